Background: an optimization exercise with open tools, aiming at small area, a short achievable clock period and few clock cycles per item. Do not read the settings as production practice. Where RTL was checked, it was by simulation tests only, not by an equivalence proof against the original. Order is by start time. A run may have started before the one above it ended, and the first run may already hold edits. Some runs may be left out. An edit can pass the tests and still lose a function that they never use. Only the layout flow was run in runs 13, 32 and 46; the RTL was not checked for function there. In runs 20 to 32 and 34 to 51 the design's own scripts or RTL, not TritonCTS, make the clock network. The clock port is modelled as an ideal driver, which makes a skipped or thinned clock tree look cheaper than it is; a real chip needs a root buffer or a tree. No activity file was given, so power comes from the tool's default toggle rates.

==> design/flow/design.v <==
module divider (clk, quot, rem, fin, dvdend, dvsor, reset);
	output [31:0] quot;
	output [63:0] rem;
	output fin;
	input [63:0] dvdend;
	input [31:0] dvsor;
	input clk, reset;
	reg [31:0] quot;
	reg [63:0] rem;
	reg fin;
	reg [5:0] rep;
	reg carry, borrow;
	always @(posedge clk)
		begin
		if (reset == 1)
			begin
			fin = 0;
			rep = 0;
			end
		else
			begin
			if (rep == 0)
				begin
				rem = dvdend;
				rep = rep + 1;
				end
			else if (rep >= 1)
				begin
				carry = rem[63];
				rem = rem << 1;
				{borrow, rem[63:32]} = {carry, rem[63:32]} - {1'b0, dvsor};
				quot = quot << 1;
				if (borrow == 1)
					rem[63:32] = rem[63:32] + dvsor;
				else
					quot[0:0] = 1;
				if (rep == 32)
					fin = 1;
				rep = rep + 1;
				end
			end
		end
endmodule
==> design/flow/run.sh <==
#!/bin/bash
# synth_recipe.tcl (not shown) runs the flow's synth.tcl, then flattens the netlist and writes it again
# the make line also repeats each setting of config.mk as NAME=value (left out here)
make -C /OpenROAD-flow-scripts/flow DESIGN_CONFIG=/design/flow/config.mk WORK_HOME=/design/flow/orfs CLKGATE_MAP_FILE= SYNTH_SCRIPT=/design/flow/synth_recipe.tcl finish
==> design/flow/config.mk <==
export PLATFORM = sky130hd
export DESIGN_NAME = divider
export DESIGN_NICKNAME = divider
export VERILOG_FILES = /design/flow/design.v
export SDC_FILE = /design/flow/constraint.sdc
export NUM_CORES = 4
export LEC_CHECK = 0
export CAP_MARGIN = 20
export CORE_MARGIN = 2
export CORE_UTILIZATION = 40
export SLEW_MARGIN = 20
==> design/flow/constraint.sdc <==
create_clock -name core_clock -period 7.0 [get_ports {clk}]
set_input_delay 1.4000 -clock core_clock [delete_from_list [all_inputs] [get_ports {clk}]]
set_output_delay 1.4000 -clock core_clock [all_outputs]
set_load 0.01 [all_outputs]
==> results of run 1 <==
critical path, cell delays in order:
cell and delay [ns]:
clkdlybuf4s50_1 0.48, ha_1 0.25, inv_1 0.08, fa_1 0.47
a211oi_1 0.24, nor2_1 0.15, o2111ai_1 0.35, nand2_1 0.18
a31oi_1 0.34, o21ai_1 0.24, xor2_1 0.21, ha_1 0.40
a21oi_1 0.17, nor2b_1 0.06, o21ai_1 0.11, nand2b_1 0.10
a21oi_2 0.16, o21ai_2 0.11, a2111oi_2 0.37, a31oi_1 0.08
a32o_1 0.26, a31o_1 0.17
power groups by stage:
stage | combinational [W] | clock, W | sequential [W]
finish | 0.00388 | 0.000561 | 0.000975
global route | 0.00432 | 0.000598 | 0.000996
CTS | 0.00388 | 0.000581 | 0.000978
detailed placement | 0.00385 | 0 | 0.000990
global placement | 0.00387 | 0 | 0.000988
floorplan | 0.00277 | 0 | 0.00104
sequential cells by signal, summed over array words and instances, names as in the netlist:
register  cells
rem          64
quot         32
rep           6
fin           1
cell families after synthesis:
kind of cell | after synthesis
mux | 5
flops | 103
buf+inv | 77
compound gates | 225
xor+xnor | 57
simple gates | 312
fa+ha+maj | 71
worst min-delay path by stage:
stage	to	slack [ns]	cells after the start
after global placement	quot[20]	0.43	0
after CTS	quot[15]	0.45	0
after detailed placement	quot[15]	0.43	0
after floorplan	rep[0]	0.43	1
after global routing	quot[20]	0.46	0
final	quot[15]	0.45	0
per-layer routing:
layer	wire length (um)	up-vias	part of all wire (%)	global-route usage, %
li1	-	3387	-	-
met1	9480	3142	45	28.2
met5	0	-	0	0
met4	287	0	1.4	6.00
met3	1620	19	7.7	5.50
met2	9650	223	46	33.3
stage by stage:
| stage | instance area (sq um) | instances | util (%) | hold slack, ns | power, W |
|---|---|---|---|---|---|
| 5_1_grt | 10100 | 1270 | 53.9 | 0.459 | 0.00591 |
| 3_3_place_gp | 9740 | 1254 | 52.2 | 0.428 | 0.00485 |
| 6_report | 10100 | 1270 | 53.9 | 0.450 | 0.00542 |
| 3_5_place_dp | 9740 | 1254 | 52.2 | 0.430 | 0.00484 |
| 2_1_floorplan | 7570 | 850 | - | 0.430 | 0.00381 |
| 4_1_cts | 10100 | 1270 | 53.9 | 0.449 | 0.00544 |
synthesized netlist by cell type (2+ instances only):
cell and number:
nor3_1 5, a21o_1 26, nand3_1 8, fa_1 2, o21ai_2 2, o21ai_0 26, o21bai_1 6, nor2b_1 9
dfxtp_1 7, a211oi_1 7, buf_2 5, a221o_1 2, inv_1 48, ha_1 69, nor2_1 68, xor2_1 17
and2_1 6, nand2_1 169, a211o_1 4, o2111ai_1 2, edfxtp_1 96, and3_1 12, o21ai_1 8, a41oi_1 3
or3_1 6, a21oi_1 78, nand3b_1 2, mux2i_1 5, xnor2_1 40, nand4_1 7, nand2b_1 12, clkbuf_1 22
or2_2 2, a31o_1 2, o211ai_1 5, a21oi_2 2, a31oi_1 31, o311a_1 3, o21a_1 6
cell type report:
cell class	count	area, sq um	share of cell area, %
Multi-Input combinational cell	670	4260	42.4
Sequential cell	103	3020	30.1
Timing Repair Buffer	198	1970	19.6
Tap cell	234	293	2.91
Clock buffer	9	225	2.24
Inverter	49	184	1.83
Clock inverter	7	95.1	0.946
==> results.json, run 1 <==
{
  "outcome": "no timing/DRC/antenna violations",
  "ys_warn_count": 1,
  "die_w_um": 142,
  "worstReg2RegStart": "rem[31]",
  "cts.repair.resized": 0,
  "hold_start": "quot[14]",
  "worst_pin_slew_ns": 1.06,
  "synthAdderAreaFrac_pct": 11.9,
  "min_period_over_period_pct": 89.0,
  "grt_pass1_wl_um": 33500,
  "post-place-ws_ns": 0.491,
  "diodes": 0,
  "hold_viol": 0,
  "fmax_ghz": 0.160,
  "synth_flop_cell": "edfxtp_1",
  "grt_usage_pct": 20.9,
  "cts_tree": "done",
  "num-fill-cells": 1786,
  "p_switching_w": 0.00256,
  "grt_start_max_net_pins": 88,
  "power_frac_comb_pct": 71.7,
  "synth-xor-area-share_pct": 6.59,
  "regToRegSetupSlack_ns": 1.84,
  "synth.area.top_cells": "edfxtp_1, ha_1, nand2_1, a21oi_1, xnor2_1",
  "syn_inst": 850,
  "finalSetupViolCount": 0,
  "drc": 0,
  "ios": 195,
  "synth_top_family_by_area": "compound AO/OA/AOI/OAI gates",
  "hold_class": "reg2reg",
  "cp.required_ns": 7.12,
  "numPortBuffers": 194,
  "cp-endpoint": "rem[61]",
  "rsz0062_at_grt": "false",
  "synth.area.mux_share_pct": 0.661,
  "synth_top_area_share_pct": 38.1,
  "die_h_um": 142,
  "p_sw_share_pct": 47.2,
  "min_period_ns": 6.23,
  "cts_buffer_depth": 2,
  "die_area_sq_um": 20000,
  "clock_latency_ns": 0.37,
  "rows": 50,
  "ys_seq_elements": 103,
  "cp-startpoint": "dvsor[0]",
  "vias_per_cell": 5.33,
  "crit_path_end_kind": "flip-flop",
  "reg2reg_to": "rem[61]",
  "ys_seq_area_share_pct": 39.9,
  "antenna_found_initial": 0,
  "tns_ns": 0,
  "areaGrowthSynthToFinish_pct": 32.8,
  "numCtsBuffers": 9,
  "fin_skew_ns": 0.0126,
  "cp.arrival_ns": 6.35,
  "core_area_sq_um": 18600,
  "grt_pass1_vias": 6582,
  "clk_pin_slew_ns": 0.08,
  "ant_nets": 0,
  "fin_ws_ns": 0.769,
  "layout-drive-gt1-share_pct": 3.67,
  "intPower_w": 0.00286,
  "avgRoutedWirePerCell_um": 16.6,
  "leakage_nw": 4.23,
  "ir_drop_v": 0.000262,
  "cap_violations": 0,
  "synthArstFlopShare_pct": 0,
  "syn_area_per_cell_sq_um": 8.91,
  "clockPowerShare_pct": 10.4,
  "routabilityCongestion": 0.853,
  "synth_compound_area_share_pct": 18.9,
  "post_cts_buffers": 0,
  "place_hpwl_um": 15900,
  "cts-root-buf": "clkbuf_16",
  "ys_types": 59,
  "vias": 6771,
  "final_cell_mix": "clkdlybuf4s50_1, nand2_1, edfxtp_1, a21oi_1, ha_1",
  "crit_fanout": 7,
  "cts_hold_buf": 0,
  "r2r_cells": 22,
  "worstSetupPathType": "in2reg",
  "power_density_nw_per_um2": 539,
  "power_frac_seq_pct": 18.0,
  "synthSimpleGateAreaFrac_pct": 18.0,
  "grt.overflow.total": 0,
  "report.final.slew_viol_count": 0,
  "layout_commonest_cell": "clkdlybuf4s50_1",
  "synth_edf_count": 96,
  "cp-start-kind": "input port",
  "cts_sinks": 103,
  "drt_iter0_drc": 366,
  "synth_top_area_cell": "edfxtp_1",
  "slew_headroom_pct": 28.9,
  "firstDrtPassIters": 6,
  "mappedNetlistArea_sq_um": 7570,
  "final_nets": 1200,
  "totalWireLength_um": 21000,
  "cts_max_level": 3,
  "start_util_pct": 40.6
}
Testbench counts, summed over its fixed seeds: cycles 108,800, items 3,200.
==> inputs of run 2 (changes only) <==
==> design/flow/design.v (replaced) <==
module divider (clk, quot, rem, fin, dvdend, dvsor, reset);
	output [31:0] quot;
	output [63:0] rem;
	output fin;
	input [63:0] dvdend;
	input [31:0] dvsor;
	input clk, reset;
	reg [31:0] r;     
	reg [31:0] q;     
	reg [4:0] cnt;    
	reg ld;           
	reg fin;
	reg [31:0] d;     
	wire [31:0] a = {r[30:0], q[31]};
	wire [31:0] p = a ^ ~d;
	wire [31:0] g0 = {a[31:1] & ~d[31:1], a[0] | ~d[0]};
	wire [31:0] p0 = p;
	wire g1_1 = g0[1] | (p0[1] & g0[0]);
	wire p1_1 = p0[1] & p0[0];
	wire g1_3 = g0[3] | (p0[3] & g0[2]);
	wire p1_3 = p0[3] & p0[2];
	wire g1_5 = g0[5] | (p0[5] & g0[4]);
	wire p1_5 = p0[5] & p0[4];
	wire g1_7 = g0[7] | (p0[7] & g0[6]);
	wire p1_7 = p0[7] & p0[6];
	wire g1_9 = g0[9] | (p0[9] & g0[8]);
	wire p1_9 = p0[9] & p0[8];
	wire g1_11 = g0[11] | (p0[11] & g0[10]);
	wire p1_11 = p0[11] & p0[10];
	wire g1_13 = g0[13] | (p0[13] & g0[12]);
	wire p1_13 = p0[13] & p0[12];
	wire g1_15 = g0[15] | (p0[15] & g0[14]);
	wire p1_15 = p0[15] & p0[14];
	wire g1_17 = g0[17] | (p0[17] & g0[16]);
	wire p1_17 = p0[17] & p0[16];
	wire g1_19 = g0[19] | (p0[19] & g0[18]);
	wire p1_19 = p0[19] & p0[18];
	wire g1_21 = g0[21] | (p0[21] & g0[20]);
	wire p1_21 = p0[21] & p0[20];
	wire g1_23 = g0[23] | (p0[23] & g0[22]);
	wire p1_23 = p0[23] & p0[22];
	wire g1_25 = g0[25] | (p0[25] & g0[24]);
	wire p1_25 = p0[25] & p0[24];
	wire g1_27 = g0[27] | (p0[27] & g0[26]);
	wire p1_27 = p0[27] & p0[26];
	wire g1_29 = g0[29] | (p0[29] & g0[28]);
	wire p1_29 = p0[29] & p0[28];
	wire g1_31 = g0[31] | (p0[31] & g0[30]);
	wire p1_31 = p0[31] & p0[30];
	wire g2_2 = g0[2] | (p0[2] & g1_1);
	wire p2_2 = p0[2] & p1_1;
	wire g2_3 = g1_3 | (p1_3 & g1_1);
	wire p2_3 = p1_3 & p1_1;
	wire g2_6 = g0[6] | (p0[6] & g1_5);
	wire p2_6 = p0[6] & p1_5;
	wire g2_7 = g1_7 | (p1_7 & g1_5);
	wire p2_7 = p1_7 & p1_5;
	wire g2_10 = g0[10] | (p0[10] & g1_9);
	wire p2_10 = p0[10] & p1_9;
	wire g2_11 = g1_11 | (p1_11 & g1_9);
	wire p2_11 = p1_11 & p1_9;
	wire g2_14 = g0[14] | (p0[14] & g1_13);
	wire p2_14 = p0[14] & p1_13;
	wire g2_15 = g1_15 | (p1_15 & g1_13);
	wire p2_15 = p1_15 & p1_13;
	wire g2_18 = g0[18] | (p0[18] & g1_17);
	wire p2_18 = p0[18] & p1_17;
	wire g2_19 = g1_19 | (p1_19 & g1_17);
	wire p2_19 = p1_19 & p1_17;
	wire g2_22 = g0[22] | (p0[22] & g1_21);
	wire p2_22 = p0[22] & p1_21;
	wire g2_23 = g1_23 | (p1_23 & g1_21);
	wire p2_23 = p1_23 & p1_21;
	wire g2_26 = g0[26] | (p0[26] & g1_25);
	wire p2_26 = p0[26] & p1_25;
	wire g2_27 = g1_27 | (p1_27 & g1_25);
	wire p2_27 = p1_27 & p1_25;
	wire g2_30 = g0[30] | (p0[30] & g1_29);
	wire p2_30 = p0[30] & p1_29;
	wire g2_31 = g1_31 | (p1_31 & g1_29);
	wire p2_31 = p1_31 & p1_29;
	wire g3_4 = g0[4] | (p0[4] & g2_3);
	wire p3_4 = p0[4] & p2_3;
	wire g3_5 = g1_5 | (p1_5 & g2_3);
	wire p3_5 = p1_5 & p2_3;
	wire g3_6 = g2_6 | (p2_6 & g2_3);
	wire p3_6 = p2_6 & p2_3;
	wire g3_7 = g2_7 | (p2_7 & g2_3);
	wire p3_7 = p2_7 & p2_3;
	wire g3_12 = g0[12] | (p0[12] & g2_11);
	wire p3_12 = p0[12] & p2_11;
	wire g3_13 = g1_13 | (p1_13 & g2_11);
	wire p3_13 = p1_13 & p2_11;
	wire g3_14 = g2_14 | (p2_14 & g2_11);
	wire p3_14 = p2_14 & p2_11;
	wire g3_15 = g2_15 | (p2_15 & g2_11);
	wire p3_15 = p2_15 & p2_11;
	wire g3_20 = g0[20] | (p0[20] & g2_19);
	wire p3_20 = p0[20] & p2_19;
	wire g3_21 = g1_21 | (p1_21 & g2_19);
	wire p3_21 = p1_21 & p2_19;
	wire g3_22 = g2_22 | (p2_22 & g2_19);
	wire p3_22 = p2_22 & p2_19;
	wire g3_23 = g2_23 | (p2_23 & g2_19);
	wire p3_23 = p2_23 & p2_19;
	wire g3_28 = g0[28] | (p0[28] & g2_27);
	wire p3_28 = p0[28] & p2_27;
	wire g3_29 = g1_29 | (p1_29 & g2_27);
	wire p3_29 = p1_29 & p2_27;
	wire g3_30 = g2_30 | (p2_30 & g2_27);
	wire p3_30 = p2_30 & p2_27;
	wire g3_31 = g2_31 | (p2_31 & g2_27);
	wire p3_31 = p2_31 & p2_27;
	wire g4_8 = g0[8] | (p0[8] & g3_7);
	wire p4_8 = p0[8] & p3_7;
	wire g4_9 = g1_9 | (p1_9 & g3_7);
	wire p4_9 = p1_9 & p3_7;
	wire g4_10 = g2_10 | (p2_10 & g3_7);
	wire p4_10 = p2_10 & p3_7;
	wire g4_11 = g2_11 | (p2_11 & g3_7);
	wire p4_11 = p2_11 & p3_7;
	wire g4_12 = g3_12 | (p3_12 & g3_7);
	wire p4_12 = p3_12 & p3_7;
	wire g4_13 = g3_13 | (p3_13 & g3_7);
	wire p4_13 = p3_13 & p3_7;
	wire g4_14 = g3_14 | (p3_14 & g3_7);
	wire p4_14 = p3_14 & p3_7;
	wire g4_15 = g3_15 | (p3_15 & g3_7);
	wire p4_15 = p3_15 & p3_7;
	wire g4_24 = g0[24] | (p0[24] & g3_23);
	wire p4_24 = p0[24] & p3_23;
	wire g4_25 = g1_25 | (p1_25 & g3_23);
	wire p4_25 = p1_25 & p3_23;
	wire g4_26 = g2_26 | (p2_26 & g3_23);
	wire p4_26 = p2_26 & p3_23;
	wire g4_27 = g2_27 | (p2_27 & g3_23);
	wire p4_27 = p2_27 & p3_23;
	wire g4_28 = g3_28 | (p3_28 & g3_23);
	wire p4_28 = p3_28 & p3_23;
	wire g4_29 = g3_29 | (p3_29 & g3_23);
	wire p4_29 = p3_29 & p3_23;
	wire g4_30 = g3_30 | (p3_30 & g3_23);
	wire p4_30 = p3_30 & p3_23;
	wire g4_31 = g3_31 | (p3_31 & g3_23);
	wire p4_31 = p3_31 & p3_23;
	wire g5_16 = g0[16] | (p0[16] & g4_15);
	wire p5_16 = p0[16] & p4_15;
	wire g5_17 = g1_17 | (p1_17 & g4_15);
	wire p5_17 = p1_17 & p4_15;
	wire g5_18 = g2_18 | (p2_18 & g4_15);
	wire p5_18 = p2_18 & p4_15;
	wire g5_19 = g2_19 | (p2_19 & g4_15);
	wire p5_19 = p2_19 & p4_15;
	wire g5_20 = g3_20 | (p3_20 & g4_15);
	wire p5_20 = p3_20 & p4_15;
	wire g5_21 = g3_21 | (p3_21 & g4_15);
	wire p5_21 = p3_21 & p4_15;
	wire g5_22 = g3_22 | (p3_22 & g4_15);
	wire p5_22 = p3_22 & p4_15;
	wire g5_23 = g3_23 | (p3_23 & g4_15);
	wire p5_23 = p3_23 & p4_15;
	wire g5_24 = g4_24 | (p4_24 & g4_15);
	wire p5_24 = p4_24 & p4_15;
	wire g5_25 = g4_25 | (p4_25 & g4_15);
	wire p5_25 = p4_25 & p4_15;
	wire g5_26 = g4_26 | (p4_26 & g4_15);
	wire p5_26 = p4_26 & p4_15;
	wire g5_27 = g4_27 | (p4_27 & g4_15);
	wire p5_27 = p4_27 & p4_15;
	wire g5_28 = g4_28 | (p4_28 & g4_15);
	wire p5_28 = p4_28 & p4_15;
	wire g5_29 = g4_29 | (p4_29 & g4_15);
	wire p5_29 = p4_29 & p4_15;
	wire g5_30 = g4_30 | (p4_30 & g4_15);
	wire p5_30 = p4_30 & p4_15;
	wire g5_31 = g4_31 | (p4_31 & g4_15);
	wire p5_31 = p4_31 & p4_15;
	wire [31:0] c = {g5_30, g5_29, g5_28, g5_27, g5_26, g5_25, g5_24, g5_23, g5_22, g5_21, g5_20, g5_19, g5_18, g5_17, g5_16, g4_15, g4_14, g4_13, g4_12, g4_11, g4_10, g4_9, g4_8, g3_7, g3_6, g3_5, g3_4, g2_3, g2_2, g1_1, g0[0], 1'b1};    
	wire [31:0] diff = p ^ c;
	wire nb = r[31] | g5_31;    
	always @(posedge clk) begin
		ld <= reset;
		d <= dvsor;
		if (reset) begin
			fin <= 1'b0;
			cnt <= 5'd0;
		end else if (!ld) begin
			cnt <= cnt + 5'd1;
			if (cnt == 5'd31)
				fin <= 1'b1;
		end
		if (ld) begin
			r <= dvdend[63:32];
			q <= dvdend[31:0];
		end else begin
			r <= nb ? diff : a;
			q <= {q[30:0], nb};
		end
	end
	assign quot = q;
	assign rem = {r, 32'h0};
endmodule
==> design/flow/flow/run.sh (new file) <==
#!/bin/bash
# Standard layout, with the port buffers made of the smallest buffer cell.
set -euo pipefail
export BUFFER_PORTS_ARGS="-buffer_cell sky130_fd_sc_hd__buf_1"
bash standard.sh > standard.log 2>&1
==> design/flow/standard.sh (new file) <==
#!/bin/bash
# synth_recipe.tcl (not shown) runs the flow's synth.tcl, then flattens the netlist and writes it again
# the make line also repeats each setting of config.mk as NAME=value (left out here)
make -C /OpenROAD-flow-scripts/flow DESIGN_CONFIG=/design/flow/config.mk WORK_HOME=/design/flow/orfs CLKGATE_MAP_FILE= SYNTH_SCRIPT=/design/flow/synth_recipe.tcl "${@:-finish}"
--- a/design/flow/config.mk
+++ b/design/flow/config.mk
@@ -8,4 +8,6 @@
 export CAP_MARGIN = 20
 export CORE_MARGIN = 2
-export CORE_UTILIZATION = 40
+export CORE_UTILIZATION = 60
+export PLACE_DENSITY = 0.75
+export SETUP_SLACK_MARGIN = 5
 export SLEW_MARGIN = 20
removed: design/flow/run.sh
==> results.json, run 2 <==
{
  "cts_max_level": 3,
  "final_nets": 859,
  "antenna_found_initial": 0,
  "worstPathBufferInverterCount": 1,
  "areaGrowthSynthToFinish_pct": 47.9,
  "routabilityCongestion": 0.813,
  "power_density_nw_per_um2": 475,
  "cpPeakStageDelay_ns": 0.43,
  "min_period_over_period_pct": 38.5,
  "slew_headroom_pct": 36.6,
  "synth_edf_count": 0,
  "die_w_um": 95.0,
  "ys_warn_count": 1,
  "hold_viol": 0,
  "cap_violations": 0,
  "cts-root-buf": "clkbuf_8",
  "cts_tree": "done",
  "yosys.cell_count.top_type": "dfxtp_1",
  "core_area_sq_um": 8130,
  "ys_types": 57,
  "start_util_pct": 61.1,
  "num-fill-cells": 333,
  "cp.arrival_ns": 2.96,
  "wl_met3_um": 1580,
  "grt_start_max_net_pins": 67,
  "synth_top_area_cell": "dfxtp_1",
  "clk_pin_slew_ns": 0.12,
  "report.final.slew_viol_count": 0,
  "rsz0062_at_grt": "true",
  "leakage_nw": 3.15,
  "cts_sinks": 103,
  "place_hpwl_um": 8230,
  "crit_family": "adder cells",
  "vias": 4903,
  "ys_seq_elements": 103,
  "firstDrtPassIters": 7,
  "diodes": 0,
  "synth_flop_cell": "dfxtp_1",
  "worst_pin_slew_ns": 0.948,
  "ios": 195,
  "dr.max_layer_used": "met4",
  "hold_class": "reg2reg",
  "outcome": "no timing/DRC/antenna violations",
  "routed-wl-met2_um": 8830,
  "ir_drop_v": 0.000267,
  "layout-drive-gt1-share_pct": 45.5,
  "fmax_ghz": 0.371,
  "worstSetupPathType": "reg2reg",
  "multiInputGateArea_sq_um": 3190,
  "grt_pass1_vias": 4647,
  "fin_ws_ns": 4.31,
  "cts_buffer_depth": 2,
  "crit_chain": "inv_2 > ha_4 > fa_2 > nand2b_4 > a21oi_4 > o21ai_4 > a21oi_2 > o21ai_1 > nand2b_1 > nand2_2 > nand2b_4 > fa_2 > mux2i_1 > o21ai_0",
  "fin_skew_ns": 0.0181,
  "syn_inst": 519,
  "mappedNetlistArea_sq_um": 4970,
  "clock_latency_ns": 0.40,
  "synth.area.top_cells": "dfxtp_1, ha_1, mux2_2, buf_4, nand2_1",
  "avgRoutedWirePerCell_um": 20.8,
  "synthArstFlopShare_pct": 0,
  "crit_fanout": 3,
  "numPortBuffers": 162,
  "finalSetupViolCount": 0,
  "vias_per_cell": 5.89,
  "crit_path_end_kind": "flip-flop",
  "ant_nets": 0,
  "die_h_um": 95.0,
  "min_period_ns": 2.69,
  "grt_pass1_wl_um": 22400,
  "die_area_sq_um": 9030,
  "rows": 33,
  "numCtsBuffers": 9,
  "regToRegSetupSlack_ns": 4.31,
  "ys_seq_area_share_pct": 41.5,
  "synth_common_cells": "dfxtp_1, nand2_1, nor2_1",
  "grt_usage_pct": 32.4,
  "cp.required_ns": 7.26,
  "post-place-ws_ns": 3.97,
  "m1WireLength_um": 5960,
  "syn_area_per_cell_sq_um": 9.58,
  "seq_area_sq_um": 2190,
  "final_cell_mix": "buf_1, buf_6, dfxtp_2, nor2_1",
  "cts_hold_buf": 0,
  "cp-start-kind": "flip-flop",
  "drc": 0,
  "tns_ns": 0,
  "layout_commonest_cell": "buf_1",
  "synth_top_area_share_pct": 41.5,
  "crit_slowest_cell": "fa_2",
  "drt_iter0_drc": 232,
  "totalWireLength_um": 17300,
  "grt.overflow.total": 0
}
[run 2: where the power goes]
| group | switching [W] | total [W] | internal (W) |
|---|---|---|---|
| Sequential | 0.000158 | 0.000925 | 0.000766 |
| Clock | 0.000254 | 0.000398 | 0.000145 |
| Combinational | 0.00109 | 0.00218 | 0.00109 |
[run 2: worst reg2reg max path, stage by stage (launching register included)]
cell	delay (ns)
dfxtp_2	0.36
inv_2	0.05
ha_4	0.15
fa_2	0.35
nand2b_4	0.18
a21oi_4	0.19
o21ai_4	0.08
a21oi_2	0.18
o21ai_1	0.10
nand2b_1	0.12
nand2_2	0.10
nand2b_4	0.08
fa_2	0.43
mux2i_1	0.14
o21ai_0	0.08
[run 2: per-layer routing]
metal  GRT usage [%]  up-vias
li1                -     2150
met1            35.0     2304
met2            59.5      347
met3            9.49      102
met4            12.4        0
met5               0        -
[run 2: area by class of cell]
cell class                      count  area share, %
Tap cell                          105           1.79
Inverter                           39           1.99
Clock inverter                      7           1.21
Sequential cell                   103           29.7
Timing Repair Buffer              208           20.2
Clock buffer                        9           1.68
Multi-Input combinational cell    362           43.4
[run 2: per-stage QoR]
step                util [%]  cell area, sq um  total power, W  instances  hold WS (ns)
finish                  90.5              7360         0.00350        833         0.501
floorplan                  -              5210         0.00182        550         0.470
global route            90.5              7360         0.00364        833         0.513
CTS                     86.0              6990         0.00304        822         0.492
global placement        69.1              5620         0.00202        770         0.451
detailed placement      69.1              5620         0.00206        770         0.469
[run 2: cells by family (layout without fill, tap and decap cells)]
group           Yosys count  after routing  share of synthesized area (%)
flops                   103            103                           41.5
buf+inv                  88            263                           9.48
other cells               1             32                         0.0754
xor+xnor                 23             23                           4.05
simple gates            137            137                           13.0
mux                      38             38                           8.45
fa+ha+maj                38             38                           10.3
compound gates           91             94                           13.2
[run 2: path summary, 6_finish.rpt]
path / from / to / cells past startpoint
setup / recovery: q[31] / r[16] / 14
hold reg to reg: q[8] / q[9] / 1
setup reg to reg: q[31] / r[16] / 14
hold / removal: q[8] / q[9] / 1
[run 2: timing repair]
| item | CTS | global route |
|---|---|---|
| gates cloned | 3 | 0 |
| pin swaps | 37 | 25 |
| resized for setup | 257 | 57 |
| buffers inserted | 33 | 11 |
| endpoints found under the setup margin | 98 | 98 |
Testbench counts for the RTL of run 2, summed over its fixed seeds: cycles 108,800, items 3,200.
==> inputs of run 3 (changes only) <==
--- a/design/flow/config.mk
+++ b/design/flow/config.mk
@@ -6,8 +6,8 @@
 export NUM_CORES = 4
 export LEC_CHECK = 0
+export ABC_CLOCK_PERIOD_IN_PS = 2000
 export CAP_MARGIN = 20
 export CORE_MARGIN = 2
-export CORE_UTILIZATION = 60
-export PLACE_DENSITY = 0.75
-export SETUP_SLACK_MARGIN = 5
+export CORE_UTILIZATION = 40
+export SETUP_SLACK_MARGIN = 4.5
 export SLEW_MARGIN = 20
==> results.json, run 3 <==
{
  "synthArstFlopShare_pct": 0,
  "diodes": 0,
  "cp.arrival_ns": 2.91,
  "drt_iter0_drc": 134,
  "cts_buffer_depth": 2,
  "synth_top_area_cell": "dfxtp_1",
  "tns_ns": 0,
  "min_period_over_period_pct": 37.9,
  "vias": 4209,
  "crit_path_end_kind": "flip-flop",
  "syn_area_per_cell_sq_um": 9.58,
  "post-place-ws_ns": 3.94,
  "cp.required_ns": 7.25,
  "ir_drop_v": 0.000205,
  "ant_nets": 0,
  "clk_pin_slew_ns": 0.08,
  "placedCellCount": 833,
  "drc": 0,
  "die_w_um": 116,
  "p_sw_share_pct": 41.0,
  "cts_hold_buf": 0,
  "clock_latency_ns": 0.36,
  "clockPowerShare_pct": 17.3,
  "outcome": "no timing/DRC/antenna violations",
  "synth_flop_cell": "dfxtp_1",
  "die_area_sq_um": 13300,
  "antenna_found_initial": 0,
  "rows": 40,
  "synth.area.top_cells": "dfxtp_1, ha_1, mux2_2, buf_4, nand2_1",
  "synth_top_area_share_pct": 41.5,
  "fin_skew_ns": 0.0117,
  "intPower_w": 0.00176,
  "power_frac_seq_pct": 28.2,
  "fin_ws_ns": 4.35,
  "worstPathBufferInverterCount": 1,
  "numPortBuffers": 162,
  "hold_class": "reg2reg",
  "die_h_um": 116,
  "cpPeakStageDelay_ns": 0.55,
  "synth_common_cells": "dfxtp_1, nand2_1, nor2_1",
  "design_area_sq_um": 6540,
  "p_switching_w": 0.00123,
  "ios": 195,
  "power_density_nw_per_um2": 456,
  "mappedNetlistArea_sq_um": 4970,
  "cts_sinks": 103,
  "slew_headroom_pct": 23.2,
  "ys_seq_area_share_pct": 41.5,
  "fmax_ghz": 0.377,
  "ys_warn_count": 1,
  "synth_edf_count": 0,
  "cap_violations": 0,
  "numCtsBuffers": 9,
  "grt_pass1_wl_um": 19400,
  "layout_commonest_cell": "buf_1",
  "syn_inst": 519,
  "leakage_nw": 2.76,
  "ys_types": 57,
  "final_nets": 842,
  "avgRoutedWirePerCell_um": 14.7,
  "vias_per_cell": 4.79,
  "firstDrtPassIters": 4,
  "ys_seq_elements": 103,
  "power_w": 0.00299,
  "regToRegSetupSlack_ns": 4.35,
  "instances_no_fill": 878,
  "cts-root-buf": "clkbuf_16",
  "postPlaceCellArea_sq_um": 5670,
  "yosys.cell_count.top_type": "dfxtp_1",
  "totalWireLength_um": 12900,
  "layout-drive-gt1-share_pct": 21.0,
  "hold_viol": 0,
  "grt_pass1_vias": 4065,
  "crit_family": "simple AND/OR/NAND/NOR gates",
  "finalSetupViolCount": 0,
  "cp-start-kind": "flip-flop",
  "routabilityCongestion": 0.840,
  "grt_start_max_net_pins": 67,
  "final_cell_mix": "buf_1, dfxtp_1, nand2_1, inv_1, nor2_1",
  "cts_max_level": 3,
  "crit_chain": "inv_2 > ha_4 > fa_2 > nand2b_4 > a211oi_4 > nor2_1 > or4_4 > a31oi_4 > xnor2_2 > nor3_2 > a211o_1",
  "worst_pin_slew_ns": 1.15,
  "worstSetupPathType": "reg2reg",
  "report.final.slew_viol_count": 0,
  "rsz0062_at_grt": "true",
  "crit_slowest_cell": "or4_4",
  "grt.overflow.total": 0,
  "min_period_ns": 2.65,
  "cts_tree": "done",
  "place_hpwl_um": 8460,
  "start_util_pct": 41.2,
  "areaGrowthSynthToFinish_pct": 31.5,
  "core_area_sq_um": 12100,
  "grt_usage_pct": 18.8,
  "crit_fanout": 3,
  "power_frac_comb_pct": 54.5
}
[run 3: cell types whose count changed in the layout (fill, tap and decap cells not counted), moves of 10 or more]
cell | before | now
buf_6 | 78 | 6
dfxtp_4 | 16 | 0
dfxtp_1 | 35 | 96
ha_4 | 17 | 7
dfxtp_2 | 52 | 7
buf_1 | 98 | 162
[run 3: final cells by class]
type                    count  area (sq um)
flip-flops and latches    103          2070
inverters                  39           146
fillers                  1099          5520
clock buffers               9           225
well taps                 168           210
clock inverters             6          73.8
multi-input cells         364          2960
repair buffers            189           858
[run 3: metrics by stage]
step	util [%]	hold WS, ns
finish	54.2	0.478
global route	54.2	0.497
detailed placement	47.0	0.465
CTS	51.5	0.478
floorplan	-	0.470
global placement	47.0	0.453
[run 3: what timing repair did]
item,CTS,global route
setup endpoints to repair,32,33
pin swaps,12,17
cloned,3,2
gates resized for setup,18,45
setup buffers,11,14
[run 3: metal layers]
metal	share of wire (%)	GRT usage (%)	vias up
li1	-	-	2112
met1	42	21.6	1909
met2	46	31.6	176
met3	10	8.37	12
met4	1.4	5.86	0
met5	0	0	-
[run 3: power by group through the flow]
stage,registers (W),clock network (W),logic [W]
2_1_floorplan,0.000875,0,0.000911
3_3_place_gp,0.000835,0,0.00119
3_5_place_dp,0.000839,0,0.00120
4_1_cts,0.000831,0.000529,0.00141
5_1_grt,0.000862,0.000554,0.00177
6_report,0.000842,0.000515,0.00163
[run 3: worst paths after layout]
kind              startpoint  endpoint  cells past startpoint
hold / removal         q[12]     q[13]                      1
hold reg to reg        q[12]     q[13]                      1
setup reg to reg       q[31]     r[19]                     11
setup / recovery       q[31]     r[19]                     11
[run 3: kinds of logic after synthesis]
family	Yosys count	synth area share, %
other	1	0.0754
XOR/XNOR	23	4.05
multiplexers	38	8.45
AO/OA/AOI/OAI	91	13.2
adder cells (fa/ha/maj)	38	10.3
AND/OR/NAND/NOR	137	13.0
buffers and inverters	88	9.48
flip-flops	103	41.5
==> inputs of run 4 (changes only) <==
==> design/flow/design.v (replaced) <==
module divider (clk, quot, rem, fin, dvdend, dvsor, reset);
	output [31:0] quot;
	output [63:0] rem;
	output fin;
	input [63:0] dvdend;
	input [31:0] dvsor;
	input clk, reset;
	reg [31:0] r;     
	reg [31:0] q;     
	reg [4:0] cnt;    
	reg ld;           
	reg fin;
	reg [31:0] d;     
	wire [31:0] a = {r[30:0], q[31]};
	wire [31:0] p = a ^ ~d;
	wire [31:0] g0 = {a[31:1] & ~d[31:1], a[0] | ~d[0]};
	wire [31:0] p0 = p;
	wire g1_1 = g0[1] | (p0[1] & g0[0]);
	wire p1_1 = p0[1] & p0[0];
	wire g1_3 = g0[3] | (p0[3] & g0[2]);
	wire p1_3 = p0[3] & p0[2];
	wire g1_5 = g0[5] | (p0[5] & g0[4]);
	wire p1_5 = p0[5] & p0[4];
	wire g1_7 = g0[7] | (p0[7] & g0[6]);
	wire p1_7 = p0[7] & p0[6];
	wire g1_9 = g0[9] | (p0[9] & g0[8]);
	wire p1_9 = p0[9] & p0[8];
	wire g1_11 = g0[11] | (p0[11] & g0[10]);
	wire p1_11 = p0[11] & p0[10];
	wire g1_13 = g0[13] | (p0[13] & g0[12]);
	wire p1_13 = p0[13] & p0[12];
	wire g1_15 = g0[15] | (p0[15] & g0[14]);
	wire p1_15 = p0[15] & p0[14];
	wire g1_17 = g0[17] | (p0[17] & g0[16]);
	wire p1_17 = p0[17] & p0[16];
	wire g1_19 = g0[19] | (p0[19] & g0[18]);
	wire p1_19 = p0[19] & p0[18];
	wire g1_21 = g0[21] | (p0[21] & g0[20]);
	wire p1_21 = p0[21] & p0[20];
	wire g1_23 = g0[23] | (p0[23] & g0[22]);
	wire p1_23 = p0[23] & p0[22];
	wire g1_25 = g0[25] | (p0[25] & g0[24]);
	wire p1_25 = p0[25] & p0[24];
	wire g1_27 = g0[27] | (p0[27] & g0[26]);
	wire p1_27 = p0[27] & p0[26];
	wire g1_29 = g0[29] | (p0[29] & g0[28]);
	wire p1_29 = p0[29] & p0[28];
	wire g1_31 = g0[31] | (p0[31] & g0[30]);
	wire p1_31 = p0[31] & p0[30];
	wire g2_3 = g1_3 | (p1_3 & g1_1);
	wire p2_3 = p1_3 & p1_1;
	wire g2_7 = g1_7 | (p1_7 & g1_5);
	wire p2_7 = p1_7 & p1_5;
	wire g2_11 = g1_11 | (p1_11 & g1_9);
	wire p2_11 = p1_11 & p1_9;
	wire g2_15 = g1_15 | (p1_15 & g1_13);
	wire p2_15 = p1_15 & p1_13;
	wire g2_19 = g1_19 | (p1_19 & g1_17);
	wire p2_19 = p1_19 & p1_17;
	wire g2_23 = g1_23 | (p1_23 & g1_21);
	wire p2_23 = p1_23 & p1_21;
	wire g2_27 = g1_27 | (p1_27 & g1_25);
	wire p2_27 = p1_27 & p1_25;
	wire g2_31 = g1_31 | (p1_31 & g1_29);
	wire p2_31 = p1_31 & p1_29;
	wire g3_7 = g2_7 | (p2_7 & g2_3);
	wire p3_7 = p2_7 & p2_3;
	wire g3_15 = g2_15 | (p2_15 & g2_11);
	wire p3_15 = p2_15 & p2_11;
	wire g3_23 = g2_23 | (p2_23 & g2_19);
	wire p3_23 = p2_23 & p2_19;
	wire g3_31 = g2_31 | (p2_31 & g2_27);
	wire p3_31 = p2_31 & p2_27;
	wire g4_15 = g3_15 | (p3_15 & g3_7);
	wire p4_15 = p3_15 & p3_7;
	wire g4_31 = g3_31 | (p3_31 & g3_23);
	wire p4_31 = p3_31 & p3_23;
	wire g5_31 = g4_31 | (p4_31 & g4_15);
	wire p5_31 = p4_31 & p4_15;
	wire g6_23 = g3_23 | (p3_23 & g4_15);
	wire p6_23 = p3_23 & p4_15;
	wire g7_11 = g2_11 | (p2_11 & g3_7);
	wire p7_11 = p2_11 & p3_7;
	wire g7_19 = g2_19 | (p2_19 & g4_15);
	wire p7_19 = p2_19 & p4_15;
	wire g7_27 = g2_27 | (p2_27 & g6_23);
	wire p7_27 = p2_27 & p6_23;
	wire g8_5 = g1_5 | (p1_5 & g2_3);
	wire p8_5 = p1_5 & p2_3;
	wire g8_9 = g1_9 | (p1_9 & g3_7);
	wire p8_9 = p1_9 & p3_7;
	wire g8_13 = g1_13 | (p1_13 & g7_11);
	wire p8_13 = p1_13 & p7_11;
	wire g8_17 = g1_17 | (p1_17 & g4_15);
	wire p8_17 = p1_17 & p4_15;
	wire g8_21 = g1_21 | (p1_21 & g7_19);
	wire p8_21 = p1_21 & p7_19;
	wire g8_25 = g1_25 | (p1_25 & g6_23);
	wire p8_25 = p1_25 & p6_23;
	wire g8_29 = g1_29 | (p1_29 & g7_27);
	wire p8_29 = p1_29 & p7_27;
	wire g9_2 = g0[2] | (p0[2] & g1_1);
	wire p9_2 = p0[2] & p1_1;
	wire g9_4 = g0[4] | (p0[4] & g2_3);
	wire p9_4 = p0[4] & p2_3;
	wire g9_6 = g0[6] | (p0[6] & g8_5);
	wire p9_6 = p0[6] & p8_5;
	wire g9_8 = g0[8] | (p0[8] & g3_7);
	wire p9_8 = p0[8] & p3_7;
	wire g9_10 = g0[10] | (p0[10] & g8_9);
	wire p9_10 = p0[10] & p8_9;
	wire g9_12 = g0[12] | (p0[12] & g7_11);
	wire p9_12 = p0[12] & p7_11;
	wire g9_14 = g0[14] | (p0[14] & g8_13);
	wire p9_14 = p0[14] & p8_13;
	wire g9_16 = g0[16] | (p0[16] & g4_15);
	wire p9_16 = p0[16] & p4_15;
	wire g9_18 = g0[18] | (p0[18] & g8_17);
	wire p9_18 = p0[18] & p8_17;
	wire g9_20 = g0[20] | (p0[20] & g7_19);
	wire p9_20 = p0[20] & p7_19;
	wire g9_22 = g0[22] | (p0[22] & g8_21);
	wire p9_22 = p0[22] & p8_21;
	wire g9_24 = g0[24] | (p0[24] & g6_23);
	wire p9_24 = p0[24] & p6_23;
	wire g9_26 = g0[26] | (p0[26] & g8_25);
	wire p9_26 = p0[26] & p8_25;
	wire g9_28 = g0[28] | (p0[28] & g7_27);
	wire p9_28 = p0[28] & p7_27;
	wire g9_30 = g0[30] | (p0[30] & g8_29);
	wire p9_30 = p0[30] & p8_29;
	wire [31:0] c = {g9_30, g8_29, g9_28, g7_27, g9_26, g8_25, g9_24, g6_23, g9_22, g8_21, g9_20, g7_19, g9_18, g8_17, g9_16, g4_15, g9_14, g8_13, g9_12, g7_11, g9_10, g8_9, g9_8, g3_7, g9_6, g8_5, g9_4, g2_3, g9_2, g1_1, g0[0], 1'b1};    
	wire [31:0] diff = p ^ c;
	wire nb = r[31] | g5_31;    
	always @(posedge clk) begin
		ld <= reset;
		d <= dvsor;
		if (reset) begin
			fin <= 1'b0;
			cnt <= 5'd0;
		end else if (!ld) begin
			cnt <= cnt + 5'd1;
			if (cnt == 5'd31)
				fin <= 1'b1;
		end
		if (ld) begin
			r <= dvdend[63:32];
			q <= dvdend[31:0];
		end else begin
			r <= nb ? diff : a;
			q <= {q[30:0], nb};
		end
	end
	assign quot = q;
	assign rem = {r, 32'h0};
endmodule
==> results.json, run 4 <==
{
  "outcome": "no timing/DRC/antenna violations",
  "min_period_ns": 2.98,
  "cp.arrival_ns": 3.22,
  "worstReg2RegStart": "q[31]",
  "synthSimpleGateAreaFrac_pct": 6.68,
  "ios": 195,
  "rsz0062_at_grt": "true",
  "place_hpwl_um": 8060,
  "drc": 0,
  "synth_top_area_cell": "dfxtp_1",
  "final_nets": 793,
  "crit_chain": "inv_2 > ha_4 > fa_2 > nand2b_4 > a21oi_4 > o2111ai_4 > o21ai_4 > inv_2 > o31ai_4 > a21oi_2 > o21ba_2 > fa_2 > nor2_1 > o22a_1",
  "r2r_cells": 14,
  "ys_seq_elements": 103,
  "whs_path_depth": 2,
  "synthArstFlopShare_pct": 0,
  "regToRegSetupSlack_ns": 4.02,
  "routabilityCongestion": 0.790,
  "post-place-ws_ns": 3.85,
  "grt_usage_pct": 16.9,
  "clock_latency_ns": 0.35,
  "cts-root-buf": "clkbuf_16",
  "fin_skew_ns": 0.00894,
  "cap_violations": 0,
  "firstDrtPassIters": 4,
  "cp.required_ns": 7.24,
  "syn_area_per_cell_sq_um": 10.3,
  "hold_start": "fin",
  "ys_seq_area_share_pct": 42.0,
  "areaGrowthSynthToFinish_pct": 24.9,
  "numCtsBuffers": 9,
  "hold_viol": 0,
  "grt.overflow.total": 0,
  "fmax_ghz": 0.335,
  "crit_path_end_kind": "flip-flop",
  "cts_sinks": 103,
  "diodes": 0,
  "instances_no_fill": 798,
  "synthAdderAreaFrac_pct": 14.9,
  "cpPeakStageDelay_ns": 0.51,
  "crit_slowest_cell": "fa_2",
  "tns_ns": 0,
  "finish.utilization_pct": 51.0,
  "mappedNetlistArea_sq_um": 4910,
  "die_w_um": 115,
  "fin_ws_ns": 4.02,
  "synth_edf_count": 0,
  "synth.area.mux_share_pct": 10.6,
  "core_area_sq_um": 12000,
  "slew_headroom_pct": 45.2,
  "power_density_nw_per_um2": 418,
  "cts_tree": "done",
  "synth.area.top_cells": "dfxtp_1, ha_1, mux2_2, fa_1, buf_4",
  "syn_inst": 477,
  "crit_family": "compound AO/OA/AOI/OAI gates",
  "layout-drive-gt1-share_pct": 15.8,
  "die_h_um": 115,
  "cts_max_level": 3,
  "grt_pass1_vias": 3693,
  "rows": 40,
  "leakage_nw": 2.68,
  "synth_common_cells": "dfxtp_1, inv_1, a21oi_1",
  "start_util_pct": 40.9,
  "synth_top_family_by_area": "adder cells",
  "grt_pass1_wl_um": 17200,
  "synth_compound_area_share_pct": 12.6,
  "worst_hold_path.endpoint": "fin",
  "antenna_found_initial": 0,
  "die_area_sq_um": 13200,
  "final_cell_mix": "buf_1, dfxtp_1, inv_1, conb_1, mux2_2",
  "worst_pin_slew_ns": 0.823,
  "finalSetupViolCount": 0,
  "ant_nets": 0,
  "ir_drop_v": 0.000214,
  "ys_warn_count": 1,
  "cts_buffer_depth": 2,
  "worstPathBufferInverterCount": 2,
  "report.final.slew_viol_count": 0,
  "yosys.cell_count.top_type": "dfxtp_1",
  "crit_fanout": 3,
  "numPortBuffers": 162,
  "totalWireLength_um": 10700,
  "drt_iter0_drc": 154,
  "power_w": 0.00256,
  "synth_top_area_share_pct": 42.0,
  "synth_flop_cell": "dfxtp_1",
  "grt_start_max_net_pins": 70,
  "cp-start-kind": "flip-flop",
  "layout_commonest_cell": "buf_1",
  "synth-xor-area-share_pct": 3.21,
  "vias": 3747,
  "ys_types": 40,
  "avgRoutedWirePerCell_um": 13.5,
  "clk_pin_slew_ns": 0.07,
  "reg2reg_to": "r[30]",
  "min_period_over_period_pct": 42.6,
  "placedCellCount": 772,
  "worstSetupPathType": "reg2reg",
  "hold_class": "reg2reg",
  "vias_per_cell": 4.70
}
run 4: changes by cell type in the layout (fill, tap and decap cells not counted), sizes merged, moves of 14 or more:
cell   previous run  this run
buf             189       175
nor3             17         0
nor2             43        28
nand2            45        23
a31oi            16         1
run 4: final cells by class:
cell class,instances,area (sq um)
Tap cell,147,184
Timing Repair Buffer,175,728
Multi-Input combinational cell,312,2640
Clock inverter,6,97.6
Fill cell,1128,5880
Clock buffer,10,239
Inverter,45,169
Sequential cell,103,2070
run 4: worst min-delay path, stage by stage (launching register included):
cell and delay (ns):
dfxtp_1 0.33, a21oi_1 0.04, nor2_1 0.07
run 4: logic make-up (layout without fill, tap and decap cells):
group	after synthesis	in the layout
AO/OA/AOI/OAI	92	92
XOR/XNOR	18	18
adder cells (fa/ha/maj)	49	49
buffers and inverters	93	236
flip-flops	103	103
multiplexers	48	48
other	1	32
AND/OR/NAND/NOR	73	73
run 4: power by group:
part / internal, W / switching, W / total (W) / leakage, nW
logic: 0.000553 / 0.000603 / 0.00116 / 1.65
clock network: 0.000330 / 0.000233 / 0.000563 / 0.166
registers: 0.000718 / 0.000125 / 0.000843 / 0.867
run 4: repair_timing:
| item | in CTS | in global routing |
|---|---|---|
| buffers inserted | 8 | 2 |
| hold buffers | 0 | 0 |
| pin swaps | 17 | 11 |
| resized for setup | 17 | 14 |
| endpoints found under the setup margin | 33 | 33 |
run 4: worst max-delay path by stage:
stage / startpoint / cells after the start / end / slack, ns
finish: q[31] / 14 / r[30] / 4.02
global route: q[31] / 14 / r[30] / 3.85
CTS: q[31] / 14 / r[30] / 3.86
detailed placement: q[31] / 14 / r[30] / 3.85
global placement: q[31] / 14 / r[30] / 3.89
floorplan: q[31] / 14 / r[30] / 4.08
run 4: per-layer routing:
layer  vias up  GRT usage (%)  wire length (um)
met3        11           7.85               972
met2       154           28.2              4950
met1      1710           19.5              4650
li1       1872              -                 -
met4         0           4.90               168
met5         -              0                 0
run 4: per-stage QoR:
| stage | cell area, sq um | hold WS (ns) |
|---|---|---|
| after global placement | 5570 | 0.462 |
| after CTS | 6050 | 0.487 |
| final | 6130 | 0.481 |
| after floorplan | 5080 | 0.470 |
| after global routing | 6130 | 0.505 |
| after detailed placement | 5590 | 0.460 |
Testbench counts for the RTL of run 4, summed over its fixed seeds: cycles 108,800, items 3,200.
==> inputs of run 5 (changes only) <==
==> design/flow/design.v: back to that of run 2 <==
--- a/design/flow/config.mk
+++ b/design/flow/config.mk
@@ -6,5 +6,5 @@
 export NUM_CORES = 4
 export LEC_CHECK = 0
-export ABC_CLOCK_PERIOD_IN_PS = 2000
+export ABC_AREA = 1
 export CAP_MARGIN = 20
 export CORE_MARGIN = 2
==> results.json, run 5 <==
{
  "min_period_over_period_pct": 34.0,
  "power_density_nw_per_um2": 393,
  "synth.area.top_cells": "dfxtp_1, nand2_1, ha_1, inv_1, nor2_1",
  "ir_drop_v": 0.000216,
  "core_area_sq_um": 13300,
  "rsz0062_at_grt": "false",
  "grt_start_max_net_pins": 90,
  "leakage_nw": 3.37,
  "worstPathBufferInverterCount": 1,
  "worst_pin_slew_ns": 0.961,
  "die_area_sq_um": 14600,
  "clockPowerShare_pct": 20.1,
  "intPower_w": 0.00145,
  "min_period_ns": 2.38,
  "yosys.cell_count.top_type": "nand2_1",
  "p_sw_share_pct": 43.1,
  "fmax_ghz": 0.420,
  "worst_hold_path.endpoint": "q[31]",
  "worstReg2RegStart": "q[31]",
  "die_h_um": 121,
  "power_frac_seq_pct": 31.8,
  "postPlaceCellArea_sq_um": 6040,
  "grt_pass1_wl_um": 21200,
  "grt.overflow.total": 0,
  "cts_tree": "done",
  "grt_pass1_vias": 4561,
  "slew_headroom_pct": 35.9,
  "design_area_sq_um": 6480,
  "vias_per_cell": 4.40,
  "antenna_found_initial": 0,
  "power_frac_comb_pct": 48.0,
  "fin_skew_ns": 0.00882,
  "tns_ns": 0,
  "synth_top_area_cell": "dfxtp_1",
  "synth_edf_count": 0,
  "crit_path_end_kind": "output port",
  "routabilityCongestion": 0.821,
  "cts_sinks": 103,
  "cp.required_ns": 5.60,
  "cpPeakStageDelay_ns": 0.43,
  "ant_nets": 0,
  "synthArstFlopShare_pct": 0,
  "worstSetupPathType": "reg2out",
  "cts_buffer_depth": 2,
  "report.final.slew_viol_count": 0,
  "p_switching_w": 0.00110,
  "diodes": 0,
  "ys_seq_area_share_pct": 37.9,
  "whs_ns": 0.444,
  "die_w_um": 121,
  "totalWireLength_um": 13400,
  "layout-drive-gt1-share_pct": 5.35,
  "clk_pin_slew_ns": 0.07,
  "num-fill-cells": 1443,
  "synth_flop_cell": "dfxtp_1",
  "finish.utilization_pct": 48.7,
  "synth_common_cells": "nand2_1, dfxtp_1, inv_1",
  "vias": 4969,
  "numCtsBuffers": 9,
  "syn_area_per_cell_sq_um": 6.90,
  "grt_usage_pct": 18.4,
  "hold_start": "q[30]",
  "r2r_cells": 15,
  "outcome": "no timing/DRC/antenna violations",
  "hold_class": "reg2reg",
  "crit_family": "flip-flops",
  "regToRegSetupSlack_ns": 4.67,
  "ys_types": 30,
  "syn_inst": 789,
  "mappedNetlistArea_sq_um": 5450,
  "reg2reg_to": "r[16]",
  "place_hpwl_um": 9290,
  "final_cell_mix": "nand2_1, buf_1, dfxtp_1, inv_1, nor2_1",
  "clock_latency_ns": 0.35,
  "cts_max_level": 3,
  "start_util_pct": 41.0,
  "drc": 0,
  "cp.arrival_ns": 0.98,
  "numPortBuffers": 162,
  "cts-root-buf": "clkbuf_16",
  "cap_violations": 0,
  "ys_warn_count": 1,
  "ys_seq_elements": 103,
  "avgRoutedWirePerCell_um": 11.9,
  "instances_no_fill": 1130,
  "firstDrtPassIters": 5,
  "final_nets": 1085,
  "crit_fanout": 4,
  "synth_top_area_share_pct": 37.9,
  "drt_iter0_drc": 155,
  "crit_chain": "buf_1",
  "crit_slowest_cell": "dfxtp_1",
  "cp-start-kind": "flip-flop",
  "placedCellCount": 1105,
  "layout_commonest_cell": "nand2_1",
  "rows": 42,
  "areaGrowthSynthToFinish_pct": 18.9,
  "whs_path_depth": 2,
  "finalSetupViolCount": 0,
  "ios": 195,
  "hold_viol": 0
}
## run 5: how the worst max path moves through the flow
stage	from	to	slack, ns	cells past startpoint
2_1_floorplan	q[31]	r[16]	4.60	16
4_1_cts	q[31]	r[14]	4.52	16
5_1_grt	q[31]	r[16]	4.49	15
6_report	r[1]	rem[33]	4.62	1
3_5_place_dp	q[31]	r[14]	4.19	16
3_3_place_gp	q[31]	r[14]	4.29	16
## run 5: cell type report
cell class	instances	area, sq um	area share (%)
multi-input cells	573	2860	44.2
flip-flops and latches	103	2070	31.9
repair buffers	168	678	10.5
inverters	94	353	5.45
clock buffers	11	233	3.59
well taps	176	220	3.40
clock inverters	5	62.6	0.966
## run 5: kinds of logic after synthesis
kind of cell | synth area share (%)
AND/OR/NAND/NOR | 33.1
buffers and inverters | 13.1
flip-flops | 37.9
AO/OA/AOI/OAI | 5.38
adder cells (fa/ha/maj) | 9.42
XOR/XNOR | 1.13
other | 0.0689
## run 5: per-stage QoR
step	power (W)	setup slack [ns]
floorplan	0.00171	4.60
global placement	0.00194	4.29
detailed placement	0.00194	4.19
CTS	0.00250	4.52
finish	0.00255	4.62
global route	0.00279	4.49
## run 5: power groups by stage
stage	Sequential (W)	Clock, W	Combinational, W
floorplan	0.000842	0	0.000865
global placement	0.000824	0	0.00111
detailed placement	0.000824	0	0.00112
CTS	0.000812	0.000531	0.00116
global route	0.000830	0.000556	0.00140
finish	0.000811	0.000513	0.00122
## run 5: timing repair
item,4_1_cts,5_1_grt
hold buffers,0,0
endpoints found under the hold margin,0,0
setup buffers,0,5
pin swaps,0,0
resized for setup,3,3
cloned,2,2
setup endpoints to repair,33,33
## run 5: layer usage
| layer | up-vias | wire, um | track usage (%) | part of all wire, % |
|---|---|---|---|---|
| met1 | 2127 | 5990 | 21.3 | 45 |
| met2 | 151 | 6160 | 31.5 | 46 |
| met4 | 0 | 123 | 4.14 | 0.92 |
| met3 | 8 | 1130 | 7.55 | 8.5 |
| met5 | - | 0 | 0 | 0 |
| li1 | 2683 | - | - | - |
Testbench counts for the RTL of run 5, summed over its fixed seeds: cycles 108,800, items 3,200.
==> inputs of run 6 (changes only) <==
==> design/flow/flow/run.sh (replaced) <==
#!/bin/bash
# Standard layout, with the port buffers made of the smallest buffer cell,
# and synthesis without Yosys's full-adder extraction (ABC maps the adder).
set -euo pipefail
export BUFFER_PORTS_ARGS="-buffer_cell sky130_fd_sc_hd__buf_1"
export ADDER_MAP_FILE=
bash standard.sh > standard.log 2>&1
==> results.json, run 6 <==
{
  "cts-root-buf": "clkbuf_16",
  "vias_per_cell": 4.52,
  "start_util_pct": 40.5,
  "report.final.slew_viol_count": 0,
  "synth_top_family_by_area": "simple AND/OR/NAND/NOR gates",
  "cts_buffer_depth": 2,
  "core_area_sq_um": 13700,
  "cp-start-kind": "flip-flop",
  "vias": 5430,
  "cts_tree": "done",
  "crit_slowest_cell": "dfxtp_1",
  "cts_sinks": 103,
  "syn_inst": 856,
  "grt_start_max_net_pins": 67,
  "synth.area.top_cells": "dfxtp_1, nand2_1, inv_1, nand3_1, buf_4",
  "slew_headroom_pct": 65.4,
  "ys_warn_count": 1,
  "final_cell_mix": "nand2_1, buf_1, dfxtp_1, inv_1, nand3_1",
  "ir_drop_v": 0.000216,
  "drc": 0,
  "ant_nets": 0,
  "layout_commonest_cell": "nand2_1",
  "syn_area_per_cell_sq_um": 6.48,
  "clk_pin_slew_ns": 0.07,
  "min_period_over_period_pct": 33.6,
  "power_w": 0.00259,
  "antenna_found_initial": 0,
  "finish.utilization_pct": 48.2,
  "synthArstFlopShare_pct": 0,
  "worstPathBufferInverterCount": 1,
  "crit_path_end_kind": "output port",
  "cp.arrival_ns": 0.95,
  "totalWireLength_um": 14400,
  "place_hpwl_um": 10200,
  "ys_seq_elements": 103,
  "hold_class": "reg2reg",
  "numPortBuffers": 162,
  "synthSimpleGateAreaFrac_pct": 41.8,
  "synth-xor-area-share_pct": 2.19,
  "layout-drive-gt1-share_pct": 7.84,
  "tns_ns": 0,
  "synth_common_cells": "nand2_1, dfxtp_1, inv_1",
  "rows": 43,
  "fin_skew_ns": 0.00800,
  "worst_pin_slew_ns": 0.519,
  "die_area_sq_um": 14800,
  "synth.area.mux_share_pct": 0,
  "clock_latency_ns": 0.35,
  "synth_edf_count": 0,
  "fmax_ghz": 0.425,
  "cpPeakStageDelay_ns": 0.43,
  "power_density_nw_per_um2": 391,
  "grt_pass1_wl_um": 23500,
  "grt_usage_pct": 20.1,
  "areaGrowthSynthToFinish_pct": 19.1,
  "cts_max_level": 3,
  "leakage_nw": 3.47,
  "synth_top_area_share_pct": 37.2,
  "numCtsBuffers": 9,
  "regToRegSetupSlack_ns": 4.74,
  "hold_viol": 0,
  "die_w_um": 122,
  "crit_fanout": 2,
  "grt.overflow.total": 0,
  "finalSetupViolCount": 0,
  "cts_hold_buf": 0,
  "final_nets": 1114,
  "ios": 195,
  "crit_chain": "buf_1",
  "outcome": "no timing/DRC/antenna violations",
  "ys_seq_area_share_pct": 37.2,
  "grt_pass1_vias": 5000,
  "min_period_ns": 2.35,
  "firstDrtPassIters": 4,
  "mappedNetlistArea_sq_um": 5550,
  "cap_violations": 0,
  "cp.required_ns": 5.60,
  "synthAdderAreaFrac_pct": 0,
  "die_h_um": 122,
  "crit_family": "flip-flops",
  "yosys.cell_count.top_type": "nand2_1",
  "rsz0062_at_grt": "false",
  "synth_compound_area_share_pct": 4.60,
  "synth_top_area_cell": "dfxtp_1",
  "ys_types": 40,
  "synth_flop_cell": "dfxtp_1",
  "drt_iter0_drc": 238,
  "diodes": 0,
  "worstSetupPathType": "reg2out",
  "avgRoutedWirePerCell_um": 12.0,
  "routabilityCongestion": 0.878
}
==> run 6: cell count changes after synthesis, moves of 4 or more <==
cell,delta
nand2_2,+5
ha_1,-33
nand4_1,+23
nand3_2,+8
xnor2_1,+4
inv_1,+11
nor3_1,-6
nor2_1,-15
nand3_1,+21
fa_1,-5
buf_2,+8
nand2_1,+42
buf_4,-4
a21oi_1,-4
==> run 6: where the power goes <==
group | switching [W] | internal [W]
clock | 0.000237 | 0.000256
combinational | 0.000826 | 0.000474
sequential | 0.0000908 | 0.000701
total | 0.00115 | 0.00143
==> run 6: cells by family (layout without fill, tap and decap cells) <==
kind of cell    Yosys count  in the layout
compound gates           44             45
flops                   103            103
other cells               1             32
xor+xnor                 13             13
buf+inv                 166            298
simple gates            529            530
==> run 6: cell type report <==
cell class	instances	area, sq um
Sequential cell	103	2060
Clock inverter	6	50.0
Tap cell	180	225
Multi-Input combinational cell	620	2880
Timing Repair Buffer	173	736
Clock buffer	10	239
Fill cell	1489	7110
Inverter	109	414
==> run 6: worst paths after layout <==
| kind | end | startpoint | cells after the start |
|---|---|---|---|
| max reg2reg | r[14] | r[15] | 14 |
| min reg2reg | q[10] | q[9] | 2 |
| min | q[10] | q[9] | 2 |
| max | rem[63] | r[31] | 1 |
==> run 6: metal layers <==
| metal | global-route usage, % | wire length [um] |
|---|---|---|
| met1 | 24.6 | 6470 |
| met2 | 34.0 | 6810 |
| met3 | 6.23 | 962 |
| met4 | 5.75 | 154 |
| met5 | 0 | 0 |
==> run 6: metrics by stage <==
stage / instance area [sq um] / hold WS (ns) / worst slack [ns] / std cells
2_1_floorplan: 5670 / 0.447 / 5.16 / 887
4_1_cts: 6500 / 0.452 / 4.44 / 1196
3_5_place_dp: 6140 / 0.435 / 3.54 / 1174
3_3_place_gp: 6140 / 0.426 / 3.61 / 1174
6_report: 6610 / 0.448 / 4.65 / 1201
5_1_grt: 6610 / 0.466 / 4.52 / 1201
==> run 6: repair_timing <==
| item | CTS | global route |
|---|---|---|
| cloned | 2 | 0 |
| setup buffers | 4 | 5 |
| gates resized for setup | 3 | 7 |
| pin swaps | 2 | 3 |
| endpoints found under the setup margin | 35 | 36 |
==> inputs of run 7 (changes only) <==
==> design/flow/flow/run.sh (replaced) <==
#!/bin/bash
# Standard layout, with the port buffers made of the smallest buffer cell.
set -euo pipefail
export BUFFER_PORTS_ARGS="-buffer_cell sky130_fd_sc_hd__buf_1"
export SKIP_REPAIR_TIE_FANOUT=1
bash standard.sh > standard.log 2>&1
--- a/design/flow/config.mk
+++ b/design/flow/config.mk
@@ -10,4 +10,5 @@
 export CORE_MARGIN = 2
 export CORE_UTILIZATION = 40
-export SETUP_SLACK_MARGIN = 4.5
+export CTS_BUF_LIST = sky130_fd_sc_hd__clkbuf_8
+export SETUP_SLACK_MARGIN = 4.8
 export SLEW_MARGIN = 20
==> results.json, run 7 <==
{
  "outcome": "no timing/DRC/antenna violations",
  "fmax_ghz": 0.435,
  "die_h_um": 121,
  "synthAdderAreaFrac_pct": 9.42,
  "slew_headroom_pct": 40.2,
  "m1WireLength_um": 6490,
  "p_switching_w": 0.00138,
  "drc": 0,
  "layout_commonest_cell": "nand2_1",
  "dr.max_layer_used": "met4",
  "grt_pass1_vias": 5086,
  "fin_skew_ns": 0.0152,
  "crit_chain": "buf_6",
  "numCtsBuffers": 9,
  "cts_buffer_depth": 2,
  "tns_ns": 0,
  "synth_compound_area_share_pct": 5.38,
  "power_density_nw_per_um2": 403,
  "p_sw_share_pct": 42.8,
  "synth_common_cells": "nand2_1, dfxtp_1, inv_1",
  "cts_sinks": 103,
  "layout-drive-gt1-share_pct": 34.3,
  "cts_hold_buf": 0,
  "drt_iter0_drc": 178,
  "vias": 5332,
  "cp.required_ns": 5.60,
  "yosys.cell_count.top_type": "nand2_1",
  "ir_drop_v": 0.000171,
  "clk_pin_slew_ns": 0.12,
  "seq_area_sq_um": 2170,
  "synth_top_area_share_pct": 37.9,
  "worstPathBufferInverterCount": 1,
  "leakage_nw": 3.97,
  "grt.overflow.total": 0,
  "hold_start": "q[7]",
  "synth_edf_count": 0,
  "diodes": 0,
  "die_area_sq_um": 14600,
  "crit_path_end_kind": "output port",
  "mappedNetlistArea_sq_um": 5450,
  "synth_top_family_by_area": "simple AND/OR/NAND/NOR gates",
  "hold_viol": 0,
  "synth-xor-area-share_pct": 1.13,
  "place_hpwl_um": 9320,
  "worst_pin_slew_ns": 0.897,
  "ys_types": 30,
  "intPower_w": 0.00184,
  "instances_no_fill": 1160,
  "rows": 42,
  "antenna_found_initial": 0,
  "power_frac_seq_pct": 25.6,
  "vias_per_cell": 4.60,
  "grt_pass1_wl_um": 23500,
  "grt_start_max_net_pins": 88,
  "cp-startpoint": "q[31]",
  "final_cell_mix": "nand2_1, buf_1, inv_1, buf_6, nor2_1",
  "ys_seq_elements": 103,
  "numPortBuffers": 162,
  "grt_usage_pct": 20.4,
  "synth.area.mux_share_pct": 0,
  "areaGrowthSynthToFinish_pct": 46.6,
  "avgRoutedWirePerCell_um": 13.5,
  "final_nets": 1115,
  "die_w_um": 121,
  "synthSimpleGateAreaFrac_pct": 33.1,
  "ios": 195,
  "cts-root-buf": "clkbuf_8",
  "finalSetupViolCount": 0,
  "num-fill-cells": 1207,
  "rsz0062_at_grt": "true",
  "ys_warn_count": 1,
  "syn_inst": 789,
  "syn_area_per_cell_sq_um": 6.90,
  "clock_latency_ns": 0.40,
  "crit_slowest_cell": "dfxtp_4",
  "synthArstFlopShare_pct": 0,
  "worstSetupPathType": "reg2out",
  "crit_family": "flip-flops",
  "totalWireLength_um": 15700,
  "multiInputGateArea_sq_um": 3360,
  "cp-start-kind": "flip-flop",
  "wl_met3_um": 1180,
  "min_period_ns": 2.30,
  "core_area_sq_um": 13300,
  "ant_nets": 0,
  "min_period_over_period_pct": 32.8,
  "hold_class": "reg2reg",
  "synth.area.top_cells": "dfxtp_1, nand2_1, ha_1, inv_1, nor2_1",
  "routabilityCongestion": 0.818,
  "report.final.slew_viol_count": 0,
  "power_frac_comb_pct": 62.2,
  "routed-wl-met2_um": 7700,
  "ys_seq_area_share_pct": 37.9,
  "cts_tree": "done",
  "cp.arrival_ns": 0.90,
  "start_util_pct": 41.0,
  "cap_violations": 0,
  "firstDrtPassIters": 4,
  "worstReg2RegStart": "r[12]",
  "clockPowerShare_pct": 12.2,
  "synth_flop_cell": "dfxtp_1",
  "cpPeakStageDelay_ns": 0.38,
  "cts_max_level": 3,
  "placedCellCount": 1075,
  "synth_top_area_cell": "dfxtp_1",
  "crit_fanout": 3
}
-- run 7: power groups by stage --
stage	sequential, W	combinational [W]	clock [W]
after floorplan	0.000842	0.000871	0
after global placement	0.000810	0.00114	0
after detailed placement	0.000812	0.00114	0
after CTS	0.000815	0.00159	0.000406
after global routing	0.000839	0.00221	0.000430
final	0.000825	0.00200	0.000392
-- run 7: per-stage QoR --
stage	total power [W]	util, %	hold slack, ns	worst slack (ns)	instance area [sq um]
after detailed placement	0.00195	44.8	0.432	4.29	5950
after global placement	0.00195	44.8	0.433	4.36	5950
after CTS	0.00282	54.3	0.461	4.68	7220
after global routing	0.00348	60.1	0.481	4.64	7990
after floorplan	0.00171	-	0.444	4.73	5470
final	0.00322	60.1	0.458	4.70	7990
-- run 7: what timing repair did --
item                                    in CTS  in global routing
endpoints found under the setup margin      98                 98
resized for setup                          216                120
hold endpoints to repair                     0                  0
gates cloned                                 5                  2
pin swaps                                    6                 42
setup buffers                               42                 20
-- run 7: final timing paths --
check | endpoint | slack (ns) | cells after the start
setup / recovery | quot[31] | 4.70 | 1
hold / removal | q[8] | 0.46 | 2
setup reg to reg | r[16] | 4.77 | 13
hold reg to reg | q[8] | 0.46 | 2
-- run 7: routing by layer --
metal / vias up / track usage (%)
met5: - / 0
met4: 0 / 7.34
met3: 28 / 6.79
met2: 162 / 34.7
met1: 2367 / 23.9
li1: 2775 / -
-- run 7: cells by family (layout without fill, tap and decap cells) --
kind of cell,after synthesis,count (layout)
adders and majority gates,38,38
xor gates and xnor gates,7,7
and+or+nand+nor,441,447
other,1,1
DFF,103,103
buffers and inverters,148,337
AOI/OAI and AO/OA,51,51
-- run 7: area by class of cell --
class	instances	area share (%)
multi-input cells	544	42.1
flip-flops and latches	103	27.2
repair buffers	227	20.9
inverters	94	4.42
well taps	176	2.76
clock buffers	9	1.55
clock inverters	7	1.11
-- run 7: worst min-delay path, cell delays in order (launching register included) --
cell and delay (ns):
dfxtp_2 0.34, nand2_1 0.06, nand2_1 0.04
==> inputs of run 8 (changes only) <==
--- a/design/flow/config.mk
+++ b/design/flow/config.mk
@@ -10,5 +10,6 @@
 export CORE_MARGIN = 2
 export CORE_UTILIZATION = 40
-export CTS_BUF_LIST = sky130_fd_sc_hd__clkbuf_8
-export SETUP_SLACK_MARGIN = 4.8
+export CTS_CLUSTER_DIAMETER = 200
+export CTS_CLUSTER_SIZE = 40
+export SETUP_SLACK_MARGIN = 4.5
 export SLEW_MARGIN = 20
==> results.json, run 8 <==
{
  "cts-root-buf": "clkbuf_16",
  "placedCellCount": 1074,
  "place_hpwl_um": 9320,
  "cpPeakStageDelay_ns": 0.42,
  "grt_pass1_wl_um": 21300,
  "slew_headroom_pct": 46.4,
  "totalWireLength_um": 13600,
  "worstSetupPathType": "reg2out",
  "cts_sinks": 103,
  "grt_usage_pct": 18.3,
  "design_area_sq_um": 6400,
  "crit_path_end_kind": "output port",
  "antenna_found_initial": 0,
  "fin_skew_ns": 0.00857,
  "avgRoutedWirePerCell_um": 12.3,
  "crit_slowest_cell": "dfxtp_1",
  "ys_seq_elements": 103,
  "cts_hold_buf": 0,
  "cp-startpoint": "r[15]",
  "grt_start_max_net_pins": 90,
  "cts_tree": "done",
  "firstDrtPassIters": 5,
  "yosys.cell_count.top_type": "nand2_1",
  "drt_iter0_drc": 196,
  "power_frac_comb_pct": 49.2,
  "diodes": 0,
  "instances_no_fill": 1105,
  "ys_types": 30,
  "synth.area.top_cells": "dfxtp_1, nand2_1, ha_1, inv_1, nor2_1",
  "grt.overflow.total": 0,
  "synth_top_area_share_pct": 37.9,
  "p_switching_w": 0.00111,
  "hold_class": "reg2reg",
  "numCtsBuffers": 9,
  "postPlaceCellArea_sq_um": 5930,
  "rsz0062_at_grt": "false",
  "drc": 0,
  "ios": 195,
  "power_frac_seq_pct": 31.8,
  "ys_seq_area_share_pct": 37.9,
  "core_area_sq_um": 13300,
  "final_cell_mix": "nand2_1, buf_1, dfxtp_1, inv_1, nor2_1",
  "finalSetupViolCount": 0,
  "vias": 4927,
  "ir_drop_v": 0.000181,
  "hold_viol": 0,
  "rows": 42,
  "crit_family": "flip-flops",
  "min_period_ns": 2.37,
  "crit_chain": "buf_1",
  "worst_pin_slew_ns": 0.803,
  "cts_max_level": 3,
  "p_sw_share_pct": 43.7,
  "min_period_over_period_pct": 33.9,
  "worstReg2RegStart": "q[31]",
  "cts_buffer_depth": 2,
  "areaGrowthSynthToFinish_pct": 17.5,
  "routabilityCongestion": 0.792,
  "mappedNetlistArea_sq_um": 5450,
  "synth_top_area_cell": "dfxtp_1",
  "syn_area_per_cell_sq_um": 6.90,
  "cp.arrival_ns": 0.97,
  "intPower_w": 0.00143,
  "syn_inst": 789,
  "report.final.slew_viol_count": 0,
  "die_w_um": 121,
  "synth_flop_cell": "dfxtp_1",
  "whs_ns": 0.446,
  "tns_ns": 0,
  "synth_edf_count": 0,
  "crit_fanout": 4,
  "ys_warn_count": 1,
  "leakage_nw": 3.31,
  "layout_commonest_cell": "nand2_1",
  "ant_nets": 0,
  "layout-drive-gt1-share_pct": 6.35,
  "worstPathBufferInverterCount": 1,
  "synth_common_cells": "nand2_1, dfxtp_1, inv_1",
  "num-fill-cells": 1396,
  "grt_pass1_vias": 4589,
  "final_nets": 1061,
  "die_h_um": 121,
  "cp.required_ns": 5.60,
  "numPortBuffers": 162,
  "start_util_pct": 41.0,
  "cp-start-kind": "flip-flop",
  "power_density_nw_per_um2": 397,
  "die_area_sq_um": 14600,
  "hold_start": "q[4]",
  "fmax_ghz": 0.421,
  "outcome": "no timing/DRC/antenna violations",
  "vias_per_cell": 4.46,
  "clock_latency_ns": 0.36,
  "clockPowerShare_pct": 19.0,
  "cap_violations": 0,
  "clk_pin_slew_ns": 0.07,
  "synthArstFlopShare_pct": 0
}
[run 8: kinds of logic (layout without fill, tap and decap cells)]
family,Yosys count,in the layout,synth area share (%)
simple gates,441,444,33.1
buf+inv,148,285,13.1
flops,103,103,37.9
compound gates,51,51,5.38
fa+ha+maj,38,38,9.42
xor+xnor,7,7,1.13
other cells,1,1,0.0689
[run 8: power groups by stage]
stage          registers [W]  clock network (W)  logic (W)
6_report            0.000808           0.000484    0.00125
5_1_grt             0.000825           0.000527    0.00143
4_1_cts             0.000813           0.000504    0.00116
3_5_place_dp        0.000825                  0    0.00111
3_3_place_gp        0.000825                  0    0.00111
2_1_floorplan       0.000842                  0   0.000865
[run 8: stage by stage]
step,total power [W],util (%),setup WS [ns]
after floorplan,0.00171,-,4.60
after global placement,0.00194,44.6,4.28
after detailed placement,0.00194,44.6,4.20
after CTS,0.00247,47.0,4.52
after global routing,0.00279,48.1,4.49
final,0.00254,48.1,4.63
[run 8: final cells by class]
type | instances | area (sq um) | area share, %
Sequential cell | 103 | 2070 | 32.3
Clock buffer | 9 | 225 | 3.52
Tap cell | 176 | 220 | 3.44
Clock inverter | 6 | 51.3 | 0.802
Inverter | 94 | 353 | 5.52
Timing Repair Buffer | 176 | 738 | 11.5
Multi-Input combinational cell | 541 | 2740 | 42.9
[run 8: final timing paths]
kind                            endpoint  cells after the start  slack [ns]
worst max-delay path             rem[47]                      1        4.63
worst min-delay path                q[5]                      2        0.45
worst max register to register     r[16]                     15        4.66
worst min register to register      q[5]                      2        0.45
[run 8: repair_timing]
action                     CTS  global route
setup endpoints to repair   33            50
resized for setup            3             4
pin swaps                    0             2
gates cloned                 2             1
setup buffers                0            13
[run 8: routing by layer]
metal	wire, um	track usage [%]	share of wire [%]
met5	0	0	0
met4	107	3.71	0.79
met3	1070	7.36	7.9
met2	6150	30.6	45
met1	6240	22.3	46
==> inputs of run 9 (changes only) <==
==> design/flow/design.v: back to that of run 4 <==
--- a/design/flow/config.mk
+++ b/design/flow/config.mk
@@ -10,6 +10,4 @@
 export CORE_MARGIN = 2
 export CORE_UTILIZATION = 40
-export CTS_CLUSTER_DIAMETER = 200
-export CTS_CLUSTER_SIZE = 40
 export SETUP_SLACK_MARGIN = 4.5
 export SLEW_MARGIN = 20
==> results.json, run 9 <==
{
  "grt_pass1_vias": 4283,
  "layout_commonest_cell": "nand2_1",
  "num-fill-cells": 1408,
  "report.final.slew_viol_count": 0,
  "regToRegSetupSlack_ns": 4.55,
  "worst_pin_slew_ns": 0.795,
  "synth_edf_count": 0,
  "multiInputGateArea_sq_um": 3160,
  "fin_ws_ns": 4.55,
  "grt_pass1_wl_um": 20600,
  "seq_area_sq_um": 2080,
  "final_nets": 965,
  "mappedNetlistArea_sq_um": 5730,
  "die_h_um": 124,
  "worstSetupPathType": "reg2reg",
  "ir_drop_v": 0.000215,
  "leakage_nw": 3.38,
  "placedCellCount": 966,
  "crit_path_end_kind": "flip-flop",
  "ys_warn_count": 1,
  "crit_family": "adder cells",
  "place_hpwl_um": 8780,
  "synth.area.top_cells": "dfxtp_1, nand2_1, ha_1, nand2_4, inv_1",
  "power_density_nw_per_um2": 461,
  "core_area_sq_um": 13900,
  "ant_nets": 0,
  "outcome": "no timing/DRC/antenna violations",
  "syn_area_per_cell_sq_um": 8.47,
  "instances_no_fill": 1003,
  "ios": 195,
  "cts_sinks": 103,
  "crit_fanout": 4,
  "tns_ns": 0,
  "cp.arrival_ns": 2.71,
  "layout-drive-gt1-share_pct": 23.5,
  "cts_max_level": 3,
  "whs_ns": 0.442,
  "cap_violations": 0,
  "crit_slowest_cell": "fa_2",
  "synth_flop_cell": "dfxtp_1",
  "power_w": 0.00321,
  "crit_chain": "inv_2 > ha_4 > fa_2 > inv_2 > nand3_2 > nand2_2 > nand2_2 > nand2_4 > nand2_4 > nand2_4 > nand2_4 > nand2_4 > nand2_2 > nand2_2 > a21oi_2 > fa_2 > nand2_4 > nand3_2 > nand2_1",
  "final_cell_mix": "nand2_1, buf_1, inv_1, dfxtp_1, nand3_1",
  "slew_headroom_pct": 47.0,
  "vias_per_cell": 4.46,
  "firstDrtPassIters": 4,
  "syn_inst": 677,
  "start_util_pct": 41.2,
  "clock_latency_ns": 0.36,
  "hold_class": "reg2reg",
  "areaGrowthSynthToFinish_pct": 21.4,
  "cts_buffer_depth": 2,
  "ys_seq_elements": 103,
  "fmax_ghz": 0.408,
  "min_period_over_period_pct": 35.0,
  "grt.overflow.total": 0,
  "synth_common_cells": "nand2_1, dfxtp_1, inv_1",
  "antenna_found_initial": 0,
  "synthArstFlopShare_pct": 0,
  "numCtsBuffers": 9,
  "cpPeakStageDelay_ns": 0.55,
  "totalWireLength_um": 13000,
  "min_period_ns": 2.45,
  "cts-root-buf": "clkbuf_16",
  "drc": 0,
  "crit_top_cell": "nand2_4",
  "worstPathBufferInverterCount": 2,
  "routabilityCongestion": 0.764,
  "grt_usage_pct": 17.5,
  "diodes": 0,
  "die_w_um": 124,
  "post-place-ws_ns": 4.17,
  "yosys.cell_count.top_type": "nand2_1",
  "synth_top_area_share_pct": 36.0,
  "ys_types": 33,
  "synth_top_area_cell": "dfxtp_1",
  "vias": 4477,
  "rows": 43,
  "hold_viol": 0,
  "drt_iter0_drc": 142,
  "finalSetupViolCount": 0,
  "cts_tree": "done",
  "cp.required_ns": 7.26,
  "avgRoutedWirePerCell_um": 13.0,
  "numPortBuffers": 162,
  "ys_seq_area_share_pct": 36.0,
  "clk_pin_slew_ns": 0.08,
  "fin_skew_ns": 0.0127,
  "rsz0062_at_grt": "true",
  "cp-start-kind": "flip-flop",
  "die_area_sq_um": 15300,
  "grt_start_max_net_pins": 68
}
## run 9: changes by cell type after synthesis, moves of 14 or more
cell,previous run,this run
a21oi_1,27,13
nand2_2,8,24
nand2_1,297,182
nor2_1,73,9
nand3_2,0,31
nand2_4,3,32
## run 9: stage by stage
step           util, %  instance area, sq um
2_1_floorplan        -                  5770
3_3_place_gp      44.6                  6220
3_5_place_dp      44.6                  6220
4_1_cts           48.3                  6740
5_1_grt           50.0                  6960
6_report          50.0                  6960
## run 9: final timing paths
kind / from / endpoint / cells past startpoint
worst min register to register: q[30] / q[31] / 2
worst max register to register: q[31] / r[30] / 19
worst min-delay path: q[30] / q[31] / 2
worst max-delay path: q[31] / r[30] / 19
## run 9: area by class of cell
type | instances | area share [%]
repair buffers | 183 | 11.7
well taps | 180 | 3.23
flip-flops and latches | 103 | 29.9
clock inverters | 7 | 1.28
multi-input cells | 424 | 45.4
clock buffers | 9 | 3.23
inverters | 97 | 5.23
## run 9: report_power, final
group	internal (W)	switching (W)	leakage [nW]
Clock	0.000255	0.000261	0.143
Sequential	0.000721	0.000127	0.867
Combinational	0.000804	0.00104	2.37
## run 9: cell families after synthesis
group | Yosys count | share of synthesized area, %
DFF | 103 | 36.0
adders and majority gates | 49 | 12.8
buffers and inverters | 153 | 13.6
other | 1 | 0.0654
and+or+nand+nor | 331 | 32.4
AOI/OAI and AO/OA | 25 | 2.90
xor gates and xnor gates | 15 | 2.29
## run 9: worst min-delay path: cells and delay by family (launching register included)
family / cells / cell delay (ns)
AND/OR/NAND/NOR: 2 / 0.10
flip-flops: 1 / 0.31
## run 9: repair_timing
action | in CTS | in global routing
gates resized for setup | 12 | 36
hold endpoints to repair | 0 | 0
hold buffers | 0 | 0
endpoints found under the setup margin | 32 | 32
pin swaps | 11 | 10
gates cloned | 3 | 0
setup buffers | 10 | 8
## run 9: layer usage
layer	GRT usage (%)	vias to the layer above	share of wire (%)
li1	-	2325	-
met1	23.1	2034	46
met2	28.5	107	46
met3	4.44	11	6.1
met4	4.47	0	1.1
met5	0	-	0
Testbench counts for the RTL of run 9, summed over its fixed seeds: cycles 108,800, items 3,200.
==> inputs of run 10 (changes only) <==
==> design/flow/design.v: back to that of run 2 <==
==> design/flow/flow/run.sh (replaced) <==
#!/bin/bash
# Standard layout with three changes: the port buffers are the smallest
# buffer cell, tie cells are not duplicated per load, and ABC maps with the
# area script in flow/abc_area.script. Each tool's output goes to its own log.
set -euo pipefail
cp -r "$FLOW_HOME/scripts" scripts_local
cp flow/abc_area.script scripts_local/abc_area.script
export SCRIPTS_DIR="$PWD/scripts_local"
export BUFFER_PORTS_ARGS="-buffer_cell sky130_fd_sc_hd__buf_1"
export SKIP_REPAIR_TIE_FANOUT=1

bash standard.sh > standard.log 2>&1
==> design/flow/flow/abc_area.script (new file) <==
strash
&get -n
&st
&dch
&nf
&put
buffer -c
topo
stime -c
upsize -c
dnsize -c
==> results.json, run 10 <==
{
  "outcome": "no timing/DRC/antenna violations",
  "crit_slowest_cell": "fa_1",
  "worstSetupPathType": "reg2reg",
  "totalWireLength_um": 12600,
  "synth_edf_count": 0,
  "worstPathBufferInverterCount": 3,
  "crit_chain": "inv_2 > ha_4 > fa_2 > nand3b_1 > a211oi_4 > o21a_4 > buf_12 > nor2_8 > inv_2 > fa_1 > mux2i_1 > o21ai_1",
  "rsz0062_at_grt": "true",
  "leakage_nw": 2.70,
  "synthArstFlopShare_pct": 0,
  "finalSetupViolCount": 0,
  "cts_max_level": 3,
  "vias": 4226,
  "grt_pass1_wl_um": 20600,
  "routabilityCongestion": 0.812,
  "min_period_over_period_pct": 37.7,
  "cp-start-kind": "flip-flop",
  "crit_family": "adder cells",
  "power_frac_seq_pct": 30.8,
  "grt_usage_pct": 18.5,
  "design_area_sq_um": 6320,
  "crit_path_end_kind": "flip-flop",
  "syn_area_per_cell_sq_um": 9.56,
  "clock_latency_ns": 0.36,
  "p_switching_w": 0.00107,
  "numPortBuffers": 162,
  "fin_skew_ns": 0.0145,
  "hold_class": "reg2reg",
  "ys_types": 62,
  "power_w": 0.00259,
  "areaGrowthSynthToFinish_pct": 23.0,
  "cp.required_ns": 7.21,
  "ys_seq_elements": 103,
  "worst_pin_slew_ns": 0.897,
  "min_period_ns": 2.64,
  "multiInputGateArea_sq_um": 2760,
  "cts_buffer_depth": 2,
  "start_util_pct": 40.9,
  "ios": 195,
  "fmax_ghz": 0.379,
  "postPlaceCellArea_sq_um": 5640,
  "cts-root-buf": "clkbuf_16",
  "yosys.cell_count.top_type": "dfxtp_1",
  "cts_tree": "done",
  "power_density_nw_per_um2": 410,
  "num-fill-cells": 1178,
  "cts_sinks": 103,
  "core_area_sq_um": 12600,
  "numCtsBuffers": 9,
  "rows": 41,
  "finish.utilization_pct": 50.3,
  "final_nets": 814,
  "tns_ns": 0,
  "layout-drive-gt1-share_pct": 15.7,
  "die_h_um": 117,
  "grt.overflow.total": 0,
  "report.final.slew_viol_count": 0,
  "clk_pin_slew_ns": 0.08,
  "ant_nets": 0,
  "ir_drop_v": 0.000222,
  "synth_flop_cell": "dfxtp_1",
  "synth_top_area_cell": "dfxtp_1",
  "final_cell_mix": "buf_1, dfxtp_1, nand2_1, inv_1, a21oi_1",
  "ys_seq_area_share_pct": 40.1,
  "place_hpwl_um": 8860,
  "p_sw_share_pct": 41.3,
  "instances_no_fill": 855,
  "mappedNetlistArea_sq_um": 5140,
  "drt_iter0_drc": 192,
  "avgRoutedWirePerCell_um": 14.8,
  "die_area_sq_um": 13800,
  "clockPowerShare_pct": 19.8,
  "intPower_w": 0.00152,
  "cap_violations": 0,
  "vias_per_cell": 4.94,
  "ys_warn_count": 1,
  "synth_common_cells": "dfxtp_1, nand2_1, inv_1",
  "hold_viol": 0,
  "seq_area_sq_um": 2070,
  "slew_headroom_pct": 40.2,
  "crit_top_cell": "inv_2",
  "cpPeakStageDelay_ns": 0.41,
  "drc": 0,
  "power_frac_comb_pct": 49.5,
  "crit_fanout": 5,
  "grt_pass1_vias": 4238,
  "syn_inst": 537,
  "die_w_um": 117,
  "layout_commonest_cell": "buf_1",
  "grt_start_max_net_pins": 80,
  "firstDrtPassIters": 4,
  "diodes": 0,
  "placedCellCount": 821,
  "synth.area.top_cells": "dfxtp_1, ha_1, mux2_2, buf_4, a21oi_1",
  "cp.arrival_ns": 2.84,
  "antenna_found_initial": 0,
  "synth_top_area_share_pct": 40.1
}
-- run 10: cell families after synthesis --
| logic type | share of synthesized area (%) |
|---|---|
| buf+inv | 9.91 |
| other cells | 0.0730 |
| compound gates | 17.4 |
| flops | 40.1 |
| xor+xnor | 2.39 |
| simple gates | 10.4 |
| mux | 9.72 |
| fa+ha+maj | 9.99 |
-- run 10: worst reg2reg max path: cells and delay by family, from the launching register on --
kind                     cells  cell delay, ns
adder cells (fa/ha/maj)      3            0.90
AO/OA/AOI/OAI                3            0.64
flip-flops                   1            0.34
AND/OR/NAND/NOR              2            0.26
buffers and inverters        3            0.23
multiplexers                 1            0.13
-- run 10: final cells by class --
type,instances,area share [%]
clock buffers,10,3.78
multi-input cells,341,43.6
inverters,45,2.67
clock inverters,6,1.11
repair buffers,178,12.7
flip-flops and latches,103,32.7
well taps,172,3.41
-- run 10: path summary, 6_finish.rpt --
| kind | slack (ns) | depth (start not counted) | to | start |
|---|---|---|---|---|
| max | 4.36 | 12 | r[16] | q[31] |
| max reg2reg | 4.36 | 12 | r[16] | q[31] |
| min reg2reg | 0.46 | 2 | fin | fin |
| min | 0.46 | 2 | fin | fin |
-- run 10: metal layers --
metal / vias up / GRT usage, % / part of all wire [%]
met5: - / 0 / 0
met4: 0 / 5.57 / 1.5
met3: 15 / 7.20 / 9.0
met2: 161 / 31.5 / 47
met1: 1913 / 21.4 / 42
li1: 2137 / - / -
-- run 10: metrics by stage --
stage	hold WS (ns)	setup WS (ns)
final	0.463	4.36
after global routing	0.505	4.24
after CTS	0.471	4.40
after detailed placement	0.452	3.66
after global placement	0.452	3.81
after floorplan	0.470	4.52
-- run 10: what timing repair did --
action	in CTS	in global routing
buffers inserted	8	6
pin swaps	13	22
setup endpoints to repair	33	33
resized for setup	22	14
gates cloned	3	1
hold buffers	0	0
-- run 10: power by group through the flow --
stage / combinational [W] / sequential (W) / clock, W
finish: 0.00128 / 0.000797 / 0.000512
global route: 0.00142 / 0.000814 / 0.000555
CTS: 0.00123 / 0.000799 / 0.000532
detailed placement: 0.00109 / 0.000810 / 0
global placement: 0.00107 / 0.000810 / 0
floorplan: 0.000811 / 0.000841 / 0
Testbench counts for the RTL of run 10, summed over its fixed seeds: cycles 108,800, items 3,200.
==> inputs of run 11 (changes only) <==
==> design/flow/flow/abc_area.script (replaced) <==
strash
dch
map -a
topo
stime -c
buffer -c
upsize -c
dnsize -c
==> results.json, run 11 <==
{
  "worst_pin_slew_ns": 0.903,
  "diodes": 0,
  "final_cell_mix": "buf_1, nand2_1, dfxtp_1, inv_1, o21ai_1",
  "power_density_nw_per_um2": 464,
  "clk_pin_slew_ns": 0.07,
  "ys_seq_area_share_pct": 41.0,
  "clockPowerShare_pct": 17.3,
  "core_area_sq_um": 12200,
  "hold_viol": 0,
  "hold_class": "reg2reg",
  "crit_slowest_cell": "ha_1",
  "layout_commonest_cell": "buf_1",
  "crit_top_cell": "inv_1",
  "multiInputGateArea_sq_um": 2690,
  "post-place-ws_ns": 3.83,
  "fin_skew_ns": 0.00620,
  "cp.required_ns": 7.21,
  "layout-drive-gt1-share_pct": 15.1,
  "crit_fanout": 6,
  "instances_no_fill": 957,
  "seq_area_sq_um": 2070,
  "grt-busiest-layer": "met2",
  "cts_max_level": 3,
  "firstDrtPassIters": 5,
  "finalSetupViolCount": 0,
  "finish.utilization_pct": 53.0,
  "drt_iter0_drc": 191,
  "crit_chain": "inv_1 > ha_1 > inv_1 > nor2_1 > inv_1 > nor2_1 > inv_1 > nor4_4 > buf_4 > nand3_4 > nand3_4 > clkbuf_16 > nand2_1 > o21ai_1 > o21ai_0",
  "synth_flop_cell": "dfxtp_1",
  "leakage_nw": 2.88,
  "cts_tree": "done",
  "die_h_um": 116,
  "die_area_sq_um": 13500,
  "totalWireLength_um": 13400,
  "final_nets": 920,
  "intPower_w": 0.00168,
  "mappedNetlistArea_sq_um": 5030,
  "die_w_um": 116,
  "synth_top_area_share_pct": 41.0,
  "placedCellCount": 910,
  "grt.overflow.total": 0,
  "ys_types": 44,
  "grt_pass1_vias": 4574,
  "synthArstFlopShare_pct": 0,
  "ys_seq_elements": 103,
  "synth_top_area_cell": "dfxtp_1",
  "syn_area_per_cell_sq_um": 7.99,
  "num-fill-cells": 1180,
  "cts-root-buf": "clkbuf_16",
  "fin_ws_ns": 4.44,
  "use_met1_pct": 22.3,
  "avgRoutedWirePerCell_um": 14.0,
  "synth_common_cells": "nand2_1, dfxtp_1, inv_1",
  "crit_path_end_kind": "flip-flop",
  "grt_start_max_net_pins": 95,
  "numPortBuffers": 162,
  "areaGrowthSynthToFinish_pct": 28.0,
  "ir_drop_v": 0.000189,
  "cp-start-kind": "flip-flop",
  "routabilityCongestion": 0.832,
  "synth.area.top_cells": "dfxtp_1, nand2_1, ha_1, o21ai_1, buf_4",
  "rows": 40,
  "yosys.cell_count.top_type": "nand2_1",
  "p_switching_w": 0.00130,
  "power_frac_seq_pct": 27.8,
  "outcome": "no timing/DRC/antenna violations",
  "fmax_ghz": 0.391,
  "ios": 195,
  "vias_per_cell": 4.68,
  "ant_nets": 0,
  "whs_ns": 0.449,
  "grt_pass1_wl_um": 20800,
  "cts_buffer_depth": 2,
  "power_frac_comb_pct": 54.8,
  "clock_latency_ns": 0.36,
  "tns_ns": 0,
  "min_period_over_period_pct": 36.5,
  "cp.arrival_ns": 2.77,
  "grt_usage_pct": 20.0,
  "vias": 4480,
  "cap_violations": 0,
  "antenna_found_initial": 0,
  "place_hpwl_um": 8530,
  "slew_headroom_pct": 39.8,
  "synth_edf_count": 0,
  "cts_sinks": 103,
  "syn_inst": 630,
  "rsz0062_at_grt": "true",
  "start_util_pct": 41.4,
  "drc": 0,
  "min_period_ns": 2.56,
  "p_sw_share_pct": 43.6,
  "use_met2_pct": 34.6,
  "ys_warn_count": 1,
  "gr-usage-met3_pct": 7.37,
  "numCtsBuffers": 9,
  "report.final.slew_viol_count": 0,
  "worstSetupPathType": "reg2reg",
  "cpPeakStageDelay_ns": 0.35
}
[run 11: cell count changes in the layout (fill, tap and decap cells not counted), sizes merged, moves of 15 or more]
| cell | previous run | this run |
|---|---|---|
| mux2i | 15 | 0 |
| mux2 | 31 | 0 |
| inv | 48 | 81 |
| o21ai | 35 | 79 |
| nand2 | 46 | 159 |
[run 11: repair_timing]
item	CTS	global route
buffers inserted	14	9
endpoints found under the setup margin	33	33
gates resized for setup	33	43
hold buffers	0	0
cloned	7	1
pin swaps	8	12
[run 11: logic make-up after synthesis]
kind of cell               synth area share (%)
and+or+nand+nor                            17.9
buffers and inverters                      12.5
AOI/OAI and AO/OA                          14.4
DFF                                        41.0
adders and majority gates                  10.2
xor gates and xnor gates                   4.00
other                                    0.0745
[run 11: power groups by stage]
| stage | logic [W] | registers, W | clock network [W] |
|---|---|---|---|
| 5_1_grt | 0.00181 | 0.000849 | 0.000558 |
| 4_1_cts | 0.00145 | 0.000826 | 0.000533 |
| 2_1_floorplan | 0.000898 | 0.000863 | 0 |
| 3_5_place_dp | 0.00119 | 0.000829 | 0 |
| 3_3_place_gp | 0.00118 | 0.000825 | 0 |
| 6_report | 0.00164 | 0.000832 | 0.000518 |
[run 11: critical path: cells and delay by family, from the launching register on]
family | cells | cell delay [ns]
simple gates | 6 | 0.93
buf+inv | 6 | 0.68
fa+ha+maj | 1 | 0.35
flops | 1 | 0.32
compound gates | 2 | 0.14
[run 11: path summary, 6_finish.rpt]
path / endpoint / cells after the start / slack, ns / start
worst min register to register: q[14] / 2 / 0.45 / q[13]
worst max register to register: r[20] / 15 / 4.44 / d[25]
worst max-delay path: r[20] / 15 / 4.44 / d[25]
worst min-delay path: q[14] / 2 / 0.45 / q[13]
[run 11: cell type report]
| type | count | area share [%] |
|---|---|---|
| well taps | 168 | 3.26 |
| multi-input cells | 405 | 41.7 |
| flip-flops and latches | 103 | 32.1 |
| repair inverters | 1 | 0.136 |
| clock inverters | 6 | 1.17 |
| clock buffers | 10 | 3.56 |
| inverters | 77 | 4.66 |
| repair buffers | 187 | 13.4 |
[run 11: routing by layer]
metal / up-vias / wire length [um]
li1: 2306 / -
met3: 25 / 1130
met4: 0 / 338
met1: 1974 / 5500
met5: - / 0
met2: 175 / 6430
[run 11: metrics by stage]
stage | total power, W | area (sq um)
after global routing | 0.00321 | 6440
after detailed placement | 0.00202 | 5530
after floorplan | 0.00176 | 5030
after global placement | 0.00200 | 5520
after CTS | 0.00281 | 6210
final | 0.00299 | 6440
==> inputs of run 12 (changes only) <==
==> design/flow/flow/run.sh (replaced) <==
#!/bin/bash
# Standard layout, with the port buffers made of the smallest buffer cell.
set -euo pipefail
export BUFFER_PORTS_ARGS="-buffer_cell sky130_fd_sc_hd__buf_1"
export SKIP_REPAIR_TIE_FANOUT=1
export RECOVER_POWER=100
bash standard.sh > standard.log 2>&1
removed: design/flow/flow/abc_area.script
==> results.json, run 12 <==
{
  "worst_hold_path.endpoint": "q[5]",
  "antenna_found_initial": 0,
  "violatedChecks": "max-capacitance violations, max-slew violations",
  "cts_buffer_depth": 2,
  "multiInputGateArea_sq_um": 2710,
  "whs_path_depth": 2,
  "grt_start_max_net_pins": 90,
  "diodes": 0,
  "die_h_um": 121,
  "cp.required_ns": 7.25,
  "worst_pin_slew_ns": 2.07,
  "fin_skew_ns": 0.00855,
  "synthAdderAreaFrac_pct": 9.42,
  "avgRoutedWirePerCell_um": 12.3,
  "synth_top_area_cell": "dfxtp_1",
  "use_met2_pct": 30.6,
  "synth_edf_count": 0,
  "grt_pass1_wl_um": 21300,
  "synthArstFlopShare_pct": 0,
  "grt_usage_pct": 18.3,
  "core_area_sq_um": 13300,
  "cts-root-buf": "clkbuf_16",
  "crit_fanout": 46,
  "synth_flop_cell": "dfxtp_1",
  "final_cell_mix": "nand2_1, buf_1, dfxtp_1, inv_1, nor2_1",
  "crit_path_end_kind": "flip-flop",
  "hold_class": "reg2reg",
  "synth_top_area_share_pct": 37.9,
  "vias": 4931,
  "syn_inst": 789,
  "numCtsBuffers": 9,
  "seq_area_sq_um": 2060,
  "clk_pin_slew_ns": 0.07,
  "report.final.slew_viol_count": 92,
  "min_period_ns": 3.72,
  "num-fill-cells": 1404,
  "cp.arrival_ns": 3.97,
  "ys_warn_count": 1,
  "synth.area.top_cells": "dfxtp_1, nand2_1, ha_1, inv_1, nor2_1",
  "vias_per_cell": 4.46,
  "grt.overflow.total": 0,
  "cap_violations": 2,
  "drt_iter0_drc": 206,
  "rows": 42,
  "hold_start": "q[4]",
  "synth_common_cells": "nand2_1, dfxtp_1, inv_1",
  "outcome": "complete, but fails checks",
  "firstDrtPassIters": 5,
  "synth_top_family_by_area": "simple AND/OR/NAND/NOR gates",
  "fmax_ghz": 0.269,
  "placedCellCount": 1074,
  "tns_ns": 0,
  "yosys.cell_count.top_type": "nand2_1",
  "mappedNetlistArea_sq_um": 5450,
  "drc": 0,
  "gr-usage-met3_pct": 7.36,
  "layout-drive-gt1-share_pct": 5.49,
  "ys_types": 30,
  "leakage_nw": 3.28,
  "synth_compound_area_share_pct": 5.38,
  "ios": 195,
  "areaGrowthSynthToFinish_pct": 16.3,
  "hold_viol": 0,
  "ir_drop_v": 0.000180,
  "cts_max_level": 3,
  "reg2reg_to": "r[12]",
  "ys_seq_elements": 103,
  "die_w_um": 121,
  "ys_seq_area_share_pct": 37.9,
  "numPortBuffers": 162,
  "rsz0062_at_grt": "false",
  "grt-busiest-layer": "met2",
  "power_density_nw_per_um2": 398,
  "synthSimpleGateAreaFrac_pct": 33.1,
  "synth-xor-area-share_pct": 1.13,
  "min_period_over_period_pct": 53.2,
  "grt_pass1_vias": 4589,
  "slew_headroom_pct": -38.3,
  "synth.area.mux_share_pct": 0,
  "clock_latency_ns": 0.36,
  "place_hpwl_um": 9320,
  "worstSetupPathType": "reg2reg",
  "totalWireLength_um": 13600,
  "cp-start-kind": "flip-flop",
  "r2r_cells": 4,
  "die_area_sq_um": 14600,
  "syn_area_per_cell_sq_um": 6.90,
  "cts_tree": "done",
  "start_util_pct": 41.0,
  "finalSetupViolCount": 0,
  "use_met1_pct": 22.3,
  "ant_nets": 0,
  "routabilityCongestion": 0.792,
  "worstReg2RegStart": "ld",
  "regToRegSetupSlack_ns": 3.28,
  "final_nets": 1061,
  "layout_commonest_cell": "nand2_1",
  "cts_sinks": 103,
  "cts_hold_buf": 0,
  "instances_no_fill": 1105
}
## run 12: changes by cell type after synthesis, sizes merged, moves of 3 or more
cell / previous run / this run
buf: 37 / 41
xor2: 20 / 5
a21boi: 1 / 4
nand3: 6 / 43
nor4: 4 / 0
a211oi: 4 / 0
o21ai: 79 / 14
nand4: 0 / 3
nand2: 159 / 308
a21oi: 24 / 31
inv: 76 / 94
nor2: 35 / 76
## run 12: critical path, cell delays in order, from the launching register on
cell and delay, ns:
dfxtp_1 1.57, inv_1 0.94, clkbuf_1 0.71, nand3_1 0.31, nand2_1 0.06
## run 12: cell families (layout without fill, tap and decap cells)
family / count (synthesis) / after routing
buf+inv: 148 / 285
fa+ha+maj: 38 / 38
xor+xnor: 7 / 7
flops: 103 / 103
compound gates: 51 / 51
simple gates: 441 / 444
other cells: 1 / 1
## run 12: what timing repair did
action | CTS | global route
pin swaps | 0 | 2
cloned | 2 | 1
buffers inserted | 0 | 13
setup endpoints to repair | 33 | 50
resized for setup | 3 | 4
## run 12: per-layer routing
| layer | vias to the layer above | wire [um] |
|---|---|---|
| li1 | 2667 | - |
| met1 | 2119 | 6180 |
| met2 | 137 | 6180 |
| met3 | 8 | 1110 |
| met4 | 0 | 107 |
| met5 | - | 0 |
## run 12: worst max-delay path by stage
stage           from     to  slack, ns
2_1_floorplan  q[31]  r[16]       4.60
3_3_place_gp   q[31]  r[14]       4.28
3_5_place_dp   q[31]  r[14]       4.20
4_1_cts        q[31]  r[16]       4.52
5_1_grt           ld  r[28]       2.80
6_report          ld  r[12]       3.28
## run 12: area by class of cell
class / instances / area share, %
Multi-Input combinational cell: 541 / 42.7
Sequential cell: 103 / 32.5
Timing Repair Buffer: 176 / 11.3
Inverter: 94 / 5.57
Clock buffer: 9 / 3.55
Tap cell: 176 / 3.48
Clock inverter: 6 / 0.810
## run 12: metrics by stage
| stage | hold WS [ns] | power, W | worst slack (ns) | area [sq um] | utilization [%] |
|---|---|---|---|---|---|
| after detailed placement | 0.428 | 0.00194 | 4.20 | 5930 | 44.6 |
| after global placement | 0.426 | 0.00194 | 4.28 | 5930 | 44.6 |
| final | 0.445 | 0.00252 | 3.28 | 6340 | 47.7 |
| after floorplan | 0.444 | 0.00171 | 4.60 | 5450 | - |
| after CTS | 0.449 | 0.00247 | 4.52 | 6240 | 47.0 |
| after global routing | 0.468 | 0.00277 | 2.80 | 6340 | 47.7 |
## run 12: report_power, final
group,internal (W),switching [W],leakage [nW]
sequential,0.000704,0.000104,0.867
clock,0.000246,0.000238,0.139
combinational,0.000475,0.000756,2.28
==> inputs of run 13 (changes only) <==
==> design/flow/design.v (replaced) <==
module divider (clk, quot, rem, fin, dvdend, dvsor, reset);
	output [31:0] quot;
	output [63:0] rem;
	output fin;
	input [63:0] dvdend;
	input [31:0] dvsor;
	input clk, reset;
	reg [31:0] r;     
	reg [31:0] q;     
	reg [4:0] cnt;    
	reg ld;           
	reg fin;
	reg [31:0] d;     
	wire [31:0] a = {r[30:0], q[31]};
	wire [31:0] p = a ^ ~d;
	wire [31:0] g0 = {a[31:1] & ~d[31:1], a[0] | ~d[0]};
	wire [31:0] p0 = p;
	wire g1_1 = g0[1] | (p0[1] & g0[0]);
	wire p1_1 = p0[1] & p0[0];
	wire g1_2 = g0[2] | (p0[2] & g0[1]);
	wire p1_2 = p0[2] & p0[1];
	wire g1_3 = g0[3] | (p0[3] & g0[2]);
	wire p1_3 = p0[3] & p0[2];
	wire g1_4 = g0[4] | (p0[4] & g0[3]);
	wire p1_4 = p0[4] & p0[3];
	wire g1_5 = g0[5] | (p0[5] & g0[4]);
	wire p1_5 = p0[5] & p0[4];
	wire g1_6 = g0[6] | (p0[6] & g0[5]);
	wire p1_6 = p0[6] & p0[5];
	wire g1_7 = g0[7] | (p0[7] & g0[6]);
	wire p1_7 = p0[7] & p0[6];
	wire g1_8 = g0[8] | (p0[8] & g0[7]);
	wire p1_8 = p0[8] & p0[7];
	wire g1_9 = g0[9] | (p0[9] & g0[8]);
	wire p1_9 = p0[9] & p0[8];
	wire g1_10 = g0[10] | (p0[10] & g0[9]);
	wire p1_10 = p0[10] & p0[9];
	wire g1_11 = g0[11] | (p0[11] & g0[10]);
	wire p1_11 = p0[11] & p0[10];
	wire g1_12 = g0[12] | (p0[12] & g0[11]);
	wire p1_12 = p0[12] & p0[11];
	wire g1_13 = g0[13] | (p0[13] & g0[12]);
	wire p1_13 = p0[13] & p0[12];
	wire g1_14 = g0[14] | (p0[14] & g0[13]);
	wire p1_14 = p0[14] & p0[13];
	wire g1_15 = g0[15] | (p0[15] & g0[14]);
	wire p1_15 = p0[15] & p0[14];
	wire g1_16 = g0[16] | (p0[16] & g0[15]);
	wire p1_16 = p0[16] & p0[15];
	wire g1_17 = g0[17] | (p0[17] & g0[16]);
	wire p1_17 = p0[17] & p0[16];
	wire g1_18 = g0[18] | (p0[18] & g0[17]);
	wire p1_18 = p0[18] & p0[17];
	wire g1_19 = g0[19] | (p0[19] & g0[18]);
	wire p1_19 = p0[19] & p0[18];
	wire g1_20 = g0[20] | (p0[20] & g0[19]);
	wire p1_20 = p0[20] & p0[19];
	wire g1_21 = g0[21] | (p0[21] & g0[20]);
	wire p1_21 = p0[21] & p0[20];
	wire g1_22 = g0[22] | (p0[22] & g0[21]);
	wire p1_22 = p0[22] & p0[21];
	wire g1_23 = g0[23] | (p0[23] & g0[22]);
	wire p1_23 = p0[23] & p0[22];
	wire g1_24 = g0[24] | (p0[24] & g0[23]);
	wire p1_24 = p0[24] & p0[23];
	wire g1_25 = g0[25] | (p0[25] & g0[24]);
	wire p1_25 = p0[25] & p0[24];
	wire g1_26 = g0[26] | (p0[26] & g0[25]);
	wire p1_26 = p0[26] & p0[25];
	wire g1_27 = g0[27] | (p0[27] & g0[26]);
	wire p1_27 = p0[27] & p0[26];
	wire g1_28 = g0[28] | (p0[28] & g0[27]);
	wire p1_28 = p0[28] & p0[27];
	wire g1_29 = g0[29] | (p0[29] & g0[28]);
	wire p1_29 = p0[29] & p0[28];
	wire g1_30 = g0[30] | (p0[30] & g0[29]);
	wire p1_30 = p0[30] & p0[29];
	wire g1_31 = g0[31] | (p0[31] & g0[30]);
	wire p1_31 = p0[31] & p0[30];
	wire g2_2 = g1_2 | (p1_2 & g0[0]);
	wire p2_2 = p1_2 & p0[0];
	wire g2_3 = g1_3 | (p1_3 & g1_1);
	wire p2_3 = p1_3 & p1_1;
	wire g2_4 = g1_4 | (p1_4 & g1_2);
	wire p2_4 = p1_4 & p1_2;
	wire g2_5 = g1_5 | (p1_5 & g1_3);
	wire p2_5 = p1_5 & p1_3;
	wire g2_6 = g1_6 | (p1_6 & g1_4);
	wire p2_6 = p1_6 & p1_4;
	wire g2_7 = g1_7 | (p1_7 & g1_5);
	wire p2_7 = p1_7 & p1_5;
	wire g2_8 = g1_8 | (p1_8 & g1_6);
	wire p2_8 = p1_8 & p1_6;
	wire g2_9 = g1_9 | (p1_9 & g1_7);
	wire p2_9 = p1_9 & p1_7;
	wire g2_10 = g1_10 | (p1_10 & g1_8);
	wire p2_10 = p1_10 & p1_8;
	wire g2_11 = g1_11 | (p1_11 & g1_9);
	wire p2_11 = p1_11 & p1_9;
	wire g2_12 = g1_12 | (p1_12 & g1_10);
	wire p2_12 = p1_12 & p1_10;
	wire g2_13 = g1_13 | (p1_13 & g1_11);
	wire p2_13 = p1_13 & p1_11;
	wire g2_14 = g1_14 | (p1_14 & g1_12);
	wire p2_14 = p1_14 & p1_12;
	wire g2_15 = g1_15 | (p1_15 & g1_13);
	wire p2_15 = p1_15 & p1_13;
	wire g2_16 = g1_16 | (p1_16 & g1_14);
	wire p2_16 = p1_16 & p1_14;
	wire g2_17 = g1_17 | (p1_17 & g1_15);
	wire p2_17 = p1_17 & p1_15;
	wire g2_18 = g1_18 | (p1_18 & g1_16);
	wire p2_18 = p1_18 & p1_16;
	wire g2_19 = g1_19 | (p1_19 & g1_17);
	wire p2_19 = p1_19 & p1_17;
	wire g2_20 = g1_20 | (p1_20 & g1_18);
	wire p2_20 = p1_20 & p1_18;
	wire g2_21 = g1_21 | (p1_21 & g1_19);
	wire p2_21 = p1_21 & p1_19;
	wire g2_22 = g1_22 | (p1_22 & g1_20);
	wire p2_22 = p1_22 & p1_20;
	wire g2_23 = g1_23 | (p1_23 & g1_21);
	wire p2_23 = p1_23 & p1_21;
	wire g2_24 = g1_24 | (p1_24 & g1_22);
	wire p2_24 = p1_24 & p1_22;
	wire g2_25 = g1_25 | (p1_25 & g1_23);
	wire p2_25 = p1_25 & p1_23;
	wire g2_26 = g1_26 | (p1_26 & g1_24);
	wire p2_26 = p1_26 & p1_24;
	wire g2_27 = g1_27 | (p1_27 & g1_25);
	wire p2_27 = p1_27 & p1_25;
	wire g2_28 = g1_28 | (p1_28 & g1_26);
	wire p2_28 = p1_28 & p1_26;
	wire g2_29 = g1_29 | (p1_29 & g1_27);
	wire p2_29 = p1_29 & p1_27;
	wire g2_30 = g1_30 | (p1_30 & g1_28);
	wire p2_30 = p1_30 & p1_28;
	wire g2_31 = g1_31 | (p1_31 & g1_29);
	wire p2_31 = p1_31 & p1_29;
	wire g3_4 = g2_4 | (p2_4 & g0[0]);
	wire p3_4 = p2_4 & p0[0];
	wire g3_5 = g2_5 | (p2_5 & g1_1);
	wire p3_5 = p2_5 & p1_1;
	wire g3_6 = g2_6 | (p2_6 & g2_2);
	wire p3_6 = p2_6 & p2_2;
	wire g3_7 = g2_7 | (p2_7 & g2_3);
	wire p3_7 = p2_7 & p2_3;
	wire g3_8 = g2_8 | (p2_8 & g2_4);
	wire p3_8 = p2_8 & p2_4;
	wire g3_9 = g2_9 | (p2_9 & g2_5);
	wire p3_9 = p2_9 & p2_5;
	wire g3_10 = g2_10 | (p2_10 & g2_6);
	wire p3_10 = p2_10 & p2_6;
	wire g3_11 = g2_11 | (p2_11 & g2_7);
	wire p3_11 = p2_11 & p2_7;
	wire g3_12 = g2_12 | (p2_12 & g2_8);
	wire p3_12 = p2_12 & p2_8;
	wire g3_13 = g2_13 | (p2_13 & g2_9);
	wire p3_13 = p2_13 & p2_9;
	wire g3_14 = g2_14 | (p2_14 & g2_10);
	wire p3_14 = p2_14 & p2_10;
	wire g3_15 = g2_15 | (p2_15 & g2_11);
	wire p3_15 = p2_15 & p2_11;
	wire g3_16 = g2_16 | (p2_16 & g2_12);
	wire p3_16 = p2_16 & p2_12;
	wire g3_17 = g2_17 | (p2_17 & g2_13);
	wire p3_17 = p2_17 & p2_13;
	wire g3_18 = g2_18 | (p2_18 & g2_14);
	wire p3_18 = p2_18 & p2_14;
	wire g3_19 = g2_19 | (p2_19 & g2_15);
	wire p3_19 = p2_19 & p2_15;
	wire g3_20 = g2_20 | (p2_20 & g2_16);
	wire p3_20 = p2_20 & p2_16;
	wire g3_21 = g2_21 | (p2_21 & g2_17);
	wire p3_21 = p2_21 & p2_17;
	wire g3_22 = g2_22 | (p2_22 & g2_18);
	wire p3_22 = p2_22 & p2_18;
	wire g3_23 = g2_23 | (p2_23 & g2_19);
	wire p3_23 = p2_23 & p2_19;
	wire g3_24 = g2_24 | (p2_24 & g2_20);
	wire p3_24 = p2_24 & p2_20;
	wire g3_25 = g2_25 | (p2_25 & g2_21);
	wire p3_25 = p2_25 & p2_21;
	wire g3_26 = g2_26 | (p2_26 & g2_22);
	wire p3_26 = p2_26 & p2_22;
	wire g3_27 = g2_27 | (p2_27 & g2_23);
	wire p3_27 = p2_27 & p2_23;
	wire g3_28 = g2_28 | (p2_28 & g2_24);
	wire p3_28 = p2_28 & p2_24;
	wire g3_29 = g2_29 | (p2_29 & g2_25);
	wire p3_29 = p2_29 & p2_25;
	wire g3_30 = g2_30 | (p2_30 & g2_26);
	wire p3_30 = p2_30 & p2_26;
	wire g3_31 = g2_31 | (p2_31 & g2_27);
	wire p3_31 = p2_31 & p2_27;
	wire g4_8 = g3_8 | (p3_8 & g0[0]);
	wire p4_8 = p3_8 & p0[0];
	wire g4_9 = g3_9 | (p3_9 & g1_1);
	wire p4_9 = p3_9 & p1_1;
	wire g4_10 = g3_10 | (p3_10 & g2_2);
	wire p4_10 = p3_10 & p2_2;
	wire g4_11 = g3_11 | (p3_11 & g2_3);
	wire p4_11 = p3_11 & p2_3;
	wire g4_12 = g3_12 | (p3_12 & g3_4);
	wire p4_12 = p3_12 & p3_4;
	wire g4_13 = g3_13 | (p3_13 & g3_5);
	wire p4_13 = p3_13 & p3_5;
	wire g4_14 = g3_14 | (p3_14 & g3_6);
	wire p4_14 = p3_14 & p3_6;
	wire g4_15 = g3_15 | (p3_15 & g3_7);
	wire p4_15 = p3_15 & p3_7;
	wire g4_16 = g3_16 | (p3_16 & g3_8);
	wire p4_16 = p3_16 & p3_8;
	wire g4_17 = g3_17 | (p3_17 & g3_9);
	wire p4_17 = p3_17 & p3_9;
	wire g4_18 = g3_18 | (p3_18 & g3_10);
	wire p4_18 = p3_18 & p3_10;
	wire g4_19 = g3_19 | (p3_19 & g3_11);
	wire p4_19 = p3_19 & p3_11;
	wire g4_20 = g3_20 | (p3_20 & g3_12);
	wire p4_20 = p3_20 & p3_12;
	wire g4_21 = g3_21 | (p3_21 & g3_13);
	wire p4_21 = p3_21 & p3_13;
	wire g4_22 = g3_22 | (p3_22 & g3_14);
	wire p4_22 = p3_22 & p3_14;
	wire g4_23 = g3_23 | (p3_23 & g3_15);
	wire p4_23 = p3_23 & p3_15;
	wire g4_24 = g3_24 | (p3_24 & g3_16);
	wire p4_24 = p3_24 & p3_16;
	wire g4_25 = g3_25 | (p3_25 & g3_17);
	wire p4_25 = p3_25 & p3_17;
	wire g4_26 = g3_26 | (p3_26 & g3_18);
	wire p4_26 = p3_26 & p3_18;
	wire g4_27 = g3_27 | (p3_27 & g3_19);
	wire p4_27 = p3_27 & p3_19;
	wire g4_28 = g3_28 | (p3_28 & g3_20);
	wire p4_28 = p3_28 & p3_20;
	wire g4_29 = g3_29 | (p3_29 & g3_21);
	wire p4_29 = p3_29 & p3_21;
	wire g4_30 = g3_30 | (p3_30 & g3_22);
	wire p4_30 = p3_30 & p3_22;
	wire g4_31 = g3_31 | (p3_31 & g3_23);
	wire p4_31 = p3_31 & p3_23;
	wire g5_16 = g4_16 | (p4_16 & g0[0]);
	wire p5_16 = p4_16 & p0[0];
	wire g5_17 = g4_17 | (p4_17 & g1_1);
	wire p5_17 = p4_17 & p1_1;
	wire g5_18 = g4_18 | (p4_18 & g2_2);
	wire p5_18 = p4_18 & p2_2;
	wire g5_19 = g4_19 | (p4_19 & g2_3);
	wire p5_19 = p4_19 & p2_3;
	wire g5_20 = g4_20 | (p4_20 & g3_4);
	wire p5_20 = p4_20 & p3_4;
	wire g5_21 = g4_21 | (p4_21 & g3_5);
	wire p5_21 = p4_21 & p3_5;
	wire g5_22 = g4_22 | (p4_22 & g3_6);
	wire p5_22 = p4_22 & p3_6;
	wire g5_23 = g4_23 | (p4_23 & g3_7);
	wire p5_23 = p4_23 & p3_7;
	wire g5_24 = g4_24 | (p4_24 & g4_8);
	wire p5_24 = p4_24 & p4_8;
	wire g5_25 = g4_25 | (p4_25 & g4_9);
	wire p5_25 = p4_25 & p4_9;
	wire g5_26 = g4_26 | (p4_26 & g4_10);
	wire p5_26 = p4_26 & p4_10;
	wire g5_27 = g4_27 | (p4_27 & g4_11);
	wire p5_27 = p4_27 & p4_11;
	wire g5_28 = g4_28 | (p4_28 & g4_12);
	wire p5_28 = p4_28 & p4_12;
	wire g5_29 = g4_29 | (p4_29 & g4_13);
	wire p5_29 = p4_29 & p4_13;
	wire g5_30 = g4_30 | (p4_30 & g4_14);
	wire p5_30 = p4_30 & p4_14;
	wire g5_31 = g4_31 | (p4_31 & g4_15);
	wire p5_31 = p4_31 & p4_15;
	wire [31:0] c = {g5_30, g5_29, g5_28, g5_27, g5_26, g5_25, g5_24, g5_23, g5_22, g5_21, g5_20, g5_19, g5_18, g5_17, g5_16, g4_15, g4_14, g4_13, g4_12, g4_11, g4_10, g4_9, g4_8, g3_7, g3_6, g3_5, g3_4, g2_3, g2_2, g1_1, g0[0], 1'b1};    
	wire [31:0] diff = p ^ c;
	wire nb = r[31] | g5_31;    
	always @(posedge clk) begin
		ld <= reset;
		d <= dvsor;
		if (reset) begin
			fin <= 1'b0;
			cnt <= 5'd0;
		end else if (!ld) begin
			cnt <= cnt + 5'd1;
			if (cnt == 5'd31)
				fin <= 1'b1;
		end
		if (ld) begin
			r <= dvdend[63:32];
			q <= dvdend[31:0];
		end else begin
			r <= nb ? diff : a;
			q <= {q[30:0], nb};
		end
	end
	assign quot = q;
	assign rem = {r, 32'h0};
endmodule
==> design/flow/flow/run.sh (replaced) <==
#!/bin/bash
# Standard layout, with the port buffers made of the smallest buffer cell.
set -euo pipefail
export BUFFER_PORTS_ARGS="-buffer_cell sky130_fd_sc_hd__buf_1"
export SKIP_REPAIR_TIE_FANOUT=1
bash standard.sh > standard.log 2>&1
==> results.json, run 13 <==
{
  "outcome": "no timing/DRC/antenna violations",
  "final_nets": 1281,
  "num-fill-cells": 1727,
  "postPlaceCellArea_sq_um": 6870,
  "core_area_sq_um": 15300,
  "cp.required_ns": 5.60,
  "avgRoutedWirePerCell_um": 13.0,
  "r2r_cells": 17,
  "design_area_sq_um": 7290,
  "synth.area.top_cells": "dfxtp_1, nand2_1, inv_1, ha_1, nand3_1",
  "antenna_found_initial": 0,
  "clk_pin_slew_ns": 0.07,
  "die_h_um": 130,
  "grt.overflow.total": 0,
  "areaGrowthSynthToFinish_pct": 15.4,
  "grt_pass1_vias": 5994,
  "instances_no_fill": 1364,
  "vias_per_cell": 4.50,
  "crit_family": "flip-flops",
  "leakage_nw": 3.99,
  "numPortBuffers": 162,
  "ant_nets": 0,
  "cap_violations": 0,
  "grt_pass1_wl_um": 29200,
  "syn_area_per_cell_sq_um": 6.20,
  "synth_top_area_cell": "dfxtp_1",
  "worstReg2RegStart": "q[31]",
  "cts_max_level": 3,
  "ys_types": 34,
  "die_w_um": 130,
  "synth_flop_cell": "dfxtp_1",
  "vias": 6142,
  "place_hpwl_um": 13700,
  "synth_top_area_share_pct": 32.6,
  "min_period_over_period_pct": 33.8,
  "worstPathBufferInverterCount": 1,
  "min_period_ns": 2.36,
  "report.final.slew_viol_count": 0,
  "crit_path_end_kind": "output port",
  "ys_seq_elements": 103,
  "firstDrtPassIters": 5,
  "grt_usage_pct": 22.1,
  "start_util_pct": 41.3,
  "crit_slowest_cell": "dfxtp_1",
  "numCtsBuffers": 9,
  "cp.arrival_ns": 0.96,
  "cts_buffer_depth": 2,
  "finalSetupViolCount": 0,
  "crit_fanout": 3,
  "totalWireLength_um": 17700,
  "synthArstFlopShare_pct": 0,
  "placedCellCount": 1340,
  "whs_path_depth": 2,
  "ir_drop_v": 0.000155,
  "routabilityCongestion": 0.960,
  "crit_chain": "buf_1",
  "drt_iter0_drc": 324,
  "cts_sinks": 103,
  "slew_headroom_pct": 53.8,
  "power_density_nw_per_um2": 423,
  "synth_edf_count": 0,
  "cts-root-buf": "clkbuf_16",
  "cts_tree": "done",
  "hold_start": "q[30]",
  "drc": 0,
  "layout_commonest_cell": "nand2_1",
  "cpPeakStageDelay_ns": 0.43,
  "die_area_sq_um": 16800,
  "cp-start-kind": "flip-flop",
  "rsz0062_at_grt": "false",
  "worstSetupPathType": "reg2out",
  "rows": 45,
  "clock_latency_ns": 0.37,
  "synth_common_cells": "nand2_1, inv_1, dfxtp_1",
  "mappedNetlistArea_sq_um": 6320,
  "syn_inst": 1019,
  "worst_pin_slew_ns": 0.692,
  "ys_seq_area_share_pct": 32.6,
  "grt_start_max_net_pins": 69,
  "diodes": 0,
  "hold_class": "reg2reg",
  "whs_ns": 0.448,
  "layout-drive-gt1-share_pct": 3.82,
  "reg2reg_to": "r[30]",
  "ys_warn_count": 1,
  "worst_hold_path.endpoint": "q[31]",
  "cts_hold_buf": 0,
  "yosys.cell_count.top_type": "nand2_1",
  "regToRegSetupSlack_ns": 4.69,
  "fmax_ghz": 0.423,
  "fin_skew_ns": 0.0126,
  "hold_viol": 0,
  "tns_ns": 0,
  "ios": 195,
  "final_cell_mix": "nand2_1, inv_1, buf_1, dfxtp_1, nand3_1"
}
run 13: how the worst max path moves through the flow:
stage	start	to	slack, ns	depth (start not counted)
finish	r[8]	rem[40]	4.64	1
global route	q[31]	r[29]	4.51	16
CTS	d[24]	r[30]	4.57	13
detailed placement	q[31]	r[18]	3.95	16
global placement	q[31]	r[25]	4.02	16
floorplan	q[31]	r[22]	4.86	16
run 13: worst register-to-register path, cell delays in order (launching register included):
cell and delay, ns:
dfxtp_1 0.33, inv_1 0.06, ha_1 0.23, fa_2 0.36, inv_1 0.10, nand2_1 0.06, nand2_1 0.07, nand3_1 0.08
nand2_2 0.13, nand2_2 0.07, nand2_4 0.10, nand3_4 0.14, buf_4 0.20, nand3_1 0.07, nand2_1 0.06, inv_1 0.10
nand2_1 0.06, nand2_1 0.05
run 13: metrics by stage:
stage	utilization, %	worst slack [ns]	total power, W
2_1_floorplan	-	4.86	0.00208
3_3_place_gp	44.8	4.02	0.00251
3_5_place_dp	44.8	3.95	0.00251
4_1_cts	47.4	4.57	0.00310
5_1_grt	47.6	4.51	0.00341
6_report	47.6	4.64	0.00309
run 13: power by group:
group          internal, W  total, W  switching [W]  leakage, nW
clock network     0.000259  0.000529       0.000270        0.151
logic             0.000623   0.00175        0.00112         2.97
registers         0.000715  0.000812      0.0000969        0.867
run 13: cell families after synthesis:
logic type	count (synthesis)	share of synthesized area, %
buf+inv	227	15.8
fa+ha+maj	35	7.05
other cells	1	0.0593
flops	103	32.6
simple gates	613	40.3
compound gates	25	2.08
xor+xnor	15	2.08
run 13: per-layer routing:
metal  vias up  routed length, um  track usage (%)
met1      2663               8250             28.5
met5         -                  0                0
li1       3282                  -                -
met4         0                250             5.00
met2       181               7930             36.4
met3        16               1310             7.05
run 13: repair_timing:
action                     in CTS  in global routing
setup endpoints to repair      33                 31
resized for setup               2                  3
gates cloned                    2                  0
pin swaps                       1                  2
buffers inserted                4                  2
run 13: final cells by class:
cell class                 instances  area [sq um]  area share (%)
multi-input combinational        691          3310            45.4
sequential                       103          2060            28.3
timing repair buffer             171           688            9.43
inverter                         172           646            8.85
tap                              211           264            3.62
clock buffer                       9           225            3.09
clock inverter                     7          95.1            1.30
==> inputs of run 14 (changes only) <==
==> design/flow/design.v: back to that of run 2 <==
--- a/design/flow/config.mk
+++ b/design/flow/config.mk
@@ -10,4 +10,4 @@
 export CORE_MARGIN = 2
 export CORE_UTILIZATION = 40
-export SETUP_SLACK_MARGIN = 4.5
+export SETUP_SLACK_MARGIN = 4.65
 export SLEW_MARGIN = 20
==> results.json, run 14 <==
{
  "finalSetupViolCount": 0,
  "cts_buffer_depth": 2,
  "crit_fanout": 3,
  "synth_flop_cell": "dfxtp_1",
  "synth.area.top_cells": "dfxtp_1, nand2_1, ha_1, inv_1, nor2_1",
  "fin_skew_ns": 0.00781,
  "hold_class": "reg2reg",
  "fin_ws_ns": 4.63,
  "cpPeakStageDelay_ns": 0.44,
  "placedCellCount": 1074,
  "ys_types": 30,
  "ant_nets": 0,
  "rsz0062_at_grt": "true",
  "antenna_found_initial": 0,
  "die_area_sq_um": 14600,
  "worst_pin_slew_ns": 0.597,
  "grt_start_max_net_pins": 90,
  "start_util_pct": 41.0,
  "crit_path_end_kind": "output port",
  "crit_family": "flip-flops",
  "cts-root-buf": "clkbuf_16",
  "cts_sinks": 103,
  "numPortBuffers": 162,
  "final_cell_mix": "nand2_1, buf_1, dfxtp_1, inv_1, nor2_1",
  "synth_top_area_cell": "dfxtp_1",
  "outcome": "no timing/DRC/antenna violations",
  "power_density_nw_per_um2": 407,
  "die_w_um": 121,
  "crit_slowest_cell": "dfxtp_1",
  "routabilityCongestion": 0.800,
  "grt_pass1_wl_um": 22300,
  "min_period_ns": 2.37,
  "slew_headroom_pct": 60.2,
  "place_hpwl_um": 9530,
  "layout-drive-gt1-share_pct": 10.4,
  "leakage_nw": 3.40,
  "drt_iter0_drc": 248,
  "grt_pass1_vias": 4767,
  "synth_top_area_share_pct": 37.9,
  "instances_no_fill": 1116,
  "ir_drop_v": 0.000226,
  "ys_warn_count": 1,
  "final_nets": 1071,
  "clock_latency_ns": 0.35,
  "cts_max_level": 3,
  "cp.arrival_ns": 0.97,
  "layout_commonest_cell": "nand2_1",
  "report.final.slew_viol_count": 0,
  "whs_ns": 0.445,
  "hold_viol": 0,
  "vias": 5022,
  "grt.overflow.total": 0,
  "die_h_um": 121,
  "ys_seq_area_share_pct": 37.9,
  "num-fill-cells": 1410,
  "cap_violations": 0,
  "drc": 0,
  "yosys.cell_count.top_type": "nand2_1",
  "crit_chain": "buf_1",
  "fmax_ghz": 0.423,
  "areaGrowthSynthToFinish_pct": 21.7,
  "grt_usage_pct": 19.2,
  "cts_tree": "done",
  "cp.required_ns": 5.60,
  "numCtsBuffers": 9,
  "worstSetupPathType": "reg2out",
  "avgRoutedWirePerCell_um": 12.7,
  "tns_ns": 0,
  "worstPathBufferInverterCount": 1,
  "mappedNetlistArea_sq_um": 5450,
  "synth_edf_count": 0,
  "multiInputGateArea_sq_um": 2820,
  "ys_seq_elements": 103,
  "clk_pin_slew_ns": 0.08,
  "cp-start-kind": "flip-flop",
  "ios": 195,
  "design_area_sq_um": 6630,
  "core_area_sq_um": 13300,
  "postPlaceCellArea_sq_um": 5930,
  "seq_area_sq_um": 2080,
  "syn_area_per_cell_sq_um": 6.90,
  "totalWireLength_um": 14100,
  "diodes": 0,
  "syn_inst": 789,
  "synth_common_cells": "nand2_1, dfxtp_1, inv_1",
  "rows": 42,
  "min_period_over_period_pct": 33.8,
  "post-place-ws_ns": 4.22,
  "firstDrtPassIters": 4,
  "synthArstFlopShare_pct": 0,
  "vias_per_cell": 4.50
}
## run 14: layout make-up
| cell class | count | area share [%] |
|---|---|---|
| multi-input combinational | 542 | 42.5 |
| timing repair buffer | 185 | 12.9 |
| inverter | 94 | 5.34 |
| sequential | 103 | 31.4 |
| clock buffer | 11 | 3.81 |
| tap | 176 | 3.32 |
| clock inverter | 5 | 0.736 |
## run 14: repair_timing
| item | 4_1_cts | 5_1_grt |
|---|---|---|
| pin swaps | 0 | 3 |
| setup endpoints to repair | 77 | 76 |
| resized for setup | 12 | 24 |
| cloned | 3 | 1 |
| hold endpoints to repair | 0 | 0 |
| buffers inserted | 6 | 16 |
| hold buffers | 0 | 0 |
## run 14: final timing paths
kind | slack, ns | to | from | cells past startpoint
worst max register to register | 4.77 | r[16] | q[31] | 15
worst min register to register | 0.44 | q[4] | q[3] | 2
worst max-delay path | 4.63 | rem[50] | r[18] | 1
worst min-delay path | 0.44 | q[4] | q[3] | 2
## run 14: cells by family (layout without fill, tap and decap cells)
| kind of cell | after synthesis | in the layout | share of synthesized area (%) |
|---|---|---|---|
| compound gates | 51 | 51 | 5.38 |
| xor+xnor | 7 | 7 | 1.13 |
| fa+ha+maj | 38 | 38 | 9.42 |
| buf+inv | 148 | 295 | 13.1 |
| flops | 103 | 103 | 37.9 |
| other cells | 1 | 1 | 0.0689 |
| simple gates | 441 | 445 | 33.1 |
## run 14: per-stage QoR
stage / power [W] / utilization (%)
5_1_grt: 0.00294 / 49.8
2_1_floorplan: 0.00171 / -
3_5_place_dp: 0.00195 / 44.6
3_3_place_gp: 0.00194 / 44.6
6_report: 0.00270 / 49.8
4_1_cts: 0.00257 / 47.9
## run 14: routing by layer
metal	part of all wire, %	GRT usage, %	vias to the layer above
li1	-	-	2690
met1	44	23.4	2192
met2	47	32.7	132
met3	7.9	7.55	8
met4	0.72	3.20	0
met5	0	0	-
## run 14: power breakdown
part / switching [W] / internal [W]
sequential: 0.000109 / 0.000709
combinational: 0.000805 / 0.000561
clock: 0.000242 / 0.000269
Testbench counts for the RTL of run 14, summed over its fixed seeds: cycles 108,800, items 3,200.
==> inputs of run 15 (changes only) <==
--- a/design/flow/config.mk
+++ b/design/flow/config.mk
@@ -9,5 +9,6 @@
 export CAP_MARGIN = 20
 export CORE_MARGIN = 2
-export CORE_UTILIZATION = 40
-export SETUP_SLACK_MARGIN = 4.65
+export CORE_UTILIZATION = 70
+export PLACE_DENSITY = 0.8
+export SETUP_SLACK_MARGIN = 4.5
 export SLEW_MARGIN = 20
==> results.json, run 15 <==
{
  "start_util_pct": 71.2,
  "crit_fanout": 4,
  "final_nets": 1061,
  "r2r_cells": 16,
  "cp.required_ns": 5.60,
  "placedCellCount": 1001,
  "slew_headroom_pct": 41.3,
  "antenna_found_initial": 0,
  "num-fill-cells": 600,
  "synth.area.top_cells": "dfxtp_1, nand2_1, ha_1, inv_1, nor2_1",
  "ys_seq_elements": 103,
  "ir_drop_v": 0.000228,
  "cts_hold_buf": 0,
  "die_h_um": 92.2,
  "routabilityCongestion": 0.842,
  "cap_violations": 0,
  "grt_usage_pct": 30.4,
  "synthArstFlopShare_pct": 0,
  "hold_viol": 0,
  "totalWireLength_um": 13300,
  "drt_iter0_drc": 168,
  "cts_sinks": 103,
  "regToRegSetupSlack_ns": 4.61,
  "syn_area_per_cell_sq_um": 6.90,
  "final_cell_mix": "nand2_1, buf_1, dfxtp_1, inv_1, nor2_1",
  "synth_top_area_share_pct": 37.9,
  "seq_area_sq_um": 2060,
  "die_area_sq_um": 8500,
  "crit_family": "flip-flops",
  "yosys.cell_count.top_type": "nand2_1",
  "cts-root-buf": "clkbuf_8",
  "min_period_over_period_pct": 34.9,
  "multiInputGateArea_sq_um": 2750,
  "worstSetupPathType": "reg2out",
  "fin_skew_ns": 0.0129,
  "synth_edf_count": 0,
  "tns_ns": 0,
  "hold_start": "q[8]",
  "mappedNetlistArea_sq_um": 5450,
  "fmax_ghz": 0.409,
  "whs_ns": 0.452,
  "avgRoutedWirePerCell_um": 12.9,
  "grt_start_max_net_pins": 89,
  "cts_tree": "done",
  "ys_types": 30,
  "clock_latency_ns": 0.37,
  "power_density_nw_per_um2": 398,
  "synth_flop_cell": "dfxtp_1",
  "diodes": 0,
  "worst_hold_path.endpoint": "q[9]",
  "reg2reg_to": "r[18]",
  "drc": 0,
  "cp-start-kind": "flip-flop",
  "cts_buffer_depth": 2,
  "numCtsBuffers": 9,
  "crit_path_end_kind": "output port",
  "synth_common_cells": "nand2_1, dfxtp_1, inv_1",
  "finish.utilization_pct": 81.3,
  "synth_top_area_cell": "dfxtp_1",
  "leakage_nw": 3.26,
  "cts_max_level": 3,
  "finalSetupViolCount": 0,
  "min_period_ns": 2.44,
  "hold_class": "reg2reg",
  "rows": 32,
  "rsz0062_at_grt": "true",
  "vias_per_cell": 5.09,
  "grt_pass1_vias": 5061,
  "worstReg2RegStart": "q[31]",
  "ios": 195,
  "ys_seq_area_share_pct": 37.9,
  "cp.arrival_ns": 1.04,
  "vias": 5258,
  "grt.overflow.total": 0,
  "grt_pass1_wl_um": 21000,
  "numPortBuffers": 162,
  "report.final.slew_viol_count": 0,
  "clk_pin_slew_ns": 0.11,
  "crit_chain": "buf_1",
  "syn_inst": 789,
  "die_w_um": 92.2,
  "firstDrtPassIters": 5,
  "core_area_sq_um": 7650,
  "place_hpwl_um": 9100,
  "layout_commonest_cell": "nand2_1",
  "ant_nets": 0,
  "instances_no_fill": 1032,
  "crit_slowest_cell": "dfxtp_1",
  "outcome": "no timing/DRC/antenna violations",
  "worst_pin_slew_ns": 0.881,
  "worstPathBufferInverterCount": 1,
  "whs_path_depth": 2,
  "areaGrowthSynthToFinish_pct": 14.1,
  "cpPeakStageDelay_ns": 0.50,
  "ys_warn_count": 1,
  "layout-drive-gt1-share_pct": 6.77
}
[run 15: kinds of logic (layout without fill, tap and decap cells)]
family                   count (synthesis)  count (layout)  share of synthesized area [%]
XOR/XNOR                                 7               7                           1.13
buffers and inverters                  148             285                           13.1
other                                    1               1                         0.0689
flip-flops                             103             103                           37.9
AND/OR/NAND/NOR                        441             445                           33.1
adder cells (fa/ha/maj)                 38              38                           9.42
AO/OA/AOI/OAI                           51              51                           5.38
[run 15: final cells by class]
cell class                      count  area share [%]
Multi-Input combinational cell    542            44.3
Sequential cell                   103            33.2
Timing Repair Buffer              175            11.4
Inverter                           94            5.68
Tap cell                          102            2.05
Clock buffer                        9            1.99
Clock inverter                      7            1.43
[run 15: through the flow]
stage	cell area [sq um]	setup WS (ns)	total power, W
6_report	6220	4.56	0.00247
5_1_grt	6220	4.47	0.00267
4_1_cts	6100	4.52	0.00238
3_5_place_dp	5840	4.13	0.00195
3_3_place_gp	5840	4.28	0.00189
2_1_floorplan	5450	4.60	0.00171
[run 15: report_power, final]
part / internal, W / switching [W] / total, W
Clock: 0.000174 / 0.000223 / 0.000398
Combinational: 0.000469 / 0.000805 / 0.00127
Sequential: 0.000704 / 0.0000979 / 0.000801
[run 15: layer usage]
layer / global-route usage, % / routed length, um
met1: 34.8 / 5460
met2: 53.6 / 6580
met3: 7.40 / 935
met4: 13.3 / 360
met5: 0 / 0
[run 15: repair_timing]
action                                  CTS  global route
resized for setup                         5             4
cloned                                    2             2
setup buffers                             0            11
pin swaps                                 0             3
endpoints found under the setup margin   33            31
[run 15: worst max path at each step]
stage	to	slack (ns)	startpoint	cells past startpoint
4_1_cts	r[16]	4.52	q[31]	15
6_report	rem[47]	4.56	r[15]	1
3_5_place_dp	r[14]	4.13	q[31]	16
3_3_place_gp	r[14]	4.28	q[31]	16
5_1_grt	r[26]	4.47	r[8]	13
2_1_floorplan	r[16]	4.60	q[31]	16
[run 15: worst reg2reg max path, cell delays in order (launching register included)]
cell and delay, ns:
dfxtp_2 0.36, inv_1 0.04, ha_1 0.20, fa_2 0.34, inv_2 0.07, nand3_1 0.07
nand2_1 0.10, nand2_1 0.09, nand2_4 0.10, nand2_2 0.09, nand2_8 0.09, nand2_4 0.12
nand3_4 0.22, buf_4 0.17, nand3_1 0.08, nand2_1 0.08, nand2_1 0.05
==> inputs of run 16 (changes only) <==
--- a/design/flow/config.mk
+++ b/design/flow/config.mk
@@ -9,6 +9,5 @@
 export CAP_MARGIN = 20
 export CORE_MARGIN = 2
-export CORE_UTILIZATION = 70
-export PLACE_DENSITY = 0.8
+export CORE_UTILIZATION = 55
 export SETUP_SLACK_MARGIN = 4.5
 export SLEW_MARGIN = 20
==> results.json, run 16 <==
{
  "firstDrtPassIters": 5,
  "cts_tree": "done",
  "ios": 195,
  "clk_pin_slew_ns": 0.10,
  "clock_latency_ns": 0.38,
  "synth_top_area_share_pct": 37.9,
  "power_density_nw_per_um2": 390,
  "ir_drop_v": 0.000198,
  "worstSetupPathType": "reg2out",
  "synth.area.top_cells": "dfxtp_1, nand2_1, ha_1, inv_1, nor2_1",
  "finalSetupViolCount": 0,
  "crit_family": "flip-flops",
  "hold_viol": 0,
  "numPortBuffers": 162,
  "syn_area_per_cell_sq_um": 6.90,
  "fmax_ghz": 0.414,
  "synth_edf_count": 0,
  "crit_fanout": 4,
  "report.final.slew_viol_count": 0,
  "grt_start_max_net_pins": 89,
  "ys_types": 30,
  "die_h_um": 104,
  "cts_buffer_depth": 2,
  "diodes": 0,
  "layout-drive-gt1-share_pct": 6.87,
  "drt_iter0_drc": 166,
  "crit_chain": "buf_1",
  "synthArstFlopShare_pct": 0,
  "cts_sinks": 103,
  "core_area_sq_um": 9680,
  "syn_inst": 789,
  "start_util_pct": 56.2,
  "avgRoutedWirePerCell_um": 12.2,
  "place_hpwl_um": 9100,
  "synth_top_area_cell": "dfxtp_1",
  "seq_area_sq_um": 2070,
  "hold_class": "reg2reg",
  "num-fill-cells": 918,
  "die_area_sq_um": 10700,
  "ys_seq_elements": 103,
  "layout_commonest_cell": "nand2_1",
  "areaGrowthSynthToFinish_pct": 15.1,
  "ant_nets": 0,
  "synth_flop_cell": "dfxtp_1",
  "rows": 36,
  "die_w_um": 104,
  "tns_ns": 0,
  "worst_pin_slew_ns": 0.911,
  "cap_violations": 0,
  "grt_pass1_wl_um": 21500,
  "rsz0062_at_grt": "false",
  "grt_usage_pct": 24.7,
  "ys_seq_area_share_pct": 37.9,
  "final_nets": 1064,
  "power_w": 0.00245,
  "postPlaceCellArea_sq_um": 5880,
  "cp-start-kind": "flip-flop",
  "multiInputGateArea_sq_um": 2760,
  "fin_skew_ns": 0.0123,
  "cp.arrival_ns": 1.02,
  "cpPeakStageDelay_ns": 0.45,
  "leakage_nw": 3.27,
  "crit_slowest_cell": "dfxtp_1",
  "routabilityCongestion": 0.824,
  "cts_max_level": 3,
  "vias": 5039,
  "grt.overflow.total": 0,
  "numCtsBuffers": 9,
  "grt_pass1_vias": 4778,
  "yosys.cell_count.top_type": "nand2_1",
  "cts-root-buf": "clkbuf_8",
  "slew_headroom_pct": 39.2,
  "worstPathBufferInverterCount": 1,
  "totalWireLength_um": 13000,
  "synth_common_cells": "nand2_1, dfxtp_1, inv_1",
  "cp.required_ns": 5.60,
  "design_area_sq_um": 6270,
  "vias_per_cell": 4.74,
  "min_period_over_period_pct": 34.5,
  "ys_warn_count": 1,
  "drc": 0,
  "outcome": "no timing/DRC/antenna violations",
  "final_cell_mix": "nand2_1, buf_1, dfxtp_1, inv_1, nor2_1",
  "min_period_ns": 2.42,
  "crit_path_end_kind": "output port",
  "mappedNetlistArea_sq_um": 5450,
  "antenna_found_initial": 0
}
## run 16: cells by family after synthesis
group	after synthesis	share of synthesized area [%]
xor+xnor	7	1.13
flops	103	37.9
buf+inv	148	13.1
simple gates	441	33.1
fa+ha+maj	38	9.42
compound gates	51	5.38
other cells	1	0.0689
## run 16: path summary, 6_finish.rpt
check,end,depth (start not counted),start,slack (ns)
max reg2reg,r[16],15,q[31],4.68
min reg2reg,q[2],2,q[1],0.45
max,rem[33],1,r[1],4.58
min,q[2],2,q[1],0.45
## run 16: through the flow
stage / instances / setup WS (ns) / hold WS, ns / util [%]
after global routing: 1064 / 4.53 / 0.459 / 64.8
after floorplan: 789 / 4.60 / 0.444 / -
after global placement: 1032 / 4.21 / 0.422 / 60.7
final: 1064 / 4.58 / 0.451 / 64.8
after detailed placement: 1032 / 4.10 / 0.436 / 60.7
after CTS: 1054 / 4.50 / 0.450 / 63.7
## run 16: report_power, final
part	total [W]	switching (W)	internal (W)
sequential	0.000801	0.0000968	0.000704
combinational	0.00127	0.000785	0.000488
clock	0.000374	0.000201	0.000173
total	0.00245	0.00108	0.00137
## run 16: cell type report
cell class                 instances  area share (%)
inverter                          94            5.63
sequential                       103            32.9
tap                              133            2.65
timing repair buffer             177            11.7
multi-input combinational        543            44.0
clock buffer                      10            2.19
clock inverter                     4           0.878
## run 16: tightest hold or removal path, cell delays in order, from the launching register on
cell and delay, ns:
dfxtp_1 0.32, nand2_1 0.06, nand2_1 0.04
## run 16: what timing repair did
action / CTS / global route
hold endpoints to repair: 0 / 0
gates cloned: 3 / 2
gates resized for setup: 4 / 5
hold buffers: 0 / 0
pin swaps: 0 / 2
setup endpoints to repair: 33 / 33
buffers inserted: 5 / 8
## run 16: metal layers
layer	part of all wire (%)	global-route usage [%]	vias up	wire length (um)
met4	2.1	7.92	0	277
met2	47	41.2	159	6070
met3	7.9	8.81	26	1030
met1	43	29.7	2186	5650
li1	-	-	2668	-
met5	0	0	-	0
==> inputs of run 17 (changes only) <==
--- a/design/flow/config.mk
+++ b/design/flow/config.mk
@@ -9,5 +9,5 @@
 export CAP_MARGIN = 20
 export CORE_MARGIN = 2
-export CORE_UTILIZATION = 55
-export SETUP_SLACK_MARGIN = 4.5
+export CORE_UTILIZATION = 40
+export SETUP_SLACK_MARGIN = 4.3
 export SLEW_MARGIN = 20
==> results.json, run 17 <==
{
  "outcome": "no timing/DRC/antenna violations",
  "min_period_over_period_pct": 35.3,
  "layout-drive-gt1-share_pct": 5.22,
  "crit_fanout": 16,
  "vias_per_cell": 4.45,
  "r2r_cells": 15,
  "die_area_sq_um": 14600,
  "worst_hold_path.endpoint": "q[5]",
  "yosys.cell_count.top_type": "nand2_1",
  "syn_area_per_cell_sq_um": 6.90,
  "finalSetupViolCount": 0,
  "numPortBuffers": 162,
  "instances_no_fill": 1095,
  "cp.arrival_ns": 2.72,
  "use_met2_pct": 30.2,
  "cts_max_level": 3,
  "place_hpwl_um": 9320,
  "synthArstFlopShare_pct": 0,
  "hold_class": "reg2reg",
  "clk_pin_slew_ns": 0.07,
  "crit_path_end_kind": "flip-flop",
  "synth_flop_cell": "dfxtp_1",
  "cts_buffer_depth": 2,
  "rsz0062_at_grt": "true",
  "drc": 0,
  "mappedNetlistArea_sq_um": 5450,
  "diodes": 0,
  "grt_pass1_vias": 4589,
  "cp.required_ns": 7.24,
  "worstReg2RegStart": "q[31]",
  "fmax_ghz": 0.404,
  "clock_latency_ns": 0.35,
  "cts_tree": "done",
  "drt_iter0_drc": 216,
  "slew_headroom_pct": 37.9,
  "grt_pass1_wl_um": 21100,
  "ir_drop_v": 0.000180,
  "reg2reg_to": "r[16]",
  "syn_inst": 789,
  "totalWireLength_um": 12800,
  "final_nets": 1051,
  "vias": 4869,
  "whs_path_depth": 2,
  "areaGrowthSynthToFinish_pct": 15.7,
  "avgRoutedWirePerCell_um": 11.7,
  "worstSetupPathType": "reg2reg",
  "synth.area.top_cells": "dfxtp_1, nand2_1, ha_1, inv_1, nor2_1",
  "cp-start-kind": "flip-flop",
  "final_cell_mix": "nand2_1, buf_1, dfxtp_1, inv_1, nor2_1",
  "synth_top_area_share_pct": 37.9,
  "cap_violations": 0,
  "fin_skew_ns": 0.00768,
  "regToRegSetupSlack_ns": 4.53,
  "synth_common_cells": "nand2_1, dfxtp_1, inv_1",
  "die_w_um": 121,
  "grt-busiest-layer": "met2",
  "gr-usage-met3_pct": 7.36,
  "rows": 42,
  "core_area_sq_um": 13300,
  "leakage_nw": 3.25,
  "synth_top_area_cell": "dfxtp_1",
  "start_util_pct": 41.0,
  "ios": 195,
  "worst_pin_slew_ns": 0.931,
  "numCtsBuffers": 9,
  "antenna_found_initial": 0,
  "cts-root-buf": "clkbuf_16",
  "grt.overflow.total": 0,
  "synth_edf_count": 0,
  "power_density_nw_per_um2": 393,
  "grt_usage_pct": 18.1,
  "ys_warn_count": 1,
  "tns_ns": 0,
  "hold_start": "q[4]",
  "cts_sinks": 103,
  "hold_viol": 0,
  "use_met1_pct": 22.0,
  "layout_commonest_cell": "nand2_1",
  "die_h_um": 121,
  "report.final.slew_viol_count": 0,
  "ys_types": 30,
  "firstDrtPassIters": 6,
  "ys_seq_elements": 103,
  "min_period_ns": 2.47,
  "placedCellCount": 1074,
  "ys_seq_area_share_pct": 37.9,
  "routabilityCongestion": 0.792,
  "grt_start_max_net_pins": 90,
  "ant_nets": 0
}
## run 17: cell counts after synthesis
No cell type changed its count.
## run 17: cells by family after synthesis
kind of cell,count (synthesis),synth area share (%)
other,1,0.0689
DFF,103,37.9
xor gates and xnor gates,7,1.13
and+or+nand+nor,441,33.1
adders and majority gates,38,9.42
buffers and inverters,148,13.1
AOI/OAI and AO/OA,51,5.38
## run 17: worst max-delay path, cell delays in order (launching register included)
cell	delay, ns
dfxtp_1	0.35
inv_1	0.05
ha_1	0.21
fa_1	0.36
inv_1	0.09
nand3_1	0.07
nand2_1	0.08
nand2_1	0.06
nand2_2	0.15
nand2_2	0.12
nand2_8	0.14
fa_1	0.43
inv_1	0.07
nand2_1	0.05
nand2_1	0.06
o21ai_0	0.08
## run 17: area by class of cell
cell class                      instances  area, sq um
Clock buffer                            9          225
Clock inverter                          6         51.3
Fill cell                            1405         6990
Inverter                               94          353
Multi-Input combinational cell        540         2720
Sequential cell                       103         2070
Tap cell                              176          220
Timing Repair Buffer                  167          671
## run 17: worst max-delay path by stage
stage / cells after the start / startpoint / to / slack (ns)
after CTS: 16 / q[31] / r[20] / 4.31
final: 15 / q[31] / r[16] / 4.53
after global placement: 16 / q[31] / r[14] / 4.28
after floorplan: 16 / q[31] / r[16] / 4.60
after global routing: 16 / q[31] / r[29] / 4.26
after detailed placement: 16 / q[31] / r[14] / 4.20
## run 17: stage by stage
stage          worst slack, ns  hold slack, ns  power (W)  cell area (sq um)  utilization, %
2_1_floorplan             4.60           0.444    0.00171               5450               -
6_report                  4.53           0.447    0.00248               6300            47.4
4_1_cts                   4.31           0.449    0.00245               6210            46.7
5_1_grt                   4.26           0.468    0.00273               6300            47.4
3_5_place_dp              4.20           0.428    0.00194               5930            44.6
3_3_place_gp              4.28           0.426    0.00194               5930            44.6
## run 17: routing by layer
layer	part of all wire (%)	wire [um]
met1	46	5860
met4	0.83	107
met3	8.1	1040
met2	45	5830
met5	0	0
## run 17: power breakdown
part           internal, W  leakage (nW)  total (W)  switching [W]
sequential        0.000704         0.867   0.000810       0.000107
combinational     0.000450          2.25    0.00118       0.000735
clock             0.000246         0.139   0.000481       0.000236
## run 17: repair_timing
action,4_1_cts,5_1_grt
buffers inserted,0,4
resized for setup,0,3
setup endpoints to repair,4,31
cloned,1,1
hold buffers,0,0
==> inputs of run 18 (changes only) <==
--- a/design/flow/config.mk
+++ b/design/flow/config.mk
@@ -10,4 +10,5 @@
 export CORE_MARGIN = 2
 export CORE_UTILIZATION = 40
-export SETUP_SLACK_MARGIN = 4.3
+export SETUP_SLACK_MARGIN = 4.5
 export SLEW_MARGIN = 20
+export TNS_END_PERCENT = 5
==> results.json, run 18 <==
{
  "r2r_cells": 15,
  "diodes": 0,
  "power_frac_comb_pct": 49.1,
  "die_area_sq_um": 14600,
  "synth_top_area_share_pct": 37.9,
  "drt_iter0_drc": 197,
  "intPower_w": 0.00143,
  "firstDrtPassIters": 4,
  "ys_types": 30,
  "place_hpwl_um": 9320,
  "grt_usage_pct": 18.3,
  "rsz0062_at_grt": "true",
  "cp-startpoint": "r[15]",
  "syn_area_per_cell_sq_um": 6.90,
  "crit_chain": "buf_1",
  "grt.overflow.total": 0,
  "yosys.cell_count.top_type": "nand2_1",
  "p_sw_share_pct": 43.7,
  "ir_drop_v": 0.000180,
  "report.final.slew_viol_count": 0,
  "start_util_pct": 41.0,
  "clockPowerShare_pct": 19.1,
  "numCtsBuffers": 9,
  "outcome": "no timing/DRC/antenna violations",
  "cap_violations": 0,
  "hold_class": "reg2reg",
  "grt_pass1_vias": 4589,
  "synthArstFlopShare_pct": 0,
  "design_area_sq_um": 6380,
  "cts-root-buf": "clkbuf_16",
  "die_h_um": 121,
  "fin_skew_ns": 0.00880,
  "crit_fanout": 4,
  "finalSetupViolCount": 0,
  "p_switching_w": 0.00111,
  "final_nets": 1060,
  "leakage_nw": 3.30,
  "synth.area.top_cells": "dfxtp_1, nand2_1, ha_1, inv_1, nor2_1",
  "cp.arrival_ns": 0.98,
  "hold_viol": 0,
  "tns_ns": 0,
  "cts_tree": "done",
  "fmax_ghz": 0.421,
  "routabilityCongestion": 0.792,
  "cts_sinks": 103,
  "synth_flop_cell": "dfxtp_1",
  "grt_pass1_wl_um": 21300,
  "ant_nets": 0,
  "cts_buffer_depth": 2,
  "vias": 4931,
  "worstPathBufferInverterCount": 1,
  "cts_max_level": 3,
  "worstReg2RegStart": "q[31]",
  "power_density_nw_per_um2": 397,
  "numPortBuffers": 162,
  "core_area_sq_um": 13300,
  "final_cell_mix": "nand2_1, buf_1, dfxtp_1, inv_1, nor2_1",
  "areaGrowthSynthToFinish_pct": 17.2,
  "antenna_found_initial": 0,
  "synth_top_area_cell": "dfxtp_1",
  "ys_seq_elements": 103,
  "avgRoutedWirePerCell_um": 12.3,
  "cp-endpoint": "rem[47]",
  "ios": 195,
  "crit_family": "flip-flops",
  "clk_pin_slew_ns": 0.07,
  "layout_commonest_cell": "nand2_1",
  "synth_common_cells": "nand2_1, dfxtp_1, inv_1",
  "totalWireLength_um": 13600,
  "num-fill-cells": 1395,
  "worst_pin_slew_ns": 0.815,
  "slew_headroom_pct": 45.6,
  "ys_seq_area_share_pct": 37.9,
  "synth_edf_count": 0,
  "min_period_over_period_pct": 34.0,
  "syn_inst": 789,
  "worst-path-stages": 1,
  "die_w_um": 121,
  "layout-drive-gt1-share_pct": 6.25,
  "rows": 42,
  "drc": 0,
  "ys_warn_count": 1,
  "regToRegSetupSlack_ns": 4.63,
  "cp-start-kind": "flip-flop",
  "min_period_ns": 2.38,
  "clock_latency_ns": 0.36,
  "postPlaceCellArea_sq_um": 5930,
  "power_frac_seq_pct": 31.9,
  "cpPeakStageDelay_ns": 0.43,
  "grt_start_max_net_pins": 90,
  "mappedNetlistArea_sq_um": 5450,
  "vias_per_cell": 4.47,
  "crit_slowest_cell": "dfxtp_1",
  "worstSetupPathType": "reg2out",
  "reg2reg_to": "r[16]",
  "crit_path_end_kind": "output port",
  "cp.required_ns": 5.60
}
-- run 18: tightest hold or removal path, cell delays in order, from the launching register on --
cell	delay [ns]
dfxtp_1	0.31
nand2_1	0.06
nand2_1	0.04
-- run 18: what timing repair did --
item | 4_1_cts | 5_1_grt
buffers inserted | 0 | 12
gates cloned | 2 | 1
setup endpoints to repair | 33 | 50
pin swaps | 0 | 2
resized for setup | 3 | 3
hold buffers | 0 | 0
-- run 18: kinds of logic (layout without fill, tap and decap cells) --
logic type | count (synthesis) | count (layout) | synth area share, %
buffers and inverters | 148 | 284 | 13.1
AND/OR/NAND/NOR | 441 | 444 | 33.1
AO/OA/AOI/OAI | 51 | 51 | 5.38
other | 1 | 1 | 0.0689
flip-flops | 103 | 103 | 37.9
XOR/XNOR | 7 | 7 | 1.13
adder cells (fa/ha/maj) | 38 | 38 | 9.42
-- run 18: per-stage QoR --
| stage | util [%] | instances | setup slack, ns | hold slack (ns) | power [W] |
|---|---|---|---|---|---|
| after CTS | 47.0 | 1091 | 4.52 | 0.449 | 0.00247 |
| after detailed placement | 44.6 | 1074 | 4.20 | 0.428 | 0.00194 |
| final | 48.0 | 1104 | 4.62 | 0.446 | 0.00253 |
| after floorplan | - | 789 | 4.60 | 0.444 | 0.00171 |
| after global placement | 44.6 | 1074 | 4.28 | 0.426 | 0.00194 |
| after global routing | 48.0 | 1104 | 4.46 | 0.468 | 0.00278 |
-- run 18: worst min path at each step --
stage                       from  cells after the start     end
after floorplan           cnt[4]                      2  cnt[4]
after detailed placement   q[17]                      2   q[18]
after global routing       q[13]                      2   q[14]
after global placement     q[21]                      2   q[22]
final                       q[4]                      2    q[5]
after CTS                   q[7]                      2    q[8]
-- run 18: power by group through the flow --
stage                     Combinational (W)  Sequential (W)  Clock [W]
after global placement              0.00111        0.000825          0
final                               0.00124        0.000808   0.000483
after detailed placement            0.00111        0.000825          0
after CTS                           0.00116        0.000813   0.000504
after floorplan                    0.000865        0.000842          0
after global routing                0.00143        0.000825   0.000527
-- run 18: area by class of cell --
| class | count | area, sq um | area share [%] |
|---|---|---|---|
| Sequential cell | 103 | 2070 | 32.4 |
| Timing Repair Buffer | 175 | 731 | 11.4 |
| Clock inverter | 6 | 51.3 | 0.803 |
| Inverter | 94 | 353 | 5.53 |
| Clock buffer | 9 | 225 | 3.53 |
| Multi-Input combinational cell | 541 | 2740 | 42.9 |
| Tap cell | 176 | 220 | 3.45 |
-- run 18: metal layers --
metal  up-vias  GRT usage, %  wire length, um
met3         8          7.36             1050
met5         -             0                0
met2       126          30.6             6170
met1      2128          22.3             6250
li1       2669             -                -
met4         0          3.71              107
==> inputs of run 19 (changes only) <==
--- a/design/flow/config.mk
+++ b/design/flow/config.mk
@@ -12,3 +12,2 @@
 export SETUP_SLACK_MARGIN = 4.5
 export SLEW_MARGIN = 20
-export TNS_END_PERCENT = 5
==> results.json, run 19 <==
{
  "outcome": "no timing/DRC/antenna violations",
  "mappedNetlistArea_sq_um": 5450,
  "fin_skew_ns": 0.00857,
  "crit_path_end_kind": "output port",
  "crit_chain": "buf_1",
  "finish.utilization_pct": 48.1,
  "vias": 4927,
  "crit_fanout": 4,
  "worst_hold_path.endpoint": "q[5]",
  "drc": 0,
  "grt_usage_pct": 18.3,
  "synthArstFlopShare_pct": 0,
  "final_nets": 1061,
  "ys_seq_area_share_pct": 37.9,
  "final_cell_mix": "nand2_1, buf_1, dfxtp_1, inv_1, nor2_1",
  "numCtsBuffers": 9,
  "design_area_sq_um": 6400,
  "postPlaceCellArea_sq_um": 5930,
  "synth_top_area_cell": "dfxtp_1",
  "num-fill-cells": 1396,
  "ant_nets": 0,
  "synth_common_cells": "nand2_1, dfxtp_1, inv_1",
  "diodes": 0,
  "whs_path_depth": 2,
  "die_area_sq_um": 14600,
  "ir_drop_v": 0.000181,
  "report.final.slew_viol_count": 0,
  "worst_pin_slew_ns": 0.803,
  "cp-start-kind": "flip-flop",
  "areaGrowthSynthToFinish_pct": 17.5,
  "ys_types": 30,
  "tns_ns": 0,
  "routabilityCongestion": 0.792,
  "cts_tree": "done",
  "drt_iter0_drc": 196,
  "cp-startpoint": "r[15]",
  "cp.required_ns": 5.60,
  "die_h_um": 121,
  "grt_pass1_vias": 4589,
  "p_sw_share_pct": 43.7,
  "layout_commonest_cell": "nand2_1",
  "place_hpwl_um": 9320,
  "hold_viol": 0,
  "r2r_cells": 15,
  "cp.arrival_ns": 0.97,
  "cts-root-buf": "clkbuf_16",
  "ys_warn_count": 1,
  "post-place-ws_ns": 4.20,
  "fin_ws_ns": 4.63,
  "multiInputGateArea_sq_um": 2740,
  "grt_start_max_net_pins": 90,
  "hold_class": "reg2reg",
  "cts_hold_buf": 0,
  "min_period_ns": 2.37,
  "grt.overflow.total": 0,
  "power_frac_seq_pct": 31.8,
  "antenna_found_initial": 0,
  "numPortBuffers": 162,
  "p_switching_w": 0.00111,
  "syn_area_per_cell_sq_um": 6.90,
  "rsz0062_at_grt": "false",
  "rows": 42,
  "worstPathBufferInverterCount": 1,
  "min_period_over_period_pct": 33.9,
  "layout-drive-gt1-share_pct": 6.35,
  "clockPowerShare_pct": 19.0,
  "crit_family": "flip-flops",
  "finalSetupViolCount": 0,
  "whs_ns": 0.446,
  "cpPeakStageDelay_ns": 0.42,
  "synth_flop_cell": "dfxtp_1",
  "seq_area_sq_um": 2070,
  "fmax_ghz": 0.421,
  "power_density_nw_per_um2": 397,
  "synth.area.top_cells": "dfxtp_1, nand2_1, ha_1, inv_1, nor2_1",
  "cts_max_level": 3,
  "regToRegSetupSlack_ns": 4.66,
  "yosys.cell_count.top_type": "nand2_1",
  "clock_latency_ns": 0.36,
  "cts_buffer_depth": 2,
  "power_frac_comb_pct": 49.2,
  "ys_seq_elements": 103,
  "firstDrtPassIters": 5,
  "worstSetupPathType": "reg2out",
  "clk_pin_slew_ns": 0.07,
  "avgRoutedWirePerCell_um": 12.3,
  "synth_edf_count": 0,
  "crit_slowest_cell": "dfxtp_1",
  "grt_pass1_wl_um": 21300,
  "synth_top_area_share_pct": 37.9,
  "vias_per_cell": 4.46,
  "totalWireLength_um": 13600,
  "slew_headroom_pct": 46.4,
  "intPower_w": 0.00143,
  "cap_violations": 0,
  "leakage_nw": 3.31,
  "ios": 195,
  "syn_inst": 789,
  "hold_start": "q[4]",
  "start_util_pct": 41.0,
  "die_w_um": 121,
  "core_area_sq_um": 13300,
  "cts_sinks": 103,
  "reg2reg_to": "r[16]",
  "worstReg2RegStart": "q[31]"
}
[run 19: cell counts after synthesis]
No cell type changed its count.
[run 19: per-layer routing]
layer / global-route usage (%) / part of all wire [%] / vias up
li1: - / - / 2671
met1: 22.3 / 46 / 2120
met2: 30.6 / 45 / 128
met3: 7.36 / 7.9 / 8
met4: 3.71 / 0.79 / 0
met5: 0 / 0 / -
[run 19: logic make-up after synthesis]
logic type / count (synthesis) / share of synthesized area, %
adder cells (fa/ha/maj): 38 / 9.42
flip-flops: 103 / 37.9
AND/OR/NAND/NOR: 441 / 33.1
other: 1 / 0.0689
AO/OA/AOI/OAI: 51 / 5.38
buffers and inverters: 148 / 13.1
XOR/XNOR: 7 / 1.13
[run 19: repair_timing]
item | 4_1_cts | 5_1_grt
pin swaps | 0 | 2
setup endpoints to repair | 33 | 50
setup buffers | 0 | 13
cloned | 2 | 1
gates resized for setup | 3 | 4
[run 19: power by group through the flow]
stage,clock (W),sequential [W],combinational [W]
6_report,0.000484,0.000808,0.00125
4_1_cts,0.000504,0.000813,0.00116
3_3_place_gp,0,0.000825,0.00111
3_5_place_dp,0,0.000825,0.00111
2_1_floorplan,0,0.000842,0.000865
5_1_grt,0.000527,0.000825,0.00143
[run 19: worst max path at each step]
| stage | endpoint | cells past startpoint |
|---|---|---|
| final | rem[47] | 1 |
| after global routing | r[16] | 15 |
| after CTS | r[16] | 15 |
| after detailed placement | r[14] | 16 |
| after global placement | r[14] | 16 |
| after floorplan | r[16] | 16 |
[run 19: metrics by stage]
| stage | std cells | total power, W |
|---|---|---|
| 2_1_floorplan | 789 | 0.00171 |
| 3_3_place_gp | 1074 | 0.00194 |
| 3_5_place_dp | 1074 | 0.00194 |
| 4_1_cts | 1091 | 0.00247 |
| 5_1_grt | 1105 | 0.00279 |
| 6_report | 1105 | 0.00254 |
[run 19: area by class of cell]
| cell class | instances | area share (%) |
|---|---|---|
| multi-input cells | 541 | 42.9 |
| clock inverters | 6 | 0.802 |
| repair buffers | 176 | 11.5 |
| clock buffers | 9 | 3.52 |
| inverters | 94 | 5.52 |
| flip-flops and latches | 103 | 32.3 |
| well taps | 176 | 3.44 |
==> inputs of run 20 (changes only) <==
--- a/design/flow/flow/run.sh
+++ b/design/flow/flow/run.sh
@@ -4,3 +4,5 @@
 export BUFFER_PORTS_ARGS="-buffer_cell sky130_fd_sc_hd__buf_1"
 export SKIP_REPAIR_TIE_FANOUT=1
+export PRE_CTS_TCL="$PWD/flow/pre_cts.tcl"
+export MANUAL_CTS_NBUF=4
 bash standard.sh > standard.log 2>&1
==> design/flow/flow/pre_cts.tcl (new file) <==
# A one-level clock tree, built in place of TritonCTS's: the clock port
# drives NBUF clkbuf_16 buffers, each placed at the centre of one group of
# flip-flops and driving that group's clock pins. Every register sees the
# same single buffer stage, so no register's clock is deliberately skewed.
set nbuf $::env(MANUAL_CTS_NBUF)
set block [ord::get_db_block]
set db [ord::get_db]
set clk_net [$block findNet clk]

set pts {}
foreach it [$clk_net getITerms] {
  set bb [[$it getInst] getBBox]
  lappend pts [list $it [expr {([$bb xMin] + [$bb xMax]) / 2.0}] [expr {([$bb yMin] + [$bb yMax]) / 2.0}]]
}

# k-means on the sinks' positions, started from points spread along the
# longer side of their bounding box.
set xs {}
set ys {}
foreach p $pts { lappend xs [lindex $p 1]; lappend ys [lindex $p 2] }
set x0 [tcl::mathfunc::min {*}$xs]; set x1 [tcl::mathfunc::max {*}$xs]
set y0 [tcl::mathfunc::min {*}$ys]; set y1 [tcl::mathfunc::max {*}$ys]
set cents {}
for {set k 0} {$k < $nbuf} {incr k} {
  set f [expr {($k + 0.5) / $nbuf}]
  if {$x1 - $x0 >= $y1 - $y0} {
    lappend cents [list [expr {$x0 + $f * ($x1 - $x0)}] [expr {($y0 + $y1) / 2.0}]]
  } else {
    lappend cents [list [expr {($x0 + $x1) / 2.0}] [expr {$y0 + $f * ($y1 - $y0)}]]
  }
}
for {set iter 0} {$iter < 30} {incr iter} {
  set groups {}
  for {set k 0} {$k < $nbuf} {incr k} { lappend groups {} }
  foreach p $pts {
    set best 0
    set bd 1e30
    for {set k 0} {$k < $nbuf} {incr k} {
      set c [lindex $cents $k]
      set dd [expr {abs([lindex $p 1] - [lindex $c 0]) + abs([lindex $p 2] - [lindex $c 1])}]
      if {$dd < $bd} { set bd $dd; set best $k }
    }
    lset groups $best [concat [lindex $groups $best] [list $p]]
  }
  set cents {}
  foreach g $groups {
    set sx 0.0; set sy 0.0
    foreach p $g { set sx [expr {$sx + [lindex $p 1]}]; set sy [expr {$sy + [lindex $p 2]}] }
    set n [llength $g]
    if {$n == 0} { set n 1 }
    lappend cents [list [expr {$sx / $n}] [expr {$sy / $n}]]
  }
}

set bufcell sky130_fd_sc_hd__clkbuf_16
if {[info exists ::env(MANUAL_CTS_BUF)]} { set bufcell $::env(MANUAL_CTS_BUF) }
set master [$db findMaster $bufcell]
for {set k 0} {$k < $nbuf} {incr k} {
  set g [lindex $groups $k]
  if {[llength $g] == 0} { continue }
  set b [odb::dbInst_create $block $master "clkbuf_man_$k"]
  set n [odb::dbNet_create $block "clknet_man_$k"]
  $n setSigType CLOCK
  [$b findITerm A] connect $clk_net
  [$b findITerm X] connect $n
  foreach p $g {
    set it [lindex $p 0]
    $it disconnect
    $it connect $n
  }
  set c [lindex $cents $k]
  $b setLocation [expr {int([lindex $c 0] - [$master getWidth] / 2)}] [expr {int([lindex $c 1] - [$master getHeight] / 2)}]
  $b setPlacementStatus PLACED
  puts "manual clock tree: clkbuf_man_$k drives [llength $g] clock pins"
}

# The tree is built: TritonCTS has nothing left to do.
proc clock_tree_synthesis {args} {
  set_propagated_clock [all_clocks]
  puts "clock_tree_synthesis skipped: the clock tree was built by flow/pre_cts.tcl"
}
==> results.json, run 20 <==
{
  "ys_seq_area_share_pct": 37.9,
  "ant_nets": 0,
  "cp.required_ns": 7.08,
  "vias": 4904,
  "regToRegSetupSlack_ns": 4.64,
  "place_hpwl_um": 9320,
  "grt_pass1_wl_um": 21000,
  "min_period_over_period_pct": 33.7,
  "hold_viol": 0,
  "totalWireLength_um": 13200,
  "final_cell_mix": "nand2_1, buf_1, dfxtp_1, inv_1, nor2_1",
  "synth_edf_count": 0,
  "synth-xor-area-share_pct": 1.13,
  "synth_compound_area_share_pct": 5.38,
  "fin_skew_ns": 0.0399,
  "synth_top_area_share_pct": 37.9,
  "min_period_ns": 2.36,
  "synth_top_family_by_area": "simple AND/OR/NAND/NOR gates",
  "grt_usage_pct": 17.1,
  "seq_area_sq_um": 2070,
  "finalSetupViolCount": 0,
  "num-fill-cells": 1408,
  "core_area_sq_um": 13300,
  "cap_violations": 0,
  "whs_path_depth": 2,
  "worst_hold_path.endpoint": "q[10]",
  "start_util_pct": 41.0,
  "routabilityCongestion": 0.792,
  "slew_headroom_pct": 45.4,
  "synth_top_area_cell": "dfxtp_1",
  "die_w_um": 121,
  "ir_drop_v": 0.000205,
  "hold_start": "q[9]",
  "ys_warn_count": 1,
  "clk_pin_slew_ns": 0.12,
  "avgRoutedWirePerCell_um": 12.1,
  "cp-start-kind": "flip-flop",
  "numPortBuffers": 162,
  "fmax_ghz": 0.424,
  "worst_pin_slew_ns": 0.818,
  "leakage_nw": 3.21,
  "mappedNetlistArea_sq_um": 5450,
  "grt_start_max_net_pins": 90,
  "synth_flop_cell": "dfxtp_1",
  "areaGrowthSynthToFinish_pct": 13.6,
  "cts_hold_buf": 0,
  "synthSimpleGateAreaFrac_pct": 33.1,
  "layout-drive-gt1-share_pct": 5.02,
  "ios": 195,
  "grt_pass1_vias": 4551,
  "tns_ns": 0,
  "clock_latency_ns": 0.18,
  "crit_fanout": 14,
  "hold_class": "reg2reg",
  "yosys.cell_count.top_type": "nand2_1",
  "antenna_found_initial": 0,
  "cp.arrival_ns": 2.44,
  "reg2reg_to": "r[3]",
  "die_area_sq_um": 14600,
  "die_h_um": 121,
  "rsz0062_at_grt": "true",
  "r2r_cells": 14,
  "whs_ns": 0.430,
  "synth_common_cells": "nand2_1, dfxtp_1, inv_1",
  "vias_per_cell": 4.49,
  "syn_area_per_cell_sq_um": 6.90,
  "rows": 42,
  "multiInputGateArea_sq_um": 2740,
  "outcome": "no timing/DRC/antenna violations",
  "report.final.slew_viol_count": 0,
  "synthAdderAreaFrac_pct": 9.42,
  "crit_path_end_kind": "flip-flop",
  "synth.area.mux_share_pct": 0,
  "ys_types": 30,
  "drc": 0,
  "drt_iter0_drc": 191,
  "layout_commonest_cell": "nand2_1",
  "worstReg2RegStart": "d[17]",
  "synthArstFlopShare_pct": 0,
  "syn_inst": 789,
  "ys_seq_elements": 103,
  "diodes": 0,
  "firstDrtPassIters": 4,
  "worstSetupPathType": "reg2reg",
  "synth.area.top_cells": "dfxtp_1, nand2_1, ha_1, inv_1, nor2_1",
  "final_nets": 1054,
  "power_density_nw_per_um2": 368,
  "grt.overflow.total": 0
}
[run 20: cells by family after synthesis]
kind of cell             Yosys count
adder cells (fa/ha/maj)           38
flip-flops                       103
XOR/XNOR                           7
AND/OR/NAND/NOR                  441
other                              1
buffers and inverters            148
AO/OA/AOI/OAI                     51
[run 20: routing by layer]
metal  global-route usage [%]  share of wire, %  wire [um]  vias to the layer above
met2                     30.1                45       5950                      139
met4                    0.945              0.61         80                        0
met1                     22.5                47       6160                     2109
met5                        0                 0          0                        -
met3                     3.92               7.5        990                        6
li1                         -                 -          -                     2650
[run 20: how the worst max path moves through the flow]
stage          cells past startpoint  slack (ns)  startpoint  endpoint
2_1_floorplan                     16        4.60       q[31]     r[16]
4_1_cts                           15        4.54       q[31]     r[16]
3_5_place_dp                      16        4.20       q[31]     r[14]
3_3_place_gp                      16        4.28       q[31]     r[14]
5_1_grt                           14        4.47       d[17]      r[3]
6_report                          14        4.64       d[17]      r[3]
[run 20: repair_timing]
action                                  in CTS  in global routing
endpoints found under the setup margin      33                 44
buffers inserted                             2                  9
gates resized for setup                      3                  3
pin swaps                                    0                  1
gates cloned                                 2                  1
[run 20: critical path, stage by stage, from the launching register on]
cell and delay, ns:
dfxtp_1 0.33, inv_1 0.05, ha_1 0.30, nand2_1 0.08, nand2_1 0.08, nand2_1 0.08
nand2_2 0.08, nand2_2 0.09, nand2_4 0.09, a21oi_4 0.35, nand3_2 0.39, nor2_1 0.18
nor2_1 0.05, nand2_1 0.09, nand2_1 0.04
[run 20: power by group]
group / leakage [nW] / switching [W] / internal, W
Combinational: 2.29 / 0.000752 / 0.000459
Clock: 0.0493 / 0.000151 / 0.000105
Sequential: 0.867 / 0.000103 / 0.000703
[run 20: through the flow]
stage	instances	setup slack, ns	power, W	utilization [%]	area [sq um]
finish	1092	4.64	0.00227	46.5	6190
floorplan	789	4.60	0.00171	-	5450
CTS	1082	4.54	0.00224	45.7	6080
global placement	1074	4.28	0.00194	44.6	5930
global route	1092	4.47	0.00251	46.5	6190
detailed placement	1074	4.20	0.00194	44.6	5930
[run 20: final cells by class]
class | count | area share (%)
inverters | 94 | 5.70
repair buffers | 174 | 11.5
plain buffers | 4 | 1.62
multi-input cells | 541 | 44.2
well taps | 176 | 3.56
flip-flops and latches | 103 | 33.4
==> inputs of run 21 (changes only) <==
--- a/design/flow/flow/pre_cts.tcl
+++ b/design/flow/flow/pre_cts.tcl
@@ -14,42 +14,27 @@
 }
 
-# k-means on the sinks' positions, started from points spread along the
-# longer side of their bounding box.
-set xs {}
-set ys {}
-foreach p $pts { lappend xs [lindex $p 1]; lappend ys [lindex $p 2] }
-set x0 [tcl::mathfunc::min {*}$xs]; set x1 [tcl::mathfunc::max {*}$xs]
-set y0 [tcl::mathfunc::min {*}$ys]; set y1 [tcl::mathfunc::max {*}$ys]
+# Recursive bisection at the median, across the longer side of each group's
+# bounding box, into nbuf groups of equal size (nbuf a power of two).
+proc bisect {pts n} {
+  if {$n <= 1 || [llength $pts] < 2} { return [list $pts] }
+  set xs {}; set ys {}
+  foreach p $pts { lappend xs [lindex $p 1]; lappend ys [lindex $p 2] }
+  set dx [expr {[tcl::mathfunc::max {*}$xs] - [tcl::mathfunc::min {*}$xs]}]
+  set dy [expr {[tcl::mathfunc::max {*}$ys] - [tcl::mathfunc::min {*}$ys]}]
+  set axis [expr {$dx >= $dy ? 1 : 2}]
+  set sorted [lsort -real -index $axis $pts]
+  set h [expr {[llength $sorted] / 2}]
+  set half [expr {$n / 2}]
+  return [concat [bisect [lrange $sorted 0 [expr {$h - 1}]] $half] [bisect [lrange $sorted $h end] $half]]
+}
+set groups [bisect $pts $nbuf]
 set cents {}
-for {set k 0} {$k < $nbuf} {incr k} {
-  set f [expr {($k + 0.5) / $nbuf}]
-  if {$x1 - $x0 >= $y1 - $y0} {
-    lappend cents [list [expr {$x0 + $f * ($x1 - $x0)}] [expr {($y0 + $y1) / 2.0}]]
-  } else {
-    lappend cents [list [expr {($x0 + $x1) / 2.0}] [expr {$y0 + $f * ($y1 - $y0)}]]
-  }
+foreach g $groups {
+  set sx 0.0; set sy 0.0
+  foreach p $g { set sx [expr {$sx + [lindex $p 1]}]; set sy [expr {$sy + [lindex $p 2]}] }
+  set n [llength $g]
+  lappend cents [list [expr {$sx / $n}] [expr {$sy / $n}]]
 }
-for {set iter 0} {$iter < 30} {incr iter} {
-  set groups {}
-  for {set k 0} {$k < $nbuf} {incr k} { lappend groups {} }
-  foreach p $pts {
-    set best 0
-    set bd 1e30
-    for {set k 0} {$k < $nbuf} {incr k} {
-      set c [lindex $cents $k]
-      set dd [expr {abs([lindex $p 1] - [lindex $c 0]) + abs([lindex $p 2] - [lindex $c 1])}]
-      if {$dd < $bd} { set bd $dd; set best $k }
-    }
-    lset groups $best [concat [lindex $groups $best] [list $p]]
-  }
-  set cents {}
-  foreach g $groups {
-    set sx 0.0; set sy 0.0
-    foreach p $g { set sx [expr {$sx + [lindex $p 1]}]; set sy [expr {$sy + [lindex $p 2]}] }
-    set n [llength $g]
-    if {$n == 0} { set n 1 }
-    lappend cents [list [expr {$sx / $n}] [expr {$sy / $n}]]
-  }
-}
+set nbuf [llength $groups]
 
 set bufcell sky130_fd_sc_hd__clkbuf_16
--- a/design/flow/config.mk
+++ b/design/flow/config.mk
@@ -10,4 +10,4 @@
 export CORE_MARGIN = 2
 export CORE_UTILIZATION = 40
-export SETUP_SLACK_MARGIN = 4.5
+export SETUP_SLACK_MARGIN = 4.65
 export SLEW_MARGIN = 20
==> results.json, run 21 <==
{
  "outcome": "no timing/DRC/antenna violations",
  "grt_start_max_net_pins": 90,
  "ios": 195,
  "reg2reg_to": "r[16]",
  "worst-path-stages": 15,
  "ys_warn_count": 1,
  "drc": 0,
  "intPower_w": 0.00134,
  "synth_top_area_cell": "dfxtp_1",
  "die_h_um": 121,
  "ys_seq_elements": 103,
  "diodes": 0,
  "worstReg2RegStart": "q[31]",
  "start_util_pct": 41.0,
  "slew_headroom_pct": 59.5,
  "numPortBuffers": 162,
  "drt_iter0_drc": 174,
  "areaGrowthSynthToFinish_pct": 17.9,
  "syn_inst": 789,
  "vias": 5060,
  "fin_ws_ns": 4.78,
  "core_area_sq_um": 13300,
  "die_w_um": 121,
  "cpPeakStageDelay_ns": 0.41,
  "hold_class": "reg2reg",
  "crit_slowest_cell": "fa_1",
  "synth_common_cells": "nand2_1, dfxtp_1, inv_1",
  "crit_chain": "inv_1 > ha_1 > fa_2 > inv_2 > nand3_1 > nand2_2 > nand2_2 > nand2_4 > nand2_4 > nand2_8 > fa_1 > inv_1 > nand2_1 > nand2_1 > o21ai_0",
  "finish.utilization_pct": 48.3,
  "crit_fanout": 5,
  "synthArstFlopShare_pct": 0,
  "grt_pass1_wl_um": 21600,
  "totalWireLength_um": 14100,
  "power_density_nw_per_um2": 377,
  "clock_latency_ns": 0.17,
  "cp.required_ns": 7.06,
  "report.final.slew_viol_count": 0,
  "leakage_nw": 3.26,
  "synth_top_area_share_pct": 37.9,
  "worst_pin_slew_ns": 0.607,
  "layout_commonest_cell": "nand2_1",
  "min_period_over_period_pct": 31.7,
  "crit_family": "adder cells",
  "cp-start-kind": "flip-flop",
  "grt_pass1_vias": 4681,
  "power_w": 0.00242,
  "whs_path_depth": 2,
  "routabilityCongestion": 0.800,
  "layout-drive-gt1-share_pct": 7.68,
  "ant_nets": 0,
  "clockPowerShare_pct": 10.6,
  "yosys.cell_count.top_type": "nand2_1",
  "regToRegSetupSlack_ns": 4.78,
  "post-place-ws_ns": 4.22,
  "ys_types": 30,
  "r2r_cells": 15,
  "worstSetupPathType": "reg2reg",
  "die_area_sq_um": 14600,
  "hold_start": "q[4]",
  "hold_viol": 0,
  "final_cell_mix": "nand2_1, buf_1, dfxtp_1, inv_1, nor2_1",
  "power_frac_comb_pct": 55.5,
  "synth_edf_count": 0,
  "finalSetupViolCount": 0,
  "cap_violations": 0,
  "cp.arrival_ns": 2.28,
  "firstDrtPassIters": 7,
  "min_period_ns": 2.22,
  "tns_ns": 0,
  "p_sw_share_pct": 44.5,
  "power_frac_seq_pct": 33.8,
  "antenna_found_initial": 0,
  "synth.area.top_cells": "dfxtp_1, nand2_1, ha_1, inv_1, nor2_1",
  "mappedNetlistArea_sq_um": 5450,
  "clk_pin_slew_ns": 0.10,
  "avgRoutedWirePerCell_um": 12.8,
  "vias_per_cell": 4.60,
  "grt_usage_pct": 17.7,
  "cts_hold_buf": 0,
  "crit_path_end_kind": "flip-flop",
  "worst_hold_path.endpoint": "q[5]",
  "final_nets": 1063,
  "rows": 42,
  "worstPathBufferInverterCount": 3,
  "synth_flop_cell": "dfxtp_1",
  "fin_skew_ns": 0.0118,
  "rsz0062_at_grt": "true",
  "syn_area_per_cell_sq_um": 6.90,
  "grt.overflow.total": 0,
  "p_switching_w": 0.00108,
  "ir_drop_v": 0.000196,
  "ys_seq_area_share_pct": 37.9,
  "fmax_ghz": 0.451,
  "place_hpwl_um": 9530
}
[run 21: kinds of logic (layout without fill, tap and decap cells)]
| family | Yosys count | in the layout | share of synthesized area, % |
|---|---|---|---|
| AO/OA/AOI/OAI | 51 | 51 | 5.38 |
| buffers and inverters | 148 | 278 | 13.1 |
| other | 1 | 1 | 0.0689 |
| adder cells (fa/ha/maj) | 38 | 38 | 9.42 |
| flip-flops | 103 | 103 | 37.9 |
| AND/OR/NAND/NOR | 441 | 447 | 33.1 |
| XOR/XNOR | 7 | 7 | 1.13 |
[run 21: repair_timing]
action | in CTS | in global routing
resized for setup | 6 | 19
buffers inserted | 4 | 13
gates cloned | 3 | 3
pin swaps | 0 | 8
setup endpoints to repair | 68 | 67
[run 21: area by class of cell]
class | instances | area, sq um
fillers | 1428 | 6870
multi-input cells | 544 | 2880
flip-flops and latches | 103 | 2070
repair buffers | 180 | 793
inverters | 94 | 354
well taps | 176 | 220
plain buffers | 4 | 100
[run 21: tightest hold or removal path: stages (launching register included)]
cell and delay, ns:
dfxtp_1 0.32, nand2_1 0.06, nand2_1 0.04
[run 21: power by group through the flow]
stage	logic [W]	registers, W	clock network (W)
2_1_floorplan	0.000867	0.000842	0
3_3_place_gp	0.00111	0.000826	0
3_5_place_dp	0.00112	0.000825	0
4_1_cts	0.00122	0.000813	0.000267
5_1_grt	0.00154	0.000837	0.000289
6_report	0.00134	0.000819	0.000257
[run 21: stage by stage]
step / instances / hold slack (ns) / area (sq um)
floorplan: 789 / 0.444 / 5450
global placement: 1074 / 0.426 / 5930
detailed placement: 1074 / 0.430 / 5930
CTS: 1085 / 0.448 / 6150
global route: 1101 / 0.475 / 6420
finish: 1101 / 0.450 / 6420
[run 21: worst max-delay path by stage]
stage,start,end,slack (ns)
3_3_place_gp,q[31],r[14],4.29
5_1_grt,d[17],r[3],4.62
3_5_place_dp,q[31],r[14],4.22
4_1_cts,q[31],r[16],4.66
6_report,q[31],r[16],4.78
2_1_floorplan,q[31],r[16],4.67
[run 21: per-layer routing]
metal	share of wire, %	wire length [um]	global-route usage, %
met4	0.72	102	1.16
met5	0	0	0
met1	45	6330	22.8
met2	47	6650	31.4
met3	7.5	1060	4.01
==> inputs of run 22 (changes only) <==
--- a/design/flow/config.mk
+++ b/design/flow/config.mk
@@ -10,4 +10,4 @@
 export CORE_MARGIN = 2
 export CORE_UTILIZATION = 40
-export SETUP_SLACK_MARGIN = 4.65
+export SETUP_SLACK_MARGIN = 4.5
 export SLEW_MARGIN = 20
==> results.json, run 22 <==
{
  "tns_ns": 0,
  "syn_area_per_cell_sq_um": 6.90,
  "regToRegSetupSlack_ns": 4.67,
  "start_util_pct": 41.0,
  "leakage_nw": 3.24,
  "cp.required_ns": 7.07,
  "ys_warn_count": 1,
  "finalSetupViolCount": 0,
  "mappedNetlistArea_sq_um": 5450,
  "final_cell_mix": "nand2_1, buf_1, dfxtp_1, inv_1, nor2_1",
  "seq_area_sq_um": 2070,
  "diodes": 0,
  "synthArstFlopShare_pct": 0,
  "grt_pass1_vias": 4548,
  "die_h_um": 121,
  "die_w_um": 121,
  "hold_class": "reg2reg",
  "post-place-ws_ns": 4.20,
  "place_hpwl_um": 9320,
  "ys_seq_elements": 103,
  "clk_pin_slew_ns": 0.11,
  "m1WireLength_um": 6020,
  "synth_top_family_by_area": "simple AND/OR/NAND/NOR gates",
  "crit_fanout": 6,
  "synth_top_area_share_pct": 37.9,
  "clock_latency_ns": 0.17,
  "outcome": "no timing/DRC/antenna violations",
  "avgRoutedWirePerCell_um": 12.3,
  "fmax_ghz": 0.430,
  "synth.area.top_cells": "dfxtp_1, nand2_1, ha_1, inv_1, nor2_1",
  "grt_usage_pct": 17.1,
  "grt_start_max_net_pins": 90,
  "routabilityCongestion": 0.792,
  "synth_edf_count": 0,
  "syn_inst": 789,
  "ir_drop_v": 0.000207,
  "ys_seq_area_share_pct": 37.9,
  "vias_per_cell": 4.49,
  "ys_types": 30,
  "fin_skew_ns": 0.0105,
  "ios": 195,
  "grt.overflow.total": 0,
  "worst_pin_slew_ns": 0.812,
  "min_period_ns": 2.33,
  "report.final.slew_viol_count": 0,
  "min_period_over_period_pct": 33.2,
  "final_nets": 1059,
  "dr.max_layer_used": "met4",
  "fin_ws_ns": 4.67,
  "cap_violations": 0,
  "firstDrtPassIters": 4,
  "hold_viol": 0,
  "routed-wl-met2_um": 6180,
  "synth-xor-area-share_pct": 1.13,
  "layout-drive-gt1-share_pct": 5.54,
  "synth.area.mux_share_pct": 0,
  "cp.arrival_ns": 2.39,
  "totalWireLength_um": 13500,
  "numPortBuffers": 162,
  "vias": 4927,
  "synth_compound_area_share_pct": 5.38,
  "worstSetupPathType": "reg2reg",
  "rows": 42,
  "rsz0062_at_grt": "false",
  "die_area_sq_um": 14600,
  "num-fill-cells": 1399,
  "multiInputGateArea_sq_um": 2760,
  "drt_iter0_drc": 159,
  "cp-start-kind": "flip-flop",
  "areaGrowthSynthToFinish_pct": 14.8,
  "wl_met3_um": 1140,
  "slew_headroom_pct": 45.8,
  "layout_commonest_cell": "nand2_1",
  "drc": 0,
  "grt_pass1_wl_um": 21000,
  "synth_top_area_cell": "dfxtp_1",
  "yosys.cell_count.top_type": "nand2_1",
  "cts_hold_buf": 0,
  "antenna_found_initial": 0,
  "core_area_sq_um": 13300,
  "synth_common_cells": "nand2_1, dfxtp_1, inv_1",
  "power_density_nw_per_um2": 372,
  "synth_flop_cell": "dfxtp_1",
  "crit_path_end_kind": "flip-flop",
  "synthAdderAreaFrac_pct": 9.42,
  "synthSimpleGateAreaFrac_pct": 33.1,
  "ant_nets": 0
}
==> run 22: changes by cell type in the layout (fill, tap and decap cells not counted), moves of 3 or more <==
cell | before | now
nand2_2 | 9 | 6
ha_1 | 27 | 33
nand2_1 | 294 | 297
ha_4 | 6 | 0
==> run 22: timing repair <==
item / 4_1_cts / 5_1_grt
setup buffers: 0 / 15
gates cloned: 2 / 2
pin swaps: 0 / 2
endpoints found under the setup margin: 33 / 51
resized for setup: 3 / 5
==> run 22: path summary, 6_finish.rpt <==
kind / from / end / cells past startpoint
worst min-delay path: q[7] / q[8] / 2
worst min register to register: q[7] / q[8] / 2
worst max-delay path: q[31] / r[16] / 15
worst max register to register: q[31] / r[16] / 15
==> run 22: per-layer routing <==
layer	vias to the layer above	track usage [%]
li1	2658	-
met1	2110	22.8
met2	151	29.6
met3	8	3.82
met4	0	1.16
met5	-	0
==> run 22: kinds of logic (layout without fill, tap and decap cells) <==
group / Yosys count / after routing
compound gates: 51 / 51
buf+inv: 148 / 276
flops: 103 / 103
xor+xnor: 7 / 7
other cells: 1 / 1
fa+ha+maj: 38 / 38
simple gates: 441 / 445
==> run 22: critical path, cell delays in order, from the launching register on <==
cell and delay (ns):
dfxtp_2 0.34, inv_1 0.04, ha_1 0.20, fa_1 0.36, inv_1 0.09, nand3_1 0.07
nand2_1 0.08, nand2_1 0.08, nand2_4 0.12, nand2_4 0.09, nand2_8 0.09, fa_1 0.41
inv_1 0.07, nand2_1 0.05, nand2_1 0.05, o21ai_0 0.08
==> run 22: layout make-up <==
| class | count | area share, % |
|---|---|---|
| Sequential cell | 103 | 33.0 |
| Inverter | 94 | 5.64 |
| Timing Repair Buffer | 178 | 12.0 |
| Tap cell | 176 | 3.52 |
| Buffer | 4 | 1.60 |
| Multi-Input combinational cell | 542 | 44.1 |
==> run 22: power breakdown <==
| group | total [W] | internal (W) | switching [W] |
|---|---|---|---|
| logic | 0.00126 | 0.000491 | 0.000771 |
| registers | 0.000807 | 0.000703 | 0.000104 |
| clock network | 0.000260 | 0.000106 | 0.000154 |
| total | 0.00233 | 0.00130 | 0.00103 |
==> run 22: metrics by stage <==
stage | total power, W | cell area [sq um] | hold WS [ns] | util (%) | std cells
floorplan | 0.00171 | 5450 | 0.444 | - | 789
global placement | 0.00194 | 5930 | 0.426 | 44.6 | 1074
detailed placement | 0.00194 | 5930 | 0.428 | 44.6 | 1074
CTS | 0.00223 | 6070 | 0.449 | 45.6 | 1080
global route | 0.00257 | 6250 | 0.471 | 47.0 | 1097
finish | 0.00233 | 6250 | 0.447 | 47.0 | 1097
==> inputs of run 23 (changes only) <==
--- a/design/flow/config.mk
+++ b/design/flow/config.mk
@@ -10,4 +10,4 @@
 export CORE_MARGIN = 2
 export CORE_UTILIZATION = 40
-export SETUP_SLACK_MARGIN = 4.5
+export SETUP_SLACK_MARGIN = 4.72
 export SLEW_MARGIN = 20
==> results.json, run 23 <==
{
  "report.final.slew_viol_count": 0,
  "synth_edf_count": 0,
  "power_frac_seq_pct": 32.7,
  "cp.required_ns": 5.60,
  "ios": 195,
  "ir_drop_v": 0.000191,
  "p_sw_share_pct": 44.1,
  "regToRegSetupSlack_ns": 4.84,
  "p_switching_w": 0.00113,
  "design_area_sq_um": 6710,
  "worstPathBufferInverterCount": 1,
  "power_frac_comb_pct": 57.2,
  "avgRoutedWirePerCell_um": 12.9,
  "clk_pin_slew_ns": 0.11,
  "ys_types": 30,
  "num-fill-cells": 1416,
  "areaGrowthSynthToFinish_pct": 23.1,
  "routabilityCongestion": 0.817,
  "synth_top_area_cell": "dfxtp_1",
  "power_density_nw_per_um2": 382,
  "whs_ns": 0.450,
  "yosys.cell_count.top_type": "nand2_1",
  "crit_family": "flip-flops",
  "crit_chain": "buf_1",
  "crit_slowest_cell": "dfxtp_1",
  "cp.arrival_ns": 0.83,
  "antenna_found_initial": 1,
  "synth_flop_cell": "dfxtp_1",
  "synth_common_cells": "nand2_1, dfxtp_1, inv_1",
  "hold_class": "reg2reg",
  "final_nets": 1067,
  "firstDrtPassIters": 4,
  "worstReg2RegStart": "q[31]",
  "cp-startpoint": "r[30]",
  "crit_path_end_kind": "output port",
  "die_area_sq_um": 14600,
  "layout_commonest_cell": "nand2_1",
  "totalWireLength_um": 14200,
  "syn_area_per_cell_sq_um": 6.90,
  "cap_violations": 0,
  "ant_nets": 0,
  "worstSetupPathType": "reg2out",
  "power_w": 0.00256,
  "postPlaceCellArea_sq_um": 5950,
  "ys_seq_elements": 103,
  "synthArstFlopShare_pct": 0,
  "core_area_sq_um": 13300,
  "numPortBuffers": 162,
  "die_h_um": 121,
  "r2r_cells": 15,
  "crit_fanout": 3,
  "ys_seq_area_share_pct": 37.9,
  "worst-path-stages": 1,
  "die_w_um": 121,
  "rows": 42,
  "clock_latency_ns": 0.17,
  "grt_usage_pct": 18.2,
  "outcome": "no timing/DRC/antenna violations",
  "grt.overflow.total": 0,
  "cp-start-kind": "flip-flop",
  "syn_inst": 789,
  "vias_per_cell": 4.55,
  "fin_skew_ns": 0.0186,
  "intPower_w": 0.00143,
  "synth_top_area_share_pct": 37.9,
  "cpPeakStageDelay_ns": 0.42,
  "worst_pin_slew_ns": 0.924,
  "min_period_over_period_pct": 31.9,
  "synth.area.top_cells": "dfxtp_1, nand2_1, ha_1, inv_1, nor2_1",
  "rsz0062_at_grt": "false",
  "cts_hold_buf": 0,
  "drt_iter0_drc": 162,
  "tns_ns": 0,
  "mappedNetlistArea_sq_um": 5450,
  "fmax_ghz": 0.448,
  "place_hpwl_um": 9520,
  "leakage_nw": 3.29,
  "start_util_pct": 41.0,
  "hold_viol": 0,
  "final_cell_mix": "nand2_1, buf_1, dfxtp_1, inv_1, nor2_1",
  "reg2reg_to": "r[16]",
  "ys_warn_count": 1,
  "grt_pass1_vias": 4670,
  "layout-drive-gt1-share_pct": 12.2,
  "slew_headroom_pct": 38.4,
  "clockPowerShare_pct": 10.1,
  "finalSetupViolCount": 0,
  "grt_pass1_wl_um": 22000,
  "vias": 5036,
  "min_period_ns": 2.23,
  "drc": 0,
  "grt_start_max_net_pins": 89,
  "cp-endpoint": "rem[62]"
}
-- run 23: cell counts after synthesis --
Identical to the previous run, type by type.
-- run 23: routing by layer --
layer	share of wire, %	global-route usage, %
met2	46	31.6
met1	44	23.2
met4	1.5	2.62
met5	0	0
met3	8.3	4.81
-- run 23: worst min path at each step --
stage / from / to / cells after the start / slack, ns
after CTS: q[12] / q[13] / 2 / 0.45
after floorplan: cnt[4] / cnt[4] / 2 / 0.44
after global routing: q[30] / q[31] / 2 / 0.47
after detailed placement: q[12] / q[13] / 2 / 0.43
final: q[17] / q[18] / 2 / 0.45
after global placement: q[17] / q[18] / 2 / 0.43
-- run 23: power groups by stage --
stage	combinational (W)	sequential (W)	clock [W]
global placement	0.00114	0.000812	0
global route	0.00167	0.000855	0.000290
CTS	0.00126	0.000802	0.000268
detailed placement	0.00113	0.000815	0
floorplan	0.000869	0.000842	0
finish	0.00147	0.000837	0.000260
-- run 23: cell type report --
class / count / area [sq um] / share of cell area, %
multi-input combinational: 544 / 3130 / 46.7
buffer: 4 / 100 / 1.49
tap: 176 / 220 / 3.28
sequential: 103 / 2090 / 31.1
timing repair buffer: 184 / 816 / 12.2
antenna: 1 / 2.50 / 0.0373
inverter: 94 / 353 / 5.26
-- run 23: kinds of logic after synthesis --
kind of cell | after synthesis | share of synthesized area [%]
and+or+nand+nor | 441 | 33.1
buffers and inverters | 148 | 13.1
DFF | 103 | 37.9
AOI/OAI and AO/OA | 51 | 5.38
adders and majority gates | 38 | 9.42
xor gates and xnor gates | 7 | 1.13
other | 1 | 0.0689
-- run 23: tightest hold or removal path, cell delays in order (launching register included) --
cell	delay (ns)
dfxtp_1	0.32
nand2_1	0.06
nand2_1	0.04
-- run 23: what timing repair did --
action / 4_1_cts / 5_1_grt
gates resized for setup: 6 / 59
endpoints found under the setup margin: 33 / 33
setup buffers: 6 / 13
gates cloned: 4 / 3
pin swaps: 3 / 18
-- run 23: through the flow --
stage	cells	setup slack [ns]	utilization, %
6_report	1106	4.77	50.4
3_5_place_dp	1075	4.30	44.7
4_1_cts	1089	4.74	46.7
5_1_grt	1105	4.70	50.4
3_3_place_gp	1075	4.36	44.7
2_1_floorplan	789	4.72	-
==> inputs of run 24 (changes only) <==
--- a/design/flow/config.mk
+++ b/design/flow/config.mk
@@ -10,4 +10,4 @@
 export CORE_MARGIN = 2
 export CORE_UTILIZATION = 40
-export SETUP_SLACK_MARGIN = 4.72
+export SETUP_SLACK_MARGIN = 4.8
 export SLEW_MARGIN = 20
==> results.json, run 24 <==
{
  "final_cell_mix": "nand2_1, buf_1, dfxtp_1, inv_1, nor2_1",
  "numPortBuffers": 162,
  "clk_pin_slew_ns": 0.10,
  "cp-start-kind": "flip-flop",
  "cp.arrival_ns": 0.81,
  "worstSetupPathType": "reg2out",
  "syn_area_per_cell_sq_um": 6.90,
  "core_area_sq_um": 13300,
  "min_period_ns": 2.21,
  "vias": 4976,
  "ys_warn_count": 1,
  "crit_chain": "buf_1",
  "ys_seq_area_share_pct": 37.9,
  "fin_skew_ns": 0.00985,
  "ant_nets": 0,
  "ir_drop_v": 0.000210,
  "start_util_pct": 41.0,
  "whs_ns": 0.441,
  "grt_pass1_vias": 4702,
  "crit_fanout": 3,
  "crit_path_end_kind": "output port",
  "hold_class": "reg2reg",
  "synth_top_area_share_pct": 37.9,
  "totalWireLength_um": 13500,
  "grt_pass1_wl_um": 21400,
  "worstPathBufferInverterCount": 1,
  "regToRegSetupSlack_ns": 4.84,
  "grt.overflow.total": 0,
  "fmax_ghz": 0.452,
  "report.final.slew_viol_count": 0,
  "rsz0062_at_grt": "true",
  "synth_top_area_cell": "dfxtp_1",
  "tns_ns": 0,
  "place_hpwl_um": 9320,
  "ys_types": 30,
  "ys_seq_elements": 103,
  "design_area_sq_um": 6620,
  "hold_viol": 0,
  "post-place-ws_ns": 4.29,
  "vias_per_cell": 4.53,
  "final_nets": 1061,
  "drc": 0,
  "layout-drive-gt1-share_pct": 11.3,
  "die_w_um": 121,
  "finalSetupViolCount": 0,
  "synthArstFlopShare_pct": 0,
  "layout_commonest_cell": "nand2_1",
  "instances_no_fill": 1099,
  "postPlaceCellArea_sq_um": 5950,
  "synth_common_cells": "nand2_1, dfxtp_1, inv_1",
  "placedCellCount": 1075,
  "rows": 42,
  "mappedNetlistArea_sq_um": 5450,
  "synth_flop_cell": "dfxtp_1",
  "routabilityCongestion": 0.818,
  "grt_start_max_net_pins": 88,
  "yosys.cell_count.top_type": "nand2_1",
  "clock_latency_ns": 0.16,
  "avgRoutedWirePerCell_um": 12.3,
  "diodes": 0,
  "synth.area.top_cells": "dfxtp_1, nand2_1, ha_1, inv_1, nor2_1",
  "drt_iter0_drc": 150,
  "cts_hold_buf": 0,
  "die_area_sq_um": 14600,
  "cap_violations": 0,
  "antenna_found_initial": 0,
  "leakage_nw": 3.27,
  "syn_inst": 789,
  "fin_ws_ns": 4.79,
  "min_period_over_period_pct": 31.6,
  "ios": 195,
  "crit_family": "flip-flops",
  "crit_slowest_cell": "dfxtp_1",
  "power_density_nw_per_um2": 376,
  "areaGrowthSynthToFinish_pct": 21.5,
  "cpPeakStageDelay_ns": 0.47,
  "grt_usage_pct": 17.5,
  "cp.required_ns": 5.60,
  "outcome": "no timing/DRC/antenna violations",
  "die_h_um": 121,
  "worst_pin_slew_ns": 0.880,
  "slew_headroom_pct": 41.4,
  "firstDrtPassIters": 4,
  "synth_edf_count": 0
}
-- run 24: cell counts after synthesis --
Identical to the previous run, type by type.
-- run 24: timing repair --
item,in CTS,in global routing
endpoints found under the setup margin,34,36
gates cloned,3,1
gates resized for setup,9,49
setup buffers,8,8
pin swaps,3,11
-- run 24: per-layer routing --
metal	wire length, um	share of wire (%)	track usage (%)
met1	5910	44	22.2
met2	6260	46	31.1
met3	1120	8.3	4.20
met4	180	1.3	1.96
met5	0	0	0
-- run 24: kinds of logic after synthesis --
logic type	after synthesis	synth area share, %
AND/OR/NAND/NOR	441	33.1
flip-flops	103	37.9
other	1	0.0689
XOR/XNOR	7	1.13
adder cells (fa/ha/maj)	38	9.42
AO/OA/AOI/OAI	51	5.38
buffers and inverters	148	13.1
-- run 24: path summary, 6_finish.rpt --
path	startpoint	end	cells after the start
max	r[27]	rem[59]	1
min	q[7]	q[8]	2
max reg2reg	q[31]	r[16]	15
min reg2reg	q[7]	q[8]	2
-- run 24: cell type report --
class | instances | area [sq um]
Buffer | 4 | 100
Fill cell | 1358 | 6680
Inverter | 94 | 353
Multi-Input combinational cell | 542 | 3080
Sequential cell | 103 | 2080
Tap cell | 176 | 220
Timing Repair Buffer | 180 | 783
-- run 24: metrics by stage --
| stage | power, W | util [%] |
|---|---|---|
| after floorplan | 0.00171 | - |
| after global placement | 0.00195 | 44.8 |
| after detailed placement | 0.00195 | 44.8 |
| after CTS | 0.00232 | 46.9 |
| after global routing | 0.00273 | 49.8 |
| final | 0.00249 | 49.8 |
-- run 24: tightest hold or removal path, delay by kind of cell (launching register included) --
family / cells / cell delay [ns]
DFF: 1 / 0.32
and+or+nand+nor: 2 / 0.10
-- run 24: power by group --
group	internal (W)	switching [W]	total (W)	leakage [nW]
Combinational	0.000583	0.000816	0.00140	2.35
Clock	0.000106	0.000152	0.000258	0.0493
Sequential	0.000709	0.000120	0.000829	0.868
==> inputs of run 25 (changes only) <==
==> design/flow/flow/run.sh (replaced) <==
#!/bin/bash
# The standard layout (standard.sh), with three changes:
# - the port buffers are the smallest buffer cell (buf_1), one per port as usual;
# - tie cells are not duplicated per load (one tie cell drives rem[31:0]);
# - the clock tree is one level of four clkbuf_16 buffers, each driving a
#   quarter of the flip-flops (flow/pre_cts.tcl), in place of TritonCTS's tree.
# Each tool's full output goes to standard.log and to ORFS's own logs.
set -euo pipefail
export BUFFER_PORTS_ARGS="-buffer_cell sky130_fd_sc_hd__buf_1"
export SKIP_REPAIR_TIE_FANOUT=1
export PRE_CTS_TCL="$PWD/flow/pre_cts.tcl"
export MANUAL_CTS_NBUF=4
bash standard.sh > standard.log 2>&1
--- a/design/flow/config.mk
+++ b/design/flow/config.mk
@@ -10,4 +10,4 @@
 export CORE_MARGIN = 2
 export CORE_UTILIZATION = 40
-export SETUP_SLACK_MARGIN = 4.8
+export SETUP_SLACK_MARGIN = 4.65
 export SLEW_MARGIN = 20
==> results.json, run 25 <==
{
  "report.final.slew_viol_count": 0,
  "min_period_over_period_pct": 31.7,
  "antenna_found_initial": 0,
  "cts_hold_buf": 0,
  "min_period_ns": 2.22,
  "slew_headroom_pct": 59.5,
  "syn_inst": 789,
  "diodes": 0,
  "fmax_ghz": 0.451,
  "power_frac_comb_pct": 55.5,
  "ys_warn_count": 1,
  "cp.arrival_ns": 2.28,
  "r2r_cells": 15,
  "hold_class": "reg2reg",
  "leakage_nw": 3.26,
  "fin_skew_ns": 0.0118,
  "layout_commonest_cell": "nand2_1",
  "clockPowerShare_pct": 10.6,
  "ys_seq_elements": 103,
  "cp.required_ns": 7.06,
  "cpPeakStageDelay_ns": 0.41,
  "grt_usage_pct": 17.7,
  "numPortBuffers": 162,
  "place_hpwl_um": 9530,
  "finish.utilization_pct": 48.3,
  "num-fill-cells": 1428,
  "die_h_um": 121,
  "synth_top_area_share_pct": 37.9,
  "layout-drive-gt1-share_pct": 7.68,
  "totalWireLength_um": 14100,
  "outcome": "no timing/DRC/antenna violations",
  "postPlaceCellArea_sq_um": 5930,
  "grt_start_max_net_pins": 90,
  "routabilityCongestion": 0.800,
  "tns_ns": 0,
  "ant_nets": 0,
  "grt_pass1_wl_um": 21600,
  "mappedNetlistArea_sq_um": 5450,
  "ir_drop_v": 0.000196,
  "intPower_w": 0.00134,
  "instances_no_fill": 1101,
  "finalSetupViolCount": 0,
  "hold_viol": 0,
  "rows": 42,
  "power_frac_seq_pct": 33.8,
  "cp-start-kind": "flip-flop",
  "synth_flop_cell": "dfxtp_1",
  "ios": 195,
  "synth_edf_count": 0,
  "grt.overflow.total": 0,
  "synth.area.top_cells": "dfxtp_1, nand2_1, ha_1, inv_1, nor2_1",
  "final_cell_mix": "nand2_1, buf_1, dfxtp_1, inv_1, nor2_1",
  "vias_per_cell": 4.60,
  "die_w_um": 121,
  "avgRoutedWirePerCell_um": 12.8,
  "p_switching_w": 0.00108,
  "drt_iter0_drc": 174,
  "synth_common_cells": "nand2_1, dfxtp_1, inv_1",
  "crit_fanout": 5,
  "areaGrowthSynthToFinish_pct": 17.9,
  "final_nets": 1063,
  "ys_types": 30,
  "synthArstFlopShare_pct": 0,
  "worstSetupPathType": "reg2reg",
  "start_util_pct": 41.0,
  "clock_latency_ns": 0.17,
  "crit_slowest_cell": "fa_1",
  "rsz0062_at_grt": "true",
  "worst_pin_slew_ns": 0.607,
  "firstDrtPassIters": 7,
  "drc": 0,
  "crit_chain": "inv_1 > ha_1 > fa_2 > inv_2 > nand3_1 > nand2_2 > nand2_2 > nand2_4 > nand2_4 > nand2_8 > fa_1 > inv_1 > nand2_1 > nand2_1 > o21ai_0",
  "synth_top_area_cell": "dfxtp_1",
  "cap_violations": 0,
  "syn_area_per_cell_sq_um": 6.90,
  "power_density_nw_per_um2": 377,
  "p_sw_share_pct": 44.5,
  "ys_seq_area_share_pct": 37.9,
  "die_area_sq_um": 14600,
  "yosys.cell_count.top_type": "nand2_1",
  "crit_path_end_kind": "flip-flop",
  "vias": 5060,
  "grt_pass1_vias": 4681,
  "design_area_sq_um": 6420,
  "placedCellCount": 1074,
  "clk_pin_slew_ns": 0.10,
  "whs_path_depth": 2,
  "core_area_sq_um": 13300
}
[run 25: power groups by stage]
stage / sequential, W / clock [W] / combinational [W]
floorplan: 0.000842 / 0 / 0.000867
global placement: 0.000826 / 0 / 0.00111
detailed placement: 0.000825 / 0 / 0.00112
CTS: 0.000813 / 0.000267 / 0.00122
global route: 0.000837 / 0.000289 / 0.00154
finish: 0.000819 / 0.000257 / 0.00134
[run 25: worst paths after layout]
kind                            startpoint  slack (ns)     to
worst max register to register       q[31]        4.78  r[16]
worst min-delay path                  q[4]        0.45   q[5]
worst max-delay path                 q[31]        4.78  r[16]
worst min register to register        q[4]        0.45   q[5]
[run 25: metrics by stage]
| stage | power (W) | hold slack, ns | setup slack (ns) |
|---|---|---|---|
| after floorplan | 0.00171 | 0.444 | 4.67 |
| after global routing | 0.00266 | 0.475 | 4.62 |
| after global placement | 0.00194 | 0.426 | 4.29 |
| after detailed placement | 0.00195 | 0.430 | 4.22 |
| final | 0.00242 | 0.450 | 4.78 |
| after CTS | 0.00230 | 0.448 | 4.66 |
[run 25: critical path, delay by kind of cell (launching register included)]
kind,cells,cell delay (ns)
adder cells (fa/ha/maj),3,0.95
flip-flops,1,0.34
AO/OA/AOI/OAI,1,0.08
AND/OR/NAND/NOR,8,0.59
buffers and inverters,3,0.17
[run 25: final cells by class]
type,count,area (sq um),area share (%)
Buffer,4,100,1.56
Timing Repair Buffer,180,793,12.4
Inverter,94,354,5.51
Multi-Input combinational cell,544,2880,44.9
Sequential cell,103,2070,32.2
Tap cell,176,220,3.43
[run 25: routing by layer]
metal	global-route usage [%]	part of all wire [%]	vias to the layer above
met2	31.4	47	167
met1	22.8	45	2216
met3	4.01	7.5	8
met5	0	0	-
li1	-	-	2669
met4	1.16	0.72	0
[run 25: cells by family after synthesis]
group | Yosys count | share of synthesized area, %
xor gates and xnor gates | 7 | 1.13
other | 1 | 0.0689
and+or+nand+nor | 441 | 33.1
DFF | 103 | 37.9
adders and majority gates | 38 | 9.42
AOI/OAI and AO/OA | 51 | 5.38
buffers and inverters | 148 | 13.1
[run 25: repair_timing]
| action | in CTS | in global routing |
|---|---|---|
| resized for setup | 6 | 19 |
| cloned | 3 | 3 |
| setup endpoints to repair | 68 | 67 |
| pin swaps | 0 | 8 |
| buffers inserted | 4 | 13 |
==> inputs of run 26 (changes only) <==
==> design/flow/flow/run.sh (replaced) <==
#!/bin/bash
# Standard layout, with the port buffers made of the smallest buffer cell.
set -euo pipefail
export BUFFER_PORTS_ARGS="-buffer_cell sky130_fd_sc_hd__buf_1"
export SKIP_REPAIR_TIE_FANOUT=1
export PRE_CTS_TCL="$PWD/flow/pre_cts.tcl"
export MANUAL_CTS_NBUF=4
bash standard.sh > standard.log 2>&1
--- a/design/flow/config.mk
+++ b/design/flow/config.mk
@@ -9,5 +9,5 @@
 export CAP_MARGIN = 20
 export CORE_MARGIN = 2
-export CORE_UTILIZATION = 40
+export CORE_UTILIZATION = 55
 export SETUP_SLACK_MARGIN = 4.65
 export SLEW_MARGIN = 20
==> results.json, run 26 <==
{
  "firstDrtPassIters": 4,
  "ys_seq_area_share_pct": 37.9,
  "report.final.slew_viol_count": 0,
  "drt_iter0_drc": 180,
  "worstReg2RegStart": "q[31]",
  "slew_headroom_pct": 42.6,
  "fin_skew_ns": 0.00923,
  "final_cell_mix": "nand2_1, buf_1, dfxtp_1, inv_1, nor2_1",
  "cp-start-kind": "flip-flop",
  "routabilityCongestion": 0.807,
  "crit_path_end_kind": "flip-flop",
  "intPower_w": 0.00129,
  "p_switching_w": 0.00106,
  "ios": 195,
  "rsz0062_at_grt": "false",
  "die_h_um": 104,
  "synthArstFlopShare_pct": 0,
  "synth_top_area_cell": "dfxtp_1",
  "leakage_nw": 3.20,
  "avgRoutedWirePerCell_um": 12.4,
  "synth_top_area_share_pct": 37.9,
  "core_area_sq_um": 9680,
  "grt_usage_pct": 22.2,
  "cp.required_ns": 7.06,
  "min_period_ns": 2.25,
  "final_nets": 1055,
  "cap_violations": 0,
  "synth.area.top_cells": "dfxtp_1, nand2_1, ha_1, inv_1, nor2_1",
  "die_area_sq_um": 10700,
  "finalSetupViolCount": 0,
  "placedCellCount": 1032,
  "areaGrowthSynthToFinish_pct": 14.1,
  "ys_warn_count": 1,
  "vias": 5068,
  "reg2reg_to": "r[16]",
  "mappedNetlistArea_sq_um": 5450,
  "hold_class": "reg2reg",
  "power_frac_comb_pct": 55.1,
  "hold_viol": 0,
  "crit_fanout": 4,
  "fmax_ghz": 0.445,
  "rows": 36,
  "start_util_pct": 56.2,
  "synth_flop_cell": "dfxtp_1",
  "grt_pass1_wl_um": 20700,
  "outcome": "no timing/DRC/antenna violations",
  "place_hpwl_um": 8970,
  "power_w": 0.00235,
  "regToRegSetupSlack_ns": 4.75,
  "r2r_cells": 15,
  "cp.arrival_ns": 2.31,
  "min_period_over_period_pct": 32.1,
  "ys_types": 30,
  "synth_edf_count": 0,
  "layout-drive-gt1-share_pct": 5.78,
  "drc": 0,
  "worst_pin_slew_ns": 0.860,
  "tns_ns": 0,
  "instances_no_fill": 1050,
  "grt_start_max_net_pins": 89,
  "grt.overflow.total": 0,
  "layout_commonest_cell": "nand2_1",
  "diodes": 0,
  "antenna_found_initial": 0,
  "whs_path_depth": 2,
  "syn_area_per_cell_sq_um": 6.90,
  "syn_inst": 789,
  "ys_seq_elements": 103,
  "ant_nets": 0,
  "numPortBuffers": 162,
  "synth_common_cells": "nand2_1, dfxtp_1, inv_1",
  "fin_ws_ns": 4.75,
  "power_density_nw_per_um2": 379,
  "totalWireLength_um": 13000,
  "grt_pass1_vias": 4804,
  "worst_hold_path.endpoint": "q[4]",
  "post-place-ws_ns": 4.16,
  "hold_start": "q[3]",
  "clk_pin_slew_ns": 0.10,
  "worstSetupPathType": "reg2reg",
  "vias_per_cell": 4.83,
  "die_w_um": 104,
  "yosys.cell_count.top_type": "nand2_1",
  "power_frac_seq_pct": 34.0,
  "clock_latency_ns": 0.16,
  "clockPowerShare_pct": 10.9,
  "p_sw_share_pct": 45.2,
  "ir_drop_v": 0.000238
}
run 26: changes by cell type in the layout (fill, tap and decap cells not counted), moves of 2 or more:
cell     before  now
nand2_2       9    7
nand3_4       5    7
ha_1         27   32
buf_4        14    8
buf_12        4    1
ha_4          6    1
nand2_1     294  296
run 26: routing by layer:
| metal | GRT usage, % | wire length (um) | part of all wire, % |
|---|---|---|---|
| met4 | 5.50 | 291 | 2.2 |
| met5 | 0 | 0 | 0 |
| met3 | 4.15 | 1040 | 8.0 |
| met1 | 27.4 | 5710 | 44 |
| met2 | 39.8 | 5950 | 46 |
run 26: metrics by stage:
step / util, % / hold WS [ns] / area (sq um)
final: 64.2 / 0.449 / 6210
after global placement: 60.7 / 0.427 / 5880
after CTS: 62.7 / 0.450 / 6070
after floorplan: - / 0.444 / 5450
after global routing: 64.2 / 0.473 / 6210
after detailed placement: 60.7 / 0.435 / 5880
run 26: final cells by class:
type	instances	area, sq um
repair buffers	171	688
flip-flops and latches	103	2070
multi-input cells	545	2840
inverters	94	353
fillers	939	3470
well taps	133	166
plain buffers	4	100
run 26: how the worst max path moves through the flow:
stage / from / to / slack [ns]
final: q[31] / r[16] / 4.75
after global routing: d[18] / r[3] / 4.63
after CTS: r[16] / r[14] / 4.66
after detailed placement: q[31] / r[14] / 4.16
after global placement: q[31] / r[14] / 4.21
after floorplan: q[31] / r[16] / 4.67
run 26: critical path, stage by stage (launching register included):
cell	delay [ns]
dfxtp_2	0.34
inv_1	0.04
ha_1	0.19
fa_2	0.34
inv_2	0.07
nand3_1	0.06
nand2_1	0.09
nand2_1	0.09
nand2_4	0.08
nand2_2	0.08
nand2_8	0.09
fa_1	0.41
inv_1	0.06
nand2_1	0.05
nand2_1	0.07
o21ai_0	0.07
run 26: power by group through the flow:
stage          sequential [W]  combinational [W]  clock (W)
5_1_grt              0.000816            0.00147   0.000279
6_report             0.000801            0.00130   0.000256
4_1_cts              0.000799            0.00120   0.000263
3_3_place_gp         0.000807            0.00111          0
2_1_floorplan        0.000842           0.000867          0
3_5_place_dp         0.000812            0.00112          0
run 26: what timing repair did:
action | CTS | global route
setup buffers | 3 | 4
resized for setup | 6 | 11
endpoints found under the setup margin | 33 | 33
hold buffers | 0 | 0
cloned | 3 | 4
pin swaps | 2 | 6
run 26: kinds of logic after synthesis:
family	count (synthesis)	synth area share (%)
DFF	103	37.9
adders and majority gates	38	9.42
xor gates and xnor gates	7	1.13
other	1	0.0689
buffers and inverters	148	13.1
AOI/OAI and AO/OA	51	5.38
and+or+nand+nor	441	33.1
==> inputs of run 27 (changes only) <==
--- a/design/flow/config.mk
+++ b/design/flow/config.mk
@@ -9,5 +9,5 @@
 export CAP_MARGIN = 20
 export CORE_MARGIN = 2
-export CORE_UTILIZATION = 55
+export CORE_UTILIZATION = 65
 export SETUP_SLACK_MARGIN = 4.65
 export SLEW_MARGIN = 20
==> results.json, run 27 <==
{
  "avgRoutedWirePerCell_um": 12.6,
  "placedCellCount": 1004,
  "cp-endpoint": "r[16]",
  "hold_viol": 0,
  "syn_area_per_cell_sq_um": 6.90,
  "ir_drop_v": 0.000283,
  "rows": 33,
  "vias_per_cell": 5.02,
  "layout_commonest_cell": "nand2_1",
  "ant_nets": 0,
  "crit_path_end_kind": "flip-flop",
  "cp-start-kind": "flip-flop",
  "rsz0062_at_grt": "false",
  "multiInputGateArea_sq_um": 2840,
  "die_area_sq_um": 9130,
  "synth_top_area_share_pct": 37.9,
  "crit_chain": "inv_1 > ha_1 > fa_2 > inv_2 > nand3_1 > nand2_2 > nand2_2 > nand2_4 > nand2_4 > nand2_8 > fa_1 > inv_1 > nand2_1 > nand2_1 > o21ai_0",
  "report.final.slew_viol_count": 0,
  "final_nets": 1056,
  "totalWireLength_um": 12900,
  "design_area_sq_um": 6240,
  "cp.required_ns": 7.06,
  "worstSetupPathType": "reg2reg",
  "routabilityCongestion": 0.901,
  "reg2reg_to": "r[16]",
  "diodes": 0,
  "outcome": "no timing/DRC/antenna violations",
  "finish.utilization_pct": 76.4,
  "vias": 5132,
  "synth.area.top_cells": "dfxtp_1, nand2_1, ha_1, inv_1, nor2_1",
  "grt_usage_pct": 27.1,
  "fmax_ghz": 0.440,
  "synthArstFlopShare_pct": 0,
  "synth_common_cells": "nand2_1, dfxtp_1, inv_1",
  "cap_violations": 0,
  "worst_pin_slew_ns": 0.869,
  "whs_ns": 0.447,
  "die_h_um": 95.5,
  "crit_slowest_cell": "fa_1",
  "numPortBuffers": 162,
  "hold_class": "reg2reg",
  "ys_types": 30,
  "yosys.cell_count.top_type": "nand2_1",
  "ys_seq_area_share_pct": 37.9,
  "cp-startpoint": "q[31]",
  "fin_skew_ns": 0.0137,
  "num-fill-cells": 674,
  "finalSetupViolCount": 0,
  "postPlaceCellArea_sq_um": 5840,
  "slew_headroom_pct": 42.1,
  "min_period_ns": 2.27,
  "drc": 0,
  "tns_ns": 0,
  "seq_area_sq_um": 2070,
  "antenna_found_initial": 0,
  "start_util_pct": 66.6,
  "leakage_nw": 3.23,
  "grt.overflow.total": 0,
  "place_hpwl_um": 8820,
  "synth_flop_cell": "dfxtp_1",
  "layout-drive-gt1-share_pct": 6.64,
  "grt_pass1_wl_um": 20500,
  "cts_hold_buf": 0,
  "power_density_nw_per_um2": 385,
  "ys_seq_elements": 103,
  "firstDrtPassIters": 5,
  "worstReg2RegStart": "q[31]",
  "regToRegSetupSlack_ns": 4.73,
  "crit_fanout": 4,
  "final_cell_mix": "nand2_1, buf_1, dfxtp_1, inv_1, nor2_1",
  "core_area_sq_um": 8180,
  "cpPeakStageDelay_ns": 0.42,
  "grt_start_max_net_pins": 89,
  "synth_top_area_cell": "dfxtp_1",
  "ios": 195,
  "clock_latency_ns": 0.17,
  "ys_warn_count": 1,
  "synth_edf_count": 0,
  "mappedNetlistArea_sq_um": 5450,
  "cp.arrival_ns": 2.33,
  "drt_iter0_drc": 227,
  "clk_pin_slew_ns": 0.10,
  "grt_pass1_vias": 4759,
  "die_w_um": 95.5,
  "r2r_cells": 15,
  "min_period_over_period_pct": 32.4,
  "syn_inst": 789,
  "areaGrowthSynthToFinish_pct": 14.6,
  "instances_no_fill": 1023
}
## run 27: cell types whose count changed in the layout (fill, tap and decap cells not counted), moves of 3 or more
cell	change
nand2_2	+3
ha_4	+3
buf_12	+3
ha_1	-3
nand3_4	-3
nand2_1	-3
## run 27: worst max-delay path, delay by kind of cell (launching register included)
kind | cells | cell delay [ns]
compound gates | 1 | 0.07
fa+ha+maj | 3 | 0.96
buf+inv | 3 | 0.19
flops | 1 | 0.35
simple gates | 8 | 0.63
## run 27: final cells by class
type / instances / area share (%)
Timing Repair Buffer: 175 / 12.1
Tap cell: 105 / 2.10
Buffer: 4 / 1.60
Sequential cell: 103 / 33.1
Multi-Input combinational cell: 542 / 45.4
Inverter: 94 / 5.65
## run 27: per-stage QoR
step / total power [W] / setup WS [ns]
finish: 0.00240 / 4.73
global route: 0.00261 / 4.64
CTS: 0.00230 / 4.66
detailed placement: 0.00194 / 4.16
global placement: 0.00190 / 4.27
floorplan: 0.00171 / 4.67
## run 27: power by group
group / internal [W] / total [W] / switching [W] / leakage [nW]
logic: 0.000521 / 0.00135 / 0.000825 / 2.31
registers: 0.000705 / 0.000803 / 0.0000985 / 0.867
clock network: 0.000105 / 0.000255 / 0.000149 / 0.0493
## run 27: repair_timing
action / 4_1_cts / 5_1_grt
endpoints found under the setup margin: 33 / 32
setup buffers: 6 / 5
gates cloned: 3 / 1
gates resized for setup: 7 / 14
pin swaps: 2 / 7
## run 27: cells by family (layout without fill, tap and decap cells)
family,Yosys count,after routing,share of synthesized area (%)
AND/OR/NAND/NOR,441,445,33.1
buffers and inverters,148,273,13.1
other,1,1,0.0689
XOR/XNOR,7,7,1.13
AO/OA/AOI/OAI,51,51,5.38
adder cells (fa/ha/maj),38,38,9.42
flip-flops,103,103,37.9
## run 27: how the worst min path moves through the flow
stage | end | slack, ns | depth (start not counted) | startpoint
after floorplan | cnt[4] | 0.44 | 2 | cnt[4]
after global placement | q[4] | 0.43 | 2 | q[3]
after detailed placement | q[24] | 0.43 | 2 | q[23]
after CTS | q[7] | 0.45 | 2 | q[6]
after global routing | q[5] | 0.46 | 2 | q[4]
final | q[28] | 0.45 | 2 | q[27]
## run 27: layer usage
layer  part of all wire (%)  track usage [%]  up-vias  wire length (um)
li1                       -                -     2642                 -
met3                    7.3             3.72       18               934
met5                      0                0        -                 0
met4                    2.1             4.29        0               269
met2                     51             52.6      171              6520
met1                     40             31.7     2301              5150
==> inputs of run 28 (changes only) <==
--- a/design/flow/config.mk
+++ b/design/flow/config.mk
@@ -9,5 +9,5 @@
 export CAP_MARGIN = 20
 export CORE_MARGIN = 2
-export CORE_UTILIZATION = 65
-export SETUP_SLACK_MARGIN = 4.65
+export CORE_UTILIZATION = 55
+export SETUP_SLACK_MARGIN = 4.75
 export SLEW_MARGIN = 20
==> results.json, run 28 <==
{
  "outcome": "no timing/DRC/antenna violations",
  "final_nets": 1067,
  "rsz0062_at_grt": "true",
  "drt_iter0_drc": 147,
  "clock_latency_ns": 0.17,
  "grt_usage_pct": 23.3,
  "ys_types": 30,
  "min_period_ns": 2.20,
  "ir_drop_v": 0.000216,
  "grt_start_max_net_pins": 89,
  "cap_violations": 0,
  "cp.required_ns": 5.60,
  "rows": 36,
  "die_h_um": 104,
  "cts_hold_buf": 0,
  "post-place-ws_ns": 4.23,
  "crit_chain": "buf_1",
  "yosys.cell_count.top_type": "nand2_1",
  "grt_pass1_wl_um": 21300,
  "ant_nets": 0,
  "core_area_sq_um": 9680,
  "crit_path_end_kind": "output port",
  "start_util_pct": 56.2,
  "synth_common_cells": "nand2_1, dfxtp_1, inv_1",
  "layout_commonest_cell": "nand2_1",
  "vias_per_cell": 4.76,
  "place_hpwl_um": 9060,
  "antenna_found_initial": 1,
  "die_area_sq_um": 10700,
  "layout-drive-gt1-share_pct": 10.3,
  "report.final.slew_viol_count": 0,
  "syn_inst": 789,
  "fin_ws_ns": 4.80,
  "routabilityCongestion": 0.806,
  "synth_flop_cell": "dfxtp_1",
  "tns_ns": 0,
  "cp.arrival_ns": 0.80,
  "fmax_ghz": 0.455,
  "slew_headroom_pct": 40.4,
  "power_density_nw_per_um2": 386,
  "totalWireLength_um": 13700,
  "die_w_um": 104,
  "leakage_nw": 3.30,
  "synth.area.top_cells": "dfxtp_1, nand2_1, ha_1, inv_1, nor2_1",
  "ios": 195,
  "areaGrowthSynthToFinish_pct": 20.4,
  "numPortBuffers": 162,
  "final_cell_mix": "nand2_1, buf_1, dfxtp_1, inv_1, nor2_1",
  "finalSetupViolCount": 0,
  "synth_top_area_cell": "dfxtp_1",
  "mappedNetlistArea_sq_um": 5450,
  "synthArstFlopShare_pct": 0,
  "hold_viol": 0,
  "worst_pin_slew_ns": 0.894,
  "min_period_over_period_pct": 31.4,
  "worstSetupPathType": "reg2out",
  "drc": 0,
  "fin_skew_ns": 0.0154,
  "synth_edf_count": 0,
  "syn_area_per_cell_sq_um": 6.90,
  "avgRoutedWirePerCell_um": 12.8,
  "cpPeakStageDelay_ns": 0.44,
  "firstDrtPassIters": 4,
  "synth_top_area_share_pct": 37.9,
  "crit_slowest_cell": "dfxtp_1",
  "cp-start-kind": "flip-flop",
  "ys_seq_area_share_pct": 37.9,
  "ys_seq_elements": 103,
  "clk_pin_slew_ns": 0.11,
  "crit_fanout": 3,
  "grt_pass1_vias": 4802,
  "vias": 5065,
  "grt.overflow.total": 0,
  "worstPathBufferInverterCount": 1,
  "hold_class": "reg2reg",
  "ys_warn_count": 1,
  "crit_family": "flip-flops"
}
==> run 28: cell count changes in the layout (fill, tap and decap cells not counted), sizes merged <==
cell    change
buf         +9
clkbuf      +1
diode       +1
nand3       +1
==> run 28: worst paths after layout <==
kind                            slack [ns]   from  depth (start not counted)  endpoint
worst max-delay path                  4.80  r[14]                          1   rem[46]
worst min register to register        0.44   q[4]                          2      q[5]
worst max register to register        4.81  q[31]                         15     r[16]
worst min-delay path                  0.44   q[4]                          2      q[5]
==> run 28: report_power, final <==
group | switching (W) | total, W | internal, W
clock network | 0.000155 | 0.000261 | 0.000106
logic | 0.000849 | 0.00144 | 0.000596
registers | 0.000115 | 0.000823 | 0.000708
total | 0.00112 | 0.00253 | 0.00141
==> run 28: final cells by class <==
| cell class | instances | area, sq um |
|---|---|---|
| diodes | 1 | 2.50 |
| inverters | 94 | 353 |
| repair buffers | 185 | 827 |
| multi-input cells | 543 | 3030 |
| flip-flops and latches | 103 | 2070 |
| fillers | 902 | 3130 |
| plain buffers | 4 | 100 |
| well taps | 133 | 166 |
==> run 28: per-layer routing <==
metal,GRT usage [%],up-vias,wire length (um)
met5,0,-,0
met4,4.44,0,167
met3,5.03,11,1010
met2,43.1,138,6680
met1,27.8,2239,5800
li1,-,2677,-
==> run 28: per-stage QoR <==
stage / hold WS [ns] / instances / total power (W) / area (sq um) / util (%)
2_1_floorplan: 0.444 / 789 / 0.00171 / 5470 / -
6_report: 0.439 / 1063 / 0.00253 / 6560 / 67.7
4_1_cts: 0.442 / 1049 / 0.00232 / 6150 / 63.5
3_5_place_dp: 0.431 / 1032 / 0.00195 / 5900 / 60.9
5_1_grt: 0.466 / 1062 / 0.00275 / 6550 / 67.7
3_3_place_gp: 0.426 / 1032 / 0.00193 / 5900 / 60.9
==> run 28: kinds of logic after synthesis <==
group                    Yosys count  synth area share, %
AO/OA/AOI/OAI                     51                 5.38
XOR/XNOR                           7                 1.13
adder cells (fa/ha/maj)           38                 9.42
buffers and inverters            148                 13.1
flip-flops                       103                 37.9
other                              1               0.0689
AND/OR/NAND/NOR                  441                 33.1
==> run 28: repair_timing <==
item                                    CTS  global route
hold endpoints to repair                  0             0
gates resized for setup                   5            40
buffers inserted                         10            10
gates cloned                              3             3
endpoints found under the setup margin   33            32
pin swaps                                 2            13
==> inputs of run 29 (changes only) <==
--- a/design/flow/config.mk
+++ b/design/flow/config.mk
@@ -10,4 +10,5 @@
 export CORE_MARGIN = 2
 export CORE_UTILIZATION = 55
-export SETUP_SLACK_MARGIN = 4.75
+export GPL_ROUTABILITY_DRIVEN = 0
+export SETUP_SLACK_MARGIN = 4.65
 export SLEW_MARGIN = 20
==> results.json, run 29 <==
{
  "yosys.cell_count.top_type": "nand2_1",
  "vias": 5002,
  "crit_path_end_kind": "flip-flop",
  "clock_latency_ns": 0.17,
  "synthArstFlopShare_pct": 0,
  "synth_flop_cell": "dfxtp_1",
  "final_nets": 1052,
  "ys_seq_area_share_pct": 37.9,
  "grt_pass1_wl_um": 20700,
  "crit_chain": "inv_1 > ha_1 > fa_1 > inv_2 > nand3_1 > nand2_1 > nand2_1 > nand2_4 > nand2_2 > nand2_8 > fa_1 > inv_1 > nand2_1 > nand2_1 > o21ai_0",
  "fmax_ghz": 0.440,
  "firstDrtPassIters": 4,
  "clk_pin_slew_ns": 0.10,
  "ios": 195,
  "ys_seq_elements": 103,
  "worstSetupPathType": "reg2reg",
  "cp-start-kind": "flip-flop",
  "power_frac_seq_pct": 34.6,
  "synth_common_cells": "nand2_1, dfxtp_1, inv_1",
  "fin_ws_ns": 4.73,
  "start_util_pct": 56.2,
  "areaGrowthSynthToFinish_pct": 12.7,
  "placedCellCount": 1032,
  "fin_skew_ns": 0.0121,
  "p_sw_share_pct": 44.9,
  "synth.area.top_cells": "dfxtp_1, nand2_1, ha_1, inv_1, nor2_1",
  "vias_per_cell": 4.78,
  "report.final.slew_viol_count": 0,
  "post-place-ws_ns": 4.16,
  "ys_types": 30,
  "syn_area_per_cell_sq_um": 6.90,
  "tns_ns": 0,
  "outcome": "no timing/DRC/antenna violations",
  "power_density_nw_per_um2": 376,
  "layout_commonest_cell": "nand2_1",
  "mappedNetlistArea_sq_um": 5450,
  "antenna_found_initial": 0,
  "synth_top_area_share_pct": 37.9,
  "ir_drop_v": 0.000238,
  "crit_top_cell": "nand2_1",
  "p_switching_w": 0.00104,
  "ant_nets": 0,
  "slew_headroom_pct": 41.8,
  "worst_pin_slew_ns": 0.874,
  "crit_fanout": 4,
  "avgRoutedWirePerCell_um": 12.2,
  "min_period_over_period_pct": 32.4,
  "syn_inst": 789,
  "cap_violations": 0,
  "clockPowerShare_pct": 11.2,
  "rsz0062_at_grt": "true",
  "intPower_w": 0.00127,
  "worstPathBufferInverterCount": 3,
  "final_cell_mix": "nand2_1, buf_1, dfxtp_1, inv_1, nor2_1",
  "grt.overflow.total": 0,
  "grt_start_max_net_pins": 89,
  "die_h_um": 104,
  "cp.arrival_ns": 2.33,
  "grt_pass1_vias": 4798,
  "rows": 36,
  "finalSetupViolCount": 0,
  "cp.required_ns": 7.06,
  "hold_viol": 0,
  "cts_hold_buf": 0,
  "crit_slowest_cell": "fa_1",
  "synth_top_area_cell": "dfxtp_1",
  "drt_iter0_drc": 157,
  "die_w_um": 104,
  "hold_class": "reg2reg",
  "min_period_ns": 2.27,
  "diodes": 0,
  "grt_usage_pct": 22.1,
  "cpPeakStageDelay_ns": 0.41,
  "ys_warn_count": 1,
  "synth_edf_count": 0,
  "drc": 0,
  "crit_family": "adder cells",
  "die_area_sq_um": 10700,
  "instances_no_fill": 1047,
  "layout-drive-gt1-share_pct": 5.25,
  "totalWireLength_um": 12800,
  "whs_ns": 0.446,
  "leakage_nw": 3.20,
  "numPortBuffers": 162,
  "core_area_sq_um": 9680,
  "place_hpwl_um": 8970,
  "power_frac_comb_pct": 54.2
}
## run 29: cell families (layout without fill, tap and decap cells)
family	after synthesis	after routing	share of synthesized area, %
compound gates	51	51	5.38
fa+ha+maj	38	38	9.42
simple gates	441	446	33.1
xor+xnor	7	7	1.13
buf+inv	148	268	13.1
other cells	1	1	0.0689
flops	103	103	37.9
## run 29: routing by layer
layer  global-route usage (%)  part of all wire (%)  up-vias
li1                         -                     -     2636
met1                     27.2                    45     2189
met2                     39.9                    46      158
met3                     4.47                   7.6       19
met4                     5.21                   2.0        0
met5                        0                     0        -
## run 29: worst paths after layout
check         from    end  slack [ns]  cells past startpoint
max          q[31]  r[16]        4.73                     15
min           q[3]   q[4]        0.45                      2
max reg2reg  q[31]  r[16]        4.73                     15
min reg2reg   q[3]   q[4]        0.45                      2
## run 29: layout make-up
type,count,area (sq um)
fillers,954,3540
multi-input cells,543,2780
flip-flops and latches,103,2070
repair buffers,170,681
inverters,94,353
well taps,133,166
plain buffers,4,100
## run 29: metrics by stage
stage	area, sq um	utilization [%]	total power, W
2_1_floorplan	5450	-	0.00171
4_1_cts	6050	62.5	0.00226
3_5_place_dp	5880	60.7	0.00194
5_1_grt	6140	63.4	0.00252
3_3_place_gp	5880	60.7	0.00191
6_report	6140	63.4	0.00231
## run 29: worst reg2reg max path: stages, from the launching register on
cell     delay, ns
dfxtp_2       0.34
inv_1         0.04
ha_1          0.19
fa_1          0.38
inv_2         0.08
nand3_1       0.06
nand2_1       0.09
nand2_1       0.09
nand2_4       0.08
nand2_2       0.09
nand2_8       0.09
fa_1          0.41
inv_1         0.06
nand2_1       0.05
nand2_1       0.07
o21ai_0       0.07
## run 29: power groups by stage
stage	logic, W	registers, W	clock network [W]
global placement	0.00111	0.000807	0
floorplan	0.000867	0.000842	0
global route	0.00142	0.000814	0.000280
finish	0.00125	0.000799	0.000258
detailed placement	0.00112	0.000812	0
CTS	0.00119	0.000799	0.000263
## run 29: what timing repair did
item                       in CTS  in global routing
pin swaps                       1                  3
gates resized for setup         4                  7
setup endpoints to repair      33                 31
setup buffers                   3                  3
cloned                          3                  2
==> inputs of run 30 (changes only) <==
--- a/design/flow/config.mk
+++ b/design/flow/config.mk
@@ -10,5 +10,5 @@
 export CORE_MARGIN = 2
 export CORE_UTILIZATION = 55
-export GPL_ROUTABILITY_DRIVEN = 0
+export PLACE_DENSITY = 0.7
 export SETUP_SLACK_MARGIN = 4.65
 export SLEW_MARGIN = 20
==> results.json, run 30 <==
{
  "outcome": "no timing/DRC/antenna violations",
  "hold_viol": 0,
  "min_period_over_period_pct": 32.8,
  "fmax_ghz": 0.435,
  "firstDrtPassIters": 4,
  "grt_pass1_wl_um": 21500,
  "cp-start-kind": "flip-flop",
  "avgRoutedWirePerCell_um": 12.3,
  "diodes": 0,
  "finalSetupViolCount": 0,
  "grt_usage_pct": 23.2,
  "ios": 195,
  "tns_ns": 0,
  "leakage_nw": 3.20,
  "worst_hold_path.endpoint": "q[31]",
  "ys_types": 30,
  "cpPeakStageDelay_ns": 0.42,
  "layout_commonest_cell": "nand2_1",
  "power_density_nw_per_um2": 378,
  "ant_nets": 0,
  "intPower_w": 0.00130,
  "synth_top_area_cell": "dfxtp_1",
  "r2r_cells": 15,
  "numPortBuffers": 162,
  "clockPowerShare_pct": 11.0,
  "worstPathBufferInverterCount": 3,
  "power_frac_comb_pct": 54.4,
  "power_frac_seq_pct": 34.6,
  "crit_family": "adder cells",
  "die_h_um": 104,
  "yosys.cell_count.top_type": "nand2_1",
  "whs_path_depth": 2,
  "synthArstFlopShare_pct": 0,
  "worst_pin_slew_ns": 0.909,
  "final_nets": 1052,
  "crit_chain": "inv_1 > ha_1 > fa_2 > inv_2 > nand3_1 > nand2_2 > nand2_1 > nand2_4 > nand2_2 > nand2_8 > fa_1 > inv_1 > nand2_1 > nand2_1 > o21ai_0",
  "grt_pass1_vias": 4984,
  "grt.overflow.total": 0,
  "vias_per_cell": 4.84,
  "synth.area.top_cells": "dfxtp_1, nand2_1, ha_1, inv_1, nor2_1",
  "rows": 36,
  "core_area_sq_um": 9680,
  "drt_iter0_drc": 165,
  "clk_pin_slew_ns": 0.10,
  "ir_drop_v": 0.000203,
  "rsz0062_at_grt": "true",
  "hold_class": "reg2reg",
  "cp.arrival_ns": 2.35,
  "areaGrowthSynthToFinish_pct": 13.5,
  "die_area_sq_um": 10700,
  "ys_seq_area_share_pct": 37.9,
  "crit_fanout": 4,
  "cap_violations": 0,
  "min_period_ns": 2.30,
  "mappedNetlistArea_sq_um": 5450,
  "crit_path_end_kind": "flip-flop",
  "final_cell_mix": "nand2_1, buf_1, dfxtp_1, inv_1, nor2_1",
  "place_hpwl_um": 9220,
  "worst-path-stages": 15,
  "syn_area_per_cell_sq_um": 6.90,
  "p_sw_share_pct": 44.5,
  "totalWireLength_um": 12900,
  "slew_headroom_pct": 39.4,
  "hold_start": "q[30]",
  "die_w_um": 104,
  "crit_slowest_cell": "fa_1",
  "whs_ns": 0.444,
  "report.final.slew_viol_count": 0,
  "start_util_pct": 56.2,
  "ys_warn_count": 1,
  "p_switching_w": 0.00104,
  "drc": 0,
  "antenna_found_initial": 0,
  "layout-drive-gt1-share_pct": 5.36,
  "vias": 5069,
  "ys_seq_elements": 103,
  "routabilityCongestion": 0.868,
  "worstSetupPathType": "reg2reg",
  "reg2reg_to": "r[16]",
  "regToRegSetupSlack_ns": 4.70,
  "synth_common_cells": "nand2_1, dfxtp_1, inv_1",
  "grt_start_max_net_pins": 89,
  "syn_inst": 789,
  "synth_edf_count": 0,
  "clock_latency_ns": 0.17,
  "synth_flop_cell": "dfxtp_1",
  "worstReg2RegStart": "q[31]",
  "cp.required_ns": 7.05,
  "fin_skew_ns": 0.0165,
  "synth_top_area_share_pct": 37.9,
  "crit_top_cell": "nand2_1"
}
run 30: changes by cell type in the layout (fill, tap and decap cells not counted), moves of 2 or more:
| cell | before | now |
|---|---|---|
| ha_4 | 0 | 2 |
| nand3_2 | 2 | 0 |
| ha_1 | 33 | 31 |
| buf_12 | 1 | 3 |
run 30: cells by family after synthesis:
kind of cell / synth area share (%)
AND/OR/NAND/NOR: 33.1
buffers and inverters: 13.1
flip-flops: 37.9
AO/OA/AOI/OAI: 5.38
adder cells (fa/ha/maj): 9.42
XOR/XNOR: 1.13
other: 0.0689
run 30: worst max path at each step:
| stage | to | start |
|---|---|---|
| after floorplan | r[16] | q[31] |
| after global placement | r[14] | q[31] |
| after detailed placement | r[14] | q[31] |
| after CTS | r[16] | q[31] |
| after global routing | r[16] | q[31] |
| final | r[16] | q[31] |
run 30: routing by layer:
metal | share of wire, % | track usage [%] | up-vias | wire length, um
met5 | 0 | 0 | - | 0
met4 | 2.0 | 4.73 | 0 | 259
met3 | 6.7 | 4.41 | 19 | 867
met2 | 49 | 44.0 | 139 | 6280
met1 | 42 | 27.1 | 2277 | 5450
li1 | - | - | 2634 | -
run 30: timing repair:
action                     CTS  global route
buffers inserted             3             5
hold buffers                 0             0
cloned                       3             0
gates resized for setup      5             6
setup endpoints to repair   33            32
pin swaps                    2             2
run 30: through the flow:
step	utilization (%)	cells	instance area, sq um	power [W]	worst slack [ns]
floorplan	-	789	5450	0.00171	4.67
global placement	60.7	1032	5880	0.00191	4.28
detailed placement	60.7	1032	5880	0.00195	4.20
CTS	62.6	1042	6060	0.00227	4.65
global route	63.8	1047	6180	0.00255	4.57
finish	63.8	1047	6180	0.00234	4.70
run 30: tightest hold or removal path, cell delays in order (launching register included):
cell	delay, ns
dfxtp_1	0.32
nand2_1	0.06
nand2_1	0.04
run 30: cell type report:
class | instances | area (sq um)
Buffer | 4 | 100
Fill cell | 928 | 3500
Inverter | 94 | 353
Multi-Input combinational cell | 541 | 2780
Sequential cell | 103 | 2060
Tap cell | 133 | 166
Timing Repair Buffer | 172 | 721
run 30: power groups by stage:
stage          registers (W)  clock network, W  logic [W]
2_1_floorplan       0.000842                 0   0.000867
3_3_place_gp        0.000815                 0    0.00110
3_5_place_dp        0.000817                 0    0.00113
4_1_cts             0.000805          0.000264    0.00120
5_1_grt             0.000825          0.000287    0.00144
6_report            0.000809          0.000257    0.00127
==> inputs of run 31 (changes only) <==
==> design/flow/flow/run.sh (replaced) <==
#!/bin/bash
# The standard layout (standard.sh), with three changes:
# - the port buffers are the smallest buffer cell (buf_1), one per port as usual;
# - tie cells are not duplicated per load (one tie cell drives rem[31:0]);
# - the clock tree is one level of four clkbuf_16 buffers, each driving a
#   quarter of the flip-flops (flow/pre_cts.tcl), in place of TritonCTS's tree.
# Each tool's full output goes to standard.log and to ORFS's own logs.
set -euo pipefail
export BUFFER_PORTS_ARGS="-buffer_cell sky130_fd_sc_hd__buf_1"
export SKIP_REPAIR_TIE_FANOUT=1
export PRE_CTS_TCL="$PWD/flow/pre_cts.tcl"
export MANUAL_CTS_NBUF=4
bash standard.sh > standard.log 2>&1
--- a/design/flow/config.mk
+++ b/design/flow/config.mk
@@ -10,5 +10,4 @@
 export CORE_MARGIN = 2
 export CORE_UTILIZATION = 55
-export PLACE_DENSITY = 0.7
 export SETUP_SLACK_MARGIN = 4.65
 export SLEW_MARGIN = 20
==> results.json, run 31 <==
{
  "grt_usage_pct": 22.2,
  "areaGrowthSynthToFinish_pct": 14.1,
  "synth.area.top_cells": "dfxtp_1, nand2_1, ha_1, inv_1, nor2_1",
  "drc": 0,
  "diodes": 0,
  "hold_viol": 0,
  "report.final.slew_viol_count": 0,
  "crit_fanout": 4,
  "worstSetupPathType": "reg2reg",
  "synth_top_area_cell": "dfxtp_1",
  "worst_hold_path.endpoint": "q[4]",
  "worst_pin_slew_ns": 0.860,
  "min_period_over_period_pct": 32.1,
  "synthArstFlopShare_pct": 0,
  "ys_types": 30,
  "synth_top_area_share_pct": 37.9,
  "finish.utilization_pct": 64.2,
  "die_w_um": 104,
  "synth_common_cells": "nand2_1, dfxtp_1, inv_1",
  "firstDrtPassIters": 4,
  "hold_start": "q[3]",
  "layout-drive-gt1-share_pct": 5.78,
  "ant_nets": 0,
  "grt_pass1_wl_um": 20700,
  "cp.arrival_ns": 2.31,
  "totalWireLength_um": 13000,
  "cpPeakStageDelay_ns": 0.41,
  "outcome": "no timing/DRC/antenna violations",
  "ir_drop_v": 0.000238,
  "leakage_nw": 3.20,
  "drt_iter0_drc": 180,
  "ys_warn_count": 1,
  "dr.max_layer_used": "met4",
  "numPortBuffers": 162,
  "cap_violations": 0,
  "wl_met3_um": 1040,
  "ios": 195,
  "power_w": 0.00235,
  "r2r_cells": 15,
  "vias": 5068,
  "die_h_um": 104,
  "grt_start_max_net_pins": 89,
  "synth_flop_cell": "dfxtp_1",
  "die_area_sq_um": 10700,
  "synth_edf_count": 0,
  "cp.required_ns": 7.06,
  "crit_chain": "inv_1 > ha_1 > fa_2 > inv_2 > nand3_1 > nand2_1 > nand2_1 > nand2_4 > nand2_2 > nand2_8 > fa_1 > inv_1 > nand2_1 > nand2_1 > o21ai_0",
  "tns_ns": 0,
  "ys_seq_area_share_pct": 37.9,
  "rsz0062_at_grt": "false",
  "final_cell_mix": "nand2_1, buf_1, dfxtp_1, inv_1, nor2_1",
  "regToRegSetupSlack_ns": 4.75,
  "mappedNetlistArea_sq_um": 5450,
  "slew_headroom_pct": 42.6,
  "vias_per_cell": 4.83,
  "power_density_nw_per_um2": 379,
  "yosys.cell_count.top_type": "nand2_1",
  "hold_class": "reg2reg",
  "syn_inst": 789,
  "syn_area_per_cell_sq_um": 6.90,
  "grt.overflow.total": 0,
  "cp-start-kind": "flip-flop",
  "fin_skew_ns": 0.00923,
  "layout_commonest_cell": "nand2_1",
  "routed-wl-met2_um": 5950,
  "crit_slowest_cell": "fa_1",
  "worstReg2RegStart": "q[31]",
  "ys_seq_elements": 103,
  "crit_path_end_kind": "flip-flop",
  "final_nets": 1055,
  "routabilityCongestion": 0.807,
  "finalSetupViolCount": 0,
  "grt_pass1_vias": 4804,
  "m1WireLength_um": 5710,
  "crit_top_cell": "nand2_1",
  "whs_path_depth": 2,
  "min_period_ns": 2.25,
  "rows": 36,
  "reg2reg_to": "r[16]",
  "antenna_found_initial": 0,
  "place_hpwl_um": 8970,
  "avgRoutedWirePerCell_um": 12.4,
  "cp-startpoint": "q[31]",
  "clock_latency_ns": 0.16,
  "core_area_sq_um": 9680,
  "start_util_pct": 56.2,
  "fmax_ghz": 0.445,
  "clk_pin_slew_ns": 0.10
}
==> run 31: cell counts after synthesis <==
No cell type changed its count.
==> run 31: worst max-delay path, delay by kind of cell (launching register included) <==
family,cells,cell delay [ns]
adder cells (fa/ha/maj),3,0.94
AO/OA/AOI/OAI,1,0.07
flip-flops,1,0.34
buffers and inverters,3,0.17
AND/OR/NAND/NOR,8,0.61
==> run 31: repair_timing <==
item	4_1_cts	5_1_grt
gates cloned	3	4
buffers inserted	3	4
pin swaps	2	6
endpoints found under the setup margin	33	33
hold buffers	0	0
gates resized for setup	6	11
==> run 31: metrics by stage <==
| stage | setup WS, ns | hold WS [ns] | cell area (sq um) | cells |
|---|---|---|---|---|
| floorplan | 4.67 | 0.444 | 5450 | 789 |
| global placement | 4.21 | 0.427 | 5880 | 1032 |
| detailed placement | 4.16 | 0.435 | 5880 | 1032 |
| CTS | 4.66 | 0.450 | 6070 | 1042 |
| global route | 4.63 | 0.473 | 6210 | 1050 |
| finish | 4.75 | 0.449 | 6210 | 1050 |
==> run 31: cells by family (layout without fill, tap and decap cells) <==
family / count (synthesis) / after routing / share of synthesized area, %
AND/OR/NAND/NOR: 441 / 448 / 33.1
buffers and inverters: 148 / 269 / 13.1
flip-flops: 103 / 103 / 37.9
AO/OA/AOI/OAI: 51 / 51 / 5.38
adder cells (fa/ha/maj): 38 / 38 / 9.42
XOR/XNOR: 7 / 7 / 1.13
other: 1 / 1 / 0.0689
==> run 31: power by group <==
group	switching, W	total [W]	internal (W)	leakage, nW
combinational	0.000816	0.00130	0.000481	2.29
sequential	0.0000968	0.000801	0.000704	0.867
clock	0.000151	0.000256	0.000106	0.0493
==> run 31: worst max path at each step <==
stage,cells after the start,slack [ns],endpoint
after global routing,15,4.63,r[3]
after detailed placement,16,4.16,r[14]
after CTS,13,4.66,r[14]
after global placement,16,4.21,r[14]
final,15,4.75,r[16]
after floorplan,16,4.67,r[16]
==> run 31: layer usage <==
metal,vias to the layer above,GRT usage (%)
li1,2655,-
met1,2219,27.4
met2,173,39.8
met3,21,4.15
met4,0,5.50
met5,-,0
==> run 31: final cells by class <==
cell class,count,area (sq um)
Timing Repair Buffer,171,688
Tap cell,133,166
Multi-Input combinational cell,545,2840
Inverter,94,353
Sequential cell,103,2070
Fill cell,939,3470
Buffer,4,100
==> inputs of run 32 (changes only) <==
==> design/flow/design.v (replaced) <==
module divider (clk, quot, rem, fin, dvdend, dvsor, reset);
	output [31:0] quot;
	output [63:0] rem;
	output fin;
	input [63:0] dvdend;
	input [31:0] dvsor;
	input clk, reset;
	reg [31:0] r;     
	reg [31:0] q;     
	reg [4:0] cnt;    
	reg ld;           
	reg fin;
	reg [31:0] d;     
	wire [31:0] a = {r[30:0], q[31]};
	wire [31:0] p = a ^ ~d;
	wire [31:0] g0 = {a[31:1] & ~d[31:1], a[0] | ~d[0]};
	wire [31:0] p0 = p;
	wire g1_1 = g0[1] | (p0[1] & g0[0]);
	wire p1_1 = p0[1] & p0[0];
	wire g1_3 = g0[3] | (p0[3] & g0[2]);
	wire p1_3 = p0[3] & p0[2];
	wire g1_5 = g0[5] | (p0[5] & g0[4]);
	wire p1_5 = p0[5] & p0[4];
	wire g1_7 = g0[7] | (p0[7] & g0[6]);
	wire p1_7 = p0[7] & p0[6];
	wire g1_9 = g0[9] | (p0[9] & g0[8]);
	wire p1_9 = p0[9] & p0[8];
	wire g1_11 = g0[11] | (p0[11] & g0[10]);
	wire p1_11 = p0[11] & p0[10];
	wire g1_13 = g0[13] | (p0[13] & g0[12]);
	wire p1_13 = p0[13] & p0[12];
	wire g1_15 = g0[15] | (p0[15] & g0[14]);
	wire p1_15 = p0[15] & p0[14];
	wire g1_17 = g0[17] | (p0[17] & g0[16]);
	wire p1_17 = p0[17] & p0[16];
	wire g1_19 = g0[19] | (p0[19] & g0[18]);
	wire p1_19 = p0[19] & p0[18];
	wire g1_21 = g0[21] | (p0[21] & g0[20]);
	wire p1_21 = p0[21] & p0[20];
	wire g1_23 = g0[23] | (p0[23] & g0[22]);
	wire p1_23 = p0[23] & p0[22];
	wire g1_25 = g0[25] | (p0[25] & g0[24]);
	wire p1_25 = p0[25] & p0[24];
	wire g1_27 = g0[27] | (p0[27] & g0[26]);
	wire p1_27 = p0[27] & p0[26];
	wire g1_29 = g0[29] | (p0[29] & g0[28]);
	wire p1_29 = p0[29] & p0[28];
	wire g1_31 = g0[31] | (p0[31] & g0[30]);
	wire p1_31 = p0[31] & p0[30];
	wire g2_3 = g1_3 | (p1_3 & g1_1);
	wire p2_3 = p1_3 & p1_1;
	wire g2_7 = g1_7 | (p1_7 & g1_5);
	wire p2_7 = p1_7 & p1_5;
	wire g2_11 = g1_11 | (p1_11 & g1_9);
	wire p2_11 = p1_11 & p1_9;
	wire g2_15 = g1_15 | (p1_15 & g1_13);
	wire p2_15 = p1_15 & p1_13;
	wire g2_19 = g1_19 | (p1_19 & g1_17);
	wire p2_19 = p1_19 & p1_17;
	wire g2_23 = g1_23 | (p1_23 & g1_21);
	wire p2_23 = p1_23 & p1_21;
	wire g2_27 = g1_27 | (p1_27 & g1_25);
	wire p2_27 = p1_27 & p1_25;
	wire g2_31 = g1_31 | (p1_31 & g1_29);
	wire p2_31 = p1_31 & p1_29;
	wire g3_5 = g1_5 | (p1_5 & g2_3);
	wire p3_5 = p1_5 & p2_3;
	wire g3_7 = g2_7 | (p2_7 & g2_3);
	wire p3_7 = p2_7 & p2_3;
	wire g3_13 = g1_13 | (p1_13 & g2_11);
	wire p3_13 = p1_13 & p2_11;
	wire g3_15 = g2_15 | (p2_15 & g2_11);
	wire p3_15 = p2_15 & p2_11;
	wire g3_21 = g1_21 | (p1_21 & g2_19);
	wire p3_21 = p1_21 & p2_19;
	wire g3_23 = g2_23 | (p2_23 & g2_19);
	wire p3_23 = p2_23 & p2_19;
	wire g3_29 = g1_29 | (p1_29 & g2_27);
	wire p3_29 = p1_29 & p2_27;
	wire g3_31 = g2_31 | (p2_31 & g2_27);
	wire p3_31 = p2_31 & p2_27;
	wire g4_9 = g1_9 | (p1_9 & g3_7);
	wire p4_9 = p1_9 & p3_7;
	wire g4_11 = g2_11 | (p2_11 & g3_7);
	wire p4_11 = p2_11 & p3_7;
	wire g4_13 = g3_13 | (p3_13 & g3_7);
	wire p4_13 = p3_13 & p3_7;
	wire g4_15 = g3_15 | (p3_15 & g3_7);
	wire p4_15 = p3_15 & p3_7;
	wire g4_25 = g1_25 | (p1_25 & g3_23);
	wire p4_25 = p1_25 & p3_23;
	wire g4_27 = g2_27 | (p2_27 & g3_23);
	wire p4_27 = p2_27 & p3_23;
	wire g4_29 = g3_29 | (p3_29 & g3_23);
	wire p4_29 = p3_29 & p3_23;
	wire g4_31 = g3_31 | (p3_31 & g3_23);
	wire p4_31 = p3_31 & p3_23;
	wire g5_17 = g1_17 | (p1_17 & g4_15);
	wire p5_17 = p1_17 & p4_15;
	wire g5_19 = g2_19 | (p2_19 & g4_15);
	wire p5_19 = p2_19 & p4_15;
	wire g5_21 = g3_21 | (p3_21 & g4_15);
	wire p5_21 = p3_21 & p4_15;
	wire g5_23 = g3_23 | (p3_23 & g4_15);
	wire p5_23 = p3_23 & p4_15;
	wire g5_25 = g4_25 | (p4_25 & g4_15);
	wire p5_25 = p4_25 & p4_15;
	wire g5_27 = g4_27 | (p4_27 & g4_15);
	wire p5_27 = p4_27 & p4_15;
	wire g5_29 = g4_29 | (p4_29 & g4_15);
	wire p5_29 = p4_29 & p4_15;
	wire g5_31 = g4_31 | (p4_31 & g4_15);
	wire p5_31 = p4_31 & p4_15;
	wire g6_2 = g0[2] | (p0[2] & g1_1);
	wire p6_2 = p0[2] & p1_1;
	wire g6_4 = g0[4] | (p0[4] & g2_3);
	wire p6_4 = p0[4] & p2_3;
	wire g6_6 = g0[6] | (p0[6] & g3_5);
	wire p6_6 = p0[6] & p3_5;
	wire g6_8 = g0[8] | (p0[8] & g3_7);
	wire p6_8 = p0[8] & p3_7;
	wire g6_10 = g0[10] | (p0[10] & g4_9);
	wire p6_10 = p0[10] & p4_9;
	wire g6_12 = g0[12] | (p0[12] & g4_11);
	wire p6_12 = p0[12] & p4_11;
	wire g6_14 = g0[14] | (p0[14] & g4_13);
	wire p6_14 = p0[14] & p4_13;
	wire g6_16 = g0[16] | (p0[16] & g4_15);
	wire p6_16 = p0[16] & p4_15;
	wire g6_18 = g0[18] | (p0[18] & g5_17);
	wire p6_18 = p0[18] & p5_17;
	wire g6_20 = g0[20] | (p0[20] & g5_19);
	wire p6_20 = p0[20] & p5_19;
	wire g6_22 = g0[22] | (p0[22] & g5_21);
	wire p6_22 = p0[22] & p5_21;
	wire g6_24 = g0[24] | (p0[24] & g5_23);
	wire p6_24 = p0[24] & p5_23;
	wire g6_26 = g0[26] | (p0[26] & g5_25);
	wire p6_26 = p0[26] & p5_25;
	wire g6_28 = g0[28] | (p0[28] & g5_27);
	wire p6_28 = p0[28] & p5_27;
	wire g6_30 = g0[30] | (p0[30] & g5_29);
	wire p6_30 = p0[30] & p5_29;
	wire [31:0] c = {g6_30, g5_29, g6_28, g5_27, g6_26, g5_25, g6_24, g5_23, g6_22, g5_21, g6_20, g5_19, g6_18, g5_17, g6_16, g4_15, g6_14, g4_13, g6_12, g4_11, g6_10, g4_9, g6_8, g3_7, g6_6, g3_5, g6_4, g2_3, g6_2, g1_1, g0[0], 1'b1};    
	wire [31:0] diff = p ^ c;
	wire nb = r[31] | g5_31;    
	always @(posedge clk) begin
		ld <= reset;
		d <= dvsor;
		if (reset) begin
			fin <= 1'b0;
			cnt <= 5'd0;
		end else if (!ld) begin
			cnt <= cnt + 5'd1;
			if (cnt == 5'd31)
				fin <= 1'b1;
		end
		if (ld) begin
			r <= dvdend[63:32];
			q <= dvdend[31:0];
		end else begin
			r <= nb ? diff : a;
			q <= {q[30:0], nb};
		end
	end
	assign quot = q;
	assign rem = {r, 32'h0};
endmodule
==> design/flow/flow/run.sh (replaced) <==
#!/bin/bash
# Standard layout, with the port buffers made of the smallest buffer cell.
set -euo pipefail
export BUFFER_PORTS_ARGS="-buffer_cell sky130_fd_sc_hd__buf_1"
export SKIP_REPAIR_TIE_FANOUT=1
export PRE_CTS_TCL="$PWD/flow/pre_cts.tcl"
export MANUAL_CTS_NBUF=4
bash standard.sh > standard.log 2>&1
==> results.json, run 32 <==
{
  "die_area_sq_um": 10300,
  "synth_flop_cell": "dfxtp_1",
  "power_density_nw_per_um2": 407,
  "num-fill-cells": 810,
  "report.final.slew_viol_count": 0,
  "grt.overflow.total": 0,
  "hold_class": "reg2reg",
  "antenna_found_initial": 0,
  "final_cell_mix": "nand2_1, buf_1, dfxtp_1, inv_1, nand3_1",
  "synth.area.top_cells": "dfxtp_1, nand2_1, ha_1, inv_1, nand3_1",
  "synth_common_cells": "nand2_1, dfxtp_1, inv_1",
  "drt_iter0_drc": 104,
  "finalSetupViolCount": 0,
  "post-place-ws_ns": 4.15,
  "syn_area_per_cell_sq_um": 7.59,
  "place_hpwl_um": 8040,
  "areaGrowthSynthToFinish_pct": 19.5,
  "yosys.cell_count.top_type": "nand2_1",
  "cp-start-kind": "flip-flop",
  "tns_ns": 0,
  "final_nets": 967,
  "rsz0062_at_grt": "true",
  "rows": 35,
  "routabilityCongestion": 0.806,
  "core_area_sq_um": 9200,
  "ys_seq_elements": 103,
  "die_h_um": 101,
  "worstSetupPathType": "reg2reg",
  "drc": 0,
  "fmax_ghz": 0.407,
  "totalWireLength_um": 12400,
  "finish.utilization_pct": 67.6,
  "multiInputGateArea_sq_um": 2780,
  "clock_latency_ns": 0.17,
  "ir_drop_v": 0.000263,
  "grt_start_max_net_pins": 71,
  "ios": 195,
  "layout-drive-gt1-share_pct": 10.6,
  "ys_warn_count": 1,
  "cts_hold_buf": 0,
  "worst_pin_slew_ns": 0.725,
  "synth_top_area_share_pct": 39.6,
  "crit_fanout": 3,
  "ant_nets": 0,
  "slew_headroom_pct": 51.7,
  "ys_types": 26,
  "regToRegSetupSlack_ns": 4.54,
  "clk_pin_slew_ns": 0.11,
  "synthArstFlopShare_pct": 0,
  "vias": 4512,
  "min_period_ns": 2.46,
  "ys_seq_area_share_pct": 39.6,
  "vias_per_cell": 4.86,
  "grt_pass1_wl_um": 18800,
  "die_w_um": 101,
  "crit_path_end_kind": "flip-flop",
  "fin_skew_ns": 0.00897,
  "cap_violations": 0,
  "leakage_nw": 3.08,
  "outcome": "no timing/DRC/antenna violations",
  "layout_commonest_cell": "nand2_1",
  "synth_edf_count": 0,
  "cp.arrival_ns": 2.53,
  "avgRoutedWirePerCell_um": 13.3,
  "grt_usage_pct": 22.1,
  "numPortBuffers": 162,
  "cp.required_ns": 7.07,
  "synth_top_area_cell": "dfxtp_1",
  "diodes": 0,
  "start_util_pct": 56.6,
  "mappedNetlistArea_sq_um": 5200,
  "min_period_over_period_pct": 35.1,
  "hold_viol": 0,
  "syn_inst": 686,
  "firstDrtPassIters": 4,
  "grt_pass1_vias": 4255,
  "seq_area_sq_um": 2070,
  "fin_ws_ns": 4.54
}
run 32: changes by cell type in the layout (fill, tap and decap cells not counted), sizes merged, moves of 11 or more:
cell and change:
nand3 +18, o21ai -14, nor2 -56, fa +11, a21oi -13, nand2 -56
run 32: final timing paths:
check / startpoint / end / cells past startpoint
max: q[31] / r[14] / 17
min: q[30] / q[31] / 2
max reg2reg: q[31] / r[14] / 17
min reg2reg: q[30] / q[31] / 2
run 32: power breakdown:
group	internal, W	switching, W	total, W
logic	0.000601	0.000829	0.00143
clock network	0.000106	0.000152	0.000257
registers	0.000717	0.000125	0.000842
total	0.00142	0.00111	0.00253
run 32: critical path: stages (launching register included):
cell and delay (ns):
dfxtp_2 0.34, inv_2 0.05, ha_4 0.15, fa_2 0.33, inv_2 0.07, nand3_2 0.07
nand2_2 0.08, nand2_2 0.06, nand2_4 0.09, inv_1 0.08, nor2_2 0.13, nor2_2 0.08
o21bai_2 0.17, fa_2 0.46, inv_1 0.06, nand2_1 0.05, nand3_1 0.06, nand2_1 0.05
run 32: cells by family (layout without fill, tap and decap cells):
family,count (synthesis),in the layout,share of synthesized area [%]
buffers and inverters,151,279,13.9
xor gates and xnor gates,15,15,2.52
AOI/OAI and AO/OA,24,25,2.79
and+or+nand+nor,343,346,27.0
adders and majority gates,49,49,14.1
DFF,103,103,39.6
other,1,1,0.0720
run 32: cell type report:
type | instances | area share [%]
timing repair buffer | 180 | 12.3
sequential | 103 | 33.3
inverter | 95 | 5.77
tap | 111 | 2.23
buffer | 4 | 1.61
multi-input combinational | 436 | 44.7
run 32: what timing repair did:
action,CTS,global route
cloned,2,2
buffers inserted,6,11
resized for setup,13,43
pin swaps,10,24
setup endpoints to repair,32,32
run 32: metal layers:
layer | track usage (%) | up-vias | share of wire [%]
li1 | - | 2323 | -
met1 | 29.2 | 2035 | 43
met2 | 39.7 | 145 | 48
met3 | 2.76 | 9 | 7.7
met4 | 2.91 | 0 | 1.4
met5 | 0 | - | 0
run 32: through the flow:
| stage | instances | hold slack, ns | power [W] | area [sq um] |
|---|---|---|---|---|
| floorplan | 686 | 0.444 | 0.00174 | 5260 |
| global placement | 904 | 0.421 | 0.00195 | 5640 |
| detailed placement | 904 | 0.430 | 0.00199 | 5650 |
| CTS | 916 | 0.445 | 0.00234 | 5900 |
| global route | 929 | 0.452 | 0.00275 | 6220 |
| finish | 929 | 0.439 | 0.00253 | 6220 |
==> inputs of run 33 (changes only) <==
==> design/flow/design.v: back to that of run 2 <==
==> design/flow/run.sh (new file) <==
#!/bin/bash
# synth_recipe.tcl (not shown) runs the flow's synth.tcl, then flattens the netlist and writes it again
# the make line also repeats each setting of config.mk as NAME=value (left out here)
make -C /OpenROAD-flow-scripts/flow DESIGN_CONFIG=/design/flow/config.mk WORK_HOME=/design/flow/orfs CLKGATE_MAP_FILE= SYNTH_SCRIPT=/design/flow/synth_recipe.tcl finish
--- a/design/flow/config.mk
+++ b/design/flow/config.mk
@@ -9,5 +9,5 @@
 export CAP_MARGIN = 20
 export CORE_MARGIN = 2
-export CORE_UTILIZATION = 55
-export SETUP_SLACK_MARGIN = 4.65
+export CORE_UTILIZATION = 40
+export SETUP_SLACK_MARGIN = 4.5
 export SLEW_MARGIN = 20
removed: design/flow/flow/run.sh
removed: design/flow/flow/pre_cts.tcl
removed: design/flow/standard.sh
==> results.json, run 33 <==
{
  "final_cell_mix": "nand2_1, dfxtp_1, clkdlybuf4s50_1, inv_1, nor2_1",
  "leakage_nw": 3.93,
  "synth_flop_cell": "dfxtp_1",
  "syn_area_per_cell_sq_um": 6.90,
  "synth.area.top_cells": "dfxtp_1, nand2_1, ha_1, inv_1, nor2_1",
  "diodes": 0,
  "outcome": "no timing/DRC/antenna violations",
  "die_w_um": 121,
  "rows": 42,
  "r2r_cells": 14,
  "ys_seq_area_share_pct": 37.9,
  "cts_sinks": 103,
  "grt_start_max_net_pins": 91,
  "core_area_sq_um": 13300,
  "areaGrowthSynthToFinish_pct": 36.4,
  "cp-endpoint": "rem[35]",
  "report.final.slew_viol_count": 0,
  "min_period_ns": 2.43,
  "vias_per_cell": 4.51,
  "power_density_nw_per_um2": 352,
  "synth_top_area_share_pct": 37.9,
  "vias": 5116,
  "cpPeakStageDelay_ns": 0.38,
  "worst-path-stages": 1,
  "cap_violations": 0,
  "mappedNetlistArea_sq_um": 5450,
  "hold_viol": 0,
  "crit_chain": "dlygate4sd2_1",
  "totalWireLength_um": 14200,
  "post-place-ws_ns": 4.13,
  "grt_usage_pct": 20.0,
  "worst_pin_slew_ns": 0.688,
  "ios": 195,
  "crit_family": "flip-flops",
  "synth_top_area_cell": "dfxtp_1",
  "fin_skew_ns": 0.00873,
  "cp.required_ns": 5.60,
  "numCtsBuffers": 9,
  "cp-start-kind": "flip-flop",
  "fmax_ghz": 0.412,
  "crit_slowest_cell": "dfxtp_1",
  "ant_nets": 0,
  "regToRegSetupSlack_ns": 4.66,
  "ir_drop_v": 0.000148,
  "crit_fanout": 4,
  "clk_pin_slew_ns": 0.07,
  "antenna_found_initial": 0,
  "layout-drive-gt1-share_pct": 6.68,
  "cts_tree": "done",
  "reg2reg_to": "r[14]",
  "worstSetupPathType": "reg2out",
  "place_hpwl_um": 10200,
  "grt.overflow.total": 0,
  "tns_ns": 0,
  "clock_latency_ns": 0.35,
  "cts_buffer_depth": 2,
  "clockPowerShare_pct": 17.9,
  "p_sw_share_pct": 42.2,
  "synth_edf_count": 0,
  "grt_pass1_wl_um": 23100,
  "syn_inst": 789,
  "ys_warn_count": 1,
  "cts_hold_buf": 0,
  "worstReg2RegStart": "r[16]",
  "layout_commonest_cell": "nand2_1",
  "num-fill-cells": 1314,
  "avgRoutedWirePerCell_um": 12.5,
  "numPortBuffers": 162,
  "cts-root-buf": "clkbuf_16",
  "min_period_over_period_pct": 34.7,
  "hold_class": "reg2reg",
  "drc": 0,
  "synth_common_cells": "nand2_1, dfxtp_1, inv_1",
  "grt_pass1_vias": 5058,
  "drt_iter0_drc": 143,
  "slew_headroom_pct": 54.1,
  "fin_ws_ns": 4.57,
  "finalSetupViolCount": 0,
  "routabilityCongestion": 0.807,
  "yosys.cell_count.top_type": "nand2_1",
  "ys_seq_elements": 103,
  "cp.arrival_ns": 1.03,
  "synthArstFlopShare_pct": 0,
  "cts_max_level": 3,
  "crit_path_end_kind": "output port",
  "ys_types": 30,
  "worstPathBufferInverterCount": 1,
  "power_frac_seq_pct": 30.6,
  "rsz0062_at_grt": "false",
  "die_h_um": 121,
  "power_frac_comb_pct": 51.5,
  "final_nets": 1089,
  "die_area_sq_um": 14600,
  "start_util_pct": 41.0,
  "cp-startpoint": "r[3]",
  "intPower_w": 0.00151,
  "p_switching_w": 0.00110,
  "firstDrtPassIters": 4
}
[run 33: changes by cell type in the layout (fill, tap and decap cells not counted), sizes merged, moves of 5 or more]
| cell | delta |
|---|---|
| a21oi | +13 |
| buf | -170 |
| clkbuf | +6 |
| clkdlybuf4s50 | +97 |
| conb | +31 |
| dlygate4sd2 | +63 |
| fa | -11 |
| nand2 | +56 |
| nand3 | -22 |
| nor2 | +56 |
| nor3 | +5 |
| o21ai | +14 |
[run 33: worst min path at each step]
stage,startpoint,to,slack [ns],cells past startpoint
after detailed placement,q[5],q[6],0.44,2
after global routing,q[16],q[17],0.47,2
final,q[5],q[6],0.45,2
after CTS,q[6],q[7],0.45,2
after global placement,q[12],q[13],0.43,2
after floorplan,cnt[4],cnt[4],0.44,2
[run 33: metal layers]
metal | vias up | wire, um | GRT usage (%) | share of wire (%)
li1 | 2686 | - | - | -
met1 | 2242 | 6070 | 23.1 | 43
met2 | 164 | 6460 | 32.8 | 45
met3 | 24 | 1360 | 8.54 | 9.6
met4 | 0 | 304 | 7.49 | 2.1
met5 | - | 0 | 0 | 0
[run 33: cell type report]
cell class	count	area (sq um)	share of cell area, %
clock buffer	10	229	3.08
clock inverter	6	43.8	0.590
inverter	94	357	4.80
multi-input combinational	572	2860	38.5
sequential	103	2070	27.9
tap	176	220	2.96
timing repair buffer	172	1650	22.2
timing repair inverter	1	5.00	0.0674
[run 33: through the flow]
step	hold WS [ns]	total power, W	instance area (sq um)	util [%]	instances
after floorplan	0.444	0.00171	5560	-	820
final	0.446	0.00262	7430	55.9	1134
after global routing	0.470	0.00285	7430	55.9	1134
after global placement	0.427	0.00209	7060	53.1	1106
after detailed placement	0.437	0.00212	7060	53.1	1106
after CTS	0.451	0.00258	7340	55.2	1126
[run 33: power by group through the flow]
stage / clock (W) / combinational, W / sequential, W
floorplan: 0 / 0.000865 / 0.000842
CTS: 0.000481 / 0.00129 / 0.000803
global placement: 0 / 0.00128 / 0.000813
finish: 0.000469 / 0.00135 / 0.000801
global route: 0.000506 / 0.00153 / 0.000819
detailed placement: 0 / 0.00130 / 0.000816
[run 33: timing repair]
item,CTS,global route
gates resized for setup,77,5
gates cloned,4,0
buffers inserted,0,8
pin swaps,0,4
endpoints found under the hold margin,0,0
setup endpoints to repair,98,34
[run 33: cells by family after synthesis]
logic type,count (synthesis),share of synthesized area [%]
simple gates,441,33.1
buf+inv,148,13.1
flops,103,37.9
compound gates,51,5.38
fa+ha+maj,38,9.42
xor+xnor,7,1.13
other cells,1,0.0689
Testbench counts for the RTL of run 33, summed over its fixed seeds: cycles 108,800, items 3,200.
==> inputs of run 34 (changes only) <==
==> design/flow/flow/run.sh (new file) <==
#!/bin/bash
# Standard layout, with the port buffers made of the smallest buffer cell.
set -euo pipefail
export BUFFER_PORTS_ARGS="-buffer_cell sky130_fd_sc_hd__buf_1"
export SKIP_REPAIR_TIE_FANOUT=1
export PRE_CTS_TCL="$PWD/flow/pre_cts.tcl"
export MANUAL_CTS_NBUF=4
bash standard.sh > standard.log 2>&1
==> design/flow/flow/pre_cts.tcl: back to that of run 21 <==
==> design/flow/standard.sh (new file) <==
#!/bin/bash
# synth_recipe.tcl (not shown) runs the flow's synth.tcl, then flattens the netlist and writes it again
# the make line also repeats each setting of config.mk as NAME=value (left out here)
make -C /OpenROAD-flow-scripts/flow DESIGN_CONFIG=/design/flow/config.mk WORK_HOME=/design/flow/orfs CLKGATE_MAP_FILE= SYNTH_SCRIPT=/design/flow/synth_recipe.tcl "${@:-finish}"
--- a/design/flow/config.mk
+++ b/design/flow/config.mk
@@ -9,5 +9,5 @@
 export CAP_MARGIN = 20
 export CORE_MARGIN = 2
-export CORE_UTILIZATION = 40
-export SETUP_SLACK_MARGIN = 4.5
+export CORE_UTILIZATION = 55
+export SETUP_SLACK_MARGIN = 4.7
 export SLEW_MARGIN = 20
removed: design/flow/run.sh
==> results.json, run 34 <==
{
  "outcome": "no timing/DRC/antenna violations",
  "ys_warn_count": 1,
  "ant_nets": 0,
  "grt_pass1_vias": 4751,
  "fin_skew_ns": 0.0154,
  "start_util_pct": 56.2,
  "tns_ns": 0,
  "min_period_ns": 2.24,
  "grt_pass1_wl_um": 21100,
  "synthArstFlopShare_pct": 0,
  "mappedNetlistArea_sq_um": 5450,
  "finish.utilization_pct": 65.2,
  "min_period_over_period_pct": 32.0,
  "worst_pin_slew_ns": 0.855,
  "ys_types": 30,
  "layout-drive-gt1-share_pct": 6.96,
  "finalSetupViolCount": 0,
  "cp-start-kind": "flip-flop",
  "ir_drop_v": 0.000219,
  "synth_edf_count": 0,
  "dr.max_layer_used": "met4",
  "p_sw_share_pct": 45.1,
  "crit_slowest_cell": "fa_1",
  "crit_path_end_kind": "flip-flop",
  "rows": 36,
  "firstDrtPassIters": 5,
  "core_area_sq_um": 9680,
  "clock_latency_ns": 0.17,
  "cap_violations": 0,
  "cp.required_ns": 7.07,
  "clk_pin_slew_ns": 0.11,
  "die_h_um": 104,
  "numPortBuffers": 162,
  "final_nets": 1057,
  "cpPeakStageDelay_ns": 0.41,
  "vias_per_cell": 4.88,
  "fmax_ghz": 0.446,
  "rsz0062_at_grt": "true",
  "worstSetupPathType": "reg2reg",
  "drt_iter0_drc": 169,
  "crit_fanout": 4,
  "avgRoutedWirePerCell_um": 12.5,
  "synth.area.top_cells": "dfxtp_1, nand2_1, ha_1, inv_1, nor2_1",
  "p_switching_w": 0.00108,
  "grt.overflow.total": 0,
  "syn_inst": 789,
  "synth_common_cells": "nand2_1, dfxtp_1, inv_1",
  "leakage_nw": 3.23,
  "final_cell_mix": "nand2_1, buf_1, dfxtp_1, inv_1, nor2_1",
  "synth_top_area_share_pct": 37.9,
  "crit_chain": "inv_2 > ha_4 > fa_2 > inv_2 > nand3_2 > nand2_2 > nand2_2 > nand2_4 > nand2_4 > nand2_8 > fa_1 > inv_1 > nand2_1 > nand2_1 > o21ai_1",
  "areaGrowthSynthToFinish_pct": 15.9,
  "syn_area_per_cell_sq_um": 6.90,
  "yosys.cell_count.top_type": "nand2_1",
  "clockPowerShare_pct": 10.7,
  "num-fill-cells": 917,
  "power_frac_seq_pct": 33.5,
  "synth_flop_cell": "dfxtp_1",
  "grt_usage_pct": 22.8,
  "whs_ns": 0.448,
  "wl_met3_um": 977,
  "ios": 195,
  "slew_headroom_pct": 43.0,
  "grt_start_max_net_pins": 89,
  "die_area_sq_um": 10700,
  "die_w_um": 104,
  "routed-wl-met2_um": 6310,
  "place_hpwl_um": 9060,
  "hold_class": "reg2reg",
  "power_w": 0.00240,
  "power_density_nw_per_um2": 380,
  "vias": 5137,
  "drc": 0,
  "power_frac_comb_pct": 55.9,
  "intPower_w": 0.00132,
  "m1WireLength_um": 5610,
  "layout_commonest_cell": "nand2_1",
  "antenna_found_initial": 1,
  "report.final.slew_viol_count": 0,
  "totalWireLength_um": 13200,
  "synth_top_area_cell": "dfxtp_1",
  "ys_seq_area_share_pct": 37.9,
  "routabilityCongestion": 0.833,
  "cp.arrival_ns": 2.31,
  "ys_seq_elements": 103,
  "hold_viol": 0
}
run 34: cell counts after synthesis:
No cell type changed its count.
run 34: worst paths after layout:
| check | from | end | slack (ns) | depth (start not counted) |
|---|---|---|---|---|
| setup / recovery | q[31] | r[16] | 4.76 | 15 |
| hold / removal | q[3] | q[4] | 0.45 | 2 |
| setup reg to reg | q[31] | r[16] | 4.76 | 15 |
| hold reg to reg | q[3] | q[4] | 0.45 | 2 |
run 34: through the flow:
step	instance area [sq um]	cells	setup slack [ns]
after floorplan	5460	789	4.71
after global placement	5880	1032	4.27
after detailed placement	5880	1032	4.19
after CTS	6090	1042	4.73
after global routing	6310	1052	4.63
final	6310	1053	4.76
run 34: final cells by class:
| type | count | area [sq um] | share of cell area [%] |
|---|---|---|---|
| Antenna cell | 1 | 2.50 | 0.0397 |
| Multi-Input combinational cell | 545 | 2900 | 46.0 |
| Inverter | 94 | 353 | 5.59 |
| Tap cell | 133 | 166 | 2.64 |
| Buffer | 4 | 100 | 1.59 |
| Sequential cell | 103 | 2070 | 32.7 |
| Timing Repair Buffer | 173 | 721 | 11.4 |
run 34: repair_timing:
action,4_1_cts,5_1_grt
endpoints found under the hold margin,0,0
pin swaps,2,14
gates cloned,3,5
hold buffers,0,0
setup buffers,3,5
endpoints found under the setup margin,33,32
gates resized for setup,6,20
run 34: logic make-up (layout without fill, tap and decap cells):
logic type	after synthesis	count (layout)	share of synthesized area, %
other	1	2	0.0689
XOR/XNOR	7	7	1.13
adder cells (fa/ha/maj)	38	38	9.42
AND/OR/NAND/NOR	441	448	33.1
buffers and inverters	148	271	13.1
AO/OA/AOI/OAI	51	51	5.38
flip-flops	103	103	37.9
run 34: worst max-delay path: cells and delay by family (launching register included):
kind	cells	cell delay (ns)
AND/OR/NAND/NOR	8	0.58
AO/OA/AOI/OAI	1	0.07
buffers and inverters	3	0.18
flip-flops	1	0.36
adder cells (fa/ha/maj)	3	0.94
run 34: power groups by stage:
stage	Combinational [W]	Clock [W]	Sequential [W]
after detailed placement	0.00114	0	0.000809
after CTS	0.00123	0.000260	0.000796
after floorplan	0.000868	0	0.000842
final	0.00134	0.000256	0.000802
after global placement	0.00111	0	0.000806
after global routing	0.00152	0.000283	0.000819
run 34: layer usage:
metal | up-vias | GRT usage [%]
met2 | 161 | 41.7
met5 | - | 0
li1 | 2665 | -
met1 | 2292 | 28.7
met4 | 0 | 3.76
met3 | 19 | 3.90
==> inputs of run 35 (changes only) <==
==> design/flow/flow/run.sh (replaced) <==
#!/bin/bash
set -euo pipefail
cp -r "$FLOW_HOME/scripts" scripts_local
cp flow/abc_area.script scripts_local/abc_area.script
export SCRIPTS_DIR="$PWD/scripts_local"
export BUFFER_PORTS_ARGS="-buffer_cell sky130_fd_sc_hd__buf_1"
export SKIP_REPAIR_TIE_FANOUT=1
export PRE_CTS_TCL="$PWD/flow/pre_cts.tcl"
export MANUAL_CTS_NBUF=4
bash standard.sh > standard.log 2>&1
==> design/flow/flow/abc_area.script (new file) <==
strash
dch
map -B 0.9
topo
--- a/design/flow/config.mk
+++ b/design/flow/config.mk
@@ -10,4 +10,4 @@
 export CORE_MARGIN = 2
 export CORE_UTILIZATION = 55
-export SETUP_SLACK_MARGIN = 4.7
+export SETUP_SLACK_MARGIN = 4.65
 export SLEW_MARGIN = 20
==> results.json, run 35 <==
{
  "layout-drive-gt1-share_pct": 7.39,
  "synth_common_cells": "nand2_1, dfxtp_1, clkinv_1",
  "vias_per_cell": 4.83,
  "routabilityCongestion": 0.877,
  "ant_nets": 0,
  "syn_area_per_cell_sq_um": 6.83,
  "finish.utilization_pct": 68.7,
  "final_cell_mix": "nand2_1, buf_1, dfxtp_1, clkinv_1, nor2_1",
  "cp.required_ns": 7.06,
  "worst_pin_slew_ns": 0.644,
  "fin_skew_ns": 0.0125,
  "antenna_found_initial": 0,
  "cp.arrival_ns": 2.27,
  "drc": 0,
  "gr-usage-met3_pct": 3.45,
  "layout_commonest_cell": "nand2_1",
  "min_period_ns": 2.21,
  "cp-start-kind": "flip-flop",
  "synth_edf_count": 0,
  "worstSetupPathType": "reg2reg",
  "yosys.cell_count.top_type": "nand2_1",
  "syn_inst": 767,
  "mappedNetlistArea_sq_um": 5240,
  "num-fill-cells": 857,
  "die_h_um": 102,
  "cp-startpoint": "q[31]",
  "final_nets": 1058,
  "fmax_ghz": 0.452,
  "rsz0062_at_grt": "false",
  "report.final.slew_viol_count": 0,
  "hold_viol": 0,
  "die_area_sq_um": 10300,
  "start_util_pct": 56.7,
  "power_density_nw_per_um2": 381,
  "grt_pass1_wl_um": 20100,
  "hold_start": "q[8]",
  "ys_types": 18,
  "finalSetupViolCount": 0,
  "drt_iter0_drc": 156,
  "ys_seq_area_share_pct": 39.4,
  "ios": 195,
  "tns_ns": 0,
  "cpPeakStageDelay_ns": 0.41,
  "ys_warn_count": 1,
  "core_area_sq_um": 9240,
  "worstPathBufferInverterCount": 3,
  "crit_family": "adder cells",
  "synth_top_area_share_pct": 39.4,
  "seq_area_sq_um": 2070,
  "synth.area.top_cells": "dfxtp_1, nand2_1, ha_1, clkinv_1, nor2_1",
  "grt.overflow.total": 0,
  "multiInputGateArea_sq_um": 2920,
  "use_met2_pct": 43.3,
  "synthArstFlopShare_pct": 0,
  "synth_top_area_cell": "dfxtp_1",
  "vias": 5062,
  "slew_headroom_pct": 57.1,
  "diodes": 0,
  "leakage_nw": 2.91,
  "crit_slowest_cell": "fa_1",
  "cts_hold_buf": 0,
  "place_hpwl_um": 8220,
  "die_w_um": 102,
  "numPortBuffers": 162,
  "ir_drop_v": 0.000228,
  "cap_violations": 0,
  "crit_fanout": 4,
  "hold_class": "reg2reg",
  "worstReg2RegStart": "q[31]",
  "rows": 35,
  "clock_latency_ns": 0.16,
  "grt-busiest-layer": "met2",
  "grt_start_max_net_pins": 90,
  "ys_seq_elements": 103,
  "use_met1_pct": 28.4,
  "crit_path_end_kind": "flip-flop",
  "firstDrtPassIters": 4,
  "totalWireLength_um": 12500,
  "min_period_over_period_pct": 31.6,
  "areaGrowthSynthToFinish_pct": 21.1,
  "avgRoutedWirePerCell_um": 11.9,
  "crit_chain": "clkinv_1 > ha_2 > fa_2 > clkinv_2 > nand3_1 > nand2_2 > nand2_2 > nand2_4 > nand2_4 > nand2_8 > fa_1 > clkinv_1 > nand2_1 > nand2_1 > o21ai_1",
  "synth_flop_cell": "dfxtp_1",
  "grt_usage_pct": 23.3,
  "clk_pin_slew_ns": 0.10,
  "outcome": "no timing/DRC/antenna violations",
  "grt_pass1_vias": 4782
}
run 35: cell count changes in the layout (fill, tap and decap cells not counted), sizes merged:
cell	before	now
clkbuf	5	4
inv	94	1
diode	1	0
nand3	50	47
buf	172	177
clkinv	0	93
run 35: cells by family (layout without fill, tap and decap cells):
kind of cell,Yosys count,count (layout),share of synthesized area (%)
AOI/OAI and AO/OA,51,51,5.21
xor gates and xnor gates,7,7,1.17
other,1,1,0.0716
and+or+nand+nor,441,445,33.1
buffers and inverters,126,275,11.3
DFF,103,103,39.4
adders and majority gates,38,38,9.79
run 35: power by group:
group | switching (W) | internal, W
Sequential | 0.000109 | 0.000704
Clock | 0.000150 | 0.000105
Combinational | 0.000820 | 0.000530
run 35: area by class of cell:
type / count / share of cell area [%]
buffer: 4 / 1.58
inverter: 94 / 5.66
multi-input combinational: 542 / 46.0
sequential: 103 / 32.6
tap: 129 / 2.54
timing repair buffer: 177 / 11.7
run 35: final timing paths:
kind | depth (start not counted) | slack [ns] | endpoint
setup / recovery | 15 | 4.79 | r[16]
hold / removal | 2 | 0.44 | q[9]
setup reg to reg | 15 | 4.79 | r[16]
hold reg to reg | 2 | 0.44 | q[9]
run 35: worst reg2reg max path: stages, from the launching register on:
cell,delay (ns)
dfxtp_2,0.34
clkinv_1,0.06
ha_2,0.18
fa_2,0.33
clkinv_2,0.06
nand3_1,0.07
nand2_2,0.09
nand2_2,0.06
nand2_4,0.10
nand2_4,0.07
nand2_8,0.11
fa_1,0.41
clkinv_1,0.05
nand2_1,0.04
nand2_1,0.05
o21ai_1,0.08
run 35: metal layers:
layer	vias up	part of all wire (%)
li1	2656	-
met1	2238	44
met2	149	48
met3	19	6.8
met4	0	1.9
met5	-	0
run 35: per-stage QoR:
step	hold slack, ns	cell area [sq um]	cells	setup WS, ns	power [W]
global placement	0.421	5820	1027	4.29	0.00189
global route	0.467	6340	1049	4.63	0.00264
floorplan	0.444	5290	767	4.65	0.00165
detailed placement	0.432	5820	1027	4.15	0.00191
finish	0.441	6340	1049	4.79	0.00242
CTS	0.449	6100	1044	4.67	0.00230
run 35: what timing repair did:
action                     CTS  global route
setup buffers               10             4
gates resized for setup     11            35
pin swaps                    2            10
setup endpoints to repair   36            32
hold endpoints to repair     0             0
cloned                       3             1
==> inputs of run 36 (changes only) <==
==> design/flow/flow/abc_area.script (replaced) <==
strash
dch
map -a
topo
==> results.json, run 36 <==
{
  "outcome": "no timing/DRC/antenna violations",
  "grt.overflow.total": 0,
  "synth.area.mux_share_pct": 0,
  "whs_ns": 0.449,
  "start_util_pct": 56.0,
  "min_period_over_period_pct": 39.7,
  "vias_per_cell": 5.08,
  "layout_commonest_cell": "buf_1",
  "cp.required_ns": 7.03,
  "core_area_sq_um": 8590,
  "r2r_cells": 17,
  "synthArstFlopShare_pct": 0,
  "rows": 34,
  "firstDrtPassIters": 4,
  "ys_seq_elements": 103,
  "die_h_um": 97.5,
  "worstSetupPathType": "reg2reg",
  "crit_fanout": 8,
  "synth_compound_area_share_pct": 13.5,
  "ios": 195,
  "die_area_sq_um": 9510,
  "layout-drive-gt1-share_pct": 18.1,
  "ant_nets": 0,
  "cap_violations": 0,
  "yosys.cell_count.top_type": "nand2_1",
  "power_density_nw_per_um2": 449,
  "power_w": 0.00288,
  "cp-start-kind": "flip-flop",
  "fin_skew_ns": 0.0110,
  "grt_start_max_net_pins": 96,
  "cpPeakStageDelay_ns": 0.34,
  "synthSimpleGateAreaFrac_pct": 17.7,
  "slew_headroom_pct": 56.5,
  "placedCellCount": 851,
  "report.final.slew_viol_count": 0,
  "synth_top_area_share_pct": 42.9,
  "whs_path_depth": 2,
  "worstReg2RegStart": "d[24]",
  "grt_usage_pct": 23.7,
  "cp.arrival_ns": 2.81,
  "areaGrowthSynthToFinish_pct": 33.5,
  "synth_common_cells": "nand2_1, dfxtp_1, o21ai_0",
  "worst_hold_path.endpoint": "q[31]",
  "fmax_ghz": 0.360,
  "syn_area_per_cell_sq_um": 7.87,
  "synth.area.top_cells": "dfxtp_1, nand2_1, ha_1, o21ai_0, clkinv_1",
  "place_hpwl_um": 7710,
  "leakage_nw": 2.67,
  "clk_pin_slew_ns": 0.11,
  "numPortBuffers": 162,
  "die_w_um": 97.5,
  "synth_top_area_cell": "dfxtp_1",
  "hold_class": "reg2reg",
  "min_period_ns": 2.78,
  "crit_slowest_cell": "ha_1",
  "finalSetupViolCount": 0,
  "crit_path_end_kind": "flip-flop",
  "synthAdderAreaFrac_pct": 10.7,
  "fin_ws_ns": 4.22,
  "instances_no_fill": 904,
  "avgRoutedWirePerCell_um": 14.4,
  "tns_ns": 0,
  "hold_start": "q[30]",
  "synth_top_family_by_area": "simple AND/OR/NAND/NOR gates",
  "grt_pass1_vias": 4305,
  "reg2reg_to": "r[14]",
  "synth-xor-area-share_pct": 4.19,
  "synth_flop_cell": "dfxtp_1",
  "syn_inst": 611,
  "post-place-ws_ns": 3.62,
  "synth_edf_count": 0,
  "mappedNetlistArea_sq_um": 4810,
  "clock_latency_ns": 0.17,
  "final_nets": 934,
  "grt_pass1_wl_um": 19500,
  "final_cell_mix": "buf_1, nand2_1, dfxtp_1, clkinv_1, o21ai_0",
  "routabilityCongestion": 0.868,
  "regToRegSetupSlack_ns": 4.22,
  "num-fill-cells": 678,
  "drt_iter0_drc": 148,
  "ys_seq_area_share_pct": 42.9,
  "ir_drop_v": 0.000216,
  "totalWireLength_um": 13000,
  "diodes": 0,
  "ys_warn_count": 1,
  "rsz0062_at_grt": "true",
  "worst_pin_slew_ns": 0.652,
  "ys_types": 27,
  "crit_chain": "clkinv_1 > ha_1 > clkinv_1 > nor2_2 > clkinv_1 > nor2_2 > inv_2 > nor4_4 > buf_4 > a211oi_4 > buf_12 > nand3_4 > clkinv_4 > a21oi_1 > o21ai_0 > o21ai_0 > o21ai_0",
  "antenna_found_initial": 0,
  "drc": 0,
  "hold_viol": 0,
  "vias": 4588
}
run 36: logic make-up (layout without fill, tap and decap cells):
group | after synthesis | count (layout)
simple gates | 217 | 222
compound gates | 120 | 120
buf+inv | 109 | 289
flops | 103 | 103
fa+ha+maj | 38 | 38
xor+xnor | 23 | 23
other cells | 1 | 1
run 36: metal layers:
layer  wire length (um)  vias up  GRT usage, %  share of wire, %
met4                376        0          3.85               2.9
met5                  0        -             0                 0
li1                   -     2333             -                 -
met2               6300      156          41.5                48
met1               5330     2068          30.3                41
met3               1020       31          5.76               7.8
run 36: critical path: cells and delay by family (launching register included):
kind | cells | cell delay, ns
buffers and inverters | 7 | 0.86
AND/OR/NAND/NOR | 4 | 0.66
AO/OA/AOI/OAI | 5 | 0.46
adder cells (fa/ha/maj) | 1 | 0.34
flip-flops | 1 | 0.33
run 36: where the power goes:
part / switching, W / total, W / internal [W]
Clock: 0.000150 / 0.000255 / 0.000105
Combinational: 0.00100 / 0.00180 / 0.000796
Sequential: 0.000117 / 0.000833 / 0.000716
run 36: metrics by stage:
stage	area (sq um)	utilization, %
after global placement	5410	63.0
final	6420	74.7
after floorplan	4900	-
after detailed placement	5410	63.0
after global routing	6420	74.7
after CTS	5870	68.3
run 36: how the worst max path moves through the flow:
stage               startpoint  slack [ns]     to
floorplan                q[31]        4.23  r[14]
global placement          d[3]        3.75  r[14]
detailed placement        d[3]        3.62  r[14]
CTS                      q[31]        4.30  r[14]
global route             d[24]        3.98  r[14]
finish                   d[24]        4.22  r[14]
run 36: layout make-up:
| cell class | count | area (sq um) | share of cell area, % |
|---|---|---|---|
| Buffer | 4 | 100 | 1.56 |
| Inverter | 77 | 313 | 4.87 |
| Multi-Input combinational cell | 404 | 2750 | 42.8 |
| Sequential cell | 103 | 2080 | 32.3 |
| Tap cell | 108 | 135 | 2.10 |
| Timing Repair Buffer | 208 | 1050 | 16.4 |
run 36: timing repair:
| item | 4_1_cts | 5_1_grt |
|---|---|---|
| buffers inserted | 17 | 27 |
| gates cloned | 4 | 1 |
| gates resized for setup | 39 | 93 |
| hold buffers | 0 | 0 |
| pin swaps | 9 | 17 |
| endpoints found under the setup margin | 33 | 66 |
==> inputs of run 37 (changes only) <==
==> design/flow/flow/run.sh (replaced) <==
#!/bin/bash
# Standard layout, with the port buffers made of the smallest buffer cell.
set -euo pipefail
export BUFFER_PORTS_ARGS="-buffer_cell sky130_fd_sc_hd__buf_1"
export SKIP_REPAIR_TIE_FANOUT=1
export PRE_CTS_TCL="$PWD/flow/pre_cts.tcl"
export MANUAL_CTS_NBUF=4
export ADDER_MAP_FILE=
bash standard.sh > standard.log 2>&1
removed: design/flow/flow/abc_area.script
==> results.json, run 37 <==
{
  "outcome": "no timing/DRC/antenna violations",
  "mappedNetlistArea_sq_um": 5550,
  "synthSimpleGateAreaFrac_pct": 41.8,
  "synth_top_family_by_area": "simple AND/OR/NAND/NOR gates",
  "avgRoutedWirePerCell_um": 12.6,
  "synthAdderAreaFrac_pct": 0,
  "post-place-ws_ns": 3.53,
  "numPortBuffers": 162,
  "worstSetupPathType": "reg2reg",
  "min_period_ns": 2.17,
  "power_frac_comb_pct": 56.0,
  "antenna_found_initial": 0,
  "ys_seq_elements": 103,
  "cp.arrival_ns": 2.23,
  "fin_ws_ns": 4.83,
  "hold_viol": 0,
  "fmax_ghz": 0.461,
  "ys_types": 40,
  "synth.area.mux_share_pct": 0,
  "synth_top_area_cell": "dfxtp_1",
  "crit_path_end_kind": "flip-flop",
  "synthArstFlopShare_pct": 0,
  "finalSetupViolCount": 0,
  "start_util_pct": 56.8,
  "die_area_sq_um": 10900,
  "ys_seq_area_share_pct": 37.2,
  "die_w_um": 104,
  "drt_iter0_drc": 277,
  "use_met1_pct": 31.8,
  "syn_area_per_cell_sq_um": 6.48,
  "yosys.cell_count.top_type": "nand2_1",
  "synth_flop_cell": "dfxtp_1",
  "grt-busiest-layer": "met2",
  "synth.area.top_cells": "dfxtp_1, nand2_1, inv_1, nand3_1, buf_4",
  "rows": 36,
  "worst_pin_slew_ns": 0.753,
  "ir_drop_v": 0.000219,
  "synth_common_cells": "nand2_1, dfxtp_1, inv_1",
  "drc": 0,
  "grt_usage_pct": 25.4,
  "rsz0062_at_grt": "true",
  "synth_compound_area_share_pct": 4.60,
  "synth-xor-area-share_pct": 2.19,
  "place_hpwl_um": 9830,
  "grt.overflow.total": 0,
  "layout-drive-gt1-share_pct": 7.72,
  "clk_pin_slew_ns": 0.11,
  "layout_commonest_cell": "nand2_1",
  "vias_per_cell": 4.87,
  "ys_warn_count": 1,
  "core_area_sq_um": 9770,
  "grt_pass1_vias": 5377,
  "syn_inst": 856,
  "grt_pass1_wl_um": 23800,
  "diodes": 0,
  "cp.required_ns": 7.06,
  "crit_fanout": 8,
  "power_density_nw_per_um2": 377,
  "final_cell_mix": "nand2_1, buf_1, dfxtp_1, inv_1, nand3_1",
  "ios": 195,
  "die_h_um": 104,
  "slew_headroom_pct": 49.8,
  "p_switching_w": 0.00109,
  "clockPowerShare_pct": 10.8,
  "power_frac_seq_pct": 33.2,
  "areaGrowthSynthToFinish_pct": 13.7,
  "synth_edf_count": 0,
  "synth_top_area_share_pct": 37.2,
  "routabilityCongestion": 0.872,
  "final_nets": 1084,
  "cap_violations": 0,
  "leakage_nw": 3.31,
  "grt_start_max_net_pins": 67,
  "ant_nets": 0,
  "intPower_w": 0.00129,
  "hold_class": "reg2reg",
  "use_met2_pct": 45.7,
  "min_period_over_period_pct": 31.0,
  "gr-usage-met3_pct": 5.45,
  "cp-start-kind": "flip-flop",
  "fin_skew_ns": 0.0176,
  "firstDrtPassIters": 5,
  "tns_ns": 0,
  "clock_latency_ns": 0.17,
  "vias": 5440,
  "totalWireLength_um": 14100,
  "report.final.slew_viol_count": 0,
  "p_sw_share_pct": 45.8
}
-- run 37: changes by cell type in the layout (fill, tap and decap cells not counted), sizes merged, moves of 30 or more --
cell,delta
clkinv,-67
nand2,+199
inv,+99
buf,-30
ha,-33
o21ai,-68
nand3,+61
-- run 37: per-stage QoR --
stage	power, W	hold slack, ns	utilization (%)	instance area (sq um)	cells
after global routing	0.00259	0.470	64.6	6310	1117
after CTS	0.00231	0.443	63.2	6170	1110
final	0.00238	0.446	64.6	6310	1117
after global placement	0.00195	0.423	61.0	5970	1096
after floorplan	0.00174	0.447	-	5550	856
after detailed placement	0.00198	0.429	61.0	5970	1096
-- run 37: path summary, 6_finish.rpt --
check                            from     to  slack, ns  depth (start not counted)
worst min-delay path             q[6]   q[7]       0.45                          2
worst max-delay path            r[16]  r[15]       4.83                         15
worst max register to register  r[16]  r[15]       4.83                         15
worst min register to register   q[6]   q[7]       0.45                          2
-- run 37: metal layers --
layer | wire length, um | part of all wire, %
met1 | 6100 | 43
met2 | 6500 | 46
met3 | 1270 | 9.0
met4 | 240 | 1.7
met5 | 0 | 0
-- run 37: kinds of logic (layout without fill, tap and decap cells) --
family                 Yosys count  after routing
AO/OA/AOI/OAI                   44             45
XOR/XNOR                        13             13
buffers and inverters          166            291
flip-flops                     103            103
other                            1              1
AND/OR/NAND/NOR                529            531
-- run 37: worst max-delay path, stage by stage, from the launching register on --
cell and delay [ns]:
dfxtp_1 0.34, inv_1 0.07, nor2_1 0.04, nor2_1 0.17, nand2_1 0.11, inv_1 0.08
nand2_1 0.11, inv_2 0.11, nand2_4 0.10, nor3_4 0.29, nand2_8 0.12, nand3_4 0.13
buf_4 0.16, nand3_1 0.07, nand3_1 0.07, nand2_1 0.08
-- run 37: layout make-up --
class / count / area (sq um)
well taps: 133 / 166
inverters: 109 / 419
plain buffers: 4 / 100
repair buffers: 178 / 778
flip-flops and latches: 103 / 2070
multi-input cells: 590 / 2780
fillers: 987 / 3460
-- run 37: power groups by stage --
stage                     Sequential, W  Clock, W  Combinational [W]
final                          0.000790  0.000257            0.00133
after global routing           0.000807  0.000287            0.00150
after CTS                      0.000789  0.000265            0.00126
after detailed placement       0.000802         0            0.00118
after global placement         0.000797         0            0.00116
after floorplan                0.000838         0           0.000897
-- run 37: repair_timing --
| item | CTS | global route |
|---|---|---|
| cloned | 2 | 1 |
| setup buffers | 8 | 6 |
| pin swaps | 2 | 4 |
| hold endpoints to repair | 0 | 0 |
| hold buffers | 0 | 0 |
| endpoints found under the setup margin | 36 | 35 |
| gates resized for setup | 5 | 11 |
==> inputs of run 38 (changes only) <==
--- a/design/flow/config.mk
+++ b/design/flow/config.mk
@@ -10,4 +10,4 @@
 export CORE_MARGIN = 2
 export CORE_UTILIZATION = 55
-export SETUP_SLACK_MARGIN = 4.65
+export SETUP_SLACK_MARGIN = 4.75
 export SLEW_MARGIN = 20
==> results.json, run 38 <==
{
  "mappedNetlistArea_sq_um": 5550,
  "tns_ns": 0,
  "synthArstFlopShare_pct": 0,
  "synth.area.top_cells": "dfxtp_1, nand2_1, inv_1, nand3_1, buf_4",
  "post-place-ws_ns": 3.53,
  "power_density_nw_per_um2": 378,
  "routabilityCongestion": 0.872,
  "crit_path_end_kind": "output port",
  "gr-usage-met3_pct": 5.45,
  "yosys.cell_count.top_type": "nand2_1",
  "outcome": "no timing/DRC/antenna violations",
  "crit_fanout": 3,
  "ios": 195,
  "leakage_nw": 3.35,
  "final_nets": 1092,
  "fin_ws_ns": 4.84,
  "crit_chain": "buf_1",
  "ys_seq_area_share_pct": 37.2,
  "drt_iter0_drc": 231,
  "clock_latency_ns": 0.17,
  "ys_seq_elements": 103,
  "start_util_pct": 56.8,
  "ant_nets": 0,
  "drc": 0,
  "final_cell_mix": "nand2_1, buf_1, inv_1, dfxtp_1, nand3_1",
  "p_sw_share_pct": 45.6,
  "power_frac_comb_pct": 56.4,
  "synth_top_area_share_pct": 37.2,
  "vias_per_cell": 4.87,
  "synth_edf_count": 0,
  "min_period_over_period_pct": 30.9,
  "slew_headroom_pct": 64.0,
  "areaGrowthSynthToFinish_pct": 14.9,
  "cap_violations": 0,
  "crit_family": "flip-flops",
  "worst_pin_slew_ns": 0.541,
  "fmax_ghz": 0.462,
  "synth_top_area_cell": "dfxtp_1",
  "grt.overflow.total": 0,
  "numPortBuffers": 162,
  "core_area_sq_um": 9770,
  "synth_flop_cell": "dfxtp_1",
  "grt_pass1_vias": 5397,
  "grt-busiest-layer": "met2",
  "worstSetupPathType": "reg2out",
  "hold_class": "reg2reg",
  "place_hpwl_um": 9830,
  "syn_inst": 856,
  "totalWireLength_um": 14200,
  "layout-drive-gt1-share_pct": 8.87,
  "grt_start_max_net_pins": 67,
  "grt_pass1_wl_um": 23900,
  "layout_commonest_cell": "nand2_1",
  "clockPowerShare_pct": 10.8,
  "use_met2_pct": 45.6,
  "cp.arrival_ns": 0.76,
  "cp-start-kind": "flip-flop",
  "cp.required_ns": 5.60,
  "avgRoutedWirePerCell_um": 12.6,
  "cpPeakStageDelay_ns": 0.41,
  "ys_warn_count": 1,
  "rows": 36,
  "grt_usage_pct": 25.5,
  "clk_pin_slew_ns": 0.09,
  "use_met1_pct": 31.9,
  "diodes": 0,
  "antenna_found_initial": 0,
  "fin_skew_ns": 0.0243,
  "ir_drop_v": 0.000219,
  "syn_area_per_cell_sq_um": 6.48,
  "die_area_sq_um": 10900,
  "design_area_sq_um": 6380,
  "power_w": 0.00241,
  "finalSetupViolCount": 0,
  "synth_common_cells": "nand2_1, dfxtp_1, inv_1",
  "vias": 5474,
  "hold_viol": 0,
  "rsz0062_at_grt": "true",
  "power_frac_seq_pct": 32.8,
  "intPower_w": 0.00131,
  "report.final.slew_viol_count": 0,
  "die_w_um": 104,
  "whs_ns": 0.447,
  "postPlaceCellArea_sq_um": 5970,
  "crit_slowest_cell": "dfxtp_1",
  "firstDrtPassIters": 5,
  "die_h_um": 104,
  "p_switching_w": 0.00110,
  "worstPathBufferInverterCount": 1,
  "ys_types": 40,
  "min_period_ns": 2.16
}
[run 38: cell counts after synthesis]
Identical to the previous run, type by type.
[run 38: layout make-up]
| type | instances | area [sq um] |
|---|---|---|
| Multi-Input combinational cell | 590 | 2790 |
| Inverter | 109 | 419 |
| Fill cell | 981 | 3390 |
| Timing Repair Buffer | 186 | 833 |
| Tap cell | 133 | 166 |
| Buffer | 4 | 100 |
| Sequential cell | 103 | 2070 |
[run 38: cell families (layout without fill, tap and decap cells)]
family | Yosys count | count (layout) | share of synthesized area, %
other cells | 1 | 1 | 0.0676
xor+xnor | 13 | 13 | 2.19
compound gates | 44 | 45 | 4.60
simple gates | 529 | 531 | 41.8
flops | 103 | 103 | 37.2
buf+inv | 166 | 299 | 14.2
[run 38: path summary, 6_finish.rpt]
kind	start	slack, ns	endpoint	cells after the start
worst max-delay path	r[3]	4.84	rem[35]	1
worst min-delay path	q[6]	0.45	q[7]	2
worst max register to register	r[16]	4.88	r[15]	15
worst min register to register	q[6]	0.45	q[7]	2
[run 38: power groups by stage]
stage | Combinational (W) | Clock, W | Sequential, W
finish | 0.00136 | 0.000259 | 0.000791
global route | 0.00153 | 0.000287 | 0.000808
CTS | 0.00130 | 0.000265 | 0.000789
global placement | 0.00116 | 0 | 0.000797
detailed placement | 0.00118 | 0 | 0.000802
floorplan | 0.000897 | 0 | 0.000838
[run 38: layer usage]
layer	vias up	routed length (um)	part of all wire [%]
met4	0	215	1.5
met3	18	1270	9.0
met5	-	0	0
li1	2876	-	-
met2	185	6590	46
met1	2395	6100	43
[run 38: stage by stage]
step                      std cells  util (%)
after global placement         1096      61.0
after detailed placement       1096      61.0
after CTS                      1113      63.8
after floorplan                 856         -
after global routing           1125      65.3
final                          1125      65.3
[run 38: repair_timing]
item / CTS / global route
resized for setup: 7 / 17
setup endpoints to repair: 37 / 36
cloned: 2 / 1
hold buffers: 0 / 0
pin swaps: 3 / 6
setup buffers: 11 / 11
==> inputs of run 39 (changes only) <==
--- a/design/flow/config.mk
+++ b/design/flow/config.mk
@@ -10,4 +10,4 @@
 export CORE_MARGIN = 2
 export CORE_UTILIZATION = 55
-export SETUP_SLACK_MARGIN = 4.75
+export SETUP_SLACK_MARGIN = 4.55
 export SLEW_MARGIN = 20
==> results.json, run 39 <==
{
  "ys_warn_count": 1,
  "core_area_sq_um": 9770,
  "ios": 195,
  "diodes": 0,
  "report.final.slew_viol_count": 0,
  "m1WireLength_um": 6010,
  "min_period_ns": 2.28,
  "ant_nets": 0,
  "drt_iter0_drc": 311,
  "die_area_sq_um": 10900,
  "antenna_found_initial": 0,
  "synth_top_area_cell": "dfxtp_1",
  "die_h_um": 104,
  "syn_inst": 856,
  "cap_violations": 0,
  "clock_latency_ns": 0.17,
  "vias": 5481,
  "layout-drive-gt1-share_pct": 7.42,
  "fin_skew_ns": 0.0183,
  "tns_ns": 0,
  "synth.area.top_cells": "dfxtp_1, nand2_1, inv_1, nand3_1, buf_4",
  "cp.required_ns": 7.07,
  "layout_commonest_cell": "nand2_1",
  "grt_start_max_net_pins": 67,
  "worstSetupPathType": "reg2reg",
  "routed-wl-met2_um": 6550,
  "wl_met3_um": 1360,
  "routabilityCongestion": 0.872,
  "clk_pin_slew_ns": 0.11,
  "ys_types": 40,
  "mappedNetlistArea_sq_um": 5550,
  "synth_compound_area_share_pct": 4.60,
  "synth_top_area_share_pct": 37.2,
  "rows": 36,
  "vias_per_cell": 4.91,
  "leakage_nw": 3.29,
  "synthAdderAreaFrac_pct": 0,
  "numPortBuffers": 162,
  "min_period_over_period_pct": 32.6,
  "rsz0062_at_grt": "true",
  "areaGrowthSynthToFinish_pct": 12.7,
  "outcome": "no timing/DRC/antenna violations",
  "synth-xor-area-share_pct": 2.19,
  "whs_path_depth": 2,
  "ys_seq_area_share_pct": 37.2,
  "drc": 0,
  "worst_pin_slew_ns": 0.789,
  "yosys.cell_count.top_type": "nand2_1",
  "grt_pass1_wl_um": 23600,
  "power_density_nw_per_um2": 376,
  "avgRoutedWirePerCell_um": 12.7,
  "dr.max_layer_used": "met4",
  "ir_drop_v": 0.000216,
  "fin_ws_ns": 4.72,
  "finalSetupViolCount": 0,
  "grt_usage_pct": 25.2,
  "grt.overflow.total": 0,
  "fmax_ghz": 0.438,
  "synth.area.mux_share_pct": 0,
  "synthArstFlopShare_pct": 0,
  "place_hpwl_um": 9830,
  "die_w_um": 104,
  "firstDrtPassIters": 5,
  "synth_common_cells": "nand2_1, dfxtp_1, inv_1",
  "cp-start-kind": "flip-flop",
  "grt_pass1_vias": 5327,
  "ys_seq_elements": 103,
  "cts_hold_buf": 0,
  "synth_top_family_by_area": "simple AND/OR/NAND/NOR gates",
  "post-place-ws_ns": 3.53,
  "syn_area_per_cell_sq_um": 6.48,
  "synth_flop_cell": "dfxtp_1",
  "hold_viol": 0,
  "r2r_cells": 9,
  "synthSimpleGateAreaFrac_pct": 41.8,
  "regToRegSetupSlack_ns": 4.72,
  "cp.arrival_ns": 2.36,
  "crit_fanout": 12,
  "hold_class": "reg2reg",
  "final_nets": 1084,
  "crit_path_end_kind": "flip-flop",
  "slew_headroom_pct": 47.4,
  "start_util_pct": 56.8,
  "totalWireLength_um": 14100,
  "final_cell_mix": "nand2_1, buf_1, dfxtp_1, inv_1, nand3_1",
  "synth_edf_count": 0
}
run 39: cell counts after synthesis:
No cell type changed its count.
run 39: cell type report:
class	instances	area [sq um]
flip-flops and latches	103	2060
inverters	109	414
fillers	995	3520
repair buffers	177	728
well taps	133	166
multi-input cells	591	2780
plain buffers	4	100
run 39: kinds of logic (layout without fill, tap and decap cells):
kind of cell           count (synthesis)  after routing
AND/OR/NAND/NOR                      529            532
buffers and inverters                166            290
flip-flops                           103            103
AO/OA/AOI/OAI                         44             45
XOR/XNOR                              13             13
other                                  1              1
run 39: path summary, 6_finish.rpt:
kind	to	from
worst max register to register	r[17]	r[22]
worst min register to register	q[22]	q[21]
worst max-delay path	r[17]	r[22]
worst min-delay path	q[22]	q[21]
run 39: per-layer routing:
metal  up-vias  GRT usage (%)
met4         0           3.19
met3        18           5.45
met5         -              0
met1      2407           31.7
li1       2852              -
met2       204           45.3
run 39: per-stage QoR:
stage	cells	utilization [%]	hold slack (ns)	total power, W	cell area (sq um)
after floorplan	856	-	0.447	0.00174	5550
after global placement	1096	61.0	0.423	0.00195	5970
after detailed placement	1096	61.0	0.429	0.00198	5970
after CTS	1105	62.8	0.443	0.00228	6130
after global routing	1117	64.0	0.470	0.00256	6250
final	1117	64.0	0.446	0.00235	6250
run 39: power by group:
| part | switching (W) | leakage [nW] | internal [W] |
|---|---|---|---|
| logic | 0.000844 | 2.38 | 0.000461 |
| clock network | 0.000151 | 0.0493 | 0.000106 |
| registers | 0.0000887 | 0.867 | 0.000701 |
| total | 0.00108 | 3.29 | 0.00127 |
run 39: timing repair:
item,CTS,global route
buffers inserted,3,10
cloned,2,2
endpoints found under the setup margin,35,34
resized for setup,4,6
pin swaps,2,3
run 39: critical path: stages, from the launching register on:
cell and delay, ns:
dfxtp_1 0.39, nand2_1 0.11, nand2_2 0.15, o21ai_0 0.10, a21oi_1 0.20, nand2_2 0.20, a21oi_2 0.66, nand4_1 0.18
nand3_1 0.14, nand2_1 0.05
==> inputs of run 40 (changes only) <==
--- a/design/flow/config.mk
+++ b/design/flow/config.mk
@@ -10,4 +10,4 @@
 export CORE_MARGIN = 2
 export CORE_UTILIZATION = 55
-export SETUP_SLACK_MARGIN = 4.55
+export SETUP_SLACK_MARGIN = 4.8
 export SLEW_MARGIN = 20
==> results.json, run 40 <==
{
  "outcome": "no timing/DRC/antenna violations",
  "ys_seq_area_share_pct": 37.2,
  "clock_latency_ns": 0.17,
  "cp.arrival_ns": 0.76,
  "worstSetupPathType": "reg2out",
  "report.final.slew_viol_count": 0,
  "cp-start-kind": "flip-flop",
  "syn_area_per_cell_sq_um": 6.48,
  "clk_pin_slew_ns": 0.11,
  "ios": 195,
  "hold_viol": 0,
  "worst_hold_path.endpoint": "q[7]",
  "layout_commonest_cell": "nand2_1",
  "routabilityCongestion": 0.872,
  "worstReg2RegStart": "r[16]",
  "die_area_sq_um": 10900,
  "fmax_ghz": 0.463,
  "synthArstFlopShare_pct": 0,
  "areaGrowthSynthToFinish_pct": 15.8,
  "totalWireLength_um": 14200,
  "synth_common_cells": "nand2_1, dfxtp_1, inv_1",
  "cp.required_ns": 5.60,
  "crit_fanout": 3,
  "die_w_um": 104,
  "power_frac_seq_pct": 32.7,
  "ys_types": 40,
  "drt_iter0_drc": 257,
  "numPortBuffers": 162,
  "core_area_sq_um": 9770,
  "die_h_um": 104,
  "cp-startpoint": "r[22]",
  "rows": 36,
  "syn_inst": 856,
  "mappedNetlistArea_sq_um": 5550,
  "reg2reg_to": "r[15]",
  "p_sw_share_pct": 45.6,
  "final_nets": 1092,
  "whs_ns": 0.446,
  "clockPowerShare_pct": 10.7,
  "leakage_nw": 3.36,
  "power_frac_comb_pct": 56.7,
  "drc": 0,
  "worstPathBufferInverterCount": 1,
  "final_cell_mix": "nand2_1, buf_1, inv_1, dfxtp_1, nand3_1",
  "grt.overflow.total": 0,
  "power_density_nw_per_um2": 378,
  "avgRoutedWirePerCell_um": 12.6,
  "r2r_cells": 15,
  "ys_seq_elements": 103,
  "crit_family": "flip-flops",
  "antenna_found_initial": 0,
  "crit_chain": "buf_1",
  "cts_hold_buf": 0,
  "whs_path_depth": 2,
  "ys_warn_count": 1,
  "regToRegSetupSlack_ns": 4.92,
  "firstDrtPassIters": 5,
  "crit_path_end_kind": "output port",
  "intPower_w": 0.00132,
  "start_util_pct": 56.8,
  "synth_edf_count": 0,
  "cap_violations": 0,
  "crit_slowest_cell": "dfxtp_1",
  "min_period_over_period_pct": 30.9,
  "grt_start_max_net_pins": 67,
  "fin_skew_ns": 0.0249,
  "vias_per_cell": 4.90,
  "grt_pass1_wl_um": 24100,
  "grt_usage_pct": 25.9,
  "tns_ns": 0,
  "yosys.cell_count.top_type": "nand2_1",
  "grt_pass1_vias": 5394,
  "hold_start": "q[6]",
  "place_hpwl_um": 9830,
  "ir_drop_v": 0.000217,
  "ant_nets": 0,
  "min_period_ns": 2.16,
  "vias": 5513,
  "p_switching_w": 0.00111,
  "synth.area.top_cells": "dfxtp_1, nand2_1, inv_1, nand3_1, buf_4",
  "rsz0062_at_grt": "true",
  "synth_flop_cell": "dfxtp_1",
  "cpPeakStageDelay_ns": 0.39,
  "synth_top_area_share_pct": 37.2,
  "diodes": 0,
  "finalSetupViolCount": 0,
  "hold_class": "reg2reg",
  "layout-drive-gt1-share_pct": 10.6,
  "synth_top_area_cell": "dfxtp_1"
}
==> run 40: changes by cell type in the layout (fill, tap and decap cells not counted), sizes merged <==
cell    before  now
nand3       73   72
buf        177  185
inv        109  108
clkbuf       4    5
clkinv       0    1
==> run 40: cells by family after synthesis <==
kind of cell / after synthesis / share of synthesized area (%)
AO/OA/AOI/OAI: 44 / 4.60
XOR/XNOR: 13 / 2.19
buffers and inverters: 166 / 14.2
flip-flops: 103 / 37.2
other: 1 / 0.0676
AND/OR/NAND/NOR: 529 / 41.8
==> run 40: cell type report <==
cell class | count | area [sq um]
buffer | 4 | 100
fill | 967 | 3340
timing repair buffer | 186 | 835
tap | 133 | 166
multi-input combinational | 590 | 2830
inverter | 109 | 424
sequential | 103 | 2070
==> run 40: power by group through the flow <==
| stage | Sequential, W | Clock [W] | Combinational (W) |
|---|---|---|---|
| 4_1_cts | 0.000789 | 0.000265 | 0.00131 |
| 2_1_floorplan | 0.000838 | 0 | 0.000897 |
| 3_5_place_dp | 0.000802 | 0 | 0.00118 |
| 3_3_place_gp | 0.000797 | 0 | 0.00116 |
| 5_1_grt | 0.000811 | 0.000287 | 0.00154 |
| 6_report | 0.000793 | 0.000259 | 0.00138 |
==> run 40: how the worst max path moves through the flow <==
stage                   end  cells after the start
global placement       r[5]                     12
CTS                   r[23]                     15
finish              rem[54]                      1
global route          r[18]                     15
detailed placement     r[0]                     13
floorplan             r[13]                     15
==> run 40: repair_timing <==
| action | CTS | global route |
|---|---|---|
| pin swaps | 4 | 8 |
| gates cloned | 3 | 0 |
| setup buffers | 12 | 10 |
| setup endpoints to repair | 37 | 39 |
| gates resized for setup | 11 | 32 |
==> run 40: stage by stage <==
step	setup slack (ns)	instance area, sq um	util [%]	instances	total power (W)
2_1_floorplan	5.16	5550	-	856	0.00174
3_3_place_gp	3.70	5970	61.0	1096	0.00195
3_5_place_dp	3.53	5970	61.0	1096	0.00198
4_1_cts	4.81	6280	64.2	1115	0.00237
5_1_grt	4.77	6430	65.8	1125	0.00264
6_report	4.84	6430	65.8	1125	0.00243
==> run 40: layer usage <==
| layer | wire length (um) | track usage [%] |
|---|---|---|
| met5 | 0 | 0 |
| met4 | 295 | 5.31 |
| met3 | 1360 | 5.51 |
| met2 | 6570 | 45.6 |
| met1 | 5970 | 32.6 |
==> inputs of run 41 (changes only) <==
--- a/design/flow/config.mk
+++ b/design/flow/config.mk
@@ -10,4 +10,4 @@
 export CORE_MARGIN = 2
 export CORE_UTILIZATION = 55
-export SETUP_SLACK_MARGIN = 4.8
+export SETUP_SLACK_MARGIN = 4.85
 export SLEW_MARGIN = 20
==> results.json, run 41 <==
{
  "crit_fanout": 4,
  "yosys.cell_count.top_type": "nand2_1",
  "ios": 195,
  "hold_viol": 0,
  "synth_top_area_cell": "dfxtp_1",
  "crit_path_end_kind": "output port",
  "hold_class": "reg2reg",
  "cp.required_ns": 5.60,
  "worstSetupPathType": "reg2out",
  "regToRegSetupSlack_ns": 4.94,
  "synth.area.mux_share_pct": 0,
  "cp.arrival_ns": 0.73,
  "leakage_nw": 3.45,
  "whs_path_depth": 2,
  "numPortBuffers": 162,
  "fin_skew_ns": 0.0238,
  "synth_top_area_share_pct": 37.2,
  "grt_pass1_vias": 5432,
  "avgRoutedWirePerCell_um": 12.9,
  "cap_violations": 0,
  "synth.area.top_cells": "dfxtp_1, nand2_1, inv_1, nand3_1, buf_4",
  "synth_flop_cell": "dfxtp_1",
  "seq_area_sq_um": 2090,
  "layout_commonest_cell": "nand2_1",
  "clock_latency_ns": 0.17,
  "crit_chain": "buf_2",
  "final_nets": 1097,
  "worst-path-stages": 1,
  "tns_ns": 0,
  "ys_types": 40,
  "min_period_over_period_pct": 30.4,
  "ant_nets": 0,
  "synth_top_family_by_area": "simple AND/OR/NAND/NOR gates",
  "crit_family": "flip-flops",
  "finalSetupViolCount": 0,
  "layout-drive-gt1-share_pct": 15.0,
  "cp-start-kind": "flip-flop",
  "antenna_found_initial": 0,
  "clk_pin_slew_ns": 0.11,
  "die_h_um": 104,
  "ys_seq_elements": 103,
  "final_cell_mix": "nand2_1, buf_1, inv_1, dfxtp_1, nand3_1",
  "vias_per_cell": 4.94,
  "routabilityCongestion": 0.872,
  "grt_usage_pct": 26.0,
  "ys_warn_count": 1,
  "synth_edf_count": 0,
  "syn_inst": 856,
  "drt_iter0_drc": 278,
  "grt_pass1_wl_um": 24300,
  "synthSimpleGateAreaFrac_pct": 41.8,
  "fmax_ghz": 0.470,
  "worstPathBufferInverterCount": 1,
  "start_util_pct": 56.8,
  "synth_compound_area_share_pct": 4.60,
  "synthArstFlopShare_pct": 0,
  "rsz0062_at_grt": "true",
  "power_w": 0.00250,
  "die_area_sq_um": 10900,
  "diodes": 0,
  "grt.overflow.total": 0,
  "grt_start_max_net_pins": 67,
  "r2r_cells": 12,
  "cpPeakStageDelay_ns": 0.40,
  "crit_slowest_cell": "dfxtp_1",
  "drc": 0,
  "synthAdderAreaFrac_pct": 0,
  "areaGrowthSynthToFinish_pct": 18.2,
  "report.final.slew_viol_count": 0,
  "firstDrtPassIters": 5,
  "syn_area_per_cell_sq_um": 6.48,
  "min_period_ns": 2.13,
  "num-fill-cells": 945,
  "ys_seq_area_share_pct": 37.2,
  "synth-xor-area-share_pct": 2.19,
  "multiInputGateArea_sq_um": 2880,
  "totalWireLength_um": 14600,
  "core_area_sq_um": 9770,
  "vias": 5585,
  "synth_common_cells": "nand2_1, dfxtp_1, inv_1",
  "place_hpwl_um": 9830,
  "rows": 36,
  "outcome": "no timing/DRC/antenna violations",
  "power_density_nw_per_um2": 380,
  "ir_drop_v": 0.000217,
  "mappedNetlistArea_sq_um": 5550,
  "die_w_um": 104
}
[run 41: changes by cell type in the layout (fill, tap and decap cells not counted), moves of 5 or more]
cell | before | now
buf_2 | 0 | 5
clkbuf_2 | 1 | 10
dfxtp_2 | 9 | 22
nor2_1 | 50 | 45
dfxtp_1 | 94 | 81
nor2_2 | 10 | 15
buf_1 | 161 | 147
nand2_1 | 335 | 330
[run 41: layer usage]
layer / part of all wire [%] / vias up / track usage, % / wire length (um)
met1: 41 / 2443 / 32.7 / 6050
met4: 1.9 / 0 / 5.31 / 282
met3: 9.9 / 24 / 5.58 / 1450
met5: 0 / - / 0 / 0
li1: - / 2888 / - / -
met2: 47 / 230 / 45.8 / 6830
[run 41: logic make-up (layout without fill, tap and decap cells)]
group           after synthesis  after routing
flops                       103            103
xor+xnor                     13             13
buf+inv                     166            304
compound gates               44             45
other cells                   1              1
simple gates                529            531
[run 41: worst paths after layout]
path	from	end
worst max-delay path	r[17]	rem[49]
worst min-delay path	q[21]	q[22]
worst max register to register	d[27]	r[6]
worst min register to register	q[21]	q[22]
[run 41: where the power goes]
group          switching (W)  total (W)  internal (W)
sequential         0.0000895   0.000801      0.000711
clock               0.000154   0.000259      0.000106
combinational       0.000894    0.00144      0.000542
[run 41: final cells by class]
class                           instances  share of cell area [%]
Buffer                                  4                    1.53
Multi-Input combinational cell        590                    43.9
Timing Repair Buffer                  191                    13.7
Tap cell                              133                    2.54
Inverter                              109                    6.46
Sequential cell                       103                    31.8
[run 41: timing repair]
item	in CTS	in global routing
gates cloned	3	0
setup endpoints to repair	47	50
resized for setup	21	69
hold buffers	0	0
buffers inserted	14	13
pin swaps	5	14
[run 41: metrics by stage]
step / util, % / std cells / worst slack, ns / cell area [sq um] / hold WS (ns)
after floorplan: - / 856 / 5.16 / 5550 / 0.447
after global placement: 61.0 / 1096 / 3.70 / 5970 / 0.423
after detailed placement: 61.0 / 1096 / 3.53 / 5970 / 0.429
after CTS: 64.5 / 1117 / 4.85 / 6300 / 0.443
after global routing: 67.1 / 1130 / 4.81 / 6560 / 0.470
final: 67.1 / 1130 / 4.87 / 6560 / 0.446
==> inputs of run 42 (changes only) <==
==> design/flow/flow/run.sh (replaced) <==
#!/bin/bash
# The standard layout (standard.sh), with four changes:
# - synthesis skips Yosys's full/half-adder extraction (ADDER_MAP_FILE empty),
#   so ABC maps the whole subtractor; registers are unchanged;
# - the port buffers are the smallest buffer cell (buf_1), one per port as usual;
# - tie cells are not duplicated per load (one tie cell drives rem[31:0]);
# - the clock tree is one level of four clkbuf_16 buffers, each driving a
#   quarter of the flip-flops (flow/pre_cts.tcl), in place of TritonCTS's tree.
# Each tool's full output goes to standard.log and to ORFS's own logs.
set -euo pipefail
export BUFFER_PORTS_ARGS="-buffer_cell sky130_fd_sc_hd__buf_1"
export SKIP_REPAIR_TIE_FANOUT=1
export PRE_CTS_TCL="$PWD/flow/pre_cts.tcl"
export MANUAL_CTS_NBUF=4
export ADDER_MAP_FILE=
bash standard.sh > standard.log 2>&1
--- a/design/flow/config.mk
+++ b/design/flow/config.mk
@@ -10,4 +10,4 @@
 export CORE_MARGIN = 2
 export CORE_UTILIZATION = 55
-export SETUP_SLACK_MARGIN = 4.85
+export SETUP_SLACK_MARGIN = 4.75
 export SLEW_MARGIN = 20
==> results.json, run 42 <==
{
  "p_switching_w": 0.00110,
  "drt_iter0_drc": 231,
  "grt_pass1_vias": 5397,
  "cap_violations": 0,
  "clk_pin_slew_ns": 0.09,
  "power_frac_seq_pct": 32.8,
  "yosys.cell_count.top_type": "nand2_1",
  "synthArstFlopShare_pct": 0,
  "hold_viol": 0,
  "rsz0062_at_grt": "true",
  "diodes": 0,
  "worst_pin_slew_ns": 0.541,
  "totalWireLength_um": 14200,
  "firstDrtPassIters": 5,
  "clockPowerShare_pct": 10.8,
  "num-fill-cells": 981,
  "leakage_nw": 3.35,
  "vias": 5474,
  "p_sw_share_pct": 45.6,
  "grt_start_max_net_pins": 67,
  "slew_headroom_pct": 64.0,
  "place_hpwl_um": 9830,
  "crit_slowest_cell": "dfxtp_1",
  "synth_flop_cell": "dfxtp_1",
  "start_util_pct": 56.8,
  "power_density_nw_per_um2": 378,
  "ys_seq_area_share_pct": 37.2,
  "grt_usage_pct": 25.5,
  "worstPathBufferInverterCount": 1,
  "fmax_ghz": 0.462,
  "crit_family": "flip-flops",
  "grt.overflow.total": 0,
  "ant_nets": 0,
  "final_cell_mix": "nand2_1, buf_1, inv_1, dfxtp_1, nand3_1",
  "instances_no_fill": 1125,
  "synth_top_area_share_pct": 37.2,
  "cts_hold_buf": 0,
  "postPlaceCellArea_sq_um": 5970,
  "rows": 36,
  "ys_seq_elements": 103,
  "power_frac_comb_pct": 56.4,
  "cpPeakStageDelay_ns": 0.41,
  "cp-start-kind": "flip-flop",
  "fin_skew_ns": 0.0243,
  "layout_commonest_cell": "nand2_1",
  "report.final.slew_viol_count": 0,
  "mappedNetlistArea_sq_um": 5550,
  "die_area_sq_um": 10900,
  "intPower_w": 0.00131,
  "vias_per_cell": 4.87,
  "ys_types": 40,
  "crit_fanout": 3,
  "worstSetupPathType": "reg2out",
  "min_period_ns": 2.16,
  "grt_pass1_wl_um": 23900,
  "placedCellCount": 1096,
  "synth_common_cells": "nand2_1, dfxtp_1, inv_1",
  "areaGrowthSynthToFinish_pct": 14.9,
  "syn_inst": 856,
  "avgRoutedWirePerCell_um": 12.6,
  "die_w_um": 104,
  "antenna_found_initial": 0,
  "synth.area.top_cells": "dfxtp_1, nand2_1, inv_1, nand3_1, buf_4",
  "tns_ns": 0,
  "core_area_sq_um": 9770,
  "min_period_over_period_pct": 30.9,
  "layout-drive-gt1-share_pct": 8.87,
  "cp.required_ns": 5.60,
  "crit_path_end_kind": "output port",
  "synth_edf_count": 0,
  "cp.arrival_ns": 0.76,
  "numPortBuffers": 162,
  "hold_class": "reg2reg",
  "outcome": "no timing/DRC/antenna violations",
  "final_nets": 1092,
  "ys_warn_count": 1,
  "ir_drop_v": 0.000219,
  "finalSetupViolCount": 0,
  "ios": 195,
  "clock_latency_ns": 0.17,
  "drc": 0,
  "synth_top_area_cell": "dfxtp_1",
  "crit_chain": "buf_1",
  "design_area_sq_um": 6380,
  "die_h_um": 104,
  "routabilityCongestion": 0.872,
  "syn_area_per_cell_sq_um": 6.48
}
==> run 42: cell counts after synthesis <==
No cell type changed its count.
==> run 42: per-stage QoR <==
| step | hold slack [ns] | worst slack (ns) | utilization, % | power (W) |
|---|---|---|---|---|
| after floorplan | 0.447 | 5.16 | - | 0.00174 |
| after global placement | 0.423 | 3.70 | 61.0 | 0.00195 |
| after detailed placement | 0.429 | 3.53 | 61.0 | 0.00198 |
| after CTS | 0.443 | 4.73 | 63.8 | 0.00235 |
| after global routing | 0.470 | 4.73 | 65.3 | 0.00262 |
| final | 0.447 | 4.84 | 65.3 | 0.00241 |
==> run 42: what timing repair did <==
item                                    in CTS  in global routing
endpoints found under the setup margin      37                 36
buffers inserted                            11                 11
pin swaps                                    3                  6
hold endpoints to repair                     0                  0
cloned                                       2                  1
gates resized for setup                      7                 17
==> run 42: cell type report <==
class                           instances  area [sq um]  area share, %
Sequential cell                       103          2070           32.4
Inverter                              109           419           6.57
Tap cell                              133           166           2.61
Buffer                                  4           100           1.57
Timing Repair Buffer                  186           833           13.1
Multi-Input combinational cell        590          2790           43.8
==> run 42: final timing paths <==
kind              cells after the start  slack (ns)      end  startpoint
setup / recovery                      1        4.84  rem[35]        r[3]
hold reg to reg                       2        0.45     q[7]        q[6]
hold / removal                        2        0.45     q[7]        q[6]
setup reg to reg                     15        4.88    r[15]       r[16]
==> run 42: cell families after synthesis <==
| logic type | synth area share (%) |
|---|---|
| other | 0.0676 |
| XOR/XNOR | 2.19 |
| AND/OR/NAND/NOR | 41.8 |
| buffers and inverters | 14.2 |
| AO/OA/AOI/OAI | 4.60 |
| flip-flops | 37.2 |
==> run 42: power groups by stage <==
stage               sequential (W)  combinational (W)  clock, W
detailed placement        0.000802            0.00118         0
finish                    0.000791            0.00136  0.000259
global placement          0.000797            0.00116         0
global route              0.000808            0.00153  0.000287
CTS                       0.000789            0.00130  0.000265
floorplan                 0.000838           0.000897         0
==> run 42: metal layers <==
layer | wire length (um) | part of all wire, % | global-route usage (%)
met1 | 6100 | 43 | 31.9
met4 | 215 | 1.5 | 4.15
met5 | 0 | 0 | 0
met2 | 6590 | 46 | 45.6
met3 | 1270 | 9.0 | 5.45
==> inputs of run 43 (changes only) <==
==> design/flow/flow/run.sh (replaced) <==
#!/bin/bash
# Standard layout, with the port buffers made of the smallest buffer cell.
set -euo pipefail
export BUFFER_PORTS_ARGS="-buffer_cell sky130_fd_sc_hd__buf_1"
export SKIP_REPAIR_TIE_FANOUT=1
export PRE_CTS_TCL="$PWD/flow/pre_cts.tcl"
export MANUAL_CTS_NBUF=4
export ADDER_MAP_FILE=
bash standard.sh > standard.log 2>&1
--- a/design/flow/config.mk
+++ b/design/flow/config.mk
@@ -9,5 +9,5 @@
 export CAP_MARGIN = 20
 export CORE_MARGIN = 2
-export CORE_UTILIZATION = 55
+export CORE_UTILIZATION = 45
 export SETUP_SLACK_MARGIN = 4.75
 export SLEW_MARGIN = 20
==> results.json, run 43 <==
{
  "power_frac_seq_pct": 33.0,
  "wl_met3_um": 1050,
  "slew_headroom_pct": 52.0,
  "syn_inst": 856,
  "core_area_sq_um": 12000,
  "reg2reg_to": "r[14]",
  "fin_skew_ns": 0.0147,
  "r2r_cells": 15,
  "ys_seq_area_share_pct": 37.2,
  "totalWireLength_um": 14200,
  "grt_pass1_vias": 5035,
  "final_nets": 1090,
  "ys_seq_elements": 103,
  "vias_per_cell": 4.70,
  "die_area_sq_um": 13200,
  "min_period_over_period_pct": 31.2,
  "fmax_ghz": 0.458,
  "p_switching_w": 0.00109,
  "drt_iter0_drc": 234,
  "cp.arrival_ns": 0.78,
  "cp-startpoint": "r[3]",
  "synth.area.top_cells": "dfxtp_1, nand2_1, inv_1, nand3_1, buf_4",
  "synth_edf_count": 0,
  "synthAdderAreaFrac_pct": 0,
  "grt.overflow.total": 0,
  "crit_family": "flip-flops",
  "grt_usage_pct": 20.9,
  "rsz0062_at_grt": "false",
  "report.final.slew_viol_count": 0,
  "synth_top_family_by_area": "simple AND/OR/NAND/NOR gates",
  "placedCellCount": 1110,
  "power_density_nw_per_um2": 376,
  "whs_ns": 0.449,
  "whs_path_depth": 2,
  "worstPathBufferInverterCount": 1,
  "crit_slowest_cell": "dfxtp_1",
  "routabilityCongestion": 0.858,
  "dr.max_layer_used": "met4",
  "start_util_pct": 46.2,
  "worstReg2RegStart": "r[16]",
  "die_h_um": 115,
  "tns_ns": 0,
  "worst_hold_path.endpoint": "q[12]",
  "areaGrowthSynthToFinish_pct": 15.1,
  "grt_start_max_net_pins": 67,
  "synthSimpleGateAreaFrac_pct": 41.8,
  "syn_area_per_cell_sq_um": 6.48,
  "num-fill-cells": 1249,
  "cp-start-kind": "flip-flop",
  "ios": 195,
  "hold_start": "q[11]",
  "ys_warn_count": 1,
  "leakage_nw": 3.35,
  "layout-drive-gt1-share_pct": 8.99,
  "crit_chain": "buf_1",
  "cp.required_ns": 5.60,
  "synth.area.mux_share_pct": 0,
  "yosys.cell_count.top_type": "nand2_1",
  "synth_common_cells": "nand2_1, dfxtp_1, inv_1",
  "layout_commonest_cell": "nand2_1",
  "finalSetupViolCount": 0,
  "clk_pin_slew_ns": 0.10,
  "p_sw_share_pct": 45.2,
  "ir_drop_v": 0.000224,
  "finish.utilization_pct": 53.2,
  "intPower_w": 0.00132,
  "diodes": 0,
  "clock_latency_ns": 0.17,
  "min_period_ns": 2.18,
  "synth_compound_area_share_pct": 4.60,
  "clockPowerShare_pct": 10.9,
  "rows": 40,
  "crit_fanout": 3,
  "outcome": "no timing/DRC/antenna violations",
  "synth-xor-area-share_pct": 2.19,
  "synth_flop_cell": "dfxtp_1",
  "instances_no_fill": 1137,
  "regToRegSetupSlack_ns": 4.91,
  "m1WireLength_um": 6430,
  "postPlaceCellArea_sq_um": 5980,
  "die_w_um": 115,
  "antenna_found_initial": 0,
  "place_hpwl_um": 9680,
  "mappedNetlistArea_sq_um": 5550,
  "crit_path_end_kind": "output port",
  "numPortBuffers": 162,
  "routed-wl-met2_um": 6510,
  "vias": 5347,
  "firstDrtPassIters": 4,
  "power_frac_comb_pct": 56.1,
  "hold_class": "reg2reg",
  "synthArstFlopShare_pct": 0,
  "final_cell_mix": "nand2_1, buf_1, dfxtp_1, inv_1, nand3_1",
  "worstSetupPathType": "reg2out",
  "hold_viol": 0,
  "design_area_sq_um": 6390,
  "cap_violations": 0,
  "ys_types": 40,
  "drc": 0,
  "cpPeakStageDelay_ns": 0.45,
  "synth_top_area_share_pct": 37.2,
  "grt_pass1_wl_um": 22900,
  "worst_pin_slew_ns": 0.720,
  "avgRoutedWirePerCell_um": 12.5,
  "cts_hold_buf": 0,
  "ant_nets": 0,
  "synth_top_area_cell": "dfxtp_1"
}
## run 43: cell counts after synthesis
No cell type changed its count.
## run 43: timing repair
item,CTS,global route
resized for setup,3,16
cloned,2,1
endpoints found under the setup margin,33,33
pin swaps,2,6
endpoints found under the hold margin,0,0
buffers inserted,7,13
## run 43: cell families (layout without fill, tap and decap cells)
group / Yosys count / in the layout
buf+inv: 166 / 297
simple gates: 529 / 531
compound gates: 44 / 45
xor+xnor: 13 / 13
flops: 103 / 103
other cells: 1 / 1
## run 43: area by class of cell
class	instances	area (sq um)	share of cell area [%]
repair buffers	184	811	12.7
plain buffers	4	100	1.57
multi-input cells	590	2810	44.1
well taps	147	184	2.88
flip-flops and latches	103	2070	32.3
inverters	109	412	6.45
## run 43: worst max path at each step
stage                          to  slack, ns  depth (start not counted)
after floorplan             r[13]       5.16                         15
after global placement       r[0]       3.60                         13
after detailed placement     r[0]       3.49                         13
after CTS                   r[14]       4.75                         13
after global routing         r[5]       4.73                         15
final                     rem[35]       4.82                          1
## run 43: metal layers
metal | vias up | track usage, %
met4 | 0 | 3.13
met3 | 17 | 3.90
li1 | 2875 | -
met2 | 170 | 37.9
met1 | 2285 | 26.3
met5 | - | 0
## run 43: power by group through the flow
| stage | registers (W) | logic (W) | clock network [W] |
|---|---|---|---|
| floorplan | 0.000838 | 0.000897 | 0 |
| global placement | 0.000800 | 0.00118 | 0 |
| detailed placement | 0.000802 | 0.00118 | 0 |
| CTS | 0.000790 | 0.00128 | 0.000268 |
| global route | 0.000807 | 0.00153 | 0.000291 |
| finish | 0.000792 | 0.00135 | 0.000262 |
## run 43: through the flow
stage,setup WS [ns],power (W)
2_1_floorplan,5.16,0.00174
3_3_place_gp,3.60,0.00198
3_5_place_dp,3.49,0.00198
4_1_cts,4.75,0.00234
5_1_grt,4.73,0.00263
6_report,4.82,0.00240
==> inputs of run 44 (changes only) <==
==> design/flow/design.v: back to that of run 4 <==
--- a/design/flow/config.mk
+++ b/design/flow/config.mk
@@ -9,5 +9,5 @@
 export CAP_MARGIN = 20
 export CORE_MARGIN = 2
-export CORE_UTILIZATION = 45
+export CORE_UTILIZATION = 55
 export SETUP_SLACK_MARGIN = 4.75
 export SLEW_MARGIN = 20
==> results.json, run 44 <==
{
  "m1WireLength_um": 5070,
  "min_period_ns": 2.21,
  "ios": 195,
  "crit_fanout": 4,
  "cts_hold_buf": 0,
  "mappedNetlistArea_sq_um": 5000,
  "vias_per_cell": 4.89,
  "synth_top_area_share_pct": 41.2,
  "num-fill-cells": 815,
  "syn_area_per_cell_sq_um": 7.03,
  "avgRoutedWirePerCell_um": 12.6,
  "hold_viol": 0,
  "areaGrowthSynthToFinish_pct": 17.7,
  "vias": 4679,
  "crit_family": "flip-flops",
  "synth_flop_cell": "dfxtp_1",
  "place_hpwl_um": 8000,
  "grt.overflow.total": 0,
  "synthArstFlopShare_pct": 0,
  "final_cell_mix": "nand2_1, buf_1, dfxtp_1, inv_1, nor2_1",
  "whs_ns": 0.447,
  "firstDrtPassIters": 4,
  "crit_chain": "buf_1",
  "ys_seq_area_share_pct": 41.2,
  "crit_path_end_kind": "output port",
  "final_nets": 948,
  "routed-wl-met2_um": 5730,
  "numPortBuffers": 162,
  "grt_pass1_vias": 4293,
  "core_area_sq_um": 8760,
  "synth.area.top_cells": "dfxtp_1, nand2_1, inv_1, buf_4, nor2_1",
  "routabilityCongestion": 0.829,
  "die_area_sq_um": 9880,
  "drt_iter0_drc": 146,
  "outcome": "no timing/DRC/antenna violations",
  "multiInputGateArea_sq_um": 2550,
  "synth_common_cells": "nand2_1, dfxtp_1, inv_1",
  "die_h_um": 99.4,
  "synth_edf_count": 0,
  "antenna_found_initial": 0,
  "report.final.slew_viol_count": 0,
  "cp.arrival_ns": 0.81,
  "synth_top_area_cell": "dfxtp_1",
  "wl_met3_um": 1060,
  "fmax_ghz": 0.452,
  "tns_ns": 0,
  "cap_violations": 0,
  "clock_latency_ns": 0.17,
  "ys_seq_elements": 103,
  "worstReg2RegStart": "r[11]",
  "layout_commonest_cell": "nand2_1",
  "leakage_nw": 2.86,
  "grt_start_max_net_pins": 73,
  "worstSetupPathType": "reg2out",
  "layout-drive-gt1-share_pct": 11.7,
  "instances_no_fill": 956,
  "power_density_nw_per_um2": 356,
  "start_util_pct": 57.1,
  "hold_start": "q[26]",
  "yosys.cell_count.top_type": "nand2_1",
  "cpPeakStageDelay_ns": 0.42,
  "ir_drop_v": 0.000225,
  "cp.required_ns": 5.60,
  "ys_warn_count": 1,
  "cp-start-kind": "flip-flop",
  "seq_area_sq_um": 2080,
  "worstPathBufferInverterCount": 1,
  "grt_usage_pct": 22.3,
  "crit_slowest_cell": "dfxtp_1",
  "ant_nets": 0,
  "grt_pass1_wl_um": 18700,
  "totalWireLength_um": 12100,
  "fin_skew_ns": 0.0166,
  "rows": 34,
  "slew_headroom_pct": 64.1,
  "syn_inst": 712,
  "dr.max_layer_used": "met4",
  "rsz0062_at_grt": "true",
  "hold_class": "reg2reg",
  "cp-startpoint": "r[24]",
  "placedCellCount": 931,
  "finalSetupViolCount": 0,
  "die_w_um": 99.4,
  "diodes": 0,
  "worst_pin_slew_ns": 0.538,
  "ys_types": 44,
  "clk_pin_slew_ns": 0.10,
  "min_period_over_period_pct": 31.6,
  "drc": 0
}
run 44: cell count changes in the layout (fill, tap and decap cells not counted), moves of 8 or more:
cell / delta
o21ai_1: +28
inv_2: -8
dfxtp_2: +8
nand3_1: -41
nand2_1: -88
inv_1: -27
nand4_1: -25
dfxtp_1: -9
run 44: through the flow:
step           utilization [%]  setup slack (ns)  area [sq um]  total power [W]
6_report                  67.2              4.79          5890          0.00210
5_1_grt                   67.2              4.67          5890          0.00226
2_1_floorplan                -              5.10          5000          0.00149
3_3_place_gp              61.7              4.42          5410          0.00164
4_1_cts                   63.8              4.76          5590          0.00196
3_5_place_dp              61.7              4.30          5410          0.00166
run 44: area by class of cell:
class | count | area share, %
multi-input cells | 489 | 43.2
repair buffers | 177 | 12.5
inverters | 75 | 4.95
flip-flops and latches | 103 | 35.3
well taps | 108 | 2.29
plain buffers | 4 | 1.70
run 44: routing by layer:
layer / up-vias / global-route usage (%)
met5: - / 0
met4: 0 / 3.27
met3: 19 / 5.34
met2: 134 / 40.4
met1: 2078 / 27.6
li1: 2448 / -
run 44: worst paths after layout:
path,cells after the start,endpoint,slack (ns)
max,1,rem[56],4.79
min,2,q[27],0.45
max reg2reg,13,r[25],4.85
min reg2reg,2,q[27],0.45
run 44: power breakdown:
part | total [W] | switching [W] | internal (W) | leakage [nW]
combinational | 0.00106 | 0.000634 | 0.000424 | 1.94
sequential | 0.000785 | 0.0000919 | 0.000693 | 0.867
clock | 0.000253 | 0.000147 | 0.000105 | 0.0493
total | 0.00210 | 0.000873 | 0.00122 | 2.86
run 44: kinds of logic (layout without fill, tap and decap cells):
family / Yosys count / in the layout / synth area share, %
DFF: 103 / 103 / 41.2
other: 1 / 1 / 0.0749
AOI/OAI and AO/OA: 80 / 80 / 9.30
and+or+nand+nor: 373 / 380 / 31.3
xor gates and xnor gates: 28 / 28 / 5.50
buffers and inverters: 127 / 256 / 12.6
run 44: what timing repair did:
item,in CTS,in global routing
pin swaps,1,12
gates cloned,2,5
setup endpoints to repair,36,37
gates resized for setup,7,43
endpoints found under the hold margin,0,0
buffers inserted,4,10
Testbench counts for the RTL of run 44, summed over its fixed seeds: cycles 108,800, items 3,200.
==> inputs of run 45 (changes only) <==
--- a/design/flow/config.mk
+++ b/design/flow/config.mk
@@ -10,4 +10,4 @@
 export CORE_MARGIN = 2
 export CORE_UTILIZATION = 55
-export SETUP_SLACK_MARGIN = 4.75
+export SETUP_SLACK_MARGIN = 4.85
 export SLEW_MARGIN = 20
==> results.json, run 45 <==
{
  "hold_start": "q[26]",
  "whs_ns": 0.440,
  "synth_top_area_cell": "dfxtp_1",
  "regToRegSetupSlack_ns": 4.74,
  "seq_area_sq_um": 2110,
  "crit_chain": "inv_1 > or2_1 > nand2_1 > nor2_1 > nor3b_4 > buf_4 > nand3_4 > buf_12 > nand3b_4 > buf_6 > o21ai_2 > o21ai_1",
  "synthArstFlopShare_pct": 0,
  "ios": 195,
  "ys_types": 44,
  "synth_edf_count": 0,
  "place_hpwl_um": 8000,
  "crit_fanout": 5,
  "cp.arrival_ns": 2.35,
  "r2r_cells": 12,
  "hold_viol": 0,
  "yosys.cell_count.top_type": "nand2_1",
  "diodes": 0,
  "grt-busiest-layer": "met2",
  "die_h_um": 99.4,
  "fmax_ghz": 0.442,
  "antenna_found_initial": 0,
  "syn_area_per_cell_sq_um": 7.03,
  "rows": 34,
  "vias": 4842,
  "layout_commonest_cell": "nand2_1",
  "report.final.slew_viol_count": 0,
  "final_cell_mix": "nand2_1, buf_1, dfxtp_1, inv_1, nor2_1",
  "numPortBuffers": 162,
  "synth.area.top_cells": "dfxtp_1, nand2_1, inv_1, buf_4, nor2_1",
  "core_area_sq_um": 8760,
  "reg2reg_to": "r[24]",
  "avgRoutedWirePerCell_um": 13.4,
  "leakage_nw": 3.04,
  "min_period_over_period_pct": 32.3,
  "slew_headroom_pct": 61.4,
  "drt_iter0_drc": 190,
  "grt_start_max_net_pins": 73,
  "worstReg2RegStart": "r[15]",
  "ir_drop_v": 0.000228,
  "worstSetupPathType": "reg2reg",
  "crit_slowest_cell": "dfxtp_2",
  "clk_pin_slew_ns": 0.11,
  "cp-start-kind": "flip-flop",
  "power_density_nw_per_um2": 359,
  "crit_path_end_kind": "flip-flop",
  "ys_seq_elements": 103,
  "vias_per_cell": 5.00,
  "num-fill-cells": 759,
  "synthSimpleGateAreaFrac_pct": 31.3,
  "layout-drive-gt1-share_pct": 23.0,
  "syn_inst": 712,
  "die_area_sq_um": 9880,
  "cap_violations": 0,
  "routabilityCongestion": 0.829,
  "start_util_pct": 57.1,
  "min_period_ns": 2.26,
  "ys_seq_area_share_pct": 41.2,
  "tns_ns": 0,
  "final_nets": 961,
  "fin_skew_ns": 0.0184,
  "outcome": "no timing/DRC/antenna violations",
  "grt_pass1_wl_um": 19300,
  "synth_flop_cell": "dfxtp_1",
  "multiInputGateArea_sq_um": 2760,
  "rsz0062_at_grt": "true",
  "gr-usage-met3_pct": 5.13,
  "worst_hold_path.endpoint": "q[27]",
  "synth_compound_area_share_pct": 9.30,
  "clock_latency_ns": 0.17,
  "synth_common_cells": "nand2_1, dfxtp_1, inv_1",
  "synth-xor-area-share_pct": 5.50,
  "cpPeakStageDelay_ns": 0.35,
  "grt_usage_pct": 23.1,
  "areaGrowthSynthToFinish_pct": 26.0,
  "whs_path_depth": 2,
  "worst_pin_slew_ns": 0.578,
  "grt.overflow.total": 0,
  "cp.required_ns": 7.09,
  "synth_top_family_by_area": "simple AND/OR/NAND/NOR gates",
  "ant_nets": 0,
  "drc": 0,
  "postPlaceCellArea_sq_um": 5410,
  "die_w_um": 99.4,
  "totalWireLength_um": 13000,
  "use_met2_pct": 42.5,
  "firstDrtPassIters": 4,
  "synth.area.mux_share_pct": 0,
  "design_area_sq_um": 6300,
  "synthAdderAreaFrac_pct": 0,
  "mappedNetlistArea_sq_um": 5000,
  "use_met1_pct": 28.6,
  "hold_class": "reg2reg",
  "synth_top_area_share_pct": 41.2,
  "grt_pass1_vias": 4370,
  "ys_warn_count": 1,
  "finalSetupViolCount": 0
}
[run 45: cell types whose count changed in the layout (fill, tap and decap cells not counted), sizes merged]
cell	change
clkbuf	+6
buf	+7
[run 45: area by class of cell]
class / count / area share (%)
Multi-Input combinational cell: 489 / 43.8
Timing Repair Buffer: 190 / 14.1
Tap cell: 108 / 2.14
Buffer: 4 / 1.59
Inverter: 75 / 4.78
Sequential cell: 103 / 33.5
[run 45: what timing repair did]
action	CTS	global route
endpoints found under the setup margin	48	51
pin swaps	3	40
gates cloned	3	4
hold buffers	0	0
resized for setup	26	135
setup buffers	5	22
[run 45: worst max path at each step]
stage,from,to,slack (ns),cells after the start
after global placement,r[28],r[25],4.42,12
after global routing,r[15],r[31],4.64,13
after floorplan,r[20],r[29],5.10,13
final,r[15],r[24],4.74,12
after CTS,r[31],rem[63],4.79,1
after detailed placement,r[20],r[25],4.30,13
[run 45: report_power, final]
group	total (W)	switching [W]	internal (W)
sequential	0.000799	0.0000952	0.000704
clock	0.000253	0.000147	0.000105
combinational	0.00121	0.000715	0.000499
[run 45: metrics by stage]
step,worst slack (ns),std cells,util (%),power (W)
after floorplan,5.10,712,-,0.00149
after global placement,4.42,931,61.7,0.00164
after detailed placement,4.30,931,61.7,0.00166
after CTS,4.79,943,64.8,0.00201
after global routing,4.64,969,71.9,0.00243
final,4.74,969,71.9,0.00227
[run 45: metal layers]
layer	wire length, um	vias to the layer above	part of all wire (%)
li1	-	2479	-
met1	5360	2194	41
met2	6390	151	49
met3	1040	18	8.0
met4	201	0	1.5
met5	0	-	0
[run 45: worst max-delay path, delay by kind of cell (launching register included)]
| kind | cells | cell delay [ns] |
|---|---|---|
| buf+inv | 4 | 0.55 |
| simple gates | 6 | 1.12 |
| compound gates | 2 | 0.18 |
| flops | 1 | 0.35 |
[run 45: cells by family after synthesis]
kind of cell / Yosys count
and+or+nand+nor: 373
buffers and inverters: 127
DFF: 103
AOI/OAI and AO/OA: 80
xor gates and xnor gates: 28
other: 1
==> inputs of run 46 (changes only) <==
==> design/flow/design.v: back to that of run 32 <==
--- a/design/flow/config.mk
+++ b/design/flow/config.mk
@@ -10,4 +10,4 @@
 export CORE_MARGIN = 2
 export CORE_UTILIZATION = 55
-export SETUP_SLACK_MARGIN = 4.85
+export SETUP_SLACK_MARGIN = 4.75
 export SLEW_MARGIN = 20
==> results.json, run 46 <==
{
  "outcome": "no timing/DRC/antenna violations",
  "final_nets": 1017,
  "worstSetupPathType": "reg2out",
  "vias": 4974,
  "layout-drive-gt1-share_pct": 10.5,
  "cp.arrival_ns": 0.79,
  "tns_ns": 0,
  "die_h_um": 102,
  "numPortBuffers": 162,
  "ys_types": 41,
  "synth_common_cells": "nand2_1, dfxtp_1, inv_1",
  "cp-start-kind": "flip-flop",
  "drc": 0,
  "areaGrowthSynthToFinish_pct": 15.5,
  "min_period_ns": 2.19,
  "reg2reg_to": "r[5]",
  "cp-endpoint": "rem[48]",
  "totalWireLength_um": 12700,
  "crit_slowest_cell": "dfxtp_1",
  "fin_skew_ns": 0.0148,
  "mappedNetlistArea_sq_um": 5260,
  "cpPeakStageDelay_ns": 0.42,
  "synth_top_area_share_pct": 39.2,
  "cp-startpoint": "r[16]",
  "grt_usage_pct": 23.3,
  "design_area_sq_um": 6070,
  "synth.area.top_cells": "dfxtp_1, nand2_1, inv_1, buf_4, nand3_1",
  "yosys.cell_count.top_type": "nand2_1",
  "crit_path_end_kind": "output port",
  "grt_pass1_vias": 4677,
  "drt_iter0_drc": 174,
  "power_density_nw_per_um2": 378,
  "antenna_found_initial": 0,
  "instances_no_fill": 1046,
  "fmax_ghz": 0.458,
  "final_cell_mix": "nand2_1, buf_1, dfxtp_1, inv_1, nor2_1",
  "crit_family": "flip-flops",
  "ys_seq_area_share_pct": 39.2,
  "die_area_sq_um": 10400,
  "regToRegSetupSlack_ns": 4.87,
  "ir_drop_v": 0.000202,
  "worstReg2RegStart": "r[29]",
  "synth_top_area_cell": "dfxtp_1",
  "synth_edf_count": 0,
  "routabilityCongestion": 0.863,
  "clock_latency_ns": 0.16,
  "grt.overflow.total": 0,
  "syn_area_per_cell_sq_um": 6.71,
  "rows": 35,
  "hold_class": "reg2reg",
  "worst-path-stages": 1,
  "power_w": 0.00229,
  "postPlaceCellArea_sq_um": 5680,
  "avgRoutedWirePerCell_um": 12.2,
  "report.final.slew_viol_count": 0,
  "cp.required_ns": 5.60,
  "syn_inst": 783,
  "r2r_cells": 14,
  "worst_pin_slew_ns": 0.786,
  "place_hpwl_um": 8700,
  "leakage_nw": 3.14,
  "worstPathBufferInverterCount": 1,
  "crit_fanout": 5,
  "finish.utilization_pct": 65.7,
  "clk_pin_slew_ns": 0.10,
  "ant_nets": 0,
  "crit_chain": "buf_1",
  "ys_seq_elements": 103,
  "ios": 195,
  "synth_flop_cell": "dfxtp_1",
  "finalSetupViolCount": 0,
  "grt_start_max_net_pins": 78,
  "ys_warn_count": 1,
  "min_period_over_period_pct": 31.2,
  "slew_headroom_pct": 47.6,
  "layout_commonest_cell": "nand2_1",
  "firstDrtPassIters": 4,
  "die_w_um": 102,
  "vias_per_cell": 4.76,
  "placedCellCount": 1024,
  "cap_violations": 0,
  "hold_viol": 0,
  "synthArstFlopShare_pct": 0,
  "diodes": 0,
  "cts_hold_buf": 0,
  "start_util_pct": 56.9,
  "grt_pass1_wl_um": 20100,
  "rsz0062_at_grt": "false",
  "core_area_sq_um": 9240
}
run 46: cell count changes in the layout (fill, tap and decap cells not counted), moves of 12 or more:
cell / change
nand2_1: +88
nand2_2: -20
dfxtp_2: -21
inv_1: +27
nand3_1: +17
nor2_2: -12
dfxtp_1: +25
run 46: cell type report:
type	count	area (sq um)
flip-flops and latches	103	2070
plain buffers	4	100
repair buffers	176	767
well taps	129	161
inverters	102	383
fillers	868	3170
multi-input cells	532	2590
run 46: power breakdown:
group	switching, W	internal [W]	total [W]
logic	0.000765	0.000465	0.00123
clock network	0.000147	0.000105	0.000253
registers	0.000107	0.000706	0.000812
run 46: repair_timing:
item,4_1_cts,5_1_grt
endpoints found under the setup margin,33,33
buffers inserted,4,8
resized for setup,4,19
gates cloned,2,3
pin swaps,1,7
run 46: cells by family after synthesis:
family / share of synthesized area [%]
AND/OR/NAND/NOR: 36.2
buffers and inverters: 14.0
flip-flops: 39.2
AO/OA/AOI/OAI: 8.14
XOR/XNOR: 2.29
other: 0.0714
run 46: routing by layer:
metal	track usage [%]	vias up	wire (um)	part of all wire [%]
li1	-	2620	-	-
met1	28.2	2185	5640	44
met2	41.9	149	5850	46
met3	4.90	20	950	7.5
met4	5.93	0	301	2.4
met5	0	-	0	0
run 46: worst min-delay path by stage:
stage                start    end  slack (ns)  depth (start not counted)
floorplan           cnt[4]    fin        0.45                          2
CTS                  q[22]  q[23]        0.45                          2
detailed placement    q[4]   q[5]        0.43                          2
finish                q[9]  q[10]        0.45                          2
global route         q[22]  q[23]        0.48                          2
global placement     q[19]  q[20]        0.42                          2
run 46: through the flow:
step                      setup slack, ns  hold WS, ns
final                                4.81        0.452
after global routing                 4.73        0.475
after CTS                            4.78        0.453
after detailed placement             4.31        0.432
after global placement               4.37        0.424
after floorplan                      5.18        0.447
run 46: worst min-delay path, delay by kind of cell (launching register included):
| family | cells | cell delay [ns] |
|---|---|---|
| flops | 1 | 0.32 |
| simple gates | 2 | 0.10 |
==> inputs of run 47 (changes only) <==
==> design/flow/design.v: back to that of run 4 <==
--- a/design/flow/config.mk
+++ b/design/flow/config.mk
@@ -10,4 +10,4 @@
 export CORE_MARGIN = 2
 export CORE_UTILIZATION = 55
-export SETUP_SLACK_MARGIN = 4.75
+export SETUP_SLACK_MARGIN = 4.7
 export SLEW_MARGIN = 20
==> results.json, run 47 <==
{
  "outcome": "no timing/DRC/antenna violations",
  "drt_iter0_drc": 123,
  "crit_path_end_kind": "output port",
  "cp.arrival_ns": 0.80,
  "synth_top_area_cell": "dfxtp_1",
  "hold_class": "reg2reg",
  "hold_viol": 0,
  "syn_inst": 712,
  "final_nets": 946,
  "fin_skew_ns": 0.0158,
  "cp-startpoint": "r[24]",
  "synth_compound_area_share_pct": 9.30,
  "clk_pin_slew_ns": 0.10,
  "worstReg2RegStart": "r[22]",
  "post-place-ws_ns": 4.30,
  "synthAdderAreaFrac_pct": 0,
  "synth_flop_cell": "dfxtp_1",
  "fin_ws_ns": 4.80,
  "placedCellCount": 931,
  "grt_pass1_vias": 4275,
  "synth_edf_count": 0,
  "cp-endpoint": "rem[56]",
  "min_period_ns": 2.20,
  "firstDrtPassIters": 5,
  "mappedNetlistArea_sq_um": 5000,
  "die_area_sq_um": 9880,
  "clock_latency_ns": 0.16,
  "worst_pin_slew_ns": 0.538,
  "die_w_um": 99.4,
  "totalWireLength_um": 12000,
  "tns_ns": 0,
  "cap_violations": 0,
  "grt_start_max_net_pins": 73,
  "grt.overflow.total": 0,
  "whs_path_depth": 2,
  "cpPeakStageDelay_ns": 0.42,
  "avgRoutedWirePerCell_um": 12.6,
  "synthArstFlopShare_pct": 0,
  "reg2reg_to": "r[23]",
  "numPortBuffers": 162,
  "instances_no_fill": 954,
  "leakage_nw": 2.85,
  "fmax_ghz": 0.454,
  "crit_family": "flip-flops",
  "power_density_nw_per_um2": 355,
  "synth.area.top_cells": "dfxtp_1, nand2_1, inv_1, buf_4, nor2_1",
  "slew_headroom_pct": 64.1,
  "hold_start": "q[26]",
  "areaGrowthSynthToFinish_pct": 16.8,
  "finalSetupViolCount": 0,
  "crit_fanout": 4,
  "layout-drive-gt1-share_pct": 10.0,
  "grt_pass1_wl_um": 18800,
  "die_h_um": 99.4,
  "crit_chain": "buf_1",
  "routabilityCongestion": 0.829,
  "start_util_pct": 57.1,
  "synth-xor-area-share_pct": 5.50,
  "worst-path-stages": 1,
  "cp.required_ns": 5.60,
  "worstSetupPathType": "reg2out",
  "antenna_found_initial": 0,
  "final_cell_mix": "nand2_1, buf_1, dfxtp_1, inv_1, nor2_1",
  "synth_common_cells": "nand2_1, dfxtp_1, inv_1",
  "synth_top_family_by_area": "simple AND/OR/NAND/NOR gates",
  "ys_types": 44,
  "diodes": 0,
  "ys_seq_area_share_pct": 41.2,
  "min_period_over_period_pct": 31.5,
  "ant_nets": 0,
  "whs_ns": 0.447,
  "drc": 0,
  "syn_area_per_cell_sq_um": 7.03,
  "cp-start-kind": "flip-flop",
  "yosys.cell_count.top_type": "nand2_1",
  "core_area_sq_um": 8760,
  "synth.area.mux_share_pct": 0,
  "synthSimpleGateAreaFrac_pct": 31.3,
  "synth_top_area_share_pct": 41.2,
  "r2r_cells": 14,
  "ys_seq_elements": 103,
  "worstPathBufferInverterCount": 1,
  "layout_commonest_cell": "nand2_1",
  "vias": 4651,
  "grt_usage_pct": 22.5,
  "ir_drop_v": 0.000226,
  "rsz0062_at_grt": "false",
  "ys_warn_count": 1,
  "place_hpwl_um": 8000,
  "rows": 34,
  "crit_slowest_cell": "dfxtp_1",
  "ios": 195,
  "regToRegSetupSlack_ns": 4.89,
  "report.final.slew_viol_count": 0,
  "vias_per_cell": 4.88
}
run 47: cell types whose count changed in the layout (fill, tap and decap cells not counted), sizes merged, moves of 2 or more:
cell / previous run / this run
a21oi: 19 / 21
nand2: 334 / 270
inv: 102 / 75
nor2: 56 / 61
o21ai: 29 / 39
a31oi: 4 / 11
xor2: 5 / 12
o211ai: 11 / 2
xnor2: 7 / 16
nand3b: 3 / 9
nand3: 47 / 23
a21boi: 1 / 3
run 47: kinds of logic after synthesis:
logic type	after synthesis
and+or+nand+nor	373
buffers and inverters	127
DFF	103
AOI/OAI and AO/OA	80
xor gates and xnor gates	28
other	1
run 47: worst min path at each step:
stage,endpoint,slack [ns]
final,q[27],0.45
after global routing,q[27],0.47
after CTS,q[27],0.45
after detailed placement,q[26],0.43
after global placement,q[23],0.42
after floorplan,fin,0.45
run 47: timing repair:
item	4_1_cts	5_1_grt
hold buffers	0	0
gates resized for setup	5	34
buffers inserted	4	8
gates cloned	2	5
setup endpoints to repair	36	36
pin swaps	1	10
run 47: routing by layer:
| layer | GRT usage, % | share of wire (%) | vias to the layer above |
|---|---|---|---|
| li1 | - | - | 2436 |
| met1 | 27.8 | 42 | 2062 |
| met2 | 40.6 | 47 | 137 |
| met3 | 5.20 | 8.7 | 16 |
| met4 | 3.58 | 1.7 | 0 |
| met5 | 0 | 0 | - |
run 47: final cells by class:
type | count | area [sq um]
tap | 108 | 135
fill | 824 | 2920
sequential | 103 | 2080
timing repair buffer | 175 | 722
inverter | 75 | 294
multi-input combinational | 489 | 2510
buffer | 4 | 100
run 47: power breakdown:
group | switching (W) | internal [W]
Clock | 0.000147 | 0.000105
Sequential | 0.0000910 | 0.000693
Combinational | 0.000621 | 0.000414
Total | 0.000859 | 0.00121
run 47: stage by stage:
stage	utilization, %	total power (W)	cell area (sq um)
2_1_floorplan	-	0.00149	5000
3_5_place_dp	61.7	0.00166	5410
6_report	66.7	0.00207	5840
3_3_place_gp	61.7	0.00164	5410
4_1_cts	63.7	0.00196	5580
5_1_grt	66.7	0.00224	5840
Testbench counts for the RTL of run 47, summed over its fixed seeds: cycles 108,800, items 3,200.
==> inputs of run 48 (changes only) <==
==> design/flow/flow/run.sh (replaced) <==
#!/bin/bash
# The standard layout (standard.sh), with four changes:
# - synthesis skips Yosys's full/half-adder extraction (ADDER_MAP_FILE empty),
#   so ABC maps the whole subtractor; registers are unchanged;
# - the port buffers are the smallest buffer cell (buf_1), one per port as usual;
# - tie cells are not duplicated per load (one tie cell drives rem[31:0]);
# - the clock tree is one level of four clkbuf_16 buffers, each driving a
#   quarter of the flip-flops (flow/pre_cts.tcl), in place of TritonCTS's tree.
# Each tool's full output goes to standard.log and to ORFS's own logs.
set -euo pipefail
export BUFFER_PORTS_ARGS="-buffer_cell sky130_fd_sc_hd__buf_1"
export SKIP_REPAIR_TIE_FANOUT=1
export PRE_CTS_TCL="$PWD/flow/pre_cts.tcl"
export MANUAL_CTS_NBUF=4
export ADDER_MAP_FILE=
bash standard.sh > standard.log 2>&1
==> results.json, run 48 <==
{
  "outcome": "no timing/DRC/antenna violations",
  "die_h_um": 99.4,
  "p_switching_w": 0.000859,
  "grt_usage_pct": 22.5,
  "crit_slowest_cell": "dfxtp_1",
  "ys_seq_area_share_pct": 41.2,
  "num-fill-cells": 824,
  "worstPathBufferInverterCount": 1,
  "ir_drop_v": 0.000226,
  "report.final.slew_viol_count": 0,
  "syn_inst": 712,
  "hold_class": "reg2reg",
  "tns_ns": 0,
  "yosys.cell_count.top_type": "nand2_1",
  "ys_types": 44,
  "worst_pin_slew_ns": 0.538,
  "grt.overflow.total": 0,
  "routabilityCongestion": 0.829,
  "synth.area.top_cells": "dfxtp_1, nand2_1, inv_1, buf_4, nor2_1",
  "power_frac_seq_pct": 37.8,
  "synth_top_area_cell": "dfxtp_1",
  "ant_nets": 0,
  "cpPeakStageDelay_ns": 0.42,
  "grt_start_max_net_pins": 73,
  "final_nets": 946,
  "worstSetupPathType": "reg2out",
  "totalWireLength_um": 12000,
  "synth_common_cells": "nand2_1, dfxtp_1, inv_1",
  "clk_pin_slew_ns": 0.10,
  "synth_edf_count": 0,
  "intPower_w": 0.00121,
  "cap_violations": 0,
  "slew_headroom_pct": 64.1,
  "ios": 195,
  "mappedNetlistArea_sq_um": 5000,
  "fin_skew_ns": 0.0158,
  "cp.arrival_ns": 0.80,
  "rsz0062_at_grt": "false",
  "instances_no_fill": 954,
  "cp-start-kind": "flip-flop",
  "placedCellCount": 931,
  "core_area_sq_um": 8760,
  "power_density_nw_per_um2": 355,
  "p_sw_share_pct": 41.5,
  "vias_per_cell": 4.88,
  "diodes": 0,
  "power_frac_comb_pct": 50.0,
  "firstDrtPassIters": 5,
  "final_cell_mix": "nand2_1, buf_1, dfxtp_1, inv_1, nor2_1",
  "cp.required_ns": 5.60,
  "place_hpwl_um": 8000,
  "drt_iter0_drc": 123,
  "fmax_ghz": 0.454,
  "rows": 34,
  "drc": 0,
  "postPlaceCellArea_sq_um": 5410,
  "cts_hold_buf": 0,
  "crit_family": "flip-flops",
  "ys_seq_elements": 103,
  "synth_flop_cell": "dfxtp_1",
  "crit_chain": "buf_1",
  "crit_path_end_kind": "output port",
  "antenna_found_initial": 0,
  "layout-drive-gt1-share_pct": 10.0,
  "min_period_over_period_pct": 31.5,
  "design_area_sq_um": 5840,
  "areaGrowthSynthToFinish_pct": 16.8,
  "synth_top_area_share_pct": 41.2,
  "hold_viol": 0,
  "layout_commonest_cell": "nand2_1",
  "grt_pass1_vias": 4275,
  "numPortBuffers": 162,
  "leakage_nw": 2.85,
  "die_area_sq_um": 9880,
  "vias": 4651,
  "ys_warn_count": 1,
  "avgRoutedWirePerCell_um": 12.6,
  "grt_pass1_wl_um": 18800,
  "clockPowerShare_pct": 12.2,
  "die_w_um": 99.4,
  "start_util_pct": 57.1,
  "clock_latency_ns": 0.16,
  "finalSetupViolCount": 0,
  "syn_area_per_cell_sq_um": 7.03,
  "crit_fanout": 4,
  "synthArstFlopShare_pct": 0,
  "min_period_ns": 2.20
}
-- run 48: through the flow --
stage	util, %	total power (W)	hold WS [ns]	setup slack (ns)
6_report	66.7	0.00207	0.447	4.80
5_1_grt	66.7	0.00224	0.471	4.68
4_1_cts	63.7	0.00196	0.445	4.67
3_5_place_dp	61.7	0.00166	0.431	4.30
3_3_place_gp	61.7	0.00164	0.421	4.42
2_1_floorplan	-	0.00149	0.447	5.10
-- run 48: path summary, 6_finish.rpt --
kind         slack [ns]  cells past startpoint  endpoint  start
min                0.45                      2     q[27]  q[26]
max                4.80                      1   rem[56]  r[24]
max reg2reg        4.89                     14     r[23]  r[22]
min reg2reg        0.45                      2     q[27]  q[26]
-- run 48: layout make-up --
type                       count  area [sq um]  share of cell area (%)
buffer                         4           100                    1.71
inverter                      75           294                    5.03
multi-input combinational    489          2510                    43.0
sequential                   103          2080                    35.6
tap                          108           135                    2.31
timing repair buffer         175           722                    12.4
-- run 48: power by group through the flow --
stage | Clock, W | Combinational (W) | Sequential, W
final | 0.000253 | 0.00103 | 0.000784
after global routing | 0.000281 | 0.00116 | 0.000799
after global placement | 0 | 0.000857 | 0.000782
after detailed placement | 0 | 0.000876 | 0.000784
after floorplan | 0 | 0.000672 | 0.000814
after CTS | 0.000260 | 0.000926 | 0.000774
-- run 48: logic make-up (layout without fill, tap and decap cells) --
kind of cell	after synthesis	in the layout	share of synthesized area [%]
XOR/XNOR	28	28	5.50
other	1	1	0.0749
AO/OA/AOI/OAI	80	80	9.30
buffers and inverters	127	254	12.6
flip-flops	103	103	41.2
AND/OR/NAND/NOR	373	380	31.3
-- run 48: routing by layer --
layer  track usage, %  wire length [um]
met5                0                 0
met4             3.58               201
met3             5.20              1040
met2             40.6              5680
met1             27.8              5080
-- run 48: what timing repair did --
item,4_1_cts,5_1_grt
cloned,2,5
endpoints found under the setup margin,36,36
pin swaps,1,10
resized for setup,5,34
setup buffers,4,8
==> inputs of run 49 (changes only) <==
==> design/flow/flow/run.sh (replaced) <==
#!/bin/bash
# Standard layout, with the port buffers made of the smallest buffer cell.
set -euo pipefail
export BUFFER_PORTS_ARGS="-buffer_cell sky130_fd_sc_hd__buf_1"
export SKIP_REPAIR_TIE_FANOUT=1
export PRE_CTS_TCL="$PWD/flow/pre_cts.tcl"
export MANUAL_CTS_NBUF=4
export ADDER_MAP_FILE=
bash standard.sh > standard.log 2>&1
--- a/design/flow/config.mk
+++ b/design/flow/config.mk
@@ -10,4 +10,4 @@
 export CORE_MARGIN = 2
 export CORE_UTILIZATION = 55
-export SETUP_SLACK_MARGIN = 4.7
+export SETUP_SLACK_MARGIN = 4.65
 export SLEW_MARGIN = 20
==> results.json, run 49 <==
{
  "outcome": "no timing/DRC/antenna violations",
  "power_density_nw_per_um2": 353,
  "report.final.slew_viol_count": 0,
  "cpPeakStageDelay_ns": 0.48,
  "cp-start-kind": "flip-flop",
  "ys_types": 44,
  "synth_top_area_share_pct": 41.2,
  "r2r_cells": 11,
  "synthArstFlopShare_pct": 0,
  "hold_viol": 0,
  "worst-path-stages": 1,
  "grt_pass1_vias": 4242,
  "grt_usage_pct": 22.4,
  "crit_slowest_cell": "dfxtp_1",
  "ys_warn_count": 1,
  "syn_area_per_cell_sq_um": 7.03,
  "layout-drive-gt1-share_pct": 8.43,
  "placedCellCount": 931,
  "cap_violations": 0,
  "synth_common_cells": "nand2_1, dfxtp_1, inv_1",
  "grt_pass1_wl_um": 18700,
  "num-fill-cells": 838,
  "fmax_ghz": 0.447,
  "cp.arrival_ns": 0.84,
  "clk_pin_slew_ns": 0.10,
  "die_w_um": 99.4,
  "instances_no_fill": 950,
  "hold_class": "reg2reg",
  "yosys.cell_count.top_type": "nand2_1",
  "layout_commonest_cell": "nand2_1",
  "worstPathBufferInverterCount": 1,
  "diodes": 0,
  "drc": 0,
  "whs_path_depth": 2,
  "mappedNetlistArea_sq_um": 5000,
  "synth_edf_count": 0,
  "final_cell_mix": "nand2_1, buf_1, dfxtp_1, inv_1, nor2_1",
  "grt.overflow.total": 0,
  "place_hpwl_um": 8000,
  "areaGrowthSynthToFinish_pct": 14.9,
  "finish.utilization_pct": 65.6,
  "postPlaceCellArea_sq_um": 5410,
  "avgRoutedWirePerCell_um": 12.4,
  "routabilityCongestion": 0.829,
  "cp.required_ns": 5.60,
  "synth_top_area_cell": "dfxtp_1",
  "ys_seq_area_share_pct": 41.2,
  "die_area_sq_um": 9880,
  "rows": 34,
  "grt_start_max_net_pins": 73,
  "ir_drop_v": 0.000225,
  "leakage_nw": 2.81,
  "fin_skew_ns": 0.0153,
  "rsz0062_at_grt": "true",
  "ant_nets": 0,
  "drt_iter0_drc": 135,
  "core_area_sq_um": 8760,
  "crit_path_end_kind": "output port",
  "worstReg2RegStart": "r[18]",
  "hold_start": "q[26]",
  "totalWireLength_um": 11800,
  "vias": 4626,
  "min_period_over_period_pct": 32.0,
  "start_util_pct": 57.1,
  "slew_headroom_pct": 49.8,
  "numPortBuffers": 162,
  "antenna_found_initial": 0,
  "ys_seq_elements": 103,
  "crit_chain": "buf_1",
  "crit_fanout": 7,
  "synth_flop_cell": "dfxtp_1",
  "design_area_sq_um": 5750,
  "worstSetupPathType": "reg2out",
  "die_h_um": 99.4,
  "clock_latency_ns": 0.16,
  "finalSetupViolCount": 0,
  "worst_pin_slew_ns": 0.753,
  "final_nets": 942,
  "min_period_ns": 2.24,
  "synth.area.top_cells": "dfxtp_1, nand2_1, inv_1, buf_4, nor2_1",
  "tns_ns": 0,
  "cp-startpoint": "r[31]",
  "vias_per_cell": 4.87,
  "whs_ns": 0.446,
  "crit_family": "flip-flops",
  "firstDrtPassIters": 4,
  "ios": 195,
  "syn_inst": 712
}
[run 49: cell counts after synthesis]
Identical to the previous run, type by type.
[run 49: area by class of cell]
type / count / area (sq um) / share of cell area [%]
multi-input cells: 487 / 2440 / 42.5
inverters: 75 / 294 / 5.11
repair buffers: 173 / 703 / 12.2
plain buffers: 4 / 100 / 1.74
flip-flops and latches: 103 / 2070 / 36.1
well taps: 108 / 135 / 2.35
[run 49: final timing paths]
check	to	slack [ns]
worst min register to register	q[27]	0.45
worst max register to register	r[4]	4.78
worst max-delay path	rem[63]	4.76
worst min-delay path	q[27]	0.45
[run 49: repair_timing]
| item | 4_1_cts | 5_1_grt |
|---|---|---|
| pin swaps | 1 | 10 |
| cloned | 2 | 3 |
| hold buffers | 0 | 0 |
| setup buffers | 0 | 10 |
| endpoints found under the hold margin | 0 | 0 |
| gates resized for setup | 5 | 19 |
| endpoints found under the setup margin | 34 | 35 |
[run 49: power by group]
part           switching [W]  internal (W)  total [W]  leakage [nW]
Sequential         0.0000882      0.000691   0.000779         0.867
Clock               0.000147      0.000105   0.000252        0.0493
Combinational       0.000604      0.000394   0.000998          1.89
[run 49: logic make-up (layout without fill, tap and decap cells)]
group                  after synthesis  after routing  share of synthesized area (%)
XOR/XNOR                            28             28                           5.50
AND/OR/NAND/NOR                    373            378                           31.3
flip-flops                         103            103                           41.2
other                                1              1                         0.0749
AO/OA/AOI/OAI                       80             80                           9.30
buffers and inverters              127            252                           12.6
[run 49: routing by layer]
metal | up-vias | GRT usage [%] | wire length (um)
met4 | 0 | 3.27 | 153
met3 | 12 | 5.20 | 974
met2 | 130 | 40.4 | 5620
li1 | 2428 | - | -
met1 | 2056 | 27.9 | 5030
met5 | - | 0 | 0
[run 49: per-stage QoR]
| step | setup WS [ns] | power, W |
|---|---|---|
| 2_1_floorplan | 5.10 | 0.00149 |
| 3_3_place_gp | 4.42 | 0.00164 |
| 5_1_grt | 4.60 | 0.00220 |
| 3_5_place_dp | 4.30 | 0.00166 |
| 6_report | 4.76 | 0.00203 |
| 4_1_cts | 4.65 | 0.00194 |
==> inputs of run 50 (changes only) <==
--- a/design/flow/config.mk
+++ b/design/flow/config.mk
@@ -9,5 +9,5 @@
 export CAP_MARGIN = 20
 export CORE_MARGIN = 2
-export CORE_UTILIZATION = 55
-export SETUP_SLACK_MARGIN = 4.65
+export CORE_UTILIZATION = 45
+export SETUP_SLACK_MARGIN = 4.7
 export SLEW_MARGIN = 20
==> results.json, run 50 <==
{
  "tns_ns": 0,
  "core_area_sq_um": 10800,
  "grt_pass1_vias": 4409,
  "fin_skew_ns": 0.0190,
  "ir_drop_v": 0.000216,
  "drt_iter0_drc": 192,
  "power_density_nw_per_um2": 351,
  "place_hpwl_um": 8340,
  "routabilityCongestion": 0.806,
  "min_period_over_period_pct": 32.1,
  "ys_types": 44,
  "worstPathBufferInverterCount": 1,
  "numPortBuffers": 162,
  "synthAdderAreaFrac_pct": 0,
  "cp.arrival_ns": 0.84,
  "synth_top_family_by_area": "simple AND/OR/NAND/NOR gates",
  "mappedNetlistArea_sq_um": 5000,
  "synthSimpleGateAreaFrac_pct": 31.3,
  "synthArstFlopShare_pct": 0,
  "grt_usage_pct": 19.4,
  "report.final.slew_viol_count": 0,
  "synth_compound_area_share_pct": 9.30,
  "crit_chain": "buf_1",
  "die_h_um": 109,
  "vias_per_cell": 4.68,
  "synth_flop_cell": "dfxtp_1",
  "slew_headroom_pct": 51.3,
  "rows": 38,
  "layout-drive-gt1-share_pct": 11.6,
  "synth.area.top_cells": "dfxtp_1, nand2_1, inv_1, buf_4, nor2_1",
  "power_w": 0.00207,
  "ys_seq_area_share_pct": 41.2,
  "cap_violations": 0,
  "ios": 195,
  "grt_start_max_net_pins": 72,
  "avgRoutedWirePerCell_um": 12.5,
  "leakage_nw": 2.85,
  "final_nets": 947,
  "antenna_found_initial": 0,
  "finalSetupViolCount": 0,
  "vias": 4619,
  "syn_area_per_cell_sq_um": 7.03,
  "cpPeakStageDelay_ns": 0.49,
  "drc": 0,
  "crit_fanout": 7,
  "ant_nets": 0,
  "cp-start-kind": "flip-flop",
  "design_area_sq_um": 5900,
  "min_period_ns": 2.24,
  "synth.area.mux_share_pct": 0,
  "diodes": 0,
  "cts_hold_buf": 0,
  "synth-xor-area-share_pct": 5.50,
  "finish.utilization_pct": 54.5,
  "worstSetupPathType": "reg2out",
  "layout_commonest_cell": "nand2_1",
  "synth_common_cells": "nand2_1, dfxtp_1, inv_1",
  "fin_ws_ns": 4.76,
  "hold_class": "reg2reg",
  "grt.overflow.total": 0,
  "crit_path_end_kind": "output port",
  "hold_viol": 0,
  "post-place-ws_ns": 4.27,
  "synth_top_area_cell": "dfxtp_1",
  "clock_latency_ns": 0.17,
  "die_w_um": 109,
  "clk_pin_slew_ns": 0.11,
  "regToRegSetupSlack_ns": 4.83,
  "synth_edf_count": 0,
  "syn_inst": 712,
  "outcome": "no timing/DRC/antenna violations",
  "areaGrowthSynthToFinish_pct": 18.0,
  "cp.required_ns": 5.60,
  "worst_pin_slew_ns": 0.731,
  "fmax_ghz": 0.446,
  "rsz0062_at_grt": "true",
  "grt_pass1_wl_um": 19200,
  "synth_top_area_share_pct": 41.2,
  "start_util_pct": 46.2,
  "crit_slowest_cell": "dfxtp_1",
  "firstDrtPassIters": 4,
  "die_area_sq_um": 12000,
  "ys_warn_count": 1,
  "postPlaceCellArea_sq_um": 5450,
  "ys_seq_elements": 103,
  "totalWireLength_um": 12400,
  "yosys.cell_count.top_type": "nand2_1",
  "crit_family": "flip-flops",
  "final_cell_mix": "nand2_1, buf_1, dfxtp_1, inv_1, nor2_1"
}
[run 50: power by group]
part	switching [W]	leakage, nW	total [W]	internal, W
Sequential	0.0000884	0.867	0.000781	0.000693
Clock	0.000151	0.0493	0.000257	0.000106
Combinational	0.000620	1.94	0.00103	0.000413
Total	0.000860	2.85	0.00207	0.00121
[run 50: area by class of cell]
type / count / area, sq um
well taps: 140 / 175
inverters: 75 / 289
fillers: 1114 / 4940
flip-flops and latches: 103 / 2080
multi-input cells: 487 / 2500
plain buffers: 4 / 100
repair buffers: 178 / 753
[run 50: worst paths after layout]
kind | from | end | cells past startpoint
hold reg to reg | q[25] | q[26] | 2
setup / recovery | r[31] | rem[63] | 1
hold / removal | q[25] | q[26] | 2
setup reg to reg | r[21] | r[3] | 14
[run 50: per-layer routing]
| metal | global-route usage, % | vias to the layer above | part of all wire (%) |
|---|---|---|---|
| met3 | 3.79 | 19 | 7.5 |
| met4 | 3.71 | 0 | 1.8 |
| met5 | 0 | - | 0 |
| met1 | 23.8 | 2024 | 43 |
| met2 | 35.2 | 142 | 47 |
| li1 | - | 2434 | - |
[run 50: stage by stage]
| stage | hold slack, ns | std cells |
|---|---|---|
| final | 0.448 | 987 |
| after global placement | 0.422 | 964 |
| after global routing | 0.475 | 987 |
| after CTS | 0.453 | 973 |
| after detailed placement | 0.432 | 964 |
| after floorplan | 0.447 | 712 |
[run 50: cells by family (layout without fill, tap and decap cells)]
logic type / after synthesis / count (layout)
simple gates: 373 / 378
buf+inv: 127 / 257
flops: 103 / 103
compound gates: 80 / 80
xor+xnor: 28 / 28
other cells: 1 / 1
[run 50: repair_timing]
action                                  in CTS  in global routing
buffers inserted                             3                 11
gates cloned                                 2                  3
endpoints found under the setup margin      32                 32
pin swaps                                    1                 12
resized for setup                            7                 39
==> inputs of run 51 (changes only) <==
--- a/design/flow/config.mk
+++ b/design/flow/config.mk
@@ -9,5 +9,5 @@
 export CAP_MARGIN = 20
 export CORE_MARGIN = 2
-export CORE_UTILIZATION = 45
-export SETUP_SLACK_MARGIN = 4.7
+export CORE_UTILIZATION = 55
+export SETUP_SLACK_MARGIN = 4.8
 export SLEW_MARGIN = 20
==> results.json, run 51 <==
{
  "outcome": "no timing/DRC/antenna violations",
  "num-fill-cells": 820,
  "grt_usage_pct": 23.0,
  "cp.required_ns": 7.04,
  "core_area_sq_um": 8760,
  "cp.arrival_ns": 2.22,
  "p_switching_w": 0.000884,
  "worstSetupPathType": "reg2reg",
  "fmax_ghz": 0.459,
  "synth_top_area_share_pct": 41.2,
  "syn_area_per_cell_sq_um": 7.03,
  "cap_violations": 0,
  "ys_types": 44,
  "drc": 0,
  "drt_iter0_drc": 142,
  "clk_pin_slew_ns": 0.10,
  "vias": 4712,
  "p_sw_share_pct": 41.7,
  "place_hpwl_um": 8000,
  "intPower_w": 0.00124,
  "rows": 34,
  "avgRoutedWirePerCell_um": 13.0,
  "min_period_over_period_pct": 31.1,
  "final_nets": 950,
  "tns_ns": 0,
  "die_h_um": 99.4,
  "layout_commonest_cell": "nand2_1",
  "hold_viol": 0,
  "power_frac_seq_pct": 37.3,
  "clockPowerShare_pct": 11.9,
  "rsz0062_at_grt": "true",
  "layout-drive-gt1-share_pct": 15.2,
  "report.final.slew_viol_count": 0,
  "hold_class": "reg2reg",
  "yosys.cell_count.top_type": "nand2_1",
  "finish.utilization_pct": 68.1,
  "cp-start-kind": "flip-flop",
  "ios": 195,
  "antenna_found_initial": 0,
  "power_frac_comb_pct": 50.8,
  "areaGrowthSynthToFinish_pct": 19.3,
  "final_cell_mix": "nand2_1, buf_1, dfxtp_1, inv_1, nor2_1",
  "synth_flop_cell": "dfxtp_1",
  "ant_nets": 0,
  "clock_latency_ns": 0.16,
  "grt_pass1_vias": 4337,
  "finalSetupViolCount": 0,
  "ys_warn_count": 1,
  "die_w_um": 99.4,
  "min_period_ns": 2.18,
  "ys_seq_area_share_pct": 41.2,
  "start_util_pct": 57.1,
  "fin_skew_ns": 0.0162,
  "firstDrtPassIters": 4,
  "routabilityCongestion": 0.829,
  "ys_seq_elements": 103,
  "crit_path_end_kind": "flip-flop",
  "worst_pin_slew_ns": 0.538,
  "totalWireLength_um": 12400,
  "syn_inst": 712,
  "grt_start_max_net_pins": 73,
  "whs_path_depth": 2,
  "leakage_nw": 2.88,
  "die_area_sq_um": 9880,
  "synth_top_area_cell": "dfxtp_1",
  "r2r_cells": 11,
  "synth_common_cells": "nand2_1, dfxtp_1, inv_1",
  "synth_edf_count": 0,
  "grt_pass1_wl_um": 19200,
  "synth.area.top_cells": "dfxtp_1, nand2_1, inv_1, buf_4, nor2_1",
  "diodes": 0,
  "mappedNetlistArea_sq_um": 5000,
  "vias_per_cell": 4.92,
  "ir_drop_v": 0.000225,
  "power_density_nw_per_um2": 355,
  "numPortBuffers": 162,
  "grt.overflow.total": 0,
  "slew_headroom_pct": 64.2,
  "synthArstFlopShare_pct": 0,
  "crit_fanout": 7
}
run 51: cell counts after synthesis:
No cell type changed its count.
run 51: cell families (layout without fill, tap and decap cells):
family	after synthesis	in the layout	synth area share, %
simple gates	373	380	31.3
buf+inv	127	258	12.6
flops	103	103	41.2
compound gates	80	80	9.30
xor+xnor	28	28	5.50
other cells	1	1	0.0749
run 51: per-stage QoR:
stage	setup WS (ns)	cell area (sq um)	std cells	total power, W	hold WS, ns
2_1_floorplan	5.10	5000	712	0.00149	0.447
3_3_place_gp	4.42	5410	931	0.00164	0.421
3_5_place_dp	4.30	5410	931	0.00166	0.431
4_1_cts	4.79	5650	943	0.00199	0.445
5_1_grt	4.65	5970	958	0.00229	0.473
6_report	4.82	5970	958	0.00212	0.446
run 51: per-layer routing:
layer	track usage (%)	vias up	wire length (um)
met5	0	-	0
met3	5.20	13	1000
met4	2.85	0	157
met1	28.2	2118	5180
li1	-	2447	-
met2	42.2	134	6070
run 51: layout make-up:
type                    count  area, sq um  area share [%]
plain buffers               4          100            1.68
inverters                  75          292            4.88
multi-input cells         489         2590            43.4
flip-flops and latches    103         2100            35.1
well taps                 108          135            2.26
repair buffers            179          753            12.6
run 51: worst max-delay path: stages, from the launching register on:
cell and delay, ns:
dfxtp_1 0.41, inv_1 0.09, or2_1 0.28, o21ai_1 0.23, a21oi_2 0.11, o21ai_1 0.25, nor2_4 0.11, buf_12 0.16
nand3b_4 0.14, nand2_1 0.07, o21ai_1 0.11, o21ai_1 0.07
run 51: worst paths after layout:
path              start  endpoint  slack, ns
setup / recovery  r[23]     r[26]       4.82
hold reg to reg   q[26]     q[27]       0.45
setup reg to reg  r[23]     r[26]       4.82
hold / removal    q[26]     q[27]       0.45
run 51: timing repair:
item	in CTS	in global routing
endpoints found under the setup margin	37	46
pin swaps	3	20
buffers inserted	5	11
hold buffers	0	0
cloned	3	4
resized for setup	12	69
run 51: power groups by stage:
stage	clock network, W	logic, W	registers [W]
floorplan	0	0.000672	0.000814
global placement	0	0.000857	0.000782
detailed placement	0	0.000876	0.000784
CTS	0.000260	0.000957	0.000776
global route	0.000281	0.00120	0.000806
finish	0.000252	0.00108	0.000792

[separate check: timing with driven ports]
The results above use ideal ports. As a check the final layouts listed here were re-extracted and re-timed, cells and wires unchanged.
Step 1 assumes that a clkbuf_16 drives the clock port and a buf_2 every other input.
Step 2 adds t to the input delays and takes it off the output delays; t is the mean of the earliest and latest rising clock arrival at the registers after step 1. Input paths then give back, and output paths get back, about the clock's delay inside the block.
Slacks: ideal ports / drivers / drivers and shift; pairs: ideal ports / drivers.
run | shift t [ns] | setup WS [ns] | slew at the worst register clock pin (ns)
run 1 | 0.401 | 0.769 / 0.773 / 0.371 | 0.09 / 0.09
run 2 | 0.420 | 4.306 / 4.306 / 4.306 | 0.13 / 0.13
run 3 | 0.396 | 4.348 / 4.348 / 4.348 | 0.08 / 0.08
run 4 | 0.391 | 4.019 / 4.019 / 4.019 | 0.07 / 0.07
run 5 | 0.391 | 4.617 / 4.573 / 4.669 | 0.07 / 0.07
run 6 | 0.389 | 4.649 / 4.607 / 4.744 | 0.08 / 0.08
run 7 | 0.432 | 4.702 / 4.665 / 4.767 | 0.12 / 0.12
run 8 | 0.391 | 4.625 / 4.587 / 4.664 | 0.07 / 0.07
run 9 | 0.392 | 4.547 / 4.547 / 4.547 | 0.08 / 0.08
run 10 | 0.392 | 4.364 / 4.364 / 4.364 | 0.08 / 0.08
run 11 | 0.395 | 4.442 / 4.442 / 4.442 | 0.07 / 0.07
run 12 | 0.390 | 3.277 / 3.277 / 3.277 | 0.07 / 0.07
run 13 | 0.405 | 4.636 / 4.594 / 4.691 | 0.08 / 0.08
run 14 | 0.391 | 4.634 / 4.595 / 4.769 | 0.08 / 0.08
run 15 | 0.394 | 4.558 / 4.525 / 4.615 | 0.11 / 0.11
run 16 | 0.405 | 4.583 / 4.550 / 4.681 | 0.10 / 0.10
run 17 | 0.388 | 4.526 / 4.526 / 4.526 | 0.07 / 0.07
run 18 | 0.390 | 4.623 / 4.585 / 4.631 | 0.07 / 0.07
run 19 | 0.391 | 4.625 / 4.587 / 4.664 | 0.07 / 0.07
run 20 | 0.253 | 4.639 / 4.639 / 4.639 | 0.12 / 0.13
run 21 | 0.243 | 4.780 / 4.703 / 4.780 | 0.10 / 0.10
run 22 | 0.244 | 4.674 / 4.673 / 4.673 | 0.11 / 0.11
run 23 | 0.243 | 4.770 / 4.686 / 4.842 | 0.11 / 0.11
run 24 | 0.244 | 4.787 / 4.702 / 4.843 | 0.10 / 0.10
run 25 | 0.243 | 4.780 / 4.703 / 4.780 | 0.10 / 0.10
run 26 | 0.240 | 4.753 / 4.732 / 4.753 | 0.10 / 0.10
run 27 | 0.238 | 4.729 / 4.729 / 4.729 | 0.10 / 0.10
run 28 | 0.243 | 4.803 / 4.724 / 4.812 | 0.11 / 0.11
run 29 | 0.243 | 4.729 / 4.729 / 4.729 | 0.10 / 0.10
run 30 | 0.245 | 4.702 / 4.702 / 4.702 | 0.11 / 0.11
run 31 | 0.240 | 4.753 / 4.732 / 4.753 | 0.10 / 0.10
run 32 | 0.242 | 4.541 / 4.541 / 4.541 | 0.11 / 0.11
run 33 | 0.392 | 4.570 / 4.528 / 4.662 | 0.07 / 0.07
run 34 | 0.242 | 4.758 / 4.722 / 4.758 | 0.11 / 0.11
run 35 | 0.240 | 4.790 / 4.717 / 4.790 | 0.10 / 0.10
run 36 | 0.243 | 4.222 / 4.222 / 4.222 | 0.11 / 0.11
run 37 | 0.239 | 4.831 / 4.756 / 4.831 | 0.11 / 0.11
run 38 | 0.242 | 4.836 / 4.756 / 4.875 | 0.11 / 0.11
run 39 | 0.239 | 4.716 / 4.716 / 4.716 | 0.11 / 0.11
run 40 | 0.242 | 4.839 / 4.758 / 4.921 | 0.11 / 0.11
run 41 | 0.242 | 4.870 / 4.789 / 4.942 | 0.11 / 0.11
run 42 | 0.242 | 4.836 / 4.756 / 4.875 | 0.11 / 0.11
run 43 | 0.245 | 4.817 / 4.733 / 4.911 | 0.11 / 0.11
run 44 | 0.240 | 4.789 / 4.706 / 4.850 | 0.10 / 0.10
run 45 | 0.240 | 4.739 / 4.737 / 4.739 | 0.11 / 0.11
run 46 | 0.240 | 4.814 / 4.731 / 4.872 | 0.10 / 0.10
run 47 | 0.238 | 4.797 / 4.716 / 4.887 | 0.10 / 0.10
run 48 | 0.238 | 4.797 / 4.716 / 4.887 | 0.10 / 0.10
run 49 | 0.239 | 4.761 / 4.679 / 4.782 | 0.10 / 0.10
run 50 | 0.237 | 4.756 / 4.679 / 4.833 | 0.11 / 0.11
run 51 | 0.239 | 4.820 / 4.750 / 4.820 | 0.10 / 0.10
For run 1, which loses most, drivers alone change the setup slack by +0.004 ns; drivers and shift together by -0.398 ns.
